This is an optimization exercise on Yosys and OpenROAD, whose aim is small area, not a production implementation. In this exercise RTL edits were held to simulation tests only and were not proved equivalent to the original. The runs stand in the order in which they began. Some may have run side by side, so a run need not build on the results above it, and the first need not be the original design. Not every run is shown, and edits may drop behaviour that the tests do not exercise. Power is estimated from default activity; no workload was simulated.

**config.mk**
```make
export PLATFORM = sky130hd
export DESIGN_NAME = vga_text_top
export DESIGN_NICKNAME = vga_text_top
export VERILOG_FILES = /design/flow/design.v
export SDC_FILE = /design/flow/constraint.sdc
export NUM_CORES = 4
export LEC_CHECK = 0
export CAP_MARGIN = 20
export CORE_MARGIN = 2
export CORE_UTILIZATION = 40
export SLEW_MARGIN = 20
```
**constraint.sdc**
```tcl
create_clock -name core_clock -period 20.0 [get_ports {clk}]
set_input_delay 4.0000 -clock core_clock [delete_from_list [all_inputs] [get_ports {clk}]]
set_output_delay 4.0000 -clock core_clock [all_outputs]
set_load 0.01 [all_outputs]
```
**design.v**
```verilog
`timescale 1ns / 1ps
`default_nettype none
 `timescale 1ns / 1ps
`default_nettype none
module ff_ar
#(
    parameter W=1,
    parameter RESET_VAL=0
)
(
    input wire clk,
    input wire rst,
    input wire [W-1:0] d,
    output reg [W-1:0] q
);
    always @(posedge clk, posedge rst) begin
        if (rst) begin
            q <= RESET_VAL;
        end else begin
            q <= d;
        end
    end
endmodule
module counter
#(
    parameter W=8,
    parameter START_VAL=0,
    parameter FINAL_VAL=2**W-1,
    parameter INC_VAL=1,
    parameter DIR=1,
    parameter SATURATE=0
)
(
    input wire clk,
    input wire rst,
    input wire x,
    input wire clr,
    output wire [W-1:0] cnt
);
    wire [W-1:0] next_num;
    generate
        if (DIR == 1) begin
            assign next_num = cnt + 'b1;
        end else begin
            assign next_num = cnt - 'b1;
        end
    endgenerate
    wire [W-1:0] cnt_n;
    assign cnt_n = clr ? START_VAL : (x ? ((cnt == FINAL_VAL) ? (SATURATE ? cnt : START_VAL) : next_num) : cnt);
    ff_ar #(.W(W), .RESET_VAL(START_VAL)) counter_ff(.clk(clk), .rst(rst), .d(cnt_n), .q(cnt));
endmodule
module shift_register
#(
    parameter W=8,
    parameter SHIFT_W=1,
    parameter RESET_VAL=0,
    parameter SHIFT_DIR=0
)
(
    input wire clk,
    input wire rst,
    input wire en,
    input wire [SHIFT_W-1:0] d,
    output wire [W-1:0] q
);
    wire [W-1:0] q_n;
    generate
        if (SHIFT_DIR == 1) begin
            assign q_n = en ? {d, q[W-1:SHIFT_W]} : q;
        end else begin
            assign q_n = en ? {q[W-1-SHIFT_W:0], d} : q;
        end
    endgenerate
    ff_ar #(.W(W), .RESET_VAL(RESET_VAL)) shift_ff(.clk(clk), .rst(rst), .d(q_n), .q(q));
endmodule
 `timescale 1ns / 1ps
`default_nettype none
module vga_text(
    input wire clk,
    input wire rst,
    input wire [9:0] vga_col,
    input wire [8:0] vga_row,
    input wire vga_display,
    output wire [2:0] vga_rgb,
    output wire [17:0] addr,
    output wire oe_l,
    output wire we_l,
    input wire [15:0] data1,
    output wire ce1_l,
    output wire ub1_l,
    output wire lb1_l,
    input wire [15:0] data2,
    output wire ce2_l,
    output wire ub2_l,
    output wire lb2_l
);
    reg px;
    wire [4:0] char_row;
    wire [6:0] char_col;
    wire [3:0] char_px_row;
    wire [2:0] char_px_col;
    wire [7:0] char;
    assign char_row = vga_row[8:4];
    assign char_col = vga_col[9:3];
    assign char_px_row = vga_row[3:0];
    assign char_px_col = vga_col[2:0];
    assign addr = { 8'b0, char_row, char_col[6:2] };
    assign oe_l = (vga_display && char_col[1:0] == 0 && char_px_col == 0) ? 1'b0 : 1'b1;
    assign we_l = 1'b1;
    assign ce1_l = 1'b0;
    assign ce2_l = 1'b0;
    assign ub1_l = 1'b0;
    assign lb1_l = 1'b0;
    assign ub2_l = 1'b0;
    assign lb2_l = 1'b0;
    reg [7:0] char_reg [0:3];
    always @(posedge clk, posedge rst) begin
        if(rst) begin
            char_reg[0] <= 8'b0;
            char_reg[1] <= 8'b0;
            char_reg[2] <= 8'b0;
            char_reg[3] <= 8'b0;
        end else if (~oe_l) begin
            char_reg[0] <= data1[15:8];
            char_reg[1] <= data1[7:0];
            char_reg[2] <= data2[15:8];
            char_reg[3] <= data2[7:0];
        end
    end
    assign char = char_reg[char_col[1:0]];
    wire [0:7] char_0x20_0;
    wire [0:7] char_0x20_1;
    wire [0:7] char_0x20_2;
    wire [0:7] char_0x20_3;
    wire [0:7] char_0x20_4;
    wire [0:7] char_0x20_5;
    wire [0:7] char_0x20_6;
    wire [0:7] char_0x20_7;
    wire [0:7] char_0x20_8;
    wire [0:7] char_0x20_9;
    wire [0:7] char_0x20_10;
    wire [0:7] char_0x20_11;
    wire [0:7] char_0x20_12;
    wire [0:7] char_0x20_13;
    wire [0:7] char_0x20_14;
    wire [0:7] char_0x20_15;
    assign char_0x20_0 = 8'b00000000;
    assign char_0x20_1 = 8'b00000000;
    assign char_0x20_2 = 8'b00000000;
    assign char_0x20_3 = 8'b00000000;
    assign char_0x20_4 = 8'b00000000;
    assign char_0x20_5 = 8'b00000000;
    assign char_0x20_6 = 8'b00000000;
    assign char_0x20_7 = 8'b00000000;
    assign char_0x20_8 = 8'b00000000;
    assign char_0x20_9 = 8'b00000000;
    assign char_0x20_10 = 8'b00000000;
    assign char_0x20_11 = 8'b00000000;
    assign char_0x20_12 = 8'b00000000;
    assign char_0x20_13 = 8'b00000000;
    assign char_0x20_14 = 8'b00000000;
    assign char_0x20_15 = 8'b00000000;
    wire [0:7] char_0x21_0;
    wire [0:7] char_0x21_1;
    wire [0:7] char_0x21_2;
    wire [0:7] char_0x21_3;
    wire [0:7] char_0x21_4;
    wire [0:7] char_0x21_5;
    wire [0:7] char_0x21_6;
    wire [0:7] char_0x21_7;
    wire [0:7] char_0x21_8;
    wire [0:7] char_0x21_9;
    wire [0:7] char_0x21_10;
    wire [0:7] char_0x21_11;
    wire [0:7] char_0x21_12;
    wire [0:7] char_0x21_13;
    wire [0:7] char_0x21_14;
    wire [0:7] char_0x21_15;
    assign char_0x21_0 = 8'b00000000;
    assign char_0x21_1 = 8'b00000000;
    assign char_0x21_2 = 8'b00011000;
    assign char_0x21_3 = 8'b00111100;
    assign char_0x21_4 = 8'b00111100;
    assign char_0x21_5 = 8'b00111100;
    assign char_0x21_6 = 8'b00011000;
    assign char_0x21_7 = 8'b00011000;
    assign char_0x21_8 = 8'b00011000;
    assign char_0x21_9 = 8'b00000000;
    assign char_0x21_10 = 8'b00011000;
    assign char_0x21_11 = 8'b00011000;
    assign char_0x21_12 = 8'b00000000;
    assign char_0x21_13 = 8'b00000000;
    assign char_0x21_14 = 8'b00000000;
    assign char_0x21_15 = 8'b00000000;
    wire [0:7] char_0x22_0;
    wire [0:7] char_0x22_1;
    wire [0:7] char_0x22_2;
    wire [0:7] char_0x22_3;
    wire [0:7] char_0x22_4;
    wire [0:7] char_0x22_5;
    wire [0:7] char_0x22_6;
    wire [0:7] char_0x22_7;
    wire [0:7] char_0x22_8;
    wire [0:7] char_0x22_9;
    wire [0:7] char_0x22_10;
    wire [0:7] char_0x22_11;
    wire [0:7] char_0x22_12;
    wire [0:7] char_0x22_13;
    wire [0:7] char_0x22_14;
    wire [0:7] char_0x22_15;
    assign char_0x22_0 = 8'b00000000;
    assign char_0x22_1 = 8'b01100110;
    assign char_0x22_2 = 8'b01100110;
    assign char_0x22_3 = 8'b01100110;
    assign char_0x22_4 = 8'b00100100;
    assign char_0x22_5 = 8'b00000000;
    assign char_0x22_6 = 8'b00000000;
    assign char_0x22_7 = 8'b00000000;
    assign char_0x22_8 = 8'b00000000;
    assign char_0x22_9 = 8'b00000000;
    assign char_0x22_10 = 8'b00000000;
    assign char_0x22_11 = 8'b00000000;
    assign char_0x22_12 = 8'b00000000;
    assign char_0x22_13 = 8'b00000000;
    assign char_0x22_14 = 8'b00000000;
    assign char_0x22_15 = 8'b00000000;
    wire [0:7] char_0x23_0;
    wire [0:7] char_0x23_1;
    wire [0:7] char_0x23_2;
    wire [0:7] char_0x23_3;
    wire [0:7] char_0x23_4;
    wire [0:7] char_0x23_5;
    wire [0:7] char_0x23_6;
    wire [0:7] char_0x23_7;
    wire [0:7] char_0x23_8;
    wire [0:7] char_0x23_9;
    wire [0:7] char_0x23_10;
    wire [0:7] char_0x23_11;
    wire [0:7] char_0x23_12;
    wire [0:7] char_0x23_13;
    wire [0:7] char_0x23_14;
    wire [0:7] char_0x23_15;
    assign char_0x23_0 = 8'b00000000;
    assign char_0x23_1 = 8'b00000000;
    assign char_0x23_2 = 8'b00000000;
    assign char_0x23_3 = 8'b01101100;
    assign char_0x23_4 = 8'b01101100;
    assign char_0x23_5 = 8'b11111110;
    assign char_0x23_6 = 8'b01101100;
    assign char_0x23_7 = 8'b01101100;
    assign char_0x23_8 = 8'b01101100;
    assign char_0x23_9 = 8'b11111110;
    assign char_0x23_10 = 8'b01101100;
    assign char_0x23_11 = 8'b01101100;
    assign char_0x23_12 = 8'b00000000;
    assign char_0x23_13 = 8'b00000000;
    assign char_0x23_14 = 8'b00000000;
    assign char_0x23_15 = 8'b00000000;
    wire [0:7] char_0x24_0;
    wire [0:7] char_0x24_1;
    wire [0:7] char_0x24_2;
    wire [0:7] char_0x24_3;
    wire [0:7] char_0x24_4;
    wire [0:7] char_0x24_5;
    wire [0:7] char_0x24_6;
    wire [0:7] char_0x24_7;
    wire [0:7] char_0x24_8;
    wire [0:7] char_0x24_9;
    wire [0:7] char_0x24_10;
    wire [0:7] char_0x24_11;
    wire [0:7] char_0x24_12;
    wire [0:7] char_0x24_13;
    wire [0:7] char_0x24_14;
    wire [0:7] char_0x24_15;
    assign char_0x24_0 = 8'b00011000;
    assign char_0x24_1 = 8'b00011000;
    assign char_0x24_2 = 8'b01111100;
    assign char_0x24_3 = 8'b11000110;
    assign char_0x24_4 = 8'b11000010;
    assign char_0x24_5 = 8'b11000000;
    assign char_0x24_6 = 8'b01111100;
    assign char_0x24_7 = 8'b00000110;
    assign char_0x24_8 = 8'b00000110;
    assign char_0x24_9 = 8'b10000110;
    assign char_0x24_10 = 8'b11000110;
    assign char_0x24_11 = 8'b01111100;
    assign char_0x24_12 = 8'b00011000;
    assign char_0x24_13 = 8'b00011000;
    assign char_0x24_14 = 8'b00000000;
    assign char_0x24_15 = 8'b00000000;
    wire [0:7] char_0x25_0;
    wire [0:7] char_0x25_1;
    wire [0:7] char_0x25_2;
    wire [0:7] char_0x25_3;
    wire [0:7] char_0x25_4;
    wire [0:7] char_0x25_5;
    wire [0:7] char_0x25_6;
    wire [0:7] char_0x25_7;
    wire [0:7] char_0x25_8;
    wire [0:7] char_0x25_9;
    wire [0:7] char_0x25_10;
    wire [0:7] char_0x25_11;
    wire [0:7] char_0x25_12;
    wire [0:7] char_0x25_13;
    wire [0:7] char_0x25_14;
    wire [0:7] char_0x25_15;
    assign char_0x25_0 = 8'b00000000;
    assign char_0x25_1 = 8'b00000000;
    assign char_0x25_2 = 8'b00000000;
    assign char_0x25_3 = 8'b00000000;
    assign char_0x25_4 = 8'b11000010;
    assign char_0x25_5 = 8'b11000110;
    assign char_0x25_6 = 8'b00001100;
    assign char_0x25_7 = 8'b00011000;
    assign char_0x25_8 = 8'b00110000;
    assign char_0x25_9 = 8'b01100000;
    assign char_0x25_10 = 8'b11000110;
    assign char_0x25_11 = 8'b10000110;
    assign char_0x25_12 = 8'b00000000;
    assign char_0x25_13 = 8'b00000000;
    assign char_0x25_14 = 8'b00000000;
    assign char_0x25_15 = 8'b00000000;
    wire [0:7] char_0x26_0;
    wire [0:7] char_0x26_1;
    wire [0:7] char_0x26_2;
    wire [0:7] char_0x26_3;
    wire [0:7] char_0x26_4;
    wire [0:7] char_0x26_5;
    wire [0:7] char_0x26_6;
    wire [0:7] char_0x26_7;
    wire [0:7] char_0x26_8;
    wire [0:7] char_0x26_9;
    wire [0:7] char_0x26_10;
    wire [0:7] char_0x26_11;
    wire [0:7] char_0x26_12;
    wire [0:7] char_0x26_13;
    wire [0:7] char_0x26_14;
    wire [0:7] char_0x26_15;
    assign char_0x26_0 = 8'b00000000;
    assign char_0x26_1 = 8'b00000000;
    assign char_0x26_2 = 8'b00111000;
    assign char_0x26_3 = 8'b01101100;
    assign char_0x26_4 = 8'b01101100;
    assign char_0x26_5 = 8'b00111000;
    assign char_0x26_6 = 8'b01110110;
    assign char_0x26_7 = 8'b11011100;
    assign char_0x26_8 = 8'b11001100;
    assign char_0x26_9 = 8'b11001100;
    assign char_0x26_10 = 8'b11001100;
    assign char_0x26_11 = 8'b01110110;
    assign char_0x26_12 = 8'b00000000;
    assign char_0x26_13 = 8'b00000000;
    assign char_0x26_14 = 8'b00000000;
    assign char_0x26_15 = 8'b00000000;
    wire [0:7] char_0x27_0;
    wire [0:7] char_0x27_1;
    wire [0:7] char_0x27_2;
    wire [0:7] char_0x27_3;
    wire [0:7] char_0x27_4;
    wire [0:7] char_0x27_5;
    wire [0:7] char_0x27_6;
    wire [0:7] char_0x27_7;
    wire [0:7] char_0x27_8;
    wire [0:7] char_0x27_9;
    wire [0:7] char_0x27_10;
    wire [0:7] char_0x27_11;
    wire [0:7] char_0x27_12;
    wire [0:7] char_0x27_13;
    wire [0:7] char_0x27_14;
    wire [0:7] char_0x27_15;
    assign char_0x27_0 = 8'b00000000;
    assign char_0x27_1 = 8'b00110000;
    assign char_0x27_2 = 8'b00110000;
    assign char_0x27_3 = 8'b00110000;
    assign char_0x27_4 = 8'b01100000;
    assign char_0x27_5 = 8'b00000000;
    assign char_0x27_6 = 8'b00000000;
    assign char_0x27_7 = 8'b00000000;
    assign char_0x27_8 = 8'b00000000;
    assign char_0x27_9 = 8'b00000000;
    assign char_0x27_10 = 8'b00000000;
    assign char_0x27_11 = 8'b00000000;
    assign char_0x27_12 = 8'b00000000;
    assign char_0x27_13 = 8'b00000000;
    assign char_0x27_14 = 8'b00000000;
    assign char_0x27_15 = 8'b00000000;
    wire [0:7] char_0x28_0;
    wire [0:7] char_0x28_1;
    wire [0:7] char_0x28_2;
    wire [0:7] char_0x28_3;
    wire [0:7] char_0x28_4;
    wire [0:7] char_0x28_5;
    wire [0:7] char_0x28_6;
    wire [0:7] char_0x28_7;
    wire [0:7] char_0x28_8;
    wire [0:7] char_0x28_9;
    wire [0:7] char_0x28_10;
    wire [0:7] char_0x28_11;
    wire [0:7] char_0x28_12;
    wire [0:7] char_0x28_13;
    wire [0:7] char_0x28_14;
    wire [0:7] char_0x28_15;
    assign char_0x28_0 = 8'b00000000;
    assign char_0x28_1 = 8'b00000000;
    assign char_0x28_2 = 8'b00001100;
    assign char_0x28_3 = 8'b00011000;
    assign char_0x28_4 = 8'b00110000;
    assign char_0x28_5 = 8'b00110000;
    assign char_0x28_6 = 8'b00110000;
    assign char_0x28_7 = 8'b00110000;
    assign char_0x28_8 = 8'b00110000;
    assign char_0x28_9 = 8'b00110000;
    assign char_0x28_10 = 8'b00011000;
    assign char_0x28_11 = 8'b00001100;
    assign char_0x28_12 = 8'b00000000;
    assign char_0x28_13 = 8'b00000000;
    assign char_0x28_14 = 8'b00000000;
    assign char_0x28_15 = 8'b00000000;
    wire [0:7] char_0x29_0;
    wire [0:7] char_0x29_1;
    wire [0:7] char_0x29_2;
    wire [0:7] char_0x29_3;
    wire [0:7] char_0x29_4;
    wire [0:7] char_0x29_5;
    wire [0:7] char_0x29_6;
    wire [0:7] char_0x29_7;
    wire [0:7] char_0x29_8;
    wire [0:7] char_0x29_9;
    wire [0:7] char_0x29_10;
    wire [0:7] char_0x29_11;
    wire [0:7] char_0x29_12;
    wire [0:7] char_0x29_13;
    wire [0:7] char_0x29_14;
    wire [0:7] char_0x29_15;
    assign char_0x29_0 = 8'b00000000;
    assign char_0x29_1 = 8'b00000000;
    assign char_0x29_2 = 8'b00110000;
    assign char_0x29_3 = 8'b00011000;
    assign char_0x29_4 = 8'b00001100;
    assign char_0x29_5 = 8'b00001100;
    assign char_0x29_6 = 8'b00001100;
    assign char_0x29_7 = 8'b00001100;
    assign char_0x29_8 = 8'b00001100;
    assign char_0x29_9 = 8'b00001100;
    assign char_0x29_10 = 8'b00011000;
    assign char_0x29_11 = 8'b00110000;
    assign char_0x29_12 = 8'b00000000;
    assign char_0x29_13 = 8'b00000000;
    assign char_0x29_14 = 8'b00000000;
    assign char_0x29_15 = 8'b00000000;
    wire [0:7] char_0x2a_0;
    wire [0:7] char_0x2a_1;
    wire [0:7] char_0x2a_2;
    wire [0:7] char_0x2a_3;
    wire [0:7] char_0x2a_4;
    wire [0:7] char_0x2a_5;
    wire [0:7] char_0x2a_6;
    wire [0:7] char_0x2a_7;
    wire [0:7] char_0x2a_8;
    wire [0:7] char_0x2a_9;
    wire [0:7] char_0x2a_10;
    wire [0:7] char_0x2a_11;
    wire [0:7] char_0x2a_12;
    wire [0:7] char_0x2a_13;
    wire [0:7] char_0x2a_14;
    wire [0:7] char_0x2a_15;
    assign char_0x2a_0 = 8'b00000000;
    assign char_0x2a_1 = 8'b00000000;
    assign char_0x2a_2 = 8'b00000000;
    assign char_0x2a_3 = 8'b00000000;
    assign char_0x2a_4 = 8'b00000000;
    assign char_0x2a_5 = 8'b01100110;
    assign char_0x2a_6 = 8'b00111100;
    assign char_0x2a_7 = 8'b11111111;
    assign char_0x2a_8 = 8'b00111100;
    assign char_0x2a_9 = 8'b01100110;
    assign char_0x2a_10 = 8'b00000000;
    assign char_0x2a_11 = 8'b00000000;
    assign char_0x2a_12 = 8'b00000000;
    assign char_0x2a_13 = 8'b00000000;
    assign char_0x2a_14 = 8'b00000000;
    assign char_0x2a_15 = 8'b00000000;
    wire [0:7] char_0x2b_0;
    wire [0:7] char_0x2b_1;
    wire [0:7] char_0x2b_2;
    wire [0:7] char_0x2b_3;
    wire [0:7] char_0x2b_4;
    wire [0:7] char_0x2b_5;
    wire [0:7] char_0x2b_6;
    wire [0:7] char_0x2b_7;
    wire [0:7] char_0x2b_8;
    wire [0:7] char_0x2b_9;
    wire [0:7] char_0x2b_10;
    wire [0:7] char_0x2b_11;
    wire [0:7] char_0x2b_12;
    wire [0:7] char_0x2b_13;
    wire [0:7] char_0x2b_14;
    wire [0:7] char_0x2b_15;
    assign char_0x2b_0 = 8'b00000000;
    assign char_0x2b_1 = 8'b00000000;
    assign char_0x2b_2 = 8'b00000000;
    assign char_0x2b_3 = 8'b00000000;
    assign char_0x2b_4 = 8'b00000000;
    assign char_0x2b_5 = 8'b00011000;
    assign char_0x2b_6 = 8'b00011000;
    assign char_0x2b_7 = 8'b01111110;
    assign char_0x2b_8 = 8'b00011000;
    assign char_0x2b_9 = 8'b00011000;
    assign char_0x2b_10 = 8'b00000000;
    assign char_0x2b_11 = 8'b00000000;
    assign char_0x2b_12 = 8'b00000000;
    assign char_0x2b_13 = 8'b00000000;
    assign char_0x2b_14 = 8'b00000000;
    assign char_0x2b_15 = 8'b00000000;
    wire [0:7] char_0x2c_0;
    wire [0:7] char_0x2c_1;
    wire [0:7] char_0x2c_2;
    wire [0:7] char_0x2c_3;
    wire [0:7] char_0x2c_4;
    wire [0:7] char_0x2c_5;
    wire [0:7] char_0x2c_6;
    wire [0:7] char_0x2c_7;
    wire [0:7] char_0x2c_8;
    wire [0:7] char_0x2c_9;
    wire [0:7] char_0x2c_10;
    wire [0:7] char_0x2c_11;
    wire [0:7] char_0x2c_12;
    wire [0:7] char_0x2c_13;
    wire [0:7] char_0x2c_14;
    wire [0:7] char_0x2c_15;
    assign char_0x2c_0 = 8'b00000000;
    assign char_0x2c_1 = 8'b00000000;
    assign char_0x2c_2 = 8'b00000000;
    assign char_0x2c_3 = 8'b00000000;
    assign char_0x2c_4 = 8'b00000000;
    assign char_0x2c_5 = 8'b00000000;
    assign char_0x2c_6 = 8'b00000000;
    assign char_0x2c_7 = 8'b00000000;
    assign char_0x2c_8 = 8'b00000000;
    assign char_0x2c_9 = 8'b00011000;
    assign char_0x2c_10 = 8'b00011000;
    assign char_0x2c_11 = 8'b00011000;
    assign char_0x2c_12 = 8'b00110000;
    assign char_0x2c_13 = 8'b00000000;
    assign char_0x2c_14 = 8'b00000000;
    assign char_0x2c_15 = 8'b00000000;
    wire [0:7] char_0x2d_0;
    wire [0:7] char_0x2d_1;
    wire [0:7] char_0x2d_2;
    wire [0:7] char_0x2d_3;
    wire [0:7] char_0x2d_4;
    wire [0:7] char_0x2d_5;
    wire [0:7] char_0x2d_6;
    wire [0:7] char_0x2d_7;
    wire [0:7] char_0x2d_8;
    wire [0:7] char_0x2d_9;
    wire [0:7] char_0x2d_10;
    wire [0:7] char_0x2d_11;
    wire [0:7] char_0x2d_12;
    wire [0:7] char_0x2d_13;
    wire [0:7] char_0x2d_14;
    wire [0:7] char_0x2d_15;
    assign char_0x2d_0 = 8'b00000000;
    assign char_0x2d_1 = 8'b00000000;
    assign char_0x2d_2 = 8'b00000000;
    assign char_0x2d_3 = 8'b00000000;
    assign char_0x2d_4 = 8'b00000000;
    assign char_0x2d_5 = 8'b00000000;
    assign char_0x2d_6 = 8'b00000000;
    assign char_0x2d_7 = 8'b11111110;
    assign char_0x2d_8 = 8'b00000000;
    assign char_0x2d_9 = 8'b00000000;
    assign char_0x2d_10 = 8'b00000000;
    assign char_0x2d_11 = 8'b00000000;
    assign char_0x2d_12 = 8'b00000000;
    assign char_0x2d_13 = 8'b00000000;
    assign char_0x2d_14 = 8'b00000000;
    assign char_0x2d_15 = 8'b00000000;
    wire [0:7] char_0x2e_0;
    wire [0:7] char_0x2e_1;
    wire [0:7] char_0x2e_2;
    wire [0:7] char_0x2e_3;
    wire [0:7] char_0x2e_4;
    wire [0:7] char_0x2e_5;
    wire [0:7] char_0x2e_6;
    wire [0:7] char_0x2e_7;
    wire [0:7] char_0x2e_8;
    wire [0:7] char_0x2e_9;
    wire [0:7] char_0x2e_10;
    wire [0:7] char_0x2e_11;
    wire [0:7] char_0x2e_12;
    wire [0:7] char_0x2e_13;
    wire [0:7] char_0x2e_14;
    wire [0:7] char_0x2e_15;
    assign char_0x2e_0 = 8'b00000000;
    assign char_0x2e_1 = 8'b00000000;
    assign char_0x2e_2 = 8'b00000000;
    assign char_0x2e_3 = 8'b00000000;
    assign char_0x2e_4 = 8'b00000000;
    assign char_0x2e_5 = 8'b00000000;
    assign char_0x2e_6 = 8'b00000000;
    assign char_0x2e_7 = 8'b00000000;
    assign char_0x2e_8 = 8'b00000000;
    assign char_0x2e_9 = 8'b00000000;
    assign char_0x2e_10 = 8'b00011000;
    assign char_0x2e_11 = 8'b00011000;
    assign char_0x2e_12 = 8'b00000000;
    assign char_0x2e_13 = 8'b00000000;
    assign char_0x2e_14 = 8'b00000000;
    assign char_0x2e_15 = 8'b00000000;
    wire [0:7] char_0x2f_0;
    wire [0:7] char_0x2f_1;
    wire [0:7] char_0x2f_2;
    wire [0:7] char_0x2f_3;
    wire [0:7] char_0x2f_4;
    wire [0:7] char_0x2f_5;
    wire [0:7] char_0x2f_6;
    wire [0:7] char_0x2f_7;
    wire [0:7] char_0x2f_8;
    wire [0:7] char_0x2f_9;
    wire [0:7] char_0x2f_10;
    wire [0:7] char_0x2f_11;
    wire [0:7] char_0x2f_12;
    wire [0:7] char_0x2f_13;
    wire [0:7] char_0x2f_14;
    wire [0:7] char_0x2f_15;
    assign char_0x2f_0 = 8'b00000000;
    assign char_0x2f_1 = 8'b00000000;
    assign char_0x2f_2 = 8'b00000000;
    assign char_0x2f_3 = 8'b00000000;
    assign char_0x2f_4 = 8'b00000010;
    assign char_0x2f_5 = 8'b00000110;
    assign char_0x2f_6 = 8'b00001100;
    assign char_0x2f_7 = 8'b00011000;
    assign char_0x2f_8 = 8'b00110000;
    assign char_0x2f_9 = 8'b01100000;
    assign char_0x2f_10 = 8'b11000000;
    assign char_0x2f_11 = 8'b10000000;
    assign char_0x2f_12 = 8'b00000000;
    assign char_0x2f_13 = 8'b00000000;
    assign char_0x2f_14 = 8'b00000000;
    assign char_0x2f_15 = 8'b00000000;
    wire [0:7] char_0x30_0;
    wire [0:7] char_0x30_1;
    wire [0:7] char_0x30_2;
    wire [0:7] char_0x30_3;
    wire [0:7] char_0x30_4;
    wire [0:7] char_0x30_5;
    wire [0:7] char_0x30_6;
    wire [0:7] char_0x30_7;
    wire [0:7] char_0x30_8;
    wire [0:7] char_0x30_9;
    wire [0:7] char_0x30_10;
    wire [0:7] char_0x30_11;
    wire [0:7] char_0x30_12;
    wire [0:7] char_0x30_13;
    wire [0:7] char_0x30_14;
    wire [0:7] char_0x30_15;
    assign char_0x30_0 = 8'b00000000;
    assign char_0x30_1 = 8'b00000000;
    assign char_0x30_2 = 8'b00111000;
    assign char_0x30_3 = 8'b01101100;
    assign char_0x30_4 = 8'b11000110;
    assign char_0x30_5 = 8'b11000110;
    assign char_0x30_6 = 8'b11010110;
    assign char_0x30_7 = 8'b11010110;
    assign char_0x30_8 = 8'b11000110;
    assign char_0x30_9 = 8'b11000110;
    assign char_0x30_10 = 8'b01101100;
    assign char_0x30_11 = 8'b00111000;
    assign char_0x30_12 = 8'b00000000;
    assign char_0x30_13 = 8'b00000000;
    assign char_0x30_14 = 8'b00000000;
    assign char_0x30_15 = 8'b00000000;
    wire [0:7] char_0x31_0;
    wire [0:7] char_0x31_1;
    wire [0:7] char_0x31_2;
    wire [0:7] char_0x31_3;
    wire [0:7] char_0x31_4;
    wire [0:7] char_0x31_5;
    wire [0:7] char_0x31_6;
    wire [0:7] char_0x31_7;
    wire [0:7] char_0x31_8;
    wire [0:7] char_0x31_9;
    wire [0:7] char_0x31_10;
    wire [0:7] char_0x31_11;
    wire [0:7] char_0x31_12;
    wire [0:7] char_0x31_13;
    wire [0:7] char_0x31_14;
    wire [0:7] char_0x31_15;
    assign char_0x31_0 = 8'b00000000;
    assign char_0x31_1 = 8'b00000000;
    assign char_0x31_2 = 8'b00011000;
    assign char_0x31_3 = 8'b00111000;
    assign char_0x31_4 = 8'b01111000;
    assign char_0x31_5 = 8'b00011000;
    assign char_0x31_6 = 8'b00011000;
    assign char_0x31_7 = 8'b00011000;
    assign char_0x31_8 = 8'b00011000;
    assign char_0x31_9 = 8'b00011000;
    assign char_0x31_10 = 8'b00011000;
    assign char_0x31_11 = 8'b01111110;
    assign char_0x31_12 = 8'b00000000;
    assign char_0x31_13 = 8'b00000000;
    assign char_0x31_14 = 8'b00000000;
    assign char_0x31_15 = 8'b00000000;
    wire [0:7] char_0x32_0;
    wire [0:7] char_0x32_1;
    wire [0:7] char_0x32_2;
    wire [0:7] char_0x32_3;
    wire [0:7] char_0x32_4;
    wire [0:7] char_0x32_5;
    wire [0:7] char_0x32_6;
    wire [0:7] char_0x32_7;
    wire [0:7] char_0x32_8;
    wire [0:7] char_0x32_9;
    wire [0:7] char_0x32_10;
    wire [0:7] char_0x32_11;
    wire [0:7] char_0x32_12;
    wire [0:7] char_0x32_13;
    wire [0:7] char_0x32_14;
    wire [0:7] char_0x32_15;
    assign char_0x32_0 = 8'b00000000;
    assign char_0x32_1 = 8'b00000000;
    assign char_0x32_2 = 8'b01111100;
    assign char_0x32_3 = 8'b11000110;
    assign char_0x32_4 = 8'b00000110;
    assign char_0x32_5 = 8'b00001100;
    assign char_0x32_6 = 8'b00011000;
    assign char_0x32_7 = 8'b00110000;
    assign char_0x32_8 = 8'b01100000;
    assign char_0x32_9 = 8'b11000000;
    assign char_0x32_10 = 8'b11000110;
    assign char_0x32_11 = 8'b11111110;
    assign char_0x32_12 = 8'b00000000;
    assign char_0x32_13 = 8'b00000000;
    assign char_0x32_14 = 8'b00000000;
    assign char_0x32_15 = 8'b00000000;
    wire [0:7] char_0x33_0;
    wire [0:7] char_0x33_1;
    wire [0:7] char_0x33_2;
    wire [0:7] char_0x33_3;
    wire [0:7] char_0x33_4;
    wire [0:7] char_0x33_5;
    wire [0:7] char_0x33_6;
    wire [0:7] char_0x33_7;
    wire [0:7] char_0x33_8;
    wire [0:7] char_0x33_9;
    wire [0:7] char_0x33_10;
    wire [0:7] char_0x33_11;
    wire [0:7] char_0x33_12;
    wire [0:7] char_0x33_13;
    wire [0:7] char_0x33_14;
    wire [0:7] char_0x33_15;
    assign char_0x33_0 = 8'b00000000;
    assign char_0x33_1 = 8'b00000000;
    assign char_0x33_2 = 8'b01111100;
    assign char_0x33_3 = 8'b11000110;
    assign char_0x33_4 = 8'b00000110;
    assign char_0x33_5 = 8'b00000110;
    assign char_0x33_6 = 8'b00111100;
    assign char_0x33_7 = 8'b00000110;
    assign char_0x33_8 = 8'b00000110;
    assign char_0x33_9 = 8'b00000110;
    assign char_0x33_10 = 8'b11000110;
    assign char_0x33_11 = 8'b01111100;
    assign char_0x33_12 = 8'b00000000;
    assign char_0x33_13 = 8'b00000000;
    assign char_0x33_14 = 8'b00000000;
    assign char_0x33_15 = 8'b00000000;
    wire [0:7] char_0x34_0;
    wire [0:7] char_0x34_1;
    wire [0:7] char_0x34_2;
    wire [0:7] char_0x34_3;
    wire [0:7] char_0x34_4;
    wire [0:7] char_0x34_5;
    wire [0:7] char_0x34_6;
    wire [0:7] char_0x34_7;
    wire [0:7] char_0x34_8;
    wire [0:7] char_0x34_9;
    wire [0:7] char_0x34_10;
    wire [0:7] char_0x34_11;
    wire [0:7] char_0x34_12;
    wire [0:7] char_0x34_13;
    wire [0:7] char_0x34_14;
    wire [0:7] char_0x34_15;
    assign char_0x34_0 = 8'b00000000;
    assign char_0x34_1 = 8'b00000000;
    assign char_0x34_2 = 8'b00001100;
    assign char_0x34_3 = 8'b00011100;
    assign char_0x34_4 = 8'b00111100;
    assign char_0x34_5 = 8'b01101100;
    assign char_0x34_6 = 8'b11001100;
    assign char_0x34_7 = 8'b11111110;
    assign char_0x34_8 = 8'b00001100;
    assign char_0x34_9 = 8'b00001100;
    assign char_0x34_10 = 8'b00001100;
    assign char_0x34_11 = 8'b00011110;
    assign char_0x34_12 = 8'b00000000;
    assign char_0x34_13 = 8'b00000000;
    assign char_0x34_14 = 8'b00000000;
    assign char_0x34_15 = 8'b00000000;
    wire [0:7] char_0x35_0;
    wire [0:7] char_0x35_1;
    wire [0:7] char_0x35_2;
    wire [0:7] char_0x35_3;
    wire [0:7] char_0x35_4;
    wire [0:7] char_0x35_5;
    wire [0:7] char_0x35_6;
    wire [0:7] char_0x35_7;
    wire [0:7] char_0x35_8;
    wire [0:7] char_0x35_9;
    wire [0:7] char_0x35_10;
    wire [0:7] char_0x35_11;
    wire [0:7] char_0x35_12;
    wire [0:7] char_0x35_13;
    wire [0:7] char_0x35_14;
    wire [0:7] char_0x35_15;
    assign char_0x35_0 = 8'b00000000;
    assign char_0x35_1 = 8'b00000000;
    assign char_0x35_2 = 8'b11111110;
    assign char_0x35_3 = 8'b11000000;
    assign char_0x35_4 = 8'b11000000;
    assign char_0x35_5 = 8'b11000000;
    assign char_0x35_6 = 8'b11111100;
    assign char_0x35_7 = 8'b00000110;
    assign char_0x35_8 = 8'b00000110;
    assign char_0x35_9 = 8'b00000110;
    assign char_0x35_10 = 8'b11000110;
    assign char_0x35_11 = 8'b01111100;
    assign char_0x35_12 = 8'b00000000;
    assign char_0x35_13 = 8'b00000000;
    assign char_0x35_14 = 8'b00000000;
    assign char_0x35_15 = 8'b00000000;
    wire [0:7] char_0x36_0;
    wire [0:7] char_0x36_1;
    wire [0:7] char_0x36_2;
    wire [0:7] char_0x36_3;
    wire [0:7] char_0x36_4;
    wire [0:7] char_0x36_5;
    wire [0:7] char_0x36_6;
    wire [0:7] char_0x36_7;
    wire [0:7] char_0x36_8;
    wire [0:7] char_0x36_9;
    wire [0:7] char_0x36_10;
    wire [0:7] char_0x36_11;
    wire [0:7] char_0x36_12;
    wire [0:7] char_0x36_13;
    wire [0:7] char_0x36_14;
    wire [0:7] char_0x36_15;
    assign char_0x36_0 = 8'b00000000;
    assign char_0x36_1 = 8'b00000000;
    assign char_0x36_2 = 8'b00111000;
    assign char_0x36_3 = 8'b01100000;
    assign char_0x36_4 = 8'b11000000;
    assign char_0x36_5 = 8'b11000000;
    assign char_0x36_6 = 8'b11111100;
    assign char_0x36_7 = 8'b11000110;
    assign char_0x36_8 = 8'b11000110;
    assign char_0x36_9 = 8'b11000110;
    assign char_0x36_10 = 8'b11000110;
    assign char_0x36_11 = 8'b01111100;
    assign char_0x36_12 = 8'b00000000;
    assign char_0x36_13 = 8'b00000000;
    assign char_0x36_14 = 8'b00000000;
    assign char_0x36_15 = 8'b00000000;
    wire [0:7] char_0x37_0;
    wire [0:7] char_0x37_1;
    wire [0:7] char_0x37_2;
    wire [0:7] char_0x37_3;
    wire [0:7] char_0x37_4;
    wire [0:7] char_0x37_5;
    wire [0:7] char_0x37_6;
    wire [0:7] char_0x37_7;
    wire [0:7] char_0x37_8;
    wire [0:7] char_0x37_9;
    wire [0:7] char_0x37_10;
    wire [0:7] char_0x37_11;
    wire [0:7] char_0x37_12;
    wire [0:7] char_0x37_13;
    wire [0:7] char_0x37_14;
    wire [0:7] char_0x37_15;
    assign char_0x37_0 = 8'b00000000;
    assign char_0x37_1 = 8'b00000000;
    assign char_0x37_2 = 8'b11111110;
    assign char_0x37_3 = 8'b11000110;
    assign char_0x37_4 = 8'b00000110;
    assign char_0x37_5 = 8'b00000110;
    assign char_0x37_6 = 8'b00001100;
    assign char_0x37_7 = 8'b00011000;
    assign char_0x37_8 = 8'b00110000;
    assign char_0x37_9 = 8'b00110000;
    assign char_0x37_10 = 8'b00110000;
    assign char_0x37_11 = 8'b00110000;
    assign char_0x37_12 = 8'b00000000;
    assign char_0x37_13 = 8'b00000000;
    assign char_0x37_14 = 8'b00000000;
    assign char_0x37_15 = 8'b00000000;
    wire [0:7] char_0x38_0;
    wire [0:7] char_0x38_1;
    wire [0:7] char_0x38_2;
    wire [0:7] char_0x38_3;
    wire [0:7] char_0x38_4;
    wire [0:7] char_0x38_5;
    wire [0:7] char_0x38_6;
    wire [0:7] char_0x38_7;
    wire [0:7] char_0x38_8;
    wire [0:7] char_0x38_9;
    wire [0:7] char_0x38_10;
    wire [0:7] char_0x38_11;
    wire [0:7] char_0x38_12;
    wire [0:7] char_0x38_13;
    wire [0:7] char_0x38_14;
    wire [0:7] char_0x38_15;
    assign char_0x38_0 = 8'b00000000;
    assign char_0x38_1 = 8'b00000000;
    assign char_0x38_2 = 8'b01111100;
    assign char_0x38_3 = 8'b11000110;
    assign char_0x38_4 = 8'b11000110;
    assign char_0x38_5 = 8'b11000110;
    assign char_0x38_6 = 8'b01111100;
    assign char_0x38_7 = 8'b11000110;
    assign char_0x38_8 = 8'b11000110;
    assign char_0x38_9 = 8'b11000110;
    assign char_0x38_10 = 8'b11000110;
    assign char_0x38_11 = 8'b01111100;
    assign char_0x38_12 = 8'b00000000;
    assign char_0x38_13 = 8'b00000000;
    assign char_0x38_14 = 8'b00000000;
    assign char_0x38_15 = 8'b00000000;
    wire [0:7] char_0x39_0;
    wire [0:7] char_0x39_1;
    wire [0:7] char_0x39_2;
    wire [0:7] char_0x39_3;
    wire [0:7] char_0x39_4;
    wire [0:7] char_0x39_5;
    wire [0:7] char_0x39_6;
    wire [0:7] char_0x39_7;
    wire [0:7] char_0x39_8;
    wire [0:7] char_0x39_9;
    wire [0:7] char_0x39_10;
    wire [0:7] char_0x39_11;
    wire [0:7] char_0x39_12;
    wire [0:7] char_0x39_13;
    wire [0:7] char_0x39_14;
    wire [0:7] char_0x39_15;
    assign char_0x39_0 = 8'b00000000;
    assign char_0x39_1 = 8'b00000000;
    assign char_0x39_2 = 8'b01111100;
    assign char_0x39_3 = 8'b11000110;
    assign char_0x39_4 = 8'b11000110;
    assign char_0x39_5 = 8'b11000110;
    assign char_0x39_6 = 8'b01111110;
    assign char_0x39_7 = 8'b00000110;
    assign char_0x39_8 = 8'b00000110;
    assign char_0x39_9 = 8'b00000110;
    assign char_0x39_10 = 8'b00001100;
    assign char_0x39_11 = 8'b01111000;
    assign char_0x39_12 = 8'b00000000;
    assign char_0x39_13 = 8'b00000000;
    assign char_0x39_14 = 8'b00000000;
    assign char_0x39_15 = 8'b00000000;
    wire [0:7] char_0x3a_0;
    wire [0:7] char_0x3a_1;
    wire [0:7] char_0x3a_2;
    wire [0:7] char_0x3a_3;
    wire [0:7] char_0x3a_4;
    wire [0:7] char_0x3a_5;
    wire [0:7] char_0x3a_6;
    wire [0:7] char_0x3a_7;
    wire [0:7] char_0x3a_8;
    wire [0:7] char_0x3a_9;
    wire [0:7] char_0x3a_10;
    wire [0:7] char_0x3a_11;
    wire [0:7] char_0x3a_12;
    wire [0:7] char_0x3a_13;
    wire [0:7] char_0x3a_14;
    wire [0:7] char_0x3a_15;
    assign char_0x3a_0 = 8'b00000000;
    assign char_0x3a_1 = 8'b00000000;
    assign char_0x3a_2 = 8'b00000000;
    assign char_0x3a_3 = 8'b00000000;
    assign char_0x3a_4 = 8'b00011000;
    assign char_0x3a_5 = 8'b00011000;
    assign char_0x3a_6 = 8'b00000000;
    assign char_0x3a_7 = 8'b00000000;
    assign char_0x3a_8 = 8'b00000000;
    assign char_0x3a_9 = 8'b00011000;
    assign char_0x3a_10 = 8'b00011000;
    assign char_0x3a_11 = 8'b00000000;
    assign char_0x3a_12 = 8'b00000000;
    assign char_0x3a_13 = 8'b00000000;
    assign char_0x3a_14 = 8'b00000000;
    assign char_0x3a_15 = 8'b00000000;
    wire [0:7] char_0x3b_0;
    wire [0:7] char_0x3b_1;
    wire [0:7] char_0x3b_2;
    wire [0:7] char_0x3b_3;
    wire [0:7] char_0x3b_4;
    wire [0:7] char_0x3b_5;
    wire [0:7] char_0x3b_6;
    wire [0:7] char_0x3b_7;
    wire [0:7] char_0x3b_8;
    wire [0:7] char_0x3b_9;
    wire [0:7] char_0x3b_10;
    wire [0:7] char_0x3b_11;
    wire [0:7] char_0x3b_12;
    wire [0:7] char_0x3b_13;
    wire [0:7] char_0x3b_14;
    wire [0:7] char_0x3b_15;
    assign char_0x3b_0 = 8'b00000000;
    assign char_0x3b_1 = 8'b00000000;
    assign char_0x3b_2 = 8'b00000000;
    assign char_0x3b_3 = 8'b00000000;
    assign char_0x3b_4 = 8'b00011000;
    assign char_0x3b_5 = 8'b00011000;
    assign char_0x3b_6 = 8'b00000000;
    assign char_0x3b_7 = 8'b00000000;
    assign char_0x3b_8 = 8'b00000000;
    assign char_0x3b_9 = 8'b00011000;
    assign char_0x3b_10 = 8'b00011000;
    assign char_0x3b_11 = 8'b00110000;
    assign char_0x3b_12 = 8'b00000000;
    assign char_0x3b_13 = 8'b00000000;
    assign char_0x3b_14 = 8'b00000000;
    assign char_0x3b_15 = 8'b00000000;
    wire [0:7] char_0x3c_0;
    wire [0:7] char_0x3c_1;
    wire [0:7] char_0x3c_2;
    wire [0:7] char_0x3c_3;
    wire [0:7] char_0x3c_4;
    wire [0:7] char_0x3c_5;
    wire [0:7] char_0x3c_6;
    wire [0:7] char_0x3c_7;
    wire [0:7] char_0x3c_8;
    wire [0:7] char_0x3c_9;
    wire [0:7] char_0x3c_10;
    wire [0:7] char_0x3c_11;
    wire [0:7] char_0x3c_12;
    wire [0:7] char_0x3c_13;
    wire [0:7] char_0x3c_14;
    wire [0:7] char_0x3c_15;
    assign char_0x3c_0 = 8'b00000000;
    assign char_0x3c_1 = 8'b00000000;
    assign char_0x3c_2 = 8'b00000000;
    assign char_0x3c_3 = 8'b00000110;
    assign char_0x3c_4 = 8'b00001100;
    assign char_0x3c_5 = 8'b00011000;
    assign char_0x3c_6 = 8'b00110000;
    assign char_0x3c_7 = 8'b01100000;
    assign char_0x3c_8 = 8'b00110000;
    assign char_0x3c_9 = 8'b00011000;
    assign char_0x3c_10 = 8'b00001100;
    assign char_0x3c_11 = 8'b00000110;
    assign char_0x3c_12 = 8'b00000000;
    assign char_0x3c_13 = 8'b00000000;
    assign char_0x3c_14 = 8'b00000000;
    assign char_0x3c_15 = 8'b00000000;
    wire [0:7] char_0x3d_0;
    wire [0:7] char_0x3d_1;
    wire [0:7] char_0x3d_2;
    wire [0:7] char_0x3d_3;
    wire [0:7] char_0x3d_4;
    wire [0:7] char_0x3d_5;
    wire [0:7] char_0x3d_6;
    wire [0:7] char_0x3d_7;
    wire [0:7] char_0x3d_8;
    wire [0:7] char_0x3d_9;
    wire [0:7] char_0x3d_10;
    wire [0:7] char_0x3d_11;
    wire [0:7] char_0x3d_12;
    wire [0:7] char_0x3d_13;
    wire [0:7] char_0x3d_14;
    wire [0:7] char_0x3d_15;
    assign char_0x3d_0 = 8'b00000000;
    assign char_0x3d_1 = 8'b00000000;
    assign char_0x3d_2 = 8'b00000000;
    assign char_0x3d_3 = 8'b00000000;
    assign char_0x3d_4 = 8'b00000000;
    assign char_0x3d_5 = 8'b01111110;
    assign char_0x3d_6 = 8'b00000000;
    assign char_0x3d_7 = 8'b00000000;
    assign char_0x3d_8 = 8'b01111110;
    assign char_0x3d_9 = 8'b00000000;
    assign char_0x3d_10 = 8'b00000000;
    assign char_0x3d_11 = 8'b00000000;
    assign char_0x3d_12 = 8'b00000000;
    assign char_0x3d_13 = 8'b00000000;
    assign char_0x3d_14 = 8'b00000000;
    assign char_0x3d_15 = 8'b00000000;
    wire [0:7] char_0x3e_0;
    wire [0:7] char_0x3e_1;
    wire [0:7] char_0x3e_2;
    wire [0:7] char_0x3e_3;
    wire [0:7] char_0x3e_4;
    wire [0:7] char_0x3e_5;
    wire [0:7] char_0x3e_6;
    wire [0:7] char_0x3e_7;
    wire [0:7] char_0x3e_8;
    wire [0:7] char_0x3e_9;
    wire [0:7] char_0x3e_10;
    wire [0:7] char_0x3e_11;
    wire [0:7] char_0x3e_12;
    wire [0:7] char_0x3e_13;
    wire [0:7] char_0x3e_14;
    wire [0:7] char_0x3e_15;
    assign char_0x3e_0 = 8'b00000000;
    assign char_0x3e_1 = 8'b00000000;
    assign char_0x3e_2 = 8'b00000000;
    assign char_0x3e_3 = 8'b01100000;
    assign char_0x3e_4 = 8'b00110000;
    assign char_0x3e_5 = 8'b00011000;
    assign char_0x3e_6 = 8'b00001100;
    assign char_0x3e_7 = 8'b00000110;
    assign char_0x3e_8 = 8'b00001100;
    assign char_0x3e_9 = 8'b00011000;
    assign char_0x3e_10 = 8'b00110000;
    assign char_0x3e_11 = 8'b01100000;
    assign char_0x3e_12 = 8'b00000000;
    assign char_0x3e_13 = 8'b00000000;
    assign char_0x3e_14 = 8'b00000000;
    assign char_0x3e_15 = 8'b00000000;
    wire [0:7] char_0x3f_0;
    wire [0:7] char_0x3f_1;
    wire [0:7] char_0x3f_2;
    wire [0:7] char_0x3f_3;
    wire [0:7] char_0x3f_4;
    wire [0:7] char_0x3f_5;
    wire [0:7] char_0x3f_6;
    wire [0:7] char_0x3f_7;
    wire [0:7] char_0x3f_8;
    wire [0:7] char_0x3f_9;
    wire [0:7] char_0x3f_10;
    wire [0:7] char_0x3f_11;
    wire [0:7] char_0x3f_12;
    wire [0:7] char_0x3f_13;
    wire [0:7] char_0x3f_14;
    wire [0:7] char_0x3f_15;
    assign char_0x3f_0 = 8'b00000000;
    assign char_0x3f_1 = 8'b00000000;
    assign char_0x3f_2 = 8'b01111100;
    assign char_0x3f_3 = 8'b11000110;
    assign char_0x3f_4 = 8'b11000110;
    assign char_0x3f_5 = 8'b00001100;
    assign char_0x3f_6 = 8'b00011000;
    assign char_0x3f_7 = 8'b00011000;
    assign char_0x3f_8 = 8'b00011000;
    assign char_0x3f_9 = 8'b00000000;
    assign char_0x3f_10 = 8'b00011000;
    assign char_0x3f_11 = 8'b00011000;
    assign char_0x3f_12 = 8'b00000000;
    assign char_0x3f_13 = 8'b00000000;
    assign char_0x3f_14 = 8'b00000000;
    assign char_0x3f_15 = 8'b00000000;
    wire [0:7] char_0x40_0;
    wire [0:7] char_0x40_1;
    wire [0:7] char_0x40_2;
    wire [0:7] char_0x40_3;
    wire [0:7] char_0x40_4;
    wire [0:7] char_0x40_5;
    wire [0:7] char_0x40_6;
    wire [0:7] char_0x40_7;
    wire [0:7] char_0x40_8;
    wire [0:7] char_0x40_9;
    wire [0:7] char_0x40_10;
    wire [0:7] char_0x40_11;
    wire [0:7] char_0x40_12;
    wire [0:7] char_0x40_13;
    wire [0:7] char_0x40_14;
    wire [0:7] char_0x40_15;
    assign char_0x40_0 = 8'b00000000;
    assign char_0x40_1 = 8'b00000000;
    assign char_0x40_2 = 8'b00000000;
    assign char_0x40_3 = 8'b01111100;
    assign char_0x40_4 = 8'b11000110;
    assign char_0x40_5 = 8'b11000110;
    assign char_0x40_6 = 8'b11011110;
    assign char_0x40_7 = 8'b11011110;
    assign char_0x40_8 = 8'b11011110;
    assign char_0x40_9 = 8'b11011100;
    assign char_0x40_10 = 8'b11000000;
    assign char_0x40_11 = 8'b01111100;
    assign char_0x40_12 = 8'b00000000;
    assign char_0x40_13 = 8'b00000000;
    assign char_0x40_14 = 8'b00000000;
    assign char_0x40_15 = 8'b00000000;
    wire [0:7] char_0x41_0;
    wire [0:7] char_0x41_1;
    wire [0:7] char_0x41_2;
    wire [0:7] char_0x41_3;
    wire [0:7] char_0x41_4;
    wire [0:7] char_0x41_5;
    wire [0:7] char_0x41_6;
    wire [0:7] char_0x41_7;
    wire [0:7] char_0x41_8;
    wire [0:7] char_0x41_9;
    wire [0:7] char_0x41_10;
    wire [0:7] char_0x41_11;
    wire [0:7] char_0x41_12;
    wire [0:7] char_0x41_13;
    wire [0:7] char_0x41_14;
    wire [0:7] char_0x41_15;
    assign char_0x41_0 = 8'b00000000;
    assign char_0x41_1 = 8'b00000000;
    assign char_0x41_2 = 8'b00010000;
    assign char_0x41_3 = 8'b00111000;
    assign char_0x41_4 = 8'b01101100;
    assign char_0x41_5 = 8'b11000110;
    assign char_0x41_6 = 8'b11000110;
    assign char_0x41_7 = 8'b11111110;
    assign char_0x41_8 = 8'b11000110;
    assign char_0x41_9 = 8'b11000110;
    assign char_0x41_10 = 8'b11000110;
    assign char_0x41_11 = 8'b11000110;
    assign char_0x41_12 = 8'b00000000;
    assign char_0x41_13 = 8'b00000000;
    assign char_0x41_14 = 8'b00000000;
    assign char_0x41_15 = 8'b00000000;
    wire [0:7] char_0x42_0;
    wire [0:7] char_0x42_1;
    wire [0:7] char_0x42_2;
    wire [0:7] char_0x42_3;
    wire [0:7] char_0x42_4;
    wire [0:7] char_0x42_5;
    wire [0:7] char_0x42_6;
    wire [0:7] char_0x42_7;
    wire [0:7] char_0x42_8;
    wire [0:7] char_0x42_9;
    wire [0:7] char_0x42_10;
    wire [0:7] char_0x42_11;
    wire [0:7] char_0x42_12;
    wire [0:7] char_0x42_13;
    wire [0:7] char_0x42_14;
    wire [0:7] char_0x42_15;
    assign char_0x42_0 = 8'b00000000;
    assign char_0x42_1 = 8'b00000000;
    assign char_0x42_2 = 8'b11111100;
    assign char_0x42_3 = 8'b01100110;
    assign char_0x42_4 = 8'b01100110;
    assign char_0x42_5 = 8'b01100110;
    assign char_0x42_6 = 8'b01111100;
    assign char_0x42_7 = 8'b01100110;
    assign char_0x42_8 = 8'b01100110;
    assign char_0x42_9 = 8'b01100110;
    assign char_0x42_10 = 8'b01100110;
    assign char_0x42_11 = 8'b11111100;
    assign char_0x42_12 = 8'b00000000;
    assign char_0x42_13 = 8'b00000000;
    assign char_0x42_14 = 8'b00000000;
    assign char_0x42_15 = 8'b00000000;
    wire [0:7] char_0x43_0;
    wire [0:7] char_0x43_1;
    wire [0:7] char_0x43_2;
    wire [0:7] char_0x43_3;
    wire [0:7] char_0x43_4;
    wire [0:7] char_0x43_5;
    wire [0:7] char_0x43_6;
    wire [0:7] char_0x43_7;
    wire [0:7] char_0x43_8;
    wire [0:7] char_0x43_9;
    wire [0:7] char_0x43_10;
    wire [0:7] char_0x43_11;
    wire [0:7] char_0x43_12;
    wire [0:7] char_0x43_13;
    wire [0:7] char_0x43_14;
    wire [0:7] char_0x43_15;
    assign char_0x43_0 = 8'b00000000;
    assign char_0x43_1 = 8'b00000000;
    assign char_0x43_2 = 8'b00111100;
    assign char_0x43_3 = 8'b01100110;
    assign char_0x43_4 = 8'b11000010;
    assign char_0x43_5 = 8'b11000000;
    assign char_0x43_6 = 8'b11000000;
    assign char_0x43_7 = 8'b11000000;
    assign char_0x43_8 = 8'b11000000;
    assign char_0x43_9 = 8'b11000010;
    assign char_0x43_10 = 8'b01100110;
    assign char_0x43_11 = 8'b00111100;
    assign char_0x43_12 = 8'b00000000;
    assign char_0x43_13 = 8'b00000000;
    assign char_0x43_14 = 8'b00000000;
    assign char_0x43_15 = 8'b00000000;
    wire [0:7] char_0x44_0;
    wire [0:7] char_0x44_1;
    wire [0:7] char_0x44_2;
    wire [0:7] char_0x44_3;
    wire [0:7] char_0x44_4;
    wire [0:7] char_0x44_5;
    wire [0:7] char_0x44_6;
    wire [0:7] char_0x44_7;
    wire [0:7] char_0x44_8;
    wire [0:7] char_0x44_9;
    wire [0:7] char_0x44_10;
    wire [0:7] char_0x44_11;
    wire [0:7] char_0x44_12;
    wire [0:7] char_0x44_13;
    wire [0:7] char_0x44_14;
    wire [0:7] char_0x44_15;
    assign char_0x44_0 = 8'b00000000;
    assign char_0x44_1 = 8'b00000000;
    assign char_0x44_2 = 8'b11111000;
    assign char_0x44_3 = 8'b01101100;
    assign char_0x44_4 = 8'b01100110;
    assign char_0x44_5 = 8'b01100110;
    assign char_0x44_6 = 8'b01100110;
    assign char_0x44_7 = 8'b01100110;
    assign char_0x44_8 = 8'b01100110;
    assign char_0x44_9 = 8'b01100110;
    assign char_0x44_10 = 8'b01101100;
    assign char_0x44_11 = 8'b11111000;
    assign char_0x44_12 = 8'b00000000;
    assign char_0x44_13 = 8'b00000000;
    assign char_0x44_14 = 8'b00000000;
    assign char_0x44_15 = 8'b00000000;
    wire [0:7] char_0x45_0;
    wire [0:7] char_0x45_1;
    wire [0:7] char_0x45_2;
    wire [0:7] char_0x45_3;
    wire [0:7] char_0x45_4;
    wire [0:7] char_0x45_5;
    wire [0:7] char_0x45_6;
    wire [0:7] char_0x45_7;
    wire [0:7] char_0x45_8;
    wire [0:7] char_0x45_9;
    wire [0:7] char_0x45_10;
    wire [0:7] char_0x45_11;
    wire [0:7] char_0x45_12;
    wire [0:7] char_0x45_13;
    wire [0:7] char_0x45_14;
    wire [0:7] char_0x45_15;
    assign char_0x45_0 = 8'b00000000;
    assign char_0x45_1 = 8'b00000000;
    assign char_0x45_2 = 8'b11111110;
    assign char_0x45_3 = 8'b01100110;
    assign char_0x45_4 = 8'b01100010;
    assign char_0x45_5 = 8'b01101000;
    assign char_0x45_6 = 8'b01111000;
    assign char_0x45_7 = 8'b01101000;
    assign char_0x45_8 = 8'b01100000;
    assign char_0x45_9 = 8'b01100010;
    assign char_0x45_10 = 8'b01100110;
    assign char_0x45_11 = 8'b11111110;
    assign char_0x45_12 = 8'b00000000;
    assign char_0x45_13 = 8'b00000000;
    assign char_0x45_14 = 8'b00000000;
    assign char_0x45_15 = 8'b00000000;
    wire [0:7] char_0x46_0;
    wire [0:7] char_0x46_1;
    wire [0:7] char_0x46_2;
    wire [0:7] char_0x46_3;
    wire [0:7] char_0x46_4;
    wire [0:7] char_0x46_5;
    wire [0:7] char_0x46_6;
    wire [0:7] char_0x46_7;
    wire [0:7] char_0x46_8;
    wire [0:7] char_0x46_9;
    wire [0:7] char_0x46_10;
    wire [0:7] char_0x46_11;
    wire [0:7] char_0x46_12;
    wire [0:7] char_0x46_13;
    wire [0:7] char_0x46_14;
    wire [0:7] char_0x46_15;
    assign char_0x46_0 = 8'b00000000;
    assign char_0x46_1 = 8'b00000000;
    assign char_0x46_2 = 8'b11111110;
    assign char_0x46_3 = 8'b01100110;
    assign char_0x46_4 = 8'b01100010;
    assign char_0x46_5 = 8'b01101000;
    assign char_0x46_6 = 8'b01111000;
    assign char_0x46_7 = 8'b01101000;
    assign char_0x46_8 = 8'b01100000;
    assign char_0x46_9 = 8'b01100000;
    assign char_0x46_10 = 8'b01100000;
    assign char_0x46_11 = 8'b11110000;
    assign char_0x46_12 = 8'b00000000;
    assign char_0x46_13 = 8'b00000000;
    assign char_0x46_14 = 8'b00000000;
    assign char_0x46_15 = 8'b00000000;
    wire [0:7] char_0x47_0;
    wire [0:7] char_0x47_1;
    wire [0:7] char_0x47_2;
    wire [0:7] char_0x47_3;
    wire [0:7] char_0x47_4;
    wire [0:7] char_0x47_5;
    wire [0:7] char_0x47_6;
    wire [0:7] char_0x47_7;
    wire [0:7] char_0x47_8;
    wire [0:7] char_0x47_9;
    wire [0:7] char_0x47_10;
    wire [0:7] char_0x47_11;
    wire [0:7] char_0x47_12;
    wire [0:7] char_0x47_13;
    wire [0:7] char_0x47_14;
    wire [0:7] char_0x47_15;
    assign char_0x47_0 = 8'b00000000;
    assign char_0x47_1 = 8'b00000000;
    assign char_0x47_2 = 8'b00111100;
    assign char_0x47_3 = 8'b01100110;
    assign char_0x47_4 = 8'b11000010;
    assign char_0x47_5 = 8'b11000000;
    assign char_0x47_6 = 8'b11000000;
    assign char_0x47_7 = 8'b11011110;
    assign char_0x47_8 = 8'b11000110;
    assign char_0x47_9 = 8'b11000110;
    assign char_0x47_10 = 8'b01100110;
    assign char_0x47_11 = 8'b00111010;
    assign char_0x47_12 = 8'b00000000;
    assign char_0x47_13 = 8'b00000000;
    assign char_0x47_14 = 8'b00000000;
    assign char_0x47_15 = 8'b00000000;
    wire [0:7] char_0x48_0;
    wire [0:7] char_0x48_1;
    wire [0:7] char_0x48_2;
    wire [0:7] char_0x48_3;
    wire [0:7] char_0x48_4;
    wire [0:7] char_0x48_5;
    wire [0:7] char_0x48_6;
    wire [0:7] char_0x48_7;
    wire [0:7] char_0x48_8;
    wire [0:7] char_0x48_9;
    wire [0:7] char_0x48_10;
    wire [0:7] char_0x48_11;
    wire [0:7] char_0x48_12;
    wire [0:7] char_0x48_13;
    wire [0:7] char_0x48_14;
    wire [0:7] char_0x48_15;
    assign char_0x48_0 = 8'b00000000;
    assign char_0x48_1 = 8'b00000000;
    assign char_0x48_2 = 8'b11000110;
    assign char_0x48_3 = 8'b11000110;
    assign char_0x48_4 = 8'b11000110;
    assign char_0x48_5 = 8'b11000110;
    assign char_0x48_6 = 8'b11111110;
    assign char_0x48_7 = 8'b11000110;
    assign char_0x48_8 = 8'b11000110;
    assign char_0x48_9 = 8'b11000110;
    assign char_0x48_10 = 8'b11000110;
    assign char_0x48_11 = 8'b11000110;
    assign char_0x48_12 = 8'b00000000;
    assign char_0x48_13 = 8'b00000000;
    assign char_0x48_14 = 8'b00000000;
    assign char_0x48_15 = 8'b00000000;
    wire [0:7] char_0x49_0;
    wire [0:7] char_0x49_1;
    wire [0:7] char_0x49_2;
    wire [0:7] char_0x49_3;
    wire [0:7] char_0x49_4;
    wire [0:7] char_0x49_5;
    wire [0:7] char_0x49_6;
    wire [0:7] char_0x49_7;
    wire [0:7] char_0x49_8;
    wire [0:7] char_0x49_9;
    wire [0:7] char_0x49_10;
    wire [0:7] char_0x49_11;
    wire [0:7] char_0x49_12;
    wire [0:7] char_0x49_13;
    wire [0:7] char_0x49_14;
    wire [0:7] char_0x49_15;
    assign char_0x49_0 = 8'b00000000;
    assign char_0x49_1 = 8'b00000000;
    assign char_0x49_2 = 8'b00111100;
    assign char_0x49_3 = 8'b00011000;
    assign char_0x49_4 = 8'b00011000;
    assign char_0x49_5 = 8'b00011000;
    assign char_0x49_6 = 8'b00011000;
    assign char_0x49_7 = 8'b00011000;
    assign char_0x49_8 = 8'b00011000;
    assign char_0x49_9 = 8'b00011000;
    assign char_0x49_10 = 8'b00011000;
    assign char_0x49_11 = 8'b00111100;
    assign char_0x49_12 = 8'b00000000;
    assign char_0x49_13 = 8'b00000000;
    assign char_0x49_14 = 8'b00000000;
    assign char_0x49_15 = 8'b00000000;
    wire [0:7] char_0x4a_0;
    wire [0:7] char_0x4a_1;
    wire [0:7] char_0x4a_2;
    wire [0:7] char_0x4a_3;
    wire [0:7] char_0x4a_4;
    wire [0:7] char_0x4a_5;
    wire [0:7] char_0x4a_6;
    wire [0:7] char_0x4a_7;
    wire [0:7] char_0x4a_8;
    wire [0:7] char_0x4a_9;
    wire [0:7] char_0x4a_10;
    wire [0:7] char_0x4a_11;
    wire [0:7] char_0x4a_12;
    wire [0:7] char_0x4a_13;
    wire [0:7] char_0x4a_14;
    wire [0:7] char_0x4a_15;
    assign char_0x4a_0 = 8'b00000000;
    assign char_0x4a_1 = 8'b00000000;
    assign char_0x4a_2 = 8'b00011110;
    assign char_0x4a_3 = 8'b00001100;
    assign char_0x4a_4 = 8'b00001100;
    assign char_0x4a_5 = 8'b00001100;
    assign char_0x4a_6 = 8'b00001100;
    assign char_0x4a_7 = 8'b00001100;
    assign char_0x4a_8 = 8'b11001100;
    assign char_0x4a_9 = 8'b11001100;
    assign char_0x4a_10 = 8'b11001100;
    assign char_0x4a_11 = 8'b01111000;
    assign char_0x4a_12 = 8'b00000000;
    assign char_0x4a_13 = 8'b00000000;
    assign char_0x4a_14 = 8'b00000000;
    assign char_0x4a_15 = 8'b00000000;
    wire [0:7] char_0x4b_0;
    wire [0:7] char_0x4b_1;
    wire [0:7] char_0x4b_2;
    wire [0:7] char_0x4b_3;
    wire [0:7] char_0x4b_4;
    wire [0:7] char_0x4b_5;
    wire [0:7] char_0x4b_6;
    wire [0:7] char_0x4b_7;
    wire [0:7] char_0x4b_8;
    wire [0:7] char_0x4b_9;
    wire [0:7] char_0x4b_10;
    wire [0:7] char_0x4b_11;
    wire [0:7] char_0x4b_12;
    wire [0:7] char_0x4b_13;
    wire [0:7] char_0x4b_14;
    wire [0:7] char_0x4b_15;
    assign char_0x4b_0 = 8'b00000000;
    assign char_0x4b_1 = 8'b00000000;
    assign char_0x4b_2 = 8'b11100110;
    assign char_0x4b_3 = 8'b01100110;
    assign char_0x4b_4 = 8'b01100110;
    assign char_0x4b_5 = 8'b01101100;
    assign char_0x4b_6 = 8'b01111000;
    assign char_0x4b_7 = 8'b01111000;
    assign char_0x4b_8 = 8'b01101100;
    assign char_0x4b_9 = 8'b01100110;
    assign char_0x4b_10 = 8'b01100110;
    assign char_0x4b_11 = 8'b11100110;
    assign char_0x4b_12 = 8'b00000000;
    assign char_0x4b_13 = 8'b00000000;
    assign char_0x4b_14 = 8'b00000000;
    assign char_0x4b_15 = 8'b00000000;
    wire [0:7] char_0x4c_0;
    wire [0:7] char_0x4c_1;
    wire [0:7] char_0x4c_2;
    wire [0:7] char_0x4c_3;
    wire [0:7] char_0x4c_4;
    wire [0:7] char_0x4c_5;
    wire [0:7] char_0x4c_6;
    wire [0:7] char_0x4c_7;
    wire [0:7] char_0x4c_8;
    wire [0:7] char_0x4c_9;
    wire [0:7] char_0x4c_10;
    wire [0:7] char_0x4c_11;
    wire [0:7] char_0x4c_12;
    wire [0:7] char_0x4c_13;
    wire [0:7] char_0x4c_14;
    wire [0:7] char_0x4c_15;
    assign char_0x4c_0 = 8'b00000000;
    assign char_0x4c_1 = 8'b00000000;
    assign char_0x4c_2 = 8'b11110000;
    assign char_0x4c_3 = 8'b01100000;
    assign char_0x4c_4 = 8'b01100000;
    assign char_0x4c_5 = 8'b01100000;
    assign char_0x4c_6 = 8'b01100000;
    assign char_0x4c_7 = 8'b01100000;
    assign char_0x4c_8 = 8'b01100000;
    assign char_0x4c_9 = 8'b01100010;
    assign char_0x4c_10 = 8'b01100110;
    assign char_0x4c_11 = 8'b11111110;
    assign char_0x4c_12 = 8'b00000000;
    assign char_0x4c_13 = 8'b00000000;
    assign char_0x4c_14 = 8'b00000000;
    assign char_0x4c_15 = 8'b00000000;
    wire [0:7] char_0x4d_0;
    wire [0:7] char_0x4d_1;
    wire [0:7] char_0x4d_2;
    wire [0:7] char_0x4d_3;
    wire [0:7] char_0x4d_4;
    wire [0:7] char_0x4d_5;
    wire [0:7] char_0x4d_6;
    wire [0:7] char_0x4d_7;
    wire [0:7] char_0x4d_8;
    wire [0:7] char_0x4d_9;
    wire [0:7] char_0x4d_10;
    wire [0:7] char_0x4d_11;
    wire [0:7] char_0x4d_12;
    wire [0:7] char_0x4d_13;
    wire [0:7] char_0x4d_14;
    wire [0:7] char_0x4d_15;
    assign char_0x4d_0 = 8'b00000000;
    assign char_0x4d_1 = 8'b00000000;
    assign char_0x4d_2 = 8'b11000110;
    assign char_0x4d_3 = 8'b11101110;
    assign char_0x4d_4 = 8'b11111110;
    assign char_0x4d_5 = 8'b11111110;
    assign char_0x4d_6 = 8'b11010110;
    assign char_0x4d_7 = 8'b11000110;
    assign char_0x4d_8 = 8'b11000110;
    assign char_0x4d_9 = 8'b11000110;
    assign char_0x4d_10 = 8'b11000110;
    assign char_0x4d_11 = 8'b11000110;
    assign char_0x4d_12 = 8'b00000000;
    assign char_0x4d_13 = 8'b00000000;
    assign char_0x4d_14 = 8'b00000000;
    assign char_0x4d_15 = 8'b00000000;
    wire [0:7] char_0x4e_0;
    wire [0:7] char_0x4e_1;
    wire [0:7] char_0x4e_2;
    wire [0:7] char_0x4e_3;
    wire [0:7] char_0x4e_4;
    wire [0:7] char_0x4e_5;
    wire [0:7] char_0x4e_6;
    wire [0:7] char_0x4e_7;
    wire [0:7] char_0x4e_8;
    wire [0:7] char_0x4e_9;
    wire [0:7] char_0x4e_10;
    wire [0:7] char_0x4e_11;
    wire [0:7] char_0x4e_12;
    wire [0:7] char_0x4e_13;
    wire [0:7] char_0x4e_14;
    wire [0:7] char_0x4e_15;
    assign char_0x4e_0 = 8'b00000000;
    assign char_0x4e_1 = 8'b00000000;
    assign char_0x4e_2 = 8'b11000110;
    assign char_0x4e_3 = 8'b11100110;
    assign char_0x4e_4 = 8'b11110110;
    assign char_0x4e_5 = 8'b11111110;
    assign char_0x4e_6 = 8'b11011110;
    assign char_0x4e_7 = 8'b11001110;
    assign char_0x4e_8 = 8'b11000110;
    assign char_0x4e_9 = 8'b11000110;
    assign char_0x4e_10 = 8'b11000110;
    assign char_0x4e_11 = 8'b11000110;
    assign char_0x4e_12 = 8'b00000000;
    assign char_0x4e_13 = 8'b00000000;
    assign char_0x4e_14 = 8'b00000000;
    assign char_0x4e_15 = 8'b00000000;
    wire [0:7] char_0x4f_0;
    wire [0:7] char_0x4f_1;
    wire [0:7] char_0x4f_2;
    wire [0:7] char_0x4f_3;
    wire [0:7] char_0x4f_4;
    wire [0:7] char_0x4f_5;
    wire [0:7] char_0x4f_6;
    wire [0:7] char_0x4f_7;
    wire [0:7] char_0x4f_8;
    wire [0:7] char_0x4f_9;
    wire [0:7] char_0x4f_10;
    wire [0:7] char_0x4f_11;
    wire [0:7] char_0x4f_12;
    wire [0:7] char_0x4f_13;
    wire [0:7] char_0x4f_14;
    wire [0:7] char_0x4f_15;
    assign char_0x4f_0 = 8'b00000000;
    assign char_0x4f_1 = 8'b00000000;
    assign char_0x4f_2 = 8'b01111100;
    assign char_0x4f_3 = 8'b11000110;
    assign char_0x4f_4 = 8'b11000110;
    assign char_0x4f_5 = 8'b11000110;
    assign char_0x4f_6 = 8'b11000110;
    assign char_0x4f_7 = 8'b11000110;
    assign char_0x4f_8 = 8'b11000110;
    assign char_0x4f_9 = 8'b11000110;
    assign char_0x4f_10 = 8'b11000110;
    assign char_0x4f_11 = 8'b01111100;
    assign char_0x4f_12 = 8'b00000000;
    assign char_0x4f_13 = 8'b00000000;
    assign char_0x4f_14 = 8'b00000000;
    assign char_0x4f_15 = 8'b00000000;
    wire [0:7] char_0x50_0;
    wire [0:7] char_0x50_1;
    wire [0:7] char_0x50_2;
    wire [0:7] char_0x50_3;
    wire [0:7] char_0x50_4;
    wire [0:7] char_0x50_5;
    wire [0:7] char_0x50_6;
    wire [0:7] char_0x50_7;
    wire [0:7] char_0x50_8;
    wire [0:7] char_0x50_9;
    wire [0:7] char_0x50_10;
    wire [0:7] char_0x50_11;
    wire [0:7] char_0x50_12;
    wire [0:7] char_0x50_13;
    wire [0:7] char_0x50_14;
    wire [0:7] char_0x50_15;
    assign char_0x50_0 = 8'b00000000;
    assign char_0x50_1 = 8'b00000000;
    assign char_0x50_2 = 8'b11111100;
    assign char_0x50_3 = 8'b01100110;
    assign char_0x50_4 = 8'b01100110;
    assign char_0x50_5 = 8'b01100110;
    assign char_0x50_6 = 8'b01111100;
    assign char_0x50_7 = 8'b01100000;
    assign char_0x50_8 = 8'b01100000;
    assign char_0x50_9 = 8'b01100000;
    assign char_0x50_10 = 8'b01100000;
    assign char_0x50_11 = 8'b11110000;
    assign char_0x50_12 = 8'b00000000;
    assign char_0x50_13 = 8'b00000000;
    assign char_0x50_14 = 8'b00000000;
    assign char_0x50_15 = 8'b00000000;
    wire [0:7] char_0x51_0;
    wire [0:7] char_0x51_1;
    wire [0:7] char_0x51_2;
    wire [0:7] char_0x51_3;
    wire [0:7] char_0x51_4;
    wire [0:7] char_0x51_5;
    wire [0:7] char_0x51_6;
    wire [0:7] char_0x51_7;
    wire [0:7] char_0x51_8;
    wire [0:7] char_0x51_9;
    wire [0:7] char_0x51_10;
    wire [0:7] char_0x51_11;
    wire [0:7] char_0x51_12;
    wire [0:7] char_0x51_13;
    wire [0:7] char_0x51_14;
    wire [0:7] char_0x51_15;
    assign char_0x51_0 = 8'b00000000;
    assign char_0x51_1 = 8'b00000000;
    assign char_0x51_2 = 8'b01111100;
    assign char_0x51_3 = 8'b11000110;
    assign char_0x51_4 = 8'b11000110;
    assign char_0x51_5 = 8'b11000110;
    assign char_0x51_6 = 8'b11000110;
    assign char_0x51_7 = 8'b11000110;
    assign char_0x51_8 = 8'b11000110;
    assign char_0x51_9 = 8'b11010110;
    assign char_0x51_10 = 8'b11011110;
    assign char_0x51_11 = 8'b01111100;
    assign char_0x51_12 = 8'b00001100;
    assign char_0x51_13 = 8'b00001110;
    assign char_0x51_14 = 8'b00000000;
    assign char_0x51_15 = 8'b00000000;
    wire [0:7] char_0x52_0;
    wire [0:7] char_0x52_1;
    wire [0:7] char_0x52_2;
    wire [0:7] char_0x52_3;
    wire [0:7] char_0x52_4;
    wire [0:7] char_0x52_5;
    wire [0:7] char_0x52_6;
    wire [0:7] char_0x52_7;
    wire [0:7] char_0x52_8;
    wire [0:7] char_0x52_9;
    wire [0:7] char_0x52_10;
    wire [0:7] char_0x52_11;
    wire [0:7] char_0x52_12;
    wire [0:7] char_0x52_13;
    wire [0:7] char_0x52_14;
    wire [0:7] char_0x52_15;
    assign char_0x52_0 = 8'b00000000;
    assign char_0x52_1 = 8'b00000000;
    assign char_0x52_2 = 8'b11111100;
    assign char_0x52_3 = 8'b01100110;
    assign char_0x52_4 = 8'b01100110;
    assign char_0x52_5 = 8'b01100110;
    assign char_0x52_6 = 8'b01111100;
    assign char_0x52_7 = 8'b01101100;
    assign char_0x52_8 = 8'b01100110;
    assign char_0x52_9 = 8'b01100110;
    assign char_0x52_10 = 8'b01100110;
    assign char_0x52_11 = 8'b11100110;
    assign char_0x52_12 = 8'b00000000;
    assign char_0x52_13 = 8'b00000000;
    assign char_0x52_14 = 8'b00000000;
    assign char_0x52_15 = 8'b00000000;
    wire [0:7] char_0x53_0;
    wire [0:7] char_0x53_1;
    wire [0:7] char_0x53_2;
    wire [0:7] char_0x53_3;
    wire [0:7] char_0x53_4;
    wire [0:7] char_0x53_5;
    wire [0:7] char_0x53_6;
    wire [0:7] char_0x53_7;
    wire [0:7] char_0x53_8;
    wire [0:7] char_0x53_9;
    wire [0:7] char_0x53_10;
    wire [0:7] char_0x53_11;
    wire [0:7] char_0x53_12;
    wire [0:7] char_0x53_13;
    wire [0:7] char_0x53_14;
    wire [0:7] char_0x53_15;
    assign char_0x53_0 = 8'b00000000;
    assign char_0x53_1 = 8'b00000000;
    assign char_0x53_2 = 8'b01111100;
    assign char_0x53_3 = 8'b11000110;
    assign char_0x53_4 = 8'b11000110;
    assign char_0x53_5 = 8'b01100000;
    assign char_0x53_6 = 8'b00111000;
    assign char_0x53_7 = 8'b00001100;
    assign char_0x53_8 = 8'b00000110;
    assign char_0x53_9 = 8'b11000110;
    assign char_0x53_10 = 8'b11000110;
    assign char_0x53_11 = 8'b01111100;
    assign char_0x53_12 = 8'b00000000;
    assign char_0x53_13 = 8'b00000000;
    assign char_0x53_14 = 8'b00000000;
    assign char_0x53_15 = 8'b00000000;
    wire [0:7] char_0x54_0;
    wire [0:7] char_0x54_1;
    wire [0:7] char_0x54_2;
    wire [0:7] char_0x54_3;
    wire [0:7] char_0x54_4;
    wire [0:7] char_0x54_5;
    wire [0:7] char_0x54_6;
    wire [0:7] char_0x54_7;
    wire [0:7] char_0x54_8;
    wire [0:7] char_0x54_9;
    wire [0:7] char_0x54_10;
    wire [0:7] char_0x54_11;
    wire [0:7] char_0x54_12;
    wire [0:7] char_0x54_13;
    wire [0:7] char_0x54_14;
    wire [0:7] char_0x54_15;
    assign char_0x54_0 = 8'b00000000;
    assign char_0x54_1 = 8'b00000000;
    assign char_0x54_2 = 8'b01111110;
    assign char_0x54_3 = 8'b01111110;
    assign char_0x54_4 = 8'b01011010;
    assign char_0x54_5 = 8'b00011000;
    assign char_0x54_6 = 8'b00011000;
    assign char_0x54_7 = 8'b00011000;
    assign char_0x54_8 = 8'b00011000;
    assign char_0x54_9 = 8'b00011000;
    assign char_0x54_10 = 8'b00011000;
    assign char_0x54_11 = 8'b00111100;
    assign char_0x54_12 = 8'b00000000;
    assign char_0x54_13 = 8'b00000000;
    assign char_0x54_14 = 8'b00000000;
    assign char_0x54_15 = 8'b00000000;
    wire [0:7] char_0x55_0;
    wire [0:7] char_0x55_1;
    wire [0:7] char_0x55_2;
    wire [0:7] char_0x55_3;
    wire [0:7] char_0x55_4;
    wire [0:7] char_0x55_5;
    wire [0:7] char_0x55_6;
    wire [0:7] char_0x55_7;
    wire [0:7] char_0x55_8;
    wire [0:7] char_0x55_9;
    wire [0:7] char_0x55_10;
    wire [0:7] char_0x55_11;
    wire [0:7] char_0x55_12;
    wire [0:7] char_0x55_13;
    wire [0:7] char_0x55_14;
    wire [0:7] char_0x55_15;
    assign char_0x55_0 = 8'b00000000;
    assign char_0x55_1 = 8'b00000000;
    assign char_0x55_2 = 8'b11000110;
    assign char_0x55_3 = 8'b11000110;
    assign char_0x55_4 = 8'b11000110;
    assign char_0x55_5 = 8'b11000110;
    assign char_0x55_6 = 8'b11000110;
    assign char_0x55_7 = 8'b11000110;
    assign char_0x55_8 = 8'b11000110;
    assign char_0x55_9 = 8'b11000110;
    assign char_0x55_10 = 8'b11000110;
    assign char_0x55_11 = 8'b01111100;
    assign char_0x55_12 = 8'b00000000;
    assign char_0x55_13 = 8'b00000000;
    assign char_0x55_14 = 8'b00000000;
    assign char_0x55_15 = 8'b00000000;
    wire [0:7] char_0x56_0;
    wire [0:7] char_0x56_1;
    wire [0:7] char_0x56_2;
    wire [0:7] char_0x56_3;
    wire [0:7] char_0x56_4;
    wire [0:7] char_0x56_5;
    wire [0:7] char_0x56_6;
    wire [0:7] char_0x56_7;
    wire [0:7] char_0x56_8;
    wire [0:7] char_0x56_9;
    wire [0:7] char_0x56_10;
    wire [0:7] char_0x56_11;
    wire [0:7] char_0x56_12;
    wire [0:7] char_0x56_13;
    wire [0:7] char_0x56_14;
    wire [0:7] char_0x56_15;
    assign char_0x56_0 = 8'b00000000;
    assign char_0x56_1 = 8'b00000000;
    assign char_0x56_2 = 8'b11000110;
    assign char_0x56_3 = 8'b11000110;
    assign char_0x56_4 = 8'b11000110;
    assign char_0x56_5 = 8'b11000110;
    assign char_0x56_6 = 8'b11000110;
    assign char_0x56_7 = 8'b11000110;
    assign char_0x56_8 = 8'b11000110;
    assign char_0x56_9 = 8'b01101100;
    assign char_0x56_10 = 8'b00111000;
    assign char_0x56_11 = 8'b00010000;
    assign char_0x56_12 = 8'b00000000;
    assign char_0x56_13 = 8'b00000000;
    assign char_0x56_14 = 8'b00000000;
    assign char_0x56_15 = 8'b00000000;
    wire [0:7] char_0x57_0;
    wire [0:7] char_0x57_1;
    wire [0:7] char_0x57_2;
    wire [0:7] char_0x57_3;
    wire [0:7] char_0x57_4;
    wire [0:7] char_0x57_5;
    wire [0:7] char_0x57_6;
    wire [0:7] char_0x57_7;
    wire [0:7] char_0x57_8;
    wire [0:7] char_0x57_9;
    wire [0:7] char_0x57_10;
    wire [0:7] char_0x57_11;
    wire [0:7] char_0x57_12;
    wire [0:7] char_0x57_13;
    wire [0:7] char_0x57_14;
    wire [0:7] char_0x57_15;
    assign char_0x57_0 = 8'b00000000;
    assign char_0x57_1 = 8'b00000000;
    assign char_0x57_2 = 8'b11000110;
    assign char_0x57_3 = 8'b11000110;
    assign char_0x57_4 = 8'b11000110;
    assign char_0x57_5 = 8'b11000110;
    assign char_0x57_6 = 8'b11010110;
    assign char_0x57_7 = 8'b11010110;
    assign char_0x57_8 = 8'b11010110;
    assign char_0x57_9 = 8'b11111110;
    assign char_0x57_10 = 8'b11101110;
    assign char_0x57_11 = 8'b01101100;
    assign char_0x57_12 = 8'b00000000;
    assign char_0x57_13 = 8'b00000000;
    assign char_0x57_14 = 8'b00000000;
    assign char_0x57_15 = 8'b00000000;
    wire [0:7] char_0x58_0;
    wire [0:7] char_0x58_1;
    wire [0:7] char_0x58_2;
    wire [0:7] char_0x58_3;
    wire [0:7] char_0x58_4;
    wire [0:7] char_0x58_5;
    wire [0:7] char_0x58_6;
    wire [0:7] char_0x58_7;
    wire [0:7] char_0x58_8;
    wire [0:7] char_0x58_9;
    wire [0:7] char_0x58_10;
    wire [0:7] char_0x58_11;
    wire [0:7] char_0x58_12;
    wire [0:7] char_0x58_13;
    wire [0:7] char_0x58_14;
    wire [0:7] char_0x58_15;
    assign char_0x58_0 = 8'b00000000;
    assign char_0x58_1 = 8'b00000000;
    assign char_0x58_2 = 8'b11000110;
    assign char_0x58_3 = 8'b11000110;
    assign char_0x58_4 = 8'b01101100;
    assign char_0x58_5 = 8'b01111100;
    assign char_0x58_6 = 8'b00111000;
    assign char_0x58_7 = 8'b00111000;
    assign char_0x58_8 = 8'b01111100;
    assign char_0x58_9 = 8'b01101100;
    assign char_0x58_10 = 8'b11000110;
    assign char_0x58_11 = 8'b11000110;
    assign char_0x58_12 = 8'b00000000;
    assign char_0x58_13 = 8'b00000000;
    assign char_0x58_14 = 8'b00000000;
    assign char_0x58_15 = 8'b00000000;
    wire [0:7] char_0x59_0;
    wire [0:7] char_0x59_1;
    wire [0:7] char_0x59_2;
    wire [0:7] char_0x59_3;
    wire [0:7] char_0x59_4;
    wire [0:7] char_0x59_5;
    wire [0:7] char_0x59_6;
    wire [0:7] char_0x59_7;
    wire [0:7] char_0x59_8;
    wire [0:7] char_0x59_9;
    wire [0:7] char_0x59_10;
    wire [0:7] char_0x59_11;
    wire [0:7] char_0x59_12;
    wire [0:7] char_0x59_13;
    wire [0:7] char_0x59_14;
    wire [0:7] char_0x59_15;
    assign char_0x59_0 = 8'b00000000;
    assign char_0x59_1 = 8'b00000000;
    assign char_0x59_2 = 8'b01100110;
    assign char_0x59_3 = 8'b01100110;
    assign char_0x59_4 = 8'b01100110;
    assign char_0x59_5 = 8'b01100110;
    assign char_0x59_6 = 8'b00111100;
    assign char_0x59_7 = 8'b00011000;
    assign char_0x59_8 = 8'b00011000;
    assign char_0x59_9 = 8'b00011000;
    assign char_0x59_10 = 8'b00011000;
    assign char_0x59_11 = 8'b00111100;
    assign char_0x59_12 = 8'b00000000;
    assign char_0x59_13 = 8'b00000000;
    assign char_0x59_14 = 8'b00000000;
    assign char_0x59_15 = 8'b00000000;
    wire [0:7] char_0x5a_0;
    wire [0:7] char_0x5a_1;
    wire [0:7] char_0x5a_2;
    wire [0:7] char_0x5a_3;
    wire [0:7] char_0x5a_4;
    wire [0:7] char_0x5a_5;
    wire [0:7] char_0x5a_6;
    wire [0:7] char_0x5a_7;
    wire [0:7] char_0x5a_8;
    wire [0:7] char_0x5a_9;
    wire [0:7] char_0x5a_10;
    wire [0:7] char_0x5a_11;
    wire [0:7] char_0x5a_12;
    wire [0:7] char_0x5a_13;
    wire [0:7] char_0x5a_14;
    wire [0:7] char_0x5a_15;
    assign char_0x5a_0 = 8'b00000000;
    assign char_0x5a_1 = 8'b00000000;
    assign char_0x5a_2 = 8'b11111110;
    assign char_0x5a_3 = 8'b11000110;
    assign char_0x5a_4 = 8'b10000110;
    assign char_0x5a_5 = 8'b00001100;
    assign char_0x5a_6 = 8'b00011000;
    assign char_0x5a_7 = 8'b00110000;
    assign char_0x5a_8 = 8'b01100000;
    assign char_0x5a_9 = 8'b11000010;
    assign char_0x5a_10 = 8'b11000110;
    assign char_0x5a_11 = 8'b11111110;
    assign char_0x5a_12 = 8'b00000000;
    assign char_0x5a_13 = 8'b00000000;
    assign char_0x5a_14 = 8'b00000000;
    assign char_0x5a_15 = 8'b00000000;
    wire [0:7] char_0x5b_0;
    wire [0:7] char_0x5b_1;
    wire [0:7] char_0x5b_2;
    wire [0:7] char_0x5b_3;
    wire [0:7] char_0x5b_4;
    wire [0:7] char_0x5b_5;
    wire [0:7] char_0x5b_6;
    wire [0:7] char_0x5b_7;
    wire [0:7] char_0x5b_8;
    wire [0:7] char_0x5b_9;
    wire [0:7] char_0x5b_10;
    wire [0:7] char_0x5b_11;
    wire [0:7] char_0x5b_12;
    wire [0:7] char_0x5b_13;
    wire [0:7] char_0x5b_14;
    wire [0:7] char_0x5b_15;
    assign char_0x5b_0 = 8'b00000000;
    assign char_0x5b_1 = 8'b00000000;
    assign char_0x5b_2 = 8'b00111100;
    assign char_0x5b_3 = 8'b00110000;
    assign char_0x5b_4 = 8'b00110000;
    assign char_0x5b_5 = 8'b00110000;
    assign char_0x5b_6 = 8'b00110000;
    assign char_0x5b_7 = 8'b00110000;
    assign char_0x5b_8 = 8'b00110000;
    assign char_0x5b_9 = 8'b00110000;
    assign char_0x5b_10 = 8'b00110000;
    assign char_0x5b_11 = 8'b00111100;
    assign char_0x5b_12 = 8'b00000000;
    assign char_0x5b_13 = 8'b00000000;
    assign char_0x5b_14 = 8'b00000000;
    assign char_0x5b_15 = 8'b00000000;
    wire [0:7] char_0x5c_0;
    wire [0:7] char_0x5c_1;
    wire [0:7] char_0x5c_2;
    wire [0:7] char_0x5c_3;
    wire [0:7] char_0x5c_4;
    wire [0:7] char_0x5c_5;
    wire [0:7] char_0x5c_6;
    wire [0:7] char_0x5c_7;
    wire [0:7] char_0x5c_8;
    wire [0:7] char_0x5c_9;
    wire [0:7] char_0x5c_10;
    wire [0:7] char_0x5c_11;
    wire [0:7] char_0x5c_12;
    wire [0:7] char_0x5c_13;
    wire [0:7] char_0x5c_14;
    wire [0:7] char_0x5c_15;
    assign char_0x5c_0 = 8'b00000000;
    assign char_0x5c_1 = 8'b00000000;
    assign char_0x5c_2 = 8'b00000000;
    assign char_0x5c_3 = 8'b10000000;
    assign char_0x5c_4 = 8'b11000000;
    assign char_0x5c_5 = 8'b11100000;
    assign char_0x5c_6 = 8'b01110000;
    assign char_0x5c_7 = 8'b00111000;
    assign char_0x5c_8 = 8'b00011100;
    assign char_0x5c_9 = 8'b00001110;
    assign char_0x5c_10 = 8'b00000110;
    assign char_0x5c_11 = 8'b00000010;
    assign char_0x5c_12 = 8'b00000000;
    assign char_0x5c_13 = 8'b00000000;
    assign char_0x5c_14 = 8'b00000000;
    assign char_0x5c_15 = 8'b00000000;
    wire [0:7] char_0x5d_0;
    wire [0:7] char_0x5d_1;
    wire [0:7] char_0x5d_2;
    wire [0:7] char_0x5d_3;
    wire [0:7] char_0x5d_4;
    wire [0:7] char_0x5d_5;
    wire [0:7] char_0x5d_6;
    wire [0:7] char_0x5d_7;
    wire [0:7] char_0x5d_8;
    wire [0:7] char_0x5d_9;
    wire [0:7] char_0x5d_10;
    wire [0:7] char_0x5d_11;
    wire [0:7] char_0x5d_12;
    wire [0:7] char_0x5d_13;
    wire [0:7] char_0x5d_14;
    wire [0:7] char_0x5d_15;
    assign char_0x5d_0 = 8'b00000000;
    assign char_0x5d_1 = 8'b00000000;
    assign char_0x5d_2 = 8'b00111100;
    assign char_0x5d_3 = 8'b00001100;
    assign char_0x5d_4 = 8'b00001100;
    assign char_0x5d_5 = 8'b00001100;
    assign char_0x5d_6 = 8'b00001100;
    assign char_0x5d_7 = 8'b00001100;
    assign char_0x5d_8 = 8'b00001100;
    assign char_0x5d_9 = 8'b00001100;
    assign char_0x5d_10 = 8'b00001100;
    assign char_0x5d_11 = 8'b00111100;
    assign char_0x5d_12 = 8'b00000000;
    assign char_0x5d_13 = 8'b00000000;
    assign char_0x5d_14 = 8'b00000000;
    assign char_0x5d_15 = 8'b00000000;
    wire [0:7] char_0x5e_0;
    wire [0:7] char_0x5e_1;
    wire [0:7] char_0x5e_2;
    wire [0:7] char_0x5e_3;
    wire [0:7] char_0x5e_4;
    wire [0:7] char_0x5e_5;
    wire [0:7] char_0x5e_6;
    wire [0:7] char_0x5e_7;
    wire [0:7] char_0x5e_8;
    wire [0:7] char_0x5e_9;
    wire [0:7] char_0x5e_10;
    wire [0:7] char_0x5e_11;
    wire [0:7] char_0x5e_12;
    wire [0:7] char_0x5e_13;
    wire [0:7] char_0x5e_14;
    wire [0:7] char_0x5e_15;
    assign char_0x5e_0 = 8'b00010000;
    assign char_0x5e_1 = 8'b00111000;
    assign char_0x5e_2 = 8'b01101100;
    assign char_0x5e_3 = 8'b11000110;
    assign char_0x5e_4 = 8'b00000000;
    assign char_0x5e_5 = 8'b00000000;
    assign char_0x5e_6 = 8'b00000000;
    assign char_0x5e_7 = 8'b00000000;
    assign char_0x5e_8 = 8'b00000000;
    assign char_0x5e_9 = 8'b00000000;
    assign char_0x5e_10 = 8'b00000000;
    assign char_0x5e_11 = 8'b00000000;
    assign char_0x5e_12 = 8'b00000000;
    assign char_0x5e_13 = 8'b00000000;
    assign char_0x5e_14 = 8'b00000000;
    assign char_0x5e_15 = 8'b00000000;
    wire [0:7] char_0x5f_0;
    wire [0:7] char_0x5f_1;
    wire [0:7] char_0x5f_2;
    wire [0:7] char_0x5f_3;
    wire [0:7] char_0x5f_4;
    wire [0:7] char_0x5f_5;
    wire [0:7] char_0x5f_6;
    wire [0:7] char_0x5f_7;
    wire [0:7] char_0x5f_8;
    wire [0:7] char_0x5f_9;
    wire [0:7] char_0x5f_10;
    wire [0:7] char_0x5f_11;
    wire [0:7] char_0x5f_12;
    wire [0:7] char_0x5f_13;
    wire [0:7] char_0x5f_14;
    wire [0:7] char_0x5f_15;
    assign char_0x5f_0 = 8'b00000000;
    assign char_0x5f_1 = 8'b00000000;
    assign char_0x5f_2 = 8'b00000000;
    assign char_0x5f_3 = 8'b00000000;
    assign char_0x5f_4 = 8'b00000000;
    assign char_0x5f_5 = 8'b00000000;
    assign char_0x5f_6 = 8'b00000000;
    assign char_0x5f_7 = 8'b00000000;
    assign char_0x5f_8 = 8'b00000000;
    assign char_0x5f_9 = 8'b00000000;
    assign char_0x5f_10 = 8'b00000000;
    assign char_0x5f_11 = 8'b00000000;
    assign char_0x5f_12 = 8'b00000000;
    assign char_0x5f_13 = 8'b11111111;
    assign char_0x5f_14 = 8'b00000000;
    assign char_0x5f_15 = 8'b00000000;
    wire [0:7] char_0x60_0;
    wire [0:7] char_0x60_1;
    wire [0:7] char_0x60_2;
    wire [0:7] char_0x60_3;
    wire [0:7] char_0x60_4;
    wire [0:7] char_0x60_5;
    wire [0:7] char_0x60_6;
    wire [0:7] char_0x60_7;
    wire [0:7] char_0x60_8;
    wire [0:7] char_0x60_9;
    wire [0:7] char_0x60_10;
    wire [0:7] char_0x60_11;
    wire [0:7] char_0x60_12;
    wire [0:7] char_0x60_13;
    wire [0:7] char_0x60_14;
    wire [0:7] char_0x60_15;
    assign char_0x60_0 = 8'b00110000;
    assign char_0x60_1 = 8'b00110000;
    assign char_0x60_2 = 8'b00011000;
    assign char_0x60_3 = 8'b00000000;
    assign char_0x60_4 = 8'b00000000;
    assign char_0x60_5 = 8'b00000000;
    assign char_0x60_6 = 8'b00000000;
    assign char_0x60_7 = 8'b00000000;
    assign char_0x60_8 = 8'b00000000;
    assign char_0x60_9 = 8'b00000000;
    assign char_0x60_10 = 8'b00000000;
    assign char_0x60_11 = 8'b00000000;
    assign char_0x60_12 = 8'b00000000;
    assign char_0x60_13 = 8'b00000000;
    assign char_0x60_14 = 8'b00000000;
    assign char_0x60_15 = 8'b00000000;
    wire [0:7] char_0x61_0;
    wire [0:7] char_0x61_1;
    wire [0:7] char_0x61_2;
    wire [0:7] char_0x61_3;
    wire [0:7] char_0x61_4;
    wire [0:7] char_0x61_5;
    wire [0:7] char_0x61_6;
    wire [0:7] char_0x61_7;
    wire [0:7] char_0x61_8;
    wire [0:7] char_0x61_9;
    wire [0:7] char_0x61_10;
    wire [0:7] char_0x61_11;
    wire [0:7] char_0x61_12;
    wire [0:7] char_0x61_13;
    wire [0:7] char_0x61_14;
    wire [0:7] char_0x61_15;
    assign char_0x61_0 = 8'b00000000;
    assign char_0x61_1 = 8'b00000000;
    assign char_0x61_2 = 8'b00000000;
    assign char_0x61_3 = 8'b00000000;
    assign char_0x61_4 = 8'b00000000;
    assign char_0x61_5 = 8'b01111000;
    assign char_0x61_6 = 8'b00001100;
    assign char_0x61_7 = 8'b01111100;
    assign char_0x61_8 = 8'b11001100;
    assign char_0x61_9 = 8'b11001100;
    assign char_0x61_10 = 8'b11001100;
    assign char_0x61_11 = 8'b01110110;
    assign char_0x61_12 = 8'b00000000;
    assign char_0x61_13 = 8'b00000000;
    assign char_0x61_14 = 8'b00000000;
    assign char_0x61_15 = 8'b00000000;
    wire [0:7] char_0x62_0;
    wire [0:7] char_0x62_1;
    wire [0:7] char_0x62_2;
    wire [0:7] char_0x62_3;
    wire [0:7] char_0x62_4;
    wire [0:7] char_0x62_5;
    wire [0:7] char_0x62_6;
    wire [0:7] char_0x62_7;
    wire [0:7] char_0x62_8;
    wire [0:7] char_0x62_9;
    wire [0:7] char_0x62_10;
    wire [0:7] char_0x62_11;
    wire [0:7] char_0x62_12;
    wire [0:7] char_0x62_13;
    wire [0:7] char_0x62_14;
    wire [0:7] char_0x62_15;
    assign char_0x62_0 = 8'b00000000;
    assign char_0x62_1 = 8'b00000000;
    assign char_0x62_2 = 8'b11100000;
    assign char_0x62_3 = 8'b01100000;
    assign char_0x62_4 = 8'b01100000;
    assign char_0x62_5 = 8'b01111000;
    assign char_0x62_6 = 8'b01101100;
    assign char_0x62_7 = 8'b01100110;
    assign char_0x62_8 = 8'b01100110;
    assign char_0x62_9 = 8'b01100110;
    assign char_0x62_10 = 8'b01100110;
    assign char_0x62_11 = 8'b01111100;
    assign char_0x62_12 = 8'b00000000;
    assign char_0x62_13 = 8'b00000000;
    assign char_0x62_14 = 8'b00000000;
    assign char_0x62_15 = 8'b00000000;
    wire [0:7] char_0x63_0;
    wire [0:7] char_0x63_1;
    wire [0:7] char_0x63_2;
    wire [0:7] char_0x63_3;
    wire [0:7] char_0x63_4;
    wire [0:7] char_0x63_5;
    wire [0:7] char_0x63_6;
    wire [0:7] char_0x63_7;
    wire [0:7] char_0x63_8;
    wire [0:7] char_0x63_9;
    wire [0:7] char_0x63_10;
    wire [0:7] char_0x63_11;
    wire [0:7] char_0x63_12;
    wire [0:7] char_0x63_13;
    wire [0:7] char_0x63_14;
    wire [0:7] char_0x63_15;
    assign char_0x63_0 = 8'b00000000;
    assign char_0x63_1 = 8'b00000000;
    assign char_0x63_2 = 8'b00000000;
    assign char_0x63_3 = 8'b00000000;
    assign char_0x63_4 = 8'b00000000;
    assign char_0x63_5 = 8'b01111100;
    assign char_0x63_6 = 8'b11000110;
    assign char_0x63_7 = 8'b11000000;
    assign char_0x63_8 = 8'b11000000;
    assign char_0x63_9 = 8'b11000000;
    assign char_0x63_10 = 8'b11000110;
    assign char_0x63_11 = 8'b01111100;
    assign char_0x63_12 = 8'b00000000;
    assign char_0x63_13 = 8'b00000000;
    assign char_0x63_14 = 8'b00000000;
    assign char_0x63_15 = 8'b00000000;
    wire [0:7] char_0x64_0;
    wire [0:7] char_0x64_1;
    wire [0:7] char_0x64_2;
    wire [0:7] char_0x64_3;
    wire [0:7] char_0x64_4;
    wire [0:7] char_0x64_5;
    wire [0:7] char_0x64_6;
    wire [0:7] char_0x64_7;
    wire [0:7] char_0x64_8;
    wire [0:7] char_0x64_9;
    wire [0:7] char_0x64_10;
    wire [0:7] char_0x64_11;
    wire [0:7] char_0x64_12;
    wire [0:7] char_0x64_13;
    wire [0:7] char_0x64_14;
    wire [0:7] char_0x64_15;
    assign char_0x64_0 = 8'b00000000;
    assign char_0x64_1 = 8'b00000000;
    assign char_0x64_2 = 8'b00011100;
    assign char_0x64_3 = 8'b00001100;
    assign char_0x64_4 = 8'b00001100;
    assign char_0x64_5 = 8'b00111100;
    assign char_0x64_6 = 8'b01101100;
    assign char_0x64_7 = 8'b11001100;
    assign char_0x64_8 = 8'b11001100;
    assign char_0x64_9 = 8'b11001100;
    assign char_0x64_10 = 8'b11001100;
    assign char_0x64_11 = 8'b01110110;
    assign char_0x64_12 = 8'b00000000;
    assign char_0x64_13 = 8'b00000000;
    assign char_0x64_14 = 8'b00000000;
    assign char_0x64_15 = 8'b00000000;
    wire [0:7] char_0x65_0;
    wire [0:7] char_0x65_1;
    wire [0:7] char_0x65_2;
    wire [0:7] char_0x65_3;
    wire [0:7] char_0x65_4;
    wire [0:7] char_0x65_5;
    wire [0:7] char_0x65_6;
    wire [0:7] char_0x65_7;
    wire [0:7] char_0x65_8;
    wire [0:7] char_0x65_9;
    wire [0:7] char_0x65_10;
    wire [0:7] char_0x65_11;
    wire [0:7] char_0x65_12;
    wire [0:7] char_0x65_13;
    wire [0:7] char_0x65_14;
    wire [0:7] char_0x65_15;
    assign char_0x65_0 = 8'b00000000;
    assign char_0x65_1 = 8'b00000000;
    assign char_0x65_2 = 8'b00000000;
    assign char_0x65_3 = 8'b00000000;
    assign char_0x65_4 = 8'b00000000;
    assign char_0x65_5 = 8'b01111100;
    assign char_0x65_6 = 8'b11000110;
    assign char_0x65_7 = 8'b11111110;
    assign char_0x65_8 = 8'b11000000;
    assign char_0x65_9 = 8'b11000000;
    assign char_0x65_10 = 8'b11000110;
    assign char_0x65_11 = 8'b01111100;
    assign char_0x65_12 = 8'b00000000;
    assign char_0x65_13 = 8'b00000000;
    assign char_0x65_14 = 8'b00000000;
    assign char_0x65_15 = 8'b00000000;
    wire [0:7] char_0x66_0;
    wire [0:7] char_0x66_1;
    wire [0:7] char_0x66_2;
    wire [0:7] char_0x66_3;
    wire [0:7] char_0x66_4;
    wire [0:7] char_0x66_5;
    wire [0:7] char_0x66_6;
    wire [0:7] char_0x66_7;
    wire [0:7] char_0x66_8;
    wire [0:7] char_0x66_9;
    wire [0:7] char_0x66_10;
    wire [0:7] char_0x66_11;
    wire [0:7] char_0x66_12;
    wire [0:7] char_0x66_13;
    wire [0:7] char_0x66_14;
    wire [0:7] char_0x66_15;
    assign char_0x66_0 = 8'b00000000;
    assign char_0x66_1 = 8'b00000000;
    assign char_0x66_2 = 8'b00111000;
    assign char_0x66_3 = 8'b01101100;
    assign char_0x66_4 = 8'b01100100;
    assign char_0x66_5 = 8'b01100000;
    assign char_0x66_6 = 8'b11110000;
    assign char_0x66_7 = 8'b01100000;
    assign char_0x66_8 = 8'b01100000;
    assign char_0x66_9 = 8'b01100000;
    assign char_0x66_10 = 8'b01100000;
    assign char_0x66_11 = 8'b11110000;
    assign char_0x66_12 = 8'b00000000;
    assign char_0x66_13 = 8'b00000000;
    assign char_0x66_14 = 8'b00000000;
    assign char_0x66_15 = 8'b00000000;
    wire [0:7] char_0x67_0;
    wire [0:7] char_0x67_1;
    wire [0:7] char_0x67_2;
    wire [0:7] char_0x67_3;
    wire [0:7] char_0x67_4;
    wire [0:7] char_0x67_5;
    wire [0:7] char_0x67_6;
    wire [0:7] char_0x67_7;
    wire [0:7] char_0x67_8;
    wire [0:7] char_0x67_9;
    wire [0:7] char_0x67_10;
    wire [0:7] char_0x67_11;
    wire [0:7] char_0x67_12;
    wire [0:7] char_0x67_13;
    wire [0:7] char_0x67_14;
    wire [0:7] char_0x67_15;
    assign char_0x67_0 = 8'b00000000;
    assign char_0x67_1 = 8'b00000000;
    assign char_0x67_2 = 8'b00000000;
    assign char_0x67_3 = 8'b00000000;
    assign char_0x67_4 = 8'b00000000;
    assign char_0x67_5 = 8'b01110110;
    assign char_0x67_6 = 8'b11001100;
    assign char_0x67_7 = 8'b11001100;
    assign char_0x67_8 = 8'b11001100;
    assign char_0x67_9 = 8'b11001100;
    assign char_0x67_10 = 8'b11001100;
    assign char_0x67_11 = 8'b01111100;
    assign char_0x67_12 = 8'b00001100;
    assign char_0x67_13 = 8'b11001100;
    assign char_0x67_14 = 8'b01111000;
    assign char_0x67_15 = 8'b00000000;
    wire [0:7] char_0x68_0;
    wire [0:7] char_0x68_1;
    wire [0:7] char_0x68_2;
    wire [0:7] char_0x68_3;
    wire [0:7] char_0x68_4;
    wire [0:7] char_0x68_5;
    wire [0:7] char_0x68_6;
    wire [0:7] char_0x68_7;
    wire [0:7] char_0x68_8;
    wire [0:7] char_0x68_9;
    wire [0:7] char_0x68_10;
    wire [0:7] char_0x68_11;
    wire [0:7] char_0x68_12;
    wire [0:7] char_0x68_13;
    wire [0:7] char_0x68_14;
    wire [0:7] char_0x68_15;
    assign char_0x68_0 = 8'b00000000;
    assign char_0x68_1 = 8'b00000000;
    assign char_0x68_2 = 8'b11100000;
    assign char_0x68_3 = 8'b01100000;
    assign char_0x68_4 = 8'b01100000;
    assign char_0x68_5 = 8'b01101100;
    assign char_0x68_6 = 8'b01110110;
    assign char_0x68_7 = 8'b01100110;
    assign char_0x68_8 = 8'b01100110;
    assign char_0x68_9 = 8'b01100110;
    assign char_0x68_10 = 8'b01100110;
    assign char_0x68_11 = 8'b11100110;
    assign char_0x68_12 = 8'b00000000;
    assign char_0x68_13 = 8'b00000000;
    assign char_0x68_14 = 8'b00000000;
    assign char_0x68_15 = 8'b00000000;
    wire [0:7] char_0x69_0;
    wire [0:7] char_0x69_1;
    wire [0:7] char_0x69_2;
    wire [0:7] char_0x69_3;
    wire [0:7] char_0x69_4;
    wire [0:7] char_0x69_5;
    wire [0:7] char_0x69_6;
    wire [0:7] char_0x69_7;
    wire [0:7] char_0x69_8;
    wire [0:7] char_0x69_9;
    wire [0:7] char_0x69_10;
    wire [0:7] char_0x69_11;
    wire [0:7] char_0x69_12;
    wire [0:7] char_0x69_13;
    wire [0:7] char_0x69_14;
    wire [0:7] char_0x69_15;
    assign char_0x69_0 = 8'b00000000;
    assign char_0x69_1 = 8'b00000000;
    assign char_0x69_2 = 8'b00011000;
    assign char_0x69_3 = 8'b00011000;
    assign char_0x69_4 = 8'b00000000;
    assign char_0x69_5 = 8'b00111000;
    assign char_0x69_6 = 8'b00011000;
    assign char_0x69_7 = 8'b00011000;
    assign char_0x69_8 = 8'b00011000;
    assign char_0x69_9 = 8'b00011000;
    assign char_0x69_10 = 8'b00011000;
    assign char_0x69_11 = 8'b00111100;
    assign char_0x69_12 = 8'b00000000;
    assign char_0x69_13 = 8'b00000000;
    assign char_0x69_14 = 8'b00000000;
    assign char_0x69_15 = 8'b00000000;
    wire [0:7] char_0x6a_0;
    wire [0:7] char_0x6a_1;
    wire [0:7] char_0x6a_2;
    wire [0:7] char_0x6a_3;
    wire [0:7] char_0x6a_4;
    wire [0:7] char_0x6a_5;
    wire [0:7] char_0x6a_6;
    wire [0:7] char_0x6a_7;
    wire [0:7] char_0x6a_8;
    wire [0:7] char_0x6a_9;
    wire [0:7] char_0x6a_10;
    wire [0:7] char_0x6a_11;
    wire [0:7] char_0x6a_12;
    wire [0:7] char_0x6a_13;
    wire [0:7] char_0x6a_14;
    wire [0:7] char_0x6a_15;
    assign char_0x6a_0 = 8'b00000000;
    assign char_0x6a_1 = 8'b00000000;
    assign char_0x6a_2 = 8'b00000110;
    assign char_0x6a_3 = 8'b00000110;
    assign char_0x6a_4 = 8'b00000000;
    assign char_0x6a_5 = 8'b00001110;
    assign char_0x6a_6 = 8'b00000110;
    assign char_0x6a_7 = 8'b00000110;
    assign char_0x6a_8 = 8'b00000110;
    assign char_0x6a_9 = 8'b00000110;
    assign char_0x6a_10 = 8'b00000110;
    assign char_0x6a_11 = 8'b00000110;
    assign char_0x6a_12 = 8'b01100110;
    assign char_0x6a_13 = 8'b01100110;
    assign char_0x6a_14 = 8'b00111100;
    assign char_0x6a_15 = 8'b00000000;
    wire [0:7] char_0x6b_0;
    wire [0:7] char_0x6b_1;
    wire [0:7] char_0x6b_2;
    wire [0:7] char_0x6b_3;
    wire [0:7] char_0x6b_4;
    wire [0:7] char_0x6b_5;
    wire [0:7] char_0x6b_6;
    wire [0:7] char_0x6b_7;
    wire [0:7] char_0x6b_8;
    wire [0:7] char_0x6b_9;
    wire [0:7] char_0x6b_10;
    wire [0:7] char_0x6b_11;
    wire [0:7] char_0x6b_12;
    wire [0:7] char_0x6b_13;
    wire [0:7] char_0x6b_14;
    wire [0:7] char_0x6b_15;
    assign char_0x6b_0 = 8'b00000000;
    assign char_0x6b_1 = 8'b00000000;
    assign char_0x6b_2 = 8'b11100000;
    assign char_0x6b_3 = 8'b01100000;
    assign char_0x6b_4 = 8'b01100000;
    assign char_0x6b_5 = 8'b01100110;
    assign char_0x6b_6 = 8'b01101100;
    assign char_0x6b_7 = 8'b01111000;
    assign char_0x6b_8 = 8'b01111000;
    assign char_0x6b_9 = 8'b01101100;
    assign char_0x6b_10 = 8'b01100110;
    assign char_0x6b_11 = 8'b11100110;
    assign char_0x6b_12 = 8'b00000000;
    assign char_0x6b_13 = 8'b00000000;
    assign char_0x6b_14 = 8'b00000000;
    assign char_0x6b_15 = 8'b00000000;
    wire [0:7] char_0x6c_0;
    wire [0:7] char_0x6c_1;
    wire [0:7] char_0x6c_2;
    wire [0:7] char_0x6c_3;
    wire [0:7] char_0x6c_4;
    wire [0:7] char_0x6c_5;
    wire [0:7] char_0x6c_6;
    wire [0:7] char_0x6c_7;
    wire [0:7] char_0x6c_8;
    wire [0:7] char_0x6c_9;
    wire [0:7] char_0x6c_10;
    wire [0:7] char_0x6c_11;
    wire [0:7] char_0x6c_12;
    wire [0:7] char_0x6c_13;
    wire [0:7] char_0x6c_14;
    wire [0:7] char_0x6c_15;
    assign char_0x6c_0 = 8'b00000000;
    assign char_0x6c_1 = 8'b00000000;
    assign char_0x6c_2 = 8'b00111000;
    assign char_0x6c_3 = 8'b00011000;
    assign char_0x6c_4 = 8'b00011000;
    assign char_0x6c_5 = 8'b00011000;
    assign char_0x6c_6 = 8'b00011000;
    assign char_0x6c_7 = 8'b00011000;
    assign char_0x6c_8 = 8'b00011000;
    assign char_0x6c_9 = 8'b00011000;
    assign char_0x6c_10 = 8'b00011000;
    assign char_0x6c_11 = 8'b00111100;
    assign char_0x6c_12 = 8'b00000000;
    assign char_0x6c_13 = 8'b00000000;
    assign char_0x6c_14 = 8'b00000000;
    assign char_0x6c_15 = 8'b00000000;
    wire [0:7] char_0x6d_0;
    wire [0:7] char_0x6d_1;
    wire [0:7] char_0x6d_2;
    wire [0:7] char_0x6d_3;
    wire [0:7] char_0x6d_4;
    wire [0:7] char_0x6d_5;
    wire [0:7] char_0x6d_6;
    wire [0:7] char_0x6d_7;
    wire [0:7] char_0x6d_8;
    wire [0:7] char_0x6d_9;
    wire [0:7] char_0x6d_10;
    wire [0:7] char_0x6d_11;
    wire [0:7] char_0x6d_12;
    wire [0:7] char_0x6d_13;
    wire [0:7] char_0x6d_14;
    wire [0:7] char_0x6d_15;
    assign char_0x6d_0 = 8'b00000000;
    assign char_0x6d_1 = 8'b00000000;
    assign char_0x6d_2 = 8'b00000000;
    assign char_0x6d_3 = 8'b00000000;
    assign char_0x6d_4 = 8'b00000000;
    assign char_0x6d_5 = 8'b11101100;
    assign char_0x6d_6 = 8'b11111110;
    assign char_0x6d_7 = 8'b11010110;
    assign char_0x6d_8 = 8'b11010110;
    assign char_0x6d_9 = 8'b11010110;
    assign char_0x6d_10 = 8'b11010110;
    assign char_0x6d_11 = 8'b11000110;
    assign char_0x6d_12 = 8'b00000000;
    assign char_0x6d_13 = 8'b00000000;
    assign char_0x6d_14 = 8'b00000000;
    assign char_0x6d_15 = 8'b00000000;
    wire [0:7] char_0x6e_0;
    wire [0:7] char_0x6e_1;
    wire [0:7] char_0x6e_2;
    wire [0:7] char_0x6e_3;
    wire [0:7] char_0x6e_4;
    wire [0:7] char_0x6e_5;
    wire [0:7] char_0x6e_6;
    wire [0:7] char_0x6e_7;
    wire [0:7] char_0x6e_8;
    wire [0:7] char_0x6e_9;
    wire [0:7] char_0x6e_10;
    wire [0:7] char_0x6e_11;
    wire [0:7] char_0x6e_12;
    wire [0:7] char_0x6e_13;
    wire [0:7] char_0x6e_14;
    wire [0:7] char_0x6e_15;
    assign char_0x6e_0 = 8'b00000000;
    assign char_0x6e_1 = 8'b00000000;
    assign char_0x6e_2 = 8'b00000000;
    assign char_0x6e_3 = 8'b00000000;
    assign char_0x6e_4 = 8'b00000000;
    assign char_0x6e_5 = 8'b11011100;
    assign char_0x6e_6 = 8'b01100110;
    assign char_0x6e_7 = 8'b01100110;
    assign char_0x6e_8 = 8'b01100110;
    assign char_0x6e_9 = 8'b01100110;
    assign char_0x6e_10 = 8'b01100110;
    assign char_0x6e_11 = 8'b01100110;
    assign char_0x6e_12 = 8'b00000000;
    assign char_0x6e_13 = 8'b00000000;
    assign char_0x6e_14 = 8'b00000000;
    assign char_0x6e_15 = 8'b00000000;
    wire [0:7] char_0x6f_0;
    wire [0:7] char_0x6f_1;
    wire [0:7] char_0x6f_2;
    wire [0:7] char_0x6f_3;
    wire [0:7] char_0x6f_4;
    wire [0:7] char_0x6f_5;
    wire [0:7] char_0x6f_6;
    wire [0:7] char_0x6f_7;
    wire [0:7] char_0x6f_8;
    wire [0:7] char_0x6f_9;
    wire [0:7] char_0x6f_10;
    wire [0:7] char_0x6f_11;
    wire [0:7] char_0x6f_12;
    wire [0:7] char_0x6f_13;
    wire [0:7] char_0x6f_14;
    wire [0:7] char_0x6f_15;
    assign char_0x6f_0 = 8'b00000000;
    assign char_0x6f_1 = 8'b00000000;
    assign char_0x6f_2 = 8'b00000000;
    assign char_0x6f_3 = 8'b00000000;
    assign char_0x6f_4 = 8'b00000000;
    assign char_0x6f_5 = 8'b01111100;
    assign char_0x6f_6 = 8'b11000110;
    assign char_0x6f_7 = 8'b11000110;
    assign char_0x6f_8 = 8'b11000110;
    assign char_0x6f_9 = 8'b11000110;
    assign char_0x6f_10 = 8'b11000110;
    assign char_0x6f_11 = 8'b01111100;
    assign char_0x6f_12 = 8'b00000000;
    assign char_0x6f_13 = 8'b00000000;
    assign char_0x6f_14 = 8'b00000000;
    assign char_0x6f_15 = 8'b00000000;
    wire [0:7] char_0x70_0;
    wire [0:7] char_0x70_1;
    wire [0:7] char_0x70_2;
    wire [0:7] char_0x70_3;
    wire [0:7] char_0x70_4;
    wire [0:7] char_0x70_5;
    wire [0:7] char_0x70_6;
    wire [0:7] char_0x70_7;
    wire [0:7] char_0x70_8;
    wire [0:7] char_0x70_9;
    wire [0:7] char_0x70_10;
    wire [0:7] char_0x70_11;
    wire [0:7] char_0x70_12;
    wire [0:7] char_0x70_13;
    wire [0:7] char_0x70_14;
    wire [0:7] char_0x70_15;
    assign char_0x70_0 = 8'b00000000;
    assign char_0x70_1 = 8'b00000000;
    assign char_0x70_2 = 8'b00000000;
    assign char_0x70_3 = 8'b00000000;
    assign char_0x70_4 = 8'b00000000;
    assign char_0x70_5 = 8'b11011100;
    assign char_0x70_6 = 8'b01100110;
    assign char_0x70_7 = 8'b01100110;
    assign char_0x70_8 = 8'b01100110;
    assign char_0x70_9 = 8'b01100110;
    assign char_0x70_10 = 8'b01100110;
    assign char_0x70_11 = 8'b01111100;
    assign char_0x70_12 = 8'b01100000;
    assign char_0x70_13 = 8'b01100000;
    assign char_0x70_14 = 8'b11110000;
    assign char_0x70_15 = 8'b00000000;
    wire [0:7] char_0x71_0;
    wire [0:7] char_0x71_1;
    wire [0:7] char_0x71_2;
    wire [0:7] char_0x71_3;
    wire [0:7] char_0x71_4;
    wire [0:7] char_0x71_5;
    wire [0:7] char_0x71_6;
    wire [0:7] char_0x71_7;
    wire [0:7] char_0x71_8;
    wire [0:7] char_0x71_9;
    wire [0:7] char_0x71_10;
    wire [0:7] char_0x71_11;
    wire [0:7] char_0x71_12;
    wire [0:7] char_0x71_13;
    wire [0:7] char_0x71_14;
    wire [0:7] char_0x71_15;
    assign char_0x71_0 = 8'b00000000;
    assign char_0x71_1 = 8'b00000000;
    assign char_0x71_2 = 8'b00000000;
    assign char_0x71_3 = 8'b00000000;
    assign char_0x71_4 = 8'b00000000;
    assign char_0x71_5 = 8'b01110110;
    assign char_0x71_6 = 8'b11001100;
    assign char_0x71_7 = 8'b11001100;
    assign char_0x71_8 = 8'b11001100;
    assign char_0x71_9 = 8'b11001100;
    assign char_0x71_10 = 8'b11001100;
    assign char_0x71_11 = 8'b01111100;
    assign char_0x71_12 = 8'b00001100;
    assign char_0x71_13 = 8'b00001100;
    assign char_0x71_14 = 8'b00011110;
    assign char_0x71_15 = 8'b00000000;
    wire [0:7] char_0x72_0;
    wire [0:7] char_0x72_1;
    wire [0:7] char_0x72_2;
    wire [0:7] char_0x72_3;
    wire [0:7] char_0x72_4;
    wire [0:7] char_0x72_5;
    wire [0:7] char_0x72_6;
    wire [0:7] char_0x72_7;
    wire [0:7] char_0x72_8;
    wire [0:7] char_0x72_9;
    wire [0:7] char_0x72_10;
    wire [0:7] char_0x72_11;
    wire [0:7] char_0x72_12;
    wire [0:7] char_0x72_13;
    wire [0:7] char_0x72_14;
    wire [0:7] char_0x72_15;
    assign char_0x72_0 = 8'b00000000;
    assign char_0x72_1 = 8'b00000000;
    assign char_0x72_2 = 8'b00000000;
    assign char_0x72_3 = 8'b00000000;
    assign char_0x72_4 = 8'b00000000;
    assign char_0x72_5 = 8'b11011100;
    assign char_0x72_6 = 8'b01110110;
    assign char_0x72_7 = 8'b01100110;
    assign char_0x72_8 = 8'b01100000;
    assign char_0x72_9 = 8'b01100000;
    assign char_0x72_10 = 8'b01100000;
    assign char_0x72_11 = 8'b11110000;
    assign char_0x72_12 = 8'b00000000;
    assign char_0x72_13 = 8'b00000000;
    assign char_0x72_14 = 8'b00000000;
    assign char_0x72_15 = 8'b00000000;
    wire [0:7] char_0x73_0;
    wire [0:7] char_0x73_1;
    wire [0:7] char_0x73_2;
    wire [0:7] char_0x73_3;
    wire [0:7] char_0x73_4;
    wire [0:7] char_0x73_5;
    wire [0:7] char_0x73_6;
    wire [0:7] char_0x73_7;
    wire [0:7] char_0x73_8;
    wire [0:7] char_0x73_9;
    wire [0:7] char_0x73_10;
    wire [0:7] char_0x73_11;
    wire [0:7] char_0x73_12;
    wire [0:7] char_0x73_13;
    wire [0:7] char_0x73_14;
    wire [0:7] char_0x73_15;
    assign char_0x73_0 = 8'b00000000;
    assign char_0x73_1 = 8'b00000000;
    assign char_0x73_2 = 8'b00000000;
    assign char_0x73_3 = 8'b00000000;
    assign char_0x73_4 = 8'b00000000;
    assign char_0x73_5 = 8'b01111100;
    assign char_0x73_6 = 8'b11000110;
    assign char_0x73_7 = 8'b01100000;
    assign char_0x73_8 = 8'b00111000;
    assign char_0x73_9 = 8'b00001100;
    assign char_0x73_10 = 8'b11000110;
    assign char_0x73_11 = 8'b01111100;
    assign char_0x73_12 = 8'b00000000;
    assign char_0x73_13 = 8'b00000000;
    assign char_0x73_14 = 8'b00000000;
    assign char_0x73_15 = 8'b00000000;
    wire [0:7] char_0x74_0;
    wire [0:7] char_0x74_1;
    wire [0:7] char_0x74_2;
    wire [0:7] char_0x74_3;
    wire [0:7] char_0x74_4;
    wire [0:7] char_0x74_5;
    wire [0:7] char_0x74_6;
    wire [0:7] char_0x74_7;
    wire [0:7] char_0x74_8;
    wire [0:7] char_0x74_9;
    wire [0:7] char_0x74_10;
    wire [0:7] char_0x74_11;
    wire [0:7] char_0x74_12;
    wire [0:7] char_0x74_13;
    wire [0:7] char_0x74_14;
    wire [0:7] char_0x74_15;
    assign char_0x74_0 = 8'b00000000;
    assign char_0x74_1 = 8'b00000000;
    assign char_0x74_2 = 8'b00010000;
    assign char_0x74_3 = 8'b00110000;
    assign char_0x74_4 = 8'b00110000;
    assign char_0x74_5 = 8'b11111100;
    assign char_0x74_6 = 8'b00110000;
    assign char_0x74_7 = 8'b00110000;
    assign char_0x74_8 = 8'b00110000;
    assign char_0x74_9 = 8'b00110000;
    assign char_0x74_10 = 8'b00110110;
    assign char_0x74_11 = 8'b00011100;
    assign char_0x74_12 = 8'b00000000;
    assign char_0x74_13 = 8'b00000000;
    assign char_0x74_14 = 8'b00000000;
    assign char_0x74_15 = 8'b00000000;
    wire [0:7] char_0x75_0;
    wire [0:7] char_0x75_1;
    wire [0:7] char_0x75_2;
    wire [0:7] char_0x75_3;
    wire [0:7] char_0x75_4;
    wire [0:7] char_0x75_5;
    wire [0:7] char_0x75_6;
    wire [0:7] char_0x75_7;
    wire [0:7] char_0x75_8;
    wire [0:7] char_0x75_9;
    wire [0:7] char_0x75_10;
    wire [0:7] char_0x75_11;
    wire [0:7] char_0x75_12;
    wire [0:7] char_0x75_13;
    wire [0:7] char_0x75_14;
    wire [0:7] char_0x75_15;
    assign char_0x75_0 = 8'b00000000;
    assign char_0x75_1 = 8'b00000000;
    assign char_0x75_2 = 8'b00000000;
    assign char_0x75_3 = 8'b00000000;
    assign char_0x75_4 = 8'b00000000;
    assign char_0x75_5 = 8'b11001100;
    assign char_0x75_6 = 8'b11001100;
    assign char_0x75_7 = 8'b11001100;
    assign char_0x75_8 = 8'b11001100;
    assign char_0x75_9 = 8'b11001100;
    assign char_0x75_10 = 8'b11001100;
    assign char_0x75_11 = 8'b01110110;
    assign char_0x75_12 = 8'b00000000;
    assign char_0x75_13 = 8'b00000000;
    assign char_0x75_14 = 8'b00000000;
    assign char_0x75_15 = 8'b00000000;
    wire [0:7] char_0x76_0;
    wire [0:7] char_0x76_1;
    wire [0:7] char_0x76_2;
    wire [0:7] char_0x76_3;
    wire [0:7] char_0x76_4;
    wire [0:7] char_0x76_5;
    wire [0:7] char_0x76_6;
    wire [0:7] char_0x76_7;
    wire [0:7] char_0x76_8;
    wire [0:7] char_0x76_9;
    wire [0:7] char_0x76_10;
    wire [0:7] char_0x76_11;
    wire [0:7] char_0x76_12;
    wire [0:7] char_0x76_13;
    wire [0:7] char_0x76_14;
    wire [0:7] char_0x76_15;
    assign char_0x76_0 = 8'b00000000;
    assign char_0x76_1 = 8'b00000000;
    assign char_0x76_2 = 8'b00000000;
    assign char_0x76_3 = 8'b00000000;
    assign char_0x76_4 = 8'b00000000;
    assign char_0x76_5 = 8'b01100110;
    assign char_0x76_6 = 8'b01100110;
    assign char_0x76_7 = 8'b01100110;
    assign char_0x76_8 = 8'b01100110;
    assign char_0x76_9 = 8'b00111100;
    assign char_0x76_10 = 8'b00011000;
    assign char_0x76_11 = 8'b00000000;
    assign char_0x76_12 = 8'b00000000;
    assign char_0x76_13 = 8'b00000000;
    assign char_0x76_14 = 8'b00000000;
    assign char_0x76_15 = 8'b00000000;
    wire [0:7] char_0x77_0;
    wire [0:7] char_0x77_1;
    wire [0:7] char_0x77_2;
    wire [0:7] char_0x77_3;
    wire [0:7] char_0x77_4;
    wire [0:7] char_0x77_5;
    wire [0:7] char_0x77_6;
    wire [0:7] char_0x77_7;
    wire [0:7] char_0x77_8;
    wire [0:7] char_0x77_9;
    wire [0:7] char_0x77_10;
    wire [0:7] char_0x77_11;
    wire [0:7] char_0x77_12;
    wire [0:7] char_0x77_13;
    wire [0:7] char_0x77_14;
    wire [0:7] char_0x77_15;
    assign char_0x77_0 = 8'b00000000;
    assign char_0x77_1 = 8'b00000000;
    assign char_0x77_2 = 8'b00000000;
    assign char_0x77_3 = 8'b00000000;
    assign char_0x77_4 = 8'b00000000;
    assign char_0x77_5 = 8'b11000110;
    assign char_0x77_6 = 8'b11000110;
    assign char_0x77_7 = 8'b11010110;
    assign char_0x77_8 = 8'b11010110;
    assign char_0x77_9 = 8'b11010110;
    assign char_0x77_10 = 8'b11111110;
    assign char_0x77_11 = 8'b01101100;
    assign char_0x77_12 = 8'b00000000;
    assign char_0x77_13 = 8'b00000000;
    assign char_0x77_14 = 8'b00000000;
    assign char_0x77_15 = 8'b00000000;
    wire [0:7] char_0x78_0;
    wire [0:7] char_0x78_1;
    wire [0:7] char_0x78_2;
    wire [0:7] char_0x78_3;
    wire [0:7] char_0x78_4;
    wire [0:7] char_0x78_5;
    wire [0:7] char_0x78_6;
    wire [0:7] char_0x78_7;
    wire [0:7] char_0x78_8;
    wire [0:7] char_0x78_9;
    wire [0:7] char_0x78_10;
    wire [0:7] char_0x78_11;
    wire [0:7] char_0x78_12;
    wire [0:7] char_0x78_13;
    wire [0:7] char_0x78_14;
    wire [0:7] char_0x78_15;
    assign char_0x78_0 = 8'b00000000;
    assign char_0x78_1 = 8'b00000000;
    assign char_0x78_2 = 8'b00000000;
    assign char_0x78_3 = 8'b00000000;
    assign char_0x78_4 = 8'b00000000;
    assign char_0x78_5 = 8'b11000110;
    assign char_0x78_6 = 8'b01101100;
    assign char_0x78_7 = 8'b00111000;
    assign char_0x78_8 = 8'b00111000;
    assign char_0x78_9 = 8'b00111000;
    assign char_0x78_10 = 8'b01101100;
    assign char_0x78_11 = 8'b11000110;
    assign char_0x78_12 = 8'b00000000;
    assign char_0x78_13 = 8'b00000000;
    assign char_0x78_14 = 8'b00000000;
    assign char_0x78_15 = 8'b00000000;
    wire [0:7] char_0x79_0;
    wire [0:7] char_0x79_1;
    wire [0:7] char_0x79_2;
    wire [0:7] char_0x79_3;
    wire [0:7] char_0x79_4;
    wire [0:7] char_0x79_5;
    wire [0:7] char_0x79_6;
    wire [0:7] char_0x79_7;
    wire [0:7] char_0x79_8;
    wire [0:7] char_0x79_9;
    wire [0:7] char_0x79_10;
    wire [0:7] char_0x79_11;
    wire [0:7] char_0x79_12;
    wire [0:7] char_0x79_13;
    wire [0:7] char_0x79_14;
    wire [0:7] char_0x79_15;
    assign char_0x79_0 = 8'b00000000;
    assign char_0x79_1 = 8'b00000000;
    assign char_0x79_2 = 8'b00000000;
    assign char_0x79_3 = 8'b00000000;
    assign char_0x79_4 = 8'b00000000;
    assign char_0x79_5 = 8'b11000110;
    assign char_0x79_6 = 8'b11000110;
    assign char_0x79_7 = 8'b11000110;
    assign char_0x79_8 = 8'b11000110;
    assign char_0x79_9 = 8'b11000110;
    assign char_0x79_10 = 8'b11000110;
    assign char_0x79_11 = 8'b01111110;
    assign char_0x79_12 = 8'b00000110;
    assign char_0x79_13 = 8'b00001100;
    assign char_0x79_14 = 8'b11111000;
    assign char_0x79_15 = 8'b00000000;
    wire [0:7] char_0x7a_0;
    wire [0:7] char_0x7a_1;
    wire [0:7] char_0x7a_2;
    wire [0:7] char_0x7a_3;
    wire [0:7] char_0x7a_4;
    wire [0:7] char_0x7a_5;
    wire [0:7] char_0x7a_6;
    wire [0:7] char_0x7a_7;
    wire [0:7] char_0x7a_8;
    wire [0:7] char_0x7a_9;
    wire [0:7] char_0x7a_10;
    wire [0:7] char_0x7a_11;
    wire [0:7] char_0x7a_12;
    wire [0:7] char_0x7a_13;
    wire [0:7] char_0x7a_14;
    wire [0:7] char_0x7a_15;
    assign char_0x7a_0 = 8'b00000000;
    assign char_0x7a_1 = 8'b00000000;
    assign char_0x7a_2 = 8'b00000000;
    assign char_0x7a_3 = 8'b00000000;
    assign char_0x7a_4 = 8'b00000000;
    assign char_0x7a_5 = 8'b11111110;
    assign char_0x7a_6 = 8'b11001100;
    assign char_0x7a_7 = 8'b00011000;
    assign char_0x7a_8 = 8'b00110000;
    assign char_0x7a_9 = 8'b01100000;
    assign char_0x7a_10 = 8'b11000110;
    assign char_0x7a_11 = 8'b11111110;
    assign char_0x7a_12 = 8'b00000000;
    assign char_0x7a_13 = 8'b00000000;
    assign char_0x7a_14 = 8'b00000000;
    assign char_0x7a_15 = 8'b00000000;
    wire [0:7] char_0x7b_0;
    wire [0:7] char_0x7b_1;
    wire [0:7] char_0x7b_2;
    wire [0:7] char_0x7b_3;
    wire [0:7] char_0x7b_4;
    wire [0:7] char_0x7b_5;
    wire [0:7] char_0x7b_6;
    wire [0:7] char_0x7b_7;
    wire [0:7] char_0x7b_8;
    wire [0:7] char_0x7b_9;
    wire [0:7] char_0x7b_10;
    wire [0:7] char_0x7b_11;
    wire [0:7] char_0x7b_12;
    wire [0:7] char_0x7b_13;
    wire [0:7] char_0x7b_14;
    wire [0:7] char_0x7b_15;
    assign char_0x7b_0 = 8'b00000000;
    assign char_0x7b_1 = 8'b00000000;
    assign char_0x7b_2 = 8'b00001110;
    assign char_0x7b_3 = 8'b00011000;
    assign char_0x7b_4 = 8'b00011000;
    assign char_0x7b_5 = 8'b00011000;
    assign char_0x7b_6 = 8'b01110000;
    assign char_0x7b_7 = 8'b00011000;
    assign char_0x7b_8 = 8'b00011000;
    assign char_0x7b_9 = 8'b00011000;
    assign char_0x7b_10 = 8'b00011000;
    assign char_0x7b_11 = 8'b00001110;
    assign char_0x7b_12 = 8'b00000000;
    assign char_0x7b_13 = 8'b00000000;
    assign char_0x7b_14 = 8'b00000000;
    assign char_0x7b_15 = 8'b00000000;
    wire [0:7] char_0x7c_0;
    wire [0:7] char_0x7c_1;
    wire [0:7] char_0x7c_2;
    wire [0:7] char_0x7c_3;
    wire [0:7] char_0x7c_4;
    wire [0:7] char_0x7c_5;
    wire [0:7] char_0x7c_6;
    wire [0:7] char_0x7c_7;
    wire [0:7] char_0x7c_8;
    wire [0:7] char_0x7c_9;
    wire [0:7] char_0x7c_10;
    wire [0:7] char_0x7c_11;
    wire [0:7] char_0x7c_12;
    wire [0:7] char_0x7c_13;
    wire [0:7] char_0x7c_14;
    wire [0:7] char_0x7c_15;
    assign char_0x7c_0 = 8'b00000000;
    assign char_0x7c_1 = 8'b00000000;
    assign char_0x7c_2 = 8'b00011000;
    assign char_0x7c_3 = 8'b00011000;
    assign char_0x7c_4 = 8'b00011000;
    assign char_0x7c_5 = 8'b00011000;
    assign char_0x7c_6 = 8'b00000000;
    assign char_0x7c_7 = 8'b00011000;
    assign char_0x7c_8 = 8'b00011000;
    assign char_0x7c_9 = 8'b00011000;
    assign char_0x7c_10 = 8'b00011000;
    assign char_0x7c_11 = 8'b00011000;
    assign char_0x7c_12 = 8'b00000000;
    assign char_0x7c_13 = 8'b00000000;
    assign char_0x7c_14 = 8'b00000000;
    assign char_0x7c_15 = 8'b00000000;
    wire [0:7] char_0x7d_0;
    wire [0:7] char_0x7d_1;
    wire [0:7] char_0x7d_2;
    wire [0:7] char_0x7d_3;
    wire [0:7] char_0x7d_4;
    wire [0:7] char_0x7d_5;
    wire [0:7] char_0x7d_6;
    wire [0:7] char_0x7d_7;
    wire [0:7] char_0x7d_8;
    wire [0:7] char_0x7d_9;
    wire [0:7] char_0x7d_10;
    wire [0:7] char_0x7d_11;
    wire [0:7] char_0x7d_12;
    wire [0:7] char_0x7d_13;
    wire [0:7] char_0x7d_14;
    wire [0:7] char_0x7d_15;
    assign char_0x7d_0 = 8'b00000000;
    assign char_0x7d_1 = 8'b00000000;
    assign char_0x7d_2 = 8'b01110000;
    assign char_0x7d_3 = 8'b00011000;
    assign char_0x7d_4 = 8'b00011000;
    assign char_0x7d_5 = 8'b00011000;
    assign char_0x7d_6 = 8'b00001110;
    assign char_0x7d_7 = 8'b00011000;
    assign char_0x7d_8 = 8'b00011000;
    assign char_0x7d_9 = 8'b00011000;
    assign char_0x7d_10 = 8'b00011000;
    assign char_0x7d_11 = 8'b01110000;
    assign char_0x7d_12 = 8'b00000000;
    assign char_0x7d_13 = 8'b00000000;
    assign char_0x7d_14 = 8'b00000000;
    assign char_0x7d_15 = 8'b00000000;
    wire [0:7] char_0x7e_0;
    wire [0:7] char_0x7e_1;
    wire [0:7] char_0x7e_2;
    wire [0:7] char_0x7e_3;
    wire [0:7] char_0x7e_4;
    wire [0:7] char_0x7e_5;
    wire [0:7] char_0x7e_6;
    wire [0:7] char_0x7e_7;
    wire [0:7] char_0x7e_8;
    wire [0:7] char_0x7e_9;
    wire [0:7] char_0x7e_10;
    wire [0:7] char_0x7e_11;
    wire [0:7] char_0x7e_12;
    wire [0:7] char_0x7e_13;
    wire [0:7] char_0x7e_14;
    wire [0:7] char_0x7e_15;
    assign char_0x7e_0 = 8'b00000000;
    assign char_0x7e_1 = 8'b00000000;
    assign char_0x7e_2 = 8'b01110110;
    assign char_0x7e_3 = 8'b11011100;
    assign char_0x7e_4 = 8'b00000000;
    assign char_0x7e_5 = 8'b00000000;
    assign char_0x7e_6 = 8'b00000000;
    assign char_0x7e_7 = 8'b00000000;
    assign char_0x7e_8 = 8'b00000000;
    assign char_0x7e_9 = 8'b00000000;
    assign char_0x7e_10 = 8'b00000000;
    assign char_0x7e_11 = 8'b00000000;
    assign char_0x7e_12 = 8'b00000000;
    assign char_0x7e_13 = 8'b00000000;
    assign char_0x7e_14 = 8'b00000000;
    assign char_0x7e_15 = 8'b00000000;
    wire [0:7] char_0x7f_0;
    wire [0:7] char_0x7f_1;
    wire [0:7] char_0x7f_2;
    wire [0:7] char_0x7f_3;
    wire [0:7] char_0x7f_4;
    wire [0:7] char_0x7f_5;
    wire [0:7] char_0x7f_6;
    wire [0:7] char_0x7f_7;
    wire [0:7] char_0x7f_8;
    wire [0:7] char_0x7f_9;
    wire [0:7] char_0x7f_10;
    wire [0:7] char_0x7f_11;
    wire [0:7] char_0x7f_12;
    wire [0:7] char_0x7f_13;
    wire [0:7] char_0x7f_14;
    wire [0:7] char_0x7f_15;
    assign char_0x7f_0 = 8'b00000000;
    assign char_0x7f_1 = 8'b00000000;
    assign char_0x7f_2 = 8'b00000000;
    assign char_0x7f_3 = 8'b00000000;
    assign char_0x7f_4 = 8'b00010000;
    assign char_0x7f_5 = 8'b00111000;
    assign char_0x7f_6 = 8'b01101100;
    assign char_0x7f_7 = 8'b11000110;
    assign char_0x7f_8 = 8'b11000110;
    assign char_0x7f_9 = 8'b11000110;
    assign char_0x7f_10 = 8'b11111110;
    assign char_0x7f_11 = 8'b00000000;
    assign char_0x7f_12 = 8'b00000000;
    assign char_0x7f_13 = 8'b00000000;
    assign char_0x7f_14 = 8'b00000000;
    assign char_0x7f_15 = 8'b00000000;
    always @(*) begin
        case (char)
            8'h20:
                case (char_px_row)
                    4'h0: px = char_0x20_0[char_px_col];
                    4'h1: px = char_0x20_1[char_px_col];
                    4'h2: px = char_0x20_2[char_px_col];
                    4'h3: px = char_0x20_3[char_px_col];
                    4'h4: px = char_0x20_4[char_px_col];
                    4'h5: px = char_0x20_5[char_px_col];
                    4'h6: px = char_0x20_6[char_px_col];
                    4'h7: px = char_0x20_7[char_px_col];
                    4'h8: px = char_0x20_8[char_px_col];
                    4'h9: px = char_0x20_9[char_px_col];
                    4'ha: px = char_0x20_10[char_px_col];
                    4'hb: px = char_0x20_11[char_px_col];
                    4'hc: px = char_0x20_12[char_px_col];
                    4'hd: px = char_0x20_13[char_px_col];
                    4'he: px = char_0x20_14[char_px_col];
                    4'hf: px = char_0x20_15[char_px_col];
                    default: px = 1'b0;
                endcase
            8'h21:
                case (char_px_row)
                    4'h0: px = char_0x21_0[char_px_col];
                    4'h1: px = char_0x21_1[char_px_col];
                    4'h2: px = char_0x21_2[char_px_col];
                    4'h3: px = char_0x21_3[char_px_col];
                    4'h4: px = char_0x21_4[char_px_col];
                    4'h5: px = char_0x21_5[char_px_col];
                    4'h6: px = char_0x21_6[char_px_col];
                    4'h7: px = char_0x21_7[char_px_col];
                    4'h8: px = char_0x21_8[char_px_col];
                    4'h9: px = char_0x21_9[char_px_col];
                    4'ha: px = char_0x21_10[char_px_col];
                    4'hb: px = char_0x21_11[char_px_col];
                    4'hc: px = char_0x21_12[char_px_col];
                    4'hd: px = char_0x21_13[char_px_col];
                    4'he: px = char_0x21_14[char_px_col];
                    4'hf: px = char_0x21_15[char_px_col];
                    default: px = 1'b0;
                endcase
            8'h22:
                case (char_px_row)
                    4'h0: px = char_0x22_0[char_px_col];
                    4'h1: px = char_0x22_1[char_px_col];
                    4'h2: px = char_0x22_2[char_px_col];
                    4'h3: px = char_0x22_3[char_px_col];
                    4'h4: px = char_0x22_4[char_px_col];
                    4'h5: px = char_0x22_5[char_px_col];
                    4'h6: px = char_0x22_6[char_px_col];
                    4'h7: px = char_0x22_7[char_px_col];
                    4'h8: px = char_0x22_8[char_px_col];
                    4'h9: px = char_0x22_9[char_px_col];
                    4'ha: px = char_0x22_10[char_px_col];
                    4'hb: px = char_0x22_11[char_px_col];
                    4'hc: px = char_0x22_12[char_px_col];
                    4'hd: px = char_0x22_13[char_px_col];
                    4'he: px = char_0x22_14[char_px_col];
                    4'hf: px = char_0x22_15[char_px_col];
                    default: px = 1'b0;
                endcase
            8'h23:
                case (char_px_row)
                    4'h0: px = char_0x23_0[char_px_col];
                    4'h1: px = char_0x23_1[char_px_col];
                    4'h2: px = char_0x23_2[char_px_col];
                    4'h3: px = char_0x23_3[char_px_col];
                    4'h4: px = char_0x23_4[char_px_col];
                    4'h5: px = char_0x23_5[char_px_col];
                    4'h6: px = char_0x23_6[char_px_col];
                    4'h7: px = char_0x23_7[char_px_col];
                    4'h8: px = char_0x23_8[char_px_col];
                    4'h9: px = char_0x23_9[char_px_col];
                    4'ha: px = char_0x23_10[char_px_col];
                    4'hb: px = char_0x23_11[char_px_col];
                    4'hc: px = char_0x23_12[char_px_col];
                    4'hd: px = char_0x23_13[char_px_col];
                    4'he: px = char_0x23_14[char_px_col];
                    4'hf: px = char_0x23_15[char_px_col];
                    default: px = 1'b0;
                endcase
            8'h24:
                case (char_px_row)
                    4'h0: px = char_0x24_0[char_px_col];
                    4'h1: px = char_0x24_1[char_px_col];
                    4'h2: px = char_0x24_2[char_px_col];
                    4'h3: px = char_0x24_3[char_px_col];
                    4'h4: px = char_0x24_4[char_px_col];
                    4'h5: px = char_0x24_5[char_px_col];
                    4'h6: px = char_0x24_6[char_px_col];
                    4'h7: px = char_0x24_7[char_px_col];
                    4'h8: px = char_0x24_8[char_px_col];
                    4'h9: px = char_0x24_9[char_px_col];
                    4'ha: px = char_0x24_10[char_px_col];
                    4'hb: px = char_0x24_11[char_px_col];
                    4'hc: px = char_0x24_12[char_px_col];
                    4'hd: px = char_0x24_13[char_px_col];
                    4'he: px = char_0x24_14[char_px_col];
                    4'hf: px = char_0x24_15[char_px_col];
                    default: px = 1'b0;
                endcase
            8'h25:
                case (char_px_row)
                    4'h0: px = char_0x25_0[char_px_col];
                    4'h1: px = char_0x25_1[char_px_col];
                    4'h2: px = char_0x25_2[char_px_col];
                    4'h3: px = char_0x25_3[char_px_col];
                    4'h4: px = char_0x25_4[char_px_col];
                    4'h5: px = char_0x25_5[char_px_col];
                    4'h6: px = char_0x25_6[char_px_col];
                    4'h7: px = char_0x25_7[char_px_col];
                    4'h8: px = char_0x25_8[char_px_col];
                    4'h9: px = char_0x25_9[char_px_col];
                    4'ha: px = char_0x25_10[char_px_col];
                    4'hb: px = char_0x25_11[char_px_col];
                    4'hc: px = char_0x25_12[char_px_col];
                    4'hd: px = char_0x25_13[char_px_col];
                    4'he: px = char_0x25_14[char_px_col];
                    4'hf: px = char_0x25_15[char_px_col];
                    default: px = 1'b0;
                endcase
            8'h26:
                case (char_px_row)
                    4'h0: px = char_0x26_0[char_px_col];
                    4'h1: px = char_0x26_1[char_px_col];
                    4'h2: px = char_0x26_2[char_px_col];
                    4'h3: px = char_0x26_3[char_px_col];
                    4'h4: px = char_0x26_4[char_px_col];
                    4'h5: px = char_0x26_5[char_px_col];
                    4'h6: px = char_0x26_6[char_px_col];
                    4'h7: px = char_0x26_7[char_px_col];
                    4'h8: px = char_0x26_8[char_px_col];
                    4'h9: px = char_0x26_9[char_px_col];
                    4'ha: px = char_0x26_10[char_px_col];
                    4'hb: px = char_0x26_11[char_px_col];
                    4'hc: px = char_0x26_12[char_px_col];
                    4'hd: px = char_0x26_13[char_px_col];
                    4'he: px = char_0x26_14[char_px_col];
                    4'hf: px = char_0x26_15[char_px_col];
                    default: px = 1'b0;
                endcase
            8'h27:
                case (char_px_row)
                    4'h0: px = char_0x27_0[char_px_col];
                    4'h1: px = char_0x27_1[char_px_col];
                    4'h2: px = char_0x27_2[char_px_col];
                    4'h3: px = char_0x27_3[char_px_col];
                    4'h4: px = char_0x27_4[char_px_col];
                    4'h5: px = char_0x27_5[char_px_col];
                    4'h6: px = char_0x27_6[char_px_col];
                    4'h7: px = char_0x27_7[char_px_col];
                    4'h8: px = char_0x27_8[char_px_col];
                    4'h9: px = char_0x27_9[char_px_col];
                    4'ha: px = char_0x27_10[char_px_col];
                    4'hb: px = char_0x27_11[char_px_col];
                    4'hc: px = char_0x27_12[char_px_col];
                    4'hd: px = char_0x27_13[char_px_col];
                    4'he: px = char_0x27_14[char_px_col];
                    4'hf: px = char_0x27_15[char_px_col];
                    default: px = 1'b0;
                endcase
            8'h28:
                case (char_px_row)
                    4'h0: px = char_0x28_0[char_px_col];
                    4'h1: px = char_0x28_1[char_px_col];
                    4'h2: px = char_0x28_2[char_px_col];
                    4'h3: px = char_0x28_3[char_px_col];
                    4'h4: px = char_0x28_4[char_px_col];
                    4'h5: px = char_0x28_5[char_px_col];
                    4'h6: px = char_0x28_6[char_px_col];
                    4'h7: px = char_0x28_7[char_px_col];
                    4'h8: px = char_0x28_8[char_px_col];
                    4'h9: px = char_0x28_9[char_px_col];
                    4'ha: px = char_0x28_10[char_px_col];
                    4'hb: px = char_0x28_11[char_px_col];
                    4'hc: px = char_0x28_12[char_px_col];
                    4'hd: px = char_0x28_13[char_px_col];
                    4'he: px = char_0x28_14[char_px_col];
                    4'hf: px = char_0x28_15[char_px_col];
                    default: px = 1'b0;
                endcase
            8'h29:
                case (char_px_row)
                    4'h0: px = char_0x29_0[char_px_col];
                    4'h1: px = char_0x29_1[char_px_col];
                    4'h2: px = char_0x29_2[char_px_col];
                    4'h3: px = char_0x29_3[char_px_col];
                    4'h4: px = char_0x29_4[char_px_col];
                    4'h5: px = char_0x29_5[char_px_col];
                    4'h6: px = char_0x29_6[char_px_col];
                    4'h7: px = char_0x29_7[char_px_col];
                    4'h8: px = char_0x29_8[char_px_col];
                    4'h9: px = char_0x29_9[char_px_col];
                    4'ha: px = char_0x29_10[char_px_col];
                    4'hb: px = char_0x29_11[char_px_col];
                    4'hc: px = char_0x29_12[char_px_col];
                    4'hd: px = char_0x29_13[char_px_col];
                    4'he: px = char_0x29_14[char_px_col];
                    4'hf: px = char_0x29_15[char_px_col];
                    default: px = 1'b0;
                endcase
            8'h2a:
                case (char_px_row)
                    4'h0: px = char_0x2a_0[char_px_col];
                    4'h1: px = char_0x2a_1[char_px_col];
                    4'h2: px = char_0x2a_2[char_px_col];
                    4'h3: px = char_0x2a_3[char_px_col];
                    4'h4: px = char_0x2a_4[char_px_col];
                    4'h5: px = char_0x2a_5[char_px_col];
                    4'h6: px = char_0x2a_6[char_px_col];
                    4'h7: px = char_0x2a_7[char_px_col];
                    4'h8: px = char_0x2a_8[char_px_col];
                    4'h9: px = char_0x2a_9[char_px_col];
                    4'ha: px = char_0x2a_10[char_px_col];
                    4'hb: px = char_0x2a_11[char_px_col];
                    4'hc: px = char_0x2a_12[char_px_col];
                    4'hd: px = char_0x2a_13[char_px_col];
                    4'he: px = char_0x2a_14[char_px_col];
                    4'hf: px = char_0x2a_15[char_px_col];
                    default: px = 1'b0;
                endcase
            8'h2b:
                case (char_px_row)
                    4'h0: px = char_0x2b_0[char_px_col];
                    4'h1: px = char_0x2b_1[char_px_col];
                    4'h2: px = char_0x2b_2[char_px_col];
                    4'h3: px = char_0x2b_3[char_px_col];
                    4'h4: px = char_0x2b_4[char_px_col];
                    4'h5: px = char_0x2b_5[char_px_col];
                    4'h6: px = char_0x2b_6[char_px_col];
                    4'h7: px = char_0x2b_7[char_px_col];
                    4'h8: px = char_0x2b_8[char_px_col];
                    4'h9: px = char_0x2b_9[char_px_col];
                    4'ha: px = char_0x2b_10[char_px_col];
                    4'hb: px = char_0x2b_11[char_px_col];
                    4'hc: px = char_0x2b_12[char_px_col];
                    4'hd: px = char_0x2b_13[char_px_col];
                    4'he: px = char_0x2b_14[char_px_col];
                    4'hf: px = char_0x2b_15[char_px_col];
                    default: px = 1'b0;
                endcase
            8'h2c:
                case (char_px_row)
                    4'h0: px = char_0x2c_0[char_px_col];
                    4'h1: px = char_0x2c_1[char_px_col];
                    4'h2: px = char_0x2c_2[char_px_col];
                    4'h3: px = char_0x2c_3[char_px_col];
                    4'h4: px = char_0x2c_4[char_px_col];
                    4'h5: px = char_0x2c_5[char_px_col];
                    4'h6: px = char_0x2c_6[char_px_col];
                    4'h7: px = char_0x2c_7[char_px_col];
                    4'h8: px = char_0x2c_8[char_px_col];
                    4'h9: px = char_0x2c_9[char_px_col];
                    4'ha: px = char_0x2c_10[char_px_col];
                    4'hb: px = char_0x2c_11[char_px_col];
                    4'hc: px = char_0x2c_12[char_px_col];
                    4'hd: px = char_0x2c_13[char_px_col];
                    4'he: px = char_0x2c_14[char_px_col];
                    4'hf: px = char_0x2c_15[char_px_col];
                    default: px = 1'b0;
                endcase
            8'h2d:
                case (char_px_row)
                    4'h0: px = char_0x2d_0[char_px_col];
                    4'h1: px = char_0x2d_1[char_px_col];
                    4'h2: px = char_0x2d_2[char_px_col];
                    4'h3: px = char_0x2d_3[char_px_col];
                    4'h4: px = char_0x2d_4[char_px_col];
                    4'h5: px = char_0x2d_5[char_px_col];
                    4'h6: px = char_0x2d_6[char_px_col];
                    4'h7: px = char_0x2d_7[char_px_col];
                    4'h8: px = char_0x2d_8[char_px_col];
                    4'h9: px = char_0x2d_9[char_px_col];
                    4'ha: px = char_0x2d_10[char_px_col];
                    4'hb: px = char_0x2d_11[char_px_col];
                    4'hc: px = char_0x2d_12[char_px_col];
                    4'hd: px = char_0x2d_13[char_px_col];
                    4'he: px = char_0x2d_14[char_px_col];
                    4'hf: px = char_0x2d_15[char_px_col];
                    default: px = 1'b0;
                endcase
            8'h2e:
                case (char_px_row)
                    4'h0: px = char_0x2e_0[char_px_col];
                    4'h1: px = char_0x2e_1[char_px_col];
                    4'h2: px = char_0x2e_2[char_px_col];
                    4'h3: px = char_0x2e_3[char_px_col];
                    4'h4: px = char_0x2e_4[char_px_col];
                    4'h5: px = char_0x2e_5[char_px_col];
                    4'h6: px = char_0x2e_6[char_px_col];
                    4'h7: px = char_0x2e_7[char_px_col];
                    4'h8: px = char_0x2e_8[char_px_col];
                    4'h9: px = char_0x2e_9[char_px_col];
                    4'ha: px = char_0x2e_10[char_px_col];
                    4'hb: px = char_0x2e_11[char_px_col];
                    4'hc: px = char_0x2e_12[char_px_col];
                    4'hd: px = char_0x2e_13[char_px_col];
                    4'he: px = char_0x2e_14[char_px_col];
                    4'hf: px = char_0x2e_15[char_px_col];
                    default: px = 1'b0;
                endcase
            8'h2f:
                case (char_px_row)
                    4'h0: px = char_0x2f_0[char_px_col];
                    4'h1: px = char_0x2f_1[char_px_col];
                    4'h2: px = char_0x2f_2[char_px_col];
                    4'h3: px = char_0x2f_3[char_px_col];
                    4'h4: px = char_0x2f_4[char_px_col];
                    4'h5: px = char_0x2f_5[char_px_col];
                    4'h6: px = char_0x2f_6[char_px_col];
                    4'h7: px = char_0x2f_7[char_px_col];
                    4'h8: px = char_0x2f_8[char_px_col];
                    4'h9: px = char_0x2f_9[char_px_col];
                    4'ha: px = char_0x2f_10[char_px_col];
                    4'hb: px = char_0x2f_11[char_px_col];
                    4'hc: px = char_0x2f_12[char_px_col];
                    4'hd: px = char_0x2f_13[char_px_col];
                    4'he: px = char_0x2f_14[char_px_col];
                    4'hf: px = char_0x2f_15[char_px_col];
                    default: px = 1'b0;
                endcase
            8'h30:
                case (char_px_row)
                    4'h0: px = char_0x30_0[char_px_col];
                    4'h1: px = char_0x30_1[char_px_col];
                    4'h2: px = char_0x30_2[char_px_col];
                    4'h3: px = char_0x30_3[char_px_col];
                    4'h4: px = char_0x30_4[char_px_col];
                    4'h5: px = char_0x30_5[char_px_col];
                    4'h6: px = char_0x30_6[char_px_col];
                    4'h7: px = char_0x30_7[char_px_col];
                    4'h8: px = char_0x30_8[char_px_col];
                    4'h9: px = char_0x30_9[char_px_col];
                    4'ha: px = char_0x30_10[char_px_col];
                    4'hb: px = char_0x30_11[char_px_col];
                    4'hc: px = char_0x30_12[char_px_col];
                    4'hd: px = char_0x30_13[char_px_col];
                    4'he: px = char_0x30_14[char_px_col];
                    4'hf: px = char_0x30_15[char_px_col];
                    default: px = 1'b0;
                endcase
            8'h31:
                case (char_px_row)
                    4'h0: px = char_0x31_0[char_px_col];
                    4'h1: px = char_0x31_1[char_px_col];
                    4'h2: px = char_0x31_2[char_px_col];
                    4'h3: px = char_0x31_3[char_px_col];
                    4'h4: px = char_0x31_4[char_px_col];
                    4'h5: px = char_0x31_5[char_px_col];
                    4'h6: px = char_0x31_6[char_px_col];
                    4'h7: px = char_0x31_7[char_px_col];
                    4'h8: px = char_0x31_8[char_px_col];
                    4'h9: px = char_0x31_9[char_px_col];
                    4'ha: px = char_0x31_10[char_px_col];
                    4'hb: px = char_0x31_11[char_px_col];
                    4'hc: px = char_0x31_12[char_px_col];
                    4'hd: px = char_0x31_13[char_px_col];
                    4'he: px = char_0x31_14[char_px_col];
                    4'hf: px = char_0x31_15[char_px_col];
                    default: px = 1'b0;
                endcase
            8'h32:
                case (char_px_row)
                    4'h0: px = char_0x32_0[char_px_col];
                    4'h1: px = char_0x32_1[char_px_col];
                    4'h2: px = char_0x32_2[char_px_col];
                    4'h3: px = char_0x32_3[char_px_col];
                    4'h4: px = char_0x32_4[char_px_col];
                    4'h5: px = char_0x32_5[char_px_col];
                    4'h6: px = char_0x32_6[char_px_col];
                    4'h7: px = char_0x32_7[char_px_col];
                    4'h8: px = char_0x32_8[char_px_col];
                    4'h9: px = char_0x32_9[char_px_col];
                    4'ha: px = char_0x32_10[char_px_col];
                    4'hb: px = char_0x32_11[char_px_col];
                    4'hc: px = char_0x32_12[char_px_col];
                    4'hd: px = char_0x32_13[char_px_col];
                    4'he: px = char_0x32_14[char_px_col];
                    4'hf: px = char_0x32_15[char_px_col];
                    default: px = 1'b0;
                endcase
            8'h33:
                case (char_px_row)
                    4'h0: px = char_0x33_0[char_px_col];
                    4'h1: px = char_0x33_1[char_px_col];
                    4'h2: px = char_0x33_2[char_px_col];
                    4'h3: px = char_0x33_3[char_px_col];
                    4'h4: px = char_0x33_4[char_px_col];
                    4'h5: px = char_0x33_5[char_px_col];
                    4'h6: px = char_0x33_6[char_px_col];
                    4'h7: px = char_0x33_7[char_px_col];
                    4'h8: px = char_0x33_8[char_px_col];
                    4'h9: px = char_0x33_9[char_px_col];
                    4'ha: px = char_0x33_10[char_px_col];
                    4'hb: px = char_0x33_11[char_px_col];
                    4'hc: px = char_0x33_12[char_px_col];
                    4'hd: px = char_0x33_13[char_px_col];
                    4'he: px = char_0x33_14[char_px_col];
                    4'hf: px = char_0x33_15[char_px_col];
                    default: px = 1'b0;
                endcase
            8'h34:
                case (char_px_row)
                    4'h0: px = char_0x34_0[char_px_col];
                    4'h1: px = char_0x34_1[char_px_col];
                    4'h2: px = char_0x34_2[char_px_col];
                    4'h3: px = char_0x34_3[char_px_col];
                    4'h4: px = char_0x34_4[char_px_col];
                    4'h5: px = char_0x34_5[char_px_col];
                    4'h6: px = char_0x34_6[char_px_col];
                    4'h7: px = char_0x34_7[char_px_col];
                    4'h8: px = char_0x34_8[char_px_col];
                    4'h9: px = char_0x34_9[char_px_col];
                    4'ha: px = char_0x34_10[char_px_col];
                    4'hb: px = char_0x34_11[char_px_col];
                    4'hc: px = char_0x34_12[char_px_col];
                    4'hd: px = char_0x34_13[char_px_col];
                    4'he: px = char_0x34_14[char_px_col];
                    4'hf: px = char_0x34_15[char_px_col];
                    default: px = 1'b0;
                endcase
            8'h35:
                case (char_px_row)
                    4'h0: px = char_0x35_0[char_px_col];
                    4'h1: px = char_0x35_1[char_px_col];
                    4'h2: px = char_0x35_2[char_px_col];
                    4'h3: px = char_0x35_3[char_px_col];
                    4'h4: px = char_0x35_4[char_px_col];
                    4'h5: px = char_0x35_5[char_px_col];
                    4'h6: px = char_0x35_6[char_px_col];
                    4'h7: px = char_0x35_7[char_px_col];
                    4'h8: px = char_0x35_8[char_px_col];
                    4'h9: px = char_0x35_9[char_px_col];
                    4'ha: px = char_0x35_10[char_px_col];
                    4'hb: px = char_0x35_11[char_px_col];
                    4'hc: px = char_0x35_12[char_px_col];
                    4'hd: px = char_0x35_13[char_px_col];
                    4'he: px = char_0x35_14[char_px_col];
                    4'hf: px = char_0x35_15[char_px_col];
                    default: px = 1'b0;
                endcase
            8'h36:
                case (char_px_row)
                    4'h0: px = char_0x36_0[char_px_col];
                    4'h1: px = char_0x36_1[char_px_col];
                    4'h2: px = char_0x36_2[char_px_col];
                    4'h3: px = char_0x36_3[char_px_col];
                    4'h4: px = char_0x36_4[char_px_col];
                    4'h5: px = char_0x36_5[char_px_col];
                    4'h6: px = char_0x36_6[char_px_col];
                    4'h7: px = char_0x36_7[char_px_col];
                    4'h8: px = char_0x36_8[char_px_col];
                    4'h9: px = char_0x36_9[char_px_col];
                    4'ha: px = char_0x36_10[char_px_col];
                    4'hb: px = char_0x36_11[char_px_col];
                    4'hc: px = char_0x36_12[char_px_col];
                    4'hd: px = char_0x36_13[char_px_col];
                    4'he: px = char_0x36_14[char_px_col];
                    4'hf: px = char_0x36_15[char_px_col];
                    default: px = 1'b0;
                endcase
            8'h37:
                case (char_px_row)
                    4'h0: px = char_0x37_0[char_px_col];
                    4'h1: px = char_0x37_1[char_px_col];
                    4'h2: px = char_0x37_2[char_px_col];
                    4'h3: px = char_0x37_3[char_px_col];
                    4'h4: px = char_0x37_4[char_px_col];
                    4'h5: px = char_0x37_5[char_px_col];
                    4'h6: px = char_0x37_6[char_px_col];
                    4'h7: px = char_0x37_7[char_px_col];
                    4'h8: px = char_0x37_8[char_px_col];
                    4'h9: px = char_0x37_9[char_px_col];
                    4'ha: px = char_0x37_10[char_px_col];
                    4'hb: px = char_0x37_11[char_px_col];
                    4'hc: px = char_0x37_12[char_px_col];
                    4'hd: px = char_0x37_13[char_px_col];
                    4'he: px = char_0x37_14[char_px_col];
                    4'hf: px = char_0x37_15[char_px_col];
                    default: px = 1'b0;
                endcase
            8'h38:
                case (char_px_row)
                    4'h0: px = char_0x38_0[char_px_col];
                    4'h1: px = char_0x38_1[char_px_col];
                    4'h2: px = char_0x38_2[char_px_col];
                    4'h3: px = char_0x38_3[char_px_col];
                    4'h4: px = char_0x38_4[char_px_col];
                    4'h5: px = char_0x38_5[char_px_col];
                    4'h6: px = char_0x38_6[char_px_col];
                    4'h7: px = char_0x38_7[char_px_col];
                    4'h8: px = char_0x38_8[char_px_col];
                    4'h9: px = char_0x38_9[char_px_col];
                    4'ha: px = char_0x38_10[char_px_col];
                    4'hb: px = char_0x38_11[char_px_col];
                    4'hc: px = char_0x38_12[char_px_col];
                    4'hd: px = char_0x38_13[char_px_col];
                    4'he: px = char_0x38_14[char_px_col];
                    4'hf: px = char_0x38_15[char_px_col];
                    default: px = 1'b0;
                endcase
            8'h39:
                case (char_px_row)
                    4'h0: px = char_0x39_0[char_px_col];
                    4'h1: px = char_0x39_1[char_px_col];
                    4'h2: px = char_0x39_2[char_px_col];
                    4'h3: px = char_0x39_3[char_px_col];
                    4'h4: px = char_0x39_4[char_px_col];
                    4'h5: px = char_0x39_5[char_px_col];
                    4'h6: px = char_0x39_6[char_px_col];
                    4'h7: px = char_0x39_7[char_px_col];
                    4'h8: px = char_0x39_8[char_px_col];
                    4'h9: px = char_0x39_9[char_px_col];
                    4'ha: px = char_0x39_10[char_px_col];
                    4'hb: px = char_0x39_11[char_px_col];
                    4'hc: px = char_0x39_12[char_px_col];
                    4'hd: px = char_0x39_13[char_px_col];
                    4'he: px = char_0x39_14[char_px_col];
                    4'hf: px = char_0x39_15[char_px_col];
                    default: px = 1'b0;
                endcase
            8'h3a:
                case (char_px_row)
                    4'h0: px = char_0x3a_0[char_px_col];
                    4'h1: px = char_0x3a_1[char_px_col];
                    4'h2: px = char_0x3a_2[char_px_col];
                    4'h3: px = char_0x3a_3[char_px_col];
                    4'h4: px = char_0x3a_4[char_px_col];
                    4'h5: px = char_0x3a_5[char_px_col];
                    4'h6: px = char_0x3a_6[char_px_col];
                    4'h7: px = char_0x3a_7[char_px_col];
                    4'h8: px = char_0x3a_8[char_px_col];
                    4'h9: px = char_0x3a_9[char_px_col];
                    4'ha: px = char_0x3a_10[char_px_col];
                    4'hb: px = char_0x3a_11[char_px_col];
                    4'hc: px = char_0x3a_12[char_px_col];
                    4'hd: px = char_0x3a_13[char_px_col];
                    4'he: px = char_0x3a_14[char_px_col];
                    4'hf: px = char_0x3a_15[char_px_col];
                    default: px = 1'b0;
                endcase
            8'h3b:
                case (char_px_row)
                    4'h0: px = char_0x3b_0[char_px_col];
                    4'h1: px = char_0x3b_1[char_px_col];
                    4'h2: px = char_0x3b_2[char_px_col];
                    4'h3: px = char_0x3b_3[char_px_col];
                    4'h4: px = char_0x3b_4[char_px_col];
                    4'h5: px = char_0x3b_5[char_px_col];
                    4'h6: px = char_0x3b_6[char_px_col];
                    4'h7: px = char_0x3b_7[char_px_col];
                    4'h8: px = char_0x3b_8[char_px_col];
                    4'h9: px = char_0x3b_9[char_px_col];
                    4'ha: px = char_0x3b_10[char_px_col];
                    4'hb: px = char_0x3b_11[char_px_col];
                    4'hc: px = char_0x3b_12[char_px_col];
                    4'hd: px = char_0x3b_13[char_px_col];
                    4'he: px = char_0x3b_14[char_px_col];
                    4'hf: px = char_0x3b_15[char_px_col];
                    default: px = 1'b0;
                endcase
            8'h3c:
                case (char_px_row)
                    4'h0: px = char_0x3c_0[char_px_col];
                    4'h1: px = char_0x3c_1[char_px_col];
                    4'h2: px = char_0x3c_2[char_px_col];
                    4'h3: px = char_0x3c_3[char_px_col];
                    4'h4: px = char_0x3c_4[char_px_col];
                    4'h5: px = char_0x3c_5[char_px_col];
                    4'h6: px = char_0x3c_6[char_px_col];
                    4'h7: px = char_0x3c_7[char_px_col];
                    4'h8: px = char_0x3c_8[char_px_col];
                    4'h9: px = char_0x3c_9[char_px_col];
                    4'ha: px = char_0x3c_10[char_px_col];
                    4'hb: px = char_0x3c_11[char_px_col];
                    4'hc: px = char_0x3c_12[char_px_col];
                    4'hd: px = char_0x3c_13[char_px_col];
                    4'he: px = char_0x3c_14[char_px_col];
                    4'hf: px = char_0x3c_15[char_px_col];
                    default: px = 1'b0;
                endcase
            8'h3d:
                case (char_px_row)
                    4'h0: px = char_0x3d_0[char_px_col];
                    4'h1: px = char_0x3d_1[char_px_col];
                    4'h2: px = char_0x3d_2[char_px_col];
                    4'h3: px = char_0x3d_3[char_px_col];
                    4'h4: px = char_0x3d_4[char_px_col];
                    4'h5: px = char_0x3d_5[char_px_col];
                    4'h6: px = char_0x3d_6[char_px_col];
                    4'h7: px = char_0x3d_7[char_px_col];
                    4'h8: px = char_0x3d_8[char_px_col];
                    4'h9: px = char_0x3d_9[char_px_col];
                    4'ha: px = char_0x3d_10[char_px_col];
                    4'hb: px = char_0x3d_11[char_px_col];
                    4'hc: px = char_0x3d_12[char_px_col];
                    4'hd: px = char_0x3d_13[char_px_col];
                    4'he: px = char_0x3d_14[char_px_col];
                    4'hf: px = char_0x3d_15[char_px_col];
                    default: px = 1'b0;
                endcase
            8'h3e:
                case (char_px_row)
                    4'h0: px = char_0x3e_0[char_px_col];
                    4'h1: px = char_0x3e_1[char_px_col];
                    4'h2: px = char_0x3e_2[char_px_col];
                    4'h3: px = char_0x3e_3[char_px_col];
                    4'h4: px = char_0x3e_4[char_px_col];
                    4'h5: px = char_0x3e_5[char_px_col];
                    4'h6: px = char_0x3e_6[char_px_col];
                    4'h7: px = char_0x3e_7[char_px_col];
                    4'h8: px = char_0x3e_8[char_px_col];
                    4'h9: px = char_0x3e_9[char_px_col];
                    4'ha: px = char_0x3e_10[char_px_col];
                    4'hb: px = char_0x3e_11[char_px_col];
                    4'hc: px = char_0x3e_12[char_px_col];
                    4'hd: px = char_0x3e_13[char_px_col];
                    4'he: px = char_0x3e_14[char_px_col];
                    4'hf: px = char_0x3e_15[char_px_col];
                    default: px = 1'b0;
                endcase
            8'h3f:
                case (char_px_row)
                    4'h0: px = char_0x3f_0[char_px_col];
                    4'h1: px = char_0x3f_1[char_px_col];
                    4'h2: px = char_0x3f_2[char_px_col];
                    4'h3: px = char_0x3f_3[char_px_col];
                    4'h4: px = char_0x3f_4[char_px_col];
                    4'h5: px = char_0x3f_5[char_px_col];
                    4'h6: px = char_0x3f_6[char_px_col];
                    4'h7: px = char_0x3f_7[char_px_col];
                    4'h8: px = char_0x3f_8[char_px_col];
                    4'h9: px = char_0x3f_9[char_px_col];
                    4'ha: px = char_0x3f_10[char_px_col];
                    4'hb: px = char_0x3f_11[char_px_col];
                    4'hc: px = char_0x3f_12[char_px_col];
                    4'hd: px = char_0x3f_13[char_px_col];
                    4'he: px = char_0x3f_14[char_px_col];
                    4'hf: px = char_0x3f_15[char_px_col];
                    default: px = 1'b0;
                endcase
            8'h40:
                case (char_px_row)
                    4'h0: px = char_0x40_0[char_px_col];
                    4'h1: px = char_0x40_1[char_px_col];
                    4'h2: px = char_0x40_2[char_px_col];
                    4'h3: px = char_0x40_3[char_px_col];
                    4'h4: px = char_0x40_4[char_px_col];
                    4'h5: px = char_0x40_5[char_px_col];
                    4'h6: px = char_0x40_6[char_px_col];
                    4'h7: px = char_0x40_7[char_px_col];
                    4'h8: px = char_0x40_8[char_px_col];
                    4'h9: px = char_0x40_9[char_px_col];
                    4'ha: px = char_0x40_10[char_px_col];
                    4'hb: px = char_0x40_11[char_px_col];
                    4'hc: px = char_0x40_12[char_px_col];
                    4'hd: px = char_0x40_13[char_px_col];
                    4'he: px = char_0x40_14[char_px_col];
                    4'hf: px = char_0x40_15[char_px_col];
                    default: px = 1'b0;
                endcase
            8'h41:
                case (char_px_row)
                    4'h0: px = char_0x41_0[char_px_col];
                    4'h1: px = char_0x41_1[char_px_col];
                    4'h2: px = char_0x41_2[char_px_col];
                    4'h3: px = char_0x41_3[char_px_col];
                    4'h4: px = char_0x41_4[char_px_col];
                    4'h5: px = char_0x41_5[char_px_col];
                    4'h6: px = char_0x41_6[char_px_col];
                    4'h7: px = char_0x41_7[char_px_col];
                    4'h8: px = char_0x41_8[char_px_col];
                    4'h9: px = char_0x41_9[char_px_col];
                    4'ha: px = char_0x41_10[char_px_col];
                    4'hb: px = char_0x41_11[char_px_col];
                    4'hc: px = char_0x41_12[char_px_col];
                    4'hd: px = char_0x41_13[char_px_col];
                    4'he: px = char_0x41_14[char_px_col];
                    4'hf: px = char_0x41_15[char_px_col];
                    default: px = 1'b0;
                endcase
            8'h42:
                case (char_px_row)
                    4'h0: px = char_0x42_0[char_px_col];
                    4'h1: px = char_0x42_1[char_px_col];
                    4'h2: px = char_0x42_2[char_px_col];
                    4'h3: px = char_0x42_3[char_px_col];
                    4'h4: px = char_0x42_4[char_px_col];
                    4'h5: px = char_0x42_5[char_px_col];
                    4'h6: px = char_0x42_6[char_px_col];
                    4'h7: px = char_0x42_7[char_px_col];
                    4'h8: px = char_0x42_8[char_px_col];
                    4'h9: px = char_0x42_9[char_px_col];
                    4'ha: px = char_0x42_10[char_px_col];
                    4'hb: px = char_0x42_11[char_px_col];
                    4'hc: px = char_0x42_12[char_px_col];
                    4'hd: px = char_0x42_13[char_px_col];
                    4'he: px = char_0x42_14[char_px_col];
                    4'hf: px = char_0x42_15[char_px_col];
                    default: px = 1'b0;
                endcase
            8'h43:
                case (char_px_row)
                    4'h0: px = char_0x43_0[char_px_col];
                    4'h1: px = char_0x43_1[char_px_col];
                    4'h2: px = char_0x43_2[char_px_col];
                    4'h3: px = char_0x43_3[char_px_col];
                    4'h4: px = char_0x43_4[char_px_col];
                    4'h5: px = char_0x43_5[char_px_col];
                    4'h6: px = char_0x43_6[char_px_col];
                    4'h7: px = char_0x43_7[char_px_col];
                    4'h8: px = char_0x43_8[char_px_col];
                    4'h9: px = char_0x43_9[char_px_col];
                    4'ha: px = char_0x43_10[char_px_col];
                    4'hb: px = char_0x43_11[char_px_col];
                    4'hc: px = char_0x43_12[char_px_col];
                    4'hd: px = char_0x43_13[char_px_col];
                    4'he: px = char_0x43_14[char_px_col];
                    4'hf: px = char_0x43_15[char_px_col];
                    default: px = 1'b0;
                endcase
            8'h44:
                case (char_px_row)
                    4'h0: px = char_0x44_0[char_px_col];
                    4'h1: px = char_0x44_1[char_px_col];
                    4'h2: px = char_0x44_2[char_px_col];
                    4'h3: px = char_0x44_3[char_px_col];
                    4'h4: px = char_0x44_4[char_px_col];
                    4'h5: px = char_0x44_5[char_px_col];
                    4'h6: px = char_0x44_6[char_px_col];
                    4'h7: px = char_0x44_7[char_px_col];
                    4'h8: px = char_0x44_8[char_px_col];
                    4'h9: px = char_0x44_9[char_px_col];
                    4'ha: px = char_0x44_10[char_px_col];
                    4'hb: px = char_0x44_11[char_px_col];
                    4'hc: px = char_0x44_12[char_px_col];
                    4'hd: px = char_0x44_13[char_px_col];
                    4'he: px = char_0x44_14[char_px_col];
                    4'hf: px = char_0x44_15[char_px_col];
                    default: px = 1'b0;
                endcase
            8'h45:
                case (char_px_row)
                    4'h0: px = char_0x45_0[char_px_col];
                    4'h1: px = char_0x45_1[char_px_col];
                    4'h2: px = char_0x45_2[char_px_col];
                    4'h3: px = char_0x45_3[char_px_col];
                    4'h4: px = char_0x45_4[char_px_col];
                    4'h5: px = char_0x45_5[char_px_col];
                    4'h6: px = char_0x45_6[char_px_col];
                    4'h7: px = char_0x45_7[char_px_col];
                    4'h8: px = char_0x45_8[char_px_col];
                    4'h9: px = char_0x45_9[char_px_col];
                    4'ha: px = char_0x45_10[char_px_col];
                    4'hb: px = char_0x45_11[char_px_col];
                    4'hc: px = char_0x45_12[char_px_col];
                    4'hd: px = char_0x45_13[char_px_col];
                    4'he: px = char_0x45_14[char_px_col];
                    4'hf: px = char_0x45_15[char_px_col];
                    default: px = 1'b0;
                endcase
            8'h46:
                case (char_px_row)
                    4'h0: px = char_0x46_0[char_px_col];
                    4'h1: px = char_0x46_1[char_px_col];
                    4'h2: px = char_0x46_2[char_px_col];
                    4'h3: px = char_0x46_3[char_px_col];
                    4'h4: px = char_0x46_4[char_px_col];
                    4'h5: px = char_0x46_5[char_px_col];
                    4'h6: px = char_0x46_6[char_px_col];
                    4'h7: px = char_0x46_7[char_px_col];
                    4'h8: px = char_0x46_8[char_px_col];
                    4'h9: px = char_0x46_9[char_px_col];
                    4'ha: px = char_0x46_10[char_px_col];
                    4'hb: px = char_0x46_11[char_px_col];
                    4'hc: px = char_0x46_12[char_px_col];
                    4'hd: px = char_0x46_13[char_px_col];
                    4'he: px = char_0x46_14[char_px_col];
                    4'hf: px = char_0x46_15[char_px_col];
                    default: px = 1'b0;
                endcase
            8'h47:
                case (char_px_row)
                    4'h0: px = char_0x47_0[char_px_col];
                    4'h1: px = char_0x47_1[char_px_col];
                    4'h2: px = char_0x47_2[char_px_col];
                    4'h3: px = char_0x47_3[char_px_col];
                    4'h4: px = char_0x47_4[char_px_col];
                    4'h5: px = char_0x47_5[char_px_col];
                    4'h6: px = char_0x47_6[char_px_col];
                    4'h7: px = char_0x47_7[char_px_col];
                    4'h8: px = char_0x47_8[char_px_col];
                    4'h9: px = char_0x47_9[char_px_col];
                    4'ha: px = char_0x47_10[char_px_col];
                    4'hb: px = char_0x47_11[char_px_col];
                    4'hc: px = char_0x47_12[char_px_col];
                    4'hd: px = char_0x47_13[char_px_col];
                    4'he: px = char_0x47_14[char_px_col];
                    4'hf: px = char_0x47_15[char_px_col];
                    default: px = 1'b0;
                endcase
            8'h48:
                case (char_px_row)
                    4'h0: px = char_0x48_0[char_px_col];
                    4'h1: px = char_0x48_1[char_px_col];
                    4'h2: px = char_0x48_2[char_px_col];
                    4'h3: px = char_0x48_3[char_px_col];
                    4'h4: px = char_0x48_4[char_px_col];
                    4'h5: px = char_0x48_5[char_px_col];
                    4'h6: px = char_0x48_6[char_px_col];
                    4'h7: px = char_0x48_7[char_px_col];
                    4'h8: px = char_0x48_8[char_px_col];
                    4'h9: px = char_0x48_9[char_px_col];
                    4'ha: px = char_0x48_10[char_px_col];
                    4'hb: px = char_0x48_11[char_px_col];
                    4'hc: px = char_0x48_12[char_px_col];
                    4'hd: px = char_0x48_13[char_px_col];
                    4'he: px = char_0x48_14[char_px_col];
                    4'hf: px = char_0x48_15[char_px_col];
                    default: px = 1'b0;
                endcase
            8'h49:
                case (char_px_row)
                    4'h0: px = char_0x49_0[char_px_col];
                    4'h1: px = char_0x49_1[char_px_col];
                    4'h2: px = char_0x49_2[char_px_col];
                    4'h3: px = char_0x49_3[char_px_col];
                    4'h4: px = char_0x49_4[char_px_col];
                    4'h5: px = char_0x49_5[char_px_col];
                    4'h6: px = char_0x49_6[char_px_col];
                    4'h7: px = char_0x49_7[char_px_col];
                    4'h8: px = char_0x49_8[char_px_col];
                    4'h9: px = char_0x49_9[char_px_col];
                    4'ha: px = char_0x49_10[char_px_col];
                    4'hb: px = char_0x49_11[char_px_col];
                    4'hc: px = char_0x49_12[char_px_col];
                    4'hd: px = char_0x49_13[char_px_col];
                    4'he: px = char_0x49_14[char_px_col];
                    4'hf: px = char_0x49_15[char_px_col];
                    default: px = 1'b0;
                endcase
            8'h4a:
                case (char_px_row)
                    4'h0: px = char_0x4a_0[char_px_col];
                    4'h1: px = char_0x4a_1[char_px_col];
                    4'h2: px = char_0x4a_2[char_px_col];
                    4'h3: px = char_0x4a_3[char_px_col];
                    4'h4: px = char_0x4a_4[char_px_col];
                    4'h5: px = char_0x4a_5[char_px_col];
                    4'h6: px = char_0x4a_6[char_px_col];
                    4'h7: px = char_0x4a_7[char_px_col];
                    4'h8: px = char_0x4a_8[char_px_col];
                    4'h9: px = char_0x4a_9[char_px_col];
                    4'ha: px = char_0x4a_10[char_px_col];
                    4'hb: px = char_0x4a_11[char_px_col];
                    4'hc: px = char_0x4a_12[char_px_col];
                    4'hd: px = char_0x4a_13[char_px_col];
                    4'he: px = char_0x4a_14[char_px_col];
                    4'hf: px = char_0x4a_15[char_px_col];
                    default: px = 1'b0;
                endcase
            8'h4b:
                case (char_px_row)
                    4'h0: px = char_0x4b_0[char_px_col];
                    4'h1: px = char_0x4b_1[char_px_col];
                    4'h2: px = char_0x4b_2[char_px_col];
                    4'h3: px = char_0x4b_3[char_px_col];
                    4'h4: px = char_0x4b_4[char_px_col];
                    4'h5: px = char_0x4b_5[char_px_col];
                    4'h6: px = char_0x4b_6[char_px_col];
                    4'h7: px = char_0x4b_7[char_px_col];
                    4'h8: px = char_0x4b_8[char_px_col];
                    4'h9: px = char_0x4b_9[char_px_col];
                    4'ha: px = char_0x4b_10[char_px_col];
                    4'hb: px = char_0x4b_11[char_px_col];
                    4'hc: px = char_0x4b_12[char_px_col];
                    4'hd: px = char_0x4b_13[char_px_col];
                    4'he: px = char_0x4b_14[char_px_col];
                    4'hf: px = char_0x4b_15[char_px_col];
                    default: px = 1'b0;
                endcase
            8'h4c:
                case (char_px_row)
                    4'h0: px = char_0x4c_0[char_px_col];
                    4'h1: px = char_0x4c_1[char_px_col];
                    4'h2: px = char_0x4c_2[char_px_col];
                    4'h3: px = char_0x4c_3[char_px_col];
                    4'h4: px = char_0x4c_4[char_px_col];
                    4'h5: px = char_0x4c_5[char_px_col];
                    4'h6: px = char_0x4c_6[char_px_col];
                    4'h7: px = char_0x4c_7[char_px_col];
                    4'h8: px = char_0x4c_8[char_px_col];
                    4'h9: px = char_0x4c_9[char_px_col];
                    4'ha: px = char_0x4c_10[char_px_col];
                    4'hb: px = char_0x4c_11[char_px_col];
                    4'hc: px = char_0x4c_12[char_px_col];
                    4'hd: px = char_0x4c_13[char_px_col];
                    4'he: px = char_0x4c_14[char_px_col];
                    4'hf: px = char_0x4c_15[char_px_col];
                    default: px = 1'b0;
                endcase
            8'h4d:
                case (char_px_row)
                    4'h0: px = char_0x4d_0[char_px_col];
                    4'h1: px = char_0x4d_1[char_px_col];
                    4'h2: px = char_0x4d_2[char_px_col];
                    4'h3: px = char_0x4d_3[char_px_col];
                    4'h4: px = char_0x4d_4[char_px_col];
                    4'h5: px = char_0x4d_5[char_px_col];
                    4'h6: px = char_0x4d_6[char_px_col];
                    4'h7: px = char_0x4d_7[char_px_col];
                    4'h8: px = char_0x4d_8[char_px_col];
                    4'h9: px = char_0x4d_9[char_px_col];
                    4'ha: px = char_0x4d_10[char_px_col];
                    4'hb: px = char_0x4d_11[char_px_col];
                    4'hc: px = char_0x4d_12[char_px_col];
                    4'hd: px = char_0x4d_13[char_px_col];
                    4'he: px = char_0x4d_14[char_px_col];
                    4'hf: px = char_0x4d_15[char_px_col];
                    default: px = 1'b0;
                endcase
            8'h4e:
                case (char_px_row)
                    4'h0: px = char_0x4e_0[char_px_col];
                    4'h1: px = char_0x4e_1[char_px_col];
                    4'h2: px = char_0x4e_2[char_px_col];
                    4'h3: px = char_0x4e_3[char_px_col];
                    4'h4: px = char_0x4e_4[char_px_col];
                    4'h5: px = char_0x4e_5[char_px_col];
                    4'h6: px = char_0x4e_6[char_px_col];
                    4'h7: px = char_0x4e_7[char_px_col];
                    4'h8: px = char_0x4e_8[char_px_col];
                    4'h9: px = char_0x4e_9[char_px_col];
                    4'ha: px = char_0x4e_10[char_px_col];
                    4'hb: px = char_0x4e_11[char_px_col];
                    4'hc: px = char_0x4e_12[char_px_col];
                    4'hd: px = char_0x4e_13[char_px_col];
                    4'he: px = char_0x4e_14[char_px_col];
                    4'hf: px = char_0x4e_15[char_px_col];
                    default: px = 1'b0;
                endcase
            8'h4f:
                case (char_px_row)
                    4'h0: px = char_0x4f_0[char_px_col];
                    4'h1: px = char_0x4f_1[char_px_col];
                    4'h2: px = char_0x4f_2[char_px_col];
                    4'h3: px = char_0x4f_3[char_px_col];
                    4'h4: px = char_0x4f_4[char_px_col];
                    4'h5: px = char_0x4f_5[char_px_col];
                    4'h6: px = char_0x4f_6[char_px_col];
                    4'h7: px = char_0x4f_7[char_px_col];
                    4'h8: px = char_0x4f_8[char_px_col];
                    4'h9: px = char_0x4f_9[char_px_col];
                    4'ha: px = char_0x4f_10[char_px_col];
                    4'hb: px = char_0x4f_11[char_px_col];
                    4'hc: px = char_0x4f_12[char_px_col];
                    4'hd: px = char_0x4f_13[char_px_col];
                    4'he: px = char_0x4f_14[char_px_col];
                    4'hf: px = char_0x4f_15[char_px_col];
                    default: px = 1'b0;
                endcase
            8'h50:
                case (char_px_row)
                    4'h0: px = char_0x50_0[char_px_col];
                    4'h1: px = char_0x50_1[char_px_col];
                    4'h2: px = char_0x50_2[char_px_col];
                    4'h3: px = char_0x50_3[char_px_col];
                    4'h4: px = char_0x50_4[char_px_col];
                    4'h5: px = char_0x50_5[char_px_col];
                    4'h6: px = char_0x50_6[char_px_col];
                    4'h7: px = char_0x50_7[char_px_col];
                    4'h8: px = char_0x50_8[char_px_col];
                    4'h9: px = char_0x50_9[char_px_col];
                    4'ha: px = char_0x50_10[char_px_col];
                    4'hb: px = char_0x50_11[char_px_col];
                    4'hc: px = char_0x50_12[char_px_col];
                    4'hd: px = char_0x50_13[char_px_col];
                    4'he: px = char_0x50_14[char_px_col];
                    4'hf: px = char_0x50_15[char_px_col];
                    default: px = 1'b0;
                endcase
            8'h51:
                case (char_px_row)
                    4'h0: px = char_0x51_0[char_px_col];
                    4'h1: px = char_0x51_1[char_px_col];
                    4'h2: px = char_0x51_2[char_px_col];
                    4'h3: px = char_0x51_3[char_px_col];
                    4'h4: px = char_0x51_4[char_px_col];
                    4'h5: px = char_0x51_5[char_px_col];
                    4'h6: px = char_0x51_6[char_px_col];
                    4'h7: px = char_0x51_7[char_px_col];
                    4'h8: px = char_0x51_8[char_px_col];
                    4'h9: px = char_0x51_9[char_px_col];
                    4'ha: px = char_0x51_10[char_px_col];
                    4'hb: px = char_0x51_11[char_px_col];
                    4'hc: px = char_0x51_12[char_px_col];
                    4'hd: px = char_0x51_13[char_px_col];
                    4'he: px = char_0x51_14[char_px_col];
                    4'hf: px = char_0x51_15[char_px_col];
                    default: px = 1'b0;
                endcase
            8'h52:
                case (char_px_row)
                    4'h0: px = char_0x52_0[char_px_col];
                    4'h1: px = char_0x52_1[char_px_col];
                    4'h2: px = char_0x52_2[char_px_col];
                    4'h3: px = char_0x52_3[char_px_col];
                    4'h4: px = char_0x52_4[char_px_col];
                    4'h5: px = char_0x52_5[char_px_col];
                    4'h6: px = char_0x52_6[char_px_col];
                    4'h7: px = char_0x52_7[char_px_col];
                    4'h8: px = char_0x52_8[char_px_col];
                    4'h9: px = char_0x52_9[char_px_col];
                    4'ha: px = char_0x52_10[char_px_col];
                    4'hb: px = char_0x52_11[char_px_col];
                    4'hc: px = char_0x52_12[char_px_col];
                    4'hd: px = char_0x52_13[char_px_col];
                    4'he: px = char_0x52_14[char_px_col];
                    4'hf: px = char_0x52_15[char_px_col];
                    default: px = 1'b0;
                endcase
            8'h53:
                case (char_px_row)
                    4'h0: px = char_0x53_0[char_px_col];
                    4'h1: px = char_0x53_1[char_px_col];
                    4'h2: px = char_0x53_2[char_px_col];
                    4'h3: px = char_0x53_3[char_px_col];
                    4'h4: px = char_0x53_4[char_px_col];
                    4'h5: px = char_0x53_5[char_px_col];
                    4'h6: px = char_0x53_6[char_px_col];
                    4'h7: px = char_0x53_7[char_px_col];
                    4'h8: px = char_0x53_8[char_px_col];
                    4'h9: px = char_0x53_9[char_px_col];
                    4'ha: px = char_0x53_10[char_px_col];
                    4'hb: px = char_0x53_11[char_px_col];
                    4'hc: px = char_0x53_12[char_px_col];
                    4'hd: px = char_0x53_13[char_px_col];
                    4'he: px = char_0x53_14[char_px_col];
                    4'hf: px = char_0x53_15[char_px_col];
                    default: px = 1'b0;
                endcase
            8'h54:
                case (char_px_row)
                    4'h0: px = char_0x54_0[char_px_col];
                    4'h1: px = char_0x54_1[char_px_col];
                    4'h2: px = char_0x54_2[char_px_col];
                    4'h3: px = char_0x54_3[char_px_col];
                    4'h4: px = char_0x54_4[char_px_col];
                    4'h5: px = char_0x54_5[char_px_col];
                    4'h6: px = char_0x54_6[char_px_col];
                    4'h7: px = char_0x54_7[char_px_col];
                    4'h8: px = char_0x54_8[char_px_col];
                    4'h9: px = char_0x54_9[char_px_col];
                    4'ha: px = char_0x54_10[char_px_col];
                    4'hb: px = char_0x54_11[char_px_col];
                    4'hc: px = char_0x54_12[char_px_col];
                    4'hd: px = char_0x54_13[char_px_col];
                    4'he: px = char_0x54_14[char_px_col];
                    4'hf: px = char_0x54_15[char_px_col];
                    default: px = 1'b0;
                endcase
            8'h55:
                case (char_px_row)
                    4'h0: px = char_0x55_0[char_px_col];
                    4'h1: px = char_0x55_1[char_px_col];
                    4'h2: px = char_0x55_2[char_px_col];
                    4'h3: px = char_0x55_3[char_px_col];
                    4'h4: px = char_0x55_4[char_px_col];
                    4'h5: px = char_0x55_5[char_px_col];
                    4'h6: px = char_0x55_6[char_px_col];
                    4'h7: px = char_0x55_7[char_px_col];
                    4'h8: px = char_0x55_8[char_px_col];
                    4'h9: px = char_0x55_9[char_px_col];
                    4'ha: px = char_0x55_10[char_px_col];
                    4'hb: px = char_0x55_11[char_px_col];
                    4'hc: px = char_0x55_12[char_px_col];
                    4'hd: px = char_0x55_13[char_px_col];
                    4'he: px = char_0x55_14[char_px_col];
                    4'hf: px = char_0x55_15[char_px_col];
                    default: px = 1'b0;
                endcase
            8'h56:
                case (char_px_row)
                    4'h0: px = char_0x56_0[char_px_col];
                    4'h1: px = char_0x56_1[char_px_col];
                    4'h2: px = char_0x56_2[char_px_col];
                    4'h3: px = char_0x56_3[char_px_col];
                    4'h4: px = char_0x56_4[char_px_col];
                    4'h5: px = char_0x56_5[char_px_col];
                    4'h6: px = char_0x56_6[char_px_col];
                    4'h7: px = char_0x56_7[char_px_col];
                    4'h8: px = char_0x56_8[char_px_col];
                    4'h9: px = char_0x56_9[char_px_col];
                    4'ha: px = char_0x56_10[char_px_col];
                    4'hb: px = char_0x56_11[char_px_col];
                    4'hc: px = char_0x56_12[char_px_col];
                    4'hd: px = char_0x56_13[char_px_col];
                    4'he: px = char_0x56_14[char_px_col];
                    4'hf: px = char_0x56_15[char_px_col];
                    default: px = 1'b0;
                endcase
            8'h57:
                case (char_px_row)
                    4'h0: px = char_0x57_0[char_px_col];
                    4'h1: px = char_0x57_1[char_px_col];
                    4'h2: px = char_0x57_2[char_px_col];
                    4'h3: px = char_0x57_3[char_px_col];
                    4'h4: px = char_0x57_4[char_px_col];
                    4'h5: px = char_0x57_5[char_px_col];
                    4'h6: px = char_0x57_6[char_px_col];
                    4'h7: px = char_0x57_7[char_px_col];
                    4'h8: px = char_0x57_8[char_px_col];
                    4'h9: px = char_0x57_9[char_px_col];
                    4'ha: px = char_0x57_10[char_px_col];
                    4'hb: px = char_0x57_11[char_px_col];
                    4'hc: px = char_0x57_12[char_px_col];
                    4'hd: px = char_0x57_13[char_px_col];
                    4'he: px = char_0x57_14[char_px_col];
                    4'hf: px = char_0x57_15[char_px_col];
                    default: px = 1'b0;
                endcase
            8'h58:
                case (char_px_row)
                    4'h0: px = char_0x58_0[char_px_col];
                    4'h1: px = char_0x58_1[char_px_col];
                    4'h2: px = char_0x58_2[char_px_col];
                    4'h3: px = char_0x58_3[char_px_col];
                    4'h4: px = char_0x58_4[char_px_col];
                    4'h5: px = char_0x58_5[char_px_col];
                    4'h6: px = char_0x58_6[char_px_col];
                    4'h7: px = char_0x58_7[char_px_col];
                    4'h8: px = char_0x58_8[char_px_col];
                    4'h9: px = char_0x58_9[char_px_col];
                    4'ha: px = char_0x58_10[char_px_col];
                    4'hb: px = char_0x58_11[char_px_col];
                    4'hc: px = char_0x58_12[char_px_col];
                    4'hd: px = char_0x58_13[char_px_col];
                    4'he: px = char_0x58_14[char_px_col];
                    4'hf: px = char_0x58_15[char_px_col];
                    default: px = 1'b0;
                endcase
            8'h59:
                case (char_px_row)
                    4'h0: px = char_0x59_0[char_px_col];
                    4'h1: px = char_0x59_1[char_px_col];
                    4'h2: px = char_0x59_2[char_px_col];
                    4'h3: px = char_0x59_3[char_px_col];
                    4'h4: px = char_0x59_4[char_px_col];
                    4'h5: px = char_0x59_5[char_px_col];
                    4'h6: px = char_0x59_6[char_px_col];
                    4'h7: px = char_0x59_7[char_px_col];
                    4'h8: px = char_0x59_8[char_px_col];
                    4'h9: px = char_0x59_9[char_px_col];
                    4'ha: px = char_0x59_10[char_px_col];
                    4'hb: px = char_0x59_11[char_px_col];
                    4'hc: px = char_0x59_12[char_px_col];
                    4'hd: px = char_0x59_13[char_px_col];
                    4'he: px = char_0x59_14[char_px_col];
                    4'hf: px = char_0x59_15[char_px_col];
                    default: px = 1'b0;
                endcase
            8'h5a:
                case (char_px_row)
                    4'h0: px = char_0x5a_0[char_px_col];
                    4'h1: px = char_0x5a_1[char_px_col];
                    4'h2: px = char_0x5a_2[char_px_col];
                    4'h3: px = char_0x5a_3[char_px_col];
                    4'h4: px = char_0x5a_4[char_px_col];
                    4'h5: px = char_0x5a_5[char_px_col];
                    4'h6: px = char_0x5a_6[char_px_col];
                    4'h7: px = char_0x5a_7[char_px_col];
                    4'h8: px = char_0x5a_8[char_px_col];
                    4'h9: px = char_0x5a_9[char_px_col];
                    4'ha: px = char_0x5a_10[char_px_col];
                    4'hb: px = char_0x5a_11[char_px_col];
                    4'hc: px = char_0x5a_12[char_px_col];
                    4'hd: px = char_0x5a_13[char_px_col];
                    4'he: px = char_0x5a_14[char_px_col];
                    4'hf: px = char_0x5a_15[char_px_col];
                    default: px = 1'b0;
                endcase
            8'h5b:
                case (char_px_row)
                    4'h0: px = char_0x5b_0[char_px_col];
                    4'h1: px = char_0x5b_1[char_px_col];
                    4'h2: px = char_0x5b_2[char_px_col];
                    4'h3: px = char_0x5b_3[char_px_col];
                    4'h4: px = char_0x5b_4[char_px_col];
                    4'h5: px = char_0x5b_5[char_px_col];
                    4'h6: px = char_0x5b_6[char_px_col];
                    4'h7: px = char_0x5b_7[char_px_col];
                    4'h8: px = char_0x5b_8[char_px_col];
                    4'h9: px = char_0x5b_9[char_px_col];
                    4'ha: px = char_0x5b_10[char_px_col];
                    4'hb: px = char_0x5b_11[char_px_col];
                    4'hc: px = char_0x5b_12[char_px_col];
                    4'hd: px = char_0x5b_13[char_px_col];
                    4'he: px = char_0x5b_14[char_px_col];
                    4'hf: px = char_0x5b_15[char_px_col];
                    default: px = 1'b0;
                endcase
            8'h5c:
                case (char_px_row)
                    4'h0: px = char_0x5c_0[char_px_col];
                    4'h1: px = char_0x5c_1[char_px_col];
                    4'h2: px = char_0x5c_2[char_px_col];
                    4'h3: px = char_0x5c_3[char_px_col];
                    4'h4: px = char_0x5c_4[char_px_col];
                    4'h5: px = char_0x5c_5[char_px_col];
                    4'h6: px = char_0x5c_6[char_px_col];
                    4'h7: px = char_0x5c_7[char_px_col];
                    4'h8: px = char_0x5c_8[char_px_col];
                    4'h9: px = char_0x5c_9[char_px_col];
                    4'ha: px = char_0x5c_10[char_px_col];
                    4'hb: px = char_0x5c_11[char_px_col];
                    4'hc: px = char_0x5c_12[char_px_col];
                    4'hd: px = char_0x5c_13[char_px_col];
                    4'he: px = char_0x5c_14[char_px_col];
                    4'hf: px = char_0x5c_15[char_px_col];
                    default: px = 1'b0;
                endcase
            8'h5d:
                case (char_px_row)
                    4'h0: px = char_0x5d_0[char_px_col];
                    4'h1: px = char_0x5d_1[char_px_col];
                    4'h2: px = char_0x5d_2[char_px_col];
                    4'h3: px = char_0x5d_3[char_px_col];
                    4'h4: px = char_0x5d_4[char_px_col];
                    4'h5: px = char_0x5d_5[char_px_col];
                    4'h6: px = char_0x5d_6[char_px_col];
                    4'h7: px = char_0x5d_7[char_px_col];
                    4'h8: px = char_0x5d_8[char_px_col];
                    4'h9: px = char_0x5d_9[char_px_col];
                    4'ha: px = char_0x5d_10[char_px_col];
                    4'hb: px = char_0x5d_11[char_px_col];
                    4'hc: px = char_0x5d_12[char_px_col];
                    4'hd: px = char_0x5d_13[char_px_col];
                    4'he: px = char_0x5d_14[char_px_col];
                    4'hf: px = char_0x5d_15[char_px_col];
                    default: px = 1'b0;
                endcase
            8'h5e:
                case (char_px_row)
                    4'h0: px = char_0x5e_0[char_px_col];
                    4'h1: px = char_0x5e_1[char_px_col];
                    4'h2: px = char_0x5e_2[char_px_col];
                    4'h3: px = char_0x5e_3[char_px_col];
                    4'h4: px = char_0x5e_4[char_px_col];
                    4'h5: px = char_0x5e_5[char_px_col];
                    4'h6: px = char_0x5e_6[char_px_col];
                    4'h7: px = char_0x5e_7[char_px_col];
                    4'h8: px = char_0x5e_8[char_px_col];
                    4'h9: px = char_0x5e_9[char_px_col];
                    4'ha: px = char_0x5e_10[char_px_col];
                    4'hb: px = char_0x5e_11[char_px_col];
                    4'hc: px = char_0x5e_12[char_px_col];
                    4'hd: px = char_0x5e_13[char_px_col];
                    4'he: px = char_0x5e_14[char_px_col];
                    4'hf: px = char_0x5e_15[char_px_col];
                    default: px = 1'b0;
                endcase
            8'h5f:
                case (char_px_row)
                    4'h0: px = char_0x5f_0[char_px_col];
                    4'h1: px = char_0x5f_1[char_px_col];
                    4'h2: px = char_0x5f_2[char_px_col];
                    4'h3: px = char_0x5f_3[char_px_col];
                    4'h4: px = char_0x5f_4[char_px_col];
                    4'h5: px = char_0x5f_5[char_px_col];
                    4'h6: px = char_0x5f_6[char_px_col];
                    4'h7: px = char_0x5f_7[char_px_col];
                    4'h8: px = char_0x5f_8[char_px_col];
                    4'h9: px = char_0x5f_9[char_px_col];
                    4'ha: px = char_0x5f_10[char_px_col];
                    4'hb: px = char_0x5f_11[char_px_col];
                    4'hc: px = char_0x5f_12[char_px_col];
                    4'hd: px = char_0x5f_13[char_px_col];
                    4'he: px = char_0x5f_14[char_px_col];
                    4'hf: px = char_0x5f_15[char_px_col];
                    default: px = 1'b0;
                endcase
            8'h60:
                case (char_px_row)
                    4'h0: px = char_0x60_0[char_px_col];
                    4'h1: px = char_0x60_1[char_px_col];
                    4'h2: px = char_0x60_2[char_px_col];
                    4'h3: px = char_0x60_3[char_px_col];
                    4'h4: px = char_0x60_4[char_px_col];
                    4'h5: px = char_0x60_5[char_px_col];
                    4'h6: px = char_0x60_6[char_px_col];
                    4'h7: px = char_0x60_7[char_px_col];
                    4'h8: px = char_0x60_8[char_px_col];
                    4'h9: px = char_0x60_9[char_px_col];
                    4'ha: px = char_0x60_10[char_px_col];
                    4'hb: px = char_0x60_11[char_px_col];
                    4'hc: px = char_0x60_12[char_px_col];
                    4'hd: px = char_0x60_13[char_px_col];
                    4'he: px = char_0x60_14[char_px_col];
                    4'hf: px = char_0x60_15[char_px_col];
                    default: px = 1'b0;
                endcase
            8'h61:
                case (char_px_row)
                    4'h0: px = char_0x61_0[char_px_col];
                    4'h1: px = char_0x61_1[char_px_col];
                    4'h2: px = char_0x61_2[char_px_col];
                    4'h3: px = char_0x61_3[char_px_col];
                    4'h4: px = char_0x61_4[char_px_col];
                    4'h5: px = char_0x61_5[char_px_col];
                    4'h6: px = char_0x61_6[char_px_col];
                    4'h7: px = char_0x61_7[char_px_col];
                    4'h8: px = char_0x61_8[char_px_col];
                    4'h9: px = char_0x61_9[char_px_col];
                    4'ha: px = char_0x61_10[char_px_col];
                    4'hb: px = char_0x61_11[char_px_col];
                    4'hc: px = char_0x61_12[char_px_col];
                    4'hd: px = char_0x61_13[char_px_col];
                    4'he: px = char_0x61_14[char_px_col];
                    4'hf: px = char_0x61_15[char_px_col];
                    default: px = 1'b0;
                endcase
            8'h62:
                case (char_px_row)
                    4'h0: px = char_0x62_0[char_px_col];
                    4'h1: px = char_0x62_1[char_px_col];
                    4'h2: px = char_0x62_2[char_px_col];
                    4'h3: px = char_0x62_3[char_px_col];
                    4'h4: px = char_0x62_4[char_px_col];
                    4'h5: px = char_0x62_5[char_px_col];
                    4'h6: px = char_0x62_6[char_px_col];
                    4'h7: px = char_0x62_7[char_px_col];
                    4'h8: px = char_0x62_8[char_px_col];
                    4'h9: px = char_0x62_9[char_px_col];
                    4'ha: px = char_0x62_10[char_px_col];
                    4'hb: px = char_0x62_11[char_px_col];
                    4'hc: px = char_0x62_12[char_px_col];
                    4'hd: px = char_0x62_13[char_px_col];
                    4'he: px = char_0x62_14[char_px_col];
                    4'hf: px = char_0x62_15[char_px_col];
                    default: px = 1'b0;
                endcase
            8'h63:
                case (char_px_row)
                    4'h0: px = char_0x63_0[char_px_col];
                    4'h1: px = char_0x63_1[char_px_col];
                    4'h2: px = char_0x63_2[char_px_col];
                    4'h3: px = char_0x63_3[char_px_col];
                    4'h4: px = char_0x63_4[char_px_col];
                    4'h5: px = char_0x63_5[char_px_col];
                    4'h6: px = char_0x63_6[char_px_col];
                    4'h7: px = char_0x63_7[char_px_col];
                    4'h8: px = char_0x63_8[char_px_col];
                    4'h9: px = char_0x63_9[char_px_col];
                    4'ha: px = char_0x63_10[char_px_col];
                    4'hb: px = char_0x63_11[char_px_col];
                    4'hc: px = char_0x63_12[char_px_col];
                    4'hd: px = char_0x63_13[char_px_col];
                    4'he: px = char_0x63_14[char_px_col];
                    4'hf: px = char_0x63_15[char_px_col];
                    default: px = 1'b0;
                endcase
            8'h64:
                case (char_px_row)
                    4'h0: px = char_0x64_0[char_px_col];
                    4'h1: px = char_0x64_1[char_px_col];
                    4'h2: px = char_0x64_2[char_px_col];
                    4'h3: px = char_0x64_3[char_px_col];
                    4'h4: px = char_0x64_4[char_px_col];
                    4'h5: px = char_0x64_5[char_px_col];
                    4'h6: px = char_0x64_6[char_px_col];
                    4'h7: px = char_0x64_7[char_px_col];
                    4'h8: px = char_0x64_8[char_px_col];
                    4'h9: px = char_0x64_9[char_px_col];
                    4'ha: px = char_0x64_10[char_px_col];
                    4'hb: px = char_0x64_11[char_px_col];
                    4'hc: px = char_0x64_12[char_px_col];
                    4'hd: px = char_0x64_13[char_px_col];
                    4'he: px = char_0x64_14[char_px_col];
                    4'hf: px = char_0x64_15[char_px_col];
                    default: px = 1'b0;
                endcase
            8'h65:
                case (char_px_row)
                    4'h0: px = char_0x65_0[char_px_col];
                    4'h1: px = char_0x65_1[char_px_col];
                    4'h2: px = char_0x65_2[char_px_col];
                    4'h3: px = char_0x65_3[char_px_col];
                    4'h4: px = char_0x65_4[char_px_col];
                    4'h5: px = char_0x65_5[char_px_col];
                    4'h6: px = char_0x65_6[char_px_col];
                    4'h7: px = char_0x65_7[char_px_col];
                    4'h8: px = char_0x65_8[char_px_col];
                    4'h9: px = char_0x65_9[char_px_col];
                    4'ha: px = char_0x65_10[char_px_col];
                    4'hb: px = char_0x65_11[char_px_col];
                    4'hc: px = char_0x65_12[char_px_col];
                    4'hd: px = char_0x65_13[char_px_col];
                    4'he: px = char_0x65_14[char_px_col];
                    4'hf: px = char_0x65_15[char_px_col];
                    default: px = 1'b0;
                endcase
            8'h66:
                case (char_px_row)
                    4'h0: px = char_0x66_0[char_px_col];
                    4'h1: px = char_0x66_1[char_px_col];
                    4'h2: px = char_0x66_2[char_px_col];
                    4'h3: px = char_0x66_3[char_px_col];
                    4'h4: px = char_0x66_4[char_px_col];
                    4'h5: px = char_0x66_5[char_px_col];
                    4'h6: px = char_0x66_6[char_px_col];
                    4'h7: px = char_0x66_7[char_px_col];
                    4'h8: px = char_0x66_8[char_px_col];
                    4'h9: px = char_0x66_9[char_px_col];
                    4'ha: px = char_0x66_10[char_px_col];
                    4'hb: px = char_0x66_11[char_px_col];
                    4'hc: px = char_0x66_12[char_px_col];
                    4'hd: px = char_0x66_13[char_px_col];
                    4'he: px = char_0x66_14[char_px_col];
                    4'hf: px = char_0x66_15[char_px_col];
                    default: px = 1'b0;
                endcase
            8'h67:
                case (char_px_row)
                    4'h0: px = char_0x67_0[char_px_col];
                    4'h1: px = char_0x67_1[char_px_col];
                    4'h2: px = char_0x67_2[char_px_col];
                    4'h3: px = char_0x67_3[char_px_col];
                    4'h4: px = char_0x67_4[char_px_col];
                    4'h5: px = char_0x67_5[char_px_col];
                    4'h6: px = char_0x67_6[char_px_col];
                    4'h7: px = char_0x67_7[char_px_col];
                    4'h8: px = char_0x67_8[char_px_col];
                    4'h9: px = char_0x67_9[char_px_col];
                    4'ha: px = char_0x67_10[char_px_col];
                    4'hb: px = char_0x67_11[char_px_col];
                    4'hc: px = char_0x67_12[char_px_col];
                    4'hd: px = char_0x67_13[char_px_col];
                    4'he: px = char_0x67_14[char_px_col];
                    4'hf: px = char_0x67_15[char_px_col];
                    default: px = 1'b0;
                endcase
            8'h68:
                case (char_px_row)
                    4'h0: px = char_0x68_0[char_px_col];
                    4'h1: px = char_0x68_1[char_px_col];
                    4'h2: px = char_0x68_2[char_px_col];
                    4'h3: px = char_0x68_3[char_px_col];
                    4'h4: px = char_0x68_4[char_px_col];
                    4'h5: px = char_0x68_5[char_px_col];
                    4'h6: px = char_0x68_6[char_px_col];
                    4'h7: px = char_0x68_7[char_px_col];
                    4'h8: px = char_0x68_8[char_px_col];
                    4'h9: px = char_0x68_9[char_px_col];
                    4'ha: px = char_0x68_10[char_px_col];
                    4'hb: px = char_0x68_11[char_px_col];
                    4'hc: px = char_0x68_12[char_px_col];
                    4'hd: px = char_0x68_13[char_px_col];
                    4'he: px = char_0x68_14[char_px_col];
                    4'hf: px = char_0x68_15[char_px_col];
                    default: px = 1'b0;
                endcase
            8'h69:
                case (char_px_row)
                    4'h0: px = char_0x69_0[char_px_col];
                    4'h1: px = char_0x69_1[char_px_col];
                    4'h2: px = char_0x69_2[char_px_col];
                    4'h3: px = char_0x69_3[char_px_col];
                    4'h4: px = char_0x69_4[char_px_col];
                    4'h5: px = char_0x69_5[char_px_col];
                    4'h6: px = char_0x69_6[char_px_col];
                    4'h7: px = char_0x69_7[char_px_col];
                    4'h8: px = char_0x69_8[char_px_col];
                    4'h9: px = char_0x69_9[char_px_col];
                    4'ha: px = char_0x69_10[char_px_col];
                    4'hb: px = char_0x69_11[char_px_col];
                    4'hc: px = char_0x69_12[char_px_col];
                    4'hd: px = char_0x69_13[char_px_col];
                    4'he: px = char_0x69_14[char_px_col];
                    4'hf: px = char_0x69_15[char_px_col];
                    default: px = 1'b0;
                endcase
            8'h6a:
                case (char_px_row)
                    4'h0: px = char_0x6a_0[char_px_col];
                    4'h1: px = char_0x6a_1[char_px_col];
                    4'h2: px = char_0x6a_2[char_px_col];
                    4'h3: px = char_0x6a_3[char_px_col];
                    4'h4: px = char_0x6a_4[char_px_col];
                    4'h5: px = char_0x6a_5[char_px_col];
                    4'h6: px = char_0x6a_6[char_px_col];
                    4'h7: px = char_0x6a_7[char_px_col];
                    4'h8: px = char_0x6a_8[char_px_col];
                    4'h9: px = char_0x6a_9[char_px_col];
                    4'ha: px = char_0x6a_10[char_px_col];
                    4'hb: px = char_0x6a_11[char_px_col];
                    4'hc: px = char_0x6a_12[char_px_col];
                    4'hd: px = char_0x6a_13[char_px_col];
                    4'he: px = char_0x6a_14[char_px_col];
                    4'hf: px = char_0x6a_15[char_px_col];
                    default: px = 1'b0;
                endcase
            8'h6b:
                case (char_px_row)
                    4'h0: px = char_0x6b_0[char_px_col];
                    4'h1: px = char_0x6b_1[char_px_col];
                    4'h2: px = char_0x6b_2[char_px_col];
                    4'h3: px = char_0x6b_3[char_px_col];
                    4'h4: px = char_0x6b_4[char_px_col];
                    4'h5: px = char_0x6b_5[char_px_col];
                    4'h6: px = char_0x6b_6[char_px_col];
                    4'h7: px = char_0x6b_7[char_px_col];
                    4'h8: px = char_0x6b_8[char_px_col];
                    4'h9: px = char_0x6b_9[char_px_col];
                    4'ha: px = char_0x6b_10[char_px_col];
                    4'hb: px = char_0x6b_11[char_px_col];
                    4'hc: px = char_0x6b_12[char_px_col];
                    4'hd: px = char_0x6b_13[char_px_col];
                    4'he: px = char_0x6b_14[char_px_col];
                    4'hf: px = char_0x6b_15[char_px_col];
                    default: px = 1'b0;
                endcase
            8'h6c:
                case (char_px_row)
                    4'h0: px = char_0x6c_0[char_px_col];
                    4'h1: px = char_0x6c_1[char_px_col];
                    4'h2: px = char_0x6c_2[char_px_col];
                    4'h3: px = char_0x6c_3[char_px_col];
                    4'h4: px = char_0x6c_4[char_px_col];
                    4'h5: px = char_0x6c_5[char_px_col];
                    4'h6: px = char_0x6c_6[char_px_col];
                    4'h7: px = char_0x6c_7[char_px_col];
                    4'h8: px = char_0x6c_8[char_px_col];
                    4'h9: px = char_0x6c_9[char_px_col];
                    4'ha: px = char_0x6c_10[char_px_col];
                    4'hb: px = char_0x6c_11[char_px_col];
                    4'hc: px = char_0x6c_12[char_px_col];
                    4'hd: px = char_0x6c_13[char_px_col];
                    4'he: px = char_0x6c_14[char_px_col];
                    4'hf: px = char_0x6c_15[char_px_col];
                    default: px = 1'b0;
                endcase
            8'h6d:
                case (char_px_row)
                    4'h0: px = char_0x6d_0[char_px_col];
                    4'h1: px = char_0x6d_1[char_px_col];
                    4'h2: px = char_0x6d_2[char_px_col];
                    4'h3: px = char_0x6d_3[char_px_col];
                    4'h4: px = char_0x6d_4[char_px_col];
                    4'h5: px = char_0x6d_5[char_px_col];
                    4'h6: px = char_0x6d_6[char_px_col];
                    4'h7: px = char_0x6d_7[char_px_col];
                    4'h8: px = char_0x6d_8[char_px_col];
                    4'h9: px = char_0x6d_9[char_px_col];
                    4'ha: px = char_0x6d_10[char_px_col];
                    4'hb: px = char_0x6d_11[char_px_col];
                    4'hc: px = char_0x6d_12[char_px_col];
                    4'hd: px = char_0x6d_13[char_px_col];
                    4'he: px = char_0x6d_14[char_px_col];
                    4'hf: px = char_0x6d_15[char_px_col];
                    default: px = 1'b0;
                endcase
            8'h6e:
                case (char_px_row)
                    4'h0: px = char_0x6e_0[char_px_col];
                    4'h1: px = char_0x6e_1[char_px_col];
                    4'h2: px = char_0x6e_2[char_px_col];
                    4'h3: px = char_0x6e_3[char_px_col];
                    4'h4: px = char_0x6e_4[char_px_col];
                    4'h5: px = char_0x6e_5[char_px_col];
                    4'h6: px = char_0x6e_6[char_px_col];
                    4'h7: px = char_0x6e_7[char_px_col];
                    4'h8: px = char_0x6e_8[char_px_col];
                    4'h9: px = char_0x6e_9[char_px_col];
                    4'ha: px = char_0x6e_10[char_px_col];
                    4'hb: px = char_0x6e_11[char_px_col];
                    4'hc: px = char_0x6e_12[char_px_col];
                    4'hd: px = char_0x6e_13[char_px_col];
                    4'he: px = char_0x6e_14[char_px_col];
                    4'hf: px = char_0x6e_15[char_px_col];
                    default: px = 1'b0;
                endcase
            8'h6f:
                case (char_px_row)
                    4'h0: px = char_0x6f_0[char_px_col];
                    4'h1: px = char_0x6f_1[char_px_col];
                    4'h2: px = char_0x6f_2[char_px_col];
                    4'h3: px = char_0x6f_3[char_px_col];
                    4'h4: px = char_0x6f_4[char_px_col];
                    4'h5: px = char_0x6f_5[char_px_col];
                    4'h6: px = char_0x6f_6[char_px_col];
                    4'h7: px = char_0x6f_7[char_px_col];
                    4'h8: px = char_0x6f_8[char_px_col];
                    4'h9: px = char_0x6f_9[char_px_col];
                    4'ha: px = char_0x6f_10[char_px_col];
                    4'hb: px = char_0x6f_11[char_px_col];
                    4'hc: px = char_0x6f_12[char_px_col];
                    4'hd: px = char_0x6f_13[char_px_col];
                    4'he: px = char_0x6f_14[char_px_col];
                    4'hf: px = char_0x6f_15[char_px_col];
                    default: px = 1'b0;
                endcase
            8'h70:
                case (char_px_row)
                    4'h0: px = char_0x70_0[char_px_col];
                    4'h1: px = char_0x70_1[char_px_col];
                    4'h2: px = char_0x70_2[char_px_col];
                    4'h3: px = char_0x70_3[char_px_col];
                    4'h4: px = char_0x70_4[char_px_col];
                    4'h5: px = char_0x70_5[char_px_col];
                    4'h6: px = char_0x70_6[char_px_col];
                    4'h7: px = char_0x70_7[char_px_col];
                    4'h8: px = char_0x70_8[char_px_col];
                    4'h9: px = char_0x70_9[char_px_col];
                    4'ha: px = char_0x70_10[char_px_col];
                    4'hb: px = char_0x70_11[char_px_col];
                    4'hc: px = char_0x70_12[char_px_col];
                    4'hd: px = char_0x70_13[char_px_col];
                    4'he: px = char_0x70_14[char_px_col];
                    4'hf: px = char_0x70_15[char_px_col];
                    default: px = 1'b0;
                endcase
            8'h71:
                case (char_px_row)
                    4'h0: px = char_0x71_0[char_px_col];
                    4'h1: px = char_0x71_1[char_px_col];
                    4'h2: px = char_0x71_2[char_px_col];
                    4'h3: px = char_0x71_3[char_px_col];
                    4'h4: px = char_0x71_4[char_px_col];
                    4'h5: px = char_0x71_5[char_px_col];
                    4'h6: px = char_0x71_6[char_px_col];
                    4'h7: px = char_0x71_7[char_px_col];
                    4'h8: px = char_0x71_8[char_px_col];
                    4'h9: px = char_0x71_9[char_px_col];
                    4'ha: px = char_0x71_10[char_px_col];
                    4'hb: px = char_0x71_11[char_px_col];
                    4'hc: px = char_0x71_12[char_px_col];
                    4'hd: px = char_0x71_13[char_px_col];
                    4'he: px = char_0x71_14[char_px_col];
                    4'hf: px = char_0x71_15[char_px_col];
                    default: px = 1'b0;
                endcase
            8'h72:
                case (char_px_row)
                    4'h0: px = char_0x72_0[char_px_col];
                    4'h1: px = char_0x72_1[char_px_col];
                    4'h2: px = char_0x72_2[char_px_col];
                    4'h3: px = char_0x72_3[char_px_col];
                    4'h4: px = char_0x72_4[char_px_col];
                    4'h5: px = char_0x72_5[char_px_col];
                    4'h6: px = char_0x72_6[char_px_col];
                    4'h7: px = char_0x72_7[char_px_col];
                    4'h8: px = char_0x72_8[char_px_col];
                    4'h9: px = char_0x72_9[char_px_col];
                    4'ha: px = char_0x72_10[char_px_col];
                    4'hb: px = char_0x72_11[char_px_col];
                    4'hc: px = char_0x72_12[char_px_col];
                    4'hd: px = char_0x72_13[char_px_col];
                    4'he: px = char_0x72_14[char_px_col];
                    4'hf: px = char_0x72_15[char_px_col];
                    default: px = 1'b0;
                endcase
            8'h73:
                case (char_px_row)
                    4'h0: px = char_0x73_0[char_px_col];
                    4'h1: px = char_0x73_1[char_px_col];
                    4'h2: px = char_0x73_2[char_px_col];
                    4'h3: px = char_0x73_3[char_px_col];
                    4'h4: px = char_0x73_4[char_px_col];
                    4'h5: px = char_0x73_5[char_px_col];
                    4'h6: px = char_0x73_6[char_px_col];
                    4'h7: px = char_0x73_7[char_px_col];
                    4'h8: px = char_0x73_8[char_px_col];
                    4'h9: px = char_0x73_9[char_px_col];
                    4'ha: px = char_0x73_10[char_px_col];
                    4'hb: px = char_0x73_11[char_px_col];
                    4'hc: px = char_0x73_12[char_px_col];
                    4'hd: px = char_0x73_13[char_px_col];
                    4'he: px = char_0x73_14[char_px_col];
                    4'hf: px = char_0x73_15[char_px_col];
                    default: px = 1'b0;
                endcase
            8'h74:
                case (char_px_row)
                    4'h0: px = char_0x74_0[char_px_col];
                    4'h1: px = char_0x74_1[char_px_col];
                    4'h2: px = char_0x74_2[char_px_col];
                    4'h3: px = char_0x74_3[char_px_col];
                    4'h4: px = char_0x74_4[char_px_col];
                    4'h5: px = char_0x74_5[char_px_col];
                    4'h6: px = char_0x74_6[char_px_col];
                    4'h7: px = char_0x74_7[char_px_col];
                    4'h8: px = char_0x74_8[char_px_col];
                    4'h9: px = char_0x74_9[char_px_col];
                    4'ha: px = char_0x74_10[char_px_col];
                    4'hb: px = char_0x74_11[char_px_col];
                    4'hc: px = char_0x74_12[char_px_col];
                    4'hd: px = char_0x74_13[char_px_col];
                    4'he: px = char_0x74_14[char_px_col];
                    4'hf: px = char_0x74_15[char_px_col];
                    default: px = 1'b0;
                endcase
            8'h75:
                case (char_px_row)
                    4'h0: px = char_0x75_0[char_px_col];
                    4'h1: px = char_0x75_1[char_px_col];
                    4'h2: px = char_0x75_2[char_px_col];
                    4'h3: px = char_0x75_3[char_px_col];
                    4'h4: px = char_0x75_4[char_px_col];
                    4'h5: px = char_0x75_5[char_px_col];
                    4'h6: px = char_0x75_6[char_px_col];
                    4'h7: px = char_0x75_7[char_px_col];
                    4'h8: px = char_0x75_8[char_px_col];
                    4'h9: px = char_0x75_9[char_px_col];
                    4'ha: px = char_0x75_10[char_px_col];
                    4'hb: px = char_0x75_11[char_px_col];
                    4'hc: px = char_0x75_12[char_px_col];
                    4'hd: px = char_0x75_13[char_px_col];
                    4'he: px = char_0x75_14[char_px_col];
                    4'hf: px = char_0x75_15[char_px_col];
                    default: px = 1'b0;
                endcase
            8'h76:
                case (char_px_row)
                    4'h0: px = char_0x76_0[char_px_col];
                    4'h1: px = char_0x76_1[char_px_col];
                    4'h2: px = char_0x76_2[char_px_col];
                    4'h3: px = char_0x76_3[char_px_col];
                    4'h4: px = char_0x76_4[char_px_col];
                    4'h5: px = char_0x76_5[char_px_col];
                    4'h6: px = char_0x76_6[char_px_col];
                    4'h7: px = char_0x76_7[char_px_col];
                    4'h8: px = char_0x76_8[char_px_col];
                    4'h9: px = char_0x76_9[char_px_col];
                    4'ha: px = char_0x76_10[char_px_col];
                    4'hb: px = char_0x76_11[char_px_col];
                    4'hc: px = char_0x76_12[char_px_col];
                    4'hd: px = char_0x76_13[char_px_col];
                    4'he: px = char_0x76_14[char_px_col];
                    4'hf: px = char_0x76_15[char_px_col];
                    default: px = 1'b0;
                endcase
            8'h77:
                case (char_px_row)
                    4'h0: px = char_0x77_0[char_px_col];
                    4'h1: px = char_0x77_1[char_px_col];
                    4'h2: px = char_0x77_2[char_px_col];
                    4'h3: px = char_0x77_3[char_px_col];
                    4'h4: px = char_0x77_4[char_px_col];
                    4'h5: px = char_0x77_5[char_px_col];
                    4'h6: px = char_0x77_6[char_px_col];
                    4'h7: px = char_0x77_7[char_px_col];
                    4'h8: px = char_0x77_8[char_px_col];
                    4'h9: px = char_0x77_9[char_px_col];
                    4'ha: px = char_0x77_10[char_px_col];
                    4'hb: px = char_0x77_11[char_px_col];
                    4'hc: px = char_0x77_12[char_px_col];
                    4'hd: px = char_0x77_13[char_px_col];
                    4'he: px = char_0x77_14[char_px_col];
                    4'hf: px = char_0x77_15[char_px_col];
                    default: px = 1'b0;
                endcase
            8'h78:
                case (char_px_row)
                    4'h0: px = char_0x78_0[char_px_col];
                    4'h1: px = char_0x78_1[char_px_col];
                    4'h2: px = char_0x78_2[char_px_col];
                    4'h3: px = char_0x78_3[char_px_col];
                    4'h4: px = char_0x78_4[char_px_col];
                    4'h5: px = char_0x78_5[char_px_col];
                    4'h6: px = char_0x78_6[char_px_col];
                    4'h7: px = char_0x78_7[char_px_col];
                    4'h8: px = char_0x78_8[char_px_col];
                    4'h9: px = char_0x78_9[char_px_col];
                    4'ha: px = char_0x78_10[char_px_col];
                    4'hb: px = char_0x78_11[char_px_col];
                    4'hc: px = char_0x78_12[char_px_col];
                    4'hd: px = char_0x78_13[char_px_col];
                    4'he: px = char_0x78_14[char_px_col];
                    4'hf: px = char_0x78_15[char_px_col];
                    default: px = 1'b0;
                endcase
            8'h79:
                case (char_px_row)
                    4'h0: px = char_0x79_0[char_px_col];
                    4'h1: px = char_0x79_1[char_px_col];
                    4'h2: px = char_0x79_2[char_px_col];
                    4'h3: px = char_0x79_3[char_px_col];
                    4'h4: px = char_0x79_4[char_px_col];
                    4'h5: px = char_0x79_5[char_px_col];
                    4'h6: px = char_0x79_6[char_px_col];
                    4'h7: px = char_0x79_7[char_px_col];
                    4'h8: px = char_0x79_8[char_px_col];
                    4'h9: px = char_0x79_9[char_px_col];
                    4'ha: px = char_0x79_10[char_px_col];
                    4'hb: px = char_0x79_11[char_px_col];
                    4'hc: px = char_0x79_12[char_px_col];
                    4'hd: px = char_0x79_13[char_px_col];
                    4'he: px = char_0x79_14[char_px_col];
                    4'hf: px = char_0x79_15[char_px_col];
                    default: px = 1'b0;
                endcase
            8'h7a:
                case (char_px_row)
                    4'h0: px = char_0x7a_0[char_px_col];
                    4'h1: px = char_0x7a_1[char_px_col];
                    4'h2: px = char_0x7a_2[char_px_col];
                    4'h3: px = char_0x7a_3[char_px_col];
                    4'h4: px = char_0x7a_4[char_px_col];
                    4'h5: px = char_0x7a_5[char_px_col];
                    4'h6: px = char_0x7a_6[char_px_col];
                    4'h7: px = char_0x7a_7[char_px_col];
                    4'h8: px = char_0x7a_8[char_px_col];
                    4'h9: px = char_0x7a_9[char_px_col];
                    4'ha: px = char_0x7a_10[char_px_col];
                    4'hb: px = char_0x7a_11[char_px_col];
                    4'hc: px = char_0x7a_12[char_px_col];
                    4'hd: px = char_0x7a_13[char_px_col];
                    4'he: px = char_0x7a_14[char_px_col];
                    4'hf: px = char_0x7a_15[char_px_col];
                    default: px = 1'b0;
                endcase
            8'h7b:
                case (char_px_row)
                    4'h0: px = char_0x7b_0[char_px_col];
                    4'h1: px = char_0x7b_1[char_px_col];
                    4'h2: px = char_0x7b_2[char_px_col];
                    4'h3: px = char_0x7b_3[char_px_col];
                    4'h4: px = char_0x7b_4[char_px_col];
                    4'h5: px = char_0x7b_5[char_px_col];
                    4'h6: px = char_0x7b_6[char_px_col];
                    4'h7: px = char_0x7b_7[char_px_col];
                    4'h8: px = char_0x7b_8[char_px_col];
                    4'h9: px = char_0x7b_9[char_px_col];
                    4'ha: px = char_0x7b_10[char_px_col];
                    4'hb: px = char_0x7b_11[char_px_col];
                    4'hc: px = char_0x7b_12[char_px_col];
                    4'hd: px = char_0x7b_13[char_px_col];
                    4'he: px = char_0x7b_14[char_px_col];
                    4'hf: px = char_0x7b_15[char_px_col];
                    default: px = 1'b0;
                endcase
            8'h7c:
                case (char_px_row)
                    4'h0: px = char_0x7c_0[char_px_col];
                    4'h1: px = char_0x7c_1[char_px_col];
                    4'h2: px = char_0x7c_2[char_px_col];
                    4'h3: px = char_0x7c_3[char_px_col];
                    4'h4: px = char_0x7c_4[char_px_col];
                    4'h5: px = char_0x7c_5[char_px_col];
                    4'h6: px = char_0x7c_6[char_px_col];
                    4'h7: px = char_0x7c_7[char_px_col];
                    4'h8: px = char_0x7c_8[char_px_col];
                    4'h9: px = char_0x7c_9[char_px_col];
                    4'ha: px = char_0x7c_10[char_px_col];
                    4'hb: px = char_0x7c_11[char_px_col];
                    4'hc: px = char_0x7c_12[char_px_col];
                    4'hd: px = char_0x7c_13[char_px_col];
                    4'he: px = char_0x7c_14[char_px_col];
                    4'hf: px = char_0x7c_15[char_px_col];
                    default: px = 1'b0;
                endcase
            8'h7d:
                case (char_px_row)
                    4'h0: px = char_0x7d_0[char_px_col];
                    4'h1: px = char_0x7d_1[char_px_col];
                    4'h2: px = char_0x7d_2[char_px_col];
                    4'h3: px = char_0x7d_3[char_px_col];
                    4'h4: px = char_0x7d_4[char_px_col];
                    4'h5: px = char_0x7d_5[char_px_col];
                    4'h6: px = char_0x7d_6[char_px_col];
                    4'h7: px = char_0x7d_7[char_px_col];
                    4'h8: px = char_0x7d_8[char_px_col];
                    4'h9: px = char_0x7d_9[char_px_col];
                    4'ha: px = char_0x7d_10[char_px_col];
                    4'hb: px = char_0x7d_11[char_px_col];
                    4'hc: px = char_0x7d_12[char_px_col];
                    4'hd: px = char_0x7d_13[char_px_col];
                    4'he: px = char_0x7d_14[char_px_col];
                    4'hf: px = char_0x7d_15[char_px_col];
                    default: px = 1'b0;
                endcase
            8'h7e:
                case (char_px_row)
                    4'h0: px = char_0x7e_0[char_px_col];
                    4'h1: px = char_0x7e_1[char_px_col];
                    4'h2: px = char_0x7e_2[char_px_col];
                    4'h3: px = char_0x7e_3[char_px_col];
                    4'h4: px = char_0x7e_4[char_px_col];
                    4'h5: px = char_0x7e_5[char_px_col];
                    4'h6: px = char_0x7e_6[char_px_col];
                    4'h7: px = char_0x7e_7[char_px_col];
                    4'h8: px = char_0x7e_8[char_px_col];
                    4'h9: px = char_0x7e_9[char_px_col];
                    4'ha: px = char_0x7e_10[char_px_col];
                    4'hb: px = char_0x7e_11[char_px_col];
                    4'hc: px = char_0x7e_12[char_px_col];
                    4'hd: px = char_0x7e_13[char_px_col];
                    4'he: px = char_0x7e_14[char_px_col];
                    4'hf: px = char_0x7e_15[char_px_col];
                    default: px = 1'b0;
                endcase
            8'h7f:
                case (char_px_row)
                    4'h0: px = char_0x7f_0[char_px_col];
                    4'h1: px = char_0x7f_1[char_px_col];
                    4'h2: px = char_0x7f_2[char_px_col];
                    4'h3: px = char_0x7f_3[char_px_col];
                    4'h4: px = char_0x7f_4[char_px_col];
                    4'h5: px = char_0x7f_5[char_px_col];
                    4'h6: px = char_0x7f_6[char_px_col];
                    4'h7: px = char_0x7f_7[char_px_col];
                    4'h8: px = char_0x7f_8[char_px_col];
                    4'h9: px = char_0x7f_9[char_px_col];
                    4'ha: px = char_0x7f_10[char_px_col];
                    4'hb: px = char_0x7f_11[char_px_col];
                    4'hc: px = char_0x7f_12[char_px_col];
                    4'hd: px = char_0x7f_13[char_px_col];
                    4'he: px = char_0x7f_14[char_px_col];
                    4'hf: px = char_0x7f_15[char_px_col];
                    default: px = 1'b0;
                endcase
            default: px = 1'b0;
        endcase
    end
    assign vga_rgb = (vga_display) ? {px,px,px} : 3'b0;
endmodule
 `timescale 1ns / 1ps
`default_nettype none
module vga_driver(
    input wire clk,
    input wire rst,
    output wire [8:0] vga_row,
    output wire [9:0] vga_col,
    output wire vga_display,
    output wire vga_hs_l,
    output wire vga_vs_l
);
    wire clk_25MHz;
    ff_ar clk_25MHz_ff(.clk(clk), .rst(rst), .d(~clk_25MHz), .q(clk_25MHz));
    wire pix_en;
    assign pix_en = ~clk_25MHz;
    wire [9:0] clk_cnt_q;
    wire [9:0] clk_cnt_n;
    wire [9:0] row_cnt_q;
    wire [9:0] row_cnt_n;
    assign clk_cnt_n = (clk_cnt_q == (640 + 16 + 96 + 48)-1) ? 10'b0 : clk_cnt_q + 10'b1;
    assign row_cnt_n = (row_cnt_q == (480 + 11 + 2 + 31)-1) ? 10'b0 : (clk_cnt_q == (640 + 16 + 96 + 48)-1) ? row_cnt_q + 10'b1 : row_cnt_q;
    ff_ar #(.W(10)) clk_cnt_ff(.clk(clk), .rst(rst), .d(pix_en ? clk_cnt_n : clk_cnt_q), .q(clk_cnt_q));
    ff_ar #(.W(10)) row_cnt_ff(.clk(clk), .rst(rst), .d(pix_en ? row_cnt_n : row_cnt_q), .q(row_cnt_q));
    assign vga_display = ((clk_cnt_q < 640) && (row_cnt_q < 480)) ? 1'b1 : 1'b0;
    assign vga_col = clk_cnt_q;
    assign vga_row = row_cnt_q[8:0];
    assign vga_hs_l = ((clk_cnt_q >= (640 + 16)) && (clk_cnt_q < (640 + 16 + 96))) ? 1'b0 : 1'b1;
    assign vga_vs_l = ((row_cnt_q >= (480 + 11)) && (row_cnt_q < (480 + 11 + 2))) ? 1'b0 : 1'b1;
endmodule
module vga_text_top(
    input wire clk,
    input wire rst,
    output wire [2:0] vga_rgb,
    output wire vga_hs_l,
    output wire vga_vs_l,
    output wire [17:0] addr,
    output wire oe_l,
    output wire we_l,
    input wire [15:0] data1,
    output wire ce1_l,
    output wire ub1_l,
    output wire lb1_l,
    input wire [15:0] data2,
    output wire ce2_l,
    output wire ub2_l,
    output wire lb2_l
);
    wire [8:0] vga_row;
    wire [9:0] vga_col;
    wire vga_display;
    vga_text vt(
        .clk(clk),
        .rst(rst),
        .vga_col(vga_col),
        .vga_row(vga_row),
        .vga_display(vga_display),
        .vga_rgb(vga_rgb),
        .addr(addr),
        .oe_l(oe_l),
        .we_l(we_l),
        .data1(data1),
        .ce1_l(ce1_l),
        .ub1_l(ub1_l),
        .lb1_l(lb1_l),
        .data2(data2),
        .ce2_l(ce2_l),
        .ub2_l(ub2_l),
        .lb2_l(lb2_l)
    );
    vga_driver vga_d(
        .clk(clk),
        .rst(rst),
        .vga_row(vga_row),
        .vga_col(vga_col),
        .vga_display(vga_display),
        .vga_hs_l(vga_hs_l),
        .vga_vs_l(vga_vs_l)
    );
endmodule
```
**run.sh**
```bash
#!/bin/bash
# synth_recipe.tcl (not shown) runs the flow's synth.tcl, then flattens the netlist and writes it again
# the make line also repeats each setting of config.mk as NAME=value (left out here)
make -C /OpenROAD-flow-scripts/flow DESIGN_CONFIG=/design/flow/config.mk WORK_HOME=/design/flow/orfs CLKGATE_MAP_FILE= SYNTH_SCRIPT=/design/flow/synth_recipe.tcl finish
```
==> flow_metrics.env, run 1 <==
export IMPL_synth_edf_count=0
export IMPL_cts_tree="built"
export IMPL_drt_iter0_markers=2081
export IMPL_die_area_mm2=0.0195
export IMPL_period_share_pct=46.3
export IMPL_wirelength_um=41400
export IMPL_syn2layout_area_growth_pct=6.76
export IMPL_skew_ps=2.77
export IMPL_cts_setup_buffers=0
export IMPL_end_kind="output port"
export IMPL_cts_sinks=53
export IMPL_timing_rr_start="vga_d.row_cnt_ff.q[0]$_DFFE_PP0P_"
export IMPL_setup_viol=0
export IMPL_ant_nets=0
export IMPL_cp_arrival_ps=5270
export IMPL_yosysUniqueCellTypes=87
export IMPL_fp_dieH_um=140
export IMPL_final_hold_violation_count=0
export IMPL_grt_pass1_wl_um=59700
export IMPL_synth_common_cells="nand2_1 (96), nor2_1 (85), a21oi_1 (77), o21ai_0 (66), dfrtp_1 (53)"
export IMPL_required_ps=16000
export IMPL_setup_ws_ps=10730
export IMPL_async_flop_share_pct=100
export IMPL_grt_usage_pct=41.3
export IMPL_grt_setup_unrepaired="no"
export IMPL_cts_clk_slew_worst_paths_ps=70
export IMPL_die_w_um=140
export IMPL_tns_ps=0
export IMPL_fillCellCount=1917
export IMPL_synthCells=1001
export IMPL_slew_limit_headroom_pct=22.9
export IMPL_cp_slowest_stage_delay_ps=980
export IMPL_final_nets=1022
export IMPL_avgSynthCellArea_um2=7.36
export IMPL_ios=65
export IMPL_syn_area_mm2=0.00736
export IMPL_yosysMostFrequentCell="nand2_1"
export IMPL_p_per_area_mw_per_mm2=29.1
export IMPL_stdcell_area_mm2=0.00786
export IMPL_crit_fanout=44
export IMPL_ctsResizeCount=0
export IMPL_htreeDepth=2
export IMPL_drtPass1Iterations=13
export IMPL_hold_path_startpoint="vt.char_reg[3][0]$_DFFE_PP0P_"
export IMPL_fin_util_pct=43.6
export IMPL_yosysWarnings=4
export IMPL_dp_hpwl_um=28300
export IMPL_synth_seq_cells=53
export IMPL_crit_type="flip-flop to output port"
export IMPL_worstHoldPathType="flip-flop to flip-flop"
export IMPL_wl_per_cell_um=34.5
export IMPL_vias=9195
export IMPL_row_count=49
export IMPL_routabilityCongestion=1.17
export IMPL_grt_max_degree=73
export IMPL_status="complete, no violations"
export IMPL_period_needed_ps=9270
export IMPL_maxCapViolCount=0
export IMPL_cts_buffers=5
export IMPL_start_kind="flip-flop"
export IMPL_multi_input_area_mm2=0.00536
export IMPL_cts_root_buf="clkbuf_16"
export IMPL_first_global_vias=8526
export IMPL_fmax_mhz=108
export IMPL_yosys_area_top_type_share_pct=18.0
export IMPL_overflow=0
export IMPL_ys_seq_area_share_pct=18.0
export IMPL_viasPerCell=7.68
export IMPL_finalMaxSlewViolations=0
export IMPL_synthTopCellsByArea="dfrtp_1 (18%), mux2_2 (5.5%), a21oi_1 (5.2%)"
export IMPL_core_area_mm2=0.0180
export IMPL_grt_antenna_before_repair=1
export IMPL_dp_slack_ps=11420
export IMPL_clk_latency_ps=290
export IMPL_remaining_drc_errors=0
export IMPL_yosys_area_top_type="dfrtp_1"
export IMPL_final_seq_area_mm2=0.00133
export IMPL_clockBufferDepth=2
export IMPL_crit_start="vga_d.row_cnt_ff.q[0]$_DFFE_PP0P_"
export IMPL_cp_cell_sequence="ha_1 -> buf_4 -> and3b_1 -> nor2_1 -> o21ai_0 -> mux2i_1 -> a2111oi_0 -> buf_4 -> nor4_1 -> nand3_1 -> nor4_1 -> a41oi_1 -> clkdlybuf4s50_1"
export IMPL_drive_gt1_share_pct=10.7
export IMPL_tightest_slew_ps=1150
export IMPL_portBuffers=49
export IMPL_initial_core_util_pct=40.9
export IMPL_hold_buffers=0
export IMPL_irDropWorstVdd_v=0.0000499
export IMPL_dpl_cell_area_mm2=0.00771
export IMPL_p_leak_nw=2.76
export IMPL_ys_flop_type="dfrtp_1"
export IMPL_largest_register_ffs=32
export IMPL_slowest_stage="and3b_1"
==> metal layers <==
layer | global-route usage (%) | share of wire [%]
met4 | 28.8 | 9.9
met3 | 15.8 | 15
met2 | 59.2 | 40
met5 | 0 | 0.019
met1 | 50.9 | 35
==> power by group <==
part	internal (mW)	switching (mW)	total, mW
registers	0.110	0.00156	0.112
logic	0.0126	0.0164	0.0289
clock network	0.0492	0.0384	0.0876
total	0.172	0.0563	0.229
==> cell usage in the layout, fill, tap and decap left out, types with 21 or more instances in the layout <==
master | Yosys | routed
nand3_1 | 27 | 27
clkdlybuf4s50_1 | 0 | 49
buf_4 | 32 | 21
mux2_2 | 36 | 36
nand2_1 | 96 | 96
nor2_1 | 85 | 85
a31oi_1 | 25 | 25
nor3_1 | 31 | 31
a21oi_1 | 77 | 77
o21ai_0 | 66 | 66
dfrtp_1 | 53 | 51
==> kinds of logic after synthesis <==
family                   synth area share [%]
other                                   0.102
adder cells (fa/ha/maj)                  3.67
AND/OR/NAND/NOR                          24.4
buffers and inverters                    9.87
AO/OA/AOI/OAI                            33.3
flip-flops                               18.0
multiplexers                             8.63
XOR/XNOR                                 2.02
==> critical path, delay by kind of cell (launching register included) <==
family                     cells  cell delay [ps]
and+or+nand+nor                5             1380
DFF                            1              470
buffers and inverters          3             1270
AOI/OAI and AO/OA              3             1480
adders and majority gates      1              190
muxes                          1              140
==> through the flow <==
step,hold WS (ps),std cells,power [mW]
2_1_floorplan,474,1014,0.131
3_3_place_gp,484,1189,0.142
4_1_cts,508,1196,0.230
5_1_grt,517,1197,0.236
3_5_place_dp,490,1189,0.142
6_report,504,1198,0.229
==> final timing paths <==
| check | to | slack [ps] | cells after the start |
|---|---|---|---|
| setup / recovery | vga_rgb[2] | 10730 | 13 |
| hold / removal | vt.char_reg[3][0]$_DFFE_PP0P_ | 500 | 1 |
| setup reg to reg | vga_d.row_cnt_ff.q[7]$_DFFE_PP0P_ | 16850 | 9 |
| hold reg to reg | vt.char_reg[3][0]$_DFFE_PP0P_ | 500 | 1 |
| max in group asynchronous | vga_d.row_cnt_ff.q[2]$_DFFE_PP0P_ | 15320 | 3 |
| min in group asynchronous | vt.char_reg[2][5]$_DFFE_PP0P_ | 4210 | 3 |
==> final cells by class <==
cell class              count  share of cell area (%)
flip-flops and latches     53                    16.9
clock buffers               6                    1.77
diodes                      1                  0.0318
clock inverters             1                  0.0955
repair buffers             71                    8.34
well taps                 229                    3.64
inverters                  22                    1.05
multi-input cells         815                    68.2
==> inputs of run 2 (changes only) <==
==> design.v (replaced) <==
`timescale 1ns / 1ps
`default_nettype none
 `timescale 1ns / 1ps
`default_nettype none
module ff_ar
#(
    parameter W=1,
    parameter RESET_VAL=0
)
(
    input wire clk,
    input wire rst,
    input wire [W-1:0] d,
    output reg [W-1:0] q
);
    always @(posedge clk, posedge rst) begin
        if (rst) begin
            q <= RESET_VAL;
        end else begin
            q <= d;
        end
    end
endmodule
 `timescale 1ns / 1ps
`default_nettype none
module vga_text(
    input wire clk,
    input wire rst,
    input wire [9:0] vga_col,
    input wire [8:0] vga_row,
    input wire vga_display,
    output wire [2:0] vga_rgb,
    output wire [17:0] addr,
    output wire oe_l,
    output wire we_l,
    input wire [15:0] data1,
    output wire ce1_l,
    output wire ub1_l,
    output wire lb1_l,
    input wire [15:0] data2,
    output wire ce2_l,
    output wire ub2_l,
    output wire lb2_l
);
    assign addr = { 8'b0, vga_row[8:4], vga_col[9:5] };
    assign oe_l = ~(vga_display & (vga_col[4:0] == 5'd0));
    assign we_l = 1'b1;
    assign ce1_l = 1'b0;
    assign ce2_l = 1'b0;
    assign ub1_l = 1'b0;
    assign lb1_l = 1'b0;
    assign ub2_l = 1'b0;
    assign lb2_l = 1'b0;
    function [6:0] code7(input [7:0] c);
        code7 = { c[6] & ~c[7], c[5] & ~c[7], c[4:0] };
    endfunction
    reg [6:0] char0;
    reg [6:0] char1, char2, char3;
    always @(posedge clk, posedge rst) begin
        if (rst)
            char0 <= 7'b0;
        else if (~oe_l)
            char0 <= code7(data1[15:8]);
    end
    always @(posedge clk) begin
        if (~oe_l) begin
            char1 <= code7(data1[7:0]);
            char2 <= code7(data2[15:8]);
            char3 <= code7(data2[7:0]);
        end
    end
    reg [6:0] char;
    always @(*) begin
        case (vga_col[4:3])
            2'd0: char = char0;
            2'd1: char = char1;
            2'd2: char = char2;
            default: char = char3;
        endcase
    end
    wire px;
    font_rom font(
        .k6(char[6]), .k5(char[5]), .k4(char[4]), .k3(char[3]), .k2(char[2]), .k1(char[1]), .k0(char[0]),
        .r3(vga_row[3]), .r2(vga_row[2]), .r1(vga_row[1]), .r0(vga_row[0]),
        .c2(vga_col[2]), .c1(vga_col[1]), .c0(vga_col[0]),
        .px(px));
    assign vga_rgb = {3{vga_display & px}};
endmodule
module font_rom ( 
    k6, k5, k4, k3, k2, k1, k0, r3, r2, r1, r0, c2, c1, c0,
    px  );
  input  k6, k5, k4, k3, k2, k1, k0, r3, r2, r1, r0, c2, c1, c0;
  output px;
  wire new_n16, new_n17, new_n18, new_n19, new_n20, new_n21, new_n22,
    new_n23, new_n24, new_n25, new_n26, new_n27, new_n28, new_n29, new_n30,
    new_n31, new_n32, new_n33, new_n34, new_n35, new_n36, new_n37, new_n38,
    new_n39, new_n40, new_n41, new_n42, new_n43, new_n44, new_n45, new_n46,
    new_n47, new_n48, new_n49, new_n50, new_n51, new_n52, new_n53, new_n54,
    new_n55, new_n56, new_n57, new_n58, new_n59, new_n60, new_n61, new_n62,
    new_n63, new_n64, new_n65, new_n66, new_n67, new_n68, new_n69, new_n70,
    new_n71, new_n72, new_n73, new_n74, new_n75, new_n76, new_n77, new_n78,
    new_n79, new_n80, new_n81, new_n82, new_n83, new_n84, new_n85, new_n86,
    new_n87, new_n88, new_n89, new_n90, new_n91, new_n92, new_n93, new_n94,
    new_n95, new_n96, new_n97, new_n98, new_n99, new_n100, new_n101,
    new_n102, new_n103, new_n104, new_n105, new_n106, new_n107, new_n108,
    new_n109, new_n110, new_n111, new_n112, new_n113, new_n114, new_n115,
    new_n116, new_n117, new_n118, new_n119, new_n120, new_n121, new_n122,
    new_n123, new_n124, new_n125, new_n126, new_n127, new_n128, new_n129,
    new_n130, new_n131, new_n132, new_n133, new_n134, new_n135, new_n136,
    new_n137, new_n138, new_n139, new_n140, new_n141, new_n142, new_n143,
    new_n144, new_n145, new_n146, new_n147, new_n148, new_n149, new_n150,
    new_n151, new_n152, new_n153, new_n154, new_n155, new_n156, new_n157,
    new_n158, new_n159, new_n160, new_n161, new_n162, new_n163, new_n164,
    new_n165, new_n166, new_n167, new_n168, new_n169, new_n170, new_n171,
    new_n172, new_n173, new_n174, new_n175, new_n176, new_n177, new_n178,
    new_n179, new_n180, new_n181, new_n182, new_n183, new_n184, new_n185,
    new_n186, new_n187, new_n188, new_n189, new_n190, new_n191, new_n192,
    new_n193, new_n194, new_n195, new_n196, new_n197, new_n198, new_n199,
    new_n200, new_n201, new_n202, new_n203, new_n204, new_n205, new_n206,
    new_n207, new_n208, new_n209, new_n210, new_n211, new_n212, new_n213,
    new_n214, new_n215, new_n216, new_n217, new_n218, new_n219, new_n220,
    new_n221, new_n222, new_n223, new_n224, new_n225, new_n226, new_n227,
    new_n228, new_n229, new_n230, new_n231, new_n232, new_n233, new_n234,
    new_n235, new_n236, new_n237, new_n238, new_n239, new_n240, new_n241,
    new_n242, new_n243, new_n244, new_n245, new_n246, new_n247, new_n248,
    new_n249, new_n250, new_n251, new_n252, new_n253, new_n254, new_n255,
    new_n256, new_n257, new_n258, new_n259, new_n260, new_n261, new_n262,
    new_n263, new_n264, new_n265, new_n266, new_n267, new_n268, new_n269,
    new_n270, new_n271, new_n272, new_n273, new_n274, new_n275, new_n276,
    new_n277, new_n278, new_n279, new_n280, new_n281, new_n282, new_n283,
    new_n284, new_n285, new_n286, new_n287, new_n288, new_n289, new_n290,
    new_n291, new_n292, new_n293, new_n294, new_n295, new_n296, new_n297,
    new_n298, new_n299, new_n300, new_n301, new_n302, new_n303, new_n304,
    new_n305, new_n306, new_n307, new_n308, new_n309, new_n310, new_n311,
    new_n312, new_n313, new_n314, new_n315, new_n316, new_n317, new_n318,
    new_n319, new_n320, new_n321, new_n322, new_n323, new_n324, new_n325,
    new_n326, new_n327, new_n328, new_n329, new_n330, new_n331, new_n332,
    new_n333, new_n334, new_n335, new_n336, new_n337, new_n338, new_n339,
    new_n340, new_n341, new_n342, new_n343, new_n344, new_n345, new_n346,
    new_n347, new_n348, new_n349, new_n350, new_n351, new_n352, new_n353,
    new_n354, new_n355, new_n356, new_n357, new_n358, new_n359, new_n360,
    new_n361, new_n362, new_n363, new_n364, new_n365, new_n366, new_n367,
    new_n368, new_n369, new_n370, new_n371, new_n372, new_n373, new_n374,
    new_n375, new_n376, new_n377, new_n378, new_n379, new_n380, new_n381,
    new_n382, new_n383, new_n384, new_n385, new_n386, new_n387, new_n388,
    new_n389, new_n390, new_n391, new_n392, new_n393, new_n394, new_n395,
    new_n396, new_n397, new_n398, new_n399, new_n400, new_n401, new_n402,
    new_n403, new_n404, new_n405, new_n406, new_n407, new_n408, new_n409,
    new_n410, new_n411, new_n412, new_n413, new_n414, new_n415, new_n416,
    new_n417, new_n418, new_n419, new_n420, new_n421, new_n422, new_n423,
    new_n424, new_n425, new_n426, new_n427, new_n428, new_n429, new_n430,
    new_n431, new_n432, new_n433, new_n434, new_n435, new_n436, new_n437,
    new_n438, new_n439, new_n440, new_n441, new_n442, new_n443, new_n444,
    new_n445, new_n446, new_n447, new_n448, new_n449, new_n450, new_n451,
    new_n452, new_n453, new_n454, new_n455, new_n456, new_n457, new_n458,
    new_n459, new_n460, new_n461, new_n462, new_n463, new_n464, new_n465,
    new_n466, new_n467, new_n468, new_n469, new_n470, new_n471, new_n472,
    new_n473, new_n474, new_n475, new_n476, new_n477, new_n478, new_n479,
    new_n480, new_n481, new_n482, new_n483, new_n484, new_n485, new_n486,
    new_n487, new_n488, new_n489, new_n490, new_n491, new_n492, new_n493,
    new_n494, new_n495, new_n496, new_n497, new_n498, new_n499, new_n500,
    new_n501, new_n502, new_n503, new_n504, new_n505, new_n506, new_n507,
    new_n508, new_n509, new_n510, new_n511, new_n512, new_n513, new_n514,
    new_n515, new_n516, new_n517, new_n518, new_n519, new_n520, new_n521,
    new_n522, new_n523, new_n524, new_n525, new_n526, new_n527, new_n528,
    new_n529, new_n530, new_n531, new_n532, new_n533, new_n534, new_n535,
    new_n536, new_n537, new_n538, new_n539, new_n540, new_n541, new_n542,
    new_n543, new_n544, new_n545, new_n546, new_n547, new_n548, new_n549,
    new_n550, new_n551, new_n552, new_n553, new_n554, new_n555, new_n556,
    new_n557, new_n558, new_n559, new_n560, new_n561, new_n562, new_n563,
    new_n564, new_n565, new_n566, new_n567, new_n568, new_n569, new_n570,
    new_n571, new_n572, new_n573, new_n574, new_n575, new_n576, new_n577,
    new_n578, new_n579, new_n580, new_n581, new_n582, new_n583, new_n584,
    new_n585, new_n586, new_n587, new_n588, new_n589, new_n590, new_n591,
    new_n592, new_n593, new_n594, new_n595, new_n596, new_n597, new_n598,
    new_n599, new_n600, new_n601, new_n602, new_n603, new_n604, new_n605,
    new_n606, new_n607, new_n608, new_n609, new_n610, new_n611, new_n612,
    new_n613, new_n614, new_n615, new_n616, new_n617, new_n618, new_n619,
    new_n620, new_n621, new_n622, new_n623, new_n624, new_n625, new_n626,
    new_n627, new_n628, new_n629, new_n630, new_n631, new_n632, new_n633,
    new_n634, new_n635, new_n636, new_n637, new_n638, new_n639, new_n640,
    new_n641, new_n642, new_n643, new_n644, new_n645, new_n646, new_n647,
    new_n648, new_n649, new_n650, new_n651, new_n652, new_n653, new_n654,
    new_n655, new_n656, new_n657, new_n658, new_n659, new_n660, new_n661,
    new_n662, new_n663, new_n664, new_n665, new_n666, new_n667, new_n668,
    new_n669, new_n670, new_n671, new_n672, new_n673, new_n674, new_n675,
    new_n676, new_n677, new_n678, new_n679, new_n680, new_n681, new_n682,
    new_n683, new_n684, new_n685, new_n686, new_n687, new_n688, new_n689,
    new_n690, new_n691, new_n692, new_n693, new_n694, new_n695, new_n696,
    new_n697, new_n698, new_n699, new_n700, new_n701, new_n702, new_n703,
    new_n704, new_n705, new_n706, new_n707, new_n708, new_n709, new_n710,
    new_n711, new_n712, new_n713, new_n714, new_n715, new_n716, new_n717,
    new_n718, new_n719, new_n720, new_n721, new_n722, new_n723, new_n724,
    new_n725, new_n726, new_n727, new_n728, new_n729, new_n730, new_n731,
    new_n732, new_n733, new_n734, new_n735, new_n736, new_n737, new_n738,
    new_n739, new_n740, new_n741, new_n742, new_n743, new_n744, new_n745,
    new_n746, new_n747, new_n748, new_n749, new_n750, new_n751, new_n752,
    new_n753, new_n754, new_n755, new_n756, new_n757, new_n758, new_n759,
    new_n760, new_n761, new_n762, new_n763, new_n764, new_n765, new_n766,
    new_n767, new_n768, new_n769, new_n770, new_n771, new_n772, new_n773,
    new_n774, new_n775, new_n776, new_n777, new_n778, new_n779, new_n780,
    new_n781, new_n782, new_n783, new_n784, new_n785, new_n786, new_n787,
    new_n788, new_n789, new_n790, new_n791, new_n792, new_n793, new_n794,
    new_n795, new_n796, new_n797, new_n798, new_n799, new_n800, new_n801,
    new_n802, new_n803, new_n804, new_n805, new_n806, new_n807, new_n808,
    new_n809, new_n810, new_n811, new_n812, new_n813, new_n814, new_n815,
    new_n816, new_n817, new_n818, new_n819, new_n820, new_n821, new_n822,
    new_n823, new_n824, new_n825, new_n826, new_n827, new_n828, new_n829,
    new_n830, new_n831, new_n832, new_n833, new_n834, new_n835, new_n836,
    new_n837, new_n838, new_n839, new_n840, new_n841, new_n842, new_n843,
    new_n844, new_n845, new_n846, new_n847, new_n848, new_n849, new_n850,
    new_n851, new_n852, new_n853, new_n854, new_n855, new_n856, new_n857,
    new_n858, new_n859, new_n860, new_n861, new_n862, new_n863, new_n864,
    new_n865, new_n866, new_n867, new_n868, new_n869, new_n870, new_n871,
    new_n872, new_n873, new_n874, new_n875, new_n876, new_n877, new_n878,
    new_n879, new_n880, new_n881, new_n882, new_n883, new_n884, new_n885,
    new_n886, new_n887, new_n888, new_n889, new_n890, new_n891, new_n892,
    new_n893, new_n894, new_n895, new_n896, new_n897, new_n898, new_n899,
    new_n900, new_n901, new_n902, new_n903, new_n904, new_n905, new_n906,
    new_n907, new_n908, new_n909, new_n910, new_n911, new_n912, new_n913,
    new_n914, new_n915, new_n916, new_n917, new_n918, new_n919, new_n920,
    new_n921, new_n922, new_n923, new_n924, new_n925, new_n926, new_n927,
    new_n928, new_n929, new_n930, new_n931, new_n932, new_n933, new_n934,
    new_n935, new_n936, new_n937, new_n938, new_n939, new_n940, new_n941,
    new_n942, new_n943, new_n944, new_n945, new_n946, new_n947, new_n948,
    new_n949, new_n950, new_n951, new_n952, new_n953, new_n954, new_n955,
    new_n956, new_n957, new_n958, new_n959, new_n960, new_n961, new_n962,
    new_n963, new_n964, new_n965, new_n966, new_n967, new_n968, new_n969,
    new_n970, new_n971, new_n972, new_n973, new_n974, new_n975, new_n976,
    new_n977, new_n978, new_n979, new_n980, new_n981, new_n982, new_n983,
    new_n984, new_n985, new_n986, new_n987, new_n988, new_n989, new_n990,
    new_n991, new_n992, new_n993, new_n994, new_n995, new_n996, new_n997,
    new_n998, new_n999, new_n1000, new_n1001, new_n1002, new_n1003,
    new_n1004, new_n1005, new_n1006, new_n1007, new_n1008, new_n1009,
    new_n1010, new_n1011, new_n1012, new_n1013, new_n1014, new_n1015,
    new_n1016, new_n1017, new_n1018, new_n1019, new_n1020, new_n1021,
    new_n1022, new_n1023, new_n1024, new_n1025, new_n1026, new_n1027,
    new_n1028, new_n1029, new_n1030, new_n1031, new_n1032, new_n1033,
    new_n1034, new_n1035, new_n1036, new_n1037, new_n1038, new_n1039,
    new_n1040, new_n1041, new_n1042, new_n1043, new_n1044, new_n1045,
    new_n1046, new_n1047, new_n1048, new_n1049, new_n1050, new_n1051,
    new_n1052, new_n1053, new_n1054, new_n1055, new_n1056, new_n1057,
    new_n1058, new_n1059, new_n1060, new_n1061, new_n1062, new_n1063,
    new_n1064, new_n1065, new_n1066, new_n1067, new_n1068, new_n1069,
    new_n1070, new_n1071, new_n1072, new_n1073, new_n1074, new_n1075,
    new_n1076, new_n1077, new_n1078, new_n1079, new_n1080, new_n1081,
    new_n1082, new_n1083, new_n1084, new_n1085, new_n1086, new_n1087,
    new_n1088, new_n1089, new_n1090, new_n1091, new_n1092, new_n1093,
    new_n1094, new_n1095, new_n1096, new_n1097, new_n1098, new_n1099;
  assign new_n16 = ~c1 & ~c0;
  assign new_n17 = ~c2 & new_n16;
  assign new_n18 = c2 & c1;
  assign new_n19 = ~new_n17 & ~new_n18;
  assign new_n20 = ~r0 & c1;
  assign new_n21 = c1 & c0;
  assign new_n22 = ~new_n16 & ~new_n21;
  assign new_n23 = r0 & new_n22;
  assign new_n24 = c2 & ~c1;
  assign new_n25 = ~c2 & c1;
  assign new_n26 = ~new_n24 & ~new_n25;
  assign new_n27 = r0 & new_n26;
  assign new_n28 = ~new_n20 & ~new_n23;
  assign new_n29 = ~new_n27 & new_n28;
  assign new_n30 = c0 & new_n29;
  assign new_n31 = new_n19 & ~new_n30;
  assign new_n32 = ~r2 & ~new_n31;
  assign new_n33 = ~k4 & k2;
  assign new_n34 = ~r2 & r1;
  assign new_n35 = r1 & ~r0;
  assign new_n36 = ~r2 & new_n35;
  assign new_n37 = ~r2 & ~r1;
  assign new_n38 = new_n22 & ~new_n37;
  assign new_n39 = ~new_n36 & ~new_n38;
  assign new_n40 = c2 & new_n34;
  assign new_n41 = new_n39 & ~new_n40;
  assign new_n42 = c2 & new_n32;
  assign new_n43 = ~new_n41 & ~new_n42;
  assign new_n44 = new_n33 & new_n43;
  assign new_n45 = r1 & ~c2;
  assign new_n46 = ~c0 & new_n24;
  assign new_n47 = ~new_n25 & ~new_n46;
  assign new_n48 = ~new_n21 & new_n47;
  assign new_n49 = c0 & new_n45;
  assign new_n50 = r2 & new_n48;
  assign new_n51 = ~new_n49 & ~new_n50;
  assign new_n52 = r1 & new_n24;
  assign new_n53 = ~new_n26 & new_n34;
  assign new_n54 = new_n51 & ~new_n52;
  assign new_n55 = ~new_n53 & new_n54;
  assign new_n56 = ~r2 & ~r0;
  assign new_n57 = ~k4 & ~k2;
  assign new_n58 = ~new_n37 & ~new_n56;
  assign new_n59 = new_n57 & new_n58;
  assign new_n60 = ~new_n55 & new_n59;
  assign new_n61 = ~k3 & ~r3;
  assign new_n62 = r2 & ~c2;
  assign new_n63 = new_n18 & new_n35;
  assign new_n64 = ~new_n37 & ~new_n63;
  assign new_n65 = new_n16 & new_n62;
  assign new_n66 = new_n64 & ~new_n65;
  assign new_n67 = c2 & ~new_n16;
  assign new_n68 = r2 & r1;
  assign new_n69 = r0 & new_n68;
  assign new_n70 = new_n67 & new_n69;
  assign new_n71 = k4 & ~new_n70;
  assign new_n72 = ~new_n22 & ~new_n35;
  assign new_n73 = new_n71 & ~new_n72;
  assign new_n74 = new_n66 & new_n73;
  assign new_n75 = ~k2 & new_n74;
  assign new_n76 = c2 & ~c0;
  assign new_n77 = ~c2 & c0;
  assign new_n78 = ~new_n76 & ~new_n77;
  assign new_n79 = ~r1 & ~r0;
  assign new_n80 = r2 & ~new_n79;
  assign new_n81 = c0 & new_n25;
  assign new_n82 = ~new_n46 & ~new_n81;
  assign new_n83 = r2 & ~new_n82;
  assign new_n84 = ~new_n37 & ~new_n80;
  assign new_n85 = ~new_n78 & new_n84;
  assign new_n86 = ~new_n83 & ~new_n85;
  assign new_n87 = new_n22 & new_n34;
  assign new_n88 = k4 & k2;
  assign new_n89 = new_n86 & ~new_n87;
  assign new_n90 = new_n88 & ~new_n89;
  assign new_n91 = new_n61 & ~new_n75;
  assign new_n92 = ~new_n90 & new_n91;
  assign new_n93 = ~c2 & new_n33;
  assign new_n94 = ~new_n39 & new_n93;
  assign new_n95 = ~r0 & c0;
  assign new_n96 = new_n68 & ~new_n95;
  assign new_n97 = ~new_n56 & ~new_n96;
  assign new_n98 = ~c1 & new_n62;
  assign new_n99 = ~new_n97 & new_n98;
  assign new_n100 = r0 & ~c2;
  assign new_n101 = new_n16 & new_n100;
  assign new_n102 = ~r2 & new_n101;
  assign new_n103 = ~new_n83 & ~new_n102;
  assign new_n104 = r0 & ~new_n103;
  assign new_n105 = ~new_n62 & ~new_n104;
  assign new_n106 = new_n88 & ~new_n99;
  assign new_n107 = ~new_n105 & new_n106;
  assign new_n108 = ~new_n94 & ~new_n107;
  assign new_n109 = r0 & ~c0;
  assign new_n110 = ~r1 & ~c1;
  assign new_n111 = r0 & new_n45;
  assign new_n112 = new_n109 & ~new_n110;
  assign new_n113 = ~new_n111 & ~new_n112;
  assign new_n114 = r1 & r0;
  assign new_n115 = c0 & new_n18;
  assign new_n116 = ~new_n16 & ~new_n115;
  assign new_n117 = new_n114 & new_n116;
  assign new_n118 = new_n82 & ~new_n117;
  assign new_n119 = r1 & ~c1;
  assign new_n120 = new_n109 & ~new_n118;
  assign new_n121 = ~new_n119 & ~new_n120;
  assign new_n122 = new_n16 & new_n114;
  assign new_n123 = ~new_n121 & ~new_n122;
  assign new_n124 = new_n25 & new_n113;
  assign new_n125 = ~new_n123 & ~new_n124;
  assign new_n126 = k4 & ~r1;
  assign new_n127 = r2 & new_n125;
  assign new_n128 = new_n126 & ~new_n127;
  assign new_n129 = k3 & ~r3;
  assign new_n130 = ~r0 & new_n68;
  assign new_n131 = k4 & ~new_n95;
  assign new_n132 = ~new_n130 & ~new_n131;
  assign new_n133 = ~k2 & ~new_n37;
  assign new_n134 = k4 & ~c0;
  assign new_n135 = k4 & r1;
  assign new_n136 = r2 & new_n47;
  assign new_n137 = ~r2 & ~new_n47;
  assign new_n138 = ~new_n136 & ~new_n137;
  assign new_n139 = ~new_n134 & ~new_n135;
  assign new_n140 = ~new_n138 & ~new_n139;
  assign new_n141 = ~new_n47 & new_n132;
  assign new_n142 = ~new_n140 & ~new_n141;
  assign new_n143 = new_n133 & new_n142;
  assign new_n144 = ~new_n115 & new_n143;
  assign new_n145 = ~new_n108 & ~new_n128;
  assign new_n146 = ~new_n144 & ~new_n145;
  assign new_n147 = new_n129 & new_n146;
  assign new_n148 = ~r2 & new_n57;
  assign new_n149 = ~c1 & c0;
  assign new_n150 = ~c1 & ~new_n114;
  assign new_n151 = new_n111 & new_n149;
  assign new_n152 = ~new_n150 & ~new_n151;
  assign new_n153 = ~new_n26 & new_n35;
  assign new_n154 = ~new_n57 & ~new_n88;
  assign new_n155 = ~new_n22 & ~new_n114;
  assign new_n156 = ~r2 & ~c2;
  assign new_n157 = ~new_n155 & new_n156;
  assign new_n158 = ~k3 & r3;
  assign new_n159 = new_n154 & new_n157;
  assign new_n160 = new_n158 & ~new_n159;
  assign new_n161 = ~new_n152 & ~new_n153;
  assign new_n162 = new_n148 & new_n161;
  assign new_n163 = new_n160 & ~new_n162;
  assign new_n164 = ~new_n26 & new_n114;
  assign new_n165 = new_n82 & ~new_n164;
  assign new_n166 = ~r2 & ~new_n165;
  assign new_n167 = ~new_n35 & new_n57;
  assign new_n168 = ~new_n88 & ~new_n167;
  assign new_n169 = new_n166 & ~new_n168;
  assign new_n170 = ~new_n24 & ~new_n76;
  assign new_n171 = r0 & c0;
  assign new_n172 = ~new_n170 & ~new_n171;
  assign new_n173 = ~r1 & c2;
  assign new_n174 = ~r2 & new_n22;
  assign new_n175 = new_n53 & new_n172;
  assign new_n176 = new_n173 & new_n174;
  assign new_n177 = ~new_n175 & ~new_n176;
  assign new_n178 = ~k2 & ~new_n79;
  assign new_n179 = ~new_n177 & ~new_n178;
  assign new_n180 = ~k4 & new_n179;
  assign new_n181 = ~new_n24 & ~new_n95;
  assign new_n182 = ~r0 & c2;
  assign new_n183 = k4 & ~new_n18;
  assign new_n184 = ~new_n16 & ~new_n173;
  assign new_n185 = ~new_n21 & new_n184;
  assign new_n186 = new_n113 & ~new_n185;
  assign new_n187 = k2 & ~new_n186;
  assign new_n188 = ~new_n182 & new_n183;
  assign new_n189 = new_n187 & ~new_n188;
  assign new_n190 = ~c0 & new_n126;
  assign new_n191 = ~new_n25 & new_n190;
  assign new_n192 = ~k2 & ~new_n191;
  assign new_n193 = ~new_n48 & ~new_n190;
  assign new_n194 = new_n192 & ~new_n193;
  assign new_n195 = new_n126 & ~new_n181;
  assign new_n196 = ~new_n26 & new_n195;
  assign new_n197 = ~new_n189 & ~new_n196;
  assign new_n198 = ~new_n194 & new_n197;
  assign new_n199 = k3 & r3;
  assign new_n200 = ~r2 & ~new_n198;
  assign new_n201 = new_n199 & ~new_n200;
  assign new_n202 = ~new_n169 & ~new_n180;
  assign new_n203 = new_n163 & new_n202;
  assign new_n204 = ~new_n201 & ~new_n203;
  assign new_n205 = ~k0 & ~new_n147;
  assign new_n206 = new_n204 & new_n205;
  assign new_n207 = ~new_n60 & new_n92;
  assign new_n208 = ~new_n44 & new_n207;
  assign new_n209 = new_n206 & ~new_n208;
  assign new_n210 = ~r1 & r0;
  assign new_n211 = new_n24 & new_n79;
  assign new_n212 = ~new_n28 & new_n45;
  assign new_n213 = ~new_n82 & new_n210;
  assign new_n214 = ~new_n212 & ~new_n213;
  assign new_n215 = ~new_n211 & new_n214;
  assign new_n216 = ~new_n36 & ~new_n86;
  assign new_n217 = new_n182 & new_n215;
  assign new_n218 = new_n216 & new_n217;
  assign new_n219 = r2 & c2;
  assign new_n220 = r2 & r0;
  assign new_n221 = new_n46 & new_n220;
  assign new_n222 = ~new_n35 & ~new_n221;
  assign new_n223 = new_n38 & ~new_n219;
  assign new_n224 = new_n222 & ~new_n223;
  assign new_n225 = ~new_n46 & new_n218;
  assign new_n226 = new_n224 & ~new_n225;
  assign new_n227 = ~k4 & ~new_n115;
  assign new_n228 = ~new_n17 & ~new_n67;
  assign new_n229 = new_n68 & ~new_n228;
  assign new_n230 = ~new_n226 & new_n227;
  assign new_n231 = ~new_n229 & new_n230;
  assign new_n232 = ~new_n21 & ~new_n37;
  assign new_n233 = k4 & new_n232;
  assign new_n234 = new_n47 & new_n233;
  assign new_n235 = k2 & ~new_n234;
  assign new_n236 = ~new_n231 & new_n235;
  assign new_n237 = ~k3 & ~new_n236;
  assign new_n238 = c0 & ~new_n55;
  assign new_n239 = ~new_n138 & new_n238;
  assign new_n240 = new_n26 & new_n80;
  assign new_n241 = c2 & c0;
  assign new_n242 = ~new_n164 & ~new_n240;
  assign new_n243 = ~new_n241 & ~new_n242;
  assign new_n244 = new_n79 & new_n232;
  assign new_n245 = ~new_n26 & new_n244;
  assign new_n246 = new_n57 & ~new_n245;
  assign new_n247 = k4 & ~k2;
  assign new_n248 = ~new_n47 & ~new_n56;
  assign new_n249 = ~new_n115 & ~new_n248;
  assign new_n250 = ~new_n37 & new_n249;
  assign new_n251 = ~new_n19 & new_n56;
  assign new_n252 = new_n250 & ~new_n251;
  assign new_n253 = ~new_n243 & new_n246;
  assign new_n254 = ~new_n239 & new_n253;
  assign new_n255 = new_n247 & ~new_n252;
  assign new_n256 = ~new_n254 & ~new_n255;
  assign new_n257 = new_n33 & ~new_n97;
  assign new_n258 = ~new_n48 & new_n257;
  assign new_n259 = k4 & ~new_n68;
  assign new_n260 = ~k2 & new_n82;
  assign new_n261 = ~k2 & ~new_n38;
  assign new_n262 = new_n259 & new_n261;
  assign new_n263 = ~new_n259 & new_n260;
  assign new_n264 = ~new_n153 & new_n263;
  assign new_n265 = k3 & ~new_n264;
  assign new_n266 = ~new_n262 & new_n265;
  assign new_n267 = new_n24 & ~new_n37;
  assign new_n268 = new_n25 & new_n36;
  assign new_n269 = ~new_n267 & ~new_n268;
  assign new_n270 = k2 & new_n269;
  assign new_n271 = ~new_n24 & new_n232;
  assign new_n272 = ~r2 & ~new_n271;
  assign new_n273 = new_n46 & new_n79;
  assign new_n274 = new_n25 & ~new_n97;
  assign new_n275 = ~new_n272 & ~new_n273;
  assign new_n276 = new_n227 & new_n275;
  assign new_n277 = ~new_n274 & new_n276;
  assign new_n278 = new_n270 & ~new_n277;
  assign new_n279 = ~new_n34 & new_n86;
  assign new_n280 = new_n57 & new_n279;
  assign new_n281 = ~new_n258 & new_n266;
  assign new_n282 = ~new_n278 & ~new_n280;
  assign new_n283 = new_n281 & new_n282;
  assign new_n284 = ~r3 & ~new_n283;
  assign new_n285 = new_n237 & new_n256;
  assign new_n286 = new_n284 & ~new_n285;
  assign new_n287 = ~r2 & new_n88;
  assign new_n288 = k4 & new_n114;
  assign new_n289 = k2 & ~new_n288;
  assign new_n290 = new_n33 & ~new_n115;
  assign new_n291 = new_n47 & new_n290;
  assign new_n292 = ~r2 & new_n291;
  assign new_n293 = new_n199 & ~new_n292;
  assign new_n294 = new_n24 & new_n287;
  assign new_n295 = new_n166 & ~new_n289;
  assign new_n296 = ~new_n294 & ~new_n295;
  assign new_n297 = new_n293 & new_n296;
  assign new_n298 = ~k4 & ~r2;
  assign new_n299 = new_n48 & ~new_n114;
  assign new_n300 = ~new_n24 & new_n299;
  assign new_n301 = ~new_n149 & ~new_n300;
  assign new_n302 = ~new_n164 & new_n301;
  assign new_n303 = ~r2 & ~new_n302;
  assign new_n304 = k4 & new_n303;
  assign new_n305 = new_n48 & new_n148;
  assign new_n306 = new_n158 & ~new_n305;
  assign new_n307 = r2 & new_n79;
  assign new_n308 = new_n62 & new_n110;
  assign new_n309 = new_n18 & new_n307;
  assign new_n310 = ~new_n308 & ~new_n309;
  assign new_n311 = ~new_n114 & new_n310;
  assign new_n312 = r1 & new_n19;
  assign new_n313 = ~r2 & ~new_n82;
  assign new_n314 = new_n311 & ~new_n312;
  assign new_n315 = ~new_n313 & new_n314;
  assign new_n316 = new_n35 & new_n313;
  assign new_n317 = ~new_n31 & new_n37;
  assign new_n318 = ~new_n316 & ~new_n317;
  assign new_n319 = new_n173 & new_n315;
  assign new_n320 = new_n318 & ~new_n319;
  assign new_n321 = ~new_n115 & new_n247;
  assign new_n322 = ~new_n320 & new_n321;
  assign new_n323 = new_n187 & new_n298;
  assign new_n324 = ~new_n322 & ~new_n323;
  assign new_n325 = new_n306 & new_n324;
  assign new_n326 = ~new_n304 & new_n325;
  assign new_n327 = k0 & ~new_n286;
  assign new_n328 = ~new_n297 & new_n327;
  assign new_n329 = ~new_n326 & new_n328;
  assign new_n330 = ~r0 & ~c0;
  assign new_n331 = r1 & ~new_n330;
  assign new_n332 = new_n24 & ~new_n331;
  assign new_n333 = new_n25 & new_n331;
  assign new_n334 = ~new_n332 & ~new_n333;
  assign new_n335 = k4 & ~new_n177;
  assign new_n336 = ~new_n150 & new_n156;
  assign new_n337 = new_n304 & new_n336;
  assign new_n338 = new_n298 & ~new_n334;
  assign new_n339 = ~new_n337 & ~new_n338;
  assign new_n340 = ~new_n335 & new_n339;
  assign new_n341 = r3 & new_n340;
  assign new_n342 = ~new_n17 & new_n35;
  assign new_n343 = new_n183 & new_n342;
  assign new_n344 = k4 & ~new_n48;
  assign new_n345 = ~new_n35 & ~new_n344;
  assign new_n346 = ~k4 & ~new_n313;
  assign new_n347 = ~new_n343 & ~new_n345;
  assign new_n348 = ~new_n346 & ~new_n347;
  assign new_n349 = new_n133 & new_n348;
  assign new_n350 = ~k4 & c2;
  assign new_n351 = ~c1 & new_n350;
  assign new_n352 = r2 & new_n351;
  assign new_n353 = ~r3 & ~new_n352;
  assign new_n354 = ~new_n268 & new_n353;
  assign new_n355 = ~k4 & ~c0;
  assign new_n356 = ~c0 & ~new_n26;
  assign new_n357 = ~new_n21 & new_n219;
  assign new_n358 = ~new_n355 & new_n357;
  assign new_n359 = ~new_n356 & new_n358;
  assign new_n360 = new_n354 & ~new_n359;
  assign new_n361 = ~k2 & ~new_n360;
  assign new_n362 = ~new_n69 & new_n349;
  assign new_n363 = ~new_n361 & ~new_n362;
  assign new_n364 = ~k4 & r1;
  assign new_n365 = ~r3 & ~new_n220;
  assign new_n366 = ~new_n126 & ~new_n364;
  assign new_n367 = ~new_n365 & ~new_n366;
  assign new_n368 = ~r1 & ~c2;
  assign new_n369 = new_n56 & new_n126;
  assign new_n370 = r3 & ~new_n369;
  assign new_n371 = new_n16 & new_n368;
  assign new_n372 = ~new_n370 & ~new_n371;
  assign new_n373 = k2 & ~new_n115;
  assign new_n374 = new_n367 & new_n373;
  assign new_n375 = new_n372 & new_n374;
  assign new_n376 = ~new_n341 & ~new_n363;
  assign new_n377 = ~new_n375 & ~new_n376;
  assign new_n378 = new_n303 & ~new_n368;
  assign new_n379 = ~r1 & ~new_n16;
  assign new_n380 = ~new_n119 & ~new_n379;
  assign new_n381 = new_n156 & ~new_n380;
  assign new_n382 = new_n110 & ~new_n171;
  assign new_n383 = r0 & ~new_n110;
  assign new_n384 = c0 & new_n383;
  assign new_n385 = ~new_n382 & ~new_n384;
  assign new_n386 = new_n381 & new_n385;
  assign new_n387 = new_n33 & ~new_n386;
  assign new_n388 = c2 & new_n87;
  assign new_n389 = new_n387 & ~new_n388;
  assign new_n390 = ~new_n82 & ~new_n210;
  assign new_n391 = k4 & ~new_n118;
  assign new_n392 = ~new_n390 & ~new_n391;
  assign new_n393 = ~r2 & ~new_n392;
  assign new_n394 = ~k2 & ~new_n393;
  assign new_n395 = new_n88 & ~new_n378;
  assign new_n396 = ~new_n394 & ~new_n395;
  assign new_n397 = ~new_n389 & new_n396;
  assign new_n398 = new_n158 & new_n397;
  assign new_n399 = new_n57 & new_n68;
  assign new_n400 = ~r2 & new_n25;
  assign new_n401 = new_n247 & ~new_n400;
  assign new_n402 = ~new_n399 & ~new_n401;
  assign new_n403 = ~new_n23 & new_n228;
  assign new_n404 = ~new_n402 & ~new_n403;
  assign new_n405 = new_n26 & new_n57;
  assign new_n406 = new_n20 & new_n229;
  assign new_n407 = ~new_n405 & ~new_n406;
  assign new_n408 = new_n61 & new_n407;
  assign new_n409 = ~new_n156 & ~new_n219;
  assign new_n410 = new_n47 & ~new_n409;
  assign new_n411 = r0 & ~new_n410;
  assign new_n412 = ~new_n133 & ~new_n308;
  assign new_n413 = new_n171 & ~new_n334;
  assign new_n414 = ~r1 & ~new_n24;
  assign new_n415 = ~new_n52 & ~new_n414;
  assign new_n416 = new_n172 & ~new_n415;
  assign new_n417 = r2 & new_n33;
  assign new_n418 = ~new_n413 & ~new_n416;
  assign new_n419 = new_n417 & ~new_n418;
  assign new_n420 = new_n135 & ~new_n411;
  assign new_n421 = ~new_n115 & new_n420;
  assign new_n422 = new_n412 & ~new_n421;
  assign new_n423 = ~new_n419 & new_n422;
  assign new_n424 = new_n35 & new_n260;
  assign new_n425 = ~new_n423 & ~new_n424;
  assign new_n426 = new_n408 & new_n425;
  assign new_n427 = ~new_n404 & new_n426;
  assign new_n428 = k3 & ~new_n377;
  assign new_n429 = ~new_n427 & ~new_n428;
  assign new_n430 = ~new_n398 & new_n429;
  assign new_n431 = k0 & new_n430;
  assign new_n432 = ~new_n34 & new_n51;
  assign new_n433 = new_n247 & ~new_n432;
  assign new_n434 = c1 & ~new_n109;
  assign new_n435 = new_n68 & ~new_n434;
  assign new_n436 = ~new_n267 & ~new_n435;
  assign new_n437 = new_n25 & new_n307;
  assign new_n438 = new_n21 & new_n111;
  assign new_n439 = ~new_n437 & ~new_n438;
  assign new_n440 = ~new_n18 & new_n220;
  assign new_n441 = new_n22 & new_n440;
  assign new_n442 = new_n439 & ~new_n441;
  assign new_n443 = new_n436 & new_n442;
  assign new_n444 = new_n34 & ~new_n330;
  assign new_n445 = new_n48 & new_n444;
  assign new_n446 = ~new_n67 & ~new_n445;
  assign new_n447 = new_n114 & new_n446;
  assign new_n448 = new_n290 & ~new_n447;
  assign new_n449 = new_n88 & ~new_n443;
  assign new_n450 = ~new_n315 & new_n448;
  assign new_n451 = ~new_n449 & ~new_n450;
  assign new_n452 = new_n61 & new_n451;
  assign new_n453 = ~new_n32 & new_n433;
  assign new_n454 = new_n452 & ~new_n453;
  assign new_n455 = r2 & ~new_n215;
  assign new_n456 = r0 & new_n388;
  assign new_n457 = ~new_n455 & ~new_n456;
  assign new_n458 = ~new_n25 & ~new_n153;
  assign new_n459 = new_n409 & ~new_n458;
  assign new_n460 = new_n57 & new_n459;
  assign new_n461 = k3 & ~new_n460;
  assign new_n462 = new_n88 & ~new_n457;
  assign new_n463 = new_n461 & ~new_n462;
  assign new_n464 = ~new_n349 & new_n463;
  assign new_n465 = ~r1 & new_n33;
  assign new_n466 = ~r1 & ~new_n47;
  assign new_n467 = r1 & new_n18;
  assign new_n468 = ~r2 & ~new_n467;
  assign new_n469 = new_n100 & ~new_n126;
  assign new_n470 = new_n21 & ~new_n469;
  assign new_n471 = ~new_n76 & ~new_n95;
  assign new_n472 = new_n119 & new_n471;
  assign new_n473 = ~k3 & new_n247;
  assign new_n474 = ~new_n472 & new_n473;
  assign new_n475 = ~new_n466 & new_n468;
  assign new_n476 = ~new_n470 & new_n475;
  assign new_n477 = new_n474 & new_n476;
  assign new_n478 = ~new_n24 & ~new_n114;
  assign new_n479 = ~new_n81 & new_n170;
  assign new_n480 = ~new_n478 & ~new_n479;
  assign new_n481 = new_n287 & new_n480;
  assign new_n482 = r3 & ~new_n477;
  assign new_n483 = ~new_n481 & new_n482;
  assign new_n484 = ~new_n103 & new_n465;
  assign new_n485 = new_n33 & new_n378;
  assign new_n486 = ~new_n484 & ~new_n485;
  assign new_n487 = new_n483 & new_n486;
  assign new_n488 = ~r2 & ~new_n45;
  assign new_n489 = ~new_n125 & new_n488;
  assign new_n490 = new_n88 & ~new_n489;
  assign new_n491 = c1 & new_n368;
  assign new_n492 = new_n37 & new_n491;
  assign new_n493 = new_n57 & ~new_n492;
  assign new_n494 = new_n36 & ~new_n82;
  assign new_n495 = new_n493 & ~new_n494;
  assign new_n496 = new_n24 & new_n114;
  assign new_n497 = ~r2 & new_n496;
  assign new_n498 = new_n495 & ~new_n497;
  assign new_n499 = ~r1 & new_n62;
  assign new_n500 = new_n20 & new_n499;
  assign new_n501 = ~new_n79 & new_n313;
  assign new_n502 = ~new_n500 & ~new_n501;
  assign new_n503 = new_n33 & new_n502;
  assign new_n504 = new_n199 & ~new_n498;
  assign new_n505 = ~new_n503 & new_n504;
  assign new_n506 = new_n247 & ~new_n303;
  assign new_n507 = new_n505 & ~new_n506;
  assign new_n508 = ~new_n490 & new_n507;
  assign new_n509 = ~new_n464 & ~new_n487;
  assign new_n510 = ~new_n454 & new_n509;
  assign new_n511 = ~k0 & ~new_n510;
  assign new_n512 = ~new_n508 & new_n511;
  assign new_n513 = ~k6 & ~new_n431;
  assign new_n514 = k5 & new_n513;
  assign new_n515 = ~new_n512 & new_n514;
  assign new_n516 = r2 & ~r1;
  assign new_n517 = r0 & new_n516;
  assign new_n518 = new_n22 & new_n364;
  assign new_n519 = ~new_n21 & new_n517;
  assign new_n520 = ~new_n518 & ~new_n519;
  assign new_n521 = ~k2 & new_n520;
  assign new_n522 = ~new_n30 & ~new_n356;
  assign new_n523 = new_n68 & ~new_n522;
  assign new_n524 = ~new_n47 & new_n517;
  assign new_n525 = ~c2 & ~new_n16;
  assign new_n526 = ~new_n524 & ~new_n525;
  assign new_n527 = new_n45 & ~new_n444;
  assign new_n528 = ~new_n96 & new_n527;
  assign new_n529 = new_n232 & ~new_n526;
  assign new_n530 = ~new_n528 & ~new_n529;
  assign new_n531 = new_n521 & ~new_n523;
  assign new_n532 = new_n530 & ~new_n531;
  assign new_n533 = ~new_n57 & new_n532;
  assign new_n534 = new_n247 & ~new_n523;
  assign new_n535 = ~new_n530 & ~new_n534;
  assign new_n536 = ~r1 & ~c0;
  assign new_n537 = r2 & ~new_n520;
  assign new_n538 = ~new_n536 & new_n537;
  assign new_n539 = ~new_n37 & ~new_n82;
  assign new_n540 = k2 & ~new_n268;
  assign new_n541 = ~new_n83 & new_n540;
  assign new_n542 = ~new_n88 & ~new_n541;
  assign new_n543 = ~new_n130 & new_n539;
  assign new_n544 = ~new_n542 & ~new_n543;
  assign new_n545 = ~new_n535 & ~new_n538;
  assign new_n546 = ~new_n533 & new_n545;
  assign new_n547 = ~new_n544 & ~new_n546;
  assign new_n548 = new_n129 & new_n547;
  assign new_n549 = ~r2 & ~new_n115;
  assign new_n550 = ~new_n47 & new_n331;
  assign new_n551 = k4 & ~new_n550;
  assign new_n552 = new_n47 & ~new_n331;
  assign new_n553 = new_n551 & ~new_n552;
  assign new_n554 = new_n57 & new_n82;
  assign new_n555 = ~k4 & new_n164;
  assign new_n556 = new_n82 & ~new_n555;
  assign new_n557 = k2 & ~new_n556;
  assign new_n558 = ~k2 & new_n553;
  assign new_n559 = ~new_n557 & ~new_n558;
  assign new_n560 = ~new_n554 & new_n559;
  assign new_n561 = new_n17 & ~new_n114;
  assign new_n562 = ~new_n560 & ~new_n561;
  assign new_n563 = new_n199 & new_n562;
  assign new_n564 = new_n549 & new_n563;
  assign new_n565 = k5 & ~k0;
  assign new_n566 = ~new_n68 & new_n155;
  assign new_n567 = new_n114 & ~new_n468;
  assign new_n568 = ~new_n101 & ~new_n567;
  assign new_n569 = ~new_n566 & new_n568;
  assign new_n570 = new_n247 & new_n569;
  assign new_n571 = ~new_n219 & new_n570;
  assign new_n572 = ~new_n117 & ~new_n150;
  assign new_n573 = ~r2 & ~new_n572;
  assign new_n574 = new_n33 & new_n573;
  assign new_n575 = ~new_n232 & new_n287;
  assign new_n576 = new_n25 & new_n575;
  assign new_n577 = ~new_n87 & ~new_n444;
  assign new_n578 = ~new_n24 & ~new_n330;
  assign new_n579 = ~new_n577 & ~new_n578;
  assign new_n580 = new_n88 & new_n579;
  assign new_n581 = ~new_n571 & ~new_n574;
  assign new_n582 = ~new_n576 & new_n581;
  assign new_n583 = ~new_n580 & new_n582;
  assign new_n584 = new_n158 & ~new_n583;
  assign new_n585 = new_n21 & new_n36;
  assign new_n586 = new_n25 & ~new_n37;
  assign new_n587 = ~new_n210 & ~new_n585;
  assign new_n588 = new_n586 & ~new_n587;
  assign new_n589 = new_n19 & ~new_n21;
  assign new_n590 = new_n130 & new_n589;
  assign new_n591 = r2 & new_n331;
  assign new_n592 = ~c1 & new_n591;
  assign new_n593 = new_n33 & ~new_n267;
  assign new_n594 = ~new_n588 & ~new_n590;
  assign new_n595 = ~new_n592 & new_n594;
  assign new_n596 = new_n593 & new_n595;
  assign new_n597 = c1 & ~new_n77;
  assign new_n598 = new_n22 & new_n68;
  assign new_n599 = new_n517 & ~new_n597;
  assign new_n600 = ~new_n598 & ~new_n599;
  assign new_n601 = new_n247 & new_n600;
  assign new_n602 = ~c0 & new_n56;
  assign new_n603 = new_n61 & new_n586;
  assign new_n604 = c1 & new_n88;
  assign new_n605 = new_n61 & ~new_n604;
  assign new_n606 = new_n88 & ~new_n517;
  assign new_n607 = new_n605 & ~new_n606;
  assign new_n608 = ~new_n602 & new_n603;
  assign new_n609 = ~new_n607 & ~new_n608;
  assign new_n610 = ~new_n596 & ~new_n601;
  assign new_n611 = ~new_n495 & new_n610;
  assign new_n612 = ~new_n609 & new_n611;
  assign new_n613 = ~new_n564 & new_n565;
  assign new_n614 = ~new_n584 & new_n613;
  assign new_n615 = ~new_n612 & new_n614;
  assign new_n616 = ~c1 & new_n33;
  assign new_n617 = ~new_n247 & ~new_n616;
  assign new_n618 = k2 & new_n114;
  assign new_n619 = new_n166 & ~new_n618;
  assign new_n620 = ~r2 & new_n46;
  assign new_n621 = new_n150 & new_n620;
  assign new_n622 = ~new_n336 & ~new_n621;
  assign new_n623 = ~new_n69 & new_n321;
  assign new_n624 = ~new_n18 & ~new_n68;
  assign new_n625 = new_n67 & ~new_n624;
  assign new_n626 = new_n80 & new_n625;
  assign new_n627 = ~new_n273 & ~new_n499;
  assign new_n628 = new_n622 & new_n623;
  assign new_n629 = ~new_n626 & new_n628;
  assign new_n630 = new_n627 & new_n629;
  assign new_n631 = new_n617 & new_n619;
  assign new_n632 = ~new_n337 & ~new_n631;
  assign new_n633 = ~new_n630 & new_n632;
  assign new_n634 = ~new_n292 & new_n633;
  assign new_n635 = ~new_n173 & new_n303;
  assign new_n636 = new_n33 & new_n635;
  assign new_n637 = ~new_n154 & new_n573;
  assign new_n638 = c1 & ~new_n68;
  assign new_n639 = ~new_n111 & new_n638;
  assign new_n640 = new_n17 & new_n114;
  assign new_n641 = ~new_n639 & ~new_n640;
  assign new_n642 = ~new_n21 & new_n62;
  assign new_n643 = new_n641 & ~new_n642;
  assign new_n644 = new_n623 & new_n643;
  assign new_n645 = ~new_n637 & ~new_n644;
  assign new_n646 = ~new_n636 & new_n645;
  assign new_n647 = new_n158 & ~new_n646;
  assign new_n648 = new_n199 & ~new_n634;
  assign new_n649 = ~new_n647 & ~new_n648;
  assign new_n650 = k5 & k0;
  assign new_n651 = ~new_n35 & new_n539;
  assign new_n652 = new_n21 & new_n499;
  assign new_n653 = new_n88 & ~new_n652;
  assign new_n654 = new_n35 & ~new_n115;
  assign new_n655 = ~new_n17 & new_n654;
  assign new_n656 = ~new_n409 & new_n655;
  assign new_n657 = ~new_n651 & new_n653;
  assign new_n658 = ~new_n656 & new_n657;
  assign new_n659 = new_n68 & ~new_n115;
  assign new_n660 = ~new_n26 & new_n109;
  assign new_n661 = new_n659 & ~new_n660;
  assign new_n662 = ~new_n110 & ~new_n661;
  assign new_n663 = ~new_n26 & new_n536;
  assign new_n664 = new_n662 & ~new_n663;
  assign new_n665 = new_n33 & new_n664;
  assign new_n666 = ~new_n88 & ~new_n364;
  assign new_n667 = ~new_n80 & new_n666;
  assign new_n668 = ~new_n491 & new_n554;
  assign new_n669 = new_n129 & ~new_n667;
  assign new_n670 = ~new_n668 & new_n669;
  assign new_n671 = ~new_n48 & new_n247;
  assign new_n672 = new_n670 & ~new_n671;
  assign new_n673 = ~new_n665 & new_n672;
  assign new_n674 = ~new_n658 & new_n673;
  assign new_n675 = ~new_n52 & new_n57;
  assign new_n676 = new_n48 & new_n69;
  assign new_n677 = ~new_n18 & ~new_n555;
  assign new_n678 = new_n220 & new_n677;
  assign new_n679 = new_n48 & new_n130;
  assign new_n680 = ~new_n678 & ~new_n679;
  assign new_n681 = ~new_n371 & ~new_n680;
  assign new_n682 = new_n33 & ~new_n676;
  assign new_n683 = ~new_n681 & new_n682;
  assign new_n684 = r0 & new_n228;
  assign new_n685 = ~new_n675 & ~new_n683;
  assign new_n686 = ~new_n684 & ~new_n685;
  assign new_n687 = ~new_n115 & ~new_n380;
  assign new_n688 = new_n247 & ~new_n687;
  assign new_n689 = new_n80 & ~new_n686;
  assign new_n690 = new_n605 & new_n689;
  assign new_n691 = ~new_n688 & new_n690;
  assign new_n692 = new_n649 & new_n650;
  assign new_n693 = ~new_n674 & new_n692;
  assign new_n694 = ~new_n691 & new_n693;
  assign new_n695 = ~new_n548 & new_n615;
  assign new_n696 = ~new_n694 & ~new_n695;
  assign new_n697 = k6 & new_n696;
  assign new_n698 = ~new_n515 & ~new_n697;
  assign new_n699 = ~new_n209 & ~new_n329;
  assign new_n700 = ~k5 & new_n699;
  assign new_n701 = ~new_n698 & ~new_n700;
  assign new_n702 = new_n109 & new_n303;
  assign new_n703 = new_n247 & new_n702;
  assign new_n704 = ~r0 & new_n22;
  assign new_n705 = new_n35 & ~new_n47;
  assign new_n706 = new_n247 & ~new_n705;
  assign new_n707 = ~new_n173 & new_n706;
  assign new_n708 = new_n549 & new_n707;
  assign new_n709 = ~new_n27 & ~new_n704;
  assign new_n710 = ~r1 & new_n709;
  assign new_n711 = new_n708 & ~new_n710;
  assign new_n712 = new_n148 & new_n243;
  assign new_n713 = new_n148 & ~new_n152;
  assign new_n714 = ~new_n712 & ~new_n713;
  assign new_n715 = new_n293 & new_n714;
  assign new_n716 = r1 & new_n25;
  assign new_n717 = ~r1 & ~new_n302;
  assign new_n718 = ~new_n716 & ~new_n717;
  assign new_n719 = ~r0 & new_n539;
  assign new_n720 = r0 & new_n663;
  assign new_n721 = ~new_n109 & ~new_n718;
  assign new_n722 = ~new_n720 & ~new_n721;
  assign new_n723 = ~new_n719 & new_n722;
  assign new_n724 = ~new_n174 & ~new_n445;
  assign new_n725 = new_n247 & ~new_n724;
  assign new_n726 = new_n148 & new_n569;
  assign new_n727 = ~k4 & new_n157;
  assign new_n728 = ~new_n726 & ~new_n727;
  assign new_n729 = new_n287 & ~new_n723;
  assign new_n730 = new_n728 & ~new_n729;
  assign new_n731 = new_n158 & new_n730;
  assign new_n732 = ~new_n725 & new_n731;
  assign new_n733 = ~new_n711 & new_n715;
  assign new_n734 = ~new_n703 & new_n733;
  assign new_n735 = ~new_n732 & ~new_n734;
  assign new_n736 = ~c2 & ~new_n21;
  assign new_n737 = new_n36 & ~new_n736;
  assign new_n738 = ~new_n241 & new_n737;
  assign new_n739 = ~new_n267 & ~new_n738;
  assign new_n740 = new_n57 & new_n739;
  assign new_n741 = k3 & ~new_n740;
  assign new_n742 = new_n109 & new_n455;
  assign new_n743 = ~new_n218 & ~new_n742;
  assign new_n744 = new_n247 & new_n743;
  assign new_n745 = ~new_n232 & ~new_n659;
  assign new_n746 = c0 & ~new_n745;
  assign new_n747 = ~new_n185 & new_n746;
  assign new_n748 = new_n17 & new_n307;
  assign new_n749 = new_n36 & ~new_n241;
  assign new_n750 = ~new_n748 & ~new_n749;
  assign new_n751 = new_n744 & ~new_n747;
  assign new_n752 = new_n750 & new_n751;
  assign new_n753 = new_n114 & ~new_n589;
  assign new_n754 = new_n549 & ~new_n753;
  assign new_n755 = ~new_n663 & new_n754;
  assign new_n756 = new_n88 & ~new_n755;
  assign new_n757 = r0 & new_n754;
  assign new_n758 = new_n756 & ~new_n757;
  assign new_n759 = k2 & ~new_n277;
  assign new_n760 = ~new_n553 & new_n759;
  assign new_n761 = ~new_n758 & ~new_n760;
  assign new_n762 = ~new_n752 & new_n761;
  assign new_n763 = ~new_n445 & ~new_n762;
  assign new_n764 = new_n68 & new_n134;
  assign new_n765 = ~new_n22 & ~new_n764;
  assign new_n766 = ~new_n35 & new_n765;
  assign new_n767 = new_n135 & new_n219;
  assign new_n768 = c1 & new_n767;
  assign new_n769 = ~new_n766 & ~new_n768;
  assign new_n770 = new_n66 & new_n769;
  assign new_n771 = ~k2 & ~new_n770;
  assign new_n772 = new_n237 & ~new_n771;
  assign new_n773 = new_n741 & ~new_n763;
  assign new_n774 = ~new_n772 & ~new_n773;
  assign new_n775 = ~r3 & new_n774;
  assign new_n776 = new_n24 & new_n34;
  assign new_n777 = r0 & new_n776;
  assign new_n778 = ~r1 & new_n330;
  assign new_n779 = new_n22 & ~new_n778;
  assign new_n780 = ~new_n211 & ~new_n779;
  assign new_n781 = ~c0 & new_n336;
  assign new_n782 = new_n57 & ~new_n781;
  assign new_n783 = ~r2 & ~new_n780;
  assign new_n784 = new_n782 & ~new_n783;
  assign new_n785 = k3 & ~new_n606;
  assign new_n786 = new_n33 & ~new_n303;
  assign new_n787 = new_n401 & ~new_n777;
  assign new_n788 = ~new_n786 & ~new_n787;
  assign new_n789 = new_n785 & new_n788;
  assign new_n790 = ~new_n784 & new_n789;
  assign new_n791 = ~new_n129 & ~new_n790;
  assign new_n792 = new_n26 & new_n216;
  assign new_n793 = ~new_n98 & ~new_n792;
  assign new_n794 = k2 & ~new_n55;
  assign new_n795 = new_n69 & new_n794;
  assign new_n796 = new_n53 & ~new_n216;
  assign new_n797 = ~new_n795 & ~new_n796;
  assign new_n798 = new_n793 & new_n797;
  assign new_n799 = ~k4 & new_n798;
  assign new_n800 = ~r1 & new_n22;
  assign new_n801 = ~new_n330 & new_n800;
  assign new_n802 = new_n62 & new_n801;
  assign new_n803 = ~new_n307 & ~new_n444;
  assign new_n804 = new_n48 & ~new_n803;
  assign new_n805 = new_n24 & new_n69;
  assign new_n806 = ~new_n804 & ~new_n805;
  assign new_n807 = ~new_n802 & new_n806;
  assign new_n808 = new_n706 & new_n807;
  assign new_n809 = ~new_n356 & ~new_n745;
  assign new_n810 = new_n88 & ~new_n809;
  assign new_n811 = ~r3 & ~new_n799;
  assign new_n812 = ~new_n808 & new_n811;
  assign new_n813 = ~new_n810 & new_n812;
  assign new_n814 = ~c2 & new_n79;
  assign new_n815 = ~new_n302 & ~new_n814;
  assign new_n816 = new_n247 & ~new_n815;
  assign new_n817 = ~new_n67 & new_n114;
  assign new_n818 = ~new_n45 & ~new_n817;
  assign new_n819 = ~new_n48 & new_n818;
  assign new_n820 = ~new_n472 & ~new_n819;
  assign new_n821 = new_n33 & ~new_n820;
  assign new_n822 = new_n158 & ~new_n821;
  assign new_n823 = ~r2 & new_n822;
  assign new_n824 = ~new_n27 & ~new_n577;
  assign new_n825 = new_n57 & ~new_n824;
  assign new_n826 = new_n26 & ~new_n434;
  assign new_n827 = new_n37 & new_n826;
  assign new_n828 = ~new_n585 & ~new_n825;
  assign new_n829 = ~new_n827 & ~new_n828;
  assign new_n830 = ~new_n758 & ~new_n816;
  assign new_n831 = new_n823 & new_n830;
  assign new_n832 = ~new_n829 & new_n831;
  assign new_n833 = ~new_n813 & ~new_n832;
  assign new_n834 = new_n791 & new_n833;
  assign new_n835 = k0 & ~new_n834;
  assign new_n836 = ~new_n459 & ~new_n716;
  assign new_n837 = new_n247 & ~new_n836;
  assign new_n838 = ~c0 & new_n226;
  assign new_n839 = ~new_n68 & ~new_n232;
  assign new_n840 = ~new_n620 & ~new_n839;
  assign new_n841 = new_n57 & ~new_n838;
  assign new_n842 = ~new_n229 & new_n841;
  assign new_n843 = new_n840 & new_n842;
  assign new_n844 = new_n33 & new_n252;
  assign new_n845 = ~new_n843 & ~new_n844;
  assign new_n846 = new_n129 & new_n845;
  assign new_n847 = ~new_n837 & new_n846;
  assign new_n848 = ~k0 & ~new_n775;
  assign new_n849 = new_n735 & new_n848;
  assign new_n850 = new_n835 & ~new_n847;
  assign new_n851 = ~new_n849 & ~new_n850;
  assign new_n852 = r1 & ~new_n16;
  assign new_n853 = new_n62 & ~new_n852;
  assign new_n854 = ~r0 & new_n853;
  assign new_n855 = ~new_n69 & ~new_n625;
  assign new_n856 = ~new_n854 & new_n855;
  assign new_n857 = new_n641 & new_n856;
  assign new_n858 = new_n33 & ~new_n857;
  assign new_n859 = k4 & new_n37;
  assign new_n860 = ~new_n100 & new_n859;
  assign new_n861 = new_n31 & new_n860;
  assign new_n862 = ~new_n126 & ~new_n173;
  assign new_n863 = new_n303 & new_n862;
  assign new_n864 = ~new_n861 & ~new_n863;
  assign new_n865 = ~k2 & new_n864;
  assign new_n866 = ~new_n756 & ~new_n858;
  assign new_n867 = ~new_n865 & new_n866;
  assign new_n868 = ~new_n524 & new_n653;
  assign new_n869 = c2 & ~new_n210;
  assign new_n870 = ~new_n21 & ~new_n869;
  assign new_n871 = new_n69 & ~new_n82;
  assign new_n872 = ~new_n39 & new_n870;
  assign new_n873 = ~new_n871 & ~new_n872;
  assign new_n874 = new_n57 & new_n873;
  assign new_n875 = ~new_n676 & new_n868;
  assign new_n876 = ~new_n874 & ~new_n875;
  assign new_n877 = ~new_n590 & ~new_n876;
  assign new_n878 = ~new_n683 & ~new_n877;
  assign new_n879 = new_n130 & new_n525;
  assign new_n880 = new_n36 & ~new_n170;
  assign new_n881 = ~new_n879 & ~new_n880;
  assign new_n882 = new_n247 & new_n881;
  assign new_n883 = ~new_n651 & new_n882;
  assign new_n884 = new_n878 & ~new_n883;
  assign new_n885 = new_n129 & ~new_n884;
  assign new_n886 = ~r2 & ~new_n111;
  assign new_n887 = ~new_n118 & new_n886;
  assign new_n888 = new_n247 & ~new_n887;
  assign new_n889 = ~new_n79 & new_n174;
  assign new_n890 = ~new_n181 & ~new_n241;
  assign new_n891 = new_n37 & new_n890;
  assign new_n892 = ~new_n536 & new_n889;
  assign new_n893 = ~new_n891 & ~new_n892;
  assign new_n894 = new_n782 & new_n893;
  assign new_n895 = ~new_n114 & new_n549;
  assign new_n896 = ~new_n466 & new_n895;
  assign new_n897 = new_n88 & ~new_n896;
  assign new_n898 = ~new_n888 & ~new_n894;
  assign new_n899 = ~new_n786 & ~new_n897;
  assign new_n900 = new_n898 & new_n899;
  assign new_n901 = new_n199 & ~new_n900;
  assign new_n902 = k4 & new_n215;
  assign new_n903 = new_n114 & new_n902;
  assign new_n904 = ~k2 & new_n681;
  assign new_n905 = ~new_n903 & new_n904;
  assign new_n906 = ~new_n26 & new_n134;
  assign new_n907 = ~k4 & new_n380;
  assign new_n908 = k2 & new_n80;
  assign new_n909 = ~new_n906 & ~new_n907;
  assign new_n910 = new_n908 & new_n909;
  assign new_n911 = ~new_n470 & new_n910;
  assign new_n912 = new_n61 & ~new_n911;
  assign new_n913 = ~new_n905 & new_n912;
  assign new_n914 = new_n650 & ~new_n913;
  assign new_n915 = new_n158 & ~new_n867;
  assign new_n916 = new_n914 & ~new_n915;
  assign new_n917 = ~new_n901 & new_n916;
  assign new_n918 = ~new_n885 & new_n917;
  assign new_n919 = ~k2 & ~c2;
  assign new_n920 = new_n298 & ~new_n919;
  assign new_n921 = new_n57 & new_n516;
  assign new_n922 = ~new_n920 & ~new_n921;
  assign new_n923 = ~r0 & ~new_n26;
  assign new_n924 = new_n22 & ~new_n922;
  assign new_n925 = new_n399 & new_n923;
  assign new_n926 = ~new_n924 & ~new_n925;
  assign new_n927 = new_n199 & new_n926;
  assign new_n928 = new_n318 & new_n708;
  assign new_n929 = new_n927 & ~new_n928;
  assign new_n930 = r1 & new_n31;
  assign new_n931 = ~new_n219 & new_n930;
  assign new_n932 = new_n33 & new_n931;
  assign new_n933 = ~new_n35 & ~new_n210;
  assign new_n934 = ~new_n62 & ~new_n933;
  assign new_n935 = new_n16 & new_n934;
  assign new_n936 = ~new_n184 & ~new_n935;
  assign new_n937 = ~new_n210 & ~new_n736;
  assign new_n938 = new_n434 & new_n937;
  assign new_n939 = ~k2 & ~new_n936;
  assign new_n940 = ~new_n488 & new_n939;
  assign new_n941 = ~new_n938 & new_n940;
  assign new_n942 = new_n93 & new_n130;
  assign new_n943 = ~new_n247 & ~new_n942;
  assign new_n944 = ~new_n932 & ~new_n941;
  assign new_n945 = new_n943 & new_n944;
  assign new_n946 = new_n601 & ~new_n879;
  assign new_n947 = ~new_n945 & ~new_n946;
  assign new_n948 = ~new_n211 & new_n350;
  assign new_n949 = ~new_n417 & ~new_n908;
  assign new_n950 = ~new_n948 & ~new_n949;
  assign new_n951 = new_n22 & new_n950;
  assign new_n952 = new_n61 & ~new_n947;
  assign new_n953 = ~new_n951 & new_n952;
  assign new_n954 = ~c0 & ~new_n572;
  assign new_n955 = r1 & new_n549;
  assign new_n956 = ~new_n954 & new_n955;
  assign new_n957 = new_n88 & ~new_n956;
  assign new_n958 = k2 & new_n600;
  assign new_n959 = ~new_n919 & ~new_n958;
  assign new_n960 = k4 & new_n80;
  assign new_n961 = new_n29 & new_n960;
  assign new_n962 = ~k4 & ~new_n959;
  assign new_n963 = new_n521 & ~new_n961;
  assign new_n964 = ~new_n962 & ~new_n963;
  assign new_n965 = ~new_n957 & new_n964;
  assign new_n966 = new_n129 & ~new_n965;
  assign new_n967 = ~new_n26 & ~new_n933;
  assign new_n968 = ~new_n704 & ~new_n967;
  assign new_n969 = ~new_n87 & ~new_n968;
  assign new_n970 = new_n287 & new_n969;
  assign new_n971 = new_n160 & ~new_n970;
  assign new_n972 = ~new_n726 & new_n971;
  assign new_n973 = new_n565 & ~new_n972;
  assign new_n974 = ~new_n929 & ~new_n953;
  assign new_n975 = ~new_n966 & new_n974;
  assign new_n976 = new_n973 & new_n975;
  assign new_n977 = ~k5 & ~new_n851;
  assign new_n978 = ~new_n976 & ~new_n977;
  assign new_n979 = ~new_n918 & new_n978;
  assign new_n980 = k6 & new_n979;
  assign new_n981 = ~new_n210 & new_n313;
  assign new_n982 = new_n88 & ~new_n981;
  assign new_n983 = k4 & new_n79;
  assign new_n984 = ~new_n364 & ~new_n983;
  assign new_n985 = ~new_n165 & new_n984;
  assign new_n986 = ~new_n622 & new_n985;
  assign new_n987 = ~k2 & ~new_n986;
  assign new_n988 = ~new_n387 & ~new_n982;
  assign new_n989 = ~new_n987 & new_n988;
  assign new_n990 = ~new_n46 & ~new_n400;
  assign new_n991 = ~new_n222 & ~new_n990;
  assign new_n992 = ~new_n747 & ~new_n991;
  assign new_n993 = ~new_n804 & new_n992;
  assign new_n994 = new_n88 & ~new_n993;
  assign new_n995 = new_n247 & new_n516;
  assign new_n996 = ~new_n82 & new_n995;
  assign new_n997 = new_n129 & ~new_n996;
  assign new_n998 = new_n57 & new_n80;
  assign new_n999 = ~new_n118 & new_n998;
  assign new_n1000 = ~new_n994 & new_n997;
  assign new_n1001 = ~new_n419 & ~new_n999;
  assign new_n1002 = new_n1000 & new_n1001;
  assign new_n1003 = new_n650 & ~new_n1002;
  assign new_n1004 = new_n199 & ~new_n989;
  assign new_n1005 = new_n1003 & ~new_n1004;
  assign new_n1006 = new_n67 & ~new_n434;
  assign new_n1007 = ~k2 & ~new_n1006;
  assign new_n1008 = new_n56 & ~new_n241;
  assign new_n1009 = k2 & ~new_n1008;
  assign new_n1010 = r0 & ~new_n83;
  assign new_n1011 = ~r0 & ~new_n24;
  assign new_n1012 = ~new_n1010 & ~new_n1011;
  assign new_n1013 = ~new_n923 & new_n1007;
  assign new_n1014 = new_n1009 & ~new_n1012;
  assign new_n1015 = ~new_n1013 & ~new_n1014;
  assign new_n1016 = ~new_n445 & ~new_n1015;
  assign new_n1017 = new_n135 & ~new_n1016;
  assign new_n1018 = new_n210 & ~new_n241;
  assign new_n1019 = ~new_n589 & ~new_n1018;
  assign new_n1020 = new_n59 & ~new_n1019;
  assign new_n1021 = c1 & ~new_n79;
  assign new_n1022 = ~r2 & new_n1021;
  assign new_n1023 = new_n516 & new_n704;
  assign new_n1024 = ~new_n1022 & ~new_n1023;
  assign new_n1025 = ~c2 & ~new_n1024;
  assign new_n1026 = new_n33 & new_n1025;
  assign new_n1027 = new_n126 & new_n359;
  assign new_n1028 = new_n61 & ~new_n1027;
  assign new_n1029 = ~new_n1020 & ~new_n1026;
  assign new_n1030 = new_n1028 & new_n1029;
  assign new_n1031 = new_n247 & new_n378;
  assign new_n1032 = new_n25 & new_n287;
  assign new_n1033 = new_n148 & ~new_n1019;
  assign new_n1034 = ~new_n1032 & ~new_n1033;
  assign new_n1035 = new_n158 & ~new_n1031;
  assign new_n1036 = new_n1034 & new_n1035;
  assign new_n1037 = ~new_n1017 & new_n1030;
  assign new_n1038 = ~new_n1036 & ~new_n1037;
  assign new_n1039 = new_n26 & ~new_n220;
  assign new_n1040 = new_n998 & ~new_n1039;
  assign new_n1041 = ~new_n566 & new_n1040;
  assign new_n1042 = new_n997 & ~new_n1041;
  assign new_n1043 = ~r2 & new_n114;
  assign new_n1044 = new_n45 & ~new_n1043;
  assign new_n1045 = ~new_n125 & ~new_n1044;
  assign new_n1046 = new_n490 & new_n1045;
  assign new_n1047 = r0 & new_n126;
  assign new_n1048 = r1 & new_n154;
  assign new_n1049 = ~new_n1047 & ~new_n1048;
  assign new_n1050 = new_n313 & ~new_n1049;
  assign new_n1051 = ~new_n23 & ~new_n923;
  assign new_n1052 = new_n57 & ~new_n1051;
  assign new_n1053 = new_n37 & new_n1052;
  assign new_n1054 = ~new_n210 & new_n415;
  assign new_n1055 = new_n287 & new_n1054;
  assign new_n1056 = ~new_n1050 & ~new_n1053;
  assign new_n1057 = new_n199 & new_n1056;
  assign new_n1058 = ~new_n1055 & new_n1057;
  assign new_n1059 = new_n88 & new_n303;
  assign new_n1060 = ~new_n574 & ~new_n1059;
  assign new_n1061 = ~new_n711 & new_n1060;
  assign new_n1062 = new_n158 & new_n1061;
  assign new_n1063 = new_n1042 & ~new_n1046;
  assign new_n1064 = ~new_n1062 & ~new_n1063;
  assign new_n1065 = ~new_n1058 & new_n1064;
  assign new_n1066 = new_n565 & new_n1065;
  assign new_n1067 = new_n26 & new_n330;
  assign new_n1068 = ~new_n763 & ~new_n1067;
  assign new_n1069 = new_n744 & ~new_n1068;
  assign new_n1070 = r2 & new_n20;
  assign new_n1071 = r2 & ~r0;
  assign new_n1072 = ~c1 & ~new_n1071;
  assign new_n1073 = new_n355 & ~new_n1072;
  assign new_n1074 = ~new_n1070 & new_n1073;
  assign new_n1075 = ~new_n246 & ~new_n1074;
  assign new_n1076 = new_n71 & ~new_n98;
  assign new_n1077 = ~new_n35 & ~new_n336;
  assign new_n1078 = new_n64 & ~new_n1077;
  assign new_n1079 = new_n1076 & ~new_n1078;
  assign new_n1080 = ~new_n115 & ~new_n1079;
  assign new_n1081 = ~new_n32 & new_n1080;
  assign new_n1082 = ~new_n889 & ~new_n1075;
  assign new_n1083 = k2 & ~new_n1081;
  assign new_n1084 = ~new_n1082 & ~new_n1083;
  assign new_n1085 = ~new_n465 & new_n1084;
  assign new_n1086 = r2 & new_n465;
  assign new_n1087 = new_n135 & new_n199;
  assign new_n1088 = ~new_n61 & ~new_n1087;
  assign new_n1089 = ~new_n522 & new_n1086;
  assign new_n1090 = ~new_n1088 & ~new_n1089;
  assign new_n1091 = ~new_n1069 & new_n1085;
  assign new_n1092 = new_n1090 & ~new_n1091;
  assign new_n1093 = new_n1005 & new_n1038;
  assign new_n1094 = new_n1066 & ~new_n1092;
  assign new_n1095 = ~new_n1093 & ~new_n1094;
  assign new_n1096 = ~k6 & new_n1095;
  assign new_n1097 = k1 & ~new_n980;
  assign new_n1098 = ~new_n1096 & new_n1097;
  assign new_n1099 = ~k1 & new_n701;
  assign px = new_n1098 | new_n1099;
endmodule
 `timescale 1ns / 1ps
`default_nettype none
module vga_driver(
    input wire clk,
    input wire rst,
    output wire [8:0] vga_row,
    output wire [9:0] vga_col,
    output wire vga_display,
    output wire vga_hs_l,
    output wire vga_vs_l
);
    reg clk_25MHz;
    reg [9:0] col;
    reg [9:0] row;
    wire col_last = col[9] & col[8] & (&col[4:0]);      
    wire row_last = row[9] & row[3] & row[1] & row[0];   
    always @(posedge clk, posedge rst) begin
        if (rst) begin
            clk_25MHz <= 1'b0;
            col <= 10'd0;
            row <= 10'd0;
        end else begin
            clk_25MHz <= ~clk_25MHz;
            if (~clk_25MHz) begin
                col <= col_last ? 10'd0 : col + 10'd1;
                row <= row_last ? 10'd0 : col_last ? row + 10'd1 : row;
            end
        end
    end
    assign vga_display = ~(col[9] & (col[8] | col[7])) &
                         ~(row[9] | (row[8] & row[7] & row[6] & row[5]));
    assign vga_col = col;
    assign vga_row = row[8:0];
    assign vga_hs_l = ~(col[9] & ~col[8] & col[7] & (col[6:4] != 3'b000) & (col[6:4] != 3'b111));
    assign vga_vs_l = ~((row[8:4] == 5'b11110) &
                        ((row[3:0] == 4'b1011) | (row[3:0] == 4'b1100)));
endmodule
module vga_text_top(
    input wire clk,
    input wire rst,
    output wire [2:0] vga_rgb,
    output wire vga_hs_l,
    output wire vga_vs_l,
    output wire [17:0] addr,
    output wire oe_l,
    output wire we_l,
    input wire [15:0] data1,
    output wire ce1_l,
    output wire ub1_l,
    output wire lb1_l,
    input wire [15:0] data2,
    output wire ce2_l,
    output wire ub2_l,
    output wire lb2_l
);
    wire [8:0] vga_row;
    wire [9:0] vga_col;
    wire vga_display;
    vga_text vt(
        .clk(clk),
        .rst(rst),
        .vga_col(vga_col),
        .vga_row(vga_row),
        .vga_display(vga_display),
        .vga_rgb(vga_rgb),
        .addr(addr),
        .oe_l(oe_l),
        .we_l(we_l),
        .data1(data1),
        .ce1_l(ce1_l),
        .ub1_l(ub1_l),
        .lb1_l(lb1_l),
        .data2(data2),
        .ce2_l(ce2_l),
        .ub2_l(ub2_l),
        .lb2_l(lb2_l)
    );
    vga_driver vga_d(
        .clk(clk),
        .rst(rst),
        .vga_row(vga_row),
        .vga_col(vga_col),
        .vga_display(vga_display),
        .vga_hs_l(vga_hs_l),
        .vga_vs_l(vga_vs_l)
    );
endmodule
--- a/config.mk
+++ b/config.mk
@@ -5,6 +5,7 @@
 export SDC_FILE = /design/flow/constraint.sdc
 export NUM_CORES = 4
 export LEC_CHECK = 0
+export ABC_AREA = 1
 export CAP_MARGIN = 20
 export CORE_MARGIN = 2
 export CORE_UTILIZATION = 40
==> run 2 against run 1 <==
Synthesized area shrank 9.4%. Routed wire length shrank 0.99%. Hold slack lost 24 ps. Cell area shrank 7.7%. Utilization grew 0.44 points. Global-route usage grew 4.5 points. Largest cell class unchanged. Critical path type unchanged. Highest routed layer unchanged. Fmax shrank 10%. First-iteration DRC count shrank 4.4%. Clock skew grew 1.3 ps. Flip-flop and latch count shrank 4. Still clean. Die area shrank 9.1%. Register-to-register slack lost 670 ps.
==> flow_metrics.env, run 2 <==
export IMPL_end_kind="output port"
export IMPL_synthTopCellsByArea="nand2_1 (17%), dfrtp_1 (10%), edfxtp_1 (9.4%)"
export IMPL_grt_use_met1_pct=51.9
export IMPL_die_w_um=133
export IMPL_remaining_drc_errors=0
export IMPL_cp_cell_sequence="buf_4 -> inv_2 -> ha_1 -> inv_1 -> nand2_1 -> nor2_1 -> inv_1 -> o21ai_0 -> nand2_1 -> nand2_1 -> nand2_1 -> nand2_1 -> nand2_1 -> nand3_1 -> nand2_1 -> nand2_1 -> nand2_1 -> a21oi_1 -> clkdlybuf4s50_1"
export IMPL_timing_rr_start="vga_d.col[0]$_DFFE_PP0N_"
export IMPL_drive_gt1_share_pct=5.47
export IMPL_dp_hpwl_um=29100
export IMPL_yosysWarnings=2
export IMPL_fin_cells=1354
export IMPL_ys_flop_type="dfrtp_1"
export IMPL_final_nets=1197
export IMPL_cts_setup_buffers=0
export IMPL_grt_usage_pct=45.8
export IMPL_gr_max_usage_layer="met2"
export IMPL_fp_dieH_um=133
export IMPL_hold_buffers=0
export IMPL_clockBufferDepth=2
export IMPL_fmax_mhz=96.9
export IMPL_yosys_area_top_type="nand2_1"
export IMPL_grt_antenna_before_repair=3
export IMPL_slowest_stage="nor2_1"
export IMPL_fillCellCount=1822
export IMPL_final_hold_violation_count=0
export IMPL_crit_start="vga_d.col[2]$_DFFE_PP0N_"
export IMPL_yosysMostFrequentCell="nand2_1"
export IMPL_row_count=47
export IMPL_drt_iter0_markers=1989
export IMPL_synth_edf_count=21
export IMPL_overflow=0
export IMPL_cts_tree="built"
export IMPL_tns_ps=0
export IMPL_syn_area_mm2=0.00667
export IMPL_clk_latency_ps=300
export IMPL_status="complete, no violations"
export IMPL_cts_buffers=5
export IMPL_required_ps=16000
export IMPL_final_cell_mix="nand2_1 (294), nor2_1 (127), nand3_1 (112)"
export IMPL_wirelength_um=41000
export IMPL_synth_seq_cells=49
export IMPL_synthCells=1128
export IMPL_cts_sinks=49
export IMPL_met3_usage_pct=22.9
export IMPL_cpMostUsedCell="nand2_1"
export IMPL_ant_nets=0
export IMPL_mostFrequentLayoutCell="nand2_1"
export IMPL_slew_limit_headroom_pct=12.1
export IMPL_cts_root_buf="clkbuf_16"
export IMPL_cp_arrival_ps=6320
export IMPL_start_kind="flip-flop"
export IMPL_reg2reg_to="vga_d.row[7]$_DFFE_PP0P_"
export IMPL_async_flop_share_pct=57.1
export IMPL_grt_setup_unrepaired="no"
export IMPL_cts_clk_slew_worst_paths_ps=70
export IMPL_initial_core_util_pct=40.5
export IMPL_drtPass1Iterations=10
export IMPL_portBuffers=49
export IMPL_period_share_pct=51.6
export IMPL_grt_max_degree=36
export IMPL_wl_per_cell_um=30.3
export IMPL_yosys_area_top_type_share_pct=16.5
export IMPL_crit_type="flip-flop to output port"
export IMPL_met2_usage_pct=63.9
export IMPL_ys_seq_area_share_pct=19.9
export IMPL_finalMaxSlewViolations=0
export IMPL_avgSynthCellArea_um2=5.92
export IMPL_vias=9246
export IMPL_tightest_slew_ps=1300
export IMPL_htreeDepth=2
export IMPL_syn2layout_area_growth_pct=8.72
export IMPL_first_global_vias=8491
export IMPL_crit_fanout=19
export IMPL_cp_slowest_stage_delay_ps=1020
export IMPL_worstHoldPathType="flip-flop to flip-flop"
export IMPL_setup_viol=0
export IMPL_viasPerCell=6.83
export IMPL_dp_cells=1346
export IMPL_antenna_cells=0
export IMPL_synth_common_cells="nand2_1 (294), nor2_1 (127), nand3_1 (112), inv_1 (111), o21ai_0 (86)"
export IMPL_yosysUniqueCellTypes=51
export IMPL_crit_path_end="vga_rgb[1]"
export IMPL_ctsResizeCount=0
export IMPL_period_needed_ps=10320
export IMPL_routabilityCongestion=1.24
export IMPL_maxCapViolCount=0
export IMPL_core_area_mm2=0.0165
export IMPL_die_area_mm2=0.0177
export IMPL_r2r_slack_ps=16180
export IMPL_grt_pass1_wl_um=58600
export IMPL_skew_ps=4.06
export IMPL_reg2reg_depth=10
export IMPL_ios=65
==> run 2: cell count changes after synthesis, sizes merged, moves of 14 or more <==
cell	before	now
nand2	98	302
inv	21	125
nand3	27	116
nor2	86	140
clkbuf	46	8
mux2	36	0
dfrtp	53	28
o21ai	67	92
edfxtp	0	21
a221oi	20	2
a31oi	25	9
a222oi	15	0
a211oi	18	4
nand2b	14	0
==> run 2: per-layer routing <==
metal	part of all wire (%)	wire length [µm]
met5	0.066	27
met4	11	4670
met3	17	7000
met2	38	15800
met1	33	13500
==> run 2: cells by family after synthesis <==
family	share of synthesized area, %
fa+ha+maj	5.62
flops	19.9
compound gates	19.1
buf+inv	14.3
xor+xnor	0.263
other cells	0.113
simple gates	40.6
==> run 2: worst min-delay path by stage <==
stage,startpoint,endpoint,slack (ps),depth (start not counted)
3_5_place_dp,vt.char0[2]$_DFFE_PP0P_,vt.char0[2]$_DFFE_PP0P_,460,2
5_1_grt,vt.char0[3]$_DFFE_PP0P_,vt.char0[3]$_DFFE_PP0P_,510,2
2_1_floorplan,vt.char0[0]$_DFFE_PP0P_,vt.char0[0]$_DFFE_PP0P_,440,2
3_3_place_gp,vt.char0[0]$_DFFE_PP0P_,vt.char0[0]$_DFFE_PP0P_,460,2
4_1_cts,vt.char0[2]$_DFFE_PP0P_,vt.char0[2]$_DFFE_PP0P_,480,2
6_report,vt.char0[2]$_DFFE_PP0P_,vt.char0[2]$_DFFE_PP0P_,480,2
==> run 2: through the flow <==
step | hold slack [ps] | cell area, µm² | util [%] | setup WS, ps
after detailed placement | 464 | 7100 | 43.1 | 10490
after global placement | 460 | 7100 | 43.1 | 10500
after CTS | 482 | 7260 | 44.1 | 10150
after floorplan | 442 | 6720 | - | 12340
after global routing | 510 | 7260 | 44.1 | 9770
final | 480 | 7260 | 44.1 | 9680
==> run 2: critical path: cells and delay by family (launching register included) <==
family                     cells  cell delay [ps]
DFF                            1              320
AOI/OAI and AO/OA              2              680
and+or+nand+nor               11             2480
buffers and inverters          5             2090
adders and majority gates      1              430
==> run 2: cell type report <==
type | instances | area [µm²] | area share (%)
clock buffer | 5 | 125 | 1.72
clock inverter | 3 | 28.8 | 0.397
inverter | 129 | 492 | 6.78
multi-input combinational | 890 | 4450 | 61.3
sequential | 49 | 1330 | 18.3
tap | 220 | 275 | 3.79
timing repair buffer | 58 | 558 | 7.69
Power of run 2 is not shown: the default activity estimate is doubtful for this run.
==> inputs of run 3 (changes only) <==
==> design.v (replaced) <==
`timescale 1ns / 1ps
`default_nettype none
 `timescale 1ns / 1ps
`default_nettype none
module ff_ar
#(
    parameter W=1,
    parameter RESET_VAL=0
)
(
    input wire clk,
    input wire rst,
    input wire [W-1:0] d,
    output reg [W-1:0] q
);
    always @(posedge clk, posedge rst) begin
        if (rst) begin
            q <= RESET_VAL;
        end else begin
            q <= d;
        end
    end
endmodule
 `timescale 1ns / 1ps
`default_nettype none
module vga_text(
    input wire clk,
    input wire rst,
    input wire [9:0] vga_col,
    input wire [8:0] vga_row,
    input wire vga_display,
    output wire [2:0] vga_rgb,
    output wire [17:0] addr,
    output wire oe_l,
    output wire we_l,
    input wire [15:0] data1,
    output wire ce1_l,
    output wire ub1_l,
    output wire lb1_l,
    input wire [15:0] data2,
    output wire ce2_l,
    output wire ub2_l,
    output wire lb2_l
);
    assign addr = { 8'b0, vga_row[8:4], vga_col[9:5] };
    assign oe_l = ~(vga_display & (vga_col[4:0] == 5'd0));
    assign we_l = 1'b1;
    assign ce1_l = 1'b0;
    assign ce2_l = 1'b0;
    assign ub1_l = 1'b0;
    assign lb1_l = 1'b0;
    assign ub2_l = 1'b0;
    assign lb2_l = 1'b0;
    function [6:0] code7(input [7:0] c);
        code7 = { c[6] & ~c[7], c[5] & ~c[7], c[4:0] };
    endfunction
    reg [6:0] char0, char1, char2, char3;
    always @(posedge clk) begin
        if (~oe_l) begin
            char0 <= code7(data1[15:8]);
            char1 <= code7(data1[7:0]);
            char2 <= code7(data2[15:8]);
            char3 <= code7(data2[7:0]);
        end
    end
    reg [6:0] char;
    always @(*) begin
        case (vga_col[4:3])
            2'd0: char = char0;
            2'd1: char = char1;
            2'd2: char = char2;
            default: char = char3;
        endcase
    end
    wire px;
    font_rom font(
        .k6(char[6]), .k5(char[5]), .k4(char[4]), .k3(char[3]), .k2(char[2]), .k1(char[1]), .k0(char[0]),
        .r3(vga_row[3]), .r2(vga_row[2]), .r1(vga_row[1]), .r0(vga_row[0]),
        .c2(vga_col[2]), .c1(vga_col[1]), .c0(vga_col[0]),
        .px(px));
    assign vga_rgb = {3{vga_display & px}};
endmodule
module font_rom ( 
    k6, k5, k4, k3, k2, k1, k0, r3, r2, r1, r0, c2, c1, c0,
    px  );
  input  k6, k5, k4, k3, k2, k1, k0, r3, r2, r1, r0, c2, c1, c0;
  output px;
  wire new_n16, new_n17, new_n18, new_n19, new_n20, new_n21, new_n22,
    new_n23, new_n24, new_n25, new_n26, new_n27, new_n28, new_n29, new_n30,
    new_n31, new_n32, new_n33, new_n34, new_n35, new_n36, new_n37, new_n38,
    new_n39, new_n40, new_n41, new_n42, new_n43, new_n44, new_n45, new_n46,
    new_n47, new_n48, new_n49, new_n50, new_n51, new_n52, new_n53, new_n54,
    new_n55, new_n56, new_n57, new_n58, new_n59, new_n60, new_n61, new_n62,
    new_n63, new_n64, new_n65, new_n66, new_n67, new_n68, new_n69, new_n70,
    new_n71, new_n72, new_n73, new_n74, new_n75, new_n76, new_n77, new_n78,
    new_n79, new_n80, new_n81, new_n82, new_n83, new_n84, new_n85, new_n86,
    new_n87, new_n88, new_n89, new_n90, new_n91, new_n92, new_n93, new_n94,
    new_n95, new_n96, new_n97, new_n98, new_n99, new_n100, new_n101,
    new_n102, new_n103, new_n104, new_n105, new_n106, new_n107, new_n108,
    new_n109, new_n110, new_n111, new_n112, new_n113, new_n114, new_n115,
    new_n116, new_n117, new_n118, new_n119, new_n120, new_n121, new_n122,
    new_n123, new_n124, new_n125, new_n126, new_n127, new_n128, new_n129,
    new_n130, new_n131, new_n132, new_n133, new_n134, new_n135, new_n136,
    new_n137, new_n138, new_n139, new_n140, new_n141, new_n142, new_n143,
    new_n144, new_n145, new_n146, new_n147, new_n148, new_n149, new_n150,
    new_n151, new_n152, new_n153, new_n154, new_n155, new_n156, new_n157,
    new_n158, new_n159, new_n160, new_n161, new_n162, new_n163, new_n164,
    new_n165, new_n166, new_n167, new_n168, new_n169, new_n170, new_n171,
    new_n172, new_n173, new_n174, new_n175, new_n176, new_n177, new_n178,
    new_n179, new_n180, new_n181, new_n182, new_n183, new_n184, new_n185,
    new_n186, new_n187, new_n188, new_n189, new_n190, new_n191, new_n192,
    new_n193, new_n194, new_n195, new_n196, new_n197, new_n198, new_n199,
    new_n200, new_n201, new_n202, new_n203, new_n204, new_n205, new_n206,
    new_n207, new_n208, new_n209, new_n210, new_n211, new_n212, new_n213,
    new_n214, new_n215, new_n216, new_n217, new_n218, new_n219, new_n220,
    new_n221, new_n222, new_n223, new_n224, new_n225, new_n226, new_n227,
    new_n228, new_n229, new_n230, new_n231, new_n232, new_n233, new_n234,
    new_n235, new_n236, new_n237, new_n238, new_n239, new_n240, new_n241,
    new_n242, new_n243, new_n244, new_n245, new_n246, new_n247, new_n248,
    new_n249, new_n250, new_n251, new_n252, new_n253, new_n254, new_n255,
    new_n256, new_n257, new_n258, new_n259, new_n260, new_n261, new_n262,
    new_n263, new_n264, new_n265, new_n266, new_n267, new_n268, new_n269,
    new_n270, new_n271, new_n272, new_n273, new_n274, new_n275, new_n276,
    new_n277, new_n278, new_n279, new_n280, new_n281, new_n282, new_n283,
    new_n284, new_n285, new_n286, new_n287, new_n288, new_n289, new_n290,
    new_n291, new_n292, new_n293, new_n294, new_n295, new_n296, new_n297,
    new_n298, new_n299, new_n300, new_n301, new_n302, new_n303, new_n304,
    new_n305, new_n306, new_n307, new_n308, new_n309, new_n310, new_n311,
    new_n312, new_n313, new_n314, new_n315, new_n316, new_n317, new_n318,
    new_n319, new_n320, new_n321, new_n322, new_n323, new_n324, new_n325,
    new_n326, new_n327, new_n328, new_n329, new_n330, new_n331, new_n332,
    new_n333, new_n334, new_n335, new_n336, new_n337, new_n338, new_n339,
    new_n340, new_n341, new_n342, new_n343, new_n344, new_n345, new_n346,
    new_n347, new_n348, new_n349, new_n350, new_n351, new_n352, new_n353,
    new_n354, new_n355, new_n356, new_n357, new_n358, new_n359, new_n360,
    new_n361, new_n362, new_n363, new_n364, new_n365, new_n366, new_n367,
    new_n368, new_n369, new_n370, new_n371, new_n372, new_n373, new_n374,
    new_n375, new_n376, new_n377, new_n378, new_n379, new_n380, new_n381,
    new_n382, new_n383, new_n384, new_n385, new_n386, new_n387, new_n388,
    new_n389, new_n390, new_n391, new_n392, new_n393, new_n394, new_n395,
    new_n396, new_n397, new_n398, new_n399, new_n400, new_n401, new_n402,
    new_n403, new_n404, new_n405, new_n406, new_n407, new_n408, new_n409,
    new_n410, new_n411, new_n412, new_n413, new_n414, new_n415, new_n416,
    new_n417, new_n418, new_n419, new_n420, new_n421, new_n422, new_n423,
    new_n424, new_n425, new_n426, new_n427, new_n428, new_n429, new_n430,
    new_n431, new_n432, new_n433, new_n434, new_n435, new_n436, new_n437,
    new_n438, new_n439, new_n440, new_n441, new_n442, new_n443, new_n444,
    new_n445, new_n446, new_n447, new_n448, new_n449, new_n450, new_n451,
    new_n452, new_n453, new_n454, new_n455, new_n456, new_n457, new_n458,
    new_n459, new_n460, new_n461, new_n462, new_n463, new_n464, new_n465,
    new_n466, new_n467, new_n468, new_n469, new_n470, new_n471, new_n472,
    new_n473, new_n474, new_n475, new_n476, new_n477, new_n478, new_n479,
    new_n480, new_n481, new_n482, new_n483, new_n484, new_n485, new_n486,
    new_n487, new_n488, new_n489, new_n490, new_n491, new_n492, new_n493,
    new_n494, new_n495, new_n496, new_n497, new_n498, new_n499, new_n500,
    new_n501, new_n502, new_n503, new_n504, new_n505, new_n506, new_n507,
    new_n508, new_n509, new_n510, new_n511, new_n512, new_n513, new_n514,
    new_n515, new_n516, new_n517, new_n518, new_n519, new_n520, new_n521,
    new_n522, new_n523, new_n524, new_n525, new_n526, new_n527, new_n528,
    new_n529, new_n530, new_n531, new_n532, new_n533, new_n534, new_n535,
    new_n536, new_n537, new_n538, new_n539, new_n540, new_n541, new_n542,
    new_n543, new_n544, new_n545, new_n546, new_n547, new_n548, new_n549,
    new_n550, new_n551, new_n552, new_n553, new_n554, new_n555, new_n556,
    new_n557, new_n558, new_n559, new_n560, new_n561, new_n562, new_n563,
    new_n564, new_n565, new_n566, new_n567, new_n568, new_n569, new_n570,
    new_n571, new_n572, new_n573, new_n574, new_n575, new_n576, new_n577,
    new_n578, new_n579, new_n580, new_n581, new_n582, new_n583, new_n584,
    new_n585, new_n586, new_n587, new_n588, new_n589, new_n590, new_n591,
    new_n592, new_n593, new_n594, new_n595, new_n596, new_n597, new_n598,
    new_n599, new_n600, new_n601, new_n602, new_n603, new_n604, new_n605,
    new_n606, new_n607, new_n608, new_n609, new_n610, new_n611, new_n612,
    new_n613, new_n614, new_n615, new_n616, new_n617, new_n618, new_n619,
    new_n620, new_n621, new_n622, new_n623, new_n624, new_n625, new_n626,
    new_n627, new_n628, new_n629, new_n630, new_n631, new_n632, new_n633,
    new_n634, new_n635, new_n636, new_n637, new_n638, new_n639, new_n640,
    new_n641, new_n642, new_n643, new_n644, new_n645, new_n646, new_n647,
    new_n648, new_n649, new_n650, new_n651, new_n652, new_n653, new_n654,
    new_n655, new_n656, new_n657, new_n658, new_n659, new_n660, new_n661,
    new_n662, new_n663, new_n664, new_n665, new_n666, new_n667, new_n668,
    new_n669, new_n670, new_n671, new_n672, new_n673, new_n674, new_n675,
    new_n676, new_n677, new_n678, new_n679, new_n680, new_n681, new_n682,
    new_n683, new_n684, new_n685, new_n686, new_n687, new_n688, new_n689,
    new_n690, new_n691, new_n692, new_n693, new_n694, new_n695, new_n696,
    new_n697, new_n698, new_n699, new_n700, new_n701, new_n702, new_n703,
    new_n704, new_n705, new_n706, new_n707, new_n708, new_n709, new_n710,
    new_n711, new_n712, new_n713, new_n714, new_n715, new_n716, new_n717,
    new_n718, new_n719, new_n720, new_n721, new_n722, new_n723, new_n724,
    new_n725, new_n726, new_n727, new_n728, new_n729, new_n730, new_n731,
    new_n732, new_n733, new_n734, new_n735, new_n736, new_n737, new_n738,
    new_n739, new_n740, new_n741, new_n742, new_n743, new_n744, new_n745,
    new_n746, new_n747, new_n748, new_n749, new_n750, new_n751, new_n752,
    new_n753, new_n754, new_n755, new_n756, new_n757, new_n758, new_n759,
    new_n760, new_n761, new_n762, new_n763, new_n764, new_n765, new_n766,
    new_n767, new_n768, new_n769, new_n770, new_n771, new_n772, new_n773,
    new_n774, new_n775, new_n776, new_n777, new_n778, new_n779, new_n780,
    new_n781, new_n782, new_n783, new_n784, new_n785, new_n786, new_n787,
    new_n788, new_n789, new_n790, new_n791, new_n792, new_n793, new_n794,
    new_n795, new_n796, new_n797, new_n798, new_n799, new_n800, new_n801,
    new_n802, new_n803, new_n804, new_n805, new_n806, new_n807, new_n808,
    new_n809, new_n810, new_n811, new_n812, new_n813, new_n814, new_n815,
    new_n816, new_n817, new_n818, new_n819, new_n820, new_n821, new_n822,
    new_n823, new_n824, new_n825, new_n826, new_n827, new_n828, new_n829,
    new_n830, new_n831, new_n832, new_n833, new_n834, new_n835, new_n836,
    new_n837, new_n838, new_n839, new_n840, new_n841, new_n842, new_n843,
    new_n844, new_n845, new_n846, new_n847, new_n848, new_n849, new_n850,
    new_n851, new_n852, new_n853, new_n854, new_n855, new_n856, new_n857,
    new_n858, new_n859, new_n860, new_n861, new_n862, new_n863, new_n864,
    new_n865, new_n866, new_n867, new_n868, new_n869, new_n870, new_n871,
    new_n872, new_n873, new_n874, new_n875, new_n876, new_n877, new_n878,
    new_n879, new_n880, new_n881, new_n882, new_n883, new_n884, new_n885,
    new_n886, new_n887, new_n888, new_n889, new_n890, new_n891, new_n892,
    new_n893, new_n894, new_n895, new_n896, new_n897, new_n898, new_n899,
    new_n900, new_n901, new_n902, new_n903, new_n904, new_n905, new_n906,
    new_n907, new_n908, new_n909, new_n910, new_n911, new_n912, new_n913,
    new_n914, new_n915, new_n916, new_n917, new_n918, new_n919, new_n920,
    new_n921, new_n922, new_n923, new_n924, new_n925, new_n926, new_n927,
    new_n928, new_n929, new_n930, new_n931, new_n932, new_n933, new_n934,
    new_n935, new_n936, new_n937, new_n938, new_n939, new_n940, new_n941,
    new_n942, new_n943, new_n944, new_n945, new_n946, new_n947, new_n948,
    new_n949, new_n950, new_n951, new_n952, new_n953, new_n954, new_n955,
    new_n956, new_n957, new_n958, new_n959, new_n960, new_n961, new_n962,
    new_n963, new_n964, new_n965, new_n966, new_n967, new_n968, new_n969,
    new_n970, new_n971, new_n972, new_n973, new_n974, new_n975, new_n976,
    new_n977, new_n978, new_n979, new_n980, new_n981, new_n982, new_n983,
    new_n984, new_n985, new_n986, new_n987, new_n988, new_n989, new_n990,
    new_n991;
  assign new_n16 = r3 & r2;
  assign new_n17 = ~c1 & c0;
  assign new_n18 = ~c2 & ~c1;
  assign new_n19 = c2 & c1;
  assign new_n20 = ~new_n18 & ~new_n19;
  assign new_n21 = ~new_n17 & new_n20;
  assign new_n22 = k2 & ~r1;
  assign new_n23 = new_n21 & new_n22;
  assign new_n24 = c1 & c0;
  assign new_n25 = ~c1 & ~c0;
  assign new_n26 = ~new_n24 & ~new_n25;
  assign new_n27 = ~k4 & ~new_n26;
  assign new_n28 = new_n23 & new_n27;
  assign new_n29 = new_n16 & ~new_n28;
  assign new_n30 = ~k3 & ~r3;
  assign new_n31 = r2 & new_n18;
  assign new_n32 = ~r2 & ~r1;
  assign new_n33 = ~k2 & ~new_n32;
  assign new_n34 = ~new_n31 & ~new_n33;
  assign new_n35 = ~c2 & ~c0;
  assign new_n36 = new_n21 & ~new_n35;
  assign new_n37 = r1 & ~r0;
  assign new_n38 = ~k4 & ~new_n37;
  assign new_n39 = ~c2 & c1;
  assign new_n40 = r1 & ~new_n39;
  assign new_n41 = ~k4 & new_n40;
  assign new_n42 = r1 & r0;
  assign new_n43 = r1 & ~c0;
  assign new_n44 = ~new_n42 & ~new_n43;
  assign new_n45 = ~k4 & r2;
  assign new_n46 = new_n44 & new_n45;
  assign new_n47 = r0 & ~c0;
  assign new_n48 = ~r2 & r1;
  assign new_n49 = new_n47 & new_n48;
  assign new_n50 = k2 & ~new_n49;
  assign new_n51 = ~new_n46 & new_n50;
  assign new_n52 = ~new_n41 & new_n51;
  assign new_n53 = ~new_n17 & ~new_n20;
  assign new_n54 = new_n37 & new_n53;
  assign new_n55 = new_n21 & ~new_n37;
  assign new_n56 = c2 & c0;
  assign new_n57 = c1 & new_n56;
  assign new_n58 = ~new_n32 & ~new_n57;
  assign new_n59 = k4 & new_n58;
  assign new_n60 = ~new_n55 & new_n59;
  assign new_n61 = ~new_n54 & new_n60;
  assign new_n62 = ~r1 & ~r0;
  assign new_n63 = ~c2 & c0;
  assign new_n64 = new_n62 & ~new_n63;
  assign new_n65 = new_n61 & new_n64;
  assign new_n66 = c2 & ~new_n26;
  assign new_n67 = ~r2 & new_n37;
  assign new_n68 = k4 & ~new_n67;
  assign new_n69 = ~new_n66 & ~new_n68;
  assign new_n70 = r2 & ~new_n62;
  assign new_n71 = r1 & c0;
  assign new_n72 = c2 & ~c1;
  assign new_n73 = ~new_n71 & new_n72;
  assign new_n74 = k4 & new_n42;
  assign new_n75 = new_n73 & ~new_n74;
  assign new_n76 = new_n39 & new_n42;
  assign new_n77 = new_n39 & new_n71;
  assign new_n78 = ~new_n76 & ~new_n77;
  assign new_n79 = ~new_n75 & new_n78;
  assign new_n80 = new_n70 & ~new_n79;
  assign new_n81 = ~new_n69 & ~new_n80;
  assign new_n82 = ~new_n65 & new_n81;
  assign new_n83 = ~new_n52 & ~new_n82;
  assign new_n84 = ~k4 & ~k2;
  assign new_n85 = ~r1 & r0;
  assign new_n86 = ~k4 & ~c0;
  assign new_n87 = new_n20 & new_n86;
  assign new_n88 = k4 & ~c0;
  assign new_n89 = ~new_n20 & new_n88;
  assign new_n90 = ~new_n87 & ~new_n89;
  assign new_n91 = ~new_n17 & new_n90;
  assign new_n92 = ~new_n85 & new_n91;
  assign new_n93 = new_n84 & ~new_n92;
  assign new_n94 = ~new_n21 & ~new_n44;
  assign new_n95 = r0 & ~new_n56;
  assign new_n96 = new_n94 & new_n95;
  assign new_n97 = new_n21 & new_n85;
  assign new_n98 = r1 & new_n26;
  assign new_n99 = ~new_n19 & ~new_n47;
  assign new_n100 = new_n98 & new_n99;
  assign new_n101 = new_n37 & new_n72;
  assign new_n102 = ~r1 & c1;
  assign new_n103 = new_n63 & new_n102;
  assign new_n104 = ~new_n101 & ~new_n103;
  assign new_n105 = ~new_n100 & new_n104;
  assign new_n106 = ~new_n97 & new_n105;
  assign new_n107 = ~new_n96 & new_n106;
  assign new_n108 = ~k2 & ~r1;
  assign new_n109 = ~k4 & k2;
  assign new_n110 = ~r2 & ~new_n109;
  assign new_n111 = ~new_n108 & new_n110;
  assign new_n112 = ~new_n107 & new_n111;
  assign new_n113 = ~new_n93 & ~new_n112;
  assign new_n114 = ~new_n83 & new_n113;
  assign new_n115 = ~new_n38 & ~new_n114;
  assign new_n116 = k4 & ~k2;
  assign new_n117 = ~c2 & ~new_n85;
  assign new_n118 = new_n116 & ~new_n117;
  assign new_n119 = r2 & r1;
  assign new_n120 = ~new_n118 & ~new_n119;
  assign new_n121 = ~new_n115 & new_n120;
  assign new_n122 = ~new_n36 & ~new_n121;
  assign new_n123 = ~new_n34 & ~new_n122;
  assign new_n124 = new_n32 & new_n36;
  assign new_n125 = ~c1 & new_n42;
  assign new_n126 = ~r2 & ~new_n72;
  assign new_n127 = ~new_n56 & ~new_n126;
  assign new_n128 = new_n125 & ~new_n127;
  assign new_n129 = ~new_n38 & ~new_n53;
  assign new_n130 = ~new_n42 & ~new_n62;
  assign new_n131 = ~c0 & new_n19;
  assign new_n132 = ~new_n32 & new_n131;
  assign new_n133 = ~new_n130 & new_n132;
  assign new_n134 = ~new_n129 & ~new_n133;
  assign new_n135 = ~new_n128 & new_n134;
  assign new_n136 = ~new_n124 & new_n135;
  assign new_n137 = ~new_n123 & new_n136;
  assign new_n138 = k2 & ~new_n137;
  assign new_n139 = new_n63 & new_n119;
  assign new_n140 = ~new_n21 & ~new_n24;
  assign new_n141 = r2 & new_n140;
  assign new_n142 = ~r2 & new_n20;
  assign new_n143 = new_n43 & new_n142;
  assign new_n144 = new_n39 & new_n67;
  assign new_n145 = c0 & new_n125;
  assign new_n146 = ~new_n144 & ~new_n145;
  assign new_n147 = ~new_n143 & new_n146;
  assign new_n148 = ~new_n141 & new_n147;
  assign new_n149 = ~new_n139 & new_n148;
  assign new_n150 = k4 & ~new_n149;
  assign new_n151 = ~new_n138 & ~new_n150;
  assign new_n152 = k4 & k2;
  assign new_n153 = c1 & new_n37;
  assign new_n154 = c1 & new_n71;
  assign new_n155 = ~r1 & ~c2;
  assign new_n156 = r0 & new_n63;
  assign new_n157 = new_n155 & ~new_n156;
  assign new_n158 = ~new_n102 & ~new_n157;
  assign new_n159 = r0 & new_n24;
  assign new_n160 = new_n39 & ~new_n159;
  assign new_n161 = ~new_n158 & ~new_n160;
  assign new_n162 = ~new_n32 & ~new_n126;
  assign new_n163 = ~new_n161 & new_n162;
  assign new_n164 = ~new_n154 & ~new_n163;
  assign new_n165 = ~new_n153 & ~new_n164;
  assign new_n166 = new_n152 & ~new_n165;
  assign new_n167 = ~new_n151 & ~new_n166;
  assign new_n168 = new_n30 & ~new_n167;
  assign new_n169 = k4 & c2;
  assign new_n170 = new_n138 & new_n169;
  assign new_n171 = ~new_n47 & new_n155;
  assign new_n172 = ~new_n42 & ~new_n131;
  assign new_n173 = ~new_n20 & new_n42;
  assign new_n174 = ~new_n172 & ~new_n173;
  assign new_n175 = ~c1 & ~new_n42;
  assign new_n176 = ~c2 & new_n175;
  assign new_n177 = ~new_n17 & ~new_n176;
  assign new_n178 = ~new_n174 & new_n177;
  assign new_n179 = k4 & ~new_n24;
  assign new_n180 = ~new_n84 & ~new_n179;
  assign new_n181 = ~new_n178 & new_n180;
  assign new_n182 = ~new_n171 & new_n181;
  assign new_n183 = new_n21 & new_n44;
  assign new_n184 = ~new_n94 & ~new_n183;
  assign new_n185 = ~new_n24 & new_n116;
  assign new_n186 = new_n184 & new_n185;
  assign new_n187 = ~new_n182 & ~new_n186;
  assign new_n188 = ~k3 & ~new_n187;
  assign new_n189 = r3 & ~r2;
  assign new_n190 = ~new_n188 & new_n189;
  assign new_n191 = ~new_n170 & new_n190;
  assign new_n192 = ~k4 & new_n42;
  assign new_n193 = ~r2 & new_n192;
  assign new_n194 = new_n36 & new_n193;
  assign new_n195 = ~new_n61 & ~new_n194;
  assign new_n196 = ~new_n39 & new_n45;
  assign new_n197 = ~new_n45 & ~new_n101;
  assign new_n198 = ~new_n196 & ~new_n197;
  assign new_n199 = new_n195 & ~new_n198;
  assign new_n200 = c2 & ~new_n114;
  assign new_n201 = ~new_n198 & new_n200;
  assign new_n202 = k2 & ~new_n201;
  assign new_n203 = ~new_n199 & ~new_n202;
  assign new_n204 = new_n24 & new_n184;
  assign new_n205 = ~r2 & ~new_n204;
  assign new_n206 = new_n152 & ~new_n205;
  assign new_n207 = ~r0 & new_n20;
  assign new_n208 = r0 & new_n26;
  assign new_n209 = ~new_n207 & ~new_n208;
  assign new_n210 = r1 & c2;
  assign new_n211 = ~new_n155 & ~new_n210;
  assign new_n212 = ~new_n85 & new_n152;
  assign new_n213 = new_n211 & new_n212;
  assign new_n214 = ~k4 & new_n108;
  assign new_n215 = ~new_n213 & ~new_n214;
  assign new_n216 = ~new_n209 & ~new_n215;
  assign new_n217 = c1 & ~new_n63;
  assign new_n218 = new_n85 & ~new_n217;
  assign new_n219 = ~new_n98 & ~new_n218;
  assign new_n220 = new_n21 & ~new_n219;
  assign new_n221 = ~new_n216 & ~new_n220;
  assign new_n222 = new_n206 & ~new_n221;
  assign new_n223 = k3 & ~new_n222;
  assign new_n224 = ~new_n203 & new_n223;
  assign new_n225 = ~new_n191 & ~new_n224;
  assign new_n226 = ~new_n168 & new_n225;
  assign new_n227 = ~k0 & ~new_n226;
  assign new_n228 = ~new_n29 & ~new_n227;
  assign new_n229 = ~r1 & new_n160;
  assign new_n230 = new_n18 & ~new_n145;
  assign new_n231 = ~new_n161 & new_n230;
  assign new_n232 = ~new_n229 & ~new_n231;
  assign new_n233 = new_n109 & ~new_n232;
  assign new_n234 = new_n116 & new_n178;
  assign new_n235 = ~r2 & ~new_n234;
  assign new_n236 = ~new_n233 & ~new_n235;
  assign new_n237 = new_n39 & new_n108;
  assign new_n238 = new_n36 & new_n37;
  assign new_n239 = ~new_n237 & ~new_n238;
  assign new_n240 = ~new_n18 & ~new_n35;
  assign new_n241 = new_n67 & new_n240;
  assign new_n242 = ~new_n32 & new_n72;
  assign new_n243 = new_n84 & ~new_n242;
  assign new_n244 = ~new_n241 & new_n243;
  assign new_n245 = ~r2 & ~r0;
  assign new_n246 = ~k4 & new_n245;
  assign new_n247 = ~new_n244 & ~new_n246;
  assign new_n248 = new_n239 & ~new_n247;
  assign new_n249 = k3 & r3;
  assign new_n250 = k4 & ~new_n85;
  assign new_n251 = new_n36 & ~new_n250;
  assign new_n252 = new_n207 & ~new_n211;
  assign new_n253 = k2 & ~new_n252;
  assign new_n254 = ~new_n251 & new_n253;
  assign new_n255 = new_n249 & ~new_n254;
  assign new_n256 = ~new_n248 & new_n255;
  assign new_n257 = ~new_n236 & new_n256;
  assign new_n258 = ~new_n228 & ~new_n257;
  assign new_n259 = new_n125 & new_n126;
  assign new_n260 = ~new_n37 & ~new_n259;
  assign new_n261 = new_n152 & ~new_n260;
  assign new_n262 = k4 & ~new_n184;
  assign new_n263 = ~k4 & new_n184;
  assign new_n264 = ~new_n262 & ~new_n263;
  assign new_n265 = new_n20 & new_n62;
  assign new_n266 = k2 & r2;
  assign new_n267 = new_n240 & new_n266;
  assign new_n268 = ~new_n265 & new_n267;
  assign new_n269 = ~new_n264 & new_n268;
  assign new_n270 = ~new_n261 & ~new_n269;
  assign new_n271 = ~new_n123 & new_n270;
  assign new_n272 = ~new_n42 & new_n240;
  assign new_n273 = ~new_n21 & ~new_n272;
  assign new_n274 = r1 & new_n207;
  assign new_n275 = ~new_n273 & ~new_n274;
  assign new_n276 = new_n206 & new_n275;
  assign new_n277 = ~new_n57 & ~new_n276;
  assign new_n278 = ~new_n20 & new_n84;
  assign new_n279 = new_n30 & ~new_n278;
  assign new_n280 = new_n277 & new_n279;
  assign new_n281 = ~new_n271 & new_n280;
  assign new_n282 = r1 & c1;
  assign new_n283 = ~new_n41 & ~new_n282;
  assign new_n284 = ~new_n21 & ~new_n283;
  assign new_n285 = ~r0 & ~c0;
  assign new_n286 = new_n195 & ~new_n285;
  assign new_n287 = ~r0 & c2;
  assign new_n288 = ~new_n156 & ~new_n287;
  assign new_n289 = ~new_n286 & new_n288;
  assign new_n290 = ~new_n284 & ~new_n289;
  assign new_n291 = r3 & ~new_n290;
  assign new_n292 = ~new_n42 & new_n61;
  assign new_n293 = c2 & ~new_n91;
  assign new_n294 = ~new_n48 & ~new_n293;
  assign new_n295 = ~new_n292 & new_n294;
  assign new_n296 = ~r0 & new_n39;
  assign new_n297 = ~r3 & ~r2;
  assign new_n298 = ~new_n296 & new_n297;
  assign new_n299 = new_n195 & new_n298;
  assign new_n300 = ~k2 & ~new_n299;
  assign new_n301 = ~new_n295 & new_n300;
  assign new_n302 = ~new_n291 & new_n301;
  assign new_n303 = k4 & ~r1;
  assign new_n304 = ~c0 & new_n18;
  assign new_n305 = new_n303 & ~new_n304;
  assign new_n306 = ~new_n192 & ~new_n305;
  assign new_n307 = r2 & r0;
  assign new_n308 = r3 & ~r0;
  assign new_n309 = ~new_n307 & ~new_n308;
  assign new_n310 = k2 & ~new_n57;
  assign new_n311 = ~new_n309 & new_n310;
  assign new_n312 = ~new_n306 & new_n311;
  assign new_n313 = ~new_n302 & ~new_n312;
  assign new_n314 = k3 & ~new_n313;
  assign new_n315 = ~k3 & r3;
  assign new_n316 = ~new_n155 & ~new_n178;
  assign new_n317 = new_n152 & ~new_n316;
  assign new_n318 = ~k2 & ~new_n36;
  assign new_n319 = ~k2 & ~new_n85;
  assign new_n320 = ~k4 & ~new_n319;
  assign new_n321 = ~new_n318 & ~new_n320;
  assign new_n322 = k2 & new_n210;
  assign new_n323 = ~new_n74 & ~new_n322;
  assign new_n324 = new_n26 & ~new_n323;
  assign new_n325 = ~new_n321 & ~new_n324;
  assign new_n326 = ~new_n317 & ~new_n325;
  assign new_n327 = ~r2 & new_n233;
  assign new_n328 = ~new_n326 & ~new_n327;
  assign new_n329 = new_n315 & ~new_n328;
  assign new_n330 = k0 & ~new_n329;
  assign new_n331 = ~new_n314 & new_n330;
  assign new_n332 = ~new_n281 & new_n331;
  assign new_n333 = k5 & ~k1;
  assign new_n334 = ~new_n332 & new_n333;
  assign new_n335 = ~new_n258 & new_n334;
  assign new_n336 = r2 & new_n109;
  assign new_n337 = new_n97 & new_n336;
  assign new_n338 = new_n30 & ~new_n337;
  assign new_n339 = ~new_n19 & new_n152;
  assign new_n340 = ~new_n272 & new_n339;
  assign new_n341 = ~r1 & new_n116;
  assign new_n342 = ~new_n26 & ~new_n42;
  assign new_n343 = k2 & new_n342;
  assign new_n344 = new_n22 & ~new_n47;
  assign new_n345 = ~new_n24 & ~new_n344;
  assign new_n346 = c2 & ~new_n345;
  assign new_n347 = ~k2 & new_n21;
  assign new_n348 = ~new_n346 & ~new_n347;
  assign new_n349 = ~new_n343 & new_n348;
  assign new_n350 = ~new_n341 & new_n349;
  assign new_n351 = ~new_n159 & new_n303;
  assign new_n352 = ~new_n53 & new_n351;
  assign new_n353 = ~new_n350 & ~new_n352;
  assign new_n354 = ~new_n340 & ~new_n353;
  assign new_n355 = new_n249 & ~new_n354;
  assign new_n356 = r1 & new_n355;
  assign new_n357 = ~new_n338 & ~new_n356;
  assign new_n358 = k4 & new_n107;
  assign new_n359 = new_n26 & ~new_n358;
  assign new_n360 = ~new_n96 & ~new_n359;
  assign new_n361 = ~k2 & ~new_n360;
  assign new_n362 = r0 & new_n169;
  assign new_n363 = ~new_n148 & ~new_n362;
  assign new_n364 = ~new_n361 & ~new_n363;
  assign new_n365 = ~new_n62 & ~new_n364;
  assign new_n366 = ~r2 & ~new_n365;
  assign new_n367 = ~k2 & new_n114;
  assign new_n368 = ~new_n25 & new_n42;
  assign new_n369 = ~new_n175 & ~new_n368;
  assign new_n370 = ~c0 & ~new_n369;
  assign new_n371 = k2 & ~new_n85;
  assign new_n372 = ~new_n370 & new_n371;
  assign new_n373 = new_n45 & ~new_n265;
  assign new_n374 = ~new_n372 & new_n373;
  assign new_n375 = k2 & ~new_n35;
  assign new_n376 = new_n102 & new_n375;
  assign new_n377 = new_n108 & ~new_n169;
  assign new_n378 = ~new_n84 & ~new_n377;
  assign new_n379 = ~new_n26 & ~new_n378;
  assign new_n380 = ~new_n376 & ~new_n379;
  assign new_n381 = ~new_n374 & new_n380;
  assign new_n382 = new_n277 & new_n381;
  assign new_n383 = ~new_n367 & new_n382;
  assign new_n384 = ~new_n366 & new_n383;
  assign new_n385 = ~new_n357 & ~new_n384;
  assign new_n386 = new_n102 & ~new_n285;
  assign new_n387 = ~r0 & new_n353;
  assign new_n388 = ~r1 & c2;
  assign new_n389 = new_n116 & ~new_n388;
  assign new_n390 = ~new_n57 & new_n389;
  assign new_n391 = ~new_n387 & new_n390;
  assign new_n392 = ~new_n386 & new_n391;
  assign new_n393 = new_n152 & ~new_n178;
  assign new_n394 = ~r2 & new_n109;
  assign new_n395 = ~new_n57 & new_n394;
  assign new_n396 = ~new_n369 & new_n395;
  assign new_n397 = new_n315 & ~new_n396;
  assign new_n398 = ~new_n393 & new_n397;
  assign new_n399 = ~new_n392 & new_n398;
  assign new_n400 = r2 & new_n207;
  assign new_n401 = ~new_n192 & ~new_n208;
  assign new_n402 = ~new_n303 & ~new_n401;
  assign new_n403 = ~new_n400 & ~new_n402;
  assign new_n404 = ~new_n109 & ~new_n116;
  assign new_n405 = k2 & ~c2;
  assign new_n406 = ~new_n70 & ~new_n405;
  assign new_n407 = new_n404 & ~new_n406;
  assign new_n408 = ~new_n403 & new_n407;
  assign new_n409 = ~new_n222 & new_n408;
  assign new_n410 = k3 & ~r3;
  assign new_n411 = ~new_n32 & new_n36;
  assign new_n412 = new_n341 & new_n411;
  assign new_n413 = new_n410 & ~new_n412;
  assign new_n414 = new_n222 & new_n403;
  assign new_n415 = new_n413 & ~new_n414;
  assign new_n416 = ~new_n409 & new_n415;
  assign new_n417 = k4 & r0;
  assign new_n418 = r1 & ~new_n404;
  assign new_n419 = ~new_n417 & ~new_n418;
  assign new_n420 = new_n36 & ~new_n419;
  assign new_n421 = ~new_n216 & new_n249;
  assign new_n422 = ~new_n420 & new_n421;
  assign new_n423 = k5 & ~k0;
  assign new_n424 = ~new_n422 & new_n423;
  assign new_n425 = ~new_n416 & new_n424;
  assign new_n426 = ~new_n399 & new_n425;
  assign new_n427 = ~new_n385 & new_n426;
  assign new_n428 = ~c2 & new_n37;
  assign new_n429 = new_n206 & ~new_n428;
  assign new_n430 = ~r2 & new_n59;
  assign new_n431 = new_n372 & new_n430;
  assign new_n432 = ~new_n429 & ~new_n431;
  assign new_n433 = ~new_n36 & ~new_n428;
  assign new_n434 = ~new_n432 & ~new_n433;
  assign new_n435 = new_n119 & new_n434;
  assign new_n436 = ~r2 & ~new_n42;
  assign new_n437 = new_n93 & ~new_n436;
  assign new_n438 = ~new_n67 & ~new_n274;
  assign new_n439 = new_n393 & ~new_n438;
  assign new_n440 = k2 & r1;
  assign new_n441 = ~new_n18 & ~new_n440;
  assign new_n442 = r2 & ~new_n441;
  assign new_n443 = new_n61 & ~new_n442;
  assign new_n444 = new_n26 & new_n336;
  assign new_n445 = ~c2 & new_n62;
  assign new_n446 = new_n444 & new_n445;
  assign new_n447 = new_n39 & ~new_n62;
  assign new_n448 = new_n394 & new_n447;
  assign new_n449 = new_n30 & ~new_n448;
  assign new_n450 = ~new_n446 & new_n449;
  assign new_n451 = ~new_n443 & new_n450;
  assign new_n452 = ~new_n439 & new_n451;
  assign new_n453 = ~new_n437 & new_n452;
  assign new_n454 = ~new_n435 & new_n453;
  assign new_n455 = ~k4 & new_n269;
  assign new_n456 = ~new_n36 & ~new_n368;
  assign new_n457 = new_n84 & ~new_n456;
  assign new_n458 = new_n70 & ~new_n73;
  assign new_n459 = ~new_n154 & new_n458;
  assign new_n460 = new_n152 & ~new_n459;
  assign new_n461 = ~new_n457 & ~new_n460;
  assign new_n462 = ~new_n61 & ~new_n70;
  assign new_n463 = ~new_n461 & ~new_n462;
  assign new_n464 = new_n413 & ~new_n463;
  assign new_n465 = ~new_n455 & new_n464;
  assign new_n466 = new_n116 & new_n316;
  assign new_n467 = new_n39 & new_n152;
  assign new_n468 = new_n315 & ~new_n467;
  assign new_n469 = ~new_n93 & new_n468;
  assign new_n470 = ~new_n466 & new_n469;
  assign new_n471 = k5 & k0;
  assign new_n472 = ~new_n57 & new_n471;
  assign new_n473 = ~new_n108 & ~new_n250;
  assign new_n474 = ~k2 & new_n42;
  assign new_n475 = new_n62 & new_n116;
  assign new_n476 = ~new_n474 & ~new_n475;
  assign new_n477 = ~new_n473 & new_n476;
  assign new_n478 = new_n36 & new_n477;
  assign new_n479 = new_n76 & new_n116;
  assign new_n480 = new_n249 & ~new_n479;
  assign new_n481 = ~new_n478 & new_n480;
  assign new_n482 = ~new_n233 & new_n481;
  assign new_n483 = new_n472 & ~new_n482;
  assign new_n484 = ~new_n470 & new_n483;
  assign new_n485 = ~new_n465 & new_n484;
  assign new_n486 = ~new_n454 & new_n485;
  assign new_n487 = ~new_n427 & ~new_n486;
  assign new_n488 = k1 & ~new_n16;
  assign new_n489 = ~new_n487 & new_n488;
  assign new_n490 = ~new_n335 & ~new_n489;
  assign new_n491 = ~k6 & ~new_n490;
  assign new_n492 = c0 & new_n62;
  assign new_n493 = ~new_n70 & ~new_n492;
  assign new_n494 = ~new_n21 & ~new_n493;
  assign new_n495 = new_n200 & ~new_n494;
  assign new_n496 = ~new_n26 & new_n438;
  assign new_n497 = ~new_n200 & ~new_n496;
  assign new_n498 = new_n109 & ~new_n497;
  assign new_n499 = ~new_n495 & new_n498;
  assign new_n500 = new_n20 & new_n152;
  assign new_n501 = ~new_n17 & new_n500;
  assign new_n502 = new_n58 & ~new_n501;
  assign new_n503 = ~k3 & new_n502;
  assign new_n504 = ~new_n499 & new_n503;
  assign new_n505 = new_n70 & ~new_n155;
  assign new_n506 = new_n17 & ~new_n505;
  assign new_n507 = ~new_n37 & ~new_n307;
  assign new_n508 = ~new_n20 & new_n507;
  assign new_n509 = r2 & c2;
  assign new_n510 = new_n125 & new_n509;
  assign new_n511 = c1 & new_n85;
  assign new_n512 = new_n35 & new_n511;
  assign new_n513 = ~new_n510 & ~new_n512;
  assign new_n514 = ~new_n508 & new_n513;
  assign new_n515 = ~new_n506 & new_n514;
  assign new_n516 = ~new_n17 & new_n274;
  assign new_n517 = new_n515 & ~new_n516;
  assign new_n518 = ~new_n119 & new_n178;
  assign new_n519 = new_n123 & ~new_n518;
  assign new_n520 = ~r2 & ~new_n519;
  assign new_n521 = ~new_n84 & ~new_n520;
  assign new_n522 = ~k4 & ~r2;
  assign new_n523 = ~k2 & new_n522;
  assign new_n524 = ~new_n148 & ~new_n523;
  assign new_n525 = ~new_n519 & ~new_n524;
  assign new_n526 = ~new_n521 & ~new_n525;
  assign new_n527 = new_n517 & new_n526;
  assign new_n528 = ~k4 & ~new_n24;
  assign new_n529 = ~r2 & ~new_n528;
  assign new_n530 = ~new_n517 & new_n529;
  assign new_n531 = ~new_n90 & ~new_n130;
  assign new_n532 = ~k2 & ~new_n494;
  assign new_n533 = ~new_n531 & new_n532;
  assign new_n534 = ~new_n530 & new_n533;
  assign new_n535 = ~new_n527 & new_n534;
  assign new_n536 = new_n504 & ~new_n535;
  assign new_n537 = r1 & new_n36;
  assign new_n538 = new_n26 & new_n48;
  assign new_n539 = ~new_n83 & new_n538;
  assign new_n540 = ~new_n537 & ~new_n539;
  assign new_n541 = new_n109 & ~new_n540;
  assign new_n542 = new_n51 & new_n541;
  assign new_n543 = ~new_n72 & ~new_n83;
  assign new_n544 = k2 & ~new_n543;
  assign new_n545 = new_n36 & ~new_n51;
  assign new_n546 = new_n20 & new_n245;
  assign new_n547 = new_n119 & ~new_n207;
  assign new_n548 = new_n116 & ~new_n547;
  assign new_n549 = ~new_n546 & ~new_n548;
  assign new_n550 = ~new_n545 & new_n549;
  assign new_n551 = ~new_n544 & new_n550;
  assign new_n552 = ~new_n26 & ~new_n119;
  assign new_n553 = new_n116 & new_n552;
  assign new_n554 = k3 & ~new_n32;
  assign new_n555 = ~new_n553 & new_n554;
  assign new_n556 = ~new_n551 & new_n555;
  assign new_n557 = ~new_n542 & new_n556;
  assign new_n558 = ~r3 & ~new_n557;
  assign new_n559 = ~new_n536 & new_n558;
  assign new_n560 = ~k4 & ~new_n349;
  assign new_n561 = ~k2 & new_n156;
  assign new_n562 = k4 & ~new_n561;
  assign new_n563 = new_n178 & new_n562;
  assign new_n564 = ~new_n123 & new_n563;
  assign new_n565 = ~new_n560 & ~new_n564;
  assign new_n566 = new_n315 & ~new_n565;
  assign new_n567 = c1 & ~new_n42;
  assign new_n568 = new_n500 & ~new_n567;
  assign new_n569 = new_n140 & new_n394;
  assign new_n570 = new_n249 & ~new_n569;
  assign new_n571 = ~k2 & ~r2;
  assign new_n572 = new_n20 & new_n571;
  assign new_n573 = ~new_n456 & new_n572;
  assign new_n574 = new_n570 & ~new_n573;
  assign new_n575 = ~new_n568 & new_n574;
  assign new_n576 = ~k5 & k0;
  assign new_n577 = c2 & new_n85;
  assign new_n578 = k4 & new_n72;
  assign new_n579 = ~new_n577 & ~new_n578;
  assign new_n580 = new_n341 & ~new_n579;
  assign new_n581 = new_n16 & ~new_n580;
  assign new_n582 = new_n576 & ~new_n581;
  assign new_n583 = ~new_n575 & new_n582;
  assign new_n584 = ~new_n566 & new_n583;
  assign new_n585 = ~new_n559 & new_n584;
  assign new_n586 = new_n394 & new_n428;
  assign new_n587 = r2 & ~new_n38;
  assign new_n588 = new_n21 & ~new_n587;
  assign new_n589 = ~new_n109 & ~new_n588;
  assign new_n590 = new_n21 & ~new_n175;
  assign new_n591 = r1 & ~new_n375;
  assign new_n592 = ~new_n114 & new_n591;
  assign new_n593 = ~new_n590 & ~new_n592;
  assign new_n594 = ~new_n344 & ~new_n492;
  assign new_n595 = ~new_n593 & new_n594;
  assign new_n596 = new_n108 & new_n163;
  assign new_n597 = new_n593 & new_n596;
  assign new_n598 = ~new_n595 & ~new_n597;
  assign new_n599 = ~new_n519 & new_n598;
  assign new_n600 = new_n589 & ~new_n599;
  assign new_n601 = ~k4 & ~new_n32;
  assign new_n602 = r2 & new_n37;
  assign new_n603 = ~new_n601 & ~new_n602;
  assign new_n604 = ~c2 & new_n26;
  assign new_n605 = k2 & new_n604;
  assign new_n606 = ~new_n603 & new_n605;
  assign new_n607 = new_n410 & ~new_n606;
  assign new_n608 = ~new_n600 & new_n607;
  assign new_n609 = new_n116 & new_n296;
  assign new_n610 = ~new_n26 & ~new_n108;
  assign new_n611 = ~new_n609 & new_n610;
  assign new_n612 = new_n70 & ~new_n611;
  assign new_n613 = ~new_n35 & ~new_n56;
  assign new_n614 = ~new_n612 & new_n613;
  assign new_n615 = new_n206 & new_n614;
  assign new_n616 = ~new_n38 & new_n210;
  assign new_n617 = ~new_n207 & new_n616;
  assign new_n618 = ~new_n496 & ~new_n617;
  assign new_n619 = ~new_n32 & new_n116;
  assign new_n620 = new_n618 & new_n619;
  assign new_n621 = new_n30 & ~new_n444;
  assign new_n622 = ~new_n620 & new_n621;
  assign new_n623 = ~new_n615 & new_n622;
  assign new_n624 = ~new_n539 & new_n623;
  assign new_n625 = ~new_n526 & new_n624;
  assign new_n626 = ~new_n608 & ~new_n625;
  assign new_n627 = ~new_n586 & ~new_n626;
  assign new_n628 = ~c2 & ~new_n404;
  assign new_n629 = ~new_n342 & new_n628;
  assign new_n630 = new_n315 & ~new_n629;
  assign new_n631 = ~k4 & ~new_n184;
  assign new_n632 = ~new_n18 & ~new_n631;
  assign new_n633 = new_n38 & ~new_n511;
  assign new_n634 = ~k2 & ~new_n633;
  assign new_n635 = new_n632 & new_n634;
  assign new_n636 = ~k2 & ~new_n153;
  assign new_n637 = ~new_n632 & ~new_n636;
  assign new_n638 = k4 & ~new_n42;
  assign new_n639 = ~new_n178 & ~new_n638;
  assign new_n640 = ~new_n36 & ~new_n639;
  assign new_n641 = ~new_n637 & ~new_n640;
  assign new_n642 = ~new_n635 & new_n641;
  assign new_n643 = new_n630 & ~new_n642;
  assign new_n644 = ~k5 & ~k0;
  assign new_n645 = ~new_n16 & new_n644;
  assign new_n646 = ~new_n355 & new_n645;
  assign new_n647 = ~new_n643 & new_n646;
  assign new_n648 = ~new_n627 & new_n647;
  assign new_n649 = ~new_n40 & new_n86;
  assign new_n650 = new_n70 & ~new_n649;
  assign new_n651 = ~new_n541 & new_n650;
  assign new_n652 = ~r1 & new_n25;
  assign new_n653 = ~new_n282 & ~new_n652;
  assign new_n654 = ~k2 & ~new_n653;
  assign new_n655 = new_n84 & ~new_n210;
  assign new_n656 = c1 & new_n152;
  assign new_n657 = ~new_n655 & ~new_n656;
  assign new_n658 = ~new_n654 & new_n657;
  assign new_n659 = new_n651 & new_n658;
  assign new_n660 = new_n45 & new_n95;
  assign new_n661 = ~new_n53 & new_n660;
  assign new_n662 = new_n30 & ~new_n661;
  assign new_n663 = ~new_n659 & new_n662;
  assign new_n664 = ~new_n18 & new_n109;
  assign new_n665 = ~new_n369 & ~new_n664;
  assign new_n666 = r1 & new_n181;
  assign new_n667 = ~new_n665 & ~new_n666;
  assign new_n668 = new_n235 & ~new_n667;
  assign new_n669 = new_n240 & new_n602;
  assign new_n670 = new_n72 & ~new_n119;
  assign new_n671 = ~new_n669 & ~new_n670;
  assign new_n672 = new_n116 & ~new_n671;
  assign new_n673 = new_n315 & ~new_n672;
  assign new_n674 = new_n200 & ~new_n245;
  assign new_n675 = r2 & new_n428;
  assign new_n676 = new_n570 & ~new_n675;
  assign new_n677 = new_n236 & new_n676;
  assign new_n678 = ~new_n674 & new_n677;
  assign new_n679 = ~new_n673 & ~new_n678;
  assign new_n680 = ~new_n668 & ~new_n679;
  assign new_n681 = k2 & ~new_n287;
  assign new_n682 = k4 & ~new_n681;
  assign new_n683 = ~new_n21 & new_n682;
  assign new_n684 = ~new_n376 & ~new_n531;
  assign new_n685 = ~new_n589 & new_n684;
  assign new_n686 = ~new_n683 & ~new_n685;
  assign new_n687 = new_n70 & ~new_n686;
  assign new_n688 = new_n84 & new_n537;
  assign new_n689 = new_n410 & ~new_n688;
  assign new_n690 = ~new_n687 & new_n689;
  assign new_n691 = ~new_n434 & new_n690;
  assign new_n692 = new_n72 & new_n342;
  assign new_n693 = ~new_n19 & ~new_n210;
  assign new_n694 = new_n368 & new_n693;
  assign new_n695 = k2 & ~new_n694;
  assign new_n696 = ~new_n692 & new_n695;
  assign new_n697 = k4 & ~new_n696;
  assign new_n698 = ~r2 & new_n24;
  assign new_n699 = new_n696 & new_n698;
  assign new_n700 = ~new_n697 & ~new_n699;
  assign new_n701 = new_n574 & new_n700;
  assign new_n702 = new_n472 & ~new_n701;
  assign new_n703 = ~new_n691 & new_n702;
  assign new_n704 = ~new_n680 & new_n703;
  assign new_n705 = ~new_n663 & new_n704;
  assign new_n706 = ~k2 & ~new_n57;
  assign new_n707 = new_n70 & new_n706;
  assign new_n708 = ~k4 & ~new_n17;
  assign new_n709 = ~r0 & c1;
  assign new_n710 = new_n708 & ~new_n709;
  assign new_n711 = new_n707 & ~new_n710;
  assign new_n712 = ~new_n541 & ~new_n711;
  assign new_n713 = ~new_n262 & ~new_n712;
  assign new_n714 = c2 & new_n307;
  assign new_n715 = new_n119 & new_n184;
  assign new_n716 = new_n35 & new_n245;
  assign new_n717 = new_n26 & new_n85;
  assign new_n718 = ~new_n716 & ~new_n717;
  assign new_n719 = ~new_n604 & new_n718;
  assign new_n720 = ~new_n715 & new_n719;
  assign new_n721 = new_n714 & ~new_n720;
  assign new_n722 = ~new_n714 & new_n720;
  assign new_n723 = new_n33 & new_n528;
  assign new_n724 = ~new_n722 & new_n723;
  assign new_n725 = ~new_n721 & new_n724;
  assign new_n726 = k2 & new_n411;
  assign new_n727 = ~new_n725 & ~new_n726;
  assign new_n728 = ~new_n602 & ~new_n727;
  assign new_n729 = new_n410 & ~new_n728;
  assign new_n730 = ~new_n713 & new_n729;
  assign new_n731 = ~new_n360 & new_n571;
  assign new_n732 = ~k2 & ~new_n303;
  assign new_n733 = ~new_n26 & ~new_n732;
  assign new_n734 = new_n42 & new_n109;
  assign new_n735 = new_n116 & new_n285;
  assign new_n736 = ~new_n734 & ~new_n735;
  assign new_n737 = ~new_n733 & new_n736;
  assign new_n738 = new_n142 & ~new_n737;
  assign new_n739 = new_n249 & ~new_n738;
  assign new_n740 = ~new_n731 & new_n739;
  assign new_n741 = ~k2 & new_n638;
  assign new_n742 = ~new_n552 & new_n741;
  assign new_n743 = ~new_n18 & new_n431;
  assign new_n744 = ~new_n742 & ~new_n743;
  assign new_n745 = ~new_n509 & ~new_n744;
  assign new_n746 = new_n74 & new_n571;
  assign new_n747 = ~new_n178 & new_n746;
  assign new_n748 = new_n32 & new_n467;
  assign new_n749 = new_n397 & ~new_n748;
  assign new_n750 = ~new_n747 & new_n749;
  assign new_n751 = ~new_n745 & new_n750;
  assign new_n752 = ~new_n72 & ~new_n125;
  assign new_n753 = ~new_n100 & new_n752;
  assign new_n754 = new_n109 & ~new_n753;
  assign new_n755 = k4 & ~new_n440;
  assign new_n756 = ~new_n219 & new_n755;
  assign new_n757 = ~new_n467 & ~new_n756;
  assign new_n758 = ~new_n754 & new_n757;
  assign new_n759 = ~new_n18 & ~new_n285;
  assign new_n760 = new_n440 & new_n759;
  assign new_n761 = ~r2 & ~new_n760;
  assign new_n762 = ~new_n758 & ~new_n761;
  assign new_n763 = ~new_n239 & new_n522;
  assign new_n764 = new_n338 & ~new_n763;
  assign new_n765 = ~new_n762 & new_n764;
  assign new_n766 = new_n423 & ~new_n765;
  assign new_n767 = ~new_n751 & new_n766;
  assign new_n768 = ~new_n740 & new_n767;
  assign new_n769 = ~new_n730 & new_n768;
  assign new_n770 = ~k1 & ~new_n769;
  assign new_n771 = ~new_n705 & new_n770;
  assign new_n772 = ~new_n648 & new_n771;
  assign new_n773 = ~new_n585 & new_n772;
  assign new_n774 = new_n169 & ~new_n515;
  assign new_n775 = ~k2 & ~new_n774;
  assign new_n776 = ~new_n618 & new_n775;
  assign new_n777 = new_n504 & ~new_n776;
  assign new_n778 = k3 & ~new_n244;
  assign new_n779 = ~new_n114 & new_n778;
  assign new_n780 = ~r3 & ~new_n779;
  assign new_n781 = ~new_n777 & new_n780;
  assign new_n782 = new_n47 & new_n683;
  assign new_n783 = c2 & new_n25;
  assign new_n784 = ~new_n175 & ~new_n783;
  assign new_n785 = ~new_n694 & new_n784;
  assign new_n786 = new_n84 & ~new_n785;
  assign new_n787 = ~new_n782 & ~new_n786;
  assign new_n788 = new_n570 & new_n787;
  assign new_n789 = ~new_n392 & new_n788;
  assign new_n790 = ~r0 & ~new_n211;
  assign new_n791 = ~new_n577 & ~new_n790;
  assign new_n792 = ~c1 & ~new_n98;
  assign new_n793 = ~new_n791 & new_n792;
  assign new_n794 = ~new_n77 & ~new_n793;
  assign new_n795 = new_n152 & ~new_n794;
  assign new_n796 = new_n567 & new_n791;
  assign new_n797 = ~k2 & ~c2;
  assign new_n798 = new_n125 & new_n797;
  assign new_n799 = ~new_n796 & ~new_n798;
  assign new_n800 = new_n88 & ~new_n799;
  assign new_n801 = ~k4 & ~c2;
  assign new_n802 = new_n84 & ~new_n173;
  assign new_n803 = ~new_n801 & ~new_n802;
  assign new_n804 = ~new_n342 & ~new_n803;
  assign new_n805 = new_n17 & new_n755;
  assign new_n806 = c1 & new_n185;
  assign new_n807 = new_n315 & ~new_n806;
  assign new_n808 = ~new_n805 & new_n807;
  assign new_n809 = ~new_n804 & new_n808;
  assign new_n810 = ~new_n800 & new_n809;
  assign new_n811 = ~new_n795 & new_n810;
  assign new_n812 = new_n645 & ~new_n811;
  assign new_n813 = ~new_n789 & new_n812;
  assign new_n814 = ~new_n781 & new_n813;
  assign new_n815 = k2 & ~new_n337;
  assign new_n816 = ~new_n651 & new_n815;
  assign new_n817 = new_n84 & new_n720;
  assign new_n818 = new_n428 & new_n612;
  assign new_n819 = ~k2 & ~new_n37;
  assign new_n820 = new_n411 & new_n819;
  assign new_n821 = new_n210 & new_n245;
  assign new_n822 = ~new_n601 & ~new_n821;
  assign new_n823 = ~new_n820 & new_n822;
  assign new_n824 = ~new_n818 & new_n823;
  assign new_n825 = ~new_n817 & ~new_n824;
  assign new_n826 = ~new_n816 & new_n825;
  assign new_n827 = ~new_n107 & new_n206;
  assign new_n828 = new_n410 & ~new_n827;
  assign new_n829 = ~new_n826 & new_n828;
  assign new_n830 = new_n109 & ~new_n140;
  assign new_n831 = ~k2 & new_n304;
  assign new_n832 = ~new_n830 & ~new_n831;
  assign new_n833 = ~new_n42 & ~new_n832;
  assign new_n834 = new_n53 & new_n734;
  assign new_n835 = ~new_n833 & ~new_n834;
  assign new_n836 = ~new_n102 & ~new_n492;
  assign new_n837 = c2 & ~new_n836;
  assign new_n838 = ~new_n159 & ~new_n837;
  assign new_n839 = ~new_n537 & new_n838;
  assign new_n840 = new_n84 & ~new_n839;
  assign new_n841 = ~r2 & ~new_n23;
  assign new_n842 = new_n74 & ~new_n118;
  assign new_n843 = ~new_n742 & ~new_n842;
  assign new_n844 = new_n841 & new_n843;
  assign new_n845 = ~new_n840 & new_n844;
  assign new_n846 = new_n835 & new_n845;
  assign new_n847 = r3 & ~new_n846;
  assign new_n848 = r0 & ~new_n693;
  assign new_n849 = ~new_n537 & ~new_n848;
  assign new_n850 = ~k2 & ~new_n849;
  assign new_n851 = ~new_n139 & ~new_n502;
  assign new_n852 = ~new_n109 & ~new_n801;
  assign new_n853 = ~new_n653 & ~new_n852;
  assign new_n854 = new_n70 & ~new_n296;
  assign new_n855 = ~new_n853 & new_n854;
  assign new_n856 = ~new_n782 & new_n855;
  assign new_n857 = ~new_n851 & new_n856;
  assign new_n858 = ~new_n850 & new_n857;
  assign new_n859 = ~k3 & ~new_n858;
  assign new_n860 = new_n472 & ~new_n859;
  assign new_n861 = ~new_n847 & new_n860;
  assign new_n862 = ~new_n829 & new_n861;
  assign new_n863 = new_n17 & new_n62;
  assign new_n864 = r2 & ~new_n428;
  assign new_n865 = ~new_n863 & new_n864;
  assign new_n866 = ~new_n604 & new_n865;
  assign new_n867 = new_n109 & ~new_n866;
  assign new_n868 = ~new_n366 & new_n867;
  assign new_n869 = c1 & new_n108;
  assign new_n870 = k4 & ~new_n869;
  assign new_n871 = ~new_n36 & ~new_n870;
  assign new_n872 = new_n612 & ~new_n871;
  assign new_n873 = new_n30 & ~new_n872;
  assign new_n874 = ~new_n725 & new_n873;
  assign new_n875 = ~new_n868 & new_n874;
  assign new_n876 = ~r1 & new_n209;
  assign new_n877 = new_n391 & ~new_n876;
  assign new_n878 = ~new_n45 & new_n249;
  assign new_n879 = ~k4 & ~new_n797;
  assign new_n880 = new_n26 & new_n879;
  assign new_n881 = new_n878 & ~new_n880;
  assign new_n882 = ~new_n877 & new_n881;
  assign new_n883 = k4 & ~new_n709;
  assign new_n884 = ~new_n125 & new_n883;
  assign new_n885 = new_n579 & ~new_n884;
  assign new_n886 = ~new_n324 & ~new_n885;
  assign new_n887 = new_n707 & new_n886;
  assign new_n888 = new_n84 & new_n210;
  assign new_n889 = ~new_n336 & ~new_n888;
  assign new_n890 = ~new_n219 & ~new_n889;
  assign new_n891 = new_n410 & ~new_n890;
  assign new_n892 = ~new_n431 & new_n891;
  assign new_n893 = ~new_n887 & new_n892;
  assign new_n894 = ~new_n304 & new_n804;
  assign new_n895 = ~new_n98 & new_n130;
  assign new_n896 = new_n500 & new_n895;
  assign new_n897 = ~r1 & new_n26;
  assign new_n898 = new_n212 & new_n897;
  assign new_n899 = new_n630 & ~new_n898;
  assign new_n900 = ~new_n896 & new_n899;
  assign new_n901 = ~new_n894 & new_n900;
  assign new_n902 = ~new_n274 & ~new_n897;
  assign new_n903 = k3 & new_n84;
  assign new_n904 = ~new_n902 & new_n903;
  assign new_n905 = new_n16 & ~new_n904;
  assign new_n906 = new_n423 & ~new_n905;
  assign new_n907 = ~new_n901 & new_n906;
  assign new_n908 = ~new_n893 & new_n907;
  assign new_n909 = ~new_n882 & new_n908;
  assign new_n910 = ~new_n875 & new_n909;
  assign new_n911 = ~new_n95 & new_n377;
  assign new_n912 = ~new_n178 & ~new_n911;
  assign new_n913 = k2 & new_n90;
  assign new_n914 = ~new_n107 & new_n913;
  assign new_n915 = ~new_n912 & ~new_n914;
  assign new_n916 = ~new_n801 & ~new_n915;
  assign new_n917 = ~c2 & new_n263;
  assign new_n918 = ~new_n916 & ~new_n917;
  assign new_n919 = new_n71 & ~new_n708;
  assign new_n920 = ~new_n737 & new_n919;
  assign new_n921 = ~r2 & new_n315;
  assign new_n922 = ~new_n920 & new_n921;
  assign new_n923 = ~new_n918 & new_n922;
  assign new_n924 = ~new_n62 & new_n783;
  assign new_n925 = new_n388 & new_n709;
  assign new_n926 = new_n528 & ~new_n925;
  assign new_n927 = ~new_n924 & new_n926;
  assign new_n928 = new_n116 & ~new_n175;
  assign new_n929 = new_n142 & new_n928;
  assign new_n930 = new_n22 & new_n307;
  assign new_n931 = ~new_n109 & ~new_n930;
  assign new_n932 = ~new_n929 & new_n931;
  assign new_n933 = ~new_n927 & new_n932;
  assign new_n934 = new_n878 & ~new_n933;
  assign new_n935 = new_n835 & new_n934;
  assign new_n936 = new_n27 & ~new_n716;
  assign new_n937 = ~new_n80 & new_n936;
  assign new_n938 = new_n494 & ~new_n693;
  assign new_n939 = k4 & ~new_n39;
  assign new_n940 = ~new_n546 & new_n939;
  assign new_n941 = ~k2 & ~new_n940;
  assign new_n942 = ~new_n938 & new_n941;
  assign new_n943 = ~new_n937 & new_n942;
  assign new_n944 = new_n21 & ~new_n245;
  assign new_n945 = new_n53 & new_n245;
  assign new_n946 = new_n109 & ~new_n945;
  assign new_n947 = ~new_n944 & new_n946;
  assign new_n948 = ~new_n943 & ~new_n947;
  assign new_n949 = k3 & ~new_n948;
  assign new_n950 = new_n116 & new_n517;
  assign new_n951 = new_n209 & new_n522;
  assign new_n952 = new_n42 & new_n375;
  assign new_n953 = ~new_n18 & new_n45;
  assign new_n954 = ~new_n925 & new_n953;
  assign new_n955 = ~new_n952 & new_n954;
  assign new_n956 = ~k3 & ~new_n955;
  assign new_n957 = ~new_n951 & new_n956;
  assign new_n958 = ~new_n950 & new_n957;
  assign new_n959 = ~new_n949 & ~new_n958;
  assign new_n960 = ~r3 & ~new_n851;
  assign new_n961 = ~new_n959 & new_n960;
  assign new_n962 = ~new_n935 & ~new_n961;
  assign new_n963 = ~new_n923 & new_n962;
  assign new_n964 = new_n576 & ~new_n963;
  assign new_n965 = new_n44 & ~new_n790;
  assign new_n966 = ~r0 & new_n21;
  assign new_n967 = ~new_n965 & ~new_n966;
  assign new_n968 = k2 & ~new_n967;
  assign new_n969 = ~new_n18 & new_n341;
  assign new_n970 = ~new_n341 & ~new_n388;
  assign new_n971 = ~new_n178 & new_n970;
  assign new_n972 = ~new_n969 & ~new_n971;
  assign new_n973 = ~new_n117 & ~new_n836;
  assign new_n974 = ~r2 & ~new_n973;
  assign new_n975 = ~new_n972 & new_n974;
  assign new_n976 = ~new_n968 & ~new_n975;
  assign new_n977 = new_n23 & new_n88;
  assign new_n978 = new_n109 & ~new_n119;
  assign new_n979 = new_n567 & new_n978;
  assign new_n980 = new_n315 & new_n471;
  assign new_n981 = ~new_n979 & new_n980;
  assign new_n982 = ~new_n977 & new_n981;
  assign new_n983 = ~new_n206 & new_n982;
  assign new_n984 = ~new_n976 & new_n983;
  assign new_n985 = k1 & ~new_n984;
  assign new_n986 = ~new_n964 & new_n985;
  assign new_n987 = ~new_n910 & new_n986;
  assign new_n988 = ~new_n862 & new_n987;
  assign new_n989 = ~new_n814 & new_n988;
  assign new_n990 = k6 & ~new_n989;
  assign new_n991 = ~new_n773 & new_n990;
  assign px = new_n491 | new_n991;
endmodule
 `timescale 1ns / 1ps
`default_nettype none
module vga_driver(
    input wire clk,
    input wire rst,
    output wire [8:0] vga_row,
    output wire [9:0] vga_col,
    output wire vga_display,
    output wire vga_hs_l,
    output wire vga_vs_l
);
    reg clk_25MHz;
    reg [9:0] col;
    reg [9:0] row;
    wire col_last = col[9] & col[8] & (&col[4:0]);      
    wire row_last = row[9] & row[3] & row[1] & row[0];   
    always @(posedge clk, posedge rst) begin
        if (rst) begin
            clk_25MHz <= 1'b0;
            col <= 10'd0;
            row <= 10'd0;
        end else begin
            clk_25MHz <= ~clk_25MHz;
            if (~clk_25MHz) begin
                col <= col_last ? 10'd0 : col + 10'd1;
                row <= row_last ? 10'd0 : col_last ? row + 10'd1 : row;
            end
        end
    end
    assign vga_display = ~(col[9] & (col[8] | col[7])) &
                         ~(row[9] | (row[8] & row[7] & row[6] & row[5]));
    assign vga_col = col;
    assign vga_row = row[8:0];
    assign vga_hs_l = ~(col[9] & ~col[8] & col[7] & (col[6:4] != 3'b000) & (col[6:4] != 3'b111));
    assign vga_vs_l = ~((row[8:4] == 5'b11110) &
                        ((row[3:0] == 4'b1011) | (row[3:0] == 4'b1100)));
endmodule
module vga_text_top(
    input wire clk,
    input wire rst,
    output wire [2:0] vga_rgb,
    output wire vga_hs_l,
    output wire vga_vs_l,
    output wire [17:0] addr,
    output wire oe_l,
    output wire we_l,
    input wire [15:0] data1,
    output wire ce1_l,
    output wire ub1_l,
    output wire lb1_l,
    input wire [15:0] data2,
    output wire ce2_l,
    output wire ub2_l,
    output wire lb2_l
);
    wire [8:0] vga_row;
    wire [9:0] vga_col;
    wire vga_display;
    vga_text vt(
        .clk(clk),
        .rst(rst),
        .vga_col(vga_col),
        .vga_row(vga_row),
        .vga_display(vga_display),
        .vga_rgb(vga_rgb),
        .addr(addr),
        .oe_l(oe_l),
        .we_l(we_l),
        .data1(data1),
        .ce1_l(ce1_l),
        .ub1_l(ub1_l),
        .lb1_l(lb1_l),
        .data2(data2),
        .ce2_l(ce2_l),
        .ub2_l(ub2_l),
        .lb2_l(lb2_l)
    );
    vga_driver vga_d(
        .clk(clk),
        .rst(rst),
        .vga_row(vga_row),
        .vga_col(vga_col),
        .vga_display(vga_display),
        .vga_hs_l(vga_hs_l),
        .vga_vs_l(vga_vs_l)
    );
endmodule
==> flow/run.sh (new file) <==
#!/bin/bash
# Layout with the standard ORFS flow (standard.sh), with these changes:
#  - synthesis maps the logic with an area-only ABC script (flow/abc_area_only.script)
#    in place of ORFS's abc_area.script, whose delay-driven mapping and upsizing
#    add area this design has no use for at a 20 ns period; ABC may not use
#    sky130_fd_sc_hd__a2111oi_0, whose pins the detailed router reaches badly;
#  - synthesis leaves the adder extraction (ADDER_MAP_FILE) and the pass-through
#    buffers (SYNTH_INSBUF) out; the registers are the standard synthesis's;
#  - the port buffers are sky130_fd_sc_hd__buf_1 cells;
#  - the constant outputs share their tie cells (no repair_tie_fanout);
#  - clock tree synthesis uses sky130_fd_sc_hd__clkbuf_8 and no dummy loads;
#  - if detailed routing ends with violations, routing is run again with
#    another router seed.
# Everything else (floorplan, power grid, tap cells, placement, CTS, routing) is
# the standard flow. Each step's full output is in the log named after it here
# (synth.log, layout.log, layout_retry*.log); ORFS's per-step logs are under orfs/logs.
set -euo pipefail
W=$(pwd)

# Standard synthesis script, with yosys's abc pass given the area-only script.
{
  cat <<'TCL'
proc abc {args} {
  set i [lsearch -exact $args -script]
  if {$i >= 0} { lset args [expr {$i + 1}] $::env(AREA_ABC_SCRIPT) }
  lappend args -dont_use sky130_fd_sc_hd__a2111oi_0
  yosys abc {*}$args
}
TCL
  cat synth_recipe.tcl
} > synth_area.tcl
export AREA_ABC_SCRIPT=$W/flow/abc_area_only.script

ARGS=(
  "SYNTH_SCRIPT=$W/synth_area.tcl"
  "ADDER_MAP_FILE="
  "SYNTH_INSBUF=0"
  "BUFFER_PORTS_ARGS=-buffer_cell sky130_fd_sc_hd__buf_1"
  "SKIP_REPAIR_TIE_FANOUT=1"
  "CTS_ARGS=-sink_clustering_enable -repair_clock_nets -dont_use_dummy_load -buf_list sky130_fd_sc_hd__clkbuf_8"
)
DRC=orfs/reports/sky130hd/vga_text_top/base/5_route_drc.rpt

bash standard.sh synth "${ARGS[@]}" > synth.log 2>&1
set +e
bash standard.sh finish "${ARGS[@]}" > layout.log 2>&1
status=$?
set -e
for seed in 17 29; do
  if [[ $status -eq 0 && -f out/final.def && ! -s $DRC ]]; then break; fi
  rm -f out/final.def
  bash standard.sh clean_route clean_finish "${ARGS[@]}" > "layout_clean_$seed.log" 2>&1
  set +e
  bash standard.sh finish "${ARGS[@]}" "OR_SEED=$seed" > "layout_retry_$seed.log" 2>&1
  status=$?
  set -e
done
exit $status
==> flow/abc_area_only.script (new file) <==
strash
dch -f
amap -F 3 -A 10 -C 2000
topo
==> standard.sh (new file) <==
#!/bin/bash
# synth_recipe.tcl (not shown) runs the flow's synth.tcl, then flattens the netlist and writes it again
# the make line also repeats each setting of config.mk as NAME=value (left out here)
make -C /OpenROAD-flow-scripts/flow DESIGN_CONFIG=/design/flow/config.mk WORK_HOME=/design/flow/orfs CLKGATE_MAP_FILE= SYNTH_SCRIPT=/design/flow/synth_recipe.tcl "${@:-finish}"
--- a/config.mk
+++ b/config.mk
@@ -7,6 +7,9 @@
 export LEC_CHECK = 0
 export ABC_AREA = 1
 export CAP_MARGIN = 20
+export CELL_PAD_IN_SITES_DETAIL_PLACEMENT = 1
+export CELL_PAD_IN_SITES_GLOBAL_PLACEMENT = 2
 export CORE_MARGIN = 2
 export CORE_UTILIZATION = 40
+export GPL_TIMING_DRIVEN = 0
 export SLEW_MARGIN = 20
removed: run.sh
==> run 3 against run 2 <==
Global-route usage rose by 4.4 points. Flip-flop and latch count unchanged. First-iteration DRC count is 18% lower. Register-to-register slack got worse by 2000 ps. Die area decreased by 24%. Sequential share of layout area grew 6.0 points. Via count is 17% lower. Final cell count decreased by 27%. Clock-buffer cell count did not move. Synthesized area down 25%. Synthesized cell count down 32%. Critical endpoint is now vga_rgb[2]. Routed wire length decreased by 19%.
==> flow_metrics.env, run 3 <==
export IMPL_period_share_pct=72.5
export IMPL_row_count=40
export IMPL_syn_area_mm2=0.00504
export IMPL_die_area_mm2=0.0135
export IMPL_cp_arrival_ps=10490
export IMPL_die_w_um=116
export IMPL_fin_util_pct=46.3
export IMPL_yosysMostFrequentCell="nor2_1"
export IMPL_clockBufferDepth=2
export IMPL_ys_seq_area_share_pct=27.1
export IMPL_whs_ps=538
export IMPL_final_cell_mix="nor2_1 (198), clkinv_1 (96), o21ai_0 (64)"
export IMPL_dp_hpwl_um=23000
export IMPL_synth_seq_cells=49
export IMPL_dp_cells=987
export IMPL_maxCapViolCount=0
export IMPL_setup_viol=0
export IMPL_ctsResizeCount=0
export IMPL_tightest_slew_ps=1180
export IMPL_final_hold_violation_count=0
export IMPL_status="complete, no violations"
export IMPL_overflow=0
export IMPL_ios=65
export IMPL_cts_tree="built"
export IMPL_grt_antenna_before_repair=1
export IMPL_slew_limit_headroom_pct=21.2
export IMPL_finalMaxSlewViolations=0
export IMPL_grt_pass1_wl_um=48300
export IMPL_skew_ps=28.0
export IMPL_vias=7663
export IMPL_cts_clk_slew_worst_paths_ps=100
export IMPL_required_ps=16000
export IMPL_cp_slowest_stage_delay_ps=1020
export IMPL_tns_ps=0
export IMPL_cts_setup_buffers=0
export IMPL_fillCellCount=1635
export IMPL_cts_root_buf="clkbuf_8"
export IMPL_core_area_mm2=0.0122
export IMPL_fmax_mhz=69.0
export IMPL_cts_sinks=49
export IMPL_crit_type="flip-flop to output port"
export IMPL_ys_flop_type="edfxtp_1"
export IMPL_portBuffers=49
export IMPL_multi_input_area_mm2=0.00338
export IMPL_start_kind="flip-flop"
export IMPL_yosysWarnings=2
export IMPL_end_kind="output port"
export IMPL_syn2layout_area_growth_pct=11.7
export IMPL_drtPass1Iterations=10
export IMPL_drt_iter0_markers=1639
export IMPL_synthCells=765
export IMPL_async_flop_share_pct=42.9
export IMPL_yosys_area_top_type_share_pct=16.7
export IMPL_htreeDepth=2
export IMPL_slowest_stage="nor2_1"
export IMPL_hold_buffers=0
export IMPL_final_nets=861
export IMPL_yosys_area_top_type="edfxtp_1"
export IMPL_synthTopCellsByArea="edfxtp_1 (17%), nor2_1 (15%), dfrtp_1 (10%)"
export IMPL_mostFrequentLayoutCell="nor2_1"
export IMPL_worstHoldPathType="flip-flop to flip-flop"
export IMPL_synth_edf_count=28
export IMPL_wl_per_cell_um=33.2
export IMPL_period_needed_ps=14490
export IMPL_fp_dieH_um=116
export IMPL_clk_latency_ps=320
export IMPL_viasPerCell=7.71
export IMPL_grt_max_degree=29
export IMPL_avgSynthCellArea_um2=6.58
export IMPL_grt_setup_unrepaired="no"
export IMPL_routabilityCongestion=1.20
export IMPL_initial_core_util_pct=41.4
export IMPL_ant_nets=0
export IMPL_r2r_slack_ps=14160
export IMPL_remaining_drc_errors=0
export IMPL_yosysUniqueCellTypes=47
export IMPL_crit_fanout=25
export IMPL_first_global_vias=7354
export IMPL_fin_cells=994
export IMPL_drive_gt1_share_pct=2.67
export IMPL_synth_common_cells="nor2_1 (203), clkinv_1 (96), o21ai_0 (68), a21oi_1 (50)"
export IMPL_wirelength_um=33000
export IMPL_cpMostUsedCell="nor2_1"
export IMPL_final_seq_area_mm2=0.00137
export IMPL_grt_usage_pct=50.1
export IMPL_cts_buffers=5
[run 3: cell families after synthesis]
group,synth area share (%)
AND/OR/NAND/NOR,29.1
flip-flops,27.1
buffers and inverters,7.15
AO/OA/AOI/OAI,36.5
other,0.149
[run 3: critical path: cells and delay by family, from the launching register on]
family / cells / cell delay, ps
flip-flops: 1 / 830
AO/OA/AOI/OAI: 9 / 3270
buffers and inverters: 6 / 2800
AND/OR/NAND/NOR: 10 / 3230
[run 3: through the flow]
| stage | area (µm²) | setup slack (ps) |
|---|---|---|
| finish | 5630 | 5510 |
| global route | 5620 | 5630 |
| CTS | 5590 | 6840 |
| detailed placement | 5520 | 7170 |
| global placement | 5430 | 5000 |
| floorplan | 5040 | 9620 |
[run 3: final cells by class]
| class | instances | share of cell area, % |
|---|---|---|
| diodes | 1 | 0.0445 |
| clock buffers | 5 | 1.22 |
| inverters | 96 | 6.40 |
| multi-input cells | 620 | 60.1 |
| flip-flops and latches | 49 | 24.3 |
| well taps | 168 | 3.74 |
| repair buffers | 55 | 4.20 |
[run 3: final timing paths]
path,startpoint,end,cells after the start
hold / removal,vga_d.clk_25MHz$_DFF_PP0_,vga_d.col[0]$_DFFE_PP0N_,1
max in group asynchronous,rst,vga_d.row[2]$_DFFE_PP0P_,2
hold reg to reg,vga_d.clk_25MHz$_DFF_PP0_,vga_d.col[0]$_DFFE_PP0N_,1
setup / recovery,vga_d.col[2]$_DFFE_PP0N_,vga_rgb[2],25
min in group asynchronous,rst,vga_d.row[6]$_DFFE_PP0P_,2
setup reg to reg,vga_d.col[1]$_DFFE_PP0N_,vga_d.row[4]$_DFFE_PP0P_,13
[run 3: per-layer routing]
layer / vias up / part of all wire (%) / track usage, %
met5: - / 0.15 / 3.33
met4: 2 / 9.8 / 34.7
met3: 315 / 17 / 28.1
met2: 841 / 40 / 71.2
met1: 3519 / 34 / 56.7
li1: 2986 / - / -
Power of run 3 is not shown: the default activity estimate is doubtful for this run.
==> inputs of run 4 (changes only) <==
--- a/design.v
+++ b/design.v
@@ -1218,6 +1218,17 @@
     reg [9:0] row;
     wire col_last = col[9] & col[8] & (&col[4:0]);      
     wire row_last = row[9] & row[3] & row[1] & row[0];   
+    wire [9:0] cy;
+    assign cy[0] = ~clk_25MHz;
+    genvar i;
+    generate for (i = 0; i < 9; i = i + 1) begin : g
+        assign cy[i+1] = cy[i] & col[i];
+    end endgenerate
+    wire [9:0] rcy;
+    assign rcy[0] = ~clk_25MHz & col_last;
+    generate for (i = 0; i < 9; i = i + 1) begin : h
+        assign rcy[i+1] = rcy[i] & row[i];
+    end endgenerate
     always @(posedge clk, posedge rst) begin
         if (rst) begin
             clk_25MHz <= 1'b0;
@@ -1225,10 +1236,8 @@
             row <= 10'd0;
         end else begin
             clk_25MHz <= ~clk_25MHz;
-            if (~clk_25MHz) begin
-                col <= col_last ? 10'd0 : col + 10'd1;
-                row <= row_last ? 10'd0 : col_last ? row + 10'd1 : row;
-            end
+            col <= (col_last & ~clk_25MHz) ? 10'd0 : col ^ cy;
+            row <= (row_last & ~clk_25MHz) ? 10'd0 : row ^ rcy;
         end
     end
     assign vga_display = ~(col[9] & (col[8] | col[7])) &
==> run 4 against run 3 <==
Critical endpoint is now vga_rgb[0]. Sequential share of layout area is 0.20 points higher. Non-clock buffer count is 1 lower. Clock-buffer cell count stayed put. Fmax is 5.8% higher. Highest routed layer is now met4.
==> flow_metrics.env, run 4 <==
export IMPL_hold_path_depth=1
export IMPL_remaining_drc_errors=0
export IMPL_timing_rr_start="vga_d.col[2]$_DFF_PP0_"
export IMPL_hold_buffers=0
export IMPL_viasPerCell=7.66
export IMPL_slew_limit_headroom_pct=11.0
export IMPL_setup_ws_ps=6300
export IMPL_core_area_mm2=0.0121
export IMPL_async_flop_share_pct=42.9
export IMPL_setup_viol=0
export IMPL_yosysUniqueCellTypes=44
export IMPL_yosys_area_top_type_share_pct=16.8
export IMPL_finalMaxSlewViolations=0
export IMPL_final_nets=853
export IMPL_synth_edf_count=28
export IMPL_wirelength_um=31800
export IMPL_synthCells=758
export IMPL_worstHoldPathType="flip-flop to flip-flop"
export IMPL_crit_start="vga_d.col[2]$_DFF_PP0_"
export IMPL_overflow=0
export IMPL_ctsResizeCount=0
export IMPL_grt_usage_pct=48.4
export IMPL_clk_latency_ps=310
export IMPL_skew_ps=14.6
export IMPL_cts_clk_slew_worst_paths_ps=90
export IMPL_cts_buffers=5
export IMPL_path_depth=26
export IMPL_routabilityCongestion=1.25
export IMPL_fmax_mhz=73.0
export IMPL_cts_sinks=49
export IMPL_fp_dieH_um=116
export IMPL_mostFrequentLayoutCell="nor2_1"
export IMPL_portBuffers=49
export IMPL_crit_type="flip-flop to output port"
export IMPL_ys_flop_type="edfxtp_1"
export IMPL_cts_root_buf="clkbuf_8"
export IMPL_reg2reg_depth=19
export IMPL_final_hold_violation_count=0
export IMPL_grt_antenna_before_repair=0
export IMPL_synth_common_cells="nor2_1 (199), clkinv_1 (101), o21ai_0 (68), a21oi_1 (52)"
export IMPL_syn2layout_area_growth_pct=11.5
export IMPL_cp_arrival_ps=9700
export IMPL_worst_path_buf_inv=6
export IMPL_required_ps=16000
export IMPL_initial_core_util_pct=41.3
export IMPL_ant_nets=0
export IMPL_start_kind="flip-flop"
export IMPL_maxCapViolCount=0
export IMPL_slowest_stage="o221ai_1"
export IMPL_fillCellCount=1650
export IMPL_tightest_slew_ps=1320
export IMPL_end_kind="output port"
export IMPL_crit_path_end="vga_rgb[0]"
export IMPL_clockBufferDepth=2
export IMPL_yosysWarnings=2
export IMPL_die_area_mm2=0.0134
export IMPL_wl_per_cell_um=32.2
export IMPL_die_w_um=116
export IMPL_cts_tree="built"
export IMPL_avgSynthCellArea_um2=6.60
export IMPL_synthTopCellsByArea="edfxtp_1 (17%), nor2_1 (15%), dfrtp_1 (11%)"
export IMPL_grt_max_degree=33
export IMPL_syn_area_mm2=0.00500
export IMPL_vias=7548
export IMPL_drive_gt1_share_pct=2.69
export IMPL_crit_fanout=22
export IMPL_r2r_slack_ps=14300
export IMPL_period_needed_ps=13700
export IMPL_ios=65
export IMPL_reg2reg_to="vga_d.row[8]$_DFF_PP0_"
export IMPL_synth_seq_cells=49
export IMPL_yosysMostFrequentCell="nor2_1"
export IMPL_drtPass1Iterations=15
export IMPL_dp_hpwl_um=21800
export IMPL_status="complete, no violations"
export IMPL_grt_pass1_wl_um=46600
export IMPL_yosys_area_top_type="edfxtp_1"
export IMPL_dp_slack_ps=6800
export IMPL_first_global_vias=7222
export IMPL_whs_ps=496
export IMPL_cp_slowest_stage_delay_ps=1030
export IMPL_grt_setup_unrepaired="no"
export IMPL_period_share_pct=68.5
export IMPL_htreeDepth=2
export IMPL_drt_iter0_markers=1688
export IMPL_antenna_cells=0
export IMPL_tns_ps=0
export IMPL_final_cell_mix="nor2_1 (192), clkinv_1 (100), o21ai_0 (64)"
export IMPL_path_delay_family="simple AND/OR/NAND/NOR gates"
export IMPL_row_count=40
export IMPL_cts_setup_buffers=0
export IMPL_ys_seq_area_share_pct=27.3
run 4: cell families after synthesis:
logic type,share of synthesized area [%]
AND/OR/NAND/NOR,28.8
AO/OA/AOI/OAI,36.1
buffers and inverters,7.58
flip-flops,27.3
other,0.150
run 4: routing by layer:
layer  vias to the layer above  track usage (%)  share of wire (%)  routed length [µm]
met4                         0             35.5                 11                3390
li1                       2948                -                  -                   -
met5                         -             1.85                  0                   0
met2                       875             67.1                 39               12300
met3                       326             29.5                 18                5720
met1                      3399             54.1                 33               10400
run 4: worst register-to-register path, stage by stage, from the launching register on:
cell,delay (ps)
dfrtp_1,940
clkinv_1,1030
nor2_1,490
clkinv_1,190
nor2_1,190
clkinv_1,160
nor3_1,570
clkinv_1,190
nor2_1,170
clkinv_1,110
nor2_1,180
clkinv_1,150
nor2_1,180
clkinv_1,130
nor2_1,210
nand4_1,190
nor2_1,230
nor2_1,70
a21oi_1,120
nor2_1,50
run 4: metrics by stage:
stage	instance area, µm²	util [%]	std cells
floorplan	5000	-	758
global placement	5400	44.6	975
detailed placement	5460	45.1	977
CTS	5530	45.6	982
global route	5580	46.0	985
finish	5580	46.0	985
run 4: layout make-up:
class	instances	area, µm²	area share [%]
repair buffers	54	253	4.53
multi-input cells	608	3300	59.2
flip-flops and latches	49	1370	24.5
well taps	168	210	3.77
clock buffers	5	68.8	1.23
inverters	101	379	6.80
run 4: worst min-delay path by stage:
stage,to,from
floorplan,vga_d.col[0]$_DFF_PP0_,vga_d.clk_25MHz$_DFF_PP0_
global placement,vga_d.col[0]$_DFF_PP0_,vga_d.clk_25MHz$_DFF_PP0_
finish,vga_d.col[0]$_DFF_PP0_,vga_d.clk_25MHz$_DFF_PP0_
detailed placement,vga_d.col[0]$_DFF_PP0_,vga_d.clk_25MHz$_DFF_PP0_
global route,vga_d.col[0]$_DFF_PP0_,vga_d.clk_25MHz$_DFF_PP0_
CTS,vga_d.col[0]$_DFF_PP0_,vga_d.clk_25MHz$_DFF_PP0_
Power of run 4 is not shown: the default activity estimate is doubtful for this run.
==> inputs of run 5 (changes only) <==
--- a/flow/run.sh
+++ b/flow/run.sh
@@ -1,8 +1,9 @@
 #!/bin/bash
 # Layout with the standard ORFS flow (standard.sh), with these changes:
-#  - synthesis maps the logic with an area-only ABC script (flow/abc_area_only.script)
-#    in place of ORFS's abc_area.script, whose delay-driven mapping and upsizing
-#    add area this design has no use for at a 20 ns period; ABC may not use
+#  - synthesis maps the logic with an area-oriented ABC script (flow/abc_area_only.script:
+#    &nf with the delay target relaxed) in place of ORFS's abc_area.script, whose
+#    delay-driven mapping and upsizing add area this design has no use for at a
+#    20 ns period; ABC may not use
 #    sky130_fd_sc_hd__a2111oi_0, whose pins the detailed router reaches badly;
 #  - synthesis leaves the adder extraction (ADDER_MAP_FILE) and the pass-through
 #    buffers (SYNTH_INSBUF) out; the registers are the standard synthesis's;
==> flow/abc_area_only.script (replaced) <==
strash
&get -n
&dch -f
&nf -R 1000 -F 8 -A 4 -p -C 32 -E 50
&put
topo
--- a/config.mk
+++ b/config.mk
@@ -9,7 +9,7 @@
 export CAP_MARGIN = 20
 export CELL_PAD_IN_SITES_DETAIL_PLACEMENT = 1
 export CELL_PAD_IN_SITES_GLOBAL_PLACEMENT = 2
-export CORE_MARGIN = 2
+export CORE_MARGIN = 5
 export CORE_UTILIZATION = 40
 export GPL_TIMING_DRIVEN = 0
 export SLEW_MARGIN = 20
==> run 5 against run 4 <==
Sequential share of layout area increased by 0.38 points. Flip-flop and latch count unchanged. Non-clock buffer count increased by 5. Highest routed layer is now met5.
==> flow_metrics.env, run 5 <==
export IMPL_syn_area_mm2=0.00488
export IMPL_row_count=40
export IMPL_cts_setup_buffers=0
export IMPL_grt_pass1_wl_um=45700
export IMPL_cts_root_buf="clkbuf_8"
export IMPL_fp_dieH_um=120
export IMPL_cp_arrival_ps=8100
export IMPL_grt_usage_pct=41.9
export IMPL_crit_start="vga_d.row[0]$_DFF_PP0_"
export IMPL_yosysMostFrequentCell="nor2_1"
export IMPL_r2r_slack_ps=15190
export IMPL_ys_seq_area_share_pct=28.0
export IMPL_cts_clk_slew_worst_paths_ps=90
export IMPL_final_cell_mix="nor2_1 (101), nand2_1 (96), a21oi_1 (78)"
export IMPL_grt_max_degree=35
export IMPL_end_kind="output port"
export IMPL_vias=7428
export IMPL_period_share_pct=60.5
export IMPL_maxCapViolCount=0
export IMPL_final_hold_violation_count=0
export IMPL_skew_ps=21.4
export IMPL_routabilityCongestion=1.13
export IMPL_ant_nets=0
export IMPL_yosysUniqueCellTypes=53
export IMPL_ys_flop_type="edfxtp_1"
export IMPL_crit_fanout=28
export IMPL_yosys_area_top_type="edfxtp_1"
export IMPL_grt_setup_unrepaired="no"
export IMPL_hold_path_startpoint="vga_d.row[9]$_DFF_PP0_"
export IMPL_cts_buffers=5
export IMPL_ios=65
export IMPL_drt_iter0_markers=1590
export IMPL_cts_tree="built"
export IMPL_timing_rr_start="vga_d.col[0]$_DFF_PP0_"
export IMPL_fillCellCount=1569
export IMPL_synthTopCellsByArea="edfxtp_1 (17%), dfrtp_1 (11%), a21oi_1 (8.1%)"
export IMPL_viasPerCell=8.24
export IMPL_cts_sinks=49
export IMPL_dp_cells=895
export IMPL_yosys_area_top_type_share_pct=17.2
export IMPL_tightest_slew_ps=1330
export IMPL_slew_limit_headroom_pct=11.1
export IMPL_first_global_vias=7258
export IMPL_remaining_drc_errors=0
export IMPL_clockBufferDepth=2
export IMPL_tns_ps=0
export IMPL_yosysWarnings=2
export IMPL_dp_hpwl_um=21600
export IMPL_final_nets=790
export IMPL_start_kind="flip-flop"
export IMPL_wl_per_cell_um=34.4
export IMPL_final_seq_area_mm2=0.00137
export IMPL_async_flop_share_pct=42.9
export IMPL_grt_antenna_before_repair=1
export IMPL_synth_seq_cells=49
export IMPL_overflow=0
export IMPL_portBuffers=49
export IMPL_clk_latency_ps=320
export IMPL_wirelength_um=31000
export IMPL_avgSynthCellArea_um2=7.07
export IMPL_syn2layout_area_growth_pct=13.0
export IMPL_synth_common_cells="nor2_1 (105), nand2_1 (98), a21oi_1 (79), o21ai_0 (64), nor3_1 (31)"
export IMPL_initial_core_util_pct=40.8
export IMPL_die_w_um=120
export IMPL_status="complete, no violations"
export IMPL_drive_gt1_share_pct=3.71
export IMPL_finalMaxSlewViolations=0
export IMPL_ctsResizeCount=0
export IMPL_core_area_mm2=0.0120
export IMPL_mostFrequentLayoutCell="nor2_1"
export IMPL_required_ps=16000
export IMPL_setup_viol=0
export IMPL_worstHoldPathType="flip-flop to flip-flop"
export IMPL_period_needed_ps=12100
export IMPL_htreeDepth=2
export IMPL_fin_cells=902
export IMPL_drtPass1Iterations=8
export IMPL_fmax_mhz=82.7
export IMPL_die_area_mm2=0.0145
export IMPL_multi_input_area_mm2=0.00350
export IMPL_synth_edf_count=28
export IMPL_hold_buffers=0
export IMPL_synthCells=690
export IMPL_crit_type="flip-flop to output port"
==> run 5: cell count changes in the layout (fill, tap and decap cells not counted), moves of 11 or more <==
cell and delta:
nor2_1 -91, nand4_1 +13, nand3_1 +14, clkinv_1 -89, nand2_1 +55, a211oi_1 -11
a21oi_1 +26
==> run 5: final timing paths <==
| kind | endpoint | depth (start not counted) |
|---|---|---|
| max in group asynchronous | vga_d.col[2]$_DFF_PP0_ | 2 |
| min in group asynchronous | vga_d.row[7]$_DFF_PP0_ | 2 |
| min reg2reg | vga_d.row[9]$_DFF_PP0_ | 2 |
| max reg2reg | vga_d.row[7]$_DFF_PP0_ | 10 |
| min | vga_d.row[9]$_DFF_PP0_ | 2 |
| max | vga_rgb[2] | 23 |
==> run 5: cell type report <==
| type | count | area share, % |
|---|---|---|
| multi-input combinational | 630 | 63.5 |
| antenna | 1 | 0.0454 |
| inverter | 11 | 0.749 |
| tap | 147 | 3.34 |
| sequential | 49 | 24.9 |
| timing repair buffer | 59 | 6.22 |
| clock buffer | 5 | 1.25 |
==> run 5: logic make-up (layout without fill, tap and decap cells) <==
group | Yosys count | after routing | share of synthesized area [%]
other | 2 | 3 | 0.154
AOI/OAI and AO/OA | 296 | 296 | 39.7
and+or+nand+nor | 326 | 326 | 30.2
DFF | 49 | 49 | 28.0
buffers and inverters | 11 | 75 | 0.847
xor gates and xnor gates | 6 | 6 | 1.08
==> run 5: metrics by stage <==
stage	worst slack (ps)	utilization, %	cell area [µm²]	hold WS, ps
floorplan	11260	-	4880	490
global placement	7830	43.8	5250	519
detailed placement	8870	45.3	5420	539
CTS	8510	45.9	5490	560
global route	7990	46.1	5510	593
finish	7900	46.1	5510	557
==> run 5: critical path, stage by stage, from the launching register on <==
cell	delay, ps
dfrtp_1	1160
clkinv_1	750
nor2_1	1090
nand2_1	380
a31oi_1	290
nor2_1	110
a311oi_1	280
a21o_1	180
o311ai_1	200
buf_2	270
nand2_1	70
nand3_1	80
a21oi_1	740
nand2_1	220
a21oi_1	200
a21oi_1	110
nor2_1	220
a21oi_1	100
a21oi_1	240
nor3_1	110
nor4_1	480
a21oi_1	150
o21a_1	220
buf_1	140
==> run 5: metal layers <==
| metal | track usage [%] | vias up | part of all wire [%] |
|---|---|---|---|
| met5 | 0 | - | 0.039 |
| met4 | 27.1 | 2 | 9.2 |
| met3 | 11.6 | 276 | 13 |
| met2 | 63.5 | 757 | 42 |
| met1 | 52.2 | 3492 | 36 |
| li1 | - | 2901 | - |
Power of run 5 is not shown: the default activity estimate is doubtful for this run.
==> inputs of run 6 (changes only) <==
--- a/config.mk
+++ b/config.mk
@@ -6,10 +6,10 @@
 export NUM_CORES = 4
 export LEC_CHECK = 0
 export ABC_AREA = 1
-export CAP_MARGIN = 20
+export CAP_MARGIN = 10
 export CELL_PAD_IN_SITES_DETAIL_PLACEMENT = 1
 export CELL_PAD_IN_SITES_GLOBAL_PLACEMENT = 2
 export CORE_MARGIN = 5
 export CORE_UTILIZATION = 40
 export GPL_TIMING_DRIVEN = 0
-export SLEW_MARGIN = 20
+export SLEW_MARGIN = 10
==> run 6 against run 5 <==
Flip-flop and latch count stayed put. Highest routed layer unchanged. Final cell count stayed put. Still clean on timing, DRC and antenna. Clock-buffer cell count did not move. Worst setup slack worse by 67 ps. Global-route usage down 0.53 points. Largest cell class unchanged.
==> flow_metrics.env, run 6 <==
export IMPL_status="complete, no violations"
export IMPL_period_needed_ps=12170
export IMPL_crit_fanout=29
export IMPL_yosysMostFrequentCell="nor2_1"
export IMPL_cpMostUsedCell="a21oi_1"
export IMPL_core_area_mm2=0.0120
export IMPL_tns_ps=0
export IMPL_clk_latency_ps=300
export IMPL_cts_tree="built"
export IMPL_ctsResizeCount=0
export IMPL_routabilityCongestion=1.13
export IMPL_cp_cell_sequence="nor2_2 -> buf_6 -> nor2b_1 -> o21ai_0 -> o21ai_0 -> nand2_1 -> o21ai_0 -> o311ai_1 -> buf_2 -> nand2_1 -> nand3_1 -> a21oi_1 -> nand2_1 -> a21oi_1 -> a21oi_1 -> nor2_1 -> a21oi_1 -> a21oi_1 -> nor3_1 -> nor4_1 -> a21oi_1 -> o21a_1 -> buf_1"
export IMPL_cts_buffers=5
export IMPL_yosysUniqueCellTypes=53
export IMPL_dpl_cell_area_mm2=0.00543
export IMPL_final_nets=791
export IMPL_slowest_stage="dfrtp_1"
export IMPL_cp_arrival_ps=8170
export IMPL_final_cell_mix="nor2_1 (101), nand2_1 (98), a21oi_1 (79)"
export IMPL_reg2reg_depth=10
export IMPL_remaining_drc_errors=0
export IMPL_die_w_um=120
export IMPL_drtPass1Iterations=8
export IMPL_dp_hpwl_um=21100
export IMPL_grt_pass1_wl_um=45400
export IMPL_maxCapViolCount=0
export IMPL_vias=7214
export IMPL_reg2reg_to="vga_d.row[7]$_DFF_PP0_"
export IMPL_setup_viol=0
export IMPL_tightest_slew_ps=1400
export IMPL_cts_sinks=49
export IMPL_syn_area_mm2=0.00488
export IMPL_hold_path_depth=2
export IMPL_synth_seq_cells=49
export IMPL_hold_path_startpoint="vga_d.row[9]$_DFF_PP0_"
export IMPL_slew_limit_headroom_pct=5.96
export IMPL_portBuffers=49
export IMPL_wl_per_cell_um=34.0
export IMPL_hold_buffers=0
export IMPL_required_ps=16000
export IMPL_drive_gt1_share_pct=3.05
export IMPL_ys_seq_area_share_pct=28.0
export IMPL_r2r_slack_ps=15100
export IMPL_row_count=40
export IMPL_finalMaxSlewViolations=0
export IMPL_timing_rr_start="vga_d.col[0]$_DFF_PP0_"
export IMPL_hold_path_end="vga_d.row[9]$_DFF_PP0_"
export IMPL_crit_type="flip-flop to output port"
export IMPL_overflow=0
export IMPL_die_area_mm2=0.0145
export IMPL_grt_max_degree=45
export IMPL_grt_setup_unrepaired="no"
export IMPL_syn2layout_area_growth_pct=12.8
export IMPL_yosys_area_top_type_share_pct=17.2
export IMPL_synth_edf_count=28
export IMPL_first_global_vias=7183
export IMPL_wirelength_um=30600
export IMPL_final_hold_violation_count=0
export IMPL_synthCells=690
export IMPL_viasPerCell=8.00
export IMPL_stdcell_area_mm2=0.00550
export IMPL_synth_common_cells="nor2_1 (105), nand2_1 (98), a21oi_1 (79), o21ai_0 (64), nor3_1 (31)"
export IMPL_async_flop_share_pct=42.9
export IMPL_initial_core_util_pct=40.8
export IMPL_grt_usage_pct=41.4
export IMPL_yosysWarnings=2
export IMPL_period_share_pct=60.8
export IMPL_cts_setup_buffers=0
export IMPL_ys_flop_type="edfxtp_1"
export IMPL_antenna_cells=0
export IMPL_cp_slowest_stage_delay_ps=1250
export IMPL_cts_clk_slew_worst_paths_ps=90
export IMPL_fmax_mhz=82.2
export IMPL_clockBufferDepth=2
export IMPL_avgSynthCellArea_um2=7.07
export IMPL_start_kind="flip-flop"
export IMPL_synthTopCellsByArea="edfxtp_1 (17%), dfrtp_1 (11%), a21oi_1 (8.1%)"
export IMPL_fp_dieH_um=120
export IMPL_drt_iter0_markers=1571
export IMPL_worstHoldPathType="flip-flop to flip-flop"
export IMPL_mostFrequentLayoutCell="nor2_1"
export IMPL_skew_ps=17.6
export IMPL_ios=65
export IMPL_yosys_area_top_type="edfxtp_1"
export IMPL_cts_root_buf="clkbuf_8"
export IMPL_htreeDepth=2
export IMPL_crit_start="vga_d.col[1]$_DFF_PP0_"
export IMPL_end_kind="output port"
export IMPL_ant_nets=0
export IMPL_grt_antenna_before_repair=1
## run 6: cell type report
class	instances	area, µm²
sequential	49	1370
tap	147	184
clock buffer	5	68.8
multi-input combinational	630	3480
inverter	11	41.3
timing repair buffer	60	355
fill	1606	6460
## run 6: cells by family (layout without fill, tap and decap cells)
group / after synthesis / in the layout / synth area share, %
AO/OA/AOI/OAI: 296 / 296 / 39.7
XOR/XNOR: 6 / 6 / 1.08
buffers and inverters: 11 / 76 / 0.847
flip-flops: 49 / 49 / 28.0
other: 2 / 2 / 0.154
AND/OR/NAND/NOR: 326 / 326 / 30.2
## run 6: worst max-delay path by stage
| stage | to | slack (ps) | cells after the start |
|---|---|---|---|
| floorplan | vga_rgb[0] | 11260 | 18 |
| global placement | vga_rgb[2] | 7830 | 20 |
| detailed placement | vga_rgb[0] | 9010 | 23 |
| CTS | vga_rgb[0] | 8650 | 23 |
| global route | vga_rgb[0] | 7920 | 23 |
| finish | vga_rgb[0] | 7830 | 23 |
## run 6: critical path: cells and delay by family, from the launching register on
kind                   cells  cell delay, ps
AO/OA/AOI/OAI             11            3560
AND/OR/NAND/NOR            9            2360
flip-flops                 1            1250
buffers and inverters      3             680
## run 6: layer usage
layer  global-route usage (%)  share of wire, %
met4                     26.6               8.3
met1                     49.9                35
met3                     13.8                14
met5                        0             0.039
met2                     63.0                42
## run 6: stage by stage
| step | worst slack [ps] | cells | hold WS [ps] | util [%] |
|---|---|---|---|---|
| 3_3_place_gp | 7830 | 886 | 519 | 43.8 |
| 2_1_floorplan | 11260 | 690 | 490 | - |
| 6_report | 7830 | 902 | 563 | 46.0 |
| 3_5_place_dp | 9010 | 897 | 541 | 45.4 |
| 4_1_cts | 8650 | 902 | 562 | 46.0 |
| 5_1_grt | 7920 | 902 | 599 | 46.0 |
Power of run 6 is not shown: the default activity estimate is doubtful for this run.
==> inputs of run 7 (changes only) <==
--- a/config.mk
+++ b/config.mk
@@ -6,10 +6,10 @@
 export NUM_CORES = 4
 export LEC_CHECK = 0
 export ABC_AREA = 1
-export CAP_MARGIN = 10
+export CAP_MARGIN = 20
 export CELL_PAD_IN_SITES_DETAIL_PLACEMENT = 1
-export CELL_PAD_IN_SITES_GLOBAL_PLACEMENT = 2
+export CELL_PAD_IN_SITES_GLOBAL_PLACEMENT = 1
 export CORE_MARGIN = 5
-export CORE_UTILIZATION = 40
+export CORE_UTILIZATION = 50
 export GPL_TIMING_DRIVEN = 0
-export SLEW_MARGIN = 10
+export SLEW_MARGIN = 20
==> run 7 against run 6 <==
Via count increased by 8.0%. Flip-flop and latch count unchanged. Sequential share of layout area increased by 0.25 points. Register-to-register slack improved by 440 ps. Critical path type unchanged. Die area decreased by 18%. Clock skew decreased by 12 ps. Critical path depth unchanged. Cell area decreased by 0.89%. Synthesized area unchanged. First-iteration DRC count increased by 30%. Largest cell class unchanged.
==> flow_metrics.env, run 7 <==
export IMPL_crit_type="flip-flop to output port"
export IMPL_drt_iter0_markers=2041
export IMPL_cts_buffers=5
export IMPL_worstHoldPathType="flip-flop to flip-flop"
export IMPL_routabilityCongestion=1.21
export IMPL_clockBufferDepth=2
export IMPL_synth_common_cells="nor2_1 (105), nand2_1 (98), a21oi_1 (79), o21ai_0 (64), nor3_1 (31)"
export IMPL_grt_usage_pct=55.5
export IMPL_dp_slack_ps=9140
export IMPL_final_hold_violation_count=0
export IMPL_yosys_area_top_type_share_pct=17.2
export IMPL_remaining_drc_errors=0
export IMPL_crit_fanout=28
export IMPL_row_count=36
export IMPL_avgSynthCellArea_um2=7.07
export IMPL_period_share_pct=61.5
export IMPL_period_needed_ps=12290
export IMPL_yosysWarnings=2
export IMPL_setup_viol=0
export IMPL_maxCapViolCount=0
export IMPL_tightest_slew_ps=1260
export IMPL_cts_sinks=49
export IMPL_first_global_vias=7529
export IMPL_status="complete, no violations"
export IMPL_grt_setup_unrepaired="no"
export IMPL_ys_seq_area_share_pct=28.0
export IMPL_dp_hpwl_um=20700
export IMPL_start_kind="flip-flop"
export IMPL_hold_buffers=0
export IMPL_fp_dieH_um=109
export IMPL_overflow=0
export IMPL_drive_gt1_share_pct=3.45
export IMPL_drtPass1Iterations=20
export IMPL_skew_ps=5.50
export IMPL_ys_flop_type="edfxtp_1"
export IMPL_synth_seq_cells=49
export IMPL_antenna_cells=0
export IMPL_grt_antenna_before_repair=1
export IMPL_final_nets=789
export IMPL_async_flop_share_pct=42.9
export IMPL_ctsResizeCount=0
export IMPL_grt_pass1_wl_um=48100
export IMPL_yosys_area_top_type="edfxtp_1"
export IMPL_die_w_um=109
export IMPL_ios=65
export IMPL_mostFrequentLayoutCell="nor2_1"
export IMPL_cp_arrival_ps=8290
export IMPL_tns_ps=0
export IMPL_cts_tree="built"
export IMPL_final_cell_mix="nor2_1 (100), nand2_1 (96), a21oi_1 (79)"
export IMPL_vias=7794
export IMPL_die_area_mm2=0.0118
export IMPL_synth_edf_count=28
export IMPL_setup_ws_ps=7710
export IMPL_viasPerCell=8.80
export IMPL_cts_root_buf="clkbuf_8"
export IMPL_finalMaxSlewViolations=0
export IMPL_syn_area_mm2=0.00488
export IMPL_clk_latency_ps=310
export IMPL_required_ps=16000
export IMPL_syn2layout_area_growth_pct=11.7
export IMPL_yosysMostFrequentCell="nor2_1"
export IMPL_portBuffers=49
export IMPL_core_area_mm2=0.00964
export IMPL_htreeDepth=2
export IMPL_fmax_mhz=81.4
export IMPL_ant_nets=0
export IMPL_slew_limit_headroom_pct=16.2
export IMPL_wirelength_um=31900
export IMPL_cts_setup_buffers=0
export IMPL_initial_core_util_pct=50.6
export IMPL_synthCells=690
export IMPL_yosysUniqueCellTypes=53
export IMPL_grt_max_degree=43
export IMPL_synthTopCellsByArea="edfxtp_1 (17%), dfrtp_1 (11%), a21oi_1 (8.1%)"
export IMPL_end_kind="output port"
export IMPL_cts_clk_slew_worst_paths_ps=90
export IMPL_wl_per_cell_um=36.0
run 7: cell counts after synthesis:
No cell type changed its count.
run 7: per-stage QoR:
stage | hold slack (ps) | util (%) | std cells | area [µm²]
after global placement | 517 | 54.2 | 872 | 5230
after detailed placement | 553 | 55.6 | 879 | 5360
after floorplan | 490 | - | 690 | 4880
after global routing | 617 | 56.5 | 886 | 5450
after CTS | 568 | 56.3 | 884 | 5430
final | 589 | 56.5 | 886 | 5450
run 7: cell families after synthesis:
| group | after synthesis | share of synthesized area, % |
|---|---|---|
| AO/OA/AOI/OAI | 296 | 39.7 |
| XOR/XNOR | 6 | 1.08 |
| buffers and inverters | 11 | 0.847 |
| flip-flops | 49 | 28.0 |
| other | 2 | 0.154 |
| AND/OR/NAND/NOR | 326 | 30.2 |
run 7: layout make-up:
class                           count  area, µm²
Fill cell                        1301       4190
Clock buffer                        5       68.8
Timing Repair Buffer               58        310
Multi-Input combinational cell    630       3490
Inverter                           11       41.3
Sequential cell                    49       1370
Tap cell                          133        166
run 7: worst paths after layout:
path                       slack (ps)              startpoint  depth (start not counted)                      to
setup / recovery                 7710  vga_d.row[0]$_DFF_PP0_                         23              vga_rgb[2]
hold / removal                    590  vga_d.row[7]$_DFF_PP0_                          1  vga_d.row[7]$_DFF_PP0_
setup reg to reg                15540  vga_d.col[1]$_DFF_PP0_                         10  vga_d.row[7]$_DFF_PP0_
hold reg to reg                   590  vga_d.row[7]$_DFF_PP0_                          1  vga_d.row[7]$_DFF_PP0_
max in group asynchronous       15850                     rst                          2  vga_d.col[0]$_DFF_PP0_
min in group asynchronous        3730                     rst                          2  vga_d.row[4]$_DFF_PP0_
run 7: routing by layer:
layer,up-vias,global-route usage (%),wire (µm)
met1,3511,62.5,10100
met4,2,39.3,3760
met5,-,0,30
li1,2900,-,-
met3,423,36.2,5950
met2,958,74.8,12100
run 7: worst max-delay path, stage by stage (launching register included):
cell	delay, ps
dfrtp_1	1180
clkinv_1	780
nor2_1	1100
nand2_1	300
a31oi_1	660
nor2_1	220
a311oi_1	290
a21o_1	170
o311ai_1	220
buf_2	270
nand2_1	70
nand3_1	80
a21oi_1	510
nand2_1	180
a21oi_1	180
a21oi_1	80
nor2_1	190
a21oi_1	90
a21oi_1	310
nor3_1	100
nor4_1	410
a21oi_1	170
o21a_1	250
buf_1	160
Power of run 7 is not shown: the default activity estimate is doubtful for this run.
==> inputs of run 8 (changes only) <==
--- a/config.mk
+++ b/config.mk
@@ -6,10 +6,10 @@
 export NUM_CORES = 4
 export LEC_CHECK = 0
 export ABC_AREA = 1
-export CAP_MARGIN = 20
+export CAP_MARGIN = 10
 export CELL_PAD_IN_SITES_DETAIL_PLACEMENT = 1
 export CELL_PAD_IN_SITES_GLOBAL_PLACEMENT = 1
-export CORE_MARGIN = 5
-export CORE_UTILIZATION = 50
+export CORE_MARGIN = 8
+export CORE_UTILIZATION = 45
 export GPL_TIMING_DRIVEN = 0
-export SLEW_MARGIN = 20
+export SLEW_MARGIN = 10
==> run 8 against run 7 <==
Final cell count is 0.11% higher. Synthesized area unchanged. Global-route usage shrank 15 points. Clock-buffer cell count unchanged. Cell area fell by 1.6%. Fmax is 2.3% higher. Routed wire length decreased by 6.6%. First-iteration DRC count decreased by 28%. Register-to-register slack worse by 450 ps. Via count down 5.5%. Flip-flop and latch count did not move. Synthesized cell count stayed put. Critical endpoint unchanged. Largest cell class unchanged.
==> flow_metrics.env, run 8 <==
export IMPL_yosys_area_top_type_share_pct=17.2
export IMPL_initial_core_util_pct=45.6
export IMPL_cts_buffers=5
export IMPL_ant_nets=0
export IMPL_start_kind="flip-flop"
export IMPL_worstHoldPathType="flip-flop to flip-flop"
export IMPL_ios=65
export IMPL_fin_cells=887
export IMPL_grt_pass1_wl_um=44800
export IMPL_clockBufferDepth=2
export IMPL_avgSynthCellArea_um2=7.07
export IMPL_final_nets=783
export IMPL_fillCellCount=1428
export IMPL_required_ps=16000
export IMPL_first_global_vias=7206
export IMPL_drt_iter0_markers=1471
export IMPL_clk_latency_ps=310
export IMPL_yosysMostFrequentCell="nor2_1"
export IMPL_yosysWarnings=2
export IMPL_crit_fanout=29
export IMPL_whs_ps=568
export IMPL_status="complete, no violations"
export IMPL_wirelength_um=29800
export IMPL_yosysUniqueCellTypes=53
export IMPL_crit_type="flip-flop to output port"
export IMPL_cts_setup_buffers=0
export IMPL_die_area_mm2=0.0144
export IMPL_grt_usage_pct=40.6
export IMPL_portBuffers=49
export IMPL_hold_buffers=0
export IMPL_die_w_um=120
export IMPL_setup_viol=0
export IMPL_row_count=38
export IMPL_ys_flop_type="edfxtp_1"
export IMPL_grt_setup_unrepaired="no"
export IMPL_antenna_cells=0
export IMPL_fmax_mhz=83.2
export IMPL_async_flop_share_pct=42.9
export IMPL_tightest_slew_ps=1340
export IMPL_cts_tree="built"
export IMPL_vias=7364
export IMPL_drtPass1Iterations=9
export IMPL_synthTopCellsByArea="edfxtp_1 (17%), dfrtp_1 (11%), a21oi_1 (8.1%)"
export IMPL_grt_max_degree=47
export IMPL_tns_ps=0
export IMPL_dpl_cell_area_mm2=0.00529
export IMPL_drive_gt1_share_pct=2.01
export IMPL_dp_hpwl_um=20300
export IMPL_cp_arrival_ps=8010
export IMPL_yosys_area_top_type="edfxtp_1"
export IMPL_grt_antenna_before_repair=1
export IMPL_maxCapViolCount=0
export IMPL_ctsResizeCount=0
export IMPL_synth_seq_cells=49
export IMPL_remaining_drc_errors=0
export IMPL_synth_edf_count=28
export IMPL_multi_input_area_mm2=0.00348
export IMPL_overflow=0
export IMPL_finalMaxSlewViolations=0
export IMPL_cts_clk_slew_worst_paths_ps=90
export IMPL_synthCells=690
export IMPL_stdcell_area_mm2=0.00536
export IMPL_final_seq_area_mm2=0.00137
export IMPL_viasPerCell=8.30
export IMPL_cts_root_buf="clkbuf_8"
export IMPL_final_hold_violation_count=0
export IMPL_routabilityCongestion=1.20
export IMPL_fp_dieH_um=120
export IMPL_period_share_pct=60.1
export IMPL_synth_common_cells="nor2_1 (105), nand2_1 (98), a21oi_1 (79), o21ai_0 (64), nor3_1 (31)"
export IMPL_core_area_mm2=0.0107
export IMPL_mostFrequentLayoutCell="nor2_1"
export IMPL_wl_per_cell_um=33.6
export IMPL_final_cell_mix="nor2_1 (102), nand2_1 (97), a21oi_1 (79)"
export IMPL_syn2layout_area_growth_pct=9.98
export IMPL_cts_sinks=49
export IMPL_skew_ps=24.2
export IMPL_end_kind="output port"
export IMPL_period_needed_ps=12010
export IMPL_ys_seq_area_share_pct=28.0
export IMPL_htreeDepth=2
export IMPL_syn_area_mm2=0.00488
export IMPL_slew_limit_headroom_pct=10.2
export IMPL_dp_cells=882
run 8: cell type report:
| type | count | area share, % |
|---|---|---|
| Clock buffer | 5 | 1.28 |
| Inverter | 11 | 0.770 |
| Multi-Input combinational cell | 630 | 64.9 |
| Sequential cell | 49 | 25.5 |
| Tap cell | 140 | 3.27 |
| Timing Repair Buffer | 52 | 4.27 |
run 8: worst paths after layout:
kind / start / end / slack (ps) / depth (start not counted)
worst max-delay path: vga_d.col[1]$_DFF_PP0_ / vga_rgb[2] / 7990 / 20
worst min-delay path: vga_d.row[9]$_DFF_PP0_ / vga_d.row[9]$_DFF_PP0_ / 570 / 2
worst max register to register: vga_d.col[0]$_DFF_PP0_ / vga_d.row[7]$_DFF_PP0_ / 15090 / 10
worst min register to register: vga_d.row[9]$_DFF_PP0_ / vga_d.row[9]$_DFF_PP0_ / 570 / 2
max in group asynchronous: rst / vga_d.col[5]$_DFF_PP0_ / 15920 / 2
min in group asynchronous: rst / vga_d.col[1]$_DFF_PP0_ / 3690 / 2
run 8: critical path: stages, from the launching register on:
cell	delay [ps]
dfrtp_1	870
nor2_1	1250
nor2b_1	540
o21ai_0	720
nand2_1	150
o21ai_0	840
o311ai_1	540
nand2_1	180
nand3_1	80
a21oi_1	530
nand2_1	170
a21oi_1	180
a21oi_1	100
nor2_1	170
a21oi_1	100
a21oi_1	260
nor3_1	90
nor4_1	370
a21oi_1	120
o21a_1	230
buf_1	160
run 8: layer usage:
layer  vias to the layer above  track usage, %  routed length [µm]
met3                       294            16.9                5090
met4                         2            29.1                3130
met2                       860            58.5               11900
met5                         -               0                  11
met1                      3326            47.9                9620
li1                       2882               -                   -
run 8: cells by family after synthesis:
logic type | count (synthesis) | synth area share, %
simple gates | 326 | 30.2
compound gates | 296 | 39.7
flops | 49 | 28.0
buf+inv | 11 | 0.847
xor+xnor | 6 | 1.08
other cells | 2 | 0.154
run 8: metrics by stage:
stage	setup slack, ps	utilization [%]
finish	7990	50.1
global route	8190	50.1
CTS	8850	50.1
detailed placement	9160	49.5
global placement	8410	48.9
floorplan	11260	-
Power of run 8 is not shown: the default activity estimate is doubtful for this run.

==> afterwards: timing with drivers on the ports <==
In the flow no input, the clock included, has a driving cell. The finished layouts below were timed again as built, in two steps.
Step 1 assumes that a clkbuf_16 drives the clock port and a buf_2 every other input.
Step 2, shift: input delay + t, output delay - t, t = (earliest + latest rising clock arrival at the registers) / 2. This alone moves slack from input paths to output paths.
Three values: ideal ports, drivers, drivers and shift; two values: the first two.
run	t, ns	setup WS [ns]	hold WS [ns]	worst data-port slew with drivers (ns)
run 1	0.331	10.731 / 10.693 / 11.024	0.504 / 0.504 / 0.504	0.04
run 2	0.335	9.675 / 9.639 / 9.974	0.480 / 0.480 / 0.480	0.03
run 3	0.334	5.509 / 5.479 / 5.813	0.538 / 0.538 / 0.538	0.05
run 4	0.338	6.298 / 6.267 / 6.605	0.496 / 0.496 / 0.496	0.04
run 5	0.336	7.901 / 7.874 / 8.210	0.557 / 0.557 / 0.557	0.04
run 6	0.321	7.834 / 7.807 / 8.128	0.563 / 0.563 / 0.563	0.04
run 7	0.335	7.708 / 7.679 / 8.014	0.589 / 0.589 / 0.589	0.05
run 8	0.331	7.988 / 7.956 / 8.287	0.568 / 0.568 / 0.568	0.04
After both steps every run listed still meets setup and hold.
